This is an optimization exercise on Yosys and OpenROAD, whose aim is small area, a short achievable clock period and few clock cycles, not a production implementation.
At most, simulation tests tie the RTL to the original design; equivalence was not proved.
The runs stand in the order in which they began. Some may have run side by side, so a run need not build on the results above it, and the first need not be the original design.
The series may have gaps, and a smaller design here may also do less where the tests do not look.
For runs 3, 4, 6 to 9, 11 to 19, 21 and 26, only the layout was checked, not whether the RTL still works.
Power figures rest on the tool's default switching activity, not on a simulated workload.

==> design.v <==
module FPU(clk, rstn, ctl, x1, x2, y, ready, en);
    input clk, rstn;
    input [4:0] ctl;
    input [31:0] x1, x2;
    input en;
    output reg ready;
    output reg [31:0] y;
    reg [3:0] count;
    wire fadd = (ctl == 0);
    wire fsub = (ctl == 1);
    wire fmul = (ctl == 2);
    wire finv = (ctl == 3);
    wire fdiv = (ctl == 4);
    wire fhalf = (ctl == 5);
    wire ftoi = (ctl == 6);
    wire itof = (ctl == 7);
    wire floor = (ctl == 8);
    wire feq = (ctl == 9);
    wire fle = (ctl == 10);
    wire fabs = (ctl == 11);
    wire fneg = (ctl == 12);
    wire fless = (ctl == 13);
    wire fmin = (ctl == 14);
    wire fmax = (ctl == 15);
    wire fiszero = (ctl == 16);
    wire fispos = (ctl == 17);
    wire fisneg = (ctl == 18);
    wire sqrt = (ctl == 19);
    wire fsqr = (ctl == 20);
    wire [31:0] fadd_y, fsub_y, fmul_y, fhalf_y, fabs_y, fneg_y;
    wire [31:0] ftoi_y, itof_y, floor_y, fmin_y, fmax_y, fsqr_y;
    wire feq_y, fle_y, fiszero_y, fispos_y, fisneg_y, fless_y;
    wire ovf_add, ovf_sub, ovf_mul, ovf_sqr;
    fadd fadd_instance(x1, x2, fadd_y, ovf_add, clk, rstn);
    fsub fsub_instance(x1, x2, fsub_y, ovf_sub, clk, rstn);
    fmul fmul_instance(x1, x2, fmul_y, ovf_mul, clk, rstn);
    fhalf fhalf_instance(x1, fhalf_y, clk, rstn);
    ftoi ftoi_instance(x1, ftoi_y, clk, rstn);
    itof itof_instance(x1, itof_y, clk, rstn);
    floor floor_instance(x1, floor_y, clk, rstn);
    feq feq_instance(x1, x2, feq_y, clk, rstn);
    fle fle_instance(x1, x2, fle_y, clk, rstn);
    fabs fabs_instance(x1, fabs_y, clk, rstn);
    fneg fneg_instance(x1, fneg_y, clk, rstn);
    fless fless_instance(x1, x2, fless_y, clk, rstn);
    fmin fmin_instance(x1, x2, fmin_y, clk, rstn);
    fmax fmax_instance(x1, x2, fmax_y, clk, rstn);
    fiszero fiszero_instance(x1, fiszero_y, clk, rstn);
    fispos fis_instance(x1, fispos_y, clk, rstn);
    fisneg fisneg_instance(x1, fisneg_y, clk, rstn);
    fmul fsqr_instance(x1, x1, fsqr_y, ovf_sqr, clk, rstn);
    localparam FADD_NSTAGE = 2;
    localparam FSUB_NSTAGE = 2;
    localparam FMUL_NSTAGE = 2;
    localparam FINV_NSTAGE = 2;
    localparam FDIV_NSTAGE = 4;
    localparam FHALF_NSTAGE = 0;
    localparam FTOI_NSTAGE = 1;
    localparam ITOF_NSTAGE = 1;
    localparam FLOOR_NSTAGE = 1;
    localparam FEQ_NSTAGE = 0;
    localparam FLE_NSTAGE = 0;
    localparam FABS_NSTAGE = 0;
    localparam FNEG_NSTAGE = 0;
    localparam FLESS_NSTAGE = 0;
    localparam FMIN_NSTAGE = 0;
    localparam FMAX_NSTAGE = 0;
    localparam FISZERO_NSTAGE = 0;
    localparam FISPOS_NSTAGE = 0;
    localparam FISNEG_NSTAGE = 0;
    localparam SQRT_NSTAGE = 4;
    localparam FSQR_NSTAGE = FMUL_NSTAGE;
    always @(posedge clk) begin
        if(~rstn) begin
            ready <= 0;
            y <= 0;
            count <= 0;
        end else if (en) begin
            if(fadd) begin
                count <= FADD_NSTAGE;
                ready <= 0;
            end else if(fsub) begin
                count <= FSUB_NSTAGE;
                ready <= 0;
            end else if(fmul) begin
                count <= FMUL_NSTAGE;
                ready <= 0;
            end else if(fhalf) begin
                count <= FHALF_NSTAGE;
                y <= fhalf_y;
                ready <= 1;
            end else if(ftoi) begin
                count <= FTOI_NSTAGE;
                ready <= 0;
            end else if(itof) begin
                count <= ITOF_NSTAGE;
                ready <= 0;
            end else if(floor) begin
                count <= FLOOR_NSTAGE;
                ready <= 0;
            end else if(feq) begin
                count <= FEQ_NSTAGE;
                y <= {31'b0, feq_y};
                ready <= 1;
            end else if(fle) begin
                count <= FLE_NSTAGE;
                y <= {31'b0, fle_y};
                ready <= 1;
            end else if(fabs) begin
                count <= FABS_NSTAGE;
                y <= fabs_y;
                ready <= 1;
            end else if(fneg) begin
                count <= FNEG_NSTAGE;
                y <= fneg_y;
                ready <= 1;
            end else if(fless) begin
                count <= FLESS_NSTAGE;
                y <= {31'b0, fless_y};
                ready <= 1;
            end else if(fmin) begin
                count <= FMIN_NSTAGE;
                y <= fmin_y;
                ready <= 1;
            end else if(fmax) begin
                count <= FMAX_NSTAGE;
                y <= fmax_y;
                ready <= 1;
            end else if(fiszero) begin
                count <= FISZERO_NSTAGE;
                y <= {31'b0, fiszero_y};
                ready <= 1;
            end else if(fispos) begin
                count <= FISPOS_NSTAGE;
                y <= {31'b0, fispos_y};
                ready <= 1;
            end else if(fisneg) begin
                count <= FISNEG_NSTAGE;
                y <= {31'b0, fisneg_y};
                ready <= 1;
            end else if(fsqr) begin
                count <= FSQR_NSTAGE;
                ready <= 0;
            end
        end else if (count == 1) begin
            if(fadd) begin
                y <= fadd_y;
            end else if (fsub) begin
                y <= fsub_y;
            end else if (fmul) begin
                y <= fmul_y;
            end else if (ftoi) begin
                y <= ftoi_y;
            end else if (itof) begin
                y <= itof_y;
            end else if (floor) begin
                y <= floor_y;
            end else if (fsqr) begin
                y <= fsqr_y;
            end
            ready <= 1;
            count <= 0;
        end else if (count == 0) begin
            ready <= 0;
        end else begin
            count <= count - 1;
        end
    end
endmodule
`default_nettype none
module fadd #(NSTAGE = 2)(
    input wire [31:0] x1,
    input wire [31:0] x2,
    output wire [31:0] y,
    output wire ovf,
    input wire clk,
    input wire rstn); 
wire [31:0] lx = (x1[30:0] >= x2[30:0]) ? x1 : x2;
wire [31:0] sx = (x1[30:0] >= x2[30:0]) ? x2 : x1;
wire [7:0] shift = lx[30:23] - sx[30:23];
wire [25:0] lf25 = {1'b1, lx[22:0], 2'b00};
wire [23:0] sfp1 = (sx[30:23] == 8'b0) ? 0 : {1'b1, sx[22:0]};
wire [25:0] sf25 =  (shift == 0) ? {sfp1, 2'b00} :
                    (shift == 1) ? {1'b0, sfp1, 1'b0} :
                    (shift == 2) ? {2'b0, sfp1} :
                    (shift == 3) ? {3'b0, sfp1[23:1]} :
                    (shift == 4) ? {4'b0, sfp1[23:2]} :
                    (shift == 5) ? {5'b0, sfp1[23:3]} :
                    (shift == 6) ? {6'b0, sfp1[23:4]} :
                    (shift == 7) ? {7'b0, sfp1[23:5]} :
                    (shift == 8) ? {8'b0, sfp1[23:6]} :
                    (shift == 9) ? {9'b0, sfp1[23:7]} :
                    (shift == 10) ? {10'b0, sfp1[23:8]} :
                    (shift == 11) ? {11'b0, sfp1[23:9]} :
                    (shift == 12) ? {12'b0, sfp1[23:10]} :
                    (shift == 13) ? {13'b0, sfp1[23:11]} :
                    (shift == 14) ? {14'b0, sfp1[23:12]} :
                    (shift == 15) ? {15'b0, sfp1[23:13]} :
                    (shift == 16) ? {16'b0, sfp1[23:14]} :
                    (shift == 17) ? {17'b0, sfp1[23:15]} :
                    (shift == 18) ? {18'b0, sfp1[23:16]} :
                    (shift == 19) ? {19'b0, sfp1[23:17]} :
                    (shift == 20) ? {20'b0, sfp1[23:18]} :
                    (shift == 21) ? {21'b0, sfp1[23:19]} :
                    (shift == 22) ? {22'b0, sfp1[23:20]} :
                    (shift == 23) ? {23'b0, sfp1[23:21]} :
                    (shift == 24) ? {24'b0, sfp1[23:22]} :
                    (shift == 25) ? {25'b0, sfp1[23]} : 26'b0;
reg [31:0] lxr[1:0];
reg [31:0] sxr;
reg [25:0] lf25r, sf25r;
wire [26:0] af26 = (lxr[0][31]^sxr[31]) ? lf25r - sf25r : lf25r + sf25r;
wire inc =  (af26[26]) ? af26[2] :
            (af26[25]) ? af26[1] :
            (af26[24]) ? af26[0] : 0;
wire [23:0] afnc =  (af26[26]) ? af26[26:3] :
                    (af26[25]) ? af26[25:2] :
                    (af26[24]) ? af26[24:1] :
                    (af26[23]) ? af26[23:0] : 
                    (af26[22]) ? {af26[22:0], 1'b0} :
                    (af26[21]) ? {af26[21:0], 2'b0} :
                    (af26[20]) ? {af26[20:0], 3'b0} :
                    (af26[19]) ? {af26[19:0], 4'b0} :
                    (af26[18]) ? {af26[18:0], 5'b0} :
                    (af26[17]) ? {af26[17:0], 6'b0} :
                    (af26[16]) ? {af26[16:0], 7'b0} :
                    (af26[15]) ? {af26[15:0], 8'b0} :
                    (af26[14]) ? {af26[14:0], 9'b0} :
                    (af26[13]) ? {af26[13:0], 10'b0} :
                    (af26[12]) ? {af26[12:0], 11'b0} :
                    (af26[11]) ? {af26[11:0], 12'b0} :
                    (af26[10]) ? {af26[10:0], 13'b0} :
                    (af26[9]) ? {af26[9:0], 14'b0} :
                    (af26[8]) ? {af26[8:0], 15'b0} :
                    (af26[7]) ? {af26[7:0], 16'b0} :
                    (af26[6]) ? {af26[6:0], 17'b0} :
                    (af26[5]) ? {af26[5:0], 18'b0} :
                    (af26[4]) ? {af26[4:0], 19'b0} :
                    (af26[3]) ? {af26[3:0], 20'b0} :
                    (af26[2]) ? {af26[2:0], 21'b0} :
                    (af26[1]) ? {af26[1:0], 22'b0} :
                    (af26[0]) ? {af26[0], 23'b0} : 0;
wire [4:0] top =    (af26[26]) ? 26 :
                    (af26[25]) ? 25 :
                    (af26[24]) ? 24 :
                    (af26[23]) ? 23 : 
                    (af26[22]) ? 22 :
                    (af26[21]) ? 21 :
                    (af26[20]) ? 20 :
                    (af26[19]) ? 19 :
                    (af26[18]) ? 18 :
                    (af26[17]) ? 17 :
                    (af26[16]) ? 16 :
                    (af26[15]) ? 15 :
                    (af26[14]) ? 14 :
                    (af26[13]) ? 13 :
                    (af26[12]) ? 12 :
                    (af26[11]) ? 11 :
                    (af26[10]) ? 10 :
                    (af26[9]) ? 9 :
                    (af26[8]) ? 8 :
                    (af26[7]) ? 7 :
                    (af26[6]) ? 6 :
                    (af26[5]) ? 5 :
                    (af26[4]) ? 4 :
                    (af26[3]) ? 3 :
                    (af26[2]) ? 2 :
                    (af26[1]) ? 1 :
                    (af26[0]) ? 0 : 0;
reg [23:0] afncr;
reg incr;
reg [4:0] topr;
wire [24:0] af = afncr + incr;
wire [4:0] ttop = topr + af[24];
wire [8:0] ae = lxr[1][30:23] + ttop - 25;
wire ys = lxr[1][31];
wire [7:0] ye = (ae[8]) ? ((ttop >= 25) ? 8'b11111111 : 8'b0) : ae[7:0];
wire [22:0] yf = (ye == 8'b0 || ye == 8'b11111111) ? 23'b0 : af[22:0];
assign y = (&lxr[1][30:23]) ? lxr[1] : {ys, ye, yf};
assign ovf = (ye == 8'b0 || ye == 8'b11111111) && (|af[22:0]);
always @(posedge clk) begin
    if(~rstn) begin
        lxr[0] <= 'b0;
        sxr <= 'b0;
        lf25r <= 'b0;
        sf25r <= 'b0;
        afncr <= 'b0;
        incr <= 'b0;
        topr <= 'b0;
    end else begin
        lxr[0] <= lx;
        lxr[1] <= lxr[0];
        sxr <= sx;
        lf25r <= lf25;
        sf25r <= sf25;
        afncr <= afnc;
        incr <= inc;
        topr <= top;
    end
end
endmodule
`default_nettype wire
`default_nettype none
module fsub #(NSTAGE = 2)(
    input wire [31:0] x1,
    input wire [31:0] x2,
    output wire [31:0] y,
    output wire ovf,
    input wire clk,
    input wire rstn); 
wire [31:0] lx = (x1[30:0] >= x2[30:0]) ? x1 : {~x2[31], x2[30:0]};
wire [31:0] sx = (x1[30:0] >= x2[30:0]) ? {~x2[31], x2[30:0]} : x1;
wire [7:0] shift = lx[30:23] - sx[30:23];
wire [25:0] lf25 = {1'b1, lx[22:0], 2'b00};
wire [23:0] sfp1 = (sx[30:23] == 8'b0) ? 0 : {1'b1, sx[22:0]};
wire [25:0] sf25 =  (shift == 0) ? {sfp1, 2'b00} :
                    (shift == 1) ? {1'b0, sfp1, 1'b0} :
                    (shift == 2) ? {2'b0, sfp1} :
                    (shift == 3) ? {3'b0, sfp1[23:1]} :
                    (shift == 4) ? {4'b0, sfp1[23:2]} :
                    (shift == 5) ? {5'b0, sfp1[23:3]} :
                    (shift == 6) ? {6'b0, sfp1[23:4]} :
                    (shift == 7) ? {7'b0, sfp1[23:5]} :
                    (shift == 8) ? {8'b0, sfp1[23:6]} :
                    (shift == 9) ? {9'b0, sfp1[23:7]} :
                    (shift == 10) ? {10'b0, sfp1[23:8]} :
                    (shift == 11) ? {11'b0, sfp1[23:9]} :
                    (shift == 12) ? {12'b0, sfp1[23:10]} :
                    (shift == 13) ? {13'b0, sfp1[23:11]} :
                    (shift == 14) ? {14'b0, sfp1[23:12]} :
                    (shift == 15) ? {15'b0, sfp1[23:13]} :
                    (shift == 16) ? {16'b0, sfp1[23:14]} :
                    (shift == 17) ? {17'b0, sfp1[23:15]} :
                    (shift == 18) ? {18'b0, sfp1[23:16]} :
                    (shift == 19) ? {19'b0, sfp1[23:17]} :
                    (shift == 20) ? {20'b0, sfp1[23:18]} :
                    (shift == 21) ? {21'b0, sfp1[23:19]} :
                    (shift == 22) ? {22'b0, sfp1[23:20]} :
                    (shift == 23) ? {23'b0, sfp1[23:21]} :
                    (shift == 24) ? {24'b0, sfp1[23:22]} :
                    (shift == 25) ? {25'b0, sfp1[23]} : 26'b0;
reg [31:0] lxr[1:0];
reg [31:0] sxr;
reg [25:0] lf25r, sf25r;
wire [26:0] af26 = (lxr[0][31]^sxr[31]) ? lf25r - sf25r : lf25r + sf25r;
wire inc =  (af26[26]) ? af26[2] :
            (af26[25]) ? af26[1] :
            (af26[24]) ? af26[0] : 0;
wire [23:0] afnc =  (af26[26]) ? af26[26:3] :
                    (af26[25]) ? af26[25:2] :
                    (af26[24]) ? af26[24:1] :
                    (af26[23]) ? af26[23:0] : 
                    (af26[22]) ? {af26[22:0], 1'b0} :
                    (af26[21]) ? {af26[21:0], 2'b0} :
                    (af26[20]) ? {af26[20:0], 3'b0} :
                    (af26[19]) ? {af26[19:0], 4'b0} :
                    (af26[18]) ? {af26[18:0], 5'b0} :
                    (af26[17]) ? {af26[17:0], 6'b0} :
                    (af26[16]) ? {af26[16:0], 7'b0} :
                    (af26[15]) ? {af26[15:0], 8'b0} :
                    (af26[14]) ? {af26[14:0], 9'b0} :
                    (af26[13]) ? {af26[13:0], 10'b0} :
                    (af26[12]) ? {af26[12:0], 11'b0} :
                    (af26[11]) ? {af26[11:0], 12'b0} :
                    (af26[10]) ? {af26[10:0], 13'b0} :
                    (af26[9]) ? {af26[9:0], 14'b0} :
                    (af26[8]) ? {af26[8:0], 15'b0} :
                    (af26[7]) ? {af26[7:0], 16'b0} :
                    (af26[6]) ? {af26[6:0], 17'b0} :
                    (af26[5]) ? {af26[5:0], 18'b0} :
                    (af26[4]) ? {af26[4:0], 19'b0} :
                    (af26[3]) ? {af26[3:0], 20'b0} :
                    (af26[2]) ? {af26[2:0], 21'b0} :
                    (af26[1]) ? {af26[1:0], 22'b0} :
                    (af26[0]) ? {af26[0], 23'b0} : 0;
wire [4:0] top =    (af26[26]) ? 26 :
                    (af26[25]) ? 25 :
                    (af26[24]) ? 24 :
                    (af26[23]) ? 23 : 
                    (af26[22]) ? 22 :
                    (af26[21]) ? 21 :
                    (af26[20]) ? 20 :
                    (af26[19]) ? 19 :
                    (af26[18]) ? 18 :
                    (af26[17]) ? 17 :
                    (af26[16]) ? 16 :
                    (af26[15]) ? 15 :
                    (af26[14]) ? 14 :
                    (af26[13]) ? 13 :
                    (af26[12]) ? 12 :
                    (af26[11]) ? 11 :
                    (af26[10]) ? 10 :
                    (af26[9]) ? 9 :
                    (af26[8]) ? 8 :
                    (af26[7]) ? 7 :
                    (af26[6]) ? 6 :
                    (af26[5]) ? 5 :
                    (af26[4]) ? 4 :
                    (af26[3]) ? 3 :
                    (af26[2]) ? 2 :
                    (af26[1]) ? 1 :
                    (af26[0]) ? 0 : 0;
reg [23:0] afncr;
reg incr;
reg [4:0] topr;
wire [24:0] af = afncr + incr;
wire [4:0] ttop = topr + af[24];
wire [8:0] ae = lxr[1][30:23] + ttop - 25;
wire ys = lxr[1][31];
wire [7:0] ye = (ae[8]) ? ((ttop >= 25) ? 8'b11111111 : 8'b0) : ae[7:0];
wire [22:0] yf = (ye == 8'b0 || ye == 8'b11111111) ? 23'b0 : af[22:0];
assign y = (&lxr[1][30:23]) ? lxr[1] : {ys, ye, yf};
assign ovf = (ye == 8'b0 || ye == 8'b11111111) && (|af[22:0]);
always @(posedge clk) begin
    if(~rstn) begin
        lxr[0] <= 'b0;
        sxr <= 'b0;
        lf25r <= 'b0;
        sf25r <= 'b0;
        afncr <= 'b0;
        incr <= 'b0;
        topr <= 'b0;
    end else begin
        lxr[0] <= lx;
        lxr[1] <= lxr[0];
        sxr <= sx;
        lf25r <= lf25;
        sf25r <= sf25;
        afncr <= afnc;
        incr <= inc;
        topr <= top;
    end
end
endmodule
`default_nettype wire
`default_nettype none
module fmul #(parameter NSTAGE = 2)(
    input wire [31:0] x1,
    input wire [31:0] x2,
    output wire [31:0] y,
    output wire ovf,
    input wire clk,
    input wire rstn);
wire [22:0] m1 = x1[22:0];
wire [22:0] m2 = x2[22:0];
wire [12:0] hi1 = {1'b1, m1[22:11]};
wire [10:0] lo1 = m1[10:0];
wire [12:0] hi2 = {1'b1, m2[22:11]};
wire [10:0] lo2 = m2[10:0];
reg [31:0] x1r[2:0];
reg [31:0] x2r[2:0];
reg [12:0] hi1r, hi2r;
reg [10:0] lo1r, lo2r;
wire [25:0] hh = hi1r * hi2r;
wire [23:0] hl = hi1r * lo2r;
wire [23:0] lh = lo1r * hi2r;
reg [25:0] hhr;
reg [23:0] hlr;
reg [23:0] lhr;
wire [26:0] mmul = hhr + hlr[23:11] + lhr[23:11] + 2;
wire [22:0] ym0 =   (mmul[26] == 1) ? mmul[25:3] :
                    (mmul[25] == 1) ? mmul[24:2] :
                    (mmul[24] == 1) ? mmul[23:1] : mmul[22:0];
wire s1 = x1r[1][31];
wire s2 = x2r[1][31];
wire ys = s1 ^ s2;
wire [7:0] e1= x1r[1][30:23];
wire [7:0] e2= x2r[1][30:23];
wire [9:0] ye0 = e1 + e2 + 129;       
wire iszero = (~(|x1r[1][30:23]) | ~(|x2r[1][30:23]));
wire isinf = (&x1r[1][30:23]) | (&x2r[1][30:23]);
wire [8:0] ye1 =    (ye0[9] == 1) ? 255 :
                    (ye0[8] == 0) ? 0 :
                    (mmul[26] == 1) ? ye0[7:0] + 2 :
                    (mmul[25] == 1) ? ye0[7:0] + 1 : ye0[7:0];
wire [7:0] ye = (ye1[8]) ? 255 : ye1[7:0];
wire [22:0] ym = (ye == 255 || ye == 0) ? 0 : ym0;
assign y =  (iszero) ? {ys, 31'b0} :
            (isinf) ? {ys, 8'b11111111, 23'b0} : {ys, ye, ym};
assign ovf = (ye0[9] == 1) ? 1 : 0;
always @(posedge clk) begin
    if(~rstn) begin
        x1r[0] <= 'b0;
        x2r[0] <= 'b0;
        hhr <= 'b0;
        hlr <= 'b0;
        lhr <= 'b0;
        hi1r <= 'b0;
        hi2r <= 'b0;
        lo1r <= 'b0;
        lo2r <= 'b0;
    end else begin
        x1r[0] <= x1;
        x2r[0] <= x2;
        x1r[1] <= x1r[0];
        x2r[1] <= x2r[0];
        hi1r <= hi1;
        lo1r <= lo1;
        hi2r <= hi2;
        lo2r <= lo2;
        hhr <= hh;
        hlr <= hl;
        lhr <= lh;
    end
end
endmodule
`default_nettype wire
`default_nettype none
module fhalf (
    input wire [31:0] x,
    output wire [31:0] y,
    input wire clk,
    input wire rstn);
wire [7:0] e = x[30:23];
wire [22:0] m = x[22:0];
wire [7:0] xem1 =   (e == 8'b00000000) ? 8'b00000000 :
                    (e == 8'b11111111) ? 8'b11111111 : e - 1;
assign y = (e == 8'b00000001) ? ( (&m) ? {x[31], 8'b00000001, 23'b0} : {x[31], 8'b0, x[23:1]} + (x[0] & x[1])) :
            {x[31], xem1, x[22:0]};
endmodule
`default_nettype wire
`default_nettype none
module ftoi #(parameter NSTAGE = 1)(
    input wire [31:0] x,
    output wire [31:0] y,
    input wire clk,
    input wire rstn);
wire [7:0] e = x[30:23];
wire [22:0] m = x[22:0];
wire [31:0] absyni =(e < 8'b01111110) ? 32'b0 :
                    (e == 8'b01111110) ? 32'b1 :
                    (e == 8'b01111111) ? 32'b1 :
                    (e == 8'b10000000) ? {31'b1, m[22]}:
                    (e == 8'b10000001) ? {30'b1, m[22:21]} :
                    (e == 8'b10000010) ? {29'b1, m[22:20]} :
                    (e == 8'b10000011) ? {28'b1, m[22:19]} :
                    (e == 8'b10000100) ? {27'b1, m[22:18]} :
                    (e == 8'b10000101) ? {26'b1, m[22:17]} :
                    (e == 8'b10000110) ? {25'b1, m[22:16]} :
                    (e == 8'b10000111) ? {24'b1, m[22:15]} :
                    (e == 8'b10001000) ? {23'b1, m[22:14]} :
                    (e == 8'b10001001) ? {22'b1, m[22:13]} :
                    (e == 8'b10001010) ? {21'b1, m[22:12]} :
                    (e == 8'b10001011) ? {20'b1, m[22:11]} :
                    (e == 8'b10001100) ? {19'b1, m[22:10]} :
                    (e == 8'b10001101) ? {18'b1, m[22:9]} :
                    (e == 8'b10001110) ? {17'b1, m[22:8]} :
                    (e == 8'b10001111) ? {16'b1, m[22:7]} :
                    (e == 8'b10010000) ? {15'b1, m[22:6]} :
                    (e == 8'b10010001) ? {14'b1, m[22:5]} :
                    (e == 8'b10010010) ? {13'b1, m[22:4]} :
                    (e == 8'b10010011) ? {12'b1, m[22:3]} :
                    (e == 8'b10010100) ? {11'b1, m[22:2]} :
                    (e == 8'b10010101) ? {10'b1, m[22:1]} :
                    (e == 8'b10010110) ? {9'b1, m[22:0]} :
                    (e == 8'b10010111) ? {8'b1, m[22:0], 1'b0} :
                    (e == 8'b10011000) ? {7'b1, m[22:0], 2'b0} :
                    (e == 8'b10011001) ? {6'b1, m[22:0], 3'b0} :
                    (e == 8'b10011010) ? {5'b1, m[22:0], 4'b0} :
                    (e == 8'b10011011) ? {4'b1, m[22:0], 5'b0} :
                    (e == 8'b10011100) ? {3'b1, m[22:0], 6'b0} :
                    (e == 8'b10011101) ? {2'b1, m[22:0], 7'b0} :
                        {1'b1, 31'b0};
wire inc =  (e == 8'b01111111) ? m[22] :
            (e == 8'b10000000) ? m[21] :
            (e == 8'b10000001) ? m[20] :
            (e == 8'b10000010) ? m[19] :
            (e == 8'b10000011) ? m[18] :
            (e == 8'b10000100) ? m[17] :
            (e == 8'b10000101) ? m[16] :
            (e == 8'b10000110) ? m[15] :
            (e == 8'b10000111) ? m[14] :
            (e == 8'b10001000) ? m[13] :
            (e == 8'b10001001) ? m[12] :
            (e == 8'b10001010) ? m[11] :
            (e == 8'b10001011) ? m[10] :
            (e == 8'b10001100) ? m[9] :
            (e == 8'b10001101) ? m[8] :
            (e == 8'b10001110) ? m[7] :
            (e == 8'b10001111) ? m[6] :
            (e == 8'b10010000) ? m[5] :
            (e == 8'b10010001) ? m[4] :
            (e == 8'b10010010) ? m[3] :
            (e == 8'b10010011) ? m[2] :
            (e == 8'b10010100) ? m[1] :
            (e == 8'b10010101) ? m[0] : 1'b0;
reg [31:0] xr;
reg [31:0] absynir;
reg incr;
wire [31:0] absy = absynir + incr;
wire s = xr[31];
assign y = (s == 0) ? absy : (~absy) + 1'b1;
always @(posedge clk) begin
    if(~rstn) begin
        xr <= 'b0;
        absynir <= 'b0;
        incr <= 'b0;
    end else begin
        xr <= x;
        absynir <= absyni;
        incr <= inc;
    end
end
endmodule
`default_nettype wire
`default_nettype none
module itof #(parameter NSTAGE = 1) (
    input wire [31:0] x,
    output wire [31:0] y,
    input wire clk,
    input wire rstn);
wire s = x[31];      
wire [31:0] absx = (s == 0) ? x : (~x) + 1'b1;       
wire [31:0] yni =   (absx[30] == 1) ? {s, 8'b10011101, absx[29:7]} :
                    (absx[29] == 1) ? {s, 8'b10011100, absx[28:6]} :
                    (absx[28] == 1) ? {s, 8'b10011011, absx[27:5]} :
                    (absx[27] == 1) ? {s, 8'b10011010, absx[26:4]} :
                    (absx[26] == 1) ? {s, 8'b10011001, absx[25:3]} :
                    (absx[25] == 1) ? {s, 8'b10011000, absx[24:2]} :
                    (absx[24] == 1) ? {s, 8'b10010111, absx[23:1]} :
                    (absx[23] == 1) ? {s, 8'b10010110, absx[22:0]} :
                    (absx[22] == 1) ? {s, 8'b10010101, absx[21:0], 1'b0} :
                    (absx[21] == 1) ? {s, 8'b10010100, absx[20:0], 2'b0} :
                    (absx[20] == 1) ? {s, 8'b10010011, absx[19:0], 3'b0} :
                    (absx[19] == 1) ? {s, 8'b10010010, absx[18:0], 4'b0} :
                    (absx[18] == 1) ? {s, 8'b10010001, absx[17:0], 5'b0} :
                    (absx[17] == 1) ? {s, 8'b10010000, absx[16:0], 6'b0} :
                    (absx[16] == 1) ? {s, 8'b10001111, absx[15:0], 7'b0} :
                    (absx[15] == 1) ? {s, 8'b10001110, absx[14:0], 8'b0} :
                    (absx[14] == 1) ? {s, 8'b10001101, absx[13:0], 9'b0} :
                    (absx[13] == 1) ? {s, 8'b10001100, absx[12:0], 10'b0} :
                    (absx[12] == 1) ? {s, 8'b10001011, absx[11:0], 11'b0} :
                    (absx[11] == 1) ? {s, 8'b10001010, absx[10:0], 12'b0} :
                    (absx[10] == 1) ? {s, 8'b10001001, absx[9:0], 13'b0} :
                    (absx[9] == 1) ? {s, 8'b10001000, absx[8:0], 14'b0} :
                    (absx[8] == 1) ? {s, 8'b10000111, absx[7:0], 15'b0} :
                    (absx[7] == 1) ? {s, 8'b10000110, absx[6:0], 16'b0} :
                    (absx[6] == 1) ? {s, 8'b10000101, absx[5:0], 17'b0} :
                    (absx[5] == 1) ? {s, 8'b10000100, absx[4:0], 18'b0} :
                    (absx[4] == 1) ? {s, 8'b10000011, absx[3:0], 19'b0} :
                    (absx[3] == 1) ? {s, 8'b10000010, absx[2:0], 20'b0} :
                    (absx[2] == 1) ? {s, 8'b10000001, absx[1:0], 21'b0} :
                    (absx[1] == 1) ? {s, 8'b10000000, absx[0], 22'b0} :
                    (absx[0] == 1) ? {s, 8'b01111111, 23'b0} : 
                    (absx[31] == 1) ? {1'b1, 8'b10011110, 23'b0} : 32'b0;
wire inc =  (absx[30] == 1) ? absx[6] :
            (absx[29] == 1) ? absx[5] :
            (absx[28] == 1) ? absx[4] :
            (absx[27] == 1) ? absx[3] :
            (absx[26] == 1) ? absx[2] :
            (absx[25] == 1) ? absx[1] :
            (absx[24] == 1) ? absx[0] : 1'b0;
reg [31:0] ynir;
reg incr;
wire [23:0] mp = ynir[22:0] + incr;
wire [8:0] ep =  ynir[30:23] + mp[23];
wire ys = ynir[31];
wire [7:0] ye = ep[7:0];
wire [22:0] ym = (mp[23]) ? {1'b0, mp[22:1]} : mp[22:0];
assign y = {ys, ye, ym};
always @(posedge clk) begin
    if(~rstn) begin
        ynir <= 'b0;
        incr <= 'b0;
    end else begin
        ynir <= yni;
        incr <= inc;
    end
end
endmodule
`default_nettype wire
`default_nettype none
module floor #(parameter NSTAGE = 1)(
    input wire [31:0] x,
    output wire [31:0] y,
    input wire clk,
    input wire rstn);
wire s = x[31];
wire [7:0] e = x[30:23];
wire [22:0] m = x[22:0];
wire [23:0] mni =   (e <= 8'b01111111) ? 24'b0 :
                    (e == 8'b10000000) ? {1'b0, m[22], 22'b0} :
                    (e == 8'b10000001) ? {1'b0, m[22:21], 21'b0} :
                    (e == 8'b10000010) ? {1'b0, m[22:20], 20'b0} :
                    (e == 8'b10000011) ? {1'b0, m[22:19], 19'b0} :
                    (e == 8'b10000100) ? {1'b0, m[22:18], 18'b0} :
                    (e == 8'b10000101) ? {1'b0, m[22:17], 17'b0} :
                    (e == 8'b10000110) ? {1'b0, m[22:16], 16'b0} :
                    (e == 8'b10000111) ? {1'b0, m[22:15], 15'b0} :
                    (e == 8'b10001000) ? {1'b0, m[22:14], 14'b0} :
                    (e == 8'b10001001) ? {1'b0, m[22:13], 13'b0} :
                    (e == 8'b10001010) ? {1'b0, m[22:12], 12'b0} :
                    (e == 8'b10001011) ? {1'b0, m[22:11], 11'b0} :
                    (e == 8'b10001100) ? {1'b0, m[22:10], 10'b0} :
                    (e == 8'b10001101) ? {1'b0, m[22:9], 9'b0} :
                    (e == 8'b10001110) ? {1'b0, m[22:8], 8'b0} :
                    (e == 8'b10001111) ? {1'b0, m[22:7], 7'b0} :
                    (e == 8'b10010000) ? {1'b0, m[22:6], 6'b0} :
                    (e == 8'b10010001) ? {1'b0, m[22:5], 5'b0} :
                    (e == 8'b10010010) ? {1'b0, m[22:4], 4'b0} :
                    (e == 8'b10010011) ? {1'b0, m[22:3], 3'b0} :
                    (e == 8'b10010100) ? {1'b0, m[22:2], 2'b0} :
                    (e == 8'b10010101) ? {1'b0, m[22:1], 1'b0} : {1'b0, m};
wire [23:0] restbit =   (e < 8'b01111111) ? {|(x[30:0]), 23'b0} :
                        (e == 8'b01111111) ? {|(m[22:0]), 23'b0} :
                        (e == 8'b10000000) ? {1'b0, |(m[21:0]), 22'b0} :
                        (e == 8'b10000001) ? {2'b0, |(m[20:0]), 21'b0} :
                        (e == 8'b10000010) ? {3'b0, |(m[19:0]), 20'b0} :
                        (e == 8'b10000011) ? {4'b0, |(m[18:0]), 19'b0} :
                        (e == 8'b10000100) ? {5'b0, |(m[17:0]), 18'b0} :
                        (e == 8'b10000101) ? {6'b0, |(m[16:0]), 17'b0} :
                        (e == 8'b10000110) ? {7'b0, |(m[15:0]), 16'b0} :
                        (e == 8'b10000111) ? {8'b0, |(m[14:0]), 15'b0} :
                        (e == 8'b10001000) ? {9'b0, |(m[13:0]), 14'b0} :
                        (e == 8'b10001001) ? {10'b0, |(m[12:0]), 13'b0} :
                        (e == 8'b10001010) ? {11'b0, |(m[11:0]), 12'b0} :
                        (e == 8'b10001011) ? {12'b0, |(m[10:0]), 11'b0} :
                        (e == 8'b10001100) ? {13'b0, |(m[9:0]), 10'b0} :
                        (e == 8'b10001101) ? {14'b0, |(m[8:0]), 9'b0} :
                        (e == 8'b10001110) ? {15'b0, |(m[7:0]), 8'b0} :
                        (e == 8'b10001111) ? {16'b0, |(m[6:0]), 7'b0} :
                        (e == 8'b10010000) ? {17'b0, |(m[5:0]), 6'b0} :
                        (e == 8'b10010001) ? {18'b0, |(m[4:0]), 5'b0} :
                        (e == 8'b10010010) ? {19'b0, |(m[3:0]), 4'b0} :
                        (e == 8'b10010011) ? {20'b0, |(m[2:0]), 3'b0} :
                        (e == 8'b10010100) ? {21'b0, |(m[1:0]), 2'b0} :
                        (e == 8'b10010101) ? {22'b0, m[0], 1'b0} : 24'b0;
wire [7:0] xep = (e < 8'b01111111) ? 8'b0 : e;
reg [31:0] xr;
reg [31:0] mnir;
reg [23:0] restbitr;
reg [7:0] xepr;
wire ys = xr[31];
wire [23:0] mp = (ys) ? mnir + restbitr : mnir;
wire [8:0] ep = (xepr == 8'b0) ? ((mp[23]) ? 9'b001111111 : 9'b000000000) : xepr + mp[23];
wire [7:0] ye = ep[7:0];
wire [22:0] ym = (mp[23]) ? {1'b0, mp[22:1]} : mp[22:0];
always @(posedge clk) begin
    if(~rstn) begin
        xr <= 'b0;
        mnir <= 'b0;
        restbitr <= 'b0;
        xepr <= 'b0;
    end else begin
        xr <= x;
        mnir <= mni;
        restbitr <= restbit;
        xepr <= xep;
    end
end
assign y = {ys, ye, ym};
endmodule
`default_nettype wire
`default_nettype none
module feq (
    input wire [31:0] x1,
    input wire [31:0] x2,
    output wire y,
    input wire clk,
    input wire rstn);
assign y = (x1 == x2);
endmodule
`default_nettype wire
`default_nettype none
module fle (
    input wire [31:0] x1,
    input wire [31:0] x2,
    output wire y,
    input wire clk,
    input wire rstn);
wire s1 = x1[31];
wire [30:0] abs1 = x1[30:0];
wire s2 = x2[31];
wire [30:0] abs2 = x2[30:0];
wire absle, abseq;
assign absle = (abs1 <= abs2);
assign abseq = (abs1 == abs2);
assign y = (~s1 & ~s2 & absle) | (s1 & ~s2) | (s1 & s2 & (~absle | abseq));
endmodule
`default_nettype wire
`default_nettype none
module fabs (
    input wire [31:0] x,
    output wire [31:0] y,
    input wire clk,
    input wire rstn);
assign y = {1'b0, x[30:0]};
endmodule
module fneg (
    input wire [31:0] x,
    output wire [31:0] y,
    input wire clk,
    input wire rstn);
wire s = x[31];
assign y = {~s, x[30:0]};
endmodule
`default_nettype wire
`default_nettype none
module fless (
    input wire [31:0] x1,
    input wire [31:0] x2,
    output wire y,
    input wire clk,
    input wire rstn);
wire s1 = x1[31];
wire [30:0] abs1 = x1[30:0];
wire s2 = x2[31];
wire [30:0] abs2 = x2[30:0];
wire abslt, abseq;
assign abslt = (abs1 < abs2);
assign abseq = (abs1 == abs2);
assign y = (~s1 & ~s2 & abslt) | (s1 & ~s2 & ((|x1[30:0]) | (|x2[30:0]))) | (s1 & s2 & ~abslt & ~abseq);
endmodule
`default_nettype wire
`default_nettype none
module fmin (
    input wire [31:0] x1,
    input wire [31:0] x2,
    output wire [31:0] y,
    input wire clk,
    input wire rstn);
wire s1 = x1[31];
wire [30:0] abs1 = x1[30:0];
wire s2 = x2[31];
wire [30:0] abs2 = x2[30:0];
wire absle = (abs1 <= abs2);
wire abseq = (abs1 == abs2);
wire le = (~s1 & ~s2 & absle) | (s1 & ~s2) | (s1 & s2 & (~absle | abseq));
assign y = (le) ? x1 : x2;
endmodule
module fmax (
    input wire [31:0] x1,
    input wire [31:0] x2,
    output wire [31:0] y,
    input wire clk,
    input wire rstn);
wire s1 = x1[31];
wire [30:0] abs1 = x1[30:0];
wire s2 = x2[31];
wire [30:0] abs2 = x2[30:0];
wire absle = (abs1 <= abs2);
wire abseq = (abs1 == abs2);
wire le = (~s1 & ~s2 & absle) | (s1 & ~s2) | (s1 & s2 & (~absle | abseq));
assign y = (le) ? x2 : x1;
endmodule
`default_nettype wire
`default_nettype none
module fiszero (
    input wire [31:0] x,
    output wire y,
    input wire clk,
    input wire rstn);
assign y = ~(|x[30:0]);
endmodule
module fispos (
    input wire [31:0] x,
    output wire y,
    input wire clk,
    input wire rstn);
assign y = (~x[31] && |x);
endmodule
module fisneg (
    input wire [31:0] x,
    output wire y,
    input wire clk,
    input wire rstn);
assign y = (x[31] && |x[30:0]);
endmodule
`default_nettype wire
==> run.sh <==
#!/bin/bash
# synth_recipe.tcl (not shown) runs the flow's synth.tcl, then flattens the netlist and writes it again
# the make line also repeats each setting of config.mk as NAME=value (left out here)
make -C /OpenROAD-flow-scripts/flow DESIGN_CONFIG=/design/flow/config.mk WORK_HOME=/design/flow/orfs CLKGATE_MAP_FILE= SYNTH_SCRIPT=/design/flow/synth_recipe.tcl finish
==> config.mk <==
export PLATFORM = sky130hd
export DESIGN_NAME = FPU
export DESIGN_NICKNAME = FPU
export VERILOG_FILES = /design/flow/design.v
export SDC_FILE = /design/flow/constraint.sdc
export NUM_CORES = 4
export LEC_CHECK = 0
export CAP_MARGIN = 20
export CORE_MARGIN = 2
export CORE_UTILIZATION = 40
export SLEW_MARGIN = 20
==> constraint.sdc <==
create_clock -name core_clock -period 10.0 [get_ports {clk}]
set_input_delay 2.0000 -clock core_clock [delete_from_list [all_inputs] [get_ports {clk}]]
set_output_delay 2.0000 -clock core_clock [all_outputs]
set_load 0.01 [all_outputs]
==> impl_summary.log, run 1 <==
[metrics] warning count from the yosys run: 11
[metrics] final hold slack: 394 ps
[metrics] setup clock skew after layout: 25.2 ps
[metrics] outcome: no timing/DRC/antenna violations
[metrics] Post-Synthesis Cells: 9856
[metrics] placeable core area: 185000 sq um
[metrics] post-CTS setup buffers: 0
[metrics] setup repair after global routing missed its margin: false
[metrics] vertical extent of the die: 435 um
[metrics] path type of the worst min-delay path: flip-flop to flip-flop
[metrics] DRC violations left: 0
[metrics] number of CTS-inserted buffers: 60
[metrics] fraction of registers with async set/reset: 0%
[metrics] number of buffers inserted by port buffering: 104
[metrics] pin count of the biggest net entering global routing: 123
[metrics] arrival time of the worst setup path: 8290 ps
[metrics] vias per cell: 6.54
[metrics] layout cell share with drive strength beyond 1: 6.90%
[metrics] share of power burned in combinational logic: 73.5%
[metrics] sequential element share of the synthesized area: 13.7%
[metrics] setup TNS: 0 ps
[metrics] post-detailed-route wirelength per cell: 29.1 um
[metrics] FMAX: 129 MHz
[metrics] Final Critical Period: 7770 ps
[metrics] synthesized cell area: 74100 sq um
[metrics] Bufs on Longest Clock Path: 3
[metrics] pwr dens: 236 nW/um^2
[metrics] Worst-Margin Slew: 1280 ps
[metrics] area grow syn2layout: 8.09%
[metrics] Chip Width: 435 um
[metrics] clock latency on the worst-skew pair: 690 ps
[metrics] largest family of logic cells by synthesized area: compound AO/OA/AOI/OAI gates
[metrics] global-route wire length before repair: 515000 um
[metrics] Post-Synth Simple-Gate Area: 21.3%
[metrics] GRT Total Usage: 36.3%
[metrics] register clock-pin slew on the reported worst setup and hold paths: 80 ps
[metrics] CTS tree: done
[metrics] Final HPWL DP: 262000 um
[metrics] via count of the first global-routing pass: 74800
[metrics] number of register bits inferred by synthesis: 483
[metrics] CP Class: flip-flop to flip-flop
[metrics] cell total after placement: 12000
[metrics] via count: 79100
[metrics] CTS HTree Levels: 2
[metrics] net total in the final layout: 10700
[metrics] Total Die Area: 189000 sq um
[metrics] Max Fanout on Critical Path: 10
[metrics] worst slew slack as a fraction of its limit: 14.6%
[metrics] hold buffers post-CTS: 0
[metrics] switching share of power: 57.2%
[metrics] number of enable flip-flop cells after synthesis: 51
[metrics] number of hold-slack violations in the final timing report: 0
[metrics] clock sink total: 483
[metrics] Internal: 0.00809 W
[metrics] clock root buffer master: sky130_fd_sc_hd__clkbuf_16
[metrics] max-slew violation count: 0
[metrics] Crit. End Element: flip-flop
[metrics] average instance area after synthesis: 7.52 sq um
[metrics] gp weighted congestion: 1.12
[metrics] Crit path required time: 10520 ps
[metrics] worst hold path depth: 0
[metrics] net switching component of the power: 0.0108 W
[metrics] total power after layout: 0.0189 W
[metrics] relative contribution of sequential cells to total power: 13.7%
[metrics] clock network fraction of total power: 12.8%
[metrics] area share of fa/ha/maj cells after synthesis: 23.3%
[metrics] instance area after placement: 77900 sq um
[metrics] total setup violations reported at the end of the flow: 0
[metrics] Worst IR Drop VDD: 450 uV
[metrics] starting density of the core: 40.1%
[metrics] I/O pins: 105
[metrics] Core Rows: 158
[metrics] total gr overflow: 0
[metrics] xor/xnor cell area share of the yosys netlist: 5.81%
[metrics] Distinct cells, synth: 126
[metrics] Final Cycle Share: 77.7%
[metrics] mux share of post-synthesis cell area: 1.76%
[metrics] max-capacitance violation count: 0
[metrics] leakage power of the design: 33.3 nW
[metrics] syn_nets: 11000
[metrics] ANT nets after route: 0
[metrics] launching element type of the critical path: flip-flop
[metrics] Synth Area in Compound Gates: 26.0%
[metrics] r2r worst-path depth: 22
[metrics] final instance area: 80100 sq um
[metrics] length of the first detailed-routing pass in iterations: 9
[metrics] Final Instance Count excl. Fillers: 12100
[metrics] total of cells resized after clock tree synthesis: 0
[metrics] flip-flop cell with the highest count after synthesis: sky130_fd_sc_hd__dfxtp_1
[metrics] number of antenna violations at the first check in global routing: 44
[metrics] Final Routed Wirelength: 353000 um
[metrics] Starting DRT DRC Count: 10400
## flip-flops by register name (all words and copies together) (netlist names), 13 cells and up
register / count
fadd_instance.lxr: 64
ftoi_instance.absynir: 32
floor_instance.restbitr: 23
fsub_instance.afncr: 24
fmul_instance.hhr: 26
fmul_instance.lhr: 13
fadd_instance.afncr: 24
fmul_instance.x2r: 20
fsqr_instance.hlr: 13
itof_instance.ynir: 31
floor_instance.mnir: 23
y: 32
fsqr_instance.hhr: 25
fsub_instance.sf25r: 23
fmul_instance.hlr: 13
## worst paths after layout
kind	startpoint	end	slack [ps]
hold reg to reg	fmul_instance.x2r[0][23]	fmul_instance.x2r[1][23]	390
hold / removal	fmul_instance.x2r[0][23]	fmul_instance.x2r[1][23]	390
setup reg to reg	fsub_instance.sf25r[2]	fadd_instance.afncr[19]	2230
setup / recovery	fsub_instance.sf25r[2]	fadd_instance.afncr[19]	2230
## final cells by class
type | instances | area, sq um
Tap cell | 2480 | 3100
Clock buffer | 73 | 1640
Multi-Input combinational cell | 7810 | 58400
Fill cell | 19000 | 105000
Clock inverter | 39 | 492
Inverter | 777 | 2920
Timing Repair Buffer | 418 | 3370
Sequential cell | 483 | 10200
Antenna cell | 22 | 55.1
## cell usage in the layout (no fill, tap or decap), types with 80 or more instances in the layout
master                            Yosys  routed
sky130_fd_sc_hd__nand2_1           1034    1034
sky130_fd_sc_hd__nor2_1             796     793
sky130_fd_sc_hd__inv_1              768     768
sky130_fd_sc_hd__a21oi_1            628     627
sky130_fd_sc_hd__o21ai_0            540     539
sky130_fd_sc_hd__ha_1               537     537
sky130_fd_sc_hd__fa_1               527     527
sky130_fd_sc_hd__dfxtp_1            432     417
sky130_fd_sc_hd__and2_1             364     364
sky130_fd_sc_hd__buf_4                3     311
sky130_fd_sc_hd__nand3_1            276     276
sky130_fd_sc_hd__xnor2_1            303     276
sky130_fd_sc_hd__nor3_1             260     255
sky130_fd_sc_hd__a211oi_1           184     181
sky130_fd_sc_hd__xor2_1             179     176
sky130_fd_sc_hd__o211ai_1           155     155
sky130_fd_sc_hd__a31oi_1            153     153
sky130_fd_sc_hd__a221oi_1           130     130
sky130_fd_sc_hd__o221ai_1           114     114
sky130_fd_sc_hd__o22ai_1            106     106
sky130_fd_sc_hd__and3_1              94      94
sky130_fd_sc_hd__clkdlybuf4s50_1      0      93
sky130_fd_sc_hd__mux2i_1             90      88
sky130_fd_sc_hd__nand4_1             80      80
## metrics by stage
step           utilization (%)  worst slack (ps)
2_1_floorplan                -              2770
3_3_place_gp              42.1              1850
3_5_place_dp              42.2              1850
4_1_cts                   43.3              2540
5_1_grt                   43.3              1760
6_report                  43.4              2230
## synth_stat cells (184+ instances only)
cell / n / area share (%)
sky130_fd_sc_hd__ha_1: 537 / 9.1
sky130_fd_sc_hd__fa_1: 527 / 14
sky130_fd_sc_hd__nand2_1: 1034 / 5.2
sky130_fd_sc_hd__a21oi_1: 628 / 4.2
sky130_fd_sc_hd__nor2_1: 796 / 4.0
sky130_fd_sc_hd__clkbuf_1: 694 / 3.5
sky130_fd_sc_hd__nor3_1: 260 / 1.8
sky130_fd_sc_hd__dfxtp_1: 432 / 12
sky130_fd_sc_hd__nand3_1: 276 / 1.9
sky130_fd_sc_hd__a211oi_1: 184 / 1.9
sky130_fd_sc_hd__xnor2_1: 303 / 3.6
sky130_fd_sc_hd__inv_1: 768 / 3.9
sky130_fd_sc_hd__and2_1: 364 / 3.1
sky130_fd_sc_hd__o21ai_0: 540 / 3.6
## kinds of logic after synthesis
group | after synthesis
AO/OA/AOI/OAI | 2830
XOR/XNOR | 487
adder cells (fa/ha/maj) | 1064
buffers and inverters | 1563
flip-flops | 483
multiplexers | 124
AND/OR/NAND/NOR | 3305
## critical path, cell delays in order, from the launching register on
cell and delay [ps]:
sky130_fd_sc_hd__dfxtp_1 440, sky130_fd_sc_hd__nor3_1 370, sky130_fd_sc_hd__nand3_1 210, sky130_fd_sc_hd__nor3_1 310
sky130_fd_sc_hd__nor3b_1 410, sky130_fd_sc_hd__nand2_1 170, sky130_fd_sc_hd__nor3_1 320, sky130_fd_sc_hd__nor3b_1 430
sky130_fd_sc_hd__nor3b_1 420, sky130_fd_sc_hd__nor3b_1 520, sky130_fd_sc_hd__nor2_1 140, sky130_fd_sc_hd__xnor2_1 170
sky130_fd_sc_hd__ha_1 380, sky130_fd_sc_hd__inv_1 110, sky130_fd_sc_hd__nor2_1 60, sky130_fd_sc_hd__o41ai_1 770
sky130_fd_sc_hd__nand2_1 260, sky130_fd_sc_hd__xor2_1 300, sky130_fd_sc_hd__nor2_1 720, sky130_fd_sc_hd__nor4b_1 690
sky130_fd_sc_hd__a211oi_1 130, sky130_fd_sc_hd__o21ai_1 190, sky130_fd_sc_hd__a311oi_1 60
## routing by layer
metal	share of wire (%)	vias to the layer above	global-route usage [%]	routed length [um]
li1	-	34600	-	-
met1	40	38500	47.1	140000
met2	42	4848	54.2	148000
met3	11	1142	8.96	37200
met4	7.6	44	22.1	26800
met5	0.080	-	0.0512	283
## power groups by stage
stage	registers, W	clock network [W]	logic, W
2_1_floorplan	0.00243	0	0.00913
3_3_place_gp	0.00262	0	0.0131
3_5_place_dp	0.00262	0	0.0132
4_1_cts	0.00258	0.00244	0.0133
5_1_grt	0.00260	0.00251	0.0148
6_report	0.00258	0.00242	0.0139
Testbench counts, summed over its fixed seeds: cycles 53,950.
==> run 2, diff against run 1 <==
==> design.v (replaced) <==
module FPU(clk, rstn, ctl, x1, x2, y, ready, en);
    input clk, rstn;
    input [4:0] ctl;
    input [31:0] x1, x2;
    input en;
    output reg ready;
    output reg [31:0] y;
    wire op_add   = (ctl == 5'd0) | (ctl == 5'd1);
    wire op_mul   = (ctl == 5'd2) | (ctl == 5'd20);
    wire op_fhalf = (ctl == 5'd5);
    wire op_ftoi  = (ctl == 5'd6);
    wire op_itof  = (ctl == 5'd7);
    wire op_floor = (ctl == 5'd8);
    wire op_feq   = (ctl == 5'd9);
    wire op_fle   = (ctl == 5'd10);
    wire op_fabs  = (ctl == 5'd11);
    wire op_fneg  = (ctl == 5'd12);
    wire op_fless = (ctl == 5'd13);
    wire op_fmin  = (ctl == 5'd14);
    wire op_fmax  = (ctl == 5'd15);
    wire op_fisz  = (ctl == 5'd16);
    wire op_fisp  = (ctl == 5'd17);
    wire op_fisn  = (ctl == 5'd18);
    wire lt = (x1[30:0] <  x2[30:0]);
    wire eq = (x1[30:0] == x2[30:0]);
    wire [31:0] add_y, mul_y, half_y, ftoi_y, itof_y, floor_y, min_y, max_y;
    wire feq_y, fle_y, fless_y;
    fadd_u  u_add  (.x1(x1), .x2(x2), .sub(ctl[0]), .ge(~lt), .y(add_y));
    fmul_u  u_mul  (.a(x1), .b(ctl[4] ? x1 : x2), .y(mul_y));
    fhalf   u_half (.x(x1), .y(half_y), .clk(clk), .rstn(rstn));
    ftoi_u  u_ftoi (.x(x1), .y(ftoi_y));
    itof_u  u_itof (.x(x1), .y(itof_y));
    floor_u u_floor(.x(x1), .y(floor_y));
    fcmp_u  u_cmp  (.x1(x1), .x2(x2), .lt(lt), .eq(eq), .feq(feq_y), .fle(fle_y),
                    .fless(fless_y), .fmin(min_y), .fmax(max_y));
    wire nz1 = |x1[30:0];
    wire bit0 = (op_feq & feq_y) | (op_fle & fle_y) | (op_fless & fless_y) |
                (op_fisz & ~nz1) | (op_fisp & ~x1[31] & nz1) | (op_fisn & x1[31] & nz1);
    wire [31:0] res =
        ({32{op_add}}   & add_y)   |
        ({32{op_mul}}   & mul_y)   |
        ({32{op_fhalf}} & half_y)  |
        ({32{op_ftoi}}  & ftoi_y)  |
        ({32{op_itof}}  & itof_y)  |
        ({32{op_floor}} & floor_y) |
        ({32{op_fmin}}  & min_y)   |
        ({32{op_fmax}}  & max_y)   |
        ({32{op_fabs}}  & {1'b0, x1[30:0]}) |
        ({32{op_fneg}}  & {~x1[31], x1[30:0]}) |
        {31'b0, bit0};
    always @(posedge clk) begin
        ready <= rstn & en;
        y <= res;
    end
endmodule
`default_nettype none
module fadd_u (
    input  wire [31:0] x1,
    input  wire [31:0] x2,
    input  wire        sub,
    input  wire        ge,       
    output wire [31:0] y);
wire [31:0] b  = {x2[31] ^ sub, x2[30:0]};
wire [31:0] lx = ge ? x1 : b;
wire [31:0] sx = ge ? b : x1;
wire [7:0]  shift = lx[30:23] - sx[30:23];
wire [25:0] lf = {1'b1, lx[22:0], 2'b00};
wire [23:0] sfp1 = (sx[30:23] == 8'b0) ? 24'd0 : {1'b1, sx[22:0]};
wire [25:0] sf = (|shift[7:5]) ? 26'd0 : ({sfp1, 2'b00} >> shift[4:0]);
wire [26:0] af26 = (lx[31] ^ sx[31]) ? lf - sf : lf + sf;
reg [4:0] lz;
integer i;
always @* begin
    lz = 5'd26;
    for (i = 0; i <= 26; i = i + 1)
        if (af26[i]) lz = 5'd26 - i[4:0];
end
wire [4:0]  top  = 5'd26 - lz;
wire [26:0] norm = af26 << lz;
wire [23:0] afnc = norm[26:3];
wire        inc  = norm[2];
wire [24:0] af   = afnc + inc;
wire [4:0]  ttop = top + af[24];
wire [8:0]  ae   = lx[30:23] + ttop - 9'd25;
wire [7:0]  ye = ae[8] ? ((ttop >= 5'd25) ? 8'hff : 8'h00) : ae[7:0];
wire [22:0] yf = (ye == 8'h00 || ye == 8'hff) ? 23'd0 : af[22:0];
assign y = (&lx[30:23]) ? lx : {lx[31], ye, yf};
endmodule
`default_nettype wire
`default_nettype none
module fmul_u (
    input  wire [31:0] a,
    input  wire [31:0] b,
    output wire [31:0] y);
wire [12:0] hi1 = {1'b1, a[22:11]};
wire [10:0] lo1 = a[10:0];
wire [12:0] hi2 = {1'b1, b[22:11]};
wire [10:0] lo2 = b[10:0];
wire [25:0] hh = hi1 * hi2;
wire [23:0] hl = hi1 * lo2;
wire [23:0] lh = lo1 * hi2;
wire [26:0] mmul = hh + hl[23:11] + lh[23:11] + 27'd2;
wire [22:0] ym0 = mmul[26] ? mmul[25:3] :
                  mmul[25] ? mmul[24:2] : mmul[23:1];
wire [7:0] e1 = a[30:23];
wire [7:0] e2 = b[30:23];
wire ys = a[31] ^ b[31];
wire [9:0] ye0 = e1 + e2 + 10'd129;
wire [8:0] c0 = {1'b0, ye0[7:0]};
wire [8:0] c1 = {1'b0, ye0[7:0]} + 9'd1;
wire [8:0] c2 = {1'b0, ye0[7:0]} + 9'd2;
wire [8:0] ye1 = ye0[9] ? 9'd255 :
                 ~ye0[8] ? 9'd0 :
                 mmul[26] ? c2 : mmul[25] ? c1 : c0;
wire [7:0] ye = ye1[8] ? 8'd255 : ye1[7:0];
wire [22:0] ym = (ye == 8'd255 || ye == 8'd0) ? 23'd0 : ym0;
wire iszero = ~(|e1) | ~(|e2);
wire isinf  = (&e1) | (&e2);
assign y = iszero ? {ys, 31'b0} :
           isinf  ? {ys, 8'hff, 23'b0} : {ys, ye, ym};
endmodule
`default_nettype wire
`default_nettype none
module fhalf (
    input wire [31:0] x,
    output wire [31:0] y,
    input wire clk,
    input wire rstn);
wire [7:0] e = x[30:23];
wire [22:0] m = x[22:0];
wire [7:0] xem1 =   (e == 8'b00000000) ? 8'b00000000 :
                    (e == 8'b11111111) ? 8'b11111111 : e - 1;
assign y = (e == 8'b00000001) ? ( (&m) ? {x[31], 8'b00000001, 23'b0} : {x[31], 8'b0, x[23:1]} + (x[0] & x[1])) :
            {x[31], xem1, x[22:0]};
endmodule
`default_nettype wire
`default_nettype none
module ftoi_u (
    input  wire [31:0] x,
    output wire [31:0] y);
wire [7:0]  e = x[30:23];
wire [31:0] r = {1'b1, x[22:0], 8'b0};      
wire [7:0]  sh = 8'd157 - e;
wire [31:0] t = (e < 8'd126) ? 32'd0 : (r >> sh[4:0]);
wire [32:0] u = {1'b0, t} ^ {33{x[31]}};
wire [32:0] z = u + 33'd1;
assign y = (e > 8'd157) ? 32'h80000000 : z[32:1];
endmodule
`default_nettype wire
`default_nettype none
module itof_u (
    input  wire [31:0] x,
    output wire [31:0] y);
wire        s = x[31];
wire [31:0] absx = s ? (~x + 32'd1) : x;
reg [4:0] lz;
integer i;
always @* begin
    lz = 5'd30;
    for (i = 0; i <= 30; i = i + 1)
        if (absx[i]) lz = 5'd30 - i[4:0];
end
wire [30:0] norm = absx[30:0] << lz;
wire [7:0]  e = 8'd157 - {3'b0, lz};
wire [30:0] r = {e, norm[29:7]} + {30'd0, norm[6]};
assign y = absx[31] ? 32'hcf000000 :
           (absx[30:0] == 31'd0) ? 32'd0 : {s, r};
endmodule
`default_nettype wire
`default_nettype none
module floor_u (
    input  wire [31:0] x,
    output wire [31:0] y);
wire        s = x[31];
wire [7:0]  e = x[30:23];
wire [22:0] m = x[22:0];
wire [7:0]  k = e - 8'd127;
wire [22:0] low = 23'h7fffff >> k[4:0];
wire        frac = |(m & low);
wire [30:0] up = {e, m | low} + 31'd1;
assign y = (e < 8'd127) ? ((s & (|x[30:0])) ? 32'hbf800000 : {s, 31'b0}) :
           (e > 8'd149) ? x :
           (s & frac)   ? {s, up} : {s, e, m & ~low};
endmodule
`default_nettype wire
`default_nettype none
module fcmp_u (
    input  wire [31:0] x1,
    input  wire [31:0] x2,
    input  wire        lt,       
    input  wire        eq,       
    output wire        feq,
    output wire        fle,
    output wire        fless,
    output wire [31:0] fmin,
    output wire [31:0] fmax);
wire s1 = x1[31];
wire s2 = x2[31];
wire absle = lt | eq;
assign feq = eq & (s1 == s2);
assign fle = (~s1 & ~s2 & absle) | (s1 & ~s2) | (s1 & s2 & (~absle | eq));
assign fless = (~s1 & ~s2 & lt) | (s1 & ~s2 & ((|x1[30:0]) | (|x2[30:0]))) |
               (s1 & s2 & ~lt & ~eq);
assign fmin = fle ? x1 : x2;
assign fmax = fle ? x2 : x1;
endmodule
`default_nettype wire
==> impl_summary.log, run 2 <==
[metrics] via count of the first global-routing pass: 42000 (-44%)
[metrics] CTS HTree Levels: 2 (unchanged)
[metrics] number of hold-slack violations in the final timing report: 0 (unchanged)
[metrics] Chip Width: 308 um (-29%)
[metrics] number of enable flip-flop cells after synthesis: 0 (-100%)
[metrics] setup repair after global routing missed its margin: true
[metrics] largest cells by area after synthesis: sky130_fd_sc_hd__fa_1 (19%), sky130_fd_sc_hd__ha_1 (12%), sky130_fd_sc_hd__nand2_1 (6.0%)
[metrics] placeable core area: 91500 sq um (-50%)
[metrics] GRT Total Usage: 38.4% (+2.0 points)
[metrics] Worst-Margin Slew: 1200 ps (-78.7 ps)
[metrics] total setup violations reported at the end of the flow: 31 (+31)
[metrics] Layout Check Failures: negative setup slack
[metrics] Largest register FFs: 32 (-50%)
[metrics] net total in the final layout: 6776 (-37%)
[metrics] sequential element share of the synthesized area: 1.79% (-12 points)
[metrics] average instance area after synthesis: 7.34 sq um (-2.5%)
[metrics] register clock-pin slew on the reported worst setup and hold paths: 60 ps (-20 ps)
[metrics] FMAX: 65.8 MHz (-49%)
[metrics] slowest cell on the critical path: sky130_fd_sc_hd__fa_1
[metrics] Crit. End Element: flip-flop
[metrics] synthesized cell area: 36900 sq um (-50%)
[metrics] Largest Register: y
[metrics] most used standard cells in the synthesized netlist: sky130_fd_sc_hd__nand2_1 (588), sky130_fd_sc_hd__inv_1 (535), sky130_fd_sc_hd__nor2_1 (462), sky130_fd_sc_hd__ha_1 (342), sky130_fd_sc_hd__fa_1 (341)
[metrics] number of antenna violations at the first check in global routing: 4 (-91%)
[metrics] Distinct cells, synth: 121 (-4.0%)
[metrics] Starting DRT DRC Count: 4856 (-53%)
[metrics] Critical Path Most Common Cell: sky130_fd_sc_hd__o21a_1
[metrics] Core Rows: 111 (-30%)
[metrics] outcome: failed layout checks
[metrics] max-capacitance violation count: 0 (unchanged)
[metrics] Crit path required time: 10150 ps (-370 ps)
[metrics] worst hold path depth: 2 (+2)
[metrics] arrival time of the worst setup path: 15350 ps (+7060 ps)
[metrics] clock root buffer master: sky130_fd_sc_hd__clkbuf_16
[metrics] Final HPWL DP: 151000 um (-42%)
[metrics] Total Die Area: 94700 sq um (-50%)
[metrics] Post-Synthesis Cells: 5030 (-49%)
[metrics] post-detailed-route wirelength per cell: 25.9 um (-11%)
[metrics] number of CTS-inserted buffers: 5 (-92%)
[metrics] syn_nets: 5785 (-47%)
[metrics] number of buffers inserted by port buffering: 104 (unchanged)
[metrics] Final Routed Wirelength: 186000 um (-47%)
[metrics] Final Instance Count excl. Fillers: 7209 (-40%)
[metrics] delay of the slowest cell on the worst path: 550 ps (-220 ps)
[metrics] total gr overflow: 0 (unchanged)
[metrics] I/O pins: 105 (unchanged)
[metrics] path type of the worst min-delay path: input port to flip-flop
[metrics] most common cell after layout, fill and taps aside: sky130_fd_sc_hd__buf_4
[metrics] via count: 43500 (-45%)
[metrics] pin count of the biggest net entering global routing: 57 (-54%)
[metrics] utilization after layout: 54.4% (+11 points)
[metrics] largest registers: y: 32 flops, ready: 1 flops
[metrics] hold buffers post-CTS: 0 (unchanged)
[metrics] Max Fanout on Critical Path: 10 (unchanged)
[metrics] Setup crit start: x2[14]
[metrics] Final Cycle Share: 152% (+74 points)
[metrics] destination of the worst hold path: ready
[metrics] count leader, synth: sky130_fd_sc_hd__nand2_1
[metrics] cell taking the most area after synthesis: sky130_fd_sc_hd__fa_1
[metrics] global-route wire length before repair: 273000 um (-47%)
[metrics] CP Class: input port to flip-flop
[metrics] warning count from the yosys run: 3 (-8)
[metrics] Buf+Inv Stages, Crit Path: 10 (+9)
[metrics] starting density of the core: 40.3% (+0.21 points)
[metrics] vertical extent of the die: 308 um (-29%)
[metrics] layout cell share with drive strength beyond 1: 28.4% (+21 points)
[metrics] final setup slack of the worst path: -5190 ps (-7430 ps)
[metrics] area grow syn2layout: 34.9%
[metrics] hold_sp: en
[metrics] final-layout fill cell count: 8753 (-54%)
[metrics] highest-count cells in the layout ignoring fill and taps: sky130_fd_sc_hd__buf_4 (1115), sky130_fd_sc_hd__nand2_1 (567), sky130_fd_sc_hd__inv_1 (506)
[metrics] number of register bits inferred by synthesis: 33 (-93%)
[metrics] cell total after placement: 7066 (-41%)
[metrics] top cell type's share of synthesized area: 18.5% (+4.3 points)
[metrics] CTS tree: done
[metrics] worst slew slack as a fraction of its limit: 19.1% (+4.5 points)
[metrics] Final Critical Period: 15190 ps (+7430 ps)
[metrics] max-slew violation count: 0 (unchanged)
[metrics] flip-flop cell with the highest count after synthesis: sky130_fd_sc_hd__dfxtp_1
[metrics] Post-Place Setup Slack: -6290 ps (-8140 ps)
[metrics] length of the first detailed-routing pass in iterations: 8 (-1)
[metrics] Bufs on Longest Clock Path: 2 (-1)
[metrics] fraction of registers with async set/reset: 0% (unchanged)
[metrics] gp weighted congestion: 1.05 (-6.3%)
[metrics] DRC violations left: 0 (unchanged)
[metrics] ANT nets after route: 0 (unchanged)
[metrics] Worst path top cell family by delay: adder cells
[metrics] vias per cell: 6.03 (-7.8%)
[metrics] launching element type of the critical path: input port
[metrics] clock sink total: 33 (-93%)
-- run 2: cell types whose count changed after synthesis, sizes merged, moves of 283 or more --
cell / before / now
nand2: 1035 / 590
clkbuf: 695 / 254
dfxtp: 432 / 33
a21oi: 629 / 258
nor2: 801 / 463
and2: 369 / 86
-- run 2: metrics by stage --
| stage | cell area, sq um | hold slack [ps] | TNS [ps] |
|---|---|---|---|
| finish | 49800 | 2310 | -151920 |
| CTS | 47900 | 2310 | -158720 |
| global route | 49800 | 2320 | -166870 |
| floorplan | 37500 | 2120 | -145080 |
| detailed placement | 46700 | 2610 | -187920 |
| global placement | 46700 | 2600 | -186170 |
-- run 2: final cells by class --
| cell class | instances | area [sq um] | share of cell area (%) |
|---|---|---|---|
| timing repair buffer | 1300 | 10700 | 21.5 |
| multi-input combinational | 4130 | 34700 | 69.7 |
| inverter | 551 | 2080 | 4.18 |
| tap | 1186 | 1480 | 2.98 |
| antenna | 1 | 2.50 | 0.00503 |
| sequential | 33 | 661 | 1.33 |
| clock inverter | 3 | 46.3 | 0.0930 |
| clock buffer | 5 | 125 | 0.251 |
-- run 2: layer usage --
metal  GRT usage (%)  part of all wire (%)
met5               0                 0.011
met3            5.98                   9.6
met4            19.8                   6.8
met1            49.9                    39
met2            61.4                    44
-- run 2: what timing repair did --
| item | in CTS | in global routing |
|---|---|---|
| setup endpoints to repair | 31 | 31 |
| cloned | 5 | 5 |
| pin swaps | 81 | 129 |
| resized for setup | 174 | 335 |
| setup buffers | 46 | 89 |
-- run 2: how the worst max path moves through the flow --
stage            end  slack [ps]  cells past startpoint
6_report       y[19]       -5190                     57
5_1_grt        y[26]       -5660                     64
4_1_cts        y[28]       -5270                     72
3_5_place_dp   y[19]       -6290                     55
3_3_place_gp   y[19]       -6280                     58
2_1_floorplan   y[7]       -4890                     62
-- run 2: cells by family (layout without fill, tap and decap cells) --
| kind of cell | count (synthesis) | count (layout) | share of synthesized area, % |
|---|---|---|---|
| mux | 242 | 242 | 8.31 |
| buf+inv | 867 | 1859 | 8.96 |
| xor+xnor | 261 | 261 | 6.28 |
| flops | 33 | 33 | 1.79 |
| other cells | 0 | 1 | 0 |
| compound gates | 1216 | 1216 | 22.5 |
| fa+ha+maj | 683 | 683 | 30.1 |
| simple gates | 1728 | 1728 | 22.1 |
Testbench counts for the RTL of run 2, summed over its fixed seeds: cycles 24,008.
Power of run 2 is not shown: default switching activity piles up to over one toggle a cycle in this logic, so the estimate is an artifact.
==> run 3, diff against run 2 <==
==> design.v (replaced) <==
module FPU(clk, rstn, ctl, x1, x2, y, ready, en);
    input clk, rstn;
    input [4:0] ctl;
    input [31:0] x1, x2;
    input en;
    output reg ready;
    output [31:0] y;
    wire op_add   = (ctl == 5'd0) | (ctl == 5'd1);
    wire op_mul   = (ctl == 5'd2) | (ctl == 5'd20);
    wire op_fhalf = (ctl == 5'd5);
    wire op_ftoi  = (ctl == 5'd6);
    wire op_itof  = (ctl == 5'd7);
    wire op_floor = (ctl == 5'd8);
    wire op_feq   = (ctl == 5'd9);
    wire op_fle   = (ctl == 5'd10);
    wire op_fabs  = (ctl == 5'd11);
    wire op_fneg  = (ctl == 5'd12);
    wire op_fless = (ctl == 5'd13);
    wire op_fmin  = (ctl == 5'd14);
    wire op_fmax  = (ctl == 5'd15);
    wire op_fisz  = (ctl == 5'd16);
    wire op_fisp  = (ctl == 5'd17);
    wire op_fisn  = (ctl == 5'd18);
    wire lt = (x1[30:0] <  x2[30:0]);
    wire eq = (x1[30:0] == x2[30:0]);
    wire [26:0] m_ra, m_rb;
    wire m_cin;
    wire [31:0] mb = ctl[4] ? x1 : x2;
    fmul_s1 u_mul1 (.a(x1[22:0]), .b(mb[22:0]), .ra(m_ra), .rb(m_rb), .cin(m_cin));
    wire [9:0] m_ye0 = x1[30:23] + mb[30:23] + 10'd129;
    wire m_zero = ~(|x1[30:23]) | ~(|mb[30:23]);
    wire m_inf  = (&x1[30:23]) | (&mb[30:23]);
    wire m_ys   = x1[31] ^ mb[31];
    wire [26:0] a_S;
    wire [24:0] a_R;
    wire [7:0]  a_le;
    wire a_effsub, a_bs, a_ls, a_near, a_spec;
    wire [31:0] a_spec_y;
    fadd_s1 u_add1 (.x1(x1), .x2(x2), .sub(ctl[0]), .ge(~lt), .S(a_S), .R(a_R), .le(a_le),
                    .effsub(a_effsub), .bs(a_bs), .ls(a_ls), .isnear(a_near),
                    .spec(a_spec), .spec_y(a_spec_y));
    wire [31:0] half_v, ftoi_v, itof_v, floor_v, min_y, max_y;
    wire half_i, ftoi_i, itof_i, floor_i;
    wire feq_y, fle_y, fless_y;
    fhalf_u u_half (.x(x1), .v(half_v), .inc(half_i));
    ftoi_u  u_ftoi (.x(x1), .v(ftoi_v), .inc(ftoi_i));
    itof_u  u_itof (.x(x1), .v(itof_v), .inc(itof_i));
    floor_u u_floor(.x(x1), .v(floor_v), .inc(floor_i));
    fcmp_u  u_cmp  (.x1(x1), .x2(x2), .lt(lt), .eq(eq), .feq(feq_y), .fle(fle_y),
                    .fless(fless_y), .fmin(min_y), .fmax(max_y));
    wire nz1 = |x1[30:0];
    wire bit0 = (op_feq & feq_y) | (op_fle & fle_y) | (op_fless & fless_y) |
                (op_fisz & ~nz1) | (op_fisp & ~x1[31] & nz1) | (op_fisn & x1[31] & nz1);
    wire add_spec = op_add & a_spec;
    wire [31:0] misc_v =
        ({32{add_spec}} & a_spec_y) |
        ({32{op_fhalf}} & half_v)  |
        ({32{op_ftoi}}  & ftoi_v)  |
        ({32{op_itof}}  & itof_v)  |
        ({32{op_floor}} & floor_v) |
        ({32{op_fmin}}  & min_y)   |
        ({32{op_fmax}}  & max_y)   |
        ({32{op_fabs}}  & {1'b0, x1[30:0]}) |
        ({32{op_fneg}}  & {~x1[31], x1[30:0]}) |
        {31'b0, bit0};
    wire misc_i = (op_fhalf & half_i) | (op_ftoi & ftoi_i) | (op_itof & itof_i) |
                  (op_floor & floor_i);
    reg sel_mul, sel_far, sel_near;
    reg [26:0] r_ra, r_rb, r_S;
    reg r_cin;
    reg [9:0] r_ye0;
    reg r_zero, r_inf, r_ys;
    reg [24:0] r_R;
    reg [7:0] r_le;
    reg r_effsub, r_bs, r_ls;
    reg [31:0] r_misc;
    reg r_inc;
    always @(posedge clk) begin
        ready <= rstn & en;
        sel_mul  <= op_mul;
        sel_far  <= op_add & ~a_spec & ~a_near;
        sel_near <= op_add & ~a_spec & a_near;
        r_ra <= m_ra; r_rb <= m_rb; r_cin <= m_cin;
        r_ye0 <= m_ye0; r_zero <= m_zero; r_inf <= m_inf; r_ys <= m_ys;
        r_S <= a_S; r_R <= a_R; r_le <= a_le;
        r_effsub <= a_effsub; r_bs <= a_bs; r_ls <= a_ls;
        r_misc <= misc_v; r_inc <= misc_i;
    end
    wire [31:0] mul_y, far_y, near_y;
    fmul_s2 u_mul2 (.ra(r_ra), .rb(r_rb), .cin(r_cin), .ye0(r_ye0), .iszero(r_zero),
                    .isinf(r_inf), .ys(r_ys), .y(mul_y));
    fadd_s2 u_add2 (.S(r_S), .R(r_R), .le(r_le), .effsub(r_effsub), .bs(r_bs), .ls(r_ls),
                    .far_y(far_y), .near_y(near_y));
    wire [31:0] misc_y = r_misc + {31'b0, r_inc};
    assign y = sel_mul ? mul_y : sel_far ? far_y : sel_near ? near_y : misc_y;
endmodule
`default_nettype none
module fadd_s1 (
    input  wire [31:0] x1,
    input  wire [31:0] x2,
    input  wire        sub,
    input  wire        ge,       
    output wire [26:0] S,        
    output wire [24:0] R,        
    output wire [7:0]  le,       
    output wire        effsub,
    output wire        bs,       
    output wire        ls,       
    output wire        isnear,
    output wire        spec,
    output wire [31:0] spec_y);
wire        s1 = x1[31];
wire        s2 = x2[31] ^ sub;
wire [7:0]  e1 = x1[30:23];
wire [7:0]  e2 = x2[30:23];
wire [22:0] m1 = x1[22:0];
wire [22:0] m2 = x2[22:0];
assign effsub = s1 ^ s2;
assign ls = ge ? s1 : s2;
wire [31:0] lx = ge ? x1 : {s2, x2[30:0]};
wire [8:0] d12 = {1'b0, e1} - {1'b0, e2};
wire [8:0] d21 = {1'b0, e2} - {1'b0, e1};
wire       e1lt = d12[8];
wire [7:0] shift = e1lt ? d21[7:0] : d12[7:0];
assign le = e1lt ? e2 : e1;
wire [22:0] bm = e1lt ? m2 : m1;
wire [22:0] sm = e1lt ? m1 : m2;
assign bs = e1lt ? s2 : s1;
wire [25:0] lf = {1'b1, bm, 2'b00};
wire [25:0] sf = (|shift[7:5]) ? 26'd0 : ({1'b1, sm, 2'b00} >> shift[4:0]);
assign S = effsub ? {1'b0, lf} - {1'b0, sf} : {1'b0, lf} + {1'b0, sf};
wire        neq = (shift == 8'd0);
wire [24:0] A = neq ? {1'b1, m1, 1'b0} : {1'b1, bm, 1'b0};
wire [24:0] B = neq ? {1'b1, m2, 1'b0} : {2'b01, sm};
wire [25:0] D  = {1'b0, A} - {1'b0, B};
wire [24:0] Dn = B - A;
assign R = D[25] ? Dn : D[24:0];
wire inf = (&e1) | (&e2);
wire z1 = ~(|e1);
wire z2 = ~(|e2);
assign spec = inf | z1 | z2;
assign spec_y = (~inf & z1 & z2) ? {ls, 31'b0} : lx;
assign isnear = effsub & (shift[7:1] == 7'd0);
endmodule
module fadd_s2 (
    input  wire [26:0] S,
    input  wire [24:0] R,
    input  wire [7:0]  le,
    input  wire        effsub,
    input  wire        bs,
    input  wire        ls,
    output wire [31:0] far_y,
    output wire [31:0] near_y);
wire t26 = ~effsub & S[26];
wire t24 = effsub & ~S[25];
wire [23:0] W = t26 ? S[26:3] : t24 ? S[24:1] : S[25:2];
wire        r = t26 ? S[2]    : t24 ? S[0]    : S[1];
wire [24:0] af = W + r;
wire [9:0]  fae = {2'b0, le} + {8'b0, t26, ~t26 & ~t24} + {9'b0, af[24]} - 10'd1;
wire [7:0]  fye = (fae[8]) ? 8'hff : fae[7:0];
wire        fflush = (fye == 8'hff) | (fye == 8'h00);
assign far_y = {bs, fye, fflush ? 23'd0 : af[22:0]};
wire [24:0] ar  = R[24:1] + R[0];
wire [7:0]  rye = le + ar[24];
wire [31:0] nr_y = {ls, rye, ar[22:0]};
reg  [4:0]  lz;
integer i;
always @* begin
    lz = 5'd24;
    for (i = 0; i <= 23; i = i + 1)
        if (R[i]) lz = 5'd23 - i[4:0];
end
wire [23:0] norm = R[23:0] << lz;
wire [8:0]  nae = {1'b0, le} - {4'b0, lz} - 9'd1;
wire        nzero = nae[8] | (nae[7:0] == 8'd0);
wire [31:0] nn_y = nzero ? {ls, 31'b0} : {ls, nae[7:0], norm[22:0]};
assign near_y = R[24] ? nr_y : nn_y;
endmodule
`default_nettype wire
`default_nettype none
module fmul_s1 (
    input  wire [22:0] a,
    input  wire [22:0] b,
    output wire [26:0] ra,
    output wire [26:0] rb,
    output wire        cin);
wire pp1 = a[11] & b[11];
wire pp2 = a[11] & b[12];
wire pp3 = a[11] & b[13];
wire pp4 = a[11] & b[14];
wire pp5 = a[11] & b[15];
wire pp6 = a[11] & b[16];
wire pp7 = a[11] & b[17];
wire pp8 = a[11] & b[18];
wire pp9 = a[11] & b[19];
wire pp10 = a[11] & b[20];
wire pp11 = a[11] & b[21];
wire pp12 = a[11] & b[22];
wire pp13 = a[12] & b[11];
wire pp14 = a[12] & b[12];
wire pp15 = a[12] & b[13];
wire pp16 = a[12] & b[14];
wire pp17 = a[12] & b[15];
wire pp18 = a[12] & b[16];
wire pp19 = a[12] & b[17];
wire pp20 = a[12] & b[18];
wire pp21 = a[12] & b[19];
wire pp22 = a[12] & b[20];
wire pp23 = a[12] & b[21];
wire pp24 = a[12] & b[22];
wire pp25 = a[13] & b[11];
wire pp26 = a[13] & b[12];
wire pp27 = a[13] & b[13];
wire pp28 = a[13] & b[14];
wire pp29 = a[13] & b[15];
wire pp30 = a[13] & b[16];
wire pp31 = a[13] & b[17];
wire pp32 = a[13] & b[18];
wire pp33 = a[13] & b[19];
wire pp34 = a[13] & b[20];
wire pp35 = a[13] & b[21];
wire pp36 = a[13] & b[22];
wire pp37 = a[14] & b[11];
wire pp38 = a[14] & b[12];
wire pp39 = a[14] & b[13];
wire pp40 = a[14] & b[14];
wire pp41 = a[14] & b[15];
wire pp42 = a[14] & b[16];
wire pp43 = a[14] & b[17];
wire pp44 = a[14] & b[18];
wire pp45 = a[14] & b[19];
wire pp46 = a[14] & b[20];
wire pp47 = a[14] & b[21];
wire pp48 = a[14] & b[22];
wire pp49 = a[15] & b[11];
wire pp50 = a[15] & b[12];
wire pp51 = a[15] & b[13];
wire pp52 = a[15] & b[14];
wire pp53 = a[15] & b[15];
wire pp54 = a[15] & b[16];
wire pp55 = a[15] & b[17];
wire pp56 = a[15] & b[18];
wire pp57 = a[15] & b[19];
wire pp58 = a[15] & b[20];
wire pp59 = a[15] & b[21];
wire pp60 = a[15] & b[22];
wire pp61 = a[16] & b[11];
wire pp62 = a[16] & b[12];
wire pp63 = a[16] & b[13];
wire pp64 = a[16] & b[14];
wire pp65 = a[16] & b[15];
wire pp66 = a[16] & b[16];
wire pp67 = a[16] & b[17];
wire pp68 = a[16] & b[18];
wire pp69 = a[16] & b[19];
wire pp70 = a[16] & b[20];
wire pp71 = a[16] & b[21];
wire pp72 = a[16] & b[22];
wire pp73 = a[17] & b[11];
wire pp74 = a[17] & b[12];
wire pp75 = a[17] & b[13];
wire pp76 = a[17] & b[14];
wire pp77 = a[17] & b[15];
wire pp78 = a[17] & b[16];
wire pp79 = a[17] & b[17];
wire pp80 = a[17] & b[18];
wire pp81 = a[17] & b[19];
wire pp82 = a[17] & b[20];
wire pp83 = a[17] & b[21];
wire pp84 = a[17] & b[22];
wire pp85 = a[18] & b[11];
wire pp86 = a[18] & b[12];
wire pp87 = a[18] & b[13];
wire pp88 = a[18] & b[14];
wire pp89 = a[18] & b[15];
wire pp90 = a[18] & b[16];
wire pp91 = a[18] & b[17];
wire pp92 = a[18] & b[18];
wire pp93 = a[18] & b[19];
wire pp94 = a[18] & b[20];
wire pp95 = a[18] & b[21];
wire pp96 = a[18] & b[22];
wire pp97 = a[19] & b[11];
wire pp98 = a[19] & b[12];
wire pp99 = a[19] & b[13];
wire pp100 = a[19] & b[14];
wire pp101 = a[19] & b[15];
wire pp102 = a[19] & b[16];
wire pp103 = a[19] & b[17];
wire pp104 = a[19] & b[18];
wire pp105 = a[19] & b[19];
wire pp106 = a[19] & b[20];
wire pp107 = a[19] & b[21];
wire pp108 = a[19] & b[22];
wire pp109 = a[20] & b[11];
wire pp110 = a[20] & b[12];
wire pp111 = a[20] & b[13];
wire pp112 = a[20] & b[14];
wire pp113 = a[20] & b[15];
wire pp114 = a[20] & b[16];
wire pp115 = a[20] & b[17];
wire pp116 = a[20] & b[18];
wire pp117 = a[20] & b[19];
wire pp118 = a[20] & b[20];
wire pp119 = a[20] & b[21];
wire pp120 = a[20] & b[22];
wire pp121 = a[21] & b[11];
wire pp122 = a[21] & b[12];
wire pp123 = a[21] & b[13];
wire pp124 = a[21] & b[14];
wire pp125 = a[21] & b[15];
wire pp126 = a[21] & b[16];
wire pp127 = a[21] & b[17];
wire pp128 = a[21] & b[18];
wire pp129 = a[21] & b[19];
wire pp130 = a[21] & b[20];
wire pp131 = a[21] & b[21];
wire pp132 = a[21] & b[22];
wire pp133 = a[22] & b[11];
wire pp134 = a[22] & b[12];
wire pp135 = a[22] & b[13];
wire pp136 = a[22] & b[14];
wire pp137 = a[22] & b[15];
wire pp138 = a[22] & b[16];
wire pp139 = a[22] & b[17];
wire pp140 = a[22] & b[18];
wire pp141 = a[22] & b[19];
wire pp142 = a[22] & b[20];
wire pp143 = a[22] & b[21];
wire pp144 = a[22] & b[22];
wire pp145 = a[11] & b[0];
wire pp146 = a[11] & b[1];
wire pp147 = a[11] & b[2];
wire pp148 = a[11] & b[3];
wire pp149 = a[11] & b[4];
wire pp150 = a[11] & b[5];
wire pp151 = a[11] & b[6];
wire pp152 = a[11] & b[7];
wire pp153 = a[11] & b[8];
wire pp154 = a[11] & b[9];
wire pp155 = a[11] & b[10];
wire pp156 = a[12] & b[0];
wire pp157 = a[12] & b[1];
wire pp158 = a[12] & b[2];
wire pp159 = a[12] & b[3];
wire pp160 = a[12] & b[4];
wire pp161 = a[12] & b[5];
wire pp162 = a[12] & b[6];
wire pp163 = a[12] & b[7];
wire pp164 = a[12] & b[8];
wire pp165 = a[12] & b[9];
wire pp166 = a[12] & b[10];
wire pp167 = a[13] & b[0];
wire pp168 = a[13] & b[1];
wire pp169 = a[13] & b[2];
wire pp170 = a[13] & b[3];
wire pp171 = a[13] & b[4];
wire pp172 = a[13] & b[5];
wire pp173 = a[13] & b[6];
wire pp174 = a[13] & b[7];
wire pp175 = a[13] & b[8];
wire pp176 = a[13] & b[9];
wire pp177 = a[13] & b[10];
wire pp178 = a[14] & b[0];
wire pp179 = a[14] & b[1];
wire pp180 = a[14] & b[2];
wire pp181 = a[14] & b[3];
wire pp182 = a[14] & b[4];
wire pp183 = a[14] & b[5];
wire pp184 = a[14] & b[6];
wire pp185 = a[14] & b[7];
wire pp186 = a[14] & b[8];
wire pp187 = a[14] & b[9];
wire pp188 = a[14] & b[10];
wire pp189 = a[15] & b[0];
wire pp190 = a[15] & b[1];
wire pp191 = a[15] & b[2];
wire pp192 = a[15] & b[3];
wire pp193 = a[15] & b[4];
wire pp194 = a[15] & b[5];
wire pp195 = a[15] & b[6];
wire pp196 = a[15] & b[7];
wire pp197 = a[15] & b[8];
wire pp198 = a[15] & b[9];
wire pp199 = a[15] & b[10];
wire pp200 = a[16] & b[0];
wire pp201 = a[16] & b[1];
wire pp202 = a[16] & b[2];
wire pp203 = a[16] & b[3];
wire pp204 = a[16] & b[4];
wire pp205 = a[16] & b[5];
wire pp206 = a[16] & b[6];
wire pp207 = a[16] & b[7];
wire pp208 = a[16] & b[8];
wire pp209 = a[16] & b[9];
wire pp210 = a[16] & b[10];
wire pp211 = a[17] & b[0];
wire pp212 = a[17] & b[1];
wire pp213 = a[17] & b[2];
wire pp214 = a[17] & b[3];
wire pp215 = a[17] & b[4];
wire pp216 = a[17] & b[5];
wire pp217 = a[17] & b[6];
wire pp218 = a[17] & b[7];
wire pp219 = a[17] & b[8];
wire pp220 = a[17] & b[9];
wire pp221 = a[17] & b[10];
wire pp222 = a[18] & b[0];
wire pp223 = a[18] & b[1];
wire pp224 = a[18] & b[2];
wire pp225 = a[18] & b[3];
wire pp226 = a[18] & b[4];
wire pp227 = a[18] & b[5];
wire pp228 = a[18] & b[6];
wire pp229 = a[18] & b[7];
wire pp230 = a[18] & b[8];
wire pp231 = a[18] & b[9];
wire pp232 = a[18] & b[10];
wire pp233 = a[19] & b[0];
wire pp234 = a[19] & b[1];
wire pp235 = a[19] & b[2];
wire pp236 = a[19] & b[3];
wire pp237 = a[19] & b[4];
wire pp238 = a[19] & b[5];
wire pp239 = a[19] & b[6];
wire pp240 = a[19] & b[7];
wire pp241 = a[19] & b[8];
wire pp242 = a[19] & b[9];
wire pp243 = a[19] & b[10];
wire pp244 = a[20] & b[0];
wire pp245 = a[20] & b[1];
wire pp246 = a[20] & b[2];
wire pp247 = a[20] & b[3];
wire pp248 = a[20] & b[4];
wire pp249 = a[20] & b[5];
wire pp250 = a[20] & b[6];
wire pp251 = a[20] & b[7];
wire pp252 = a[20] & b[8];
wire pp253 = a[20] & b[9];
wire pp254 = a[20] & b[10];
wire pp255 = a[21] & b[0];
wire pp256 = a[21] & b[1];
wire pp257 = a[21] & b[2];
wire pp258 = a[21] & b[3];
wire pp259 = a[21] & b[4];
wire pp260 = a[21] & b[5];
wire pp261 = a[21] & b[6];
wire pp262 = a[21] & b[7];
wire pp263 = a[21] & b[8];
wire pp264 = a[21] & b[9];
wire pp265 = a[21] & b[10];
wire pp266 = a[22] & b[0];
wire pp267 = a[22] & b[1];
wire pp268 = a[22] & b[2];
wire pp269 = a[22] & b[3];
wire pp270 = a[22] & b[4];
wire pp271 = a[22] & b[5];
wire pp272 = a[22] & b[6];
wire pp273 = a[22] & b[7];
wire pp274 = a[22] & b[8];
wire pp275 = a[22] & b[9];
wire pp276 = a[22] & b[10];
wire s277 = pp147 ^ pp157 ^ pp167;
wire c278 = (pp147 & pp157) | (pp147 & pp167) | (pp157 & pp167);
wire s279 = pp148 ^ pp158 ^ pp168;
wire c280 = (pp148 & pp158) | (pp148 & pp168) | (pp158 & pp168);
wire s281 = pp178 ^ c278 ^ s279;
wire c282 = (pp178 & c278) | (pp178 & s279) | (c278 & s279);
wire s283 = pp149 ^ pp159 ^ pp169;
wire c284 = (pp149 & pp159) | (pp149 & pp169) | (pp159 & pp169);
wire s285 = pp179 ^ pp189 ^ c280;
wire c286 = (pp179 & pp189) | (pp179 & c280) | (pp189 & c280);
wire s287 = s283 ^ c282 ^ s285;
wire c288 = (s283 & c282) | (s283 & s285) | (c282 & s285);
wire s289 = pp150 ^ pp160 ^ pp170;
wire c290 = (pp150 & pp160) | (pp150 & pp170) | (pp160 & pp170);
wire s291 = pp180 ^ pp190 ^ pp200;
wire c292 = (pp180 & pp190) | (pp180 & pp200) | (pp190 & pp200);
wire s293 = c284 ^ s289 ^ s291;
wire c294 = (c284 & s289) | (c284 & s291) | (s289 & s291);
wire s295 = c286 ^ s293 ^ c288;
wire c296 = (c286 & s293) | (c286 & c288) | (s293 & c288);
wire s297 = pp151 ^ pp161 ^ pp171;
wire c298 = (pp151 & pp161) | (pp151 & pp171) | (pp161 & pp171);
wire s299 = pp181 ^ pp191 ^ pp201;
wire c300 = (pp181 & pp191) | (pp181 & pp201) | (pp191 & pp201);
wire s301 = pp211 ^ c290 ^ c292;
wire c302 = (pp211 & c290) | (pp211 & c292) | (c290 & c292);
wire s303 = s297 ^ s299 ^ c294;
wire c304 = (s297 & s299) | (s297 & c294) | (s299 & c294);
wire s305 = s301 ^ s303 ^ c296;
wire c306 = (s301 & s303) | (s301 & c296) | (s303 & c296);
wire s307 = pp152 ^ pp162 ^ pp172;
wire c308 = (pp152 & pp162) | (pp152 & pp172) | (pp162 & pp172);
wire s309 = pp182 ^ pp192 ^ pp202;
wire c310 = (pp182 & pp192) | (pp182 & pp202) | (pp192 & pp202);
wire s311 = pp212 ^ pp222 ^ c298;
wire c312 = (pp212 & pp222) | (pp212 & c298) | (pp222 & c298);
wire s313 = c300 ^ s307 ^ s309;
wire c314 = (c300 & s307) | (c300 & s309) | (s307 & s309);
wire s315 = c302 ^ s311 ^ s313;
wire c316 = (c302 & s311) | (c302 & s313) | (s311 & s313);
wire s317 = c304 ^ s315 ^ c306;
wire c318 = (c304 & s315) | (c304 & c306) | (s315 & c306);
wire s319 = pp153 ^ pp163 ^ pp173;
wire c320 = (pp153 & pp163) | (pp153 & pp173) | (pp163 & pp173);
wire s321 = pp183 ^ pp193 ^ pp203;
wire c322 = (pp183 & pp193) | (pp183 & pp203) | (pp193 & pp203);
wire s323 = pp213 ^ pp223 ^ pp233;
wire c324 = (pp213 & pp223) | (pp213 & pp233) | (pp223 & pp233);
wire s325 = c308 ^ c310 ^ s319;
wire c326 = (c308 & c310) | (c308 & s319) | (c310 & s319);
wire s327 = s321 ^ s323 ^ c312;
wire c328 = (s321 & s323) | (s321 & c312) | (s323 & c312);
wire s329 = c314 ^ s325 ^ s327;
wire c330 = (c314 & s325) | (c314 & s327) | (s325 & s327);
wire s331 = c316 ^ s329 ^ c318;
wire c332 = (c316 & s329) | (c316 & c318) | (s329 & c318);
wire s333 = pp154 ^ pp164 ^ pp174;
wire c334 = (pp154 & pp164) | (pp154 & pp174) | (pp164 & pp174);
wire s335 = pp184 ^ pp194 ^ pp204;
wire c336 = (pp184 & pp194) | (pp184 & pp204) | (pp194 & pp204);
wire s337 = pp214 ^ pp224 ^ pp234;
wire c338 = (pp214 & pp224) | (pp214 & pp234) | (pp224 & pp234);
wire s339 = pp244 ^ c320 ^ c322;
wire c340 = (pp244 & c320) | (pp244 & c322) | (c320 & c322);
wire s341 = c324 ^ s333 ^ s335;
wire c342 = (c324 & s333) | (c324 & s335) | (s333 & s335);
wire s343 = s337 ^ c326 ^ s339;
wire c344 = (s337 & c326) | (s337 & s339) | (c326 & s339);
wire s345 = s341 ^ c328 ^ s343;
wire c346 = (s341 & c328) | (s341 & s343) | (c328 & s343);
wire s347 = c330 ^ s345 ^ c332;
wire c348 = (c330 & s345) | (c330 & c332) | (s345 & c332);
wire s349 = pp155 ^ pp165 ^ pp175;
wire c350 = (pp155 & pp165) | (pp155 & pp175) | (pp165 & pp175);
wire s351 = pp185 ^ pp195 ^ pp205;
wire c352 = (pp185 & pp195) | (pp185 & pp205) | (pp195 & pp205);
wire s353 = pp215 ^ pp225 ^ pp235;
wire c354 = (pp215 & pp225) | (pp215 & pp235) | (pp225 & pp235);
wire s355 = pp245 ^ pp255 ^ c334;
wire c356 = (pp245 & pp255) | (pp245 & c334) | (pp255 & c334);
wire s357 = c336 ^ c338 ^ s349;
wire c358 = (c336 & c338) | (c336 & s349) | (c338 & s349);
wire s359 = s351 ^ s353 ^ c340;
wire c360 = (s351 & s353) | (s351 & c340) | (s353 & c340);
wire s361 = c342 ^ s355 ^ s357;
wire c362 = (c342 & s355) | (c342 & s357) | (s355 & s357);
wire s363 = c344 ^ s359 ^ s361;
wire c364 = (c344 & s359) | (c344 & s361) | (s359 & s361);
wire s365 = c346 ^ s363 ^ c348;
wire c366 = (c346 & s363) | (c346 & c348) | (s363 & c348);
wire g367 = pp145 & 1'b0;
wire g368 = pp146 & pp156;
wire g369 = s277 & 1'b0;
wire g370 = s281 & 1'b0;
wire g371 = s287 & 1'b0;
wire g372 = s295 & 1'b0;
wire g373 = s305 & 1'b0;
wire g374 = s317 & 1'b0;
wire g375 = s331 & 1'b0;
wire g376 = s347 & 1'b0;
wire g377 = s365 & 1'b0;
wire p378 = pp145 ^ 1'b0;
wire p379 = pp146 ^ pp156;
wire p380 = s277 ^ 1'b0;
wire p381 = s281 ^ 1'b0;
wire p382 = s287 ^ 1'b0;
wire p383 = s295 ^ 1'b0;
wire p384 = s305 ^ 1'b0;
wire p385 = s317 ^ 1'b0;
wire p386 = s331 ^ 1'b0;
wire p387 = s347 ^ 1'b0;
wire p388 = s365 ^ 1'b0;
wire g389 = g368 | (p379 & g367);
wire q390 = p379 & p378;
wire g391 = g370 | (p381 & g369);
wire q392 = p381 & p380;
wire g393 = g372 | (p383 & g371);
wire q394 = p383 & p382;
wire g395 = g374 | (p385 & g373);
wire q396 = p385 & p384;
wire g397 = g376 | (p387 & g375);
wire q398 = p387 & p386;
wire g399 = g369 | (p380 & g389);
wire q400 = p380 & q390;
wire g401 = g391 | (q392 & g389);
wire q402 = q392 & q390;
wire g403 = g373 | (p384 & g393);
wire q404 = p384 & q394;
wire g405 = g395 | (q396 & g393);
wire q406 = q396 & q394;
wire g407 = g377 | (p388 & g397);
wire q408 = p388 & q398;
wire g409 = g371 | (p382 & g401);
wire q410 = p382 & q402;
wire g411 = g393 | (q394 & g401);
wire q412 = q394 & q402;
wire g413 = g403 | (q404 & g401);
wire q414 = q404 & q402;
wire g415 = g405 | (q406 & g401);
wire q416 = q406 & q402;
wire g417 = g375 | (p386 & g415);
wire q418 = p386 & q416;
wire g419 = g397 | (q398 & g415);
wire q420 = q398 & q416;
wire g421 = g407 | (q408 & g415);
wire q422 = q408 & q416;
wire z423 = p378 ^ 1'b0;
wire z424 = p379 ^ g367;
wire z425 = p380 ^ g389;
wire z426 = p381 ^ g399;
wire z427 = p382 ^ g401;
wire z428 = p383 ^ g409;
wire z429 = p384 ^ g411;
wire z430 = p385 ^ g413;
wire z431 = p386 ^ g415;
wire z432 = p387 ^ g417;
wire z433 = p388 ^ g419;
wire pp434 = a[0] & b[11];
wire pp435 = a[0] & b[12];
wire pp436 = a[0] & b[13];
wire pp437 = a[0] & b[14];
wire pp438 = a[0] & b[15];
wire pp439 = a[0] & b[16];
wire pp440 = a[0] & b[17];
wire pp441 = a[0] & b[18];
wire pp442 = a[0] & b[19];
wire pp443 = a[0] & b[20];
wire pp444 = a[0] & b[21];
wire pp445 = a[0] & b[22];
wire pp446 = a[1] & b[11];
wire pp447 = a[1] & b[12];
wire pp448 = a[1] & b[13];
wire pp449 = a[1] & b[14];
wire pp450 = a[1] & b[15];
wire pp451 = a[1] & b[16];
wire pp452 = a[1] & b[17];
wire pp453 = a[1] & b[18];
wire pp454 = a[1] & b[19];
wire pp455 = a[1] & b[20];
wire pp456 = a[1] & b[21];
wire pp457 = a[1] & b[22];
wire pp458 = a[2] & b[11];
wire pp459 = a[2] & b[12];
wire pp460 = a[2] & b[13];
wire pp461 = a[2] & b[14];
wire pp462 = a[2] & b[15];
wire pp463 = a[2] & b[16];
wire pp464 = a[2] & b[17];
wire pp465 = a[2] & b[18];
wire pp466 = a[2] & b[19];
wire pp467 = a[2] & b[20];
wire pp468 = a[2] & b[21];
wire pp469 = a[2] & b[22];
wire pp470 = a[3] & b[11];
wire pp471 = a[3] & b[12];
wire pp472 = a[3] & b[13];
wire pp473 = a[3] & b[14];
wire pp474 = a[3] & b[15];
wire pp475 = a[3] & b[16];
wire pp476 = a[3] & b[17];
wire pp477 = a[3] & b[18];
wire pp478 = a[3] & b[19];
wire pp479 = a[3] & b[20];
wire pp480 = a[3] & b[21];
wire pp481 = a[3] & b[22];
wire pp482 = a[4] & b[11];
wire pp483 = a[4] & b[12];
wire pp484 = a[4] & b[13];
wire pp485 = a[4] & b[14];
wire pp486 = a[4] & b[15];
wire pp487 = a[4] & b[16];
wire pp488 = a[4] & b[17];
wire pp489 = a[4] & b[18];
wire pp490 = a[4] & b[19];
wire pp491 = a[4] & b[20];
wire pp492 = a[4] & b[21];
wire pp493 = a[4] & b[22];
wire pp494 = a[5] & b[11];
wire pp495 = a[5] & b[12];
wire pp496 = a[5] & b[13];
wire pp497 = a[5] & b[14];
wire pp498 = a[5] & b[15];
wire pp499 = a[5] & b[16];
wire pp500 = a[5] & b[17];
wire pp501 = a[5] & b[18];
wire pp502 = a[5] & b[19];
wire pp503 = a[5] & b[20];
wire pp504 = a[5] & b[21];
wire pp505 = a[5] & b[22];
wire pp506 = a[6] & b[11];
wire pp507 = a[6] & b[12];
wire pp508 = a[6] & b[13];
wire pp509 = a[6] & b[14];
wire pp510 = a[6] & b[15];
wire pp511 = a[6] & b[16];
wire pp512 = a[6] & b[17];
wire pp513 = a[6] & b[18];
wire pp514 = a[6] & b[19];
wire pp515 = a[6] & b[20];
wire pp516 = a[6] & b[21];
wire pp517 = a[6] & b[22];
wire pp518 = a[7] & b[11];
wire pp519 = a[7] & b[12];
wire pp520 = a[7] & b[13];
wire pp521 = a[7] & b[14];
wire pp522 = a[7] & b[15];
wire pp523 = a[7] & b[16];
wire pp524 = a[7] & b[17];
wire pp525 = a[7] & b[18];
wire pp526 = a[7] & b[19];
wire pp527 = a[7] & b[20];
wire pp528 = a[7] & b[21];
wire pp529 = a[7] & b[22];
wire pp530 = a[8] & b[11];
wire pp531 = a[8] & b[12];
wire pp532 = a[8] & b[13];
wire pp533 = a[8] & b[14];
wire pp534 = a[8] & b[15];
wire pp535 = a[8] & b[16];
wire pp536 = a[8] & b[17];
wire pp537 = a[8] & b[18];
wire pp538 = a[8] & b[19];
wire pp539 = a[8] & b[20];
wire pp540 = a[8] & b[21];
wire pp541 = a[8] & b[22];
wire pp542 = a[9] & b[11];
wire pp543 = a[9] & b[12];
wire pp544 = a[9] & b[13];
wire pp545 = a[9] & b[14];
wire pp546 = a[9] & b[15];
wire pp547 = a[9] & b[16];
wire pp548 = a[9] & b[17];
wire pp549 = a[9] & b[18];
wire pp550 = a[9] & b[19];
wire pp551 = a[9] & b[20];
wire pp552 = a[9] & b[21];
wire pp553 = a[9] & b[22];
wire pp554 = a[10] & b[11];
wire pp555 = a[10] & b[12];
wire pp556 = a[10] & b[13];
wire pp557 = a[10] & b[14];
wire pp558 = a[10] & b[15];
wire pp559 = a[10] & b[16];
wire pp560 = a[10] & b[17];
wire pp561 = a[10] & b[18];
wire pp562 = a[10] & b[19];
wire pp563 = a[10] & b[20];
wire pp564 = a[10] & b[21];
wire pp565 = a[10] & b[22];
wire s566 = pp436 ^ pp447 ^ pp458;
wire c567 = (pp436 & pp447) | (pp436 & pp458) | (pp447 & pp458);
wire s568 = pp437 ^ pp448 ^ pp459;
wire c569 = (pp437 & pp448) | (pp437 & pp459) | (pp448 & pp459);
wire s570 = pp470 ^ c567 ^ s568;
wire c571 = (pp470 & c567) | (pp470 & s568) | (c567 & s568);
wire s572 = pp438 ^ pp449 ^ pp460;
wire c573 = (pp438 & pp449) | (pp438 & pp460) | (pp449 & pp460);
wire s574 = pp471 ^ pp482 ^ c569;
wire c575 = (pp471 & pp482) | (pp471 & c569) | (pp482 & c569);
wire s576 = s572 ^ c571 ^ s574;
wire c577 = (s572 & c571) | (s572 & s574) | (c571 & s574);
wire s578 = pp439 ^ pp450 ^ pp461;
wire c579 = (pp439 & pp450) | (pp439 & pp461) | (pp450 & pp461);
wire s580 = pp472 ^ pp483 ^ pp494;
wire c581 = (pp472 & pp483) | (pp472 & pp494) | (pp483 & pp494);
wire s582 = c573 ^ s578 ^ s580;
wire c583 = (c573 & s578) | (c573 & s580) | (s578 & s580);
wire s584 = c575 ^ s582 ^ c577;
wire c585 = (c575 & s582) | (c575 & c577) | (s582 & c577);
wire s586 = pp440 ^ pp451 ^ pp462;
wire c587 = (pp440 & pp451) | (pp440 & pp462) | (pp451 & pp462);
wire s588 = pp473 ^ pp484 ^ pp495;
wire c589 = (pp473 & pp484) | (pp473 & pp495) | (pp484 & pp495);
wire s590 = pp506 ^ c579 ^ c581;
wire c591 = (pp506 & c579) | (pp506 & c581) | (c579 & c581);
wire s592 = s586 ^ s588 ^ c583;
wire c593 = (s586 & s588) | (s586 & c583) | (s588 & c583);
wire s594 = s590 ^ s592 ^ c585;
wire c595 = (s590 & s592) | (s590 & c585) | (s592 & c585);
wire s596 = pp441 ^ pp452 ^ pp463;
wire c597 = (pp441 & pp452) | (pp441 & pp463) | (pp452 & pp463);
wire s598 = pp474 ^ pp485 ^ pp496;
wire c599 = (pp474 & pp485) | (pp474 & pp496) | (pp485 & pp496);
wire s600 = pp507 ^ pp518 ^ c587;
wire c601 = (pp507 & pp518) | (pp507 & c587) | (pp518 & c587);
wire s602 = c589 ^ s596 ^ s598;
wire c603 = (c589 & s596) | (c589 & s598) | (s596 & s598);
wire s604 = c591 ^ s600 ^ s602;
wire c605 = (c591 & s600) | (c591 & s602) | (s600 & s602);
wire s606 = c593 ^ s604 ^ c595;
wire c607 = (c593 & s604) | (c593 & c595) | (s604 & c595);
wire s608 = pp442 ^ pp453 ^ pp464;
wire c609 = (pp442 & pp453) | (pp442 & pp464) | (pp453 & pp464);
wire s610 = pp475 ^ pp486 ^ pp497;
wire c611 = (pp475 & pp486) | (pp475 & pp497) | (pp486 & pp497);
wire s612 = pp508 ^ pp519 ^ pp530;
wire c613 = (pp508 & pp519) | (pp508 & pp530) | (pp519 & pp530);
wire s614 = c597 ^ c599 ^ s608;
wire c615 = (c597 & c599) | (c597 & s608) | (c599 & s608);
wire s616 = s610 ^ s612 ^ c601;
wire c617 = (s610 & s612) | (s610 & c601) | (s612 & c601);
wire s618 = c603 ^ s614 ^ s616;
wire c619 = (c603 & s614) | (c603 & s616) | (s614 & s616);
wire s620 = c605 ^ s618 ^ c607;
wire c621 = (c605 & s618) | (c605 & c607) | (s618 & c607);
wire s622 = pp443 ^ pp454 ^ pp465;
wire c623 = (pp443 & pp454) | (pp443 & pp465) | (pp454 & pp465);
wire s624 = pp476 ^ pp487 ^ pp498;
wire c625 = (pp476 & pp487) | (pp476 & pp498) | (pp487 & pp498);
wire s626 = pp509 ^ pp520 ^ pp531;
wire c627 = (pp509 & pp520) | (pp509 & pp531) | (pp520 & pp531);
wire s628 = pp542 ^ c609 ^ c611;
wire c629 = (pp542 & c609) | (pp542 & c611) | (c609 & c611);
wire s630 = c613 ^ s622 ^ s624;
wire c631 = (c613 & s622) | (c613 & s624) | (s622 & s624);
wire s632 = s626 ^ c615 ^ s628;
wire c633 = (s626 & c615) | (s626 & s628) | (c615 & s628);
wire s634 = s630 ^ c617 ^ s632;
wire c635 = (s630 & c617) | (s630 & s632) | (c617 & s632);
wire s636 = c619 ^ s634 ^ c621;
wire c637 = (c619 & s634) | (c619 & c621) | (s634 & c621);
wire s638 = pp444 ^ pp455 ^ pp466;
wire c639 = (pp444 & pp455) | (pp444 & pp466) | (pp455 & pp466);
wire s640 = pp477 ^ pp488 ^ pp499;
wire c641 = (pp477 & pp488) | (pp477 & pp499) | (pp488 & pp499);
wire s642 = pp510 ^ pp521 ^ pp532;
wire c643 = (pp510 & pp521) | (pp510 & pp532) | (pp521 & pp532);
wire s644 = pp543 ^ pp554 ^ c623;
wire c645 = (pp543 & pp554) | (pp543 & c623) | (pp554 & c623);
wire s646 = c625 ^ c627 ^ s638;
wire c647 = (c625 & c627) | (c625 & s638) | (c627 & s638);
wire s648 = s640 ^ s642 ^ c629;
wire c649 = (s640 & s642) | (s640 & c629) | (s642 & c629);
wire s650 = c631 ^ s644 ^ s646;
wire c651 = (c631 & s644) | (c631 & s646) | (s644 & s646);
wire s652 = c633 ^ s648 ^ s650;
wire c653 = (c633 & s648) | (c633 & s650) | (s648 & s650);
wire s654 = c635 ^ s652 ^ c637;
wire c655 = (c635 & s652) | (c635 & c637) | (s652 & c637);
wire g656 = pp434 & 1'b0;
wire g657 = pp435 & pp446;
wire g658 = s566 & 1'b0;
wire g659 = s570 & 1'b0;
wire g660 = s576 & 1'b0;
wire g661 = s584 & 1'b0;
wire g662 = s594 & 1'b0;
wire g663 = s606 & 1'b0;
wire g664 = s620 & 1'b0;
wire g665 = s636 & 1'b0;
wire g666 = s654 & 1'b0;
wire p667 = pp434 ^ 1'b0;
wire p668 = pp435 ^ pp446;
wire p669 = s566 ^ 1'b0;
wire p670 = s570 ^ 1'b0;
wire p671 = s576 ^ 1'b0;
wire p672 = s584 ^ 1'b0;
wire p673 = s594 ^ 1'b0;
wire p674 = s606 ^ 1'b0;
wire p675 = s620 ^ 1'b0;
wire p676 = s636 ^ 1'b0;
wire p677 = s654 ^ 1'b0;
wire g678 = g657 | (p668 & g656);
wire q679 = p668 & p667;
wire g680 = g659 | (p670 & g658);
wire q681 = p670 & p669;
wire g682 = g661 | (p672 & g660);
wire q683 = p672 & p671;
wire g684 = g663 | (p674 & g662);
wire q685 = p674 & p673;
wire g686 = g665 | (p676 & g664);
wire q687 = p676 & p675;
wire g688 = g658 | (p669 & g678);
wire q689 = p669 & q679;
wire g690 = g680 | (q681 & g678);
wire q691 = q681 & q679;
wire g692 = g662 | (p673 & g682);
wire q693 = p673 & q683;
wire g694 = g684 | (q685 & g682);
wire q695 = q685 & q683;
wire g696 = g666 | (p677 & g686);
wire q697 = p677 & q687;
wire g698 = g660 | (p671 & g690);
wire q699 = p671 & q691;
wire g700 = g682 | (q683 & g690);
wire q701 = q683 & q691;
wire g702 = g692 | (q693 & g690);
wire q703 = q693 & q691;
wire g704 = g694 | (q695 & g690);
wire q705 = q695 & q691;
wire g706 = g664 | (p675 & g704);
wire q707 = p675 & q705;
wire g708 = g686 | (q687 & g704);
wire q709 = q687 & q705;
wire g710 = g696 | (q697 & g704);
wire q711 = q697 & q705;
wire z712 = p667 ^ 1'b0;
wire z713 = p668 ^ g656;
wire z714 = p669 ^ g678;
wire z715 = p670 ^ g688;
wire z716 = p671 ^ g690;
wire z717 = p672 ^ g698;
wire z718 = p673 ^ g700;
wire z719 = p674 ^ g702;
wire z720 = p675 ^ g704;
wire z721 = p676 ^ g706;
wire z722 = p677 ^ g708;
wire s723 = pp1 ^ pp166 ^ pp176;
wire c724 = (pp1 & pp166) | (pp1 & pp176) | (pp166 & pp176);
wire s725 = pp186 ^ pp196 ^ pp206;
wire c726 = (pp186 & pp196) | (pp186 & pp206) | (pp196 & pp206);
wire s727 = pp216 ^ pp226 ^ pp236;
wire c728 = (pp216 & pp226) | (pp216 & pp236) | (pp226 & pp236);
wire s729 = pp246 ^ pp256 ^ pp266;
wire c730 = (pp246 & pp256) | (pp246 & pp266) | (pp256 & pp266);
wire s731 = pp445 ^ pp456 ^ pp467;
wire c732 = (pp445 & pp456) | (pp445 & pp467) | (pp456 & pp467);
wire s733 = pp478 ^ pp489 ^ pp500;
wire c734 = (pp478 & pp489) | (pp478 & pp500) | (pp489 & pp500);
wire s735 = pp511 ^ pp522 ^ pp533;
wire c736 = (pp511 & pp522) | (pp511 & pp533) | (pp522 & pp533);
wire s737 = pp544 ^ pp555 ^ c350;
wire c738 = (pp544 & pp555) | (pp544 & c350) | (pp555 & c350);
wire s739 = c352 ^ c354 ^ c639;
wire c740 = (c352 & c354) | (c352 & c639) | (c354 & c639);
wire s741 = c641 ^ c643 ^ s723;
wire c742 = (c641 & c643) | (c641 & s723) | (c643 & s723);
wire s743 = s725 ^ s727 ^ s729;
wire c744 = (s725 & s727) | (s725 & s729) | (s727 & s729);
wire s745 = s731 ^ s733 ^ s735;
wire c746 = (s731 & s733) | (s731 & s735) | (s733 & s735);
wire s747 = c356 ^ c645 ^ c358;
wire c748 = (c356 & c645) | (c356 & c358) | (c645 & c358);
wire s749 = c647 ^ s737 ^ s739;
wire c750 = (c647 & s737) | (c647 & s739) | (s737 & s739);
wire s751 = s741 ^ s743 ^ s745;
wire c752 = (s741 & s743) | (s741 & s745) | (s743 & s745);
wire s753 = c360 ^ c649 ^ c362;
wire c754 = (c360 & c649) | (c360 & c362) | (c649 & c362);
wire s755 = c651 ^ s747 ^ s749;
wire c756 = (c651 & s747) | (c651 & s749) | (s747 & s749);
wire s757 = s751 ^ c364 ^ c653;
wire c758 = (s751 & c364) | (s751 & c653) | (c364 & c653);
wire s759 = s753 ^ s755 ^ s757;
wire c760 = (s753 & s755) | (s753 & s757) | (s755 & s757);
wire s761 = s759 ^ c366 ^ c655;
wire c762 = (s759 & c366) | (s759 & c655) | (c366 & c655);
wire s763 = b[0] ^ a[0] ^ 1'b1;
wire c764 = (b[0] & a[0]) | (b[0] & 1'b1) | (a[0] & 1'b1);
wire s765 = pp2 ^ pp13 ^ pp177;
wire c766 = (pp2 & pp13) | (pp2 & pp177) | (pp13 & pp177);
wire s767 = pp187 ^ pp197 ^ pp207;
wire c768 = (pp187 & pp197) | (pp187 & pp207) | (pp197 & pp207);
wire s769 = pp217 ^ pp227 ^ pp237;
wire c770 = (pp217 & pp227) | (pp217 & pp237) | (pp227 & pp237);
wire s771 = pp247 ^ pp257 ^ pp267;
wire c772 = (pp247 & pp257) | (pp247 & pp267) | (pp257 & pp267);
wire s773 = pp457 ^ pp468 ^ pp479;
wire c774 = (pp457 & pp468) | (pp457 & pp479) | (pp468 & pp479);
wire s775 = pp490 ^ pp501 ^ pp512;
wire c776 = (pp490 & pp501) | (pp490 & pp512) | (pp501 & pp512);
wire s777 = pp523 ^ pp534 ^ pp545;
wire c778 = (pp523 & pp534) | (pp523 & pp545) | (pp534 & pp545);
wire s779 = pp556 ^ s763 ^ c724;
wire c780 = (pp556 & s763) | (pp556 & c724) | (s763 & c724);
wire s781 = c726 ^ c728 ^ c730;
wire c782 = (c726 & c728) | (c726 & c730) | (c728 & c730);
wire s783 = c732 ^ c734 ^ c736;
wire c784 = (c732 & c734) | (c732 & c736) | (c734 & c736);
wire s785 = s765 ^ s767 ^ s769;
wire c786 = (s765 & s767) | (s765 & s769) | (s767 & s769);
wire s787 = s771 ^ s773 ^ s775;
wire c788 = (s771 & s773) | (s771 & s775) | (s773 & s775);
wire s789 = s777 ^ c738 ^ c740;
wire c790 = (s777 & c738) | (s777 & c740) | (c738 & c740);
wire s791 = c742 ^ c744 ^ c746;
wire c792 = (c742 & c744) | (c742 & c746) | (c744 & c746);
wire s793 = s779 ^ s781 ^ s783;
wire c794 = (s779 & s781) | (s779 & s783) | (s781 & s783);
wire s795 = s785 ^ s787 ^ c748;
wire c796 = (s785 & s787) | (s785 & c748) | (s787 & c748);
wire s797 = c750 ^ s789 ^ c752;
wire c798 = (c750 & s789) | (c750 & c752) | (s789 & c752);
wire s799 = s791 ^ s793 ^ c754;
wire c800 = (s791 & s793) | (s791 & c754) | (s793 & c754);
wire s801 = c756 ^ s795 ^ s797;
wire c802 = (c756 & s795) | (c756 & s797) | (s795 & s797);
wire s803 = s799 ^ c758 ^ s801;
wire c804 = (s799 & c758) | (s799 & s801) | (c758 & s801);
wire s805 = c760 ^ s803 ^ c762;
wire c806 = (c760 & s803) | (c760 & c762) | (s803 & c762);
wire s807 = b[1] ^ a[1] ^ pp3;
wire c808 = (b[1] & a[1]) | (b[1] & pp3) | (a[1] & pp3);
wire s809 = pp14 ^ pp25 ^ pp188;
wire c810 = (pp14 & pp25) | (pp14 & pp188) | (pp25 & pp188);
wire s811 = pp198 ^ pp208 ^ pp218;
wire c812 = (pp198 & pp208) | (pp198 & pp218) | (pp208 & pp218);
wire s813 = pp228 ^ pp238 ^ pp248;
wire c814 = (pp228 & pp238) | (pp228 & pp248) | (pp238 & pp248);
wire s815 = pp258 ^ pp268 ^ pp469;
wire c816 = (pp258 & pp268) | (pp258 & pp469) | (pp268 & pp469);
wire s817 = pp480 ^ pp491 ^ pp502;
wire c818 = (pp480 & pp491) | (pp480 & pp502) | (pp491 & pp502);
wire s819 = pp513 ^ pp524 ^ pp535;
wire c820 = (pp513 & pp524) | (pp513 & pp535) | (pp524 & pp535);
wire s821 = pp546 ^ pp557 ^ c764;
wire c822 = (pp546 & pp557) | (pp546 & c764) | (pp557 & c764);
wire s823 = c766 ^ c768 ^ c770;
wire c824 = (c766 & c768) | (c766 & c770) | (c768 & c770);
wire s825 = c772 ^ c774 ^ c776;
wire c826 = (c772 & c774) | (c772 & c776) | (c774 & c776);
wire s827 = c778 ^ s807 ^ s809;
wire c828 = (c778 & s807) | (c778 & s809) | (s807 & s809);
wire s829 = s811 ^ s813 ^ s815;
wire c830 = (s811 & s813) | (s811 & s815) | (s813 & s815);
wire s831 = s817 ^ s819 ^ s821;
wire c832 = (s817 & s819) | (s817 & s821) | (s819 & s821);
wire s833 = c780 ^ c782 ^ c784;
wire c834 = (c780 & c782) | (c780 & c784) | (c782 & c784);
wire s835 = c786 ^ c788 ^ s823;
wire c836 = (c786 & c788) | (c786 & s823) | (c788 & s823);
wire s837 = s825 ^ s827 ^ s829;
wire c838 = (s825 & s827) | (s825 & s829) | (s827 & s829);
wire s839 = s831 ^ c790 ^ c792;
wire c840 = (s831 & c790) | (s831 & c792) | (c790 & c792);
wire s841 = c794 ^ s833 ^ s835;
wire c842 = (c794 & s833) | (c794 & s835) | (s833 & s835);
wire s843 = s837 ^ c796 ^ c798;
wire c844 = (s837 & c796) | (s837 & c798) | (c796 & c798);
wire s845 = s839 ^ s841 ^ c800;
wire c846 = (s839 & s841) | (s839 & c800) | (s841 & c800);
wire s847 = s843 ^ c802 ^ s845;
wire c848 = (s843 & c802) | (s843 & s845) | (c802 & s845);
wire s849 = c804 ^ s847 ^ c806;
wire c850 = (c804 & s847) | (c804 & c806) | (s847 & c806);
wire s851 = b[2] ^ a[2] ^ pp4;
wire c852 = (b[2] & a[2]) | (b[2] & pp4) | (a[2] & pp4);
wire s853 = pp15 ^ pp26 ^ pp37;
wire c854 = (pp15 & pp26) | (pp15 & pp37) | (pp26 & pp37);
wire s855 = pp199 ^ pp209 ^ pp219;
wire c856 = (pp199 & pp209) | (pp199 & pp219) | (pp209 & pp219);
wire s857 = pp229 ^ pp239 ^ pp249;
wire c858 = (pp229 & pp239) | (pp229 & pp249) | (pp239 & pp249);
wire s859 = pp259 ^ pp269 ^ pp481;
wire c860 = (pp259 & pp269) | (pp259 & pp481) | (pp269 & pp481);
wire s861 = pp492 ^ pp503 ^ pp514;
wire c862 = (pp492 & pp503) | (pp492 & pp514) | (pp503 & pp514);
wire s863 = pp525 ^ pp536 ^ pp547;
wire c864 = (pp525 & pp536) | (pp525 & pp547) | (pp536 & pp547);
wire s865 = pp558 ^ c808 ^ c810;
wire c866 = (pp558 & c808) | (pp558 & c810) | (c808 & c810);
wire s867 = c812 ^ c814 ^ c816;
wire c868 = (c812 & c814) | (c812 & c816) | (c814 & c816);
wire s869 = c818 ^ c820 ^ s851;
wire c870 = (c818 & c820) | (c818 & s851) | (c820 & s851);
wire s871 = s853 ^ s855 ^ s857;
wire c872 = (s853 & s855) | (s853 & s857) | (s855 & s857);
wire s873 = s859 ^ s861 ^ s863;
wire c874 = (s859 & s861) | (s859 & s863) | (s861 & s863);
wire s875 = c822 ^ c824 ^ c826;
wire c876 = (c822 & c824) | (c822 & c826) | (c824 & c826);
wire s877 = c828 ^ c830 ^ s865;
wire c878 = (c828 & c830) | (c828 & s865) | (c830 & s865);
wire s879 = s867 ^ s869 ^ s871;
wire c880 = (s867 & s869) | (s867 & s871) | (s869 & s871);
wire s881 = s873 ^ c832 ^ c834;
wire c882 = (s873 & c832) | (s873 & c834) | (c832 & c834);
wire s883 = c836 ^ s875 ^ c838;
wire c884 = (c836 & s875) | (c836 & c838) | (s875 & c838);
wire s885 = s877 ^ s879 ^ s881;
wire c886 = (s877 & s879) | (s877 & s881) | (s879 & s881);
wire s887 = c840 ^ c842 ^ s883;
wire c888 = (c840 & c842) | (c840 & s883) | (c842 & s883);
wire s889 = s885 ^ c844 ^ s887;
wire c890 = (s885 & c844) | (s885 & s887) | (c844 & s887);
wire s891 = c846 ^ s889 ^ c848;
wire c892 = (c846 & s889) | (c846 & c848) | (s889 & c848);
wire s893 = b[3] ^ a[3] ^ pp5;
wire c894 = (b[3] & a[3]) | (b[3] & pp5) | (a[3] & pp5);
wire s895 = pp16 ^ pp27 ^ pp38;
wire c896 = (pp16 & pp27) | (pp16 & pp38) | (pp27 & pp38);
wire s897 = pp49 ^ pp210 ^ pp220;
wire c898 = (pp49 & pp210) | (pp49 & pp220) | (pp210 & pp220);
wire s899 = pp230 ^ pp240 ^ pp250;
wire c900 = (pp230 & pp240) | (pp230 & pp250) | (pp240 & pp250);
wire s901 = pp260 ^ pp270 ^ pp493;
wire c902 = (pp260 & pp270) | (pp260 & pp493) | (pp270 & pp493);
wire s903 = pp504 ^ pp515 ^ pp526;
wire c904 = (pp504 & pp515) | (pp504 & pp526) | (pp515 & pp526);
wire s905 = pp537 ^ pp548 ^ pp559;
wire c906 = (pp537 & pp548) | (pp537 & pp559) | (pp548 & pp559);
wire s907 = c852 ^ c854 ^ c856;
wire c908 = (c852 & c854) | (c852 & c856) | (c854 & c856);
wire s909 = c858 ^ c860 ^ c862;
wire c910 = (c858 & c860) | (c858 & c862) | (c860 & c862);
wire s911 = c864 ^ s893 ^ s895;
wire c912 = (c864 & s893) | (c864 & s895) | (s893 & s895);
wire s913 = s897 ^ s899 ^ s901;
wire c914 = (s897 & s899) | (s897 & s901) | (s899 & s901);
wire s915 = s903 ^ s905 ^ c866;
wire c916 = (s903 & s905) | (s903 & c866) | (s905 & c866);
wire s917 = c868 ^ c870 ^ c872;
wire c918 = (c868 & c870) | (c868 & c872) | (c870 & c872);
wire s919 = c874 ^ s907 ^ s909;
wire c920 = (c874 & s907) | (c874 & s909) | (s907 & s909);
wire s921 = s911 ^ s913 ^ c876;
wire c922 = (s911 & s913) | (s911 & c876) | (s913 & c876);
wire s923 = c878 ^ s915 ^ c880;
wire c924 = (c878 & s915) | (c878 & c880) | (s915 & c880);
wire s925 = s917 ^ s919 ^ c882;
wire c926 = (s917 & s919) | (s917 & c882) | (s919 & c882);
wire s927 = s921 ^ c884 ^ s923;
wire c928 = (s921 & c884) | (s921 & s923) | (c884 & s923);
wire s929 = c886 ^ s925 ^ c888;
wire c930 = (c886 & s925) | (c886 & c888) | (s925 & c888);
wire s931 = s927 ^ c890 ^ s929;
wire c932 = (s927 & c890) | (s927 & s929) | (c890 & s929);
wire s933 = b[4] ^ a[4] ^ pp6;
wire c934 = (b[4] & a[4]) | (b[4] & pp6) | (a[4] & pp6);
wire s935 = pp17 ^ pp28 ^ pp39;
wire c936 = (pp17 & pp28) | (pp17 & pp39) | (pp28 & pp39);
wire s937 = pp50 ^ pp61 ^ pp221;
wire c938 = (pp50 & pp61) | (pp50 & pp221) | (pp61 & pp221);
wire s939 = pp231 ^ pp241 ^ pp251;
wire c940 = (pp231 & pp241) | (pp231 & pp251) | (pp241 & pp251);
wire s941 = pp261 ^ pp271 ^ pp505;
wire c942 = (pp261 & pp271) | (pp261 & pp505) | (pp271 & pp505);
wire s943 = pp516 ^ pp527 ^ pp538;
wire c944 = (pp516 & pp527) | (pp516 & pp538) | (pp527 & pp538);
wire s945 = pp549 ^ pp560 ^ c894;
wire c946 = (pp549 & pp560) | (pp549 & c894) | (pp560 & c894);
wire s947 = c896 ^ c898 ^ c900;
wire c948 = (c896 & c898) | (c896 & c900) | (c898 & c900);
wire s949 = c902 ^ c904 ^ c906;
wire c950 = (c902 & c904) | (c902 & c906) | (c904 & c906);
wire s951 = s933 ^ s935 ^ s937;
wire c952 = (s933 & s935) | (s933 & s937) | (s935 & s937);
wire s953 = s939 ^ s941 ^ s943;
wire c954 = (s939 & s941) | (s939 & s943) | (s941 & s943);
wire s955 = c908 ^ c910 ^ c912;
wire c956 = (c908 & c910) | (c908 & c912) | (c910 & c912);
wire s957 = c914 ^ s945 ^ s947;
wire c958 = (c914 & s945) | (c914 & s947) | (s945 & s947);
wire s959 = s949 ^ s951 ^ s953;
wire c960 = (s949 & s951) | (s949 & s953) | (s951 & s953);
wire s961 = c916 ^ c918 ^ c920;
wire c962 = (c916 & c918) | (c916 & c920) | (c918 & c920);
wire s963 = s955 ^ s957 ^ s959;
wire c964 = (s955 & s957) | (s955 & s959) | (s957 & s959);
wire s965 = c922 ^ c924 ^ s961;
wire c966 = (c922 & c924) | (c922 & s961) | (c924 & s961);
wire s967 = s963 ^ c926 ^ s965;
wire c968 = (s963 & c926) | (s963 & s965) | (c926 & s965);
wire s969 = c928 ^ c930 ^ s967;
wire c970 = (c928 & c930) | (c928 & s967) | (c930 & s967);
wire s971 = b[5] ^ a[5] ^ pp7;
wire c972 = (b[5] & a[5]) | (b[5] & pp7) | (a[5] & pp7);
wire s973 = pp18 ^ pp29 ^ pp40;
wire c974 = (pp18 & pp29) | (pp18 & pp40) | (pp29 & pp40);
wire s975 = pp51 ^ pp62 ^ pp73;
wire c976 = (pp51 & pp62) | (pp51 & pp73) | (pp62 & pp73);
wire s977 = pp232 ^ pp242 ^ pp252;
wire c978 = (pp232 & pp242) | (pp232 & pp252) | (pp242 & pp252);
wire s979 = pp262 ^ pp272 ^ pp517;
wire c980 = (pp262 & pp272) | (pp262 & pp517) | (pp272 & pp517);
wire s981 = pp528 ^ pp539 ^ pp550;
wire c982 = (pp528 & pp539) | (pp528 & pp550) | (pp539 & pp550);
wire s983 = pp561 ^ c934 ^ c936;
wire c984 = (pp561 & c934) | (pp561 & c936) | (c934 & c936);
wire s985 = c938 ^ c940 ^ c942;
wire c986 = (c938 & c940) | (c938 & c942) | (c940 & c942);
wire s987 = c944 ^ s971 ^ s973;
wire c988 = (c944 & s971) | (c944 & s973) | (s971 & s973);
wire s989 = s975 ^ s977 ^ s979;
wire c990 = (s975 & s977) | (s975 & s979) | (s977 & s979);
wire s991 = s981 ^ c946 ^ c948;
wire c992 = (s981 & c946) | (s981 & c948) | (c946 & c948);
wire s993 = c950 ^ c952 ^ c954;
wire c994 = (c950 & c952) | (c950 & c954) | (c952 & c954);
wire s995 = s983 ^ s985 ^ s987;
wire c996 = (s983 & s985) | (s983 & s987) | (s985 & s987);
wire s997 = s989 ^ c956 ^ c958;
wire c998 = (s989 & c956) | (s989 & c958) | (c956 & c958);
wire s999 = s991 ^ c960 ^ s993;
wire c1000 = (s991 & c960) | (s991 & s993) | (c960 & s993);
wire s1001 = s995 ^ c962 ^ s997;
wire c1002 = (s995 & c962) | (s995 & s997) | (c962 & s997);
wire s1003 = c964 ^ s999 ^ c966;
wire c1004 = (c964 & s999) | (c964 & c966) | (s999 & c966);
wire s1005 = s1001 ^ c968 ^ s1003;
wire c1006 = (s1001 & c968) | (s1001 & s1003) | (c968 & s1003);
wire s1007 = b[6] ^ a[6] ^ pp8;
wire c1008 = (b[6] & a[6]) | (b[6] & pp8) | (a[6] & pp8);
wire s1009 = pp19 ^ pp30 ^ pp41;
wire c1010 = (pp19 & pp30) | (pp19 & pp41) | (pp30 & pp41);
wire s1011 = pp52 ^ pp63 ^ pp74;
wire c1012 = (pp52 & pp63) | (pp52 & pp74) | (pp63 & pp74);
wire s1013 = pp85 ^ pp243 ^ pp253;
wire c1014 = (pp85 & pp243) | (pp85 & pp253) | (pp243 & pp253);
wire s1015 = pp263 ^ pp273 ^ pp529;
wire c1016 = (pp263 & pp273) | (pp263 & pp529) | (pp273 & pp529);
wire s1017 = pp540 ^ pp551 ^ pp562;
wire c1018 = (pp540 & pp551) | (pp540 & pp562) | (pp551 & pp562);
wire s1019 = c972 ^ c974 ^ c976;
wire c1020 = (c972 & c974) | (c972 & c976) | (c974 & c976);
wire s1021 = c978 ^ c980 ^ c982;
wire c1022 = (c978 & c980) | (c978 & c982) | (c980 & c982);
wire s1023 = s1007 ^ s1009 ^ s1011;
wire c1024 = (s1007 & s1009) | (s1007 & s1011) | (s1009 & s1011);
wire s1025 = s1013 ^ s1015 ^ s1017;
wire c1026 = (s1013 & s1015) | (s1013 & s1017) | (s1015 & s1017);
wire s1027 = c984 ^ c986 ^ c988;
wire c1028 = (c984 & c986) | (c984 & c988) | (c986 & c988);
wire s1029 = c990 ^ s1019 ^ s1021;
wire c1030 = (c990 & s1019) | (c990 & s1021) | (s1019 & s1021);
wire s1031 = s1023 ^ s1025 ^ c992;
wire c1032 = (s1023 & s1025) | (s1023 & c992) | (s1025 & c992);
wire s1033 = c994 ^ c996 ^ s1027;
wire c1034 = (c994 & c996) | (c994 & s1027) | (c996 & s1027);
wire s1035 = s1029 ^ s1031 ^ c998;
wire c1036 = (s1029 & s1031) | (s1029 & c998) | (s1031 & c998);
wire s1037 = c1000 ^ s1033 ^ c1002;
wire c1038 = (c1000 & s1033) | (c1000 & c1002) | (s1033 & c1002);
wire s1039 = s1035 ^ c1004 ^ s1037;
wire c1040 = (s1035 & c1004) | (s1035 & s1037) | (c1004 & s1037);
wire s1041 = b[7] ^ a[7] ^ pp9;
wire c1042 = (b[7] & a[7]) | (b[7] & pp9) | (a[7] & pp9);
wire s1043 = pp20 ^ pp31 ^ pp42;
wire c1044 = (pp20 & pp31) | (pp20 & pp42) | (pp31 & pp42);
wire s1045 = pp53 ^ pp64 ^ pp75;
wire c1046 = (pp53 & pp64) | (pp53 & pp75) | (pp64 & pp75);
wire s1047 = pp86 ^ pp97 ^ pp254;
wire c1048 = (pp86 & pp97) | (pp86 & pp254) | (pp97 & pp254);
wire s1049 = pp264 ^ pp274 ^ pp541;
wire c1050 = (pp264 & pp274) | (pp264 & pp541) | (pp274 & pp541);
wire s1051 = pp552 ^ pp563 ^ c1008;
wire c1052 = (pp552 & pp563) | (pp552 & c1008) | (pp563 & c1008);
wire s1053 = c1010 ^ c1012 ^ c1014;
wire c1054 = (c1010 & c1012) | (c1010 & c1014) | (c1012 & c1014);
wire s1055 = c1016 ^ c1018 ^ s1041;
wire c1056 = (c1016 & c1018) | (c1016 & s1041) | (c1018 & s1041);
wire s1057 = s1043 ^ s1045 ^ s1047;
wire c1058 = (s1043 & s1045) | (s1043 & s1047) | (s1045 & s1047);
wire s1059 = s1049 ^ c1020 ^ c1022;
wire c1060 = (s1049 & c1020) | (s1049 & c1022) | (c1020 & c1022);
wire s1061 = c1024 ^ c1026 ^ s1051;
wire c1062 = (c1024 & c1026) | (c1024 & s1051) | (c1026 & s1051);
wire s1063 = s1053 ^ s1055 ^ s1057;
wire c1064 = (s1053 & s1055) | (s1053 & s1057) | (s1055 & s1057);
wire s1065 = c1028 ^ c1030 ^ s1059;
wire c1066 = (c1028 & c1030) | (c1028 & s1059) | (c1030 & s1059);
wire s1067 = s1061 ^ s1063 ^ c1032;
wire c1068 = (s1061 & s1063) | (s1061 & c1032) | (s1063 & c1032);
wire s1069 = c1034 ^ s1065 ^ s1067;
wire c1070 = (c1034 & s1065) | (c1034 & s1067) | (s1065 & s1067);
wire s1071 = c1036 ^ s1069 ^ c1038;
wire c1072 = (c1036 & s1069) | (c1036 & c1038) | (s1069 & c1038);
wire s1073 = b[8] ^ a[8] ^ pp10;
wire c1074 = (b[8] & a[8]) | (b[8] & pp10) | (a[8] & pp10);
wire s1075 = pp21 ^ pp32 ^ pp43;
wire c1076 = (pp21 & pp32) | (pp21 & pp43) | (pp32 & pp43);
wire s1077 = pp54 ^ pp65 ^ pp76;
wire c1078 = (pp54 & pp65) | (pp54 & pp76) | (pp65 & pp76);
wire s1079 = pp87 ^ pp98 ^ pp109;
wire c1080 = (pp87 & pp98) | (pp87 & pp109) | (pp98 & pp109);
wire s1081 = pp265 ^ pp275 ^ pp553;
wire c1082 = (pp265 & pp275) | (pp265 & pp553) | (pp275 & pp553);
wire s1083 = pp564 ^ c1042 ^ c1044;
wire c1084 = (pp564 & c1042) | (pp564 & c1044) | (c1042 & c1044);
wire s1085 = c1046 ^ c1048 ^ c1050;
wire c1086 = (c1046 & c1048) | (c1046 & c1050) | (c1048 & c1050);
wire s1087 = s1073 ^ s1075 ^ s1077;
wire c1088 = (s1073 & s1075) | (s1073 & s1077) | (s1075 & s1077);
wire s1089 = s1079 ^ s1081 ^ c1052;
wire c1090 = (s1079 & s1081) | (s1079 & c1052) | (s1081 & c1052);
wire s1091 = c1054 ^ c1056 ^ c1058;
wire c1092 = (c1054 & c1056) | (c1054 & c1058) | (c1056 & c1058);
wire s1093 = s1083 ^ s1085 ^ s1087;
wire c1094 = (s1083 & s1085) | (s1083 & s1087) | (s1085 & s1087);
wire s1095 = c1060 ^ c1062 ^ s1089;
wire c1096 = (c1060 & c1062) | (c1060 & s1089) | (c1062 & s1089);
wire s1097 = c1064 ^ s1091 ^ s1093;
wire c1098 = (c1064 & s1091) | (c1064 & s1093) | (s1091 & s1093);
wire s1099 = c1066 ^ s1095 ^ s1097;
wire c1100 = (c1066 & s1095) | (c1066 & s1097) | (s1095 & s1097);
wire s1101 = c1068 ^ s1099 ^ c1070;
wire c1102 = (c1068 & s1099) | (c1068 & c1070) | (s1099 & c1070);
wire s1103 = b[9] ^ a[9] ^ pp11;
wire c1104 = (b[9] & a[9]) | (b[9] & pp11) | (a[9] & pp11);
wire s1105 = pp22 ^ pp33 ^ pp44;
wire c1106 = (pp22 & pp33) | (pp22 & pp44) | (pp33 & pp44);
wire s1107 = pp55 ^ pp66 ^ pp77;
wire c1108 = (pp55 & pp66) | (pp55 & pp77) | (pp66 & pp77);
wire s1109 = pp88 ^ pp99 ^ pp110;
wire c1110 = (pp88 & pp99) | (pp88 & pp110) | (pp99 & pp110);
wire s1111 = pp121 ^ pp276 ^ pp565;
wire c1112 = (pp121 & pp276) | (pp121 & pp565) | (pp276 & pp565);
wire s1113 = c1074 ^ c1076 ^ c1078;
wire c1114 = (c1074 & c1076) | (c1074 & c1078) | (c1076 & c1078);
wire s1115 = c1080 ^ c1082 ^ s1103;
wire c1116 = (c1080 & c1082) | (c1080 & s1103) | (c1082 & s1103);
wire s1117 = s1105 ^ s1107 ^ s1109;
wire c1118 = (s1105 & s1107) | (s1105 & s1109) | (s1107 & s1109);
wire s1119 = s1111 ^ c1084 ^ c1086;
wire c1120 = (s1111 & c1084) | (s1111 & c1086) | (c1084 & c1086);
wire s1121 = c1088 ^ s1113 ^ s1115;
wire c1122 = (c1088 & s1113) | (c1088 & s1115) | (s1113 & s1115);
wire s1123 = s1117 ^ c1090 ^ c1092;
wire c1124 = (s1117 & c1090) | (s1117 & c1092) | (c1090 & c1092);
wire s1125 = s1119 ^ c1094 ^ s1121;
wire c1126 = (s1119 & c1094) | (s1119 & s1121) | (c1094 & s1121);
wire s1127 = c1096 ^ s1123 ^ c1098;
wire c1128 = (c1096 & s1123) | (c1096 & c1098) | (s1123 & c1098);
wire s1129 = s1125 ^ c1100 ^ s1127;
wire c1130 = (s1125 & c1100) | (s1125 & s1127) | (c1100 & s1127);
wire s1131 = b[10] ^ a[10] ^ pp12;
wire c1132 = (b[10] & a[10]) | (b[10] & pp12) | (a[10] & pp12);
wire s1133 = pp23 ^ pp34 ^ pp45;
wire c1134 = (pp23 & pp34) | (pp23 & pp45) | (pp34 & pp45);
wire s1135 = pp56 ^ pp67 ^ pp78;
wire c1136 = (pp56 & pp67) | (pp56 & pp78) | (pp67 & pp78);
wire s1137 = pp89 ^ pp100 ^ pp111;
wire c1138 = (pp89 & pp100) | (pp89 & pp111) | (pp100 & pp111);
wire s1139 = pp122 ^ pp133 ^ c1104;
wire c1140 = (pp122 & pp133) | (pp122 & c1104) | (pp133 & c1104);
wire s1141 = c1106 ^ c1108 ^ c1110;
wire c1142 = (c1106 & c1108) | (c1106 & c1110) | (c1108 & c1110);
wire s1143 = c1112 ^ s1131 ^ s1133;
wire c1144 = (c1112 & s1131) | (c1112 & s1133) | (s1131 & s1133);
wire s1145 = s1135 ^ s1137 ^ c1114;
wire c1146 = (s1135 & s1137) | (s1135 & c1114) | (s1137 & c1114);
wire s1147 = c1116 ^ c1118 ^ s1139;
wire c1148 = (c1116 & c1118) | (c1116 & s1139) | (c1118 & s1139);
wire s1149 = s1141 ^ s1143 ^ c1120;
wire c1150 = (s1141 & s1143) | (s1141 & c1120) | (s1143 & c1120);
wire s1151 = s1145 ^ c1122 ^ s1147;
wire c1152 = (s1145 & c1122) | (s1145 & s1147) | (c1122 & s1147);
wire s1153 = s1149 ^ c1124 ^ c1126;
wire c1154 = (s1149 & c1124) | (s1149 & c1126) | (c1124 & c1126);
wire s1155 = s1151 ^ c1128 ^ s1153;
wire c1156 = (s1151 & c1128) | (s1151 & s1153) | (c1128 & s1153);
wire s1157 = a[11] ^ b[11] ^ pp24;
wire c1158 = (a[11] & b[11]) | (a[11] & pp24) | (b[11] & pp24);
wire s1159 = pp35 ^ pp46 ^ pp57;
wire c1160 = (pp35 & pp46) | (pp35 & pp57) | (pp46 & pp57);
wire s1161 = pp68 ^ pp79 ^ pp90;
wire c1162 = (pp68 & pp79) | (pp68 & pp90) | (pp79 & pp90);
wire s1163 = pp101 ^ pp112 ^ pp123;
wire c1164 = (pp101 & pp112) | (pp101 & pp123) | (pp112 & pp123);
wire s1165 = pp134 ^ c1132 ^ c1134;
wire c1166 = (pp134 & c1132) | (pp134 & c1134) | (c1132 & c1134);
wire s1167 = c1136 ^ c1138 ^ s1157;
wire c1168 = (c1136 & c1138) | (c1136 & s1157) | (c1138 & s1157);
wire s1169 = s1159 ^ s1161 ^ s1163;
wire c1170 = (s1159 & s1161) | (s1159 & s1163) | (s1161 & s1163);
wire s1171 = c1140 ^ c1142 ^ c1144;
wire c1172 = (c1140 & c1142) | (c1140 & c1144) | (c1142 & c1144);
wire s1173 = s1165 ^ s1167 ^ s1169;
wire c1174 = (s1165 & s1167) | (s1165 & s1169) | (s1167 & s1169);
wire s1175 = c1146 ^ c1148 ^ s1171;
wire c1176 = (c1146 & c1148) | (c1146 & s1171) | (c1148 & s1171);
wire s1177 = s1173 ^ c1150 ^ c1152;
wire c1178 = (s1173 & c1150) | (s1173 & c1152) | (c1150 & c1152);
wire s1179 = s1175 ^ s1177 ^ c1154;
wire c1180 = (s1175 & s1177) | (s1175 & c1154) | (s1177 & c1154);
wire s1181 = a[12] ^ b[12] ^ pp36;
wire c1182 = (a[12] & b[12]) | (a[12] & pp36) | (b[12] & pp36);
wire s1183 = pp47 ^ pp58 ^ pp69;
wire c1184 = (pp47 & pp58) | (pp47 & pp69) | (pp58 & pp69);
wire s1185 = pp80 ^ pp91 ^ pp102;
wire c1186 = (pp80 & pp91) | (pp80 & pp102) | (pp91 & pp102);
wire s1187 = pp113 ^ pp124 ^ pp135;
wire c1188 = (pp113 & pp124) | (pp113 & pp135) | (pp124 & pp135);
wire s1189 = c1158 ^ c1160 ^ c1162;
wire c1190 = (c1158 & c1160) | (c1158 & c1162) | (c1160 & c1162);
wire s1191 = c1164 ^ s1181 ^ s1183;
wire c1192 = (c1164 & s1181) | (c1164 & s1183) | (s1181 & s1183);
wire s1193 = s1185 ^ s1187 ^ c1166;
wire c1194 = (s1185 & s1187) | (s1185 & c1166) | (s1187 & c1166);
wire s1195 = c1168 ^ c1170 ^ s1189;
wire c1196 = (c1168 & c1170) | (c1168 & s1189) | (c1170 & s1189);
wire s1197 = s1191 ^ c1172 ^ s1193;
wire c1198 = (s1191 & c1172) | (s1191 & s1193) | (c1172 & s1193);
wire s1199 = c1174 ^ s1195 ^ c1176;
wire c1200 = (c1174 & s1195) | (c1174 & c1176) | (s1195 & c1176);
wire s1201 = s1197 ^ c1178 ^ s1199;
wire c1202 = (s1197 & c1178) | (s1197 & s1199) | (c1178 & s1199);
wire s1203 = a[13] ^ b[13] ^ pp48;
wire c1204 = (a[13] & b[13]) | (a[13] & pp48) | (b[13] & pp48);
wire s1205 = pp59 ^ pp70 ^ pp81;
wire c1206 = (pp59 & pp70) | (pp59 & pp81) | (pp70 & pp81);
wire s1207 = pp92 ^ pp103 ^ pp114;
wire c1208 = (pp92 & pp103) | (pp92 & pp114) | (pp103 & pp114);
wire s1209 = pp125 ^ pp136 ^ c1182;
wire c1210 = (pp125 & pp136) | (pp125 & c1182) | (pp136 & c1182);
wire s1211 = c1184 ^ c1186 ^ c1188;
wire c1212 = (c1184 & c1186) | (c1184 & c1188) | (c1186 & c1188);
wire s1213 = s1203 ^ s1205 ^ s1207;
wire c1214 = (s1203 & s1205) | (s1203 & s1207) | (s1205 & s1207);
wire s1215 = c1190 ^ c1192 ^ s1209;
wire c1216 = (c1190 & c1192) | (c1190 & s1209) | (c1192 & s1209);
wire s1217 = s1211 ^ s1213 ^ c1194;
wire c1218 = (s1211 & s1213) | (s1211 & c1194) | (s1213 & c1194);
wire s1219 = c1196 ^ s1215 ^ s1217;
wire c1220 = (c1196 & s1215) | (c1196 & s1217) | (s1215 & s1217);
wire s1221 = c1198 ^ s1219 ^ c1200;
wire c1222 = (c1198 & s1219) | (c1198 & c1200) | (s1219 & c1200);
wire s1223 = a[14] ^ b[14] ^ pp60;
wire c1224 = (a[14] & b[14]) | (a[14] & pp60) | (b[14] & pp60);
wire s1225 = pp71 ^ pp82 ^ pp93;
wire c1226 = (pp71 & pp82) | (pp71 & pp93) | (pp82 & pp93);
wire s1227 = pp104 ^ pp115 ^ pp126;
wire c1228 = (pp104 & pp115) | (pp104 & pp126) | (pp115 & pp126);
wire s1229 = pp137 ^ c1204 ^ c1206;
wire c1230 = (pp137 & c1204) | (pp137 & c1206) | (c1204 & c1206);
wire s1231 = c1208 ^ s1223 ^ s1225;
wire c1232 = (c1208 & s1223) | (c1208 & s1225) | (s1223 & s1225);
wire s1233 = s1227 ^ c1210 ^ c1212;
wire c1234 = (s1227 & c1210) | (s1227 & c1212) | (c1210 & c1212);
wire s1235 = c1214 ^ s1229 ^ s1231;
wire c1236 = (c1214 & s1229) | (c1214 & s1231) | (s1229 & s1231);
wire s1237 = c1216 ^ s1233 ^ s1235;
wire c1238 = (c1216 & s1233) | (c1216 & s1235) | (s1233 & s1235);
wire s1239 = c1218 ^ s1237 ^ c1220;
wire c1240 = (c1218 & s1237) | (c1218 & c1220) | (s1237 & c1220);
wire s1241 = a[15] ^ b[15] ^ pp72;
wire c1242 = (a[15] & b[15]) | (a[15] & pp72) | (b[15] & pp72);
wire s1243 = pp83 ^ pp94 ^ pp105;
wire c1244 = (pp83 & pp94) | (pp83 & pp105) | (pp94 & pp105);
wire s1245 = pp116 ^ pp127 ^ pp138;
wire c1246 = (pp116 & pp127) | (pp116 & pp138) | (pp127 & pp138);
wire s1247 = c1224 ^ c1226 ^ c1228;
wire c1248 = (c1224 & c1226) | (c1224 & c1228) | (c1226 & c1228);
wire s1249 = s1241 ^ s1243 ^ s1245;
wire c1250 = (s1241 & s1243) | (s1241 & s1245) | (s1243 & s1245);
wire s1251 = c1230 ^ c1232 ^ s1247;
wire c1252 = (c1230 & c1232) | (c1230 & s1247) | (c1232 & s1247);
wire s1253 = s1249 ^ c1234 ^ c1236;
wire c1254 = (s1249 & c1234) | (s1249 & c1236) | (c1234 & c1236);
wire s1255 = s1251 ^ c1238 ^ s1253;
wire c1256 = (s1251 & c1238) | (s1251 & s1253) | (c1238 & s1253);
wire s1257 = a[16] ^ b[16] ^ pp84;
wire c1258 = (a[16] & b[16]) | (a[16] & pp84) | (b[16] & pp84);
wire s1259 = pp95 ^ pp106 ^ pp117;
wire c1260 = (pp95 & pp106) | (pp95 & pp117) | (pp106 & pp117);
wire s1261 = pp128 ^ pp139 ^ c1242;
wire c1262 = (pp128 & pp139) | (pp128 & c1242) | (pp139 & c1242);
wire s1263 = c1244 ^ c1246 ^ s1257;
wire c1264 = (c1244 & c1246) | (c1244 & s1257) | (c1246 & s1257);
wire s1265 = s1259 ^ c1248 ^ c1250;
wire c1266 = (s1259 & c1248) | (s1259 & c1250) | (c1248 & c1250);
wire s1267 = s1261 ^ s1263 ^ c1252;
wire c1268 = (s1261 & s1263) | (s1261 & c1252) | (s1263 & c1252);
wire s1269 = s1265 ^ c1254 ^ s1267;
wire c1270 = (s1265 & c1254) | (s1265 & s1267) | (c1254 & s1267);
wire s1271 = a[17] ^ b[17] ^ pp96;
wire c1272 = (a[17] & b[17]) | (a[17] & pp96) | (b[17] & pp96);
wire s1273 = pp107 ^ pp118 ^ pp129;
wire c1274 = (pp107 & pp118) | (pp107 & pp129) | (pp118 & pp129);
wire s1275 = pp140 ^ c1258 ^ c1260;
wire c1276 = (pp140 & c1258) | (pp140 & c1260) | (c1258 & c1260);
wire s1277 = s1271 ^ s1273 ^ c1262;
wire c1278 = (s1271 & s1273) | (s1271 & c1262) | (s1273 & c1262);
wire s1279 = c1264 ^ s1275 ^ c1266;
wire c1280 = (c1264 & s1275) | (c1264 & c1266) | (s1275 & c1266);
wire s1281 = s1277 ^ c1268 ^ s1279;
wire c1282 = (s1277 & c1268) | (s1277 & s1279) | (c1268 & s1279);
wire s1283 = a[18] ^ b[18] ^ pp108;
wire c1284 = (a[18] & b[18]) | (a[18] & pp108) | (b[18] & pp108);
wire s1285 = pp119 ^ pp130 ^ pp141;
wire c1286 = (pp119 & pp130) | (pp119 & pp141) | (pp130 & pp141);
wire s1287 = c1272 ^ c1274 ^ s1283;
wire c1288 = (c1272 & c1274) | (c1272 & s1283) | (c1274 & s1283);
wire s1289 = s1285 ^ c1276 ^ s1287;
wire c1290 = (s1285 & c1276) | (s1285 & s1287) | (c1276 & s1287);
wire s1291 = c1278 ^ s1289 ^ c1280;
wire c1292 = (c1278 & s1289) | (c1278 & c1280) | (s1289 & c1280);
wire s1293 = a[19] ^ b[19] ^ pp120;
wire c1294 = (a[19] & b[19]) | (a[19] & pp120) | (b[19] & pp120);
wire s1295 = pp131 ^ pp142 ^ c1284;
wire c1296 = (pp131 & pp142) | (pp131 & c1284) | (pp142 & c1284);
wire s1297 = c1286 ^ s1293 ^ c1288;
wire c1298 = (c1286 & s1293) | (c1286 & c1288) | (s1293 & c1288);
wire s1299 = s1295 ^ c1290 ^ s1297;
wire c1300 = (s1295 & c1290) | (s1295 & s1297) | (c1290 & s1297);
wire s1301 = a[20] ^ b[20] ^ pp132;
wire c1302 = (a[20] & b[20]) | (a[20] & pp132) | (b[20] & pp132);
wire s1303 = pp143 ^ c1294 ^ s1301;
wire c1304 = (pp143 & c1294) | (pp143 & s1301) | (c1294 & s1301);
wire s1305 = c1296 ^ s1303 ^ c1298;
wire c1306 = (c1296 & s1303) | (c1296 & c1298) | (s1303 & c1298);
wire s1307 = a[21] ^ b[21] ^ pp144;
wire c1308 = (a[21] & b[21]) | (a[21] & pp144) | (b[21] & pp144);
wire s1309 = c1302 ^ s1307 ^ c1304;
wire c1310 = (c1302 & s1307) | (c1302 & c1304) | (s1307 & c1304);
wire s1311 = a[22] ^ b[22] ^ c1308;
wire c1312 = (a[22] & b[22]) | (a[22] & c1308) | (b[22] & c1308);
assign ra = {1'b0, 1'b0, 1'b1, c1310, c1306, c1300, c1292, c1282, c1270, c1256, c1240, c1222, c1202, c1180, c1156, c1130, c1102, c1072, c1040, c1006, c970, c932, c892, c850, s849, s805, s761};
assign rb = {1'b0, 1'b0, c1312, s1311, s1309, s1305, s1299, s1291, s1281, s1269, s1255, s1239, s1221, s1201, s1179, s1155, s1129, s1101, s1071, s1039, s1005, s969, s931, s891, 1'b0, 1'b0, g421};
assign cin = g710;
endmodule
module fmul_s2 (
    input  wire [26:0] ra,
    input  wire [26:0] rb,
    input  wire        cin,
    input  wire [9:0]  ye0,      
    input  wire        iszero,
    input  wire        isinf,
    input  wire        ys,
    output wire [31:0] y);
wire [26:0] mmul = ra + rb + {26'd0, cin};
wire [8:0] c0 = {1'b0, ye0[7:0]};
wire [8:0] c1 = {1'b0, ye0[7:0]} + 9'd1;
wire [8:0] c2 = {1'b0, ye0[7:0]} + 9'd2;
function [8:0] fin;    
    input [9:0] y0;
    input [8:0] c;
    input zero, inf;
    reg [8:0] y1;
    reg [7:0] e;
    begin
        y1 = y0[9] ? 9'd255 : ~y0[8] ? 9'd0 : c;
        e = y1[8] ? 8'd255 : y1[7:0];
        fin = zero ? 9'h100 : inf ? {1'b1, 8'hff} : {(e == 8'd255) | (e == 8'd0), e};
    end
endfunction
wire [8:0] f0 = fin(ye0, c0, iszero, isinf);
wire [8:0] f1 = fin(ye0, c1, iszero, isinf);
wire [8:0] f2 = fin(ye0, c2, iszero, isinf);
wire [8:0]  fs  = mmul[26] ? f2 : mmul[25] ? f1 : f0;
wire [22:0] ym0 = mmul[26] ? mmul[25:3] : mmul[25] ? mmul[24:2] : mmul[23:1];
assign y = {ys, fs[7:0], fs[8] ? 23'd0 : ym0};
endmodule
`default_nettype wire
`default_nettype none
module fhalf_u (
    input  wire [31:0] x,
    output wire [31:0] v,
    output wire        inc);
wire [7:0] e = x[30:23];
wire [7:0] xem1 = (e == 8'd0) ? 8'd0 : (e == 8'hff) ? 8'hff : e - 8'd1;
wire e1 = (e == 8'd1);
assign v = e1 ? {x[31], 8'b0, x[23:1]} : {x[31], xem1, x[22:0]};
assign inc = e1 & x[0] & x[1];
endmodule
`default_nettype wire
`default_nettype none
module ftoi_u (
    input  wire [31:0] x,
    output wire [31:0] v,
    output wire        inc);
wire [7:0]  e = x[30:23];
wire [31:0] r = {1'b1, x[22:0], 8'b0};      
wire [7:0]  sh = 8'd157 - e;
wire [31:0] t = (e < 8'd126) ? 32'd0 : (r >> sh[4:0]);
wire [32:0] u = {1'b0, t} ^ {33{x[31]}};
wire        big = (e > 8'd157);
assign v = big ? 32'h80000000 : u[32:1];
assign inc = ~big & u[0];
endmodule
`default_nettype wire
`default_nettype none
module itof_u (
    input  wire [31:0] x,
    output wire [31:0] v,
    output wire        inc);
wire        s = x[31];
wire [31:0] absx = s ? (~x + 32'd1) : x;
reg [4:0] lz;
integer i;
always @* begin
    lz = 5'd30;
    for (i = 0; i <= 30; i = i + 1)
        if (absx[i]) lz = 5'd30 - i[4:0];
end
wire [30:0] norm = absx[30:0] << lz;
wire [7:0]  e = 8'd157 - {3'b0, lz};
wire        zero = (absx[30:0] == 31'd0);
assign v = absx[31] ? 32'hcf000000 : zero ? 32'd0 : {s, e, norm[29:7]};
assign inc = ~absx[31] & ~zero & norm[6];
endmodule
`default_nettype wire
`default_nettype none
module floor_u (
    input  wire [31:0] x,
    output wire [31:0] v,
    output wire        inc);
wire        s = x[31];
wire [7:0]  e = x[30:23];
wire [22:0] m = x[22:0];
wire [7:0]  k = e - 8'd127;
wire [22:0] low = 23'h7fffff >> k[4:0];
wire        frac = |(m & low);
wire        lo = (e < 8'd127);
wire        hi = (e > 8'd149);
wire        up = ~lo & ~hi & s & frac;
assign v = lo ? ((s & (|x[30:0])) ? 32'hbf800000 : {s, 31'b0}) :
           hi ? x :
           up ? {s, e, m | low} : {s, e, m & ~low};
assign inc = up;
endmodule
`default_nettype wire
`default_nettype none
module fcmp_u (
    input  wire [31:0] x1,
    input  wire [31:0] x2,
    input  wire        lt,       
    input  wire        eq,       
    output wire        feq,
    output wire        fle,
    output wire        fless,
    output wire [31:0] fmin,
    output wire [31:0] fmax);
wire s1 = x1[31];
wire s2 = x2[31];
wire absle = lt | eq;
assign feq = eq & (s1 == s2);
assign fle = (~s1 & ~s2 & absle) | (s1 & ~s2) | (s1 & s2 & (~absle | eq));
assign fless = (~s1 & ~s2 & lt) | (s1 & ~s2 & ((|x1[30:0]) | (|x2[30:0]))) |
               (s1 & s2 & ~lt & ~eq);
assign fmin = fle ? x1 : x2;
assign fmax = fle ? x2 : x1;
endmodule
`default_nettype wire
==> impl_summary.log, run 3 <==
[metrics] outcome: no timing/DRC/antenna violations
[metrics] Worst-Margin Slew: 1280 ps (+83.4 ps)
[metrics] length of the first detailed-routing pass in iterations: 8 (unchanged)
[metrics] CP Class: flip-flop to primary output
[metrics] Worst IR Drop VDD: 364 uV
[metrics] hold buffers post-CTS: 0 (unchanged)
[metrics] Post-Place Setup Slack: 642 ps (+6940 ps)
[metrics] post-CTS setup buffers: 0 (-100%)
[metrics] pin count of the biggest net entering global routing: 65 (+14%)
[metrics] most common cell after layout, fill and taps aside: sky130_fd_sc_hd__inv_1
[metrics] FMAX: 106 MHz (+61%)
[metrics] count leader, synth: sky130_fd_sc_hd__inv_1
[metrics] fraction of registers with async set/reset: 0% (unchanged)
[metrics] warning count from the yosys run: 4 (+1)
[metrics] post-detailed-route wirelength per cell: 27.0 um (+4.3%)
[metrics] flip-flop cell with the highest count after synthesis: sky130_fd_sc_hd__dfxtp_1
[metrics] Largest Register: r_misc
[metrics] setup repair after global routing missed its margin: false
[metrics] number of register bits inferred by synthesis: 161 (+390%)
[metrics] slowest cell on the critical path: sky130_fd_sc_hd__clkdlybuf4s50_1
[metrics] I/O pins: 105 (unchanged)
[metrics] area grow syn2layout: 7.20%
[metrics] clock root buffer master: sky130_fd_sc_hd__clkbuf_16
[metrics] Chip Width: 327 um (+6.2%)
[metrics] largest registers: r_misc: 32 flops, r_S: 27 flops, r_R: 25 flops
[metrics] Starting DRT DRC Count: 5243 (+8.0%)
[metrics] Final Routed Wirelength: 186000 um (-0.11%)
[metrics] Final Critical Period: 9420 ps (-5770 ps)
[metrics] Max Fanout on Critical Path: 18 (+8)
[metrics] total power after layout: 0.0102 W
[metrics] destination of the worst hold path: ready
[metrics] CTS HTree Levels: 4 (+2)
[metrics] vias per cell: 6.23 (+3.3%)
[metrics] cell taking the most area after synthesis: sky130_fd_sc_hd__fa_1
[metrics] delay of the slowest cell on the worst path: 600 ps (+50 ps)
[metrics] arrival time of the worst setup path: 7420 ps (-7930 ps)
[metrics] clock sink total: 161 (+390%)
[metrics] largest cells by area after synthesis: sky130_fd_sc_hd__fa_1 (19%), sky130_fd_sc_hd__dfxtp_1 (7.7%), sky130_fd_sc_hd__ha_1 (7.1%)
[metrics] starting density of the core: 40.3% (-0.046 points)
[metrics] Core Rows: 118 (+6.3%)
[metrics] worst slew slack as a fraction of its limit: 13.5% (-5.6 points)
[metrics] number of buffers inserted by port buffering: 104 (unchanged)
[metrics] layout cell share with drive strength beyond 1: 6.67% (-22 points)
[metrics] total gr overflow: 0 (unchanged)
[metrics] path type of the worst min-delay path: input port to flip-flop
[metrics] register clock-pin slew on the reported worst setup and hold paths: 70 ps (about the same)
[metrics] pwr dens: 227 nW/um^2
[metrics] most used standard cells in the synthesized netlist: sky130_fd_sc_hd__inv_1 (646), sky130_fd_sc_hd__nand2_1 (524), sky130_fd_sc_hd__nor2_1 (483), sky130_fd_sc_hd__fa_1 (392), sky130_fd_sc_hd__a21oi_1 (353)
[metrics] DRC violations left: 0 (unchanged)
[metrics] via count of the first global-routing pass: 41500 (-1.1%)
[metrics] launching element type of the critical path: flip-flop
[metrics] Bufs on Longest Clock Path: 2 (unchanged)
[metrics] sequential element share of the synthesized area: 7.73% (+5.9 points)
[metrics] ANT nets after route: 0 (unchanged)
[metrics] Setup crit start: r_S[25]
[metrics] hold_sp: en
[metrics] Crit path required time: 8000 ps (-2150 ps)
[metrics] Distinct cells, synth: 114 (-5.8%)
[metrics] syn_nets: 6310 (+9.1%)
[metrics] total setup violations reported at the end of the flow: 0 (-100%)
[metrics] via count: 43000 (-1.1%)
[metrics] GRT Total Usage: 34.0% (-4.3 points)
[metrics] highest-count cells in the layout ignoring fill and taps: sky130_fd_sc_hd__inv_1 (645), sky130_fd_sc_hd__nand2_1 (523), sky130_fd_sc_hd__nor2_1 (482)
[metrics] utilization after layout: 43.2% (-11 points)
[metrics] placeable core area: 103000 sq um (+13%)
[metrics] CTS tree: done
[metrics] total of cells resized after clock tree synthesis: 0 (-100%)
[metrics] setup TNS: 0 ps (+151920 ps)
[metrics] Crit. End Element: primary output
[metrics] number of hold-slack violations in the final timing report: 0 (unchanged)
[metrics] net total in the final layout: 6207 (-8.4%)
[metrics] average instance area after synthesis: 7.43 sq um (+1.3%)
[metrics] number of antenna violations at the first check in global routing: 10 (+6)
[metrics] number of enable flip-flop cells after synthesis: 0 (unchanged)
[metrics] worst hold path depth: 2 (unchanged)
[metrics] top cell type's share of synthesized area: 18.8% (+0.33 points)
[metrics] final setup slack of the worst path: 580 ps (+5770 ps)
[metrics] Total Die Area: 107000 sq um (+13%)
[metrics] Post-Synthesis Cells: 5610 (+12%)
[metrics] synthesized cell area: 41700 sq um (+13%)
[metrics] Critical Path Most Common Cell: sky130_fd_sc_hd__ha_1
[metrics] gp weighted congestion: 1.03 (-2.0%)
[metrics] Largest register FFs: 32 (unchanged)
[metrics] vertical extent of the die: 327 um (+6.2%)
[metrics] Final HPWL DP: 147000 um (-2.7%)
[metrics] max-capacitance violation count: 0 (unchanged)
[metrics] number of CTS-inserted buffers: 17 (+12)
[metrics] leakage power of the design: 19.5 nW
[metrics] max-slew violation count: 0 (unchanged)
[metrics] final-layout fill cell count: 10700 (+22%)
[metrics] Final Cycle Share: 94.2% (-58 points)
[metrics] global-route wire length before repair: 275000 um (+0.62%)
[run 3: cell count changes after synthesis, sizes merged, moves of 26 or more]
cell	before	now
ha	342	236
mux2i	151	209
dfxtp	33	161
nor2b	72	218
nand4	36	69
mux4	47	21
and2	86	34
clkbuf	254	321
fa	341	392
inv	539	652
a21oi	258	356
nand2	590	524
[run 3: per-stage QoR]
step / instances / hold WS, ps / instance area (sq um)
global placement: 6868 / 2580 / 44100
CTS: 6899 / 2090 / 44600
floorplan: 5610 / 2080 / 41700
global route: 6899 / 2110 / 44700
detailed placement: 6868 / 2590 / 44100
finish: 6902 / 2110 / 44700
[run 3: cells by family after synthesis]
logic type               synth area share (%)
AO/OA/AOI/OAI                            22.2
buffers and inverters                    9.73
adder cells (fa/ha/maj)                  25.9
multiplexers                             7.06
flip-flops                               7.73
AND/OR/NAND/NOR                          21.8
XOR/XNOR                                 5.63
[run 3: worst max-delay path, delay by kind of cell (launching register included)]
| kind | cells | cell delay, ps |
|---|---|---|
| AOI/OAI and AO/OA | 7 | 1340 |
| adders and majority gates | 5 | 1260 |
| buffers and inverters | 6 | 1410 |
| DFF | 1 | 380 |
| and+or+nand+nor | 14 | 2570 |
[run 3: where the power goes]
| part | total (W) | switching (W) | internal (W) |
|---|---|---|---|
| Sequential | 0.00125 | 0.000322 | 0.000929 |
| Clock | 0.000668 | 0.000319 | 0.000349 |
| Combinational | 0.00823 | 0.00525 | 0.00299 |
| Total | 0.0102 | 0.00589 | 0.00427 |
[run 3: worst max path at each step]
| stage | cells past startpoint | endpoint | slack (ps) |
|---|---|---|---|
| final | 32 | y[21] | 580 |
| after global routing | 33 | y[20] | 9 |
| after CTS | 31 | y[12] | 120 |
| after detailed placement | 31 | y[12] | 640 |
| after global placement | 31 | y[12] | 690 |
| after floorplan | 33 | y[20] | 1200 |
[run 3: area by class of cell]
type	instances	area (sq um)	area share, %
multi-input cells	4394	34500	77.1
flip-flops and latches	161	3230	7.22
inverters	666	2500	5.60
repair buffers	267	2180	4.88
well taps	1380	1730	3.86
clock buffers	17	425	0.952
clock inverters	14	144	0.322
diodes	3	7.51	0.0168
[run 3: metal layers]
| metal | share of wire, % | track usage (%) | vias to the layer above | wire, um |
|---|---|---|---|---|
| met4 | 5.5 | 16.2 | 4 | 10200 |
| met5 | 0.013 | 0 | - | 24 |
| met1 | 41 | 45.8 | 20800 | 76400 |
| met2 | 43 | 51.9 | 2596 | 79900 |
| li1 | - | - | 19100 | - |
| met3 | 11 | 7.12 | 505 | 19600 |
==> run 4, diff against run 3 <==
==> design.v (replaced) <==
module FPU(clk, rstn, ctl, x1, x2, y, ready, en);
    input clk, rstn;
    input [4:0] ctl;
    input [31:0] x1, x2;
    input en;
    output reg ready;
    output [31:0] y;
    wire op_add   = (ctl == 5'd0) | (ctl == 5'd1);
    wire op_mul   = (ctl == 5'd2) | (ctl == 5'd20);
    wire op_fhalf = (ctl == 5'd5);
    wire op_ftoi  = (ctl == 5'd6);
    wire op_itof  = (ctl == 5'd7);
    wire op_floor = (ctl == 5'd8);
    wire op_feq   = (ctl == 5'd9);
    wire op_fle   = (ctl == 5'd10);
    wire op_fabs  = (ctl == 5'd11);
    wire op_fneg  = (ctl == 5'd12);
    wire op_fless = (ctl == 5'd13);
    wire op_fmin  = (ctl == 5'd14);
    wire op_fmax  = (ctl == 5'd15);
    wire op_fisz  = (ctl == 5'd16);
    wire op_fisp  = (ctl == 5'd17);
    wire op_fisn  = (ctl == 5'd18);
    wire lt = (x1[30:0] <  x2[30:0]);
    wire eq = (x1[30:0] == x2[30:0]);
    wire [26:0] m_ra, m_rb;
    wire m_cin;
    wire [31:0] mb = ctl[4] ? x1 : x2;
    fmul_s1 u_mul1 (.a(x1[22:0]), .b(mb[22:0]), .ra(m_ra), .rb(m_rb), .cin(m_cin));
    wire [9:0] m_ye0 = x1[30:23] + mb[30:23] + 10'd129;
    wire m_zero = ~(|x1[30:23]) | ~(|mb[30:23]);
    wire m_inf  = (&x1[30:23]) | (&mb[30:23]);
    wire m_ys   = x1[31] ^ mb[31];
    wire [26:0] a_S;
    wire [24:0] a_R;
    wire [7:0]  a_le;
    wire a_effsub, a_bs, a_ls, a_near, a_spec;
    wire [31:0] a_spec_y;
    fadd_s1 u_add1 (.x1(x1), .x2(x2), .sub(ctl[0]), .ge(~lt), .S(a_S), .R(a_R), .le(a_le),
                    .effsub(a_effsub), .bs(a_bs), .ls(a_ls), .isnear(a_near),
                    .spec(a_spec), .spec_y(a_spec_y));
    wire [31:0] half_v, ftoi_v, itof_v, floor_v, min_y, max_y;
    wire half_i, ftoi_i, itof_i, floor_i;
    wire feq_y, fle_y, fless_y;
    fhalf_u u_half (.x(x1), .v(half_v), .inc(half_i));
    ftoi_u  u_ftoi (.x(x1), .v(ftoi_v), .inc(ftoi_i));
    itof_u  u_itof (.x(x1), .v(itof_v), .inc(itof_i));
    floor_u u_floor(.x(x1), .v(floor_v), .inc(floor_i));
    fcmp_u  u_cmp  (.x1(x1), .x2(x2), .lt(lt), .eq(eq), .feq(feq_y), .fle(fle_y),
                    .fless(fless_y), .fmin(min_y), .fmax(max_y));
    wire nz1 = |x1[30:0];
    wire bit0 = (op_feq & feq_y) | (op_fle & fle_y) | (op_fless & fless_y) |
                (op_fisz & ~nz1) | (op_fisp & ~x1[31] & nz1) | (op_fisn & x1[31] & nz1);
    wire add_spec = op_add & a_spec;
    wire [31:0] misc_v =
        ({32{add_spec}} & a_spec_y) |
        ({32{op_fhalf}} & half_v)  |
        ({32{op_ftoi}}  & ftoi_v)  |
        ({32{op_itof}}  & itof_v)  |
        ({32{op_floor}} & floor_v) |
        ({32{op_fmin}}  & min_y)   |
        ({32{op_fmax}}  & max_y)   |
        ({32{op_fabs}}  & {1'b0, x1[30:0]}) |
        ({32{op_fneg}}  & {~x1[31], x1[30:0]}) |
        {31'b0, bit0};
    wire misc_i = (op_fhalf & half_i) | (op_ftoi & ftoi_i) | (op_itof & itof_i) |
                  (op_floor & floor_i);
    reg sel_mul, sel_far, sel_near;
    reg [26:0] r_ra, r_rb, r_S;
    reg r_cin;
    reg [9:0] r_ye0;
    reg r_zero, r_inf, r_ys;
    reg [24:0] r_R;
    reg [7:0] r_le;
    reg r_effsub, r_bs, r_ls;
    reg [31:0] r_misc;
    reg r_inc;
    always @(posedge clk) begin
        ready <= rstn & en;
        sel_mul  <= op_mul;
        sel_far  <= op_add & ~a_spec & ~a_near;
        sel_near <= op_add & ~a_spec & a_near;
        r_ra <= m_ra; r_rb <= m_rb; r_cin <= m_cin;
        r_ye0 <= m_ye0; r_zero <= m_zero; r_inf <= m_inf; r_ys <= m_ys;
        r_S <= a_S; r_R <= a_R; r_le <= a_le;
        r_effsub <= a_effsub; r_bs <= a_bs; r_ls <= a_ls;
        r_misc <= misc_v; r_inc <= misc_i;
    end
    wire [31:0] mul_y, far_y, near_y;
    fmul_s2 u_mul2 (.ra(r_ra), .rb(r_rb), .cin(r_cin), .ye0(r_ye0), .iszero(r_zero),
                    .isinf(r_inf), .ys(r_ys), .y(mul_y));
    fadd_s2 u_add2 (.S(r_S), .R(r_R), .le(r_le), .effsub(r_effsub), .bs(r_bs), .ls(r_ls),
                    .far_y(far_y), .near_y(near_y));
    wire [31:0] misc_y = r_misc + {31'b0, r_inc};
    assign y = sel_mul ? mul_y : sel_far ? far_y : sel_near ? near_y : misc_y;
endmodule
`default_nettype none
module fadd_s1 (
    input  wire [31:0] x1,
    input  wire [31:0] x2,
    input  wire        sub,
    input  wire        ge,       
    output wire [26:0] S,        
    output wire [24:0] R,        
    output wire [7:0]  le,       
    output wire        effsub,
    output wire        bs,       
    output wire        ls,       
    output wire        isnear,
    output wire        spec,
    output wire [31:0] spec_y);
wire        s1 = x1[31];
wire        s2 = x2[31] ^ sub;
wire [7:0]  e1 = x1[30:23];
wire [7:0]  e2 = x2[30:23];
wire [22:0] m1 = x1[22:0];
wire [22:0] m2 = x2[22:0];
assign effsub = s1 ^ s2;
assign ls = ge ? s1 : s2;
wire [31:0] lx = ge ? x1 : {s2, x2[30:0]};
wire [8:0] d12 = {1'b0, e1} - {1'b0, e2};
wire [8:0] d21 = {1'b0, e2} - {1'b0, e1};
wire       e1lt = d12[8];
wire [7:0] shift = e1lt ? d21[7:0] : d12[7:0];
assign le = e1lt ? e2 : e1;
wire [22:0] bm = e1lt ? m2 : m1;
wire [22:0] sm = e1lt ? m1 : m2;
assign bs = e1lt ? s2 : s1;
wire [25:0] lf = {1'b1, bm, 2'b00};
wire [25:0] sf = (|shift[7:5]) ? 26'd0 : ({1'b1, sm, 2'b00} >> shift[4:0]);
assign S = effsub ? {1'b0, lf} - {1'b0, sf} : {1'b0, lf} + {1'b0, sf};
wire        neq = (shift == 8'd0);
wire [24:0] A = neq ? {1'b1, m1, 1'b0} : {1'b1, bm, 1'b0};
wire [24:0] B = neq ? {1'b1, m2, 1'b0} : {2'b01, sm};
wire [25:0] D  = {1'b0, A} - {1'b0, B};
wire [24:0] Dn = B - A;
assign R = D[25] ? Dn : D[24:0];
wire inf = (&e1) | (&e2);
wire z1 = ~(|e1);
wire z2 = ~(|e2);
assign spec = inf | z1 | z2;
assign spec_y = (~inf & z1 & z2) ? {ls, 31'b0} : lx;
assign isnear = effsub & (shift[7:1] == 7'd0);
endmodule
module fadd_s2 (
    input  wire [26:0] S,
    input  wire [24:0] R,
    input  wire [7:0]  le,
    input  wire        effsub,
    input  wire        bs,
    input  wire        ls,
    output wire [31:0] far_y,
    output wire [31:0] near_y);
wire t26 = ~effsub & S[26];
wire t24 = effsub & ~S[25];
wire [23:0] W = t26 ? S[26:3] : t24 ? S[24:1] : S[25:2];
wire        r = t26 ? S[2]    : t24 ? S[0]    : S[1];
wire [24:0] af = W + r;
wire [9:0]  fae = {2'b0, le} + {8'b0, t26, ~t26 & ~t24} + {9'b0, af[24]} - 10'd1;
wire [7:0]  fye = (fae[8]) ? 8'hff : fae[7:0];
wire        fflush = (fye == 8'hff) | (fye == 8'h00);
assign far_y = {bs, fye, fflush ? 23'd0 : af[22:0]};
wire [24:0] ar  = R[24:1] + R[0];
wire [7:0]  rye = le + ar[24];
wire [31:0] nr_y = {ls, rye, ar[22:0]};
reg  [4:0]  lz;
integer i;
always @* begin
    lz = 5'd24;
    for (i = 0; i <= 23; i = i + 1)
        if (R[i]) lz = 5'd23 - i[4:0];
end
wire [23:0] norm = R[23:0] << lz;
wire [8:0]  nae = {1'b0, le} - {4'b0, lz} - 9'd1;
wire        nzero = nae[8] | (nae[7:0] == 8'd0);
wire [31:0] nn_y = nzero ? {ls, 31'b0} : {ls, nae[7:0], norm[22:0]};
assign near_y = R[24] ? nr_y : nn_y;
endmodule
`default_nettype wire
`default_nettype none
module fmul_s1 (
    input  wire [22:0] a,
    input  wire [22:0] b,
    output wire [26:0] ra,
    output wire [26:0] rb,
    output wire        cin);
wire uone1 = b[0] ^ 1'b0;
wire utwo2 = (b[1] & ~b[0] & ~1'b0) | (~b[1] & b[0] & 1'b0);
wire upp3 = ((uone1 & a[11])) ^ b[1];
wire upp4 = ((uone1 & a[12]) | (utwo2 & a[11])) ^ b[1];
wire upp5 = ((uone1 & a[13]) | (utwo2 & a[12])) ^ b[1];
wire upp6 = ((uone1 & a[14]) | (utwo2 & a[13])) ^ b[1];
wire upp7 = ((uone1 & a[15]) | (utwo2 & a[14])) ^ b[1];
wire upp8 = ((uone1 & a[16]) | (utwo2 & a[15])) ^ b[1];
wire upp9 = ((uone1 & a[17]) | (utwo2 & a[16])) ^ b[1];
wire upp10 = ((uone1 & a[18]) | (utwo2 & a[17])) ^ b[1];
wire upp11 = ((uone1 & a[19]) | (utwo2 & a[18])) ^ b[1];
wire upp12 = ((uone1 & a[20]) | (utwo2 & a[19])) ^ b[1];
wire upp13 = ((uone1 & a[21]) | (utwo2 & a[20])) ^ b[1];
wire upp14 = ((uone1 & a[22]) | (utwo2 & a[21])) ^ b[1];
wire upp15 = (uone1 | (utwo2 & a[22])) ^ b[1];
wire upp16 = (utwo2) ^ b[1];
wire unn17 = ~b[1];
wire uone18 = b[2] ^ b[1];
wire utwo19 = (b[3] & ~b[2] & ~b[1]) | (~b[3] & b[2] & b[1]);
wire upp20 = ((uone18 & a[11])) ^ b[3];
wire upp21 = ((uone18 & a[12]) | (utwo19 & a[11])) ^ b[3];
wire upp22 = ((uone18 & a[13]) | (utwo19 & a[12])) ^ b[3];
wire upp23 = ((uone18 & a[14]) | (utwo19 & a[13])) ^ b[3];
wire upp24 = ((uone18 & a[15]) | (utwo19 & a[14])) ^ b[3];
wire upp25 = ((uone18 & a[16]) | (utwo19 & a[15])) ^ b[3];
wire upp26 = ((uone18 & a[17]) | (utwo19 & a[16])) ^ b[3];
wire upp27 = ((uone18 & a[18]) | (utwo19 & a[17])) ^ b[3];
wire upp28 = ((uone18 & a[19]) | (utwo19 & a[18])) ^ b[3];
wire upp29 = ((uone18 & a[20]) | (utwo19 & a[19])) ^ b[3];
wire upp30 = ((uone18 & a[21]) | (utwo19 & a[20])) ^ b[3];
wire upp31 = ((uone18 & a[22]) | (utwo19 & a[21])) ^ b[3];
wire upp32 = (uone18 | (utwo19 & a[22])) ^ b[3];
wire upp33 = (utwo19) ^ b[3];
wire unn34 = ~b[3];
wire uone35 = b[4] ^ b[3];
wire utwo36 = (b[5] & ~b[4] & ~b[3]) | (~b[5] & b[4] & b[3]);
wire upp37 = ((uone35 & a[11])) ^ b[5];
wire upp38 = ((uone35 & a[12]) | (utwo36 & a[11])) ^ b[5];
wire upp39 = ((uone35 & a[13]) | (utwo36 & a[12])) ^ b[5];
wire upp40 = ((uone35 & a[14]) | (utwo36 & a[13])) ^ b[5];
wire upp41 = ((uone35 & a[15]) | (utwo36 & a[14])) ^ b[5];
wire upp42 = ((uone35 & a[16]) | (utwo36 & a[15])) ^ b[5];
wire upp43 = ((uone35 & a[17]) | (utwo36 & a[16])) ^ b[5];
wire upp44 = ((uone35 & a[18]) | (utwo36 & a[17])) ^ b[5];
wire upp45 = ((uone35 & a[19]) | (utwo36 & a[18])) ^ b[5];
wire upp46 = ((uone35 & a[20]) | (utwo36 & a[19])) ^ b[5];
wire upp47 = ((uone35 & a[21]) | (utwo36 & a[20])) ^ b[5];
wire upp48 = ((uone35 & a[22]) | (utwo36 & a[21])) ^ b[5];
wire upp49 = (uone35 | (utwo36 & a[22])) ^ b[5];
wire upp50 = (utwo36) ^ b[5];
wire unn51 = ~b[5];
wire uone52 = b[6] ^ b[5];
wire utwo53 = (b[7] & ~b[6] & ~b[5]) | (~b[7] & b[6] & b[5]);
wire upp54 = ((uone52 & a[11])) ^ b[7];
wire upp55 = ((uone52 & a[12]) | (utwo53 & a[11])) ^ b[7];
wire upp56 = ((uone52 & a[13]) | (utwo53 & a[12])) ^ b[7];
wire upp57 = ((uone52 & a[14]) | (utwo53 & a[13])) ^ b[7];
wire upp58 = ((uone52 & a[15]) | (utwo53 & a[14])) ^ b[7];
wire upp59 = ((uone52 & a[16]) | (utwo53 & a[15])) ^ b[7];
wire upp60 = ((uone52 & a[17]) | (utwo53 & a[16])) ^ b[7];
wire upp61 = ((uone52 & a[18]) | (utwo53 & a[17])) ^ b[7];
wire upp62 = ((uone52 & a[19]) | (utwo53 & a[18])) ^ b[7];
wire upp63 = ((uone52 & a[20]) | (utwo53 & a[19])) ^ b[7];
wire upp64 = ((uone52 & a[21]) | (utwo53 & a[20])) ^ b[7];
wire upp65 = ((uone52 & a[22]) | (utwo53 & a[21])) ^ b[7];
wire upp66 = (uone52 | (utwo53 & a[22])) ^ b[7];
wire upp67 = (utwo53) ^ b[7];
wire unn68 = ~b[7];
wire uone69 = b[8] ^ b[7];
wire utwo70 = (b[9] & ~b[8] & ~b[7]) | (~b[9] & b[8] & b[7]);
wire upp71 = ((uone69 & a[11])) ^ b[9];
wire upp72 = ((uone69 & a[12]) | (utwo70 & a[11])) ^ b[9];
wire upp73 = ((uone69 & a[13]) | (utwo70 & a[12])) ^ b[9];
wire upp74 = ((uone69 & a[14]) | (utwo70 & a[13])) ^ b[9];
wire upp75 = ((uone69 & a[15]) | (utwo70 & a[14])) ^ b[9];
wire upp76 = ((uone69 & a[16]) | (utwo70 & a[15])) ^ b[9];
wire upp77 = ((uone69 & a[17]) | (utwo70 & a[16])) ^ b[9];
wire upp78 = ((uone69 & a[18]) | (utwo70 & a[17])) ^ b[9];
wire upp79 = ((uone69 & a[19]) | (utwo70 & a[18])) ^ b[9];
wire upp80 = ((uone69 & a[20]) | (utwo70 & a[19])) ^ b[9];
wire upp81 = ((uone69 & a[21]) | (utwo70 & a[20])) ^ b[9];
wire upp82 = ((uone69 & a[22]) | (utwo70 & a[21])) ^ b[9];
wire upp83 = (uone69 | (utwo70 & a[22])) ^ b[9];
wire upp84 = (utwo70) ^ b[9];
wire unn85 = ~b[9];
wire uone86 = b[10] ^ b[9];
wire utwo87 = (b[11] & ~b[10] & ~b[9]) | (~b[11] & b[10] & b[9]);
wire upp88 = ((uone86 & a[11])) ^ b[11];
wire upp89 = ((uone86 & a[12]) | (utwo87 & a[11])) ^ b[11];
wire upp90 = ((uone86 & a[13]) | (utwo87 & a[12])) ^ b[11];
wire upp91 = ((uone86 & a[14]) | (utwo87 & a[13])) ^ b[11];
wire upp92 = ((uone86 & a[15]) | (utwo87 & a[14])) ^ b[11];
wire upp93 = ((uone86 & a[16]) | (utwo87 & a[15])) ^ b[11];
wire upp94 = ((uone86 & a[17]) | (utwo87 & a[16])) ^ b[11];
wire upp95 = ((uone86 & a[18]) | (utwo87 & a[17])) ^ b[11];
wire upp96 = ((uone86 & a[19]) | (utwo87 & a[18])) ^ b[11];
wire upp97 = ((uone86 & a[20]) | (utwo87 & a[19])) ^ b[11];
wire upp98 = ((uone86 & a[21]) | (utwo87 & a[20])) ^ b[11];
wire upp99 = ((uone86 & a[22]) | (utwo87 & a[21])) ^ b[11];
wire upp100 = (uone86 | (utwo87 & a[22])) ^ b[11];
wire upp101 = (utwo87) ^ b[11];
wire unn102 = ~b[11];
wire uone103 = b[12] ^ b[11];
wire utwo104 = (b[13] & ~b[12] & ~b[11]) | (~b[13] & b[12] & b[11]);
wire upp105 = ((uone103 & a[11])) ^ b[13];
wire upp106 = ((uone103 & a[12]) | (utwo104 & a[11])) ^ b[13];
wire upp107 = ((uone103 & a[13]) | (utwo104 & a[12])) ^ b[13];
wire upp108 = ((uone103 & a[14]) | (utwo104 & a[13])) ^ b[13];
wire upp109 = ((uone103 & a[15]) | (utwo104 & a[14])) ^ b[13];
wire upp110 = ((uone103 & a[16]) | (utwo104 & a[15])) ^ b[13];
wire upp111 = ((uone103 & a[17]) | (utwo104 & a[16])) ^ b[13];
wire upp112 = ((uone103 & a[18]) | (utwo104 & a[17])) ^ b[13];
wire upp113 = ((uone103 & a[19]) | (utwo104 & a[18])) ^ b[13];
wire upp114 = ((uone103 & a[20]) | (utwo104 & a[19])) ^ b[13];
wire upp115 = ((uone103 & a[21]) | (utwo104 & a[20])) ^ b[13];
wire upp116 = ((uone103 & a[22]) | (utwo104 & a[21])) ^ b[13];
wire upp117 = (uone103 | (utwo104 & a[22])) ^ b[13];
wire upp118 = (utwo104) ^ b[13];
wire unn119 = ~b[13];
wire uone120 = b[14] ^ b[13];
wire utwo121 = (b[15] & ~b[14] & ~b[13]) | (~b[15] & b[14] & b[13]);
wire upp122 = ((uone120 & a[11])) ^ b[15];
wire upp123 = ((uone120 & a[12]) | (utwo121 & a[11])) ^ b[15];
wire upp124 = ((uone120 & a[13]) | (utwo121 & a[12])) ^ b[15];
wire upp125 = ((uone120 & a[14]) | (utwo121 & a[13])) ^ b[15];
wire upp126 = ((uone120 & a[15]) | (utwo121 & a[14])) ^ b[15];
wire upp127 = ((uone120 & a[16]) | (utwo121 & a[15])) ^ b[15];
wire upp128 = ((uone120 & a[17]) | (utwo121 & a[16])) ^ b[15];
wire upp129 = ((uone120 & a[18]) | (utwo121 & a[17])) ^ b[15];
wire upp130 = ((uone120 & a[19]) | (utwo121 & a[18])) ^ b[15];
wire upp131 = ((uone120 & a[20]) | (utwo121 & a[19])) ^ b[15];
wire upp132 = ((uone120 & a[21]) | (utwo121 & a[20])) ^ b[15];
wire upp133 = ((uone120 & a[22]) | (utwo121 & a[21])) ^ b[15];
wire upp134 = (uone120 | (utwo121 & a[22])) ^ b[15];
wire upp135 = (utwo121) ^ b[15];
wire unn136 = ~b[15];
wire uone137 = b[16] ^ b[15];
wire utwo138 = (b[17] & ~b[16] & ~b[15]) | (~b[17] & b[16] & b[15]);
wire upp139 = ((uone137 & a[11])) ^ b[17];
wire upp140 = ((uone137 & a[12]) | (utwo138 & a[11])) ^ b[17];
wire upp141 = ((uone137 & a[13]) | (utwo138 & a[12])) ^ b[17];
wire upp142 = ((uone137 & a[14]) | (utwo138 & a[13])) ^ b[17];
wire upp143 = ((uone137 & a[15]) | (utwo138 & a[14])) ^ b[17];
wire upp144 = ((uone137 & a[16]) | (utwo138 & a[15])) ^ b[17];
wire upp145 = ((uone137 & a[17]) | (utwo138 & a[16])) ^ b[17];
wire upp146 = ((uone137 & a[18]) | (utwo138 & a[17])) ^ b[17];
wire upp147 = ((uone137 & a[19]) | (utwo138 & a[18])) ^ b[17];
wire upp148 = ((uone137 & a[20]) | (utwo138 & a[19])) ^ b[17];
wire upp149 = ((uone137 & a[21]) | (utwo138 & a[20])) ^ b[17];
wire upp150 = ((uone137 & a[22]) | (utwo138 & a[21])) ^ b[17];
wire upp151 = (uone137 | (utwo138 & a[22])) ^ b[17];
wire upp152 = (utwo138) ^ b[17];
wire unn153 = ~b[17];
wire uone154 = b[18] ^ b[17];
wire utwo155 = (b[19] & ~b[18] & ~b[17]) | (~b[19] & b[18] & b[17]);
wire upp156 = ((uone154 & a[11])) ^ b[19];
wire upp157 = ((uone154 & a[12]) | (utwo155 & a[11])) ^ b[19];
wire upp158 = ((uone154 & a[13]) | (utwo155 & a[12])) ^ b[19];
wire upp159 = ((uone154 & a[14]) | (utwo155 & a[13])) ^ b[19];
wire upp160 = ((uone154 & a[15]) | (utwo155 & a[14])) ^ b[19];
wire upp161 = ((uone154 & a[16]) | (utwo155 & a[15])) ^ b[19];
wire upp162 = ((uone154 & a[17]) | (utwo155 & a[16])) ^ b[19];
wire upp163 = ((uone154 & a[18]) | (utwo155 & a[17])) ^ b[19];
wire upp164 = ((uone154 & a[19]) | (utwo155 & a[18])) ^ b[19];
wire upp165 = ((uone154 & a[20]) | (utwo155 & a[19])) ^ b[19];
wire upp166 = ((uone154 & a[21]) | (utwo155 & a[20])) ^ b[19];
wire upp167 = ((uone154 & a[22]) | (utwo155 & a[21])) ^ b[19];
wire upp168 = (uone154 | (utwo155 & a[22])) ^ b[19];
wire upp169 = (utwo155) ^ b[19];
wire unn170 = ~b[19];
wire uone171 = b[20] ^ b[19];
wire utwo172 = (b[21] & ~b[20] & ~b[19]) | (~b[21] & b[20] & b[19]);
wire upp173 = ((uone171 & a[11])) ^ b[21];
wire upp174 = ((uone171 & a[12]) | (utwo172 & a[11])) ^ b[21];
wire upp175 = ((uone171 & a[13]) | (utwo172 & a[12])) ^ b[21];
wire upp176 = ((uone171 & a[14]) | (utwo172 & a[13])) ^ b[21];
wire upp177 = ((uone171 & a[15]) | (utwo172 & a[14])) ^ b[21];
wire upp178 = ((uone171 & a[16]) | (utwo172 & a[15])) ^ b[21];
wire upp179 = ((uone171 & a[17]) | (utwo172 & a[16])) ^ b[21];
wire upp180 = ((uone171 & a[18]) | (utwo172 & a[17])) ^ b[21];
wire upp181 = ((uone171 & a[19]) | (utwo172 & a[18])) ^ b[21];
wire upp182 = ((uone171 & a[20]) | (utwo172 & a[19])) ^ b[21];
wire upp183 = ((uone171 & a[21]) | (utwo172 & a[20])) ^ b[21];
wire upp184 = ((uone171 & a[22]) | (utwo172 & a[21])) ^ b[21];
wire upp185 = (uone171 | (utwo172 & a[22])) ^ b[21];
wire upp186 = (utwo172) ^ b[21];
wire unn187 = ~b[21];
wire uone188 = b[22] ^ b[21];
wire utwo189 = (1'b1 & ~b[22] & ~b[21]) | (~1'b1 & b[22] & b[21]);
wire upp190 = ((uone188 & a[11])) ^ 1'b1;
wire upp191 = ((uone188 & a[12]) | (utwo189 & a[11])) ^ 1'b1;
wire upp192 = ((uone188 & a[13]) | (utwo189 & a[12])) ^ 1'b1;
wire upp193 = ((uone188 & a[14]) | (utwo189 & a[13])) ^ 1'b1;
wire upp194 = ((uone188 & a[15]) | (utwo189 & a[14])) ^ 1'b1;
wire upp195 = ((uone188 & a[16]) | (utwo189 & a[15])) ^ 1'b1;
wire upp196 = ((uone188 & a[17]) | (utwo189 & a[16])) ^ 1'b1;
wire upp197 = ((uone188 & a[18]) | (utwo189 & a[17])) ^ 1'b1;
wire upp198 = ((uone188 & a[19]) | (utwo189 & a[18])) ^ 1'b1;
wire upp199 = ((uone188 & a[20]) | (utwo189 & a[19])) ^ 1'b1;
wire upp200 = ((uone188 & a[21]) | (utwo189 & a[20])) ^ 1'b1;
wire upp201 = ((uone188 & a[22]) | (utwo189 & a[21])) ^ 1'b1;
wire upp202 = (uone188 | (utwo189 & a[22])) ^ 1'b1;
wire upp203 = (utwo189) ^ 1'b1;
wire unn204 = ~1'b1;
wire vone205 = a[0] ^ 1'b0;
wire vtwo206 = (a[1] & ~a[0] & ~1'b0) | (~a[1] & a[0] & 1'b0);
wire vpp207 = ((vone205 & b[11])) ^ a[1];
wire vpp208 = ((vone205 & b[12]) | (vtwo206 & b[11])) ^ a[1];
wire vpp209 = ((vone205 & b[13]) | (vtwo206 & b[12])) ^ a[1];
wire vpp210 = ((vone205 & b[14]) | (vtwo206 & b[13])) ^ a[1];
wire vpp211 = ((vone205 & b[15]) | (vtwo206 & b[14])) ^ a[1];
wire vpp212 = ((vone205 & b[16]) | (vtwo206 & b[15])) ^ a[1];
wire vpp213 = ((vone205 & b[17]) | (vtwo206 & b[16])) ^ a[1];
wire vpp214 = ((vone205 & b[18]) | (vtwo206 & b[17])) ^ a[1];
wire vpp215 = ((vone205 & b[19]) | (vtwo206 & b[18])) ^ a[1];
wire vpp216 = ((vone205 & b[20]) | (vtwo206 & b[19])) ^ a[1];
wire vpp217 = ((vone205 & b[21]) | (vtwo206 & b[20])) ^ a[1];
wire vpp218 = ((vone205 & b[22]) | (vtwo206 & b[21])) ^ a[1];
wire vpp219 = (vone205 | (vtwo206 & b[22])) ^ a[1];
wire vpp220 = (vtwo206) ^ a[1];
wire vnn221 = ~a[1];
wire vone222 = a[2] ^ a[1];
wire vtwo223 = (a[3] & ~a[2] & ~a[1]) | (~a[3] & a[2] & a[1]);
wire vpp224 = ((vone222 & b[11])) ^ a[3];
wire vpp225 = ((vone222 & b[12]) | (vtwo223 & b[11])) ^ a[3];
wire vpp226 = ((vone222 & b[13]) | (vtwo223 & b[12])) ^ a[3];
wire vpp227 = ((vone222 & b[14]) | (vtwo223 & b[13])) ^ a[3];
wire vpp228 = ((vone222 & b[15]) | (vtwo223 & b[14])) ^ a[3];
wire vpp229 = ((vone222 & b[16]) | (vtwo223 & b[15])) ^ a[3];
wire vpp230 = ((vone222 & b[17]) | (vtwo223 & b[16])) ^ a[3];
wire vpp231 = ((vone222 & b[18]) | (vtwo223 & b[17])) ^ a[3];
wire vpp232 = ((vone222 & b[19]) | (vtwo223 & b[18])) ^ a[3];
wire vpp233 = ((vone222 & b[20]) | (vtwo223 & b[19])) ^ a[3];
wire vpp234 = ((vone222 & b[21]) | (vtwo223 & b[20])) ^ a[3];
wire vpp235 = ((vone222 & b[22]) | (vtwo223 & b[21])) ^ a[3];
wire vpp236 = (vone222 | (vtwo223 & b[22])) ^ a[3];
wire vpp237 = (vtwo223) ^ a[3];
wire vnn238 = ~a[3];
wire vone239 = a[4] ^ a[3];
wire vtwo240 = (a[5] & ~a[4] & ~a[3]) | (~a[5] & a[4] & a[3]);
wire vpp241 = ((vone239 & b[11])) ^ a[5];
wire vpp242 = ((vone239 & b[12]) | (vtwo240 & b[11])) ^ a[5];
wire vpp243 = ((vone239 & b[13]) | (vtwo240 & b[12])) ^ a[5];
wire vpp244 = ((vone239 & b[14]) | (vtwo240 & b[13])) ^ a[5];
wire vpp245 = ((vone239 & b[15]) | (vtwo240 & b[14])) ^ a[5];
wire vpp246 = ((vone239 & b[16]) | (vtwo240 & b[15])) ^ a[5];
wire vpp247 = ((vone239 & b[17]) | (vtwo240 & b[16])) ^ a[5];
wire vpp248 = ((vone239 & b[18]) | (vtwo240 & b[17])) ^ a[5];
wire vpp249 = ((vone239 & b[19]) | (vtwo240 & b[18])) ^ a[5];
wire vpp250 = ((vone239 & b[20]) | (vtwo240 & b[19])) ^ a[5];
wire vpp251 = ((vone239 & b[21]) | (vtwo240 & b[20])) ^ a[5];
wire vpp252 = ((vone239 & b[22]) | (vtwo240 & b[21])) ^ a[5];
wire vpp253 = (vone239 | (vtwo240 & b[22])) ^ a[5];
wire vpp254 = (vtwo240) ^ a[5];
wire vnn255 = ~a[5];
wire vone256 = a[6] ^ a[5];
wire vtwo257 = (a[7] & ~a[6] & ~a[5]) | (~a[7] & a[6] & a[5]);
wire vpp258 = ((vone256 & b[11])) ^ a[7];
wire vpp259 = ((vone256 & b[12]) | (vtwo257 & b[11])) ^ a[7];
wire vpp260 = ((vone256 & b[13]) | (vtwo257 & b[12])) ^ a[7];
wire vpp261 = ((vone256 & b[14]) | (vtwo257 & b[13])) ^ a[7];
wire vpp262 = ((vone256 & b[15]) | (vtwo257 & b[14])) ^ a[7];
wire vpp263 = ((vone256 & b[16]) | (vtwo257 & b[15])) ^ a[7];
wire vpp264 = ((vone256 & b[17]) | (vtwo257 & b[16])) ^ a[7];
wire vpp265 = ((vone256 & b[18]) | (vtwo257 & b[17])) ^ a[7];
wire vpp266 = ((vone256 & b[19]) | (vtwo257 & b[18])) ^ a[7];
wire vpp267 = ((vone256 & b[20]) | (vtwo257 & b[19])) ^ a[7];
wire vpp268 = ((vone256 & b[21]) | (vtwo257 & b[20])) ^ a[7];
wire vpp269 = ((vone256 & b[22]) | (vtwo257 & b[21])) ^ a[7];
wire vpp270 = (vone256 | (vtwo257 & b[22])) ^ a[7];
wire vpp271 = (vtwo257) ^ a[7];
wire vnn272 = ~a[7];
wire vone273 = a[8] ^ a[7];
wire vtwo274 = (a[9] & ~a[8] & ~a[7]) | (~a[9] & a[8] & a[7]);
wire vpp275 = ((vone273 & b[11])) ^ a[9];
wire vpp276 = ((vone273 & b[12]) | (vtwo274 & b[11])) ^ a[9];
wire vpp277 = ((vone273 & b[13]) | (vtwo274 & b[12])) ^ a[9];
wire vpp278 = ((vone273 & b[14]) | (vtwo274 & b[13])) ^ a[9];
wire vpp279 = ((vone273 & b[15]) | (vtwo274 & b[14])) ^ a[9];
wire vpp280 = ((vone273 & b[16]) | (vtwo274 & b[15])) ^ a[9];
wire vpp281 = ((vone273 & b[17]) | (vtwo274 & b[16])) ^ a[9];
wire vpp282 = ((vone273 & b[18]) | (vtwo274 & b[17])) ^ a[9];
wire vpp283 = ((vone273 & b[19]) | (vtwo274 & b[18])) ^ a[9];
wire vpp284 = ((vone273 & b[20]) | (vtwo274 & b[19])) ^ a[9];
wire vpp285 = ((vone273 & b[21]) | (vtwo274 & b[20])) ^ a[9];
wire vpp286 = ((vone273 & b[22]) | (vtwo274 & b[21])) ^ a[9];
wire vpp287 = (vone273 | (vtwo274 & b[22])) ^ a[9];
wire vpp288 = (vtwo274) ^ a[9];
wire vnn289 = ~a[9];
wire vone290 = a[10] ^ a[9];
wire vtwo291 = (1'b0 & ~a[10] & ~a[9]) | (~1'b0 & a[10] & a[9]);
wire vpp292 = (vone290 & b[11]);
wire vpp293 = (vone290 & b[12]) | (vtwo291 & b[11]);
wire vpp294 = (vone290 & b[13]) | (vtwo291 & b[12]);
wire vpp295 = (vone290 & b[14]) | (vtwo291 & b[13]);
wire vpp296 = (vone290 & b[15]) | (vtwo291 & b[14]);
wire vpp297 = (vone290 & b[16]) | (vtwo291 & b[15]);
wire vpp298 = (vone290 & b[17]) | (vtwo291 & b[16]);
wire vpp299 = (vone290 & b[18]) | (vtwo291 & b[17]);
wire vpp300 = (vone290 & b[19]) | (vtwo291 & b[18]);
wire vpp301 = (vone290 & b[20]) | (vtwo291 & b[19]);
wire vpp302 = (vone290 & b[21]) | (vtwo291 & b[20]);
wire vpp303 = (vone290 & b[22]) | (vtwo291 & b[21]);
wire vpp304 = vone290 | (vtwo291 & b[22]);
wire vpp305 = vtwo291;
wire s306 = b[11] ^ upp13;
wire c307 = b[11] & upp13;
wire s308 = b[7] ^ upp9;
wire c309 = b[7] & upp9;
wire s310 = upp10 ^ upp25;
wire c311 = upp10 & upp25;
wire s312 = b[9] ^ upp11 ^ upp26;
wire c313 = (b[9] & upp11) | (b[9] & upp26) | (upp11 & upp26);
wire s314 = upp41 ^ upp56;
wire c315 = upp41 & upp56;
wire s316 = upp12 ^ upp27 ^ upp42;
wire c317 = (upp12 & upp27) | (upp12 & upp42) | (upp27 & upp42);
wire s318 = upp57 ^ upp72;
wire c319 = upp57 & upp72;
wire s320 = upp28 ^ upp43 ^ upp58;
wire c321 = (upp28 & upp43) | (upp28 & upp58) | (upp43 & upp58);
wire s322 = upp73 ^ upp88 ^ s306;
wire c323 = (upp73 & upp88) | (upp73 & s306) | (upp88 & s306);
wire s324 = b[5] ^ upp7;
wire c325 = b[5] & upp7;
wire s326 = upp8 ^ upp23;
wire c327 = upp8 & upp23;
wire s328 = upp24 ^ upp39 ^ upp54;
wire c329 = (upp24 & upp39) | (upp24 & upp54) | (upp39 & upp54);
wire s330 = upp40 ^ upp55 ^ c309;
wire c331 = (upp40 & upp55) | (upp40 & c309) | (upp55 & c309);
wire s332 = upp71 ^ c311 ^ s314;
wire c333 = (upp71 & c311) | (upp71 & s314) | (c311 & s314);
wire s334 = c315 ^ s318 ^ c313;
wire c335 = (c315 & s318) | (c315 & c313) | (s318 & c313);
wire s336 = c319 ^ c317 ^ s320;
wire c337 = (c319 & c317) | (c319 & s320) | (c317 & s320);
wire s338 = b[3] ^ upp5;
wire c339 = b[3] & upp5;
wire s340 = upp6 ^ upp21;
wire c341 = upp6 & upp21;
wire s342 = upp22 ^ upp37 ^ s324;
wire c343 = (upp22 & upp37) | (upp22 & s324) | (upp37 & s324);
wire s344 = upp38 ^ c325 ^ s326;
wire c345 = (upp38 & c325) | (upp38 & s326) | (c325 & s326);
wire s346 = c327 ^ s308 ^ s328;
wire c347 = (c327 & s308) | (c327 & s328) | (s308 & s328);
wire s348 = s310 ^ c329 ^ s330;
wire c349 = (s310 & c329) | (s310 & s330) | (c329 & s330);
wire s350 = s312 ^ c331 ^ s332;
wire c351 = (s312 & c331) | (s312 & s332) | (c331 & s332);
wire s352 = s316 ^ c333 ^ s334;
wire c353 = (s316 & c333) | (s316 & s334) | (c333 & s334);
wire s354 = s322 ^ c335 ^ s336;
wire c355 = (s322 & c335) | (s322 & s336) | (c335 & s336);
wire g356 = b[1] & upp3;
wire g357 = upp4 & 1'b0;
wire g358 = upp20 & s338;
wire g359 = s340 & c339;
wire g360 = s342 & c341;
wire g361 = s344 & c343;
wire g362 = s346 & c345;
wire g363 = s348 & c347;
wire g364 = s350 & c349;
wire g365 = s352 & c351;
wire g366 = s354 & c353;
wire p367 = b[1] ^ upp3;
wire p368 = upp4 ^ 1'b0;
wire p369 = upp20 ^ s338;
wire p370 = s340 ^ c339;
wire p371 = s342 ^ c341;
wire p372 = s344 ^ c343;
wire p373 = s346 ^ c345;
wire p374 = s348 ^ c347;
wire p375 = s350 ^ c349;
wire p376 = s352 ^ c351;
wire p377 = s354 ^ c353;
wire g378 = g357 | (p368 & g356);
wire q379 = p368 & p367;
wire g380 = g359 | (p370 & g358);
wire q381 = p370 & p369;
wire g382 = g361 | (p372 & g360);
wire q383 = p372 & p371;
wire g384 = g363 | (p374 & g362);
wire q385 = p374 & p373;
wire g386 = g365 | (p376 & g364);
wire q387 = p376 & p375;
wire g388 = g358 | (p369 & g378);
wire q389 = p369 & q379;
wire g390 = g380 | (q381 & g378);
wire q391 = q381 & q379;
wire g392 = g362 | (p373 & g382);
wire q393 = p373 & q383;
wire g394 = g384 | (q385 & g382);
wire q395 = q385 & q383;
wire g396 = g366 | (p377 & g386);
wire q397 = p377 & q387;
wire g398 = g360 | (p371 & g390);
wire q399 = p371 & q391;
wire g400 = g382 | (q383 & g390);
wire q401 = q383 & q391;
wire g402 = g392 | (q393 & g390);
wire q403 = q393 & q391;
wire g404 = g394 | (q395 & g390);
wire q405 = q395 & q391;
wire g406 = g364 | (p375 & g404);
wire q407 = p375 & q405;
wire g408 = g386 | (q387 & g404);
wire q409 = q387 & q405;
wire g410 = g396 | (q397 & g404);
wire q411 = q397 & q405;
wire z412 = p367 ^ 1'b0;
wire z413 = p368 ^ g356;
wire z414 = p369 ^ g378;
wire z415 = p370 ^ g388;
wire z416 = p371 ^ g390;
wire z417 = p372 ^ g398;
wire z418 = p373 ^ g400;
wire z419 = p374 ^ g402;
wire z420 = p375 ^ g404;
wire z421 = p376 ^ g406;
wire z422 = p377 ^ g408;
wire s423 = a[7] ^ vpp213;
wire c424 = a[7] & vpp213;
wire s425 = vpp214 ^ vpp229;
wire c426 = vpp214 & vpp229;
wire s427 = a[9] ^ vpp215 ^ vpp230;
wire c428 = (a[9] & vpp215) | (a[9] & vpp230) | (vpp215 & vpp230);
wire s429 = vpp245 ^ vpp260;
wire c430 = vpp245 & vpp260;
wire s431 = vpp216 ^ vpp231 ^ vpp246;
wire c432 = (vpp216 & vpp231) | (vpp216 & vpp246) | (vpp231 & vpp246);
wire s433 = vpp261 ^ vpp276;
wire c434 = vpp261 & vpp276;
wire s435 = vpp217 ^ vpp232 ^ vpp247;
wire c436 = (vpp217 & vpp232) | (vpp217 & vpp247) | (vpp232 & vpp247);
wire s437 = vpp262 ^ vpp277 ^ vpp292;
wire c438 = (vpp262 & vpp277) | (vpp262 & vpp292) | (vpp277 & vpp292);
wire s439 = a[5] ^ vpp211;
wire c440 = a[5] & vpp211;
wire s441 = vpp212 ^ vpp227;
wire c442 = vpp212 & vpp227;
wire s443 = vpp228 ^ vpp243 ^ vpp258;
wire c444 = (vpp228 & vpp243) | (vpp228 & vpp258) | (vpp243 & vpp258);
wire s445 = vpp244 ^ vpp259 ^ c424;
wire c446 = (vpp244 & vpp259) | (vpp244 & c424) | (vpp259 & c424);
wire s447 = vpp275 ^ c426 ^ s429;
wire c448 = (vpp275 & c426) | (vpp275 & s429) | (c426 & s429);
wire s449 = c430 ^ s433 ^ c428;
wire c450 = (c430 & s433) | (c430 & c428) | (s433 & c428);
wire s451 = c434 ^ c432 ^ s435;
wire c452 = (c434 & c432) | (c434 & s435) | (c432 & s435);
wire s453 = a[3] ^ vpp209;
wire c454 = a[3] & vpp209;
wire s455 = vpp210 ^ vpp225;
wire c456 = vpp210 & vpp225;
wire s457 = vpp226 ^ vpp241 ^ s439;
wire c458 = (vpp226 & vpp241) | (vpp226 & s439) | (vpp241 & s439);
wire s459 = vpp242 ^ c440 ^ s441;
wire c460 = (vpp242 & c440) | (vpp242 & s441) | (c440 & s441);
wire s461 = c442 ^ s423 ^ s443;
wire c462 = (c442 & s423) | (c442 & s443) | (s423 & s443);
wire s463 = s425 ^ c444 ^ s445;
wire c464 = (s425 & c444) | (s425 & s445) | (c444 & s445);
wire s465 = s427 ^ c446 ^ s447;
wire c466 = (s427 & c446) | (s427 & s447) | (c446 & s447);
wire s467 = s431 ^ c448 ^ s449;
wire c468 = (s431 & c448) | (s431 & s449) | (c448 & s449);
wire s469 = s437 ^ c450 ^ s451;
wire c470 = (s437 & c450) | (s437 & s451) | (c450 & s451);
wire g471 = a[1] & vpp207;
wire g472 = vpp208 & 1'b0;
wire g473 = vpp224 & s453;
wire g474 = s455 & c454;
wire g475 = s457 & c456;
wire g476 = s459 & c458;
wire g477 = s461 & c460;
wire g478 = s463 & c462;
wire g479 = s465 & c464;
wire g480 = s467 & c466;
wire g481 = s469 & c468;
wire p482 = a[1] ^ vpp207;
wire p483 = vpp208 ^ 1'b0;
wire p484 = vpp224 ^ s453;
wire p485 = s455 ^ c454;
wire p486 = s457 ^ c456;
wire p487 = s459 ^ c458;
wire p488 = s461 ^ c460;
wire p489 = s463 ^ c462;
wire p490 = s465 ^ c464;
wire p491 = s467 ^ c466;
wire p492 = s469 ^ c468;
wire g493 = g472 | (p483 & g471);
wire q494 = p483 & p482;
wire g495 = g474 | (p485 & g473);
wire q496 = p485 & p484;
wire g497 = g476 | (p487 & g475);
wire q498 = p487 & p486;
wire g499 = g478 | (p489 & g477);
wire q500 = p489 & p488;
wire g501 = g480 | (p491 & g479);
wire q502 = p491 & p490;
wire g503 = g473 | (p484 & g493);
wire q504 = p484 & q494;
wire g505 = g495 | (q496 & g493);
wire q506 = q496 & q494;
wire g507 = g477 | (p488 & g497);
wire q508 = p488 & q498;
wire g509 = g499 | (q500 & g497);
wire q510 = q500 & q498;
wire g511 = g481 | (p492 & g501);
wire q512 = p492 & q502;
wire g513 = g475 | (p486 & g505);
wire q514 = p486 & q506;
wire g515 = g497 | (q498 & g505);
wire q516 = q498 & q506;
wire g517 = g507 | (q508 & g505);
wire q518 = q508 & q506;
wire g519 = g509 | (q510 & g505);
wire q520 = q510 & q506;
wire g521 = g479 | (p490 & g519);
wire q522 = p490 & q520;
wire g523 = g501 | (q502 & g519);
wire q524 = q502 & q520;
wire g525 = g511 | (q512 & g519);
wire q526 = q512 & q520;
wire z527 = p482 ^ 1'b0;
wire z528 = p483 ^ g471;
wire z529 = p484 ^ g493;
wire z530 = p485 ^ g503;
wire z531 = p486 ^ g505;
wire z532 = p487 ^ g513;
wire z533 = p488 ^ g515;
wire z534 = p489 ^ g517;
wire z535 = p490 ^ g519;
wire z536 = p491 ^ g521;
wire z537 = p492 ^ g523;
wire s538 = upp14 ^ upp29 ^ upp44;
wire c539 = (upp14 & upp29) | (upp14 & upp44) | (upp29 & upp44);
wire s540 = upp59 ^ upp74 ^ upp89;
wire c541 = (upp59 & upp74) | (upp59 & upp89) | (upp74 & upp89);
wire s542 = vpp218 ^ vpp233 ^ vpp248;
wire c543 = (vpp218 & vpp233) | (vpp218 & vpp248) | (vpp233 & vpp248);
wire s544 = vpp263 ^ vpp278 ^ vpp293;
wire c545 = (vpp263 & vpp278) | (vpp263 & vpp293) | (vpp278 & vpp293);
wire s546 = b[13] ^ 1'b1 ^ upp15;
wire c547 = (b[13] & 1'b1) | (b[13] & upp15) | (1'b1 & upp15);
wire s548 = upp30 ^ upp45 ^ upp60;
wire c549 = (upp30 & upp45) | (upp30 & upp60) | (upp45 & upp60);
wire s550 = upp75 ^ upp90 ^ upp105;
wire c551 = (upp75 & upp90) | (upp75 & upp105) | (upp90 & upp105);
wire s552 = upp16 ^ upp31 ^ upp46;
wire c553 = (upp16 & upp31) | (upp16 & upp46) | (upp31 & upp46);
wire s554 = upp61 ^ upp76;
wire c555 = upp61 & upp76;
wire s556 = b[15] ^ unn17 ^ vnn221;
wire c557 = (b[15] & unn17) | (b[15] & vnn221) | (unn17 & vnn221);
wire s558 = upp32 ^ upp47 ^ upp62;
wire c559 = (upp32 & upp47) | (upp32 & upp62) | (upp47 & upp62);
wire s560 = 1'b1 ^ upp33 ^ upp48;
wire c561 = (1'b1 & upp33) | (1'b1 & upp48) | (upp33 & upp48);
wire s562 = b[17] ^ 1'b1 ^ unn34;
wire c563 = (b[17] & 1'b1) | (b[17] & unn34) | (1'b1 & unn34);
wire s564 = vnn238 ^ upp49;
wire c565 = vnn238 & upp49;
wire s566 = b[19] ^ 1'b1;
wire c567 = b[19] & 1'b1;
wire s568 = c307 ^ c321 ^ c436;
wire c569 = (c307 & c321) | (c307 & c436) | (c321 & c436);
wire s570 = c438 ^ s538 ^ s540;
wire c571 = (c438 & s538) | (c438 & s540) | (s538 & s540);
wire s572 = vpp219 ^ vpp234 ^ vpp249;
wire c573 = (vpp219 & vpp234) | (vpp219 & vpp249) | (vpp234 & vpp249);
wire s574 = vpp264 ^ vpp279 ^ vpp294;
wire c575 = (vpp264 & vpp279) | (vpp264 & vpp294) | (vpp279 & vpp294);
wire s576 = c539 ^ c541 ^ c543;
wire c577 = (c539 & c541) | (c539 & c543) | (c541 & c543);
wire s578 = upp91 ^ upp106 ^ vpp220;
wire c579 = (upp91 & upp106) | (upp91 & vpp220) | (upp106 & vpp220);
wire s580 = vpp235 ^ vpp250 ^ vpp265;
wire c581 = (vpp235 & vpp250) | (vpp235 & vpp265) | (vpp250 & vpp265);
wire s582 = vpp280 ^ vpp295 ^ s554;
wire c583 = (vpp280 & vpp295) | (vpp280 & s554) | (vpp295 & s554);
wire s584 = c547 ^ c549;
wire c585 = c547 & c549;
wire s586 = upp77 ^ upp92 ^ upp107;
wire c587 = (upp77 & upp92) | (upp77 & upp107) | (upp92 & upp107);
wire s588 = upp122 ^ vpp236 ^ vpp251;
wire c589 = (upp122 & vpp236) | (upp122 & vpp251) | (vpp236 & vpp251);
wire s590 = vpp266 ^ vpp281 ^ vpp296;
wire c591 = (vpp266 & vpp281) | (vpp266 & vpp296) | (vpp281 & vpp296);
wire s592 = s556 ^ c555 ^ c553;
wire c593 = (s556 & c555) | (s556 & c553) | (c555 & c553);
wire s594 = c557 ^ upp63 ^ upp78;
wire c595 = (c557 & upp63) | (c557 & upp78) | (upp63 & upp78);
wire s596 = upp93 ^ upp108 ^ upp123;
wire c597 = (upp93 & upp108) | (upp93 & upp123) | (upp108 & upp123);
wire s598 = vpp237 ^ vpp252 ^ vpp267;
wire c599 = (vpp237 & vpp252) | (vpp237 & vpp267) | (vpp252 & vpp267);
wire s600 = vpp282 ^ vpp297 ^ c559;
wire c601 = (vpp282 & vpp297) | (vpp282 & c559) | (vpp297 & c559);
wire s602 = upp64 ^ upp79 ^ upp94;
wire c603 = (upp64 & upp79) | (upp64 & upp94) | (upp79 & upp94);
wire s604 = upp109 ^ upp124 ^ upp139;
wire c605 = (upp109 & upp124) | (upp109 & upp139) | (upp124 & upp139);
wire s606 = vpp253 ^ vpp268 ^ vpp283;
wire c607 = (vpp253 & vpp268) | (vpp253 & vpp283) | (vpp268 & vpp283);
wire s608 = vpp298 ^ s562 ^ s564;
wire c609 = (vpp298 & s562) | (vpp298 & s564) | (s562 & s564);
wire s610 = c563 ^ upp50 ^ upp65;
wire c611 = (c563 & upp50) | (c563 & upp65) | (upp50 & upp65);
wire s612 = upp80 ^ upp95 ^ upp110;
wire c613 = (upp80 & upp95) | (upp80 & upp110) | (upp95 & upp110);
wire s614 = upp125 ^ upp140 ^ vpp254;
wire c615 = (upp125 & upp140) | (upp125 & vpp254) | (upp140 & vpp254);
wire s616 = vpp269 ^ vpp284 ^ vpp299;
wire c617 = (vpp269 & vpp284) | (vpp269 & vpp299) | (vpp284 & vpp299);
wire s618 = unn51 ^ vnn255 ^ s566;
wire c619 = (unn51 & vnn255) | (unn51 & s566) | (vnn255 & s566);
wire s620 = upp66 ^ upp81 ^ upp96;
wire c621 = (upp66 & upp81) | (upp66 & upp96) | (upp81 & upp96);
wire s622 = upp111 ^ upp126 ^ upp141;
wire c623 = (upp111 & upp126) | (upp111 & upp141) | (upp126 & upp141);
wire s624 = upp156 ^ vpp270 ^ vpp285;
wire c625 = (upp156 & vpp270) | (upp156 & vpp285) | (vpp270 & vpp285);
wire s626 = c567 ^ upp67 ^ upp82;
wire c627 = (c567 & upp67) | (c567 & upp82) | (upp67 & upp82);
wire s628 = upp97 ^ upp112 ^ upp127;
wire c629 = (upp97 & upp112) | (upp97 & upp127) | (upp112 & upp127);
wire s630 = upp142 ^ upp157 ^ vpp271;
wire c631 = (upp142 & upp157) | (upp142 & vpp271) | (upp157 & vpp271);
wire s632 = b[21] ^ 1'b1 ^ unn68;
wire c633 = (b[21] & 1'b1) | (b[21] & unn68) | (1'b1 & unn68);
wire s634 = vnn272 ^ upp83 ^ upp98;
wire c635 = (vnn272 & upp83) | (vnn272 & upp98) | (upp83 & upp98);
wire s636 = upp113 ^ upp128 ^ upp143;
wire c637 = (upp113 & upp128) | (upp113 & upp143) | (upp128 & upp143);
wire s638 = upp158 ^ upp173;
wire c639 = upp158 & upp173;
wire s640 = upp84 ^ upp99 ^ upp114;
wire c641 = (upp84 & upp99) | (upp84 & upp114) | (upp99 & upp114);
wire s642 = upp129 ^ upp144 ^ upp159;
wire c643 = (upp129 & upp144) | (upp129 & upp159) | (upp144 & upp159);
wire s644 = 1'b1 ^ 1'b1 ^ unn85;
wire c645 = (1'b1 & 1'b1) | (1'b1 & unn85) | (1'b1 & unn85);
wire s646 = vnn289 ^ upp100 ^ upp115;
wire c647 = (vnn289 & upp100) | (vnn289 & upp115) | (upp100 & upp115);
wire s648 = upp130 ^ upp145;
wire c649 = upp130 & upp145;
wire s650 = upp101 ^ upp116 ^ upp131;
wire c651 = (upp101 & upp116) | (upp101 & upp131) | (upp116 & upp131);
wire s652 = s542 ^ s544 ^ c323;
wire c653 = (s542 & s544) | (s542 & c323) | (s544 & c323);
wire s654 = c337 ^ c452;
wire c655 = c337 & c452;
wire s656 = c545 ^ s546 ^ s548;
wire c657 = (c545 & s546) | (c545 & s548) | (s546 & s548);
wire s658 = s550 ^ s572 ^ s574;
wire c659 = (s550 & s572) | (s550 & s574) | (s572 & s574);
wire s660 = c569 ^ s576;
wire c661 = c569 & s576;
wire s662 = c551 ^ c573 ^ c575;
wire c663 = (c551 & c573) | (c551 & c575) | (c573 & c575);
wire s664 = s552 ^ s578 ^ s580;
wire c665 = (s552 & s578) | (s552 & s580) | (s578 & s580);
wire s666 = s584 ^ s582 ^ c577;
wire c667 = (s584 & s582) | (s584 & c577) | (s582 & c577);
wire s668 = c579 ^ c581 ^ s558;
wire c669 = (c579 & c581) | (c579 & s558) | (c581 & s558);
wire s670 = s586 ^ s588 ^ s590;
wire c671 = (s586 & s588) | (s586 & s590) | (s588 & s590);
wire s672 = c585 ^ c583 ^ s592;
wire c673 = (c585 & c583) | (c585 & s592) | (c583 & s592);
wire s674 = c587 ^ c589 ^ c591;
wire c675 = (c587 & c589) | (c587 & c591) | (c589 & c591);
wire s676 = s560 ^ s594 ^ s596;
wire c677 = (s560 & s594) | (s560 & s596) | (s594 & s596);
wire s678 = s598 ^ c593 ^ s600;
wire c679 = (s598 & c593) | (s598 & s600) | (c593 & s600);
wire s680 = c561 ^ c595 ^ c597;
wire c681 = (c561 & c595) | (c561 & c597) | (c595 & c597);
wire s682 = c599 ^ s602 ^ s604;
wire c683 = (c599 & s602) | (c599 & s604) | (s602 & s604);
wire s684 = s606 ^ s608 ^ c601;
wire c685 = (s606 & s608) | (s606 & c601) | (s608 & c601);
wire s686 = c565 ^ c603 ^ c605;
wire c687 = (c565 & c603) | (c565 & c605) | (c603 & c605);
wire s688 = c607 ^ s610 ^ s612;
wire c689 = (c607 & s610) | (c607 & s612) | (s610 & s612);
wire s690 = s614 ^ s616 ^ c609;
wire c691 = (s614 & s616) | (s614 & c609) | (s616 & c609);
wire s692 = vpp300 ^ s618 ^ c611;
wire c693 = (vpp300 & s618) | (vpp300 & c611) | (s618 & c611);
wire s694 = c613 ^ c615 ^ c617;
wire c695 = (c613 & c615) | (c613 & c617) | (c615 & c617);
wire s696 = s620 ^ s622 ^ s624;
wire c697 = (s620 & s622) | (s620 & s624) | (s622 & s624);
wire s698 = vpp286 ^ vpp301 ^ c619;
wire c699 = (vpp286 & vpp301) | (vpp286 & c619) | (vpp301 & c619);
wire s700 = c621 ^ c623 ^ c625;
wire c701 = (c621 & c623) | (c621 & c625) | (c623 & c625);
wire s702 = s626 ^ s628 ^ s630;
wire c703 = (s626 & s628) | (s626 & s630) | (s628 & s630);
wire s704 = vpp287 ^ vpp302 ^ s632;
wire c705 = (vpp287 & vpp302) | (vpp287 & s632) | (vpp302 & s632);
wire s706 = s638 ^ c627 ^ c629;
wire c707 = (s638 & c627) | (s638 & c629) | (c627 & c629);
wire s708 = c631 ^ s634 ^ s636;
wire c709 = (c631 & s634) | (c631 & s636) | (s634 & s636);
wire s710 = c633 ^ upp174 ^ vpp288;
wire c711 = (c633 & upp174) | (c633 & vpp288) | (upp174 & vpp288);
wire s712 = vpp303 ^ c639 ^ c635;
wire c713 = (vpp303 & c639) | (vpp303 & c635) | (c639 & c635);
wire s714 = c637 ^ s640 ^ s642;
wire c715 = (c637 & s640) | (c637 & s642) | (s640 & s642);
wire s716 = upp160 ^ upp175 ^ upp190;
wire c717 = (upp160 & upp175) | (upp160 & upp190) | (upp175 & upp190);
wire s718 = vpp304 ^ s644 ^ s648;
wire c719 = (vpp304 & s644) | (vpp304 & s648) | (s644 & s648);
wire s720 = c641 ^ c643 ^ s646;
wire c721 = (c641 & c643) | (c641 & s646) | (c643 & s646);
wire s722 = c645 ^ upp146 ^ upp161;
wire c723 = (c645 & upp146) | (c645 & upp161) | (upp146 & upp161);
wire s724 = upp176 ^ upp191 ^ vpp305;
wire c725 = (upp176 & upp191) | (upp176 & vpp305) | (upp191 & vpp305);
wire s726 = c649 ^ c647 ^ s650;
wire c727 = (c649 & c647) | (c649 & s650) | (c647 & s650);
wire s728 = a[11] ^ unn102 ^ upp117;
wire c729 = (a[11] & unn102) | (a[11] & upp117) | (unn102 & upp117);
wire s730 = upp132 ^ upp147 ^ upp162;
wire c731 = (upp132 & upp147) | (upp132 & upp162) | (upp147 & upp162);
wire s732 = upp177 ^ upp192 ^ c651;
wire c733 = (upp177 & upp192) | (upp177 & c651) | (upp192 & c651);
wire s734 = a[12] ^ 1'b1 ^ upp118;
wire c735 = (a[12] & 1'b1) | (a[12] & upp118) | (1'b1 & upp118);
wire s736 = upp133 ^ upp148 ^ upp163;
wire c737 = (upp133 & upp148) | (upp133 & upp163) | (upp148 & upp163);
wire s738 = upp178 ^ upp193;
wire c739 = upp178 & upp193;
wire s740 = a[13] ^ unn119 ^ upp134;
wire c741 = (a[13] & unn119) | (a[13] & upp134) | (unn119 & upp134);
wire s742 = upp149 ^ upp164 ^ upp179;
wire c743 = (upp149 & upp164) | (upp149 & upp179) | (upp164 & upp179);
wire s744 = a[14] ^ 1'b1 ^ upp135;
wire c745 = (a[14] & 1'b1) | (a[14] & upp135) | (1'b1 & upp135);
wire s746 = upp150 ^ upp165;
wire c747 = upp150 & upp165;
wire s748 = a[15] ^ unn136 ^ upp151;
wire c749 = (a[15] & unn136) | (a[15] & upp151) | (unn136 & upp151);
wire s750 = a[16] ^ 1'b1;
wire c751 = a[16] & 1'b1;
wire s752 = s568 ^ s570 ^ s652;
wire c753 = (s568 & s570) | (s568 & s652) | (s570 & s652);
wire s754 = c571 ^ s656 ^ s658;
wire c755 = (c571 & s656) | (c571 & s658) | (s656 & s658);
wire s756 = c655 ^ c653;
wire c757 = c655 & c653;
wire s758 = s662 ^ c657 ^ c659;
wire c759 = (s662 & c657) | (s662 & c659) | (c657 & c659);
wire s760 = s664 ^ c661 ^ s666;
wire c761 = (s664 & c661) | (s664 & s666) | (c661 & s666);
wire s762 = c663 ^ c665 ^ s668;
wire c763 = (c663 & c665) | (c663 & s668) | (c665 & s668);
wire s764 = s670 ^ c667 ^ s672;
wire c765 = (s670 & c667) | (s670 & s672) | (c667 & s672);
wire s766 = s674 ^ c669 ^ c671;
wire c767 = (s674 & c669) | (s674 & c671) | (c669 & c671);
wire s768 = s676 ^ c673 ^ s678;
wire c769 = (s676 & c673) | (s676 & s678) | (c673 & s678);
wire s770 = c675 ^ s680 ^ c677;
wire c771 = (c675 & s680) | (c675 & c677) | (s680 & c677);
wire s772 = s682 ^ s684 ^ c679;
wire c773 = (s682 & s684) | (s682 & c679) | (s684 & c679);
wire s774 = c681 ^ s686 ^ c683;
wire c775 = (c681 & s686) | (c681 & c683) | (s686 & c683);
wire s776 = s688 ^ s690 ^ c685;
wire c777 = (s688 & s690) | (s688 & c685) | (s690 & c685);
wire s778 = c687 ^ s692 ^ s694;
wire c779 = (c687 & s692) | (c687 & s694) | (s692 & s694);
wire s780 = c689 ^ s696 ^ c691;
wire c781 = (c689 & s696) | (c689 & c691) | (s696 & c691);
wire s782 = s698 ^ c693 ^ c695;
wire c783 = (s698 & c693) | (s698 & c695) | (c693 & c695);
wire s784 = s700 ^ c697 ^ s702;
wire c785 = (s700 & c697) | (s700 & s702) | (c697 & s702);
wire s786 = s704 ^ c699 ^ c701;
wire c787 = (s704 & c699) | (s704 & c701) | (c699 & c701);
wire s788 = s706 ^ c703 ^ s708;
wire c789 = (s706 & c703) | (s706 & s708) | (c703 & s708);
wire s790 = c705 ^ s710 ^ c707;
wire c791 = (c705 & s710) | (c705 & c707) | (s710 & c707);
wire s792 = s712 ^ c709 ^ s714;
wire c793 = (s712 & c709) | (s712 & s714) | (c709 & s714);
wire s794 = c711 ^ s716 ^ s718;
wire c795 = (c711 & s716) | (c711 & s718) | (s716 & s718);
wire s796 = c713 ^ c715 ^ s720;
wire c797 = (c713 & c715) | (c713 & s720) | (c715 & s720);
wire s798 = c717 ^ s722 ^ s724;
wire c799 = (c717 & s722) | (c717 & s724) | (s722 & s724);
wire s800 = c719 ^ c721 ^ s726;
wire c801 = (c719 & c721) | (c719 & s726) | (c721 & s726);
wire s802 = c723 ^ c725 ^ s728;
wire c803 = (c723 & c725) | (c723 & s728) | (c725 & s728);
wire s804 = s730 ^ s732 ^ c727;
wire c805 = (s730 & s732) | (s730 & c727) | (s732 & c727);
wire s806 = s738 ^ c729 ^ c731;
wire c807 = (s738 & c729) | (s738 & c731) | (c729 & c731);
wire s808 = s734 ^ s736 ^ c733;
wire c809 = (s734 & s736) | (s734 & c733) | (s736 & c733);
wire s810 = upp194 ^ c739 ^ c735;
wire c811 = (upp194 & c739) | (upp194 & c735) | (c739 & c735);
wire s812 = c737 ^ s740 ^ s742;
wire c813 = (c737 & s740) | (c737 & s742) | (s740 & s742);
wire s814 = upp180 ^ upp195 ^ s746;
wire c815 = (upp180 & upp195) | (upp180 & s746) | (upp195 & s746);
wire s816 = c741 ^ c743 ^ s744;
wire c817 = (c741 & c743) | (c741 & s744) | (c743 & s744);
wire s818 = upp166 ^ upp181 ^ upp196;
wire c819 = (upp166 & upp181) | (upp166 & upp196) | (upp181 & upp196);
wire s820 = c747 ^ c745 ^ s748;
wire c821 = (c747 & c745) | (c747 & s748) | (c745 & s748);
wire s822 = s750 ^ upp152 ^ upp167;
wire c823 = (s750 & upp152) | (s750 & upp167) | (upp152 & upp167);
wire s824 = upp182 ^ upp197 ^ c749;
wire c825 = (upp182 & upp197) | (upp182 & c749) | (upp197 & c749);
wire s826 = a[17] ^ unn153 ^ c751;
wire c827 = (a[17] & unn153) | (a[17] & c751) | (unn153 & c751);
wire s828 = upp168 ^ upp183 ^ upp198;
wire c829 = (upp168 & upp183) | (upp168 & upp198) | (upp183 & upp198);
wire s830 = a[18] ^ 1'b1 ^ upp169;
wire c831 = (a[18] & 1'b1) | (a[18] & upp169) | (1'b1 & upp169);
wire s832 = upp184 ^ upp199;
wire c833 = upp184 & upp199;
wire s834 = a[19] ^ unn170 ^ upp185;
wire c835 = (a[19] & unn170) | (a[19] & upp185) | (unn170 & upp185);
wire s836 = a[20] ^ 1'b1;
wire c837 = a[20] & 1'b1;
wire s838 = s654 ^ c355;
wire c839 = s654 & c355;
wire s840 = s660 ^ s756 ^ s754;
wire c841 = (s660 & s756) | (s660 & s754) | (s756 & s754);
wire s842 = c757 ^ s758 ^ c755;
wire c843 = (c757 & s758) | (c757 & c755) | (s758 & c755);
wire s844 = c759 ^ s762 ^ c761;
wire c845 = (c759 & s762) | (c759 & c761) | (s762 & c761);
wire s846 = s766 ^ c763 ^ c765;
wire c847 = (s766 & c763) | (s766 & c765) | (c763 & c765);
wire s848 = c767 ^ s770 ^ s772;
wire c849 = (c767 & s770) | (c767 & s772) | (s770 & s772);
wire s850 = c771 ^ s774 ^ s776;
wire c851 = (c771 & s774) | (c771 & s776) | (s774 & s776);
wire s852 = c775 ^ s778 ^ s780;
wire c853 = (c775 & s778) | (c775 & s780) | (s778 & s780);
wire s854 = s782 ^ c779 ^ s784;
wire c855 = (s782 & c779) | (s782 & s784) | (c779 & s784);
wire s856 = c783 ^ s786 ^ c785;
wire c857 = (c783 & s786) | (c783 & c785) | (s786 & c785);
wire s858 = c787 ^ s790 ^ c789;
wire c859 = (c787 & s790) | (c787 & c789) | (s790 & c789);
wire s860 = s794 ^ c791 ^ c793;
wire c861 = (s794 & c791) | (s794 & c793) | (c791 & c793);
wire s862 = s798 ^ c795 ^ c797;
wire c863 = (s798 & c795) | (s798 & c797) | (c795 & c797);
wire s864 = c799 ^ s802 ^ s804;
wire c865 = (c799 & s802) | (c799 & s804) | (s802 & s804);
wire s866 = s806 ^ c803 ^ s808;
wire c867 = (s806 & c803) | (s806 & s808) | (c803 & s808);
wire s868 = c807 ^ s810 ^ s812;
wire c869 = (c807 & s810) | (c807 & s812) | (s810 & s812);
wire s870 = s814 ^ c811 ^ c813;
wire c871 = (s814 & c811) | (s814 & c813) | (c811 & c813);
wire s872 = s818 ^ c815 ^ c817;
wire c873 = (s818 & c815) | (s818 & c817) | (c815 & c817);
wire s874 = c819 ^ s822 ^ s824;
wire c875 = (c819 & s822) | (c819 & s824) | (s822 & s824);
wire s876 = s826 ^ c823 ^ s828;
wire c877 = (s826 & c823) | (s826 & s828) | (c823 & s828);
wire s878 = c827 ^ s832 ^ c829;
wire c879 = (c827 & s832) | (c827 & c829) | (s832 & c829);
wire s880 = upp200 ^ c833 ^ c831;
wire c881 = (upp200 & c833) | (upp200 & c831) | (c833 & c831);
wire s882 = s836 ^ upp186 ^ upp201;
wire c883 = (s836 & upp186) | (s836 & upp201) | (upp186 & upp201);
wire s884 = a[21] ^ unn187 ^ c837;
wire c885 = (a[21] & unn187) | (a[21] & c837) | (unn187 & c837);
wire s886 = a[22] ^ 1'b1;
wire c887 = a[22] & 1'b1;
wire s888 = c470 ^ s752 ^ s838;
wire c889 = (c470 & s752) | (c470 & s838) | (s752 & s838);
wire s890 = c839 ^ c753 ^ s840;
wire c891 = (c839 & c753) | (c839 & s840) | (c753 & s840);
wire s892 = s760 ^ s842 ^ c841;
wire c893 = (s760 & s842) | (s760 & c841) | (s842 & c841);
wire s894 = c843 ^ s764 ^ s844;
wire c895 = (c843 & s764) | (c843 & s844) | (s764 & s844);
wire s896 = s768 ^ c845 ^ s846;
wire c897 = (s768 & c845) | (s768 & s846) | (c845 & s846);
wire s898 = c769 ^ c847 ^ s848;
wire c899 = (c769 & c847) | (c769 & s848) | (c847 & s848);
wire s900 = c773 ^ s850 ^ c849;
wire c901 = (c773 & s850) | (c773 & c849) | (s850 & c849);
wire s902 = c777 ^ s852 ^ c851;
wire c903 = (c777 & s852) | (c777 & c851) | (s852 & c851);
wire s904 = c781 ^ s854 ^ c853;
wire c905 = (c781 & s854) | (c781 & c853) | (s854 & c853);
wire s906 = s788 ^ s856 ^ c855;
wire c907 = (s788 & s856) | (s788 & c855) | (s856 & c855);
wire s908 = s792 ^ c857 ^ s858;
wire c909 = (s792 & c857) | (s792 & s858) | (c857 & s858);
wire s910 = s796 ^ c859 ^ s860;
wire c911 = (s796 & c859) | (s796 & s860) | (c859 & s860);
wire s912 = s800 ^ c861 ^ s862;
wire c913 = (s800 & c861) | (s800 & s862) | (c861 & s862);
wire s914 = c801 ^ c863 ^ s864;
wire c915 = (c801 & c863) | (c801 & s864) | (c863 & s864);
wire s916 = c805 ^ s866 ^ c865;
wire c917 = (c805 & s866) | (c805 & c865) | (s866 & c865);
wire s918 = c809 ^ s868 ^ c867;
wire c919 = (c809 & s868) | (c809 & c867) | (s868 & c867);
wire s920 = s816 ^ s870 ^ c869;
wire c921 = (s816 & s870) | (s816 & c869) | (s870 & c869);
wire s922 = s820 ^ c871 ^ s872;
wire c923 = (s820 & c871) | (s820 & s872) | (c871 & s872);
wire s924 = c821 ^ c873 ^ s874;
wire c925 = (c821 & c873) | (c821 & s874) | (c873 & s874);
wire s926 = c825 ^ s876 ^ c875;
wire c927 = (c825 & s876) | (c825 & c875) | (s876 & c875);
wire s928 = s830 ^ s878 ^ c877;
wire c929 = (s830 & s878) | (s830 & c877) | (s878 & c877);
wire s930 = s834 ^ c879 ^ s880;
wire c931 = (s834 & c879) | (s834 & s880) | (c879 & s880);
wire s932 = c835 ^ s882 ^ c881;
wire c933 = (c835 & s882) | (c835 & c881) | (s882 & c881);
wire s934 = upp202 ^ s884 ^ c883;
wire c935 = (upp202 & s884) | (upp202 & c883) | (s884 & c883);
wire s936 = s886 ^ upp203 ^ c885;
wire c937 = (s886 & upp203) | (s886 & c885) | (upp203 & c885);
wire s938 = 1'b1 ^ unn204 ^ c887;
wire c939 = (1'b1 & unn204) | (1'b1 & c887) | (unn204 & c887);
assign ra = {1'b1, s938, s936, s934, s932, s930, s928, s926, s924, s922, s920, s918, s916, s914, s912, s910, s908, s906, s904, s902, s900, s898, s896, s894, s892, s890, s888};
assign rb = {c939, c937, c935, c933, c931, c929, c927, c925, c923, c921, c919, c917, c915, c913, c911, c909, c907, c905, c903, c901, c899, c897, c895, c893, c891, c889, g410};
assign cin = g525;
endmodule
module fmul_s2 (
    input  wire [26:0] ra,
    input  wire [26:0] rb,
    input  wire        cin,
    input  wire [9:0]  ye0,      
    input  wire        iszero,
    input  wire        isinf,
    input  wire        ys,
    output wire [31:0] y);
wire [26:0] mmul = ra + rb + {26'd0, cin};
wire [8:0] c0 = {1'b0, ye0[7:0]};
wire [8:0] c1 = {1'b0, ye0[7:0]} + 9'd1;
wire [8:0] c2 = {1'b0, ye0[7:0]} + 9'd2;
function [8:0] fin;    
    input [9:0] y0;
    input [8:0] c;
    input zero, inf;
    reg [8:0] y1;
    reg [7:0] e;
    begin
        y1 = y0[9] ? 9'd255 : ~y0[8] ? 9'd0 : c;
        e = y1[8] ? 8'd255 : y1[7:0];
        fin = zero ? 9'h100 : inf ? {1'b1, 8'hff} : {(e == 8'd255) | (e == 8'd0), e};
    end
endfunction
wire [8:0] f0 = fin(ye0, c0, iszero, isinf);
wire [8:0] f1 = fin(ye0, c1, iszero, isinf);
wire [8:0] f2 = fin(ye0, c2, iszero, isinf);
wire [8:0]  fs  = mmul[26] ? f2 : mmul[25] ? f1 : f0;
wire [22:0] ym0 = mmul[26] ? mmul[25:3] : mmul[25] ? mmul[24:2] : mmul[23:1];
assign y = {ys, fs[7:0], fs[8] ? 23'd0 : ym0};
endmodule
`default_nettype wire
`default_nettype none
module fhalf_u (
    input  wire [31:0] x,
    output wire [31:0] v,
    output wire        inc);
wire [7:0] e = x[30:23];
wire [7:0] xem1 = (e == 8'd0) ? 8'd0 : (e == 8'hff) ? 8'hff : e - 8'd1;
wire e1 = (e == 8'd1);
assign v = e1 ? {x[31], 8'b0, x[23:1]} : {x[31], xem1, x[22:0]};
assign inc = e1 & x[0] & x[1];
endmodule
`default_nettype wire
`default_nettype none
module ftoi_u (
    input  wire [31:0] x,
    output wire [31:0] v,
    output wire        inc);
wire [7:0]  e = x[30:23];
wire [31:0] r = {1'b1, x[22:0], 8'b0};      
wire [7:0]  sh = 8'd157 - e;
wire [31:0] t = (e < 8'd126) ? 32'd0 : (r >> sh[4:0]);
wire [32:0] u = {1'b0, t} ^ {33{x[31]}};
wire        big = (e > 8'd157);
assign v = big ? 32'h80000000 : u[32:1];
assign inc = ~big & u[0];
endmodule
`default_nettype wire
`default_nettype none
module itof_u (
    input  wire [31:0] x,
    output wire [31:0] v,
    output wire        inc);
wire        s = x[31];
wire [31:0] absx = s ? (~x + 32'd1) : x;
reg [4:0] lz;
integer i;
always @* begin
    lz = 5'd30;
    for (i = 0; i <= 30; i = i + 1)
        if (absx[i]) lz = 5'd30 - i[4:0];
end
wire [30:0] norm = absx[30:0] << lz;
wire [7:0]  e = 8'd157 - {3'b0, lz};
wire        zero = (absx[30:0] == 31'd0);
assign v = absx[31] ? 32'hcf000000 : zero ? 32'd0 : {s, e, norm[29:7]};
assign inc = ~absx[31] & ~zero & norm[6];
endmodule
`default_nettype wire
`default_nettype none
module floor_u (
    input  wire [31:0] x,
    output wire [31:0] v,
    output wire        inc);
wire        s = x[31];
wire [7:0]  e = x[30:23];
wire [22:0] m = x[22:0];
wire [7:0]  k = e - 8'd127;
wire [22:0] low = 23'h7fffff >> k[4:0];
wire        frac = |(m & low);
wire        lo = (e < 8'd127);
wire        hi = (e > 8'd149);
wire        up = ~lo & ~hi & s & frac;
assign v = lo ? ((s & (|x[30:0])) ? 32'hbf800000 : {s, 31'b0}) :
           hi ? x :
           up ? {s, e, m | low} : {s, e, m & ~low};
assign inc = up;
endmodule
`default_nettype wire
`default_nettype none
module fcmp_u (
    input  wire [31:0] x1,
    input  wire [31:0] x2,
    input  wire        lt,       
    input  wire        eq,       
    output wire        feq,
    output wire        fle,
    output wire        fless,
    output wire [31:0] fmin,
    output wire [31:0] fmax);
wire s1 = x1[31];
wire s2 = x2[31];
wire absle = lt | eq;
assign feq = eq & (s1 == s2);
assign fle = (~s1 & ~s2 & absle) | (s1 & ~s2) | (s1 & s2 & (~absle | eq));
assign fless = (~s1 & ~s2 & lt) | (s1 & ~s2 & ((|x1[30:0]) | (|x2[30:0]))) |
               (s1 & s2 & ~lt & ~eq);
assign fmin = fle ? x1 : x2;
assign fmax = fle ? x2 : x1;
endmodule
`default_nettype wire
--- a/config.mk
+++ b/config.mk
@@ -6,6 +6,8 @@
 export NUM_CORES = 4
 export LEC_CHECK = 0
+export ABC_CLOCK_PERIOD_IN_PS = 6000
 export CAP_MARGIN = 20
 export CORE_MARGIN = 2
 export CORE_UTILIZATION = 40
+export SETUP_SLACK_MARGIN = 3
 export SLEW_MARGIN = 20
==> impl_summary.log, run 4 <==
[metrics] delay of the slowest cell on the worst path: 530 ps (-70 ps)
[metrics] leakage power of the design: 20.3 nW (+3.8%)
[metrics] net total in the final layout: 6354 (+2.4%)
[metrics] total power after layout: 0.0105 W (+3.0%)
[metrics] arrival time of the worst setup path: 6090 ps (-1330 ps)
[metrics] most used standard cells in the synthesized netlist: sky130_fd_sc_hd__nand2_1 (539), sky130_fd_sc_hd__a21oi_1 (531), sky130_fd_sc_hd__nor2_1 (492), sky130_fd_sc_hd__inv_1 (476), sky130_fd_sc_hd__o21ai_0 (443)
[metrics] fraction of registers with async set/reset: 0% (unchanged)
[metrics] path type of the worst min-delay path: input port to flip-flop
[metrics] clock sink total: 167 (+3.7%)
[metrics] instance area after placement: 43000 sq um (-2.5%)
[metrics] count leader, synth: sky130_fd_sc_hd__nand2_1
[metrics] total gr overflow: 0 (unchanged)
[metrics] CTS HTree Levels: 4 (unchanged)
[metrics] starting density of the core: 40.4% (+0.16 points)
[metrics] register clock-pin slew on the reported worst setup and hold paths: 80 ps (about the same)
[metrics] Worst-Margin Slew: 1140 ps (-140 ps)
[metrics] Bufs on Longest Clock Path: 2 (unchanged)
[metrics] total setup violations reported at the end of the flow: 0 (unchanged)
[metrics] warning count from the yosys run: 4 (unchanged)
[metrics] placeable core area: 100000 sq um (-3.1%)
[metrics] Post-Synthesis Cells: 5743 (+2.4%)
[metrics] sequential element share of the synthesized area: 8.24% (+0.51 points)
[metrics] Starting DRT DRC Count: 6447 (+23%)
[metrics] flip-flop cell with the highest count after synthesis: sky130_fd_sc_hd__dfxtp_1
[metrics] Post-Place Setup Slack: 1030 ps (+386 ps)
[metrics] vertical extent of the die: 322 um (-1.3%)
[metrics] number of hold-slack violations in the final timing report: 0 (unchanged)
[metrics] Largest register FFs: 32 (unchanged)
[metrics] Distinct cells, synth: 109 (-4.4%)
[metrics] number of buffers inserted by port buffering: 104 (unchanged)
[metrics] largest cells by area after synthesis: sky130_fd_sc_hd__fa_1 (11%), sky130_fd_sc_hd__ha_1 (8.9%), sky130_fd_sc_hd__dfxtp_1 (8.2%)
[metrics] final instance area: 48100 sq um (+7.6%)
[metrics] hold buffers post-CTS: 0 (unchanged)
[metrics] via count: 46400 (+7.8%)
[metrics] I/O pins: 105 (unchanged)
[metrics] Core Rows: 116 (-1.7%)
[metrics] cell taking the most area after synthesis: sky130_fd_sc_hd__fa_1
[metrics] via count of the first global-routing pass: 42400 (+2.1%)
[metrics] vias per cell: 6.49 (+4.1%)
[metrics] slowest cell on the critical path: sky130_fd_sc_hd__or4_1
[metrics] average instance area after synthesis: 7.06 sq um (-5.0%)
[metrics] length of the first detailed-routing pass in iterations: 8 (unchanged)
[metrics] number of register bits inferred by synthesis: 167 (+3.7%)
[metrics] Critical Path Most Common Cell: sky130_fd_sc_hd__ha_4
[metrics] max-capacitance violation count: 0 (unchanged)
[metrics] pwr dens: 217 nW/um^2 (-4.3%)
[metrics] top cell type's share of synthesized area: 10.7% (-8.2 points)
[metrics] Final HPWL DP: 144000 um (-1.9%)
[metrics] synthesized cell area: 40600 sq um (-2.7%)
[metrics] hold_sp: x2[30]
[metrics] final hold slack: 1970 ps (-144 ps)
[metrics] FMAX: 124 MHz (+16%)
[metrics] number of antenna violations at the first check in global routing: 7 (-3)
[metrics] CP Class: flip-flop to primary output
[metrics] Worst path top cell family by delay: simple AND/OR/NAND/NOR gates
[metrics] Crit. End Element: primary output
[metrics] layout cell share with drive strength beyond 1: 17.4% (+11 points)
[metrics] Final Critical Period: 8090 ps (-1330 ps)
[metrics] gp weighted congestion: 1.02 (-1.5%)
[metrics] post-detailed-route wirelength per cell: 27.4 um (+1.6%)
[metrics] Final Routed Wirelength: 196000 um (+5.2%)
[metrics] Largest Register: r_misc
[metrics] largest registers: r_misc: 32 flops, r_S: 27 flops, r_rb: 27 flops
[metrics] Worst IR Drop VDD: 241 uV (-34%)
[metrics] highest-count cells in the layout ignoring fill and taps: sky130_fd_sc_hd__nand2_1 (526), sky130_fd_sc_hd__a21oi_1 (459), sky130_fd_sc_hd__inv_1 (457)
[metrics] GRT Total Usage: 36.0% (+1.9 points)
[metrics] Total Die Area: 104000 sq um (-2.7%)
[metrics] final setup slack of the worst path: 1910 ps (+1330 ps)
[metrics] Setup crit start: r_effsub
[metrics] global-route wire length before repair: 282000 um (+2.8%)
[metrics] clock root buffer master: sky130_fd_sc_hd__clkbuf_16
[metrics] setup TNS: 0 ps (unchanged)
[metrics] syn_nets: 6321 (+0.17%)
[metrics] Final Cycle Share: 80.9% (-13 points)
[metrics] most common cell after layout, fill and taps aside: sky130_fd_sc_hd__nand2_1
[metrics] ANT nets after route: 0 (unchanged)
[metrics] Max Fanout on Critical Path: 5 (-13)
[metrics] launching element type of the critical path: flip-flop
[metrics] number of enable flip-flop cells after synthesis: 0 (unchanged)
[metrics] number of CTS-inserted buffers: 17 (unchanged)
[metrics] setup repair after global routing missed its margin: true
[metrics] CTS tree: done
[metrics] worst slew slack as a fraction of its limit: 22.9% (+9.4 points)
[metrics] pin count of the biggest net entering global routing: 64 (-1.5%)
[metrics] Buf+Inv Stages, Crit Path: 4 (-2)
[metrics] Crit path required time: 8000 ps (about the same)
[metrics] max-slew violation count: 0 (unchanged)
[metrics] outcome: no timing/DRC/antenna violations
[metrics] DRC violations left: 0 (unchanged)
[metrics] area grow syn2layout: 18.6%
[metrics] Chip Width: 322 um (-1.3%)
run 4: cell count changes after synthesis, moves of 82 or more:
| cell | delta |
|---|---|
| sky130_fd_sc_hd__a21oi_1 | +178 |
| sky130_fd_sc_hd__a22oi_1 | +140 |
| sky130_fd_sc_hd__fa_1 | -176 |
| sky130_fd_sc_hd__inv_1 | -170 |
| sky130_fd_sc_hd__nor2b_1 | -183 |
| sky130_fd_sc_hd__o21ai_0 | +170 |
| sky130_fd_sc_hd__xnor2_1 | +82 |
run 4: final timing paths:
| check | endpoint | slack (ps) | cells after the start |
|---|---|---|---|
| max | y[20] | 1910 | 31 |
| min | r_misc[30] | 1970 | 2 |
run 4: area by class of cell:
type	count	area [sq um]
clock buffer	19	443
inverter	501	1980
timing repair buffer	480	4490
sequential	167	3360
multi-input combinational	4608	36000
timing repair inverter	1	7.51
clock inverter	13	158
fill	9957	52200
tap	1357	1700
antenna	2	5.00
run 4: what timing repair did:
| item | in CTS | in global routing |
|---|---|---|
| cloned | 15 | 10 |
| gates resized for setup | 482 | 310 |
| buffers inserted | 119 | 91 |
| pin swaps | 99 | 122 |
| setup endpoints to repair | 131 | 123 |
run 4: cell families after synthesis:
group,share of synthesized area (%)
mux,6.95
xor+xnor,7.26
fa+ha+maj,19.7
compound gates,30.3
buf+inv,9.27
flops,8.24
simple gates,18.3
run 4: metal layers:
layer	GRT usage [%]	vias to the layer above	share of wire, %
met2	53.9	3062	42
li1	-	20500	-
met3	8.69	676	12
met1	47.6	22100	40
met5	0	-	0.027
met4	18.9	8	6.3
run 4: power breakdown:
group          internal (W)  switching (W)
sequential         0.000975       0.000294
clock              0.000362       0.000321
combinational       0.00322        0.00529
run 4: stage by stage:
step           util, %  instances
5_1_grt           47.9       7146
3_3_place_gp      42.8       6879
2_1_floorplan        -       5743
3_5_place_dp      42.8       6879
4_1_cts           45.8       7045
6_report          48.0       7148
==> run 5, diff against run 4 <==
--- a/design.v
+++ b/design.v
@@ -66,5 +66,5 @@
     wire misc_i = (op_fhalf & half_i) | (op_ftoi & ftoi_i) | (op_itof & itof_i) |
                   (op_floor & floor_i);
-    reg sel_mul, sel_far, sel_near;
+    reg sel_mul, sel_far, sel_near, sel_misc;
     reg [26:0] r_ra, r_rb, r_S;
     reg r_cin;
@@ -81,4 +81,5 @@
         sel_far  <= op_add & ~a_spec & ~a_near;
         sel_near <= op_add & ~a_spec & a_near;
+        sel_misc <= ~op_mul & ~(op_add & ~a_spec);
         r_ra <= m_ra; r_rb <= m_rb; r_cin <= m_cin;
         r_ye0 <= m_ye0; r_zero <= m_zero; r_inf <= m_inf; r_ys <= m_ys;
@@ -93,5 +94,6 @@
                     .far_y(far_y), .near_y(near_y));
     wire [31:0] misc_y = r_misc + {31'b0, r_inc};
-    assign y = sel_mul ? mul_y : sel_far ? far_y : sel_near ? near_y : misc_y;
+    assign y = ({32{sel_mul}}  & mul_y)  | ({32{sel_far}}  & far_y) |
+               ({32{sel_near}} & near_y) | ({32{sel_misc}} & misc_y);
 endmodule
 `default_nettype none
@@ -130,5 +132,5 @@
 wire [25:0] sf = (|shift[7:5]) ? 26'd0 : ({1'b1, sm, 2'b00} >> shift[4:0]);
 assign S = effsub ? {1'b0, lf} - {1'b0, sf} : {1'b0, lf} + {1'b0, sf};
-wire        neq = (shift == 8'd0);
+wire        neq = (e1 == e2);
 wire [24:0] A = neq ? {1'b1, m1, 1'b0} : {1'b1, bm, 1'b0};
 wire [24:0] B = neq ? {1'b1, m2, 1'b0} : {2'b01, sm};
@@ -152,16 +154,31 @@
     output wire [31:0] far_y,
     output wire [31:0] near_y);
-wire t26 = ~effsub & S[26];
-wire t24 = effsub & ~S[25];
-wire [23:0] W = t26 ? S[26:3] : t24 ? S[24:1] : S[25:2];
-wire        r = t26 ? S[2]    : t24 ? S[0]    : S[1];
-wire [24:0] af = W + r;
-wire [9:0]  fae = {2'b0, le} + {8'b0, t26, ~t26 & ~t24} + {9'b0, af[24]} - 10'd1;
-wire [7:0]  fye = (fae[8]) ? 8'hff : fae[7:0];
-wire        fflush = (fye == 8'hff) | (fye == 8'h00);
-assign far_y = {bs, fye, fflush ? 23'd0 : af[22:0]};
-wire [24:0] ar  = R[24:1] + R[0];
-wire [7:0]  rye = le + ar[24];
-wire [31:0] nr_y = {ls, rye, ar[22:0]};
+function [8:0] fexp;   
+    input [9:0] e;
+    begin
+        fexp = e[8] ? {1'b1, 8'hff} : {(e[7:0] == 8'hff) | (e[7:0] == 8'h00), e[7:0]};
+    end
+endfunction
+wire [8:0] em1 = fexp({2'b0, le} - 10'd1);
+wire [8:0] e0  = fexp({2'b0, le});
+wire [8:0] ep1 = fexp({2'b0, le} + 10'd1);
+wire [8:0] ep2 = fexp({2'b0, le} + 10'd2);
+wire [23:0] w25 = S[25:2];
+wire [23:0] wx  = effsub ? S[24:1] : S[26:3];
+wire        r25 = S[1];
+wire        rx  = effsub ? S[0] : S[2];
+wire [23:0] i25 = w25 + r25;
+wire [23:0] ix  = wx + rx;
+wire        o25 = r25 & (&w25);      
+wire        ox  = rx & (&wx);
+wire        tx  = effsub ? ~S[25] : S[26];        
+wire [8:0]  fe25 = o25 ? ep1 : e0;
+wire [8:0]  fex  = effsub ? (ox ? e0 : em1) : (ox ? ep2 : ep1);
+wire [8:0]  fe   = tx ? fex : fe25;
+wire [22:0] fm   = tx ? ix[22:0] : i25[22:0];
+assign far_y = {bs, fe[7:0], fe[8] ? 23'd0 : fm};
+wire [23:0] ar  = R[24:1] + R[0];
+wire        ro  = R[0] & (&R[24:1]);
+wire [31:0] nr_y = {ls, ro ? ep1[7:0] : le, ar[22:0]};
 reg  [4:0]  lz;
 integer i;
==> impl_summary.log, run 5 <==
[metrics] warning count from the yosys run: 4 (unchanged)
[metrics] number of CTS-inserted buffers: 17 (unchanged)
[metrics] DRC violations left: 0 (unchanged)
[metrics] vias per cell: 6.41 (-1.1%)
[metrics] CTS tree: done
[metrics] average instance area after synthesis: 7.05 sq um (-0.16%)
[metrics] number of hold-slack violations in the final timing report: 0 (unchanged)
[metrics] flip-flop cell with the highest count after synthesis: sky130_fd_sc_hd__dfxtp_1
[metrics] most common cell after layout, fill and taps aside: sky130_fd_sc_hd__nand2_1
[metrics] clock root buffer master: sky130_fd_sc_hd__clkbuf_16
[metrics] number of enable flip-flop cells after synthesis: 0 (unchanged)
[metrics] fraction of registers with async set/reset: 0% (unchanged)
[metrics] max-capacitance violation count: 0 (unchanged)
[metrics] Final Routed Wirelength: 183000 um (-6.4%)
[metrics] Largest Register: r_misc
[metrics] instance area after placement: 42100 sq um (-2.0%)
[metrics] placeable core area: 98700 sq um (-1.6%)
[metrics] final instance area: 45800 sq um (-4.7%)
[metrics] count leader, synth: sky130_fd_sc_hd__nand2_1
[metrics] Max Fanout on Critical Path: 5 (unchanged)
[metrics] Total Die Area: 102000 sq um (-1.5%)
[metrics] mux share of post-synthesis cell area: 7.38% (+0.43 points)
[metrics] number of buffers inserted by port buffering: 104 (unchanged)
[metrics] final setup slack of the worst path: 2640 ps (+731 ps)
[metrics] net total in the final layout: 6216 (-2.2%)
[metrics] pin count of the biggest net entering global routing: 52 (-19%)
[metrics] number of antenna violations at the first check in global routing: 13 (+6)
[metrics] synthesized cell area: 39900 sq um (-1.6%)
[metrics] setup TNS: 0 ps (unchanged)
[metrics] ANT nets after route: 0 (unchanged)
[metrics] post-detailed-route wirelength per cell: 26.4 um (-3.6%)
[metrics] xor/xnor cell area share of the yosys netlist: 7.54% (+0.28 points)
[metrics] Post-Place Setup Slack: 916 ps (-111 ps)
[metrics] Worst IR Drop VDD: 178 uV (-26%)
[metrics] global-route wire length before repair: 268000 um (-4.9%)
[metrics] top cell type's share of synthesized area: 10.8% (+0.12 points)
[metrics] number of register bits inferred by synthesis: 168 (+0.60%)
[metrics] CP Class: flip-flop to primary output
[metrics] outcome: no timing/DRC/antenna violations
[metrics] max-slew violation count: 0 (unchanged)
[metrics] Worst-Margin Slew: 1090 ps (-52.5 ps)
[metrics] Starting DRT DRC Count: 6199 (-3.8%)
[metrics] Core Rows: 115 (-0.86%)
[metrics] starting density of the core: 40.4% (about the same)
[metrics] area share of fa/ha/maj cells after synthesis: 19.6% (-0.020 points)
[metrics] via count: 44500 (-3.9%)
[metrics] Crit. End Element: primary output
[metrics] length of the first detailed-routing pass in iterations: 10 (+2)
[metrics] syn_nets: 6230 (-1.4%)
[metrics] launching element type of the critical path: flip-flop
[metrics] CTS HTree Levels: 4 (unchanged)
[metrics] Post-Synthesis Cells: 5662 (-1.4%)
[metrics] setup repair after global routing missed its margin: true
[metrics] Bufs on Longest Clock Path: 2 (unchanged)
[metrics] area grow syn2layout: 14.8%
[metrics] total power after layout: 0.00969 W (-7.3%)
[metrics] layout cell share with drive strength beyond 1: 14.2% (-3.1 points)
[metrics] clock sink total: 168 (+0.60%)
[metrics] largest registers: r_misc: 32 flops, r_S: 27 flops, r_rb: 27 flops
[metrics] GRT Total Usage: 34.4% (-1.6 points)
[metrics] hold buffers post-CTS: 0 (unchanged)
[metrics] Crit path required time: 8000 ps (about the same)
[metrics] Chip Width: 320 um (-0.78%)
[metrics] arrival time of the worst setup path: 5360 ps (-730 ps)
[metrics] total gr overflow: 0 (unchanged)
[metrics] largest cells by area after synthesis: sky130_fd_sc_hd__fa_1 (11%), sky130_fd_sc_hd__ha_1 (8.8%), sky130_fd_sc_hd__dfxtp_1 (8.4%)
[metrics] via count of the first global-routing pass: 40900 (-3.6%)
[metrics] leakage power of the design: 19.6 nW (-3.3%)
[metrics] FMAX: 136 MHz (+9.9%)
[metrics] Synth Area in Compound Gates: 29.6% (-0.80 points)
[metrics] worst slew slack as a fraction of its limit: 26.7% (+3.8 points)
[metrics] largest family of logic cells by synthesized area: compound AO/OA/AOI/OAI gates
[metrics] Largest register FFs: 32 (unchanged)
[metrics] Final Cycle Share: 73.6% (-7.3 points)
[metrics] Final HPWL DP: 138000 um (-4.5%)
[metrics] pwr dens: 211 nW/um^2 (-2.7%)
[metrics] I/O pins: 105 (unchanged)
[metrics] Post-Synth Simple-Gate Area: 18.3% (+0.036 points)
[metrics] highest-count cells in the layout ignoring fill and taps: sky130_fd_sc_hd__nand2_1 (578), sky130_fd_sc_hd__a21oi_1 (487), sky130_fd_sc_hd__inv_1 (444)
[metrics] cell taking the most area after synthesis: sky130_fd_sc_hd__fa_1
[metrics] sequential element share of the synthesized area: 8.43% (+0.18 points)
[metrics] most used standard cells in the synthesized netlist: sky130_fd_sc_hd__nand2_1 (590), sky130_fd_sc_hd__a21oi_1 (520), sky130_fd_sc_hd__o21ai_0 (505), sky130_fd_sc_hd__inv_1 (466), sky130_fd_sc_hd__nor2_1 (423)
[metrics] total setup violations reported at the end of the flow: 0 (unchanged)
[metrics] path type of the worst min-delay path: input port to flip-flop
[metrics] vertical extent of the die: 320 um (-0.78%)
[metrics] gp weighted congestion: 1.06 (+4.5%)
[metrics] Final Critical Period: 7360 ps (-731 ps)
[metrics] Distinct cells, synth: 111 (+1.8%)
[metrics] register clock-pin slew on the reported worst setup and hold paths: 60 ps (-20 ps)
==> run 5: through the flow <==
stage	std cells	hold slack (ps)	utilization [%]
after floorplan	5662	2030	-
after global placement	6749	2580	42.7
after detailed placement	6749	2580	42.7
after CTS	6876	1960	44.9
after global routing	6943	1990	46.4
final	6945	1970	46.4
==> run 5: layout make-up <==
class	instances	area (sq um)
diodes	2	5.00
clock buffers	18	429
clock inverters	9	108
fillers	9998	52900
inverters	487	1910
multi-input cells	4556	34700
flip-flops and latches	168	3380
well taps	1287	1610
repair buffers	417	3710
repair inverters	1	6.26
==> run 5: repair_timing <==
item	CTS	global route
resized for setup	366	259
hold endpoints to repair	0	0
setup buffers	87	66
pin swaps	72	104
setup endpoints to repair	131	115
gates cloned	13	1
==> run 5: worst max-delay path: stages, from the launching register on <==
cell and delay, ps:
sky130_fd_sc_hd__dfxtp_4 390, sky130_fd_sc_hd__inv_4 60, sky130_fd_sc_hd__ha_4 160, sky130_fd_sc_hd__nor3_2 90
sky130_fd_sc_hd__nor3_1 60, sky130_fd_sc_hd__nor3_1 190, sky130_fd_sc_hd__nor3_1 70, sky130_fd_sc_hd__nor3_1 180
sky130_fd_sc_hd__nor3_1 70, sky130_fd_sc_hd__o31ai_1 250, sky130_fd_sc_hd__a211o_1 240, sky130_fd_sc_hd__nand2_4 110
sky130_fd_sc_hd__fa_2 400, sky130_fd_sc_hd__a21o_1 170, sky130_fd_sc_hd__a21o_1 190, sky130_fd_sc_hd__nor2_4 150
sky130_fd_sc_hd__o21ai_2 70, sky130_fd_sc_hd__a21oi_2 150, sky130_fd_sc_hd__a31oi_2 70, sky130_fd_sc_hd__nor4_4 300
sky130_fd_sc_hd__buf_4 190, sky130_fd_sc_hd__buf_12 100, sky130_fd_sc_hd__nor3_4 40, sky130_fd_sc_hd__a22o_1 230
sky130_fd_sc_hd__a222oi_1 510, sky130_fd_sc_hd__o21ai_1 260, sky130_fd_sc_hd__buf_2 210
==> run 5: path summary, 6_finish.rpt <==
kind | depth (start not counted) | start | endpoint | slack (ps)
setup / recovery | 26 | r_R[1] | y[2] | 2640
hold / removal | 3 | x2[27] | r_misc[27] | 1970
==> run 5: power by group <==
group          total [W]  switching, W  internal (W)
clock network   0.000643      0.000284      0.000359
logic            0.00771       0.00461       0.00309
registers        0.00134      0.000362      0.000979
total            0.00969       0.00526       0.00443
==> run 5: layer usage <==
metal / up-vias / global-route usage, % / part of all wire (%) / wire length, um
li1: 20000 / - / - / -
met1: 21000 / 47.6 / 42 / 76900
met2: 2888 / 49.7 / 40 / 74000
met3: 628 / 7.61 / 11 / 20900
met4: 6 / 17.8 / 6.3 / 11500
met5: - / 0 / 0.020 / 36
==> run 5: kinds of logic after synthesis <==
logic type,Yosys count
buf+inv,947
mux,276
xor+xnor,342
flops,168
fa+ha+maj,498
simple gates,1582
compound gates,1849
Testbench counts for the RTL of run 5, summed over its fixed seeds: cycles 24,008.
==> run 6, diff against run 5 <==
--- a/design.v
+++ b/design.v
@@ -37,16 +37,22 @@
     wire a_effsub, a_bs, a_ls, a_near, a_spec;
     wire [31:0] a_spec_y;
-    fadd_s1 u_add1 (.x1(x1), .x2(x2), .sub(ctl[0]), .ge(~lt), .S(a_S), .R(a_R), .le(a_le),
+    wire [31:0] tsh;
+    wire [31:0] mx;
+    fadd_s1 u_add1 (.x1(x1), .x2(x2), .sub(ctl[0]), .ge(~lt), .is_ftoi(op_ftoi), .mx(mx[30:0]),
+                    .tsh(tsh), .S(a_S), .R(a_R), .le(a_le),
                     .effsub(a_effsub), .bs(a_bs), .ls(a_ls), .isnear(a_near),
                     .spec(a_spec), .spec_y(a_spec_y));
-    wire [31:0] half_v, ftoi_v, itof_v, floor_v, min_y, max_y;
+    wire [31:0] half_v, ftoi_v, itof_v, floor_v;
+    wire fmin_x1;
     wire half_i, ftoi_i, itof_i, floor_i;
     wire feq_y, fle_y, fless_y;
     fhalf_u u_half (.x(x1), .v(half_v), .inc(half_i));
-    ftoi_u  u_ftoi (.x(x1), .v(ftoi_v), .inc(ftoi_i));
+    ftoi_u  u_ftoi (.x(x1), .t(tsh), .v(ftoi_v), .inc(ftoi_i));
     itof_u  u_itof (.x(x1), .v(itof_v), .inc(itof_i));
     floor_u u_floor(.x(x1), .v(floor_v), .inc(floor_i));
     fcmp_u  u_cmp  (.x1(x1), .x2(x2), .lt(lt), .eq(eq), .feq(feq_y), .fle(fle_y),
-                    .fless(fless_y), .fmin(min_y), .fmax(max_y));
+                    .fless(fless_y), .fmin_x1(fmin_x1));
+    wire pick_x1 = op_add ? ~lt : (fmin_x1 ^ op_fmax);
+    assign mx = pick_x1 ? x1 : x2;
     wire nz1 = |x1[30:0];
     wire bit0 = (op_feq & feq_y) | (op_fle & fle_y) | (op_fless & fless_y) |
@@ -59,6 +65,5 @@
         ({32{op_itof}}  & itof_v)  |
         ({32{op_floor}} & floor_v) |
-        ({32{op_fmin}}  & min_y)   |
-        ({32{op_fmax}}  & max_y)   |
+        ({32{op_fmin | op_fmax}} & mx) |
         ({32{op_fabs}}  & {1'b0, x1[30:0]}) |
         ({32{op_fneg}}  & {~x1[31], x1[30:0]}) |
@@ -103,4 +108,7 @@
     input  wire        sub,
     input  wire        ge,       
+    input  wire        is_ftoi,  
+    input  wire [30:0] mx,       
+    output wire [31:0] tsh,      
     output wire [26:0] S,        
     output wire [24:0] R,        
@@ -120,27 +128,28 @@
 assign effsub = s1 ^ s2;
 assign ls = ge ? s1 : s2;
-wire [31:0] lx = ge ? x1 : {s2, x2[30:0]};
-wire [8:0] d12 = {1'b0, e1} - {1'b0, e2};
-wire [8:0] d21 = {1'b0, e2} - {1'b0, e1};
-wire       e1lt = d12[8];
-wire [7:0] shift = e1lt ? d21[7:0] : d12[7:0];
-assign le = e1lt ? e2 : e1;
-wire [22:0] bm = e1lt ? m2 : m1;
-wire [22:0] sm = e1lt ? m1 : m2;
-assign bs = e1lt ? s2 : s1;
+wire [7:0]  d12 = e1 - e2;
+wire [7:0]  d21 = e2 - e1;
+wire [7:0]  shift = ge ? d12 : d21;
+assign le = mx[30:23];
+wire [22:0] bm = mx[22:0];
+wire [22:0] sm = (ge & ~is_ftoi) ? m2 : m1;
+assign bs = ls;
 wire [25:0] lf = {1'b1, bm, 2'b00};
-wire [25:0] sf = (|shift[7:5]) ? 26'd0 : ({1'b1, sm, 2'b00} >> shift[4:0]);
+wire [7:0]  fsh = 8'd157 - e1;
+wire [4:0]  sa = is_ftoi ? fsh[4:0] : shift[4:0];
+wire        sz = is_ftoi ? (e1 < 8'd126) : (|shift[7:5]);
+wire [31:0] sh32 = sz ? 32'd0 : ({1'b1, sm, 8'b0} >> sa);
+wire [25:0] sf = sh32[31:6];
+assign tsh = sh32;
 assign S = effsub ? {1'b0, lf} - {1'b0, sf} : {1'b0, lf} + {1'b0, sf};
 wire        neq = (e1 == e2);
-wire [24:0] A = neq ? {1'b1, m1, 1'b0} : {1'b1, bm, 1'b0};
-wire [24:0] B = neq ? {1'b1, m2, 1'b0} : {2'b01, sm};
-wire [25:0] D  = {1'b0, A} - {1'b0, B};
-wire [24:0] Dn = B - A;
-assign R = D[25] ? Dn : D[24:0];
+wire [24:0] A = {1'b1, bm, 1'b0};
+wire [24:0] B = neq ? {1'b1, sm, 1'b0} : {2'b01, sm};
+assign R = A - B;
 wire inf = (&e1) | (&e2);
 wire z1 = ~(|e1);
 wire z2 = ~(|e2);
 assign spec = inf | z1 | z2;
-assign spec_y = (~inf & z1 & z2) ? {ls, 31'b0} : lx;
+assign spec_y = {ls, (~inf & z1 & z2) ? 31'b0 : mx};
 assign isnear = effsub & (shift[7:1] == 7'd0);
 endmodule
@@ -181,12 +190,9 @@
 wire        ro  = R[0] & (&R[24:1]);
 wire [31:0] nr_y = {ls, ro ? ep1[7:0] : le, ar[22:0]};
-reg  [4:0]  lz;
-integer i;
-always @* begin
-    lz = 5'd24;
-    for (i = 0; i <= 23; i = i + 1)
-        if (R[i]) lz = 5'd23 - i[4:0];
-end
-wire [23:0] norm = R[23:0] << lz;
+wire [4:0]  lz;
+wire [31:0] nv;
+lzc32 u_lzc (.v({R[23:0], 8'h80}), .n(lz));
+shl32 u_shl (.v({R[23:0], 8'h00}), .n(lz), .y(nv));
+wire [23:0] norm = nv[31:8];
 wire [8:0]  nae = {1'b0, le} - {4'b0, lz} - 9'd1;
 wire        nzero = nae[8] | (nae[7:0] == 8'd0);
@@ -1193,10 +1199,8 @@
 module ftoi_u (
     input  wire [31:0] x,
+    input  wire [31:0] t,        
     output wire [31:0] v,
     output wire        inc);
 wire [7:0]  e = x[30:23];
-wire [31:0] r = {1'b1, x[22:0], 8'b0};      
-wire [7:0]  sh = 8'd157 - e;
-wire [31:0] t = (e < 8'd126) ? 32'd0 : (r >> sh[4:0]);
 wire [32:0] u = {1'b0, t} ^ {33{x[31]}};
 wire        big = (e > 8'd157);
@@ -1212,12 +1216,9 @@
 wire        s = x[31];
 wire [31:0] absx = s ? (~x + 32'd1) : x;
-reg [4:0] lz;
-integer i;
-always @* begin
-    lz = 5'd30;
-    for (i = 0; i <= 30; i = i + 1)
-        if (absx[i]) lz = 5'd30 - i[4:0];
-end
-wire [30:0] norm = absx[30:0] << lz;
+wire [4:0]  lz;
+wire [31:0] nv;
+lzc32 u_lzc (.v({absx[30:0], 1'b1}), .n(lz));
+shl32 u_shl (.v({absx[30:0], 1'b0}), .n(lz), .y(nv));
+wire [30:0] norm = nv[31:1];
 wire [7:0]  e = 8'd157 - {3'b0, lz};
 wire        zero = (absx[30:0] == 31'd0);
@@ -1255,6 +1256,5 @@
     output wire        fle,
     output wire        fless,
-    output wire [31:0] fmin,
-    output wire [31:0] fmax);
+    output wire        fmin_x1);   
 wire s1 = x1[31];
 wire s2 = x2[31];
@@ -1264,6 +1264,45 @@
 assign fless = (~s1 & ~s2 & lt) | (s1 & ~s2 & ((|x1[30:0]) | (|x2[30:0]))) |
                (s1 & s2 & ~lt & ~eq);
-assign fmin = fle ? x1 : x2;
-assign fmax = fle ? x2 : x1;
+assign fmin_x1 = fle;
+endmodule
+`default_nettype wire
+`default_nettype none
+module lzc32 (
+    input  wire [31:0] v,
+    output wire [4:0]  n);
+wire [15:0] z1;  wire [15:0] c1;
+wire [7:0]  z2;  wire [15:0] c2;
+wire [3:0]  z3;  wire [11:0] c3;
+wire [1:0]  z4;  wire [7:0]  c4;
+genvar i;
+generate
+    for (i = 0; i < 16; i = i + 1) begin : l1
+        assign z1[i] = ~v[2*i+1] & ~v[2*i];
+        assign c1[i] = ~v[2*i+1];
+    end
+    for (i = 0; i < 8; i = i + 1) begin : l2
+        assign z2[i] = z1[2*i+1] & z1[2*i];
+        assign c2[2*i+1:2*i] = z1[2*i+1] ? {1'b1, c1[2*i]} : {1'b0, c1[2*i+1]};
+    end
+    for (i = 0; i < 4; i = i + 1) begin : l3
+        assign z3[i] = z2[2*i+1] & z2[2*i];
+        assign c3[3*i+2:3*i] = z2[2*i+1] ? {1'b1, c2[4*i+1:4*i]} : {1'b0, c2[4*i+3:4*i+2]};
+    end
+    for (i = 0; i < 2; i = i + 1) begin : l4
+        assign z4[i] = z3[2*i+1] & z3[2*i];
+        assign c4[4*i+3:4*i] = z3[2*i+1] ? {1'b1, c3[6*i+2:6*i]} : {1'b0, c3[6*i+5:6*i+3]};
+    end
+endgenerate
+assign n = z4[1] ? {1'b1, c4[3:0]} : {1'b0, c4[7:4]};
+endmodule
+module shl32 (
+    input  wire [31:0] v,
+    input  wire [4:0]  n,
+    output wire [31:0] y);
+wire [31:0] s4 = n[4] ? {v[15:0], 16'b0} : v;
+wire [31:0] s3 = n[3] ? {s4[23:0], 8'b0} : s4;
+wire [31:0] s2 = n[2] ? {s3[27:0], 4'b0} : s3;
+wire [31:0] s1 = n[1] ? {s2[29:0], 2'b0} : s2;
+assign y = n[0] ? {s1[30:0], 1'b0} : s1;
 endmodule
 `default_nettype wire
==> impl_summary.log, run 6 <==
[metrics] delay of the slowest cell on the worst path: 520 ps (about the same)
[metrics] Largest register FFs: 32 (unchanged)
[metrics] total setup violations reported at the end of the flow: 0 (unchanged)
[metrics] number of hold-slack violations in the final timing report: 0 (unchanged)
[metrics] Post-Synthesis Cells: 5262 (-7.1%)
[metrics] FMAX: 127 MHz (-6.8%)
[metrics] Total Die Area: 95000 sq um (-7.2%)
[metrics] Worst-Margin Slew: 1160 ps (+69.9 ps)
[metrics] arrival time of the worst setup path: 8300 ps (+2940 ps)
[metrics] gp weighted congestion: 1.03 (-3.3%)
[metrics] syn_nets: 5800 (-6.9%)
[metrics] outcome: no timing/DRC/antenna violations
[metrics] post-detailed-route wirelength per cell: 26.7 um (+0.93%)
[metrics] hold buffers post-CTS: 0 (unchanged)
[metrics] Final Routed Wirelength: 178000 um (-2.8%)
[metrics] global-route wire length before repair: 260000 um (-3.2%)
[metrics] most used standard cells in the synthesized netlist: sky130_fd_sc_hd__nand2_1 (574), sky130_fd_sc_hd__o21ai_0 (530), sky130_fd_sc_hd__a21oi_1 (461), sky130_fd_sc_hd__inv_1 (429), sky130_fd_sc_hd__nor2_1 (367)
[metrics] number of CTS-inserted buffers: 17 (unchanged)
[metrics] highest-count cells in the layout ignoring fill and taps: sky130_fd_sc_hd__nand2_1 (555), sky130_fd_sc_hd__o21ai_0 (463), sky130_fd_sc_hd__a21oi_1 (402)
[metrics] synthesized cell area: 37000 sq um (-7.3%)
[metrics] count leader, synth: sky130_fd_sc_hd__nand2_1
[metrics] slowest cell on the critical path: sky130_fd_sc_hd__mux2i_1
[metrics] sequential element share of the synthesized area: 9.03% (+0.61 points)
[metrics] max-capacitance violation count: 0 (unchanged)
[metrics] setup repair after global routing missed its margin: true
[metrics] I/O pins: 105 (unchanged)
[metrics] CP Class: input port to flip-flop
[metrics] via count: 42600 (-4.3%)
[metrics] met3 capacity usage during global routing: 7.73% (+0.12 points)
[metrics] length of the first detailed-routing pass in iterations: 7 (-3)
[metrics] Distinct cells, synth: 111 (unchanged)
[metrics] path type of the worst min-delay path: input port to flip-flop
[metrics] Critical Path Most Common Cell: sky130_fd_sc_hd__a21o_1
[metrics] Crit. End Element: flip-flop
[metrics] CTS HTree Levels: 4 (unchanged)
[metrics] Final Cycle Share: 78.9% (+5.3 points)
[metrics] Crit path required time: 10410 ps (+2410 ps)
[metrics] Worst IR Drop VDD: 235 uV (+32%)
[metrics] vias per cell: 6.37 (-0.65%)
[metrics] clock root buffer master: sky130_fd_sc_hd__clkbuf_16
[metrics] DRC violations left: 0 (unchanged)
[metrics] layer carrying the most global-route usage: met2
[metrics] worst slew slack as a fraction of its limit: 21.7% (-5.0 points)
[metrics] Final HPWL DP: 133000 um (-3.7%)
[metrics] Post-Place Setup Slack: 451 ps (-465 ps)
[metrics] largest cells by area after synthesis: sky130_fd_sc_hd__fa_1 (12%), sky130_fd_sc_hd__dfxtp_1 (9.0%), sky130_fd_sc_hd__ha_1 (8.5%)
[metrics] max-slew violation count: 0 (unchanged)
[metrics] starting density of the core: 40.4% (-0.066 points)
[metrics] fraction of registers with async set/reset: 0% (unchanged)
[metrics] layout cell share with drive strength beyond 1: 20.4% (+6.2 points)
[metrics] Bufs on Longest Clock Path: 2 (unchanged)
[metrics] final-layout fill cell count: 9092 (-9.1%)
[metrics] Core Rows: 111 (-3.5%)
[metrics] area grow syn2layout: 23.1%
[metrics] most common cell after layout, fill and taps aside: sky130_fd_sc_hd__nand2_1
[metrics] number of register bits inferred by synthesis: 167 (-0.60%)
[metrics] CTS tree: done
[metrics] Chip Width: 308 um (-3.7%)
[metrics] ANT nets after route: 0 (unchanged)
[metrics] Final Critical Period: 7890 ps (+533 ps)
[metrics] via count of the first global-routing pass: 39200 (-4.0%)
[metrics] GRT Total Usage: 36.3% (+1.9 points)
[metrics] met1 Track Usage GR: 50.3% (+2.7 points)
[metrics] setup TNS: 0 ps (unchanged)
[metrics] cell taking the most area after synthesis: sky130_fd_sc_hd__fa_1
[metrics] number of buffers inserted by port buffering: 104 (unchanged)
[metrics] Starting DRT DRC Count: 5857 (-5.5%)
[metrics] net total in the final layout: 6026 (-3.1%)
[metrics] register clock-pin slew on the reported worst setup and hold paths: 80 ps (+20 ps)
[metrics] launching element type of the critical path: input port
[metrics] Largest Register: r_misc
[metrics] number of enable flip-flop cells after synthesis: 0 (unchanged)
[metrics] top cell type's share of synthesized area: 11.6% (+0.79 points)
[metrics] average instance area after synthesis: 7.03 sq um (-0.24%)
[metrics] leakage power of the design: 19.2 nW (-1.9%)
[metrics] total gr overflow: 0 (unchanged)
[metrics] clock sink total: 167 (-0.60%)
[metrics] placeable core area: 91700 sq um (-7.1%)
[metrics] final setup slack of the worst path: 2110 ps (-533 ps)
[metrics] largest registers: r_misc: 32 flops, r_S: 27 flops, r_rb: 27 flops
[metrics] met2 global-route usage: 52.0% (+2.3 points)
[metrics] Max Fanout on Critical Path: 7 (+2)
[metrics] warning count from the yosys run: 3 (-1)
[metrics] pwr dens: 233 nW/um^2 (+10%)
[metrics] flip-flop cell with the highest count after synthesis: sky130_fd_sc_hd__dfxtp_1
[metrics] pin count of the biggest net entering global routing: 67 (+29%)
[metrics] number of antenna violations at the first check in global routing: 9 (-4)
[metrics] vertical extent of the die: 308 um (-3.7%)
## run 6: changes by cell type after synthesis, sizes merged, moves of 29 or more
cell	previous run	this run
a21oi	524	467
nor2	426	373
buf	91	54
o21ai	524	555
inv	470	432
ha	281	252
mux2i	230	172
## run 6: cell type report
class	instances	area (sq um)	area share [%]
multi-input cells	4252	33000	72.3
repair buffers	605	5420	11.9
flip-flops and latches	167	3370	7.39
inverters	445	1740	3.81
well taps	1186	1480	3.26
clock buffers	17	425	0.934
clock inverters	15	159	0.349
diodes	1	2.50	0.00549
## run 6: worst paths after layout
kind	startpoint	end	slack (ps)	depth (start not counted)
setup / recovery	x2[20]	r_S[24]	2110	33
hold / removal	x1[27]	r_misc[27]	2040	6
## run 6: routing by layer
| layer | share of wire [%] | up-vias |
|---|---|---|
| met5 | 0.022 | - |
| met3 | 11 | 554 |
| met4 | 6.5 | 6 |
| met1 | 42 | 20300 |
| met2 | 41 | 2729 |
| li1 | - | 19000 |
## run 6: worst max-delay path, delay by kind of cell
family,cells,cell delay [ps]
AO/OA/AOI/OAI,22,4060
multiplexers,2,700
adder cells (fa/ha/maj),2,560
AND/OR/NAND/NOR,3,410
buffers and inverters,3,380
XOR/XNOR,1,130
## run 6: metrics by stage
stage / area (sq um) / utilization [%] / std cells / power, W / hold WS [ps]
after floorplan: 37300 / - / 5262 / 0.00609 / 2030
after global placement: 39800 / 43.4 / 6349 / 0.00857 / 2530
after detailed placement: 39800 / 43.4 / 6350 / 0.00862 / 2540
after CTS: 44200 / 48.2 / 6614 / 0.0102 / 2000
after global routing: 45600 / 49.7 / 6687 / 0.0115 / 2050
final: 45600 / 49.7 / 6688 / 0.0106 / 2040
## run 6: kinds of logic after synthesis
family          share of synthesized area, %
compound gates                          29.3
mux                                     5.64
simple gates                            18.9
flops                                   9.03
buf+inv                                 8.73
xor+xnor                                8.22
fa+ha+maj                               20.2
## run 6: timing repair
item / in CTS / in global routing
pin swaps: 197 / 141
setup endpoints to repair: 133 / 102
buffers inserted: 218 / 73
gates cloned: 14 / 0
resized for setup: 809 / 210
## run 6: report_power, final
group | switching, W | total, W | internal [W]
sequential | 0.000393 | 0.00138 | 0.000988
combinational | 0.00504 | 0.00858 | 0.00354
clock | 0.000325 | 0.000656 | 0.000331
==> run 7, diff against run 6 <==
--- a/config.mk
+++ b/config.mk
@@ -6,8 +6,8 @@
 export NUM_CORES = 4
 export LEC_CHECK = 0
-export ABC_CLOCK_PERIOD_IN_PS = 6000
+export ABC_CLOCK_PERIOD_IN_PS = 3500
 export CAP_MARGIN = 20
 export CORE_MARGIN = 2
 export CORE_UTILIZATION = 40
-export SETUP_SLACK_MARGIN = 3
+export SETUP_SLACK_MARGIN = 2.5
 export SLEW_MARGIN = 20
==> impl_summary.log, run 7 <==
[metrics] outcome: no timing/DRC/antenna violations
[metrics] xor/xnor cell area share of the yosys netlist: 8.22% (unchanged)
[metrics] net total in the final layout: 5936 (-1.5%)
[metrics] leakage power of the design: 18.5 nW (-3.5%)
[metrics] Crit. End Element: flip-flop
[metrics] layout cell share with drive strength beyond 1: 15.9% (-4.5 points)
[metrics] length of the first detailed-routing pass in iterations: 9 (+2)
[metrics] setup repair after global routing missed its margin: true
[metrics] Critical Path Most Common Cell: sky130_fd_sc_hd__a21o_1
[metrics] fraction of registers with async set/reset: 0% (unchanged)
[metrics] placeable core area: 91700 sq um (unchanged)
[metrics] ANT nets after route: 0 (unchanged)
[metrics] area share of fa/ha/maj cells after synthesis: 20.2% (unchanged)
[metrics] clock root buffer master: sky130_fd_sc_hd__clkbuf_16
[metrics] most common cell after layout, fill and taps aside: sky130_fd_sc_hd__nand2_1
[metrics] total gr overflow: 0 (unchanged)
[metrics] number of buffers inserted by port buffering: 104 (unchanged)
[metrics] Worst IR Drop VDD: 195 uV (-17%)
[metrics] net switching component of the power: 0.00561 W (-2.5%)
[metrics] gp weighted congestion: 1.01 (-1.5%)
[metrics] pin count of the biggest net entering global routing: 69 (+3.0%)
[metrics] slowest cell on the critical path: sky130_fd_sc_hd__a221o_1
[metrics] cell taking the most area after synthesis: sky130_fd_sc_hd__fa_1
[metrics] number of antenna violations at the first check in global routing: 9 (unchanged)
[metrics] largest registers: r_misc: 32 flops, r_S: 27 flops, r_rb: 27 flops
[metrics] number of register bits inferred by synthesis: 167 (unchanged)
[metrics] vias per cell: 6.31 (-0.97%)
[metrics] average instance area after synthesis: 7.03 sq um (unchanged)
[metrics] warning count from the yosys run: 3 (unchanged)
[metrics] sequential element share of the synthesized area: 9.03% (unchanged)
[metrics] max-slew violation count: 0 (unchanged)
[metrics] largest cells by area after synthesis: sky130_fd_sc_hd__fa_1 (12%), sky130_fd_sc_hd__dfxtp_1 (9.0%), sky130_fd_sc_hd__ha_1 (8.5%)
[metrics] global-route wire length before repair: 254000 um (-2.1%)
[metrics] via count of the first global-routing pass: 38600 (-1.5%)
[metrics] delay of the slowest cell on the worst path: 420 ps (-100 ps)
[metrics] setup TNS: 0 ps (unchanged)
[metrics] launching element type of the critical path: input port
[metrics] I/O pins: 105 (unchanged)
[metrics] top cell type's share of synthesized area: 11.6% (unchanged)
[metrics] Largest register FFs: 32 (unchanged)
[metrics] DRC violations left: 0 (unchanged)
[metrics] most used standard cells in the synthesized netlist: sky130_fd_sc_hd__nand2_1 (574), sky130_fd_sc_hd__o21ai_0 (530), sky130_fd_sc_hd__a21oi_1 (461), sky130_fd_sc_hd__inv_1 (429), sky130_fd_sc_hd__nor2_1 (367)
[metrics] FMAX: 126 MHz (-0.36%)
[metrics] Final Routed Wirelength: 175000 um (-2.1%)
[metrics] flip-flop cell with the highest count after synthesis: sky130_fd_sc_hd__dfxtp_1
[metrics] mux share of post-synthesis cell area: 5.64% (unchanged)
[metrics] largest family of logic cells by synthesized area: compound AO/OA/AOI/OAI gates
[metrics] switching share of power: 54.8% (+0.60 points)
[metrics] total setup violations reported at the end of the flow: 0 (unchanged)
[metrics] Max Fanout on Critical Path: 8 (+1)
[metrics] Buf+Inv Stages, Crit Path: 8 (+5)
[metrics] vertical extent of the die: 308 um (unchanged)
[metrics] starting density of the core: 40.4% (unchanged)
[metrics] Worst path top cell family by delay: compound AO/OA/AOI/OAI gates
[metrics] Post-Place Setup Slack: 377 ps (-74.8 ps)
[metrics] pwr dens: 235 nW/um^2 (+0.68%)
[metrics] Core Rows: 111 (unchanged)
[metrics] Final Critical Period: 7920 ps (+28.4 ps)
[metrics] Chip Width: 308 um (unchanged)
[metrics] via count: 41700 (-2.3%)
[metrics] path type of the worst min-delay path: input port to flip-flop
[metrics] synthesized cell area: 37000 sq um (unchanged)
[metrics] number of CTS-inserted buffers: 17 (unchanged)
[metrics] worst slew slack as a fraction of its limit: 19.3% (-2.4 points)
[metrics] Synth Area in Compound Gates: 29.3% (unchanged)
[metrics] Post-Synth Simple-Gate Area: 18.9% (unchanged)
[metrics] Distinct cells, synth: 111 (unchanged)
[metrics] number of hold-slack violations in the final timing report: 0 (unchanged)
[metrics] Worst-Margin Slew: 1200 ps (+35.8 ps)
[metrics] Final Cycle Share: 79.2% (+0.28 points)
[metrics] Internal: 0.00462 W (-4.9%)
[metrics] Post-Synthesis Cells: 5262 (unchanged)
[metrics] hold buffers post-CTS: 0 (unchanged)
[metrics] Crit path required time: 10360 ps (-50 ps)
[metrics] syn_nets: 5800 (unchanged)
[metrics] number of enable flip-flop cells after synthesis: 0 (unchanged)
[metrics] CTS HTree Levels: 4 (unchanged)
[metrics] post-detailed-route wirelength per cell: 26.4 um (-0.77%)
[metrics] Bufs on Longest Clock Path: 2 (unchanged)
[metrics] GRT Total Usage: 35.6% (-0.73 points)
[metrics] clock sink total: 167 (unchanged)
[metrics] Final HPWL DP: 133000 um (+0.52%)
[metrics] highest-count cells in the layout ignoring fill and taps: sky130_fd_sc_hd__nand2_1 (559), sky130_fd_sc_hd__o21ai_0 (479), sky130_fd_sc_hd__a21oi_1 (427)
[metrics] Starting DRT DRC Count: 5952 (+1.6%)
[metrics] CP Class: input port to flip-flop
[metrics] clock network fraction of total power: 6.5% (+0.3 points)
[metrics] register clock-pin slew on the reported worst setup and hold paths: 80 ps (about the same)
[metrics] Total Die Area: 95000 sq um (unchanged)
[metrics] relative contribution of sequential cells to total power: 13.0% (about the same)
[metrics] Largest Register: r_misc
[metrics] count leader, synth: sky130_fd_sc_hd__nand2_1
[metrics] share of power burned in combinational logic: 80.5% (-0.3 points)
[metrics] CTS tree: done
[metrics] final setup slack of the worst path: 2080 ps (-28.4 ps)
[metrics] arrival time of the worst setup path: 8270 ps (-30 ps)
[metrics] area grow syn2layout: 17.9%
[metrics] max-capacitance violation count: 0 (unchanged)
-- run 7: cell counts after synthesis --
No cell type changed its count.
-- run 7: stage by stage --
stage	total power, W	utilization [%]	cell area, sq um	hold slack, ps	cells
floorplan	0.00609	-	37300	2030	5262
global placement	0.00862	43.6	40000	2570	6379
detailed placement	0.00866	43.6	40000	2570	6379
CTS	0.00988	46.7	42800	2030	6548
global route	0.0110	47.6	43600	2040	6598
finish	0.0102	47.6	43600	2040	6601
-- run 7: tightest hold or removal path: stages --
cell,delay (ps)
sky130_fd_sc_hd__buf_6,120
sky130_fd_sc_hd__nand2_1,60
sky130_fd_sc_hd__o21ai_0,80
sky130_fd_sc_hd__clkbuf_4,210
-- run 7: cell families after synthesis --
group	count (synthesis)
mux	200
flops	167
fa+ha+maj	468
buf+inv	846
simple gates	1517
compound gates	1719
xor+xnor	345
-- run 7: final timing paths --
kind                  endpoint  slack (ps)  cells past startpoint  startpoint
worst max-delay path   r_S[18]        2080                     36      x2[10]
worst min-delay path   r_le[5]        2040                      4      x2[28]
-- run 7: what timing repair did --
item                                    in CTS  in global routing
pin swaps                                  117                 78
gates resized for setup                    507                103
buffers inserted                           131                 46
endpoints found under the setup margin     116                 94
gates cloned                                 6                  2
-- run 7: final cells by class --
class                      count  area, sq um
timing repair buffer         514         4330
clock buffer                  17          425
inverter                     445         1730
antenna                        4         10.0
tap                         1186         1480
fill                        9405        48000
sequential                   167         3360
clock inverter                15          174
multi-input combinational   4253        32100
-- run 7: per-layer routing --
metal	share of wire [%]	track usage [%]	up-vias
met5	0.0086	0	-
met4	6.2	18.3	2
met3	11	7.26	508
met2	41	51.6	2508
met1	42	49.4	19800
li1	-	-	18900
-- run 7: power groups by stage --
stage / combinational [W] / sequential, W / clock, W
3_5_place_dp: 0.00735 / 0.00131 / 0
5_1_grt: 0.00896 / 0.00135 / 0.000705
2_1_floorplan: 0.00498 / 0.00111 / 0
3_3_place_gp: 0.00730 / 0.00131 / 0
6_report: 0.00824 / 0.00133 / 0.000667
4_1_cts: 0.00788 / 0.00131 / 0.000685
==> run 8, diff against run 7 <==
--- a/design.v
+++ b/design.v
@@ -128,22 +128,25 @@
 assign effsub = s1 ^ s2;
 assign ls = ge ? s1 : s2;
-wire [7:0]  d12 = e1 - e2;
+wire [8:0]  d12 = {1'b0, e1} - {1'b0, e2};
 wire [7:0]  d21 = e2 - e1;
-wire [7:0]  shift = ge ? d12 : d21;
-assign le = mx[30:23];
-wire [22:0] bm = mx[22:0];
-wire [22:0] sm = (ge & ~is_ftoi) ? m2 : m1;
+wire        e1lt = d12[8];
+wire [7:0]  shift = e1lt ? d21 : d12[7:0];
+assign le = e1lt ? e2 : e1;
+wire [22:0] fbm = e1lt ? m2 : m1;
+wire [22:0] fsm = (e1lt | is_ftoi) ? m1 : m2;
 assign bs = ls;
-wire [25:0] lf = {1'b1, bm, 2'b00};
+wire [26:0] lf = {2'b01, fbm, 2'b00};
 wire [7:0]  fsh = 8'd157 - e1;
 wire [4:0]  sa = is_ftoi ? fsh[4:0] : shift[4:0];
 wire        sz = is_ftoi ? (e1 < 8'd126) : (|shift[7:5]);
-wire [31:0] sh32 = sz ? 32'd0 : ({1'b1, sm, 8'b0} >> sa);
-wire [25:0] sf = sh32[31:6];
+wire [31:0] sh32 = sz ? 32'd0 : ({1'b1, fsm, 8'b0} >> sa);
+wire [26:0] sf = {1'b0, sh32[31:6]};
 assign tsh = sh32;
-assign S = effsub ? {1'b0, lf} - {1'b0, sf} : {1'b0, lf} + {1'b0, sf};
+assign S = lf + (sf ^ {27{effsub}}) + {26'd0, effsub};
 wire        neq = (e1 == e2);
-wire [24:0] A = {1'b1, bm, 1'b0};
-wire [24:0] B = neq ? {1'b1, sm, 1'b0} : {2'b01, sm};
+wire [22:0] nbm = mx[22:0];
+wire [22:0] nsm = ge ? m2 : m1;
+wire [24:0] A = {1'b1, nbm, 1'b0};
+wire [24:0] B = neq ? {1'b1, nsm, 1'b0} : {2'b01, nsm};
 assign R = A - B;
 wire inf = (&e1) | (&e2);
--- a/config.mk
+++ b/config.mk
@@ -6,5 +6,4 @@
 export NUM_CORES = 4
 export LEC_CHECK = 0
-export ABC_CLOCK_PERIOD_IN_PS = 3500
 export CAP_MARGIN = 20
 export CORE_MARGIN = 2
==> impl_summary.log, run 8 <==
[metrics] sequential element share of the synthesized area: 9.12% (+0.086 points)
[metrics] I/O pins: 105 (unchanged)
[metrics] Buf+Inv Stages, Crit Path: 8 (unchanged)
[metrics] net total in the final layout: 5618 (-5.4%)
[metrics] slowest cell on the critical path: sky130_fd_sc_hd__clkdlybuf4s50_1
[metrics] synthesized cell area: 36700 sq um (-0.94%)
[metrics] ANT nets after route: 0 (unchanged)
[metrics] CTS HTree Levels: 4 (unchanged)
[metrics] largest registers: r_misc: 32 flops, r_S: 27 flops, r_rb: 27 flops
[metrics] flip-flop cell with the highest count after synthesis: sky130_fd_sc_hd__dfxtp_1
[metrics] highest-count cells in the layout ignoring fill and taps: sky130_fd_sc_hd__nand2_1 (506), sky130_fd_sc_hd__o21ai_0 (446), sky130_fd_sc_hd__a21oi_1 (407)
[metrics] hold buffers post-CTS: 0 (unchanged)
[metrics] pwr dens: 246 nW/um^2 (+5.0%)
[metrics] final-layout fill cell count: 9183 (-2.4%)
[metrics] post-detailed-route wirelength per cell: 26.7 um (+1.1%)
[metrics] total setup violations reported at the end of the flow: 0 (unchanged)
[metrics] Largest Register: r_misc
[metrics] Largest register FFs: 32 (unchanged)
[metrics] starting density of the core: 40.2% (-0.20 points)
[metrics] outcome: no timing/DRC/antenna violations
[metrics] max-capacitance violation count: 0 (unchanged)
[metrics] placeable core area: 91200 sq um (-0.45%)
[metrics] vertical extent of the die: 307 um (-0.47%)
[metrics] pin count of the biggest net entering global routing: 55 (-20%)
[metrics] number of enable flip-flop cells after synthesis: 0 (unchanged)
[metrics] warning count from the yosys run: 3 (unchanged)
[metrics] setup TNS: 0 ps (unchanged)
[metrics] most common cell after layout, fill and taps aside: sky130_fd_sc_hd__nand2_1
[metrics] register clock-pin slew on the reported worst setup and hold paths: 60 ps (-20 ps)
[metrics] most used standard cells in the synthesized netlist: sky130_fd_sc_hd__nand2_1 (514), sky130_fd_sc_hd__o21ai_0 (470), sky130_fd_sc_hd__a21oi_1 (432), sky130_fd_sc_hd__inv_1 (383), sky130_fd_sc_hd__nor2_1 (378)
[metrics] Post-Synthesis Cells: 5090 (-3.3%)
[metrics] layout cell share with drive strength beyond 1: 13.0% (-2.9 points)
[metrics] GRT Total Usage: 34.5% (-1.1 points)
[metrics] Core Rows: 111 (unchanged)
[metrics] number of buffers inserted by port buffering: 104 (unchanged)
[metrics] Worst path top cell family by delay: compound AO/OA/AOI/OAI gates
[metrics] FMAX: 133 MHz (+5.6%)
[metrics] worst slew slack as a fraction of its limit: 16.9% (-2.4 points)
[metrics] Worst IR Drop VDD: 193 uV (-0.78%)
[metrics] delay of the slowest cell on the worst path: 610 ps (+190 ps)
[metrics] path type of the worst min-delay path: input port to flip-flop
[metrics] DRC violations left: 0 (unchanged)
[metrics] Distinct cells, synth: 105 (-5.4%)
[metrics] top cell type's share of synthesized area: 11.6% (+0.056 points)
[metrics] arrival time of the worst setup path: 7710 ps (-560 ps)
[metrics] number of register bits inferred by synthesis: 167 (unchanged)
[metrics] setup repair after global routing missed its margin: true
[metrics] length of the first detailed-routing pass in iterations: 8 (-1)
[metrics] via count of the first global-routing pass: 36900 (-4.5%)
[metrics] count leader, synth: sky130_fd_sc_hd__nand2_1
[metrics] Crit. End Element: flip-flop
[metrics] total power after layout: 0.0103 W (+0.19%)
[metrics] clock root buffer master: sky130_fd_sc_hd__clkbuf_16
[metrics] Max Fanout on Critical Path: 23 (+15)
[metrics] Final HPWL DP: 127000 um (-4.4%)
[metrics] Final Cycle Share: 75.0% (-4.2 points)
[metrics] Crit path required time: 10210 ps (-150 ps)
[metrics] Chip Width: 307 um (-0.47%)
[metrics] clock sink total: 167 (unchanged)
[metrics] total gr overflow: 0 (unchanged)
[metrics] average instance area after synthesis: 7.20 sq um (+2.4%)
[metrics] gp weighted congestion: 1.05 (+3.7%)
[metrics] area grow syn2layout: 13.6%
[metrics] Worst-Margin Slew: 1230 ps (+35.7 ps)
[metrics] Final Routed Wirelength: 169000 um (-3.3%)
[metrics] Total Die Area: 94100 sq um (-0.93%)
[metrics] max-slew violation count: 0 (unchanged)
[metrics] CTS tree: done
[metrics] number of antenna violations at the first check in global routing: 6 (-3)
[metrics] number of hold-slack violations in the final timing report: 0 (unchanged)
[metrics] Critical Path Most Common Cell: sky130_fd_sc_hd__buf_4
[metrics] vias per cell: 6.44 (+2.1%)
[metrics] via count: 40700 (-2.4%)
[metrics] Starting DRT DRC Count: 6325 (+6.3%)
[metrics] cell taking the most area after synthesis: sky130_fd_sc_hd__fa_1
[metrics] number of CTS-inserted buffers: 17 (unchanged)
[metrics] CP Class: input port to flip-flop
[metrics] Final Critical Period: 7500 ps (-417 ps)
[metrics] launching element type of the critical path: input port
[metrics] largest cells by area after synthesis: sky130_fd_sc_hd__fa_1 (12%), sky130_fd_sc_hd__dfxtp_1 (9.1%), sky130_fd_sc_hd__ha_1 (7.7%)
[metrics] global-route wire length before repair: 246000 um (-3.1%)
[metrics] syn_nets: 5600 (-3.4%)
[metrics] leakage power of the design: 17.4 nW (-6.1%)
[metrics] cell chain of the critical path: clkdlybuf4s50_1 -> buf_4 -> inv_1 -> buf_4 -> ha_1 -> and2_1 -> nand4_1 -> a2111o_1 -> a211oi_1 -> o211ai_1 -> a211oi_4 -> buf_4 -> inv_1 -> nor3_1 -> a41oi_2 -> buf_4 -> buf_4 -> a211oi_1 -> a21o_1 -> o221ai_1 -> a21oi_1 -> o21ai_0
[metrics] fraction of registers with async set/reset: 0% (unchanged)
[metrics] Bufs on Longest Clock Path: 2 (unchanged)
## run 8: cell types whose count changed after synthesis, sizes merged, moves of 21 or more
cell and delta:
xor2 +24, mux2i +22, o21ai -66, inv -43, nand3 -33, nand2 -58, nor3 -24, ha -27
a21oi -30, mux2 +21
## run 8: kinds of logic (layout without fill, tap and decap cells)
logic type / count (synthesis) / in the layout / synth area share, %
compound gates: 1656 / 1656 / 28.9
simple gates: 1384 / 1385 / 17.5
buf+inv: 804 / 831 / 8.42
fa+ha+maj: 444 / 444 / 19.5
xor+xnor: 384 / 384 / 9.17
mux: 251 / 254 / 7.42
flops: 167 / 167 / 9.12
other cells: 0 / 4 / 0
## run 8: what timing repair did
item	CTS	global route
gates resized for setup	181	165
setup endpoints to repair	104	92
gates cloned	7	1
pin swaps	71	74
setup buffers	86	55
## run 8: power by group
group | switching (W) | internal (W)
logic | 0.00498 | 0.00322
registers | 0.000416 | 0.000996
clock network | 0.000288 | 0.000353
total | 0.00568 | 0.00457
## run 8: per-layer routing
layer / wire length, um / GRT usage (%) / part of all wire [%] / up-vias
met5: 129 / 0 / 0.076 / -
met4: 8860 / 15.2 / 5.3 / 8
met3: 20700 / 8.68 / 12 / 511
met2: 68500 / 49.7 / 41 / 2727
met1: 70500 / 48.3 / 42 / 19300
li1: - / - / - / 18200
## run 8: cell type report
| type | instances | area (sq um) | area share (%) |
|---|---|---|---|
| repair inverters | 1 | 5.00 | 0.0120 |
| multi-input cells | 4123 | 31300 | 75.2 |
| inverters | 402 | 1540 | 3.71 |
| diodes | 4 | 10.0 | 0.0240 |
| well taps | 1186 | 1480 | 3.56 |
| clock buffers | 20 | 447 | 1.07 |
| clock inverters | 12 | 118 | 0.283 |
| repair buffers | 396 | 3340 | 8.02 |
| flip-flops and latches | 167 | 3370 | 8.09 |
## run 8: path summary, 6_finish.rpt
path	start	to	slack (ps)	depth (start not counted)
max	x1[9]	r_misc[1]	2500	22
min	x2[30]	r_misc[30]	2020	3
## run 8: per-stage QoR
stage                     worst slack [ps]  instances  utilization [%]  hold slack (ps)  instance area (sq um)
after floorplan                       2500       5090                -             2030                  36800
after global placement                 972       6126             42.6             2570                  38900
after detailed placement               860       6126             42.6             2570                  38900
after CTS                             2500       6251             44.7             2080                  40800
after global routing                  2460       6308             45.6             2020                  41600
final                                 2500       6311             45.6             2020                  41600
## run 8: tightest hold or removal path, cell delays in order
cell	delay [ps]
sky130_fd_sc_hd__clkbuf_2	160
sky130_fd_sc_hd__a221oi_1	150
sky130_fd_sc_hd__o2111ai_1	120
==> run 9, diff against run 8 <==
--- a/design.v
+++ b/design.v
@@ -98,5 +98,6 @@
     fadd_s2 u_add2 (.S(r_S), .R(r_R), .le(r_le), .effsub(r_effsub), .bs(r_bs), .ls(r_ls),
                     .far_y(far_y), .near_y(near_y));
-    wire [31:0] misc_y = r_misc + {31'b0, r_inc};
+    wire [31:0] misc_y;
+    addw #(32) u_inc (.a(r_misc), .b(32'd0), .ci(r_inc), .s(misc_y));
     assign y = ({32{sel_mul}}  & mul_y)  | ({32{sel_far}}  & far_y) |
                ({32{sel_near}} & near_y) | ({32{sel_misc}} & misc_y);
@@ -143,5 +144,5 @@
 wire [26:0] sf = {1'b0, sh32[31:6]};
 assign tsh = sh32;
-assign S = lf + (sf ^ {27{effsub}}) + {26'd0, effsub};
+addw #(27) u_addS (.a(lf), .b(sf ^ {27{effsub}}), .ci(effsub), .s(S));
 wire        neq = (e1 == e2);
 wire [22:0] nbm = mx[22:0];
@@ -149,5 +150,5 @@
 wire [24:0] A = {1'b1, nbm, 1'b0};
 wire [24:0] B = neq ? {1'b1, nsm, 1'b0} : {2'b01, nsm};
-assign R = A - B;
+addw #(25) u_addR (.a(A), .b(~B), .ci(1'b1), .s(R));
 wire inf = (&e1) | (&e2);
 wire z1 = ~(|e1);
@@ -180,6 +181,7 @@
 wire        r25 = S[1];
 wire        rx  = effsub ? S[0] : S[2];
-wire [23:0] i25 = w25 + r25;
-wire [23:0] ix  = wx + rx;
+wire [23:0] i25, ix;
+addw #(24) u_i25 (.a(w25), .b(24'd0), .ci(r25), .s(i25));
+addw #(24) u_ix  (.a(wx),  .b(24'd0), .ci(rx),  .s(ix));
 wire        o25 = r25 & (&w25);      
 wire        ox  = rx & (&wx);
@@ -190,5 +192,6 @@
 wire [22:0] fm   = tx ? ix[22:0] : i25[22:0];
 assign far_y = {bs, fe[7:0], fe[8] ? 23'd0 : fm};
-wire [23:0] ar  = R[24:1] + R[0];
+wire [23:0] ar;
+addw #(24) u_ar (.a(R[24:1]), .b(24'd0), .ci(R[0]), .s(ar));
 wire        ro  = R[0] & (&R[24:1]);
 wire [31:0] nr_y = {ls, ro ? ep1[7:0] : le, ar[22:0]};
@@ -1163,5 +1166,6 @@
     input  wire        ys,
     output wire [31:0] y);
-wire [26:0] mmul = ra + rb + {26'd0, cin};
+wire [26:0] mmul;
+addw #(27) u_add (.a(ra), .b(rb), .ci(cin), .s(mmul));
 wire [8:0] c0 = {1'b0, ye0[7:0]};
 wire [8:0] c1 = {1'b0, ye0[7:0]} + 9'd1;
@@ -1218,5 +1222,6 @@
     output wire        inc);
 wire        s = x[31];
-wire [31:0] absx = s ? (~x + 32'd1) : x;
+wire [31:0] absx;
+addw #(32) u_neg (.a(x ^ {32{s}}), .b(32'd0), .ci(s), .s(absx));
 wire [4:0]  lz;
 wire [31:0] nv;
@@ -1310,2 +1315,11 @@
 endmodule
 `default_nettype wire
+`default_nettype none
+module addw #(parameter W = 8) (
+    input  wire [W-1:0] a,
+    input  wire [W-1:0] b,
+    input  wire         ci,
+    output wire [W-1:0] s);
+assign s = a + b + {{(W-1){1'b0}}, ci};
+endmodule
+`default_nettype wire
--- a/config.mk
+++ b/config.mk
@@ -11,2 +11,4 @@
 export SETUP_SLACK_MARGIN = 2.5
 export SLEW_MARGIN = 20
+export SYNTH_HIERARCHICAL = 1
+export SYNTH_MINIMUM_KEEP_SIZE = 400
==> impl_summary.log, run 9 <==
[metrics] clock network fraction of total power: 6.7% (+0.5 points)
[metrics] Largest register FFs: 32 (unchanged)
[metrics] fraction of registers with async set/reset: 0% (unchanged)
[metrics] Worst IR Drop VDD: 196 uV (+1.6%)
[metrics] CP Class: flip-flop to primary output
[metrics] Total Die Area: 113000 sq um (+20%)
[metrics] Bufs on Longest Clock Path: 3 (+1)
[metrics] arrival time of the worst setup path: 5440 ps (-2270 ps)
[metrics] share of power burned in combinational logic: 80.6% (+0.6 points)
[metrics] sequential element share of the synthesized area: 7.67% (-1.4 points)
[metrics] setup TNS: 0 ps (unchanged)
[metrics] net total in the final layout: 6227 (+11%)
[metrics] total setup violations reported at the end of the flow: 0 (unchanged)
[metrics] Largest Register: r_misc
[metrics] syn_nets: 6436 (+15%)
[metrics] number of hold-slack violations in the final timing report: 0 (unchanged)
[metrics] Chip Width: 336 um (+9.5%)
[metrics] outcome: no timing/DRC/antenna violations
[metrics] Crit. End Element: primary output
[metrics] max-slew violation count: 0 (unchanged)
[metrics] Core Rows: 121 (+9.0%)
[metrics] Crit path required time: 8000 ps (-2210 ps)
[metrics] leakage power of the design: 19.2 nW (+10%)
[metrics] setup repair after global routing missed its margin: true
[metrics] length of the first detailed-routing pass in iterations: 11 (+3)
[metrics] Final Cycle Share: 74.4% (-0.60 points)
[metrics] hold buffers post-CTS: 0 (unchanged)
[metrics] Distinct cells, synth: 143 (+36%)
[metrics] via count: 47100 (+16%)
[metrics] largest cells by area after synthesis: sky130_fd_sc_hd__fa_1 (9.7%), sky130_fd_sc_hd__dfxtp_1 (7.7%), sky130_fd_sc_hd__ha_1 (6.5%)
[metrics] destination of the worst hold path: r_ys
[metrics] highest-count cells in the layout ignoring fill and taps: sky130_fd_sc_hd__a21oi_1 (450), sky130_fd_sc_hd__inv_1 (428), sky130_fd_sc_hd__nand2_1 (413)
[metrics] global-route wire length before repair: 287000 um (+16%)
[metrics] average instance area after synthesis: 7.45 sq um (+3.4%)
[metrics] Internal: 0.00488 W (+6.6%)
[metrics] number of enable flip-flop cells after synthesis: 0 (unchanged)
[metrics] placeable core area: 109000 sq um (+20%)
[metrics] top cell type's share of synthesized area: 9.67% (-2.0 points)
[metrics] gp weighted congestion: 1.06 (+0.41%)
[metrics] Max Fanout on Critical Path: 11 (-52%)
[metrics] total gr overflow: 0 (unchanged)
[metrics] Post-Synthesis Cells: 5921 (+16%)
[metrics] launching element type of the critical path: flip-flop
[metrics] ANT nets after route: 0 (unchanged)
[metrics] I/O pins: 105 (unchanged)
[metrics] post-detailed-route wirelength per cell: 27.2 um (+1.6%)
[metrics] flip-flop cell with the highest count after synthesis: sky130_fd_sc_hd__dfxtp_1
[metrics] FMAX: 134 MHz (+0.81%)
[metrics] final-layout fill cell count: 11200 (+22%)
[metrics] register clock-pin slew on the reported worst setup and hold paths: 60 ps (about the same)
[metrics] vertical extent of the die: 336 um (+9.5%)
[metrics] Worst-Margin Slew: 1170 ps (-67.2 ps)
[metrics] synthesized cell area: 44100 sq um (+20%)
[metrics] max-capacitance violation count: 0 (unchanged)
[metrics] DRC violations left: 0 (unchanged)
[metrics] GRT Total Usage: 33.4% (-1.1 points)
[metrics] clock sink total: 169 (+1.2%)
[metrics] relative contribution of sequential cells to total power: 12.7% (-1.1 points)
[metrics] CTS tree: done
[metrics] hold_sp: ctl[4]
[metrics] most used standard cells in the synthesized netlist: sky130_fd_sc_hd__a21oi_1 (466), sky130_fd_sc_hd__inv_1 (436), sky130_fd_sc_hd__nand2_1 (416), sky130_fd_sc_hd__nor2_1 (373), sky130_fd_sc_hd__o21ai_0 (352)
[metrics] clock root buffer master: sky130_fd_sc_hd__clkbuf_16
[metrics] number of antenna violations at the first check in global routing: 23 (+17)
[metrics] instance area after placement: 45200 sq um (+16%)
[metrics] number of CTS-inserted buffers: 25 (+8)
[metrics] layout cell share with drive strength beyond 1: 13.5% (+0.55 points)
[metrics] pin count of the biggest net entering global routing: 67 (+22%)
[metrics] number of register bits inferred by synthesis: 169 (+1.2%)
[metrics] pwr dens: 234 nW/um^2 (-5.1%)
[metrics] multi-input logic area: 37000 sq um (+18%)
[metrics] count leader, synth: sky130_fd_sc_hd__a21oi_1
[metrics] total power after layout: 0.0112 W (+8.8%)
[metrics] via count of the first global-routing pass: 42800 (+16%)
[metrics] vias per cell: 6.54 (+1.6%)
[metrics] worst slew slack as a fraction of its limit: 21.4% (+4.5 points)
[metrics] worst hold path depth: 2 (-1)
[metrics] net switching component of the power: 0.00628 W (+10%)
[metrics] most common cell after layout, fill and taps aside: sky130_fd_sc_hd__a21oi_1
[metrics] Final Critical Period: 7440 ps (-60.4 ps)
[metrics] Final Routed Wirelength: 196000 um (+16%)
[metrics] Starting DRT DRC Count: 6359 (+0.54%)
[metrics] path type of the worst min-delay path: input port to flip-flop
[metrics] area grow syn2layout: 8.19%
[metrics] starting density of the core: 40.4% (+0.22 points)
[metrics] FF+latch area: 3400 sq um (+0.89%)
[metrics] cell taking the most area after synthesis: sky130_fd_sc_hd__fa_1
[metrics] warning count from the yosys run: 9 (+6)
[metrics] CTS HTree Levels: 4 (unchanged)
[metrics] Final HPWL DP: 147000 um (+15%)
[metrics] number of buffers inserted by port buffering: 104 (unchanged)
[metrics] switching share of power: 56.3% (+0.88 points)
[metrics] final instance area: 47700 sq um (+15%)
run 9: worst max path at each step:
stage | start | to | slack, ps | cells past startpoint
final | r_R[10] | y[19] | 2560 | 20
after CTS | r_R[18] | y[8] | 2470 | 21
after floorplan | x1[23] | r_S[26] | 2500 | 32
after global placement | x2[24] | r_S[24] | 940 | 30
after detailed placement | x2[13] | r_R[24] | 840 | 26
after global routing | r_R[14] | y[19] | 2370 | 21
run 9: stage by stage:
step | hold WS, ps | setup slack [ps] | utilization (%) | std cells
floorplan | 2100 | 2500 | - | 5921
detailed placement | 2420 | 842 | 41.4 | 7060
finish | 1940 | 2560 | 43.7 | 7201
global route | 1970 | 2370 | 43.7 | 7197
global placement | 2430 | 941 | 41.4 | 7060
CTS | 1910 | 2470 | 43.0 | 7151
run 9: power groups by stage:
stage / sequential (W) / clock (W) / combinational, W
global route: 0.00144 / 0.000791 / 0.00968
finish: 0.00141 / 0.000747 / 0.00900
detailed placement: 0.00139 / 0 / 0.00843
global placement: 0.00139 / 0 / 0.00842
floorplan: 0.00110 / 0 / 0.00673
CTS: 0.00139 / 0.000767 / 0.00864
run 9: modules after synthesis (local to each module, per instance):
module,area (sq um),times used,flops+latches
itof_u,3820,1,0
fadd_s2,5560,1,0
fmul_s1,14500,1,0
FPU,9400,1,169
fmul_s2,2920,1,0
floor_u,1290,1,0
fadd_s1,6620,1,0
run 9: layout make-up:
| cell class | count | area share, % |
|---|---|---|
| inverters | 444 | 3.51 |
| multi-input cells | 4710 | 77.5 |
| diodes | 7 | 0.0367 |
| clock inverters | 3 | 0.0367 |
| clock buffers | 30 | 1.46 |
| flip-flops and latches | 169 | 7.12 |
| well taps | 1476 | 3.87 |
| repair buffers | 362 | 6.46 |
run 9: cell families (layout without fill, tap and decap cells):
| kind of cell | count (synthesis) | count (layout) | share of synthesized area [%] |
|---|---|---|---|
| other cells | 1 | 8 | 0.00851 |
| mux | 285 | 286 | 7.71 |
| xor+xnor | 326 | 326 | 6.73 |
| fa+ha+maj | 475 | 475 | 16.9 |
| flops | 169 | 169 | 7.67 |
| compound gates | 1952 | 1955 | 30.8 |
| simple gates | 1664 | 1667 | 19.2 |
| buf+inv | 1049 | 839 | 11.0 |
run 9: critical path, stage by stage (launching register included):
cell and delay, ps:
sky130_fd_sc_hd__dfxtp_1 520, sky130_fd_sc_hd__or4_4 560, sky130_fd_sc_hd__nor4_4 240, sky130_fd_sc_hd__buf_6 180
sky130_fd_sc_hd__o32a_4 220, sky130_fd_sc_hd__nand2_4 80, sky130_fd_sc_hd__clkinvlp_4 90, sky130_fd_sc_hd__ha_1 150
sky130_fd_sc_hd__inv_1 60, sky130_fd_sc_hd__fa_1 400, sky130_fd_sc_hd__inv_1 120, sky130_fd_sc_hd__a21oi_4 80
sky130_fd_sc_hd__o2111a_1 250, sky130_fd_sc_hd__a311oi_2 370, sky130_fd_sc_hd__xnor2_1 170, sky130_fd_sc_hd__o31ai_4 300
sky130_fd_sc_hd__buf_6 200, sky130_fd_sc_hd__o32ai_1 100, sky130_fd_sc_hd__a222oi_1 220, sky130_fd_sc_hd__o21ai_0 240
sky130_fd_sc_hd__dlygate4sd2_1 390
run 9: per-layer routing:
metal | GRT usage [%] | vias to the layer above | part of all wire [%]
met5 | 0 | - | 0.039
met1 | 46.9 | 22700 | 42
li1 | - | 21200 | -
met3 | 6.10 | 490 | 10
met4 | 16.4 | 12 | 5.7
met2 | 48.7 | 2754 | 41
run 9: what timing repair did:
| action | CTS | global route |
|---|---|---|
| gates cloned | 7 | 0 |
| setup endpoints to repair | 90 | 85 |
| resized for setup | 142 | 165 |
| pin swaps | 26 | 47 |
| setup buffers | 51 | 42 |
==> run 10, diff against run 9 <==
==> design.v: back to that of run 5 <==
--- a/config.mk
+++ b/config.mk
@@ -9,6 +9,4 @@
 export CORE_MARGIN = 2
 export CORE_UTILIZATION = 40
-export SETUP_SLACK_MARGIN = 2.5
+export SETUP_SLACK_MARGIN = 3
 export SLEW_MARGIN = 20
-export SYNTH_HIERARCHICAL = 1
-export SYNTH_MINIMUM_KEEP_SIZE = 400
==> impl_summary.log, run 10 <==
[metrics] outcome: no timing/DRC/antenna violations
[metrics] layout cell share with drive strength beyond 1: 14.2% (+0.71 points)
[metrics] syn_nets: 6230 (-3.2%)
[metrics] CP Class: flip-flop to primary output
[metrics] clock root buffer master: sky130_fd_sc_hd__clkbuf_16
[metrics] launching element type of the critical path: flip-flop
[metrics] register clock-pin slew on the reported worst setup and hold paths: 60 ps (about the same)
[metrics] final instance area: 45800 sq um (-3.9%)
[metrics] area grow syn2layout: 14.8%
[metrics] Crit path required time: 8000 ps (about the same)
[metrics] top cell type's share of synthesized area: 10.8% (+1.1 points)
[metrics] Final HPWL DP: 138000 um (-6.0%)
[metrics] arrival time of the worst setup path: 5360 ps (-80 ps)
[metrics] fraction of registers with async set/reset: 0% (unchanged)
[metrics] highest-count cells in the layout ignoring fill and taps: sky130_fd_sc_hd__nand2_1 (578), sky130_fd_sc_hd__a21oi_1 (487), sky130_fd_sc_hd__inv_1 (444)
[metrics] setup repair after global routing missed its margin: true
[metrics] length of the first detailed-routing pass in iterations: 10 (-1)
[metrics] clock sink total: 168 (-0.59%)
[metrics] cell total after placement: 6749 (-4.4%)
[metrics] delay of the slowest cell on the worst path: 510 ps (-50 ps)
[metrics] Distinct cells, synth: 111 (-22%)
[metrics] CTS HTree Levels: 4 (unchanged)
[metrics] Worst path top cell family by delay: compound AO/OA/AOI/OAI gates
[metrics] cell taking the most area after synthesis: sky130_fd_sc_hd__fa_1
[metrics] Starting DRT DRC Count: 6199 (-2.5%)
[metrics] number of register bits inferred by synthesis: 168 (-0.59%)
[metrics] post-detailed-route wirelength per cell: 26.4 um (-2.8%)
[metrics] worst slew slack as a fraction of its limit: 26.7% (+5.3 points)
[metrics] CTS tree: done
[metrics] pwr dens: 211 nW/um^2 (-9.6%)
[metrics] max-slew violation count: 0 (unchanged)
[metrics] total setup violations reported at the end of the flow: 0 (unchanged)
[metrics] Total Die Area: 102000 sq um (-9.4%)
[metrics] Post-Synthesis Cells: 5662 (-4.4%)
[metrics] Worst-Margin Slew: 1090 ps (-74.2 ps)
[metrics] Core Rows: 115 (-5.0%)
[metrics] largest registers: r_misc: 32 flops, r_S: 27 flops, r_rb: 27 flops
[metrics] utilization after layout: 46.4% (+2.7 points)
[metrics] slowest cell on the critical path: sky130_fd_sc_hd__a222oi_1
[metrics] number of antenna violations at the first check in global routing: 13 (-43%)
[metrics] number of buffers inserted by port buffering: 104 (unchanged)
[metrics] Max Fanout on Critical Path: 5 (-6)
[metrics] total gr overflow: 0 (unchanged)
[metrics] FF+latch area: 3380 sq um (-0.48%)
[metrics] GRT Total Usage: 34.4% (+1.0 points)
[metrics] instance area after placement: 42100 sq um (-6.8%)
[metrics] FMAX: 136 MHz (+1.1%)
[metrics] final-layout fill cell count: 9998 (-11%)
[metrics] leakage power of the design: 19.6 nW (+2.0%)
[metrics] starting density of the core: 40.4% (+0.047 points)
[metrics] placeable core area: 98700 sq um (-9.6%)
[metrics] Chip Width: 320 um (-4.8%)
[metrics] total stage count of the critical path: 26 (+30%)
[metrics] Critical Path Most Common Cell: sky130_fd_sc_hd__nor3_1
[metrics] destination of the critical timing path: y[2]
[metrics] max-capacitance violation count: 0 (unchanged)
[metrics] number of CTS-inserted buffers: 17 (-32%)
[metrics] number of enable flip-flop cells after synthesis: 0 (unchanged)
[metrics] Final Instance Count excl. Fillers: 6945 (-3.6%)
[metrics] largest cells by area after synthesis: sky130_fd_sc_hd__fa_1 (11%), sky130_fd_sc_hd__ha_1 (8.8%), sky130_fd_sc_hd__dfxtp_1 (8.4%)
[metrics] Largest register FFs: 32 (unchanged)
[metrics] Crit. End Element: primary output
[metrics] sequential element share of the synthesized area: 8.43% (+0.75 points)
[metrics] most used standard cells in the synthesized netlist: sky130_fd_sc_hd__nand2_1 (590), sky130_fd_sc_hd__a21oi_1 (520), sky130_fd_sc_hd__o21ai_0 (505), sky130_fd_sc_hd__inv_1 (466), sky130_fd_sc_hd__nor2_1 (423)
[metrics] vias per cell: 6.41 (-2.0%)
[metrics] warning count from the yosys run: 4 (-5)
[metrics] global-route wire length before repair: 268000 um (-6.5%)
[metrics] via count: 44500 (-5.5%)
[metrics] path type of the worst min-delay path: input port to flip-flop
[metrics] most common cell after layout, fill and taps aside: sky130_fd_sc_hd__nand2_1
[metrics] Bufs on Longest Clock Path: 2 (-1)
[metrics] multi-input logic area: 34700 sq um (-6.2%)
[metrics] Final Critical Period: 7360 ps (-84.3 ps)
[metrics] gp weighted congestion: 1.06 (+0.81%)
[metrics] Worst IR Drop VDD: 178 uV (-9.2%)
[metrics] net total in the final layout: 6216 (-0.18%)
[metrics] Buf+Inv Stages, Crit Path: 4 (-2)
[metrics] via count of the first global-routing pass: 40900 (-4.4%)
[metrics] pin count of the biggest net entering global routing: 52 (-22%)
[metrics] synthesized cell area: 39900 sq um (-9.5%)
[metrics] Largest Register: r_misc
[metrics] count leader, synth: sky130_fd_sc_hd__nand2_1
[metrics] number of hold-slack violations in the final timing report: 0 (unchanged)
[metrics] DRC violations left: 0 (unchanged)
[metrics] Final Routed Wirelength: 183000 um (-6.2%)
[metrics] average instance area after synthesis: 7.05 sq um (-5.3%)
[metrics] ANT nets after route: 0 (unchanged)
[metrics] I/O pins: 105 (unchanged)
[metrics] flip-flop cell with the highest count after synthesis: sky130_fd_sc_hd__dfxtp_1
[metrics] Setup crit start: r_R[1]
[metrics] Final Cycle Share: 73.6% (-0.84 points)
[metrics] vertical extent of the die: 320 um (-4.8%)
[metrics] setup TNS: 0 ps (unchanged)
run 10: cell types whose count changed after synthesis, moves of 64 or more:
cell,previous run,this run
sky130_fd_sc_hd__o21ai_0,352,505
sky130_fd_sc_hd__nand3_1,185,121
sky130_fd_sc_hd__buf_4,98,5
sky130_fd_sc_hd__clkbuf_1,246,369
sky130_fd_sc_hd__o22ai_1,120,18
sky130_fd_sc_hd__nand2_1,416,590
sky130_fd_sc_hd__buf_2,193,28
run 10: stage by stage:
step / hold WS (ps) / setup WS (ps) / power (W)
finish: 1970 / 2640 / 0.00969
global route: 1990 / 2480 / 0.0106
CTS: 1960 / 2560 / 0.00940
detailed placement: 2580 / 916 / 0.00842
global placement: 2580 / 1090 / 0.00832
floorplan: 2030 / 2670 / 0.00622
run 10: worst min path at each step:
stage                start         end  depth (start not counted)
detailed placement      en       ready                          2
finish              x2[27]  r_misc[27]                          3
CTS                 x2[28]     r_le[5]                          3
floorplan           x1[22]    r_rb[26]                          0
global route        x2[27]  r_misc[27]                          3
global placement        en       ready                          2
run 10: layer usage:
layer  vias up  track usage (%)  routed length (um)  part of all wire (%)
li1      20000                -                   -                     -
met1     21000             47.6               76900                    42
met2      2888             49.7               74000                    40
met3       628             7.61               20900                    11
met4         6             17.8               11500                   6.3
met5         -                0                  36                 0.020
run 10: timing repair:
| action | CTS | global route |
|---|---|---|
| gates cloned | 13 | 1 |
| pin swaps | 72 | 104 |
| hold buffers | 0 | 0 |
| setup endpoints to repair | 131 | 115 |
| hold endpoints to repair | 0 | 0 |
| buffers inserted | 87 | 66 |
| resized for setup | 366 | 259 |
run 10: area by class of cell:
| type | count | area share (%) |
|---|---|---|
| antenna | 2 | 0.0109 |
| clock buffer | 18 | 0.936 |
| clock inverter | 9 | 0.235 |
| inverter | 487 | 4.17 |
| multi-input combinational | 4556 | 75.7 |
| sequential | 168 | 7.37 |
| tap | 1287 | 3.51 |
| timing repair buffer | 417 | 8.10 |
| timing repair inverter | 1 | 0.0136 |
run 10: cells by family after synthesis:
family                     Yosys count  share of synthesized area [%]
and+or+nand+nor                   1582                           18.3
adders and majority gates          498                           19.6
buffers and inverters              947                           9.15
muxes                              276                           7.38
AOI/OAI and AO/OA                 1849                           29.6
xor gates and xnor gates           342                           7.54
DFF                                168                           8.43
run 10: report_power, final:
part	switching [W]	total, W	internal [W]
Sequential	0.000362	0.00134	0.000979
Clock	0.000284	0.000643	0.000359
Combinational	0.00461	0.00771	0.00309
Total	0.00526	0.00969	0.00443
run 10: worst min-delay path, stage by stage:
cell and delay, ps:
sky130_fd_sc_hd__buf_6 110, sky130_fd_sc_hd__a221oi_1 90, sky130_fd_sc_hd__nand2_1 170
Testbench counts for the RTL of run 10, summed over its fixed seeds: cycles 24,008.
==> run 11, diff against run 10 <==
--- a/design.v
+++ b/design.v
@@ -37,16 +37,22 @@
     wire a_effsub, a_bs, a_ls, a_near, a_spec;
     wire [31:0] a_spec_y;
-    fadd_s1 u_add1 (.x1(x1), .x2(x2), .sub(ctl[0]), .ge(~lt), .S(a_S), .R(a_R), .le(a_le),
+    wire [31:0] tsh;
+    wire [31:0] mx;
+    fadd_s1 u_add1 (.x1(x1), .x2(x2), .sub(ctl[0]), .ge(~lt), .is_ftoi(op_ftoi), .mx(mx[30:0]),
+                    .tsh(tsh), .S(a_S), .R(a_R), .le(a_le),
                     .effsub(a_effsub), .bs(a_bs), .ls(a_ls), .isnear(a_near),
                     .spec(a_spec), .spec_y(a_spec_y));
-    wire [31:0] half_v, ftoi_v, itof_v, floor_v, min_y, max_y;
+    wire [31:0] half_v, ftoi_v, itof_v, floor_v;
+    wire fmin_x1;
     wire half_i, ftoi_i, itof_i, floor_i;
     wire feq_y, fle_y, fless_y;
     fhalf_u u_half (.x(x1), .v(half_v), .inc(half_i));
-    ftoi_u  u_ftoi (.x(x1), .v(ftoi_v), .inc(ftoi_i));
+    ftoi_u  u_ftoi (.x(x1), .t(tsh), .v(ftoi_v), .inc(ftoi_i));
     itof_u  u_itof (.x(x1), .v(itof_v), .inc(itof_i));
     floor_u u_floor(.x(x1), .v(floor_v), .inc(floor_i));
     fcmp_u  u_cmp  (.x1(x1), .x2(x2), .lt(lt), .eq(eq), .feq(feq_y), .fle(fle_y),
-                    .fless(fless_y), .fmin(min_y), .fmax(max_y));
+                    .fless(fless_y), .fmin_x1(fmin_x1));
+    wire pick_x1 = op_add ? ~lt : (fmin_x1 ^ op_fmax);
+    assign mx = pick_x1 ? x1 : x2;
     wire nz1 = |x1[30:0];
     wire bit0 = (op_feq & feq_y) | (op_fle & fle_y) | (op_fless & fless_y) |
@@ -59,6 +65,5 @@
         ({32{op_itof}}  & itof_v)  |
         ({32{op_floor}} & floor_v) |
-        ({32{op_fmin}}  & min_y)   |
-        ({32{op_fmax}}  & max_y)   |
+        ({32{op_fmin | op_fmax}} & mx) |
         ({32{op_fabs}}  & {1'b0, x1[30:0]}) |
         ({32{op_fneg}}  & {~x1[31], x1[30:0]}) |
@@ -71,5 +76,4 @@
     reg [9:0] r_ye0;
     reg r_zero, r_inf, r_ys;
-    reg [24:0] r_R;
     reg [7:0] r_le;
     reg r_effsub, r_bs, r_ls;
@@ -84,5 +88,5 @@
         r_ra <= m_ra; r_rb <= m_rb; r_cin <= m_cin;
         r_ye0 <= m_ye0; r_zero <= m_zero; r_inf <= m_inf; r_ys <= m_ys;
-        r_S <= a_S; r_R <= a_R; r_le <= a_le;
+        r_S <= a_S; r_le <= a_le;
         r_effsub <= a_effsub; r_bs <= a_bs; r_ls <= a_ls;
         r_misc <= misc_v; r_inc <= misc_i;
@@ -91,5 +95,5 @@
     fmul_s2 u_mul2 (.ra(r_ra), .rb(r_rb), .cin(r_cin), .ye0(r_ye0), .iszero(r_zero),
                     .isinf(r_inf), .ys(r_ys), .y(mul_y));
-    fadd_s2 u_add2 (.S(r_S), .R(r_R), .le(r_le), .effsub(r_effsub), .bs(r_bs), .ls(r_ls),
+    fadd_s2 u_add2 (.S(r_S), .R(r_S[25:1]), .le(r_le), .effsub(r_effsub), .bs(r_bs), .ls(r_ls),
                     .far_y(far_y), .near_y(near_y));
     wire [31:0] misc_y = r_misc + {31'b0, r_inc};
@@ -103,4 +107,7 @@
     input  wire        sub,
     input  wire        ge,       
+    input  wire        is_ftoi,  
+    input  wire [30:0] mx,       
+    output wire [31:0] tsh,      
     output wire [26:0] S,        
     output wire [24:0] R,        
@@ -120,27 +127,30 @@
 assign effsub = s1 ^ s2;
 assign ls = ge ? s1 : s2;
-wire [31:0] lx = ge ? x1 : {s2, x2[30:0]};
-wire [8:0] d12 = {1'b0, e1} - {1'b0, e2};
-wire [8:0] d21 = {1'b0, e2} - {1'b0, e1};
-wire       e1lt = d12[8];
-wire [7:0] shift = e1lt ? d21[7:0] : d12[7:0];
+wire [8:0]  d12 = {1'b0, e1} - {1'b0, e2};
+wire [7:0]  d21 = e2 - e1;
+wire        e1lt = d12[8];
+wire [7:0]  shift = e1lt ? d21 : d12[7:0];
 assign le = e1lt ? e2 : e1;
-wire [22:0] bm = e1lt ? m2 : m1;
-wire [22:0] sm = e1lt ? m1 : m2;
-assign bs = e1lt ? s2 : s1;
-wire [25:0] lf = {1'b1, bm, 2'b00};
-wire [25:0] sf = (|shift[7:5]) ? 26'd0 : ({1'b1, sm, 2'b00} >> shift[4:0]);
-assign S = effsub ? {1'b0, lf} - {1'b0, sf} : {1'b0, lf} + {1'b0, sf};
+wire [22:0] fbm = e1lt ? m2 : m1;
+wire [22:0] fsm = (e1lt | is_ftoi) ? m1 : m2;
+assign bs = ls;
+wire [26:0] lf = {2'b01, fbm, 2'b00};
+wire [7:0]  fsh = 8'd157 - e1;
+wire [4:0]  sa = is_ftoi ? fsh[4:0] : shift[4:0];
+wire        sz = is_ftoi ? (e1 < 8'd126) : (|shift[7:5]);
+wire [31:0] sh32 = sz ? 32'd0 : ({1'b1, fsm, 8'b0} >> sa);
+wire [26:0] sf = {1'b0, sh32[31:6]};
+assign tsh = sh32;
 wire        neq = (e1 == e2);
-wire [24:0] A = neq ? {1'b1, m1, 1'b0} : {1'b1, bm, 1'b0};
-wire [24:0] B = neq ? {1'b1, m2, 1'b0} : {2'b01, sm};
-wire [25:0] D  = {1'b0, A} - {1'b0, B};
-wire [24:0] Dn = B - A;
-assign R = D[25] ? Dn : D[24:0];
+wire        swap = neq & ~ge;
+wire [26:0] opa = swap ? sf : lf;
+wire [26:0] opb = swap ? lf : sf;
+assign S = opa + (opb ^ {27{effsub}}) + {26'd0, effsub};
+assign R = S[25:1];
 wire inf = (&e1) | (&e2);
 wire z1 = ~(|e1);
 wire z2 = ~(|e2);
 assign spec = inf | z1 | z2;
-assign spec_y = (~inf & z1 & z2) ? {ls, 31'b0} : lx;
+assign spec_y = {ls, (~inf & z1 & z2) ? 31'b0 : mx};
 assign isnear = effsub & (shift[7:1] == 7'd0);
 endmodule
@@ -181,12 +191,9 @@
 wire        ro  = R[0] & (&R[24:1]);
 wire [31:0] nr_y = {ls, ro ? ep1[7:0] : le, ar[22:0]};
-reg  [4:0]  lz;
-integer i;
-always @* begin
-    lz = 5'd24;
-    for (i = 0; i <= 23; i = i + 1)
-        if (R[i]) lz = 5'd23 - i[4:0];
-end
-wire [23:0] norm = R[23:0] << lz;
+wire [4:0]  lz;
+wire [31:0] nv;
+lzc32 u_lzc (.v({R[23:0], 8'h80}), .n(lz));
+shl32 u_shl (.v({R[23:0], 8'h00}), .n(lz), .y(nv));
+wire [23:0] norm = nv[31:8];
 wire [8:0]  nae = {1'b0, le} - {4'b0, lz} - 9'd1;
 wire        nzero = nae[8] | (nae[7:0] == 8'd0);
@@ -1193,10 +1200,8 @@
 module ftoi_u (
     input  wire [31:0] x,
+    input  wire [31:0] t,        
     output wire [31:0] v,
     output wire        inc);
 wire [7:0]  e = x[30:23];
-wire [31:0] r = {1'b1, x[22:0], 8'b0};      
-wire [7:0]  sh = 8'd157 - e;
-wire [31:0] t = (e < 8'd126) ? 32'd0 : (r >> sh[4:0]);
 wire [32:0] u = {1'b0, t} ^ {33{x[31]}};
 wire        big = (e > 8'd157);
@@ -1212,12 +1217,9 @@
 wire        s = x[31];
 wire [31:0] absx = s ? (~x + 32'd1) : x;
-reg [4:0] lz;
-integer i;
-always @* begin
-    lz = 5'd30;
-    for (i = 0; i <= 30; i = i + 1)
-        if (absx[i]) lz = 5'd30 - i[4:0];
-end
-wire [30:0] norm = absx[30:0] << lz;
+wire [4:0]  lz;
+wire [31:0] nv;
+lzc32 u_lzc (.v({absx[30:0], 1'b1}), .n(lz));
+shl32 u_shl (.v({absx[30:0], 1'b0}), .n(lz), .y(nv));
+wire [30:0] norm = nv[31:1];
 wire [7:0]  e = 8'd157 - {3'b0, lz};
 wire        zero = (absx[30:0] == 31'd0);
@@ -1255,6 +1257,5 @@
     output wire        fle,
     output wire        fless,
-    output wire [31:0] fmin,
-    output wire [31:0] fmax);
+    output wire        fmin_x1);   
 wire s1 = x1[31];
 wire s2 = x2[31];
@@ -1264,6 +1265,45 @@
 assign fless = (~s1 & ~s2 & lt) | (s1 & ~s2 & ((|x1[30:0]) | (|x2[30:0]))) |
                (s1 & s2 & ~lt & ~eq);
-assign fmin = fle ? x1 : x2;
-assign fmax = fle ? x2 : x1;
+assign fmin_x1 = fle;
+endmodule
+`default_nettype wire
+`default_nettype none
+module lzc32 (
+    input  wire [31:0] v,
+    output wire [4:0]  n);
+wire [15:0] z1;  wire [15:0] c1;
+wire [7:0]  z2;  wire [15:0] c2;
+wire [3:0]  z3;  wire [11:0] c3;
+wire [1:0]  z4;  wire [7:0]  c4;
+genvar i;
+generate
+    for (i = 0; i < 16; i = i + 1) begin : l1
+        assign z1[i] = ~v[2*i+1] & ~v[2*i];
+        assign c1[i] = ~v[2*i+1];
+    end
+    for (i = 0; i < 8; i = i + 1) begin : l2
+        assign z2[i] = z1[2*i+1] & z1[2*i];
+        assign c2[2*i+1:2*i] = z1[2*i+1] ? {1'b1, c1[2*i]} : {1'b0, c1[2*i+1]};
+    end
+    for (i = 0; i < 4; i = i + 1) begin : l3
+        assign z3[i] = z2[2*i+1] & z2[2*i];
+        assign c3[3*i+2:3*i] = z2[2*i+1] ? {1'b1, c2[4*i+1:4*i]} : {1'b0, c2[4*i+3:4*i+2]};
+    end
+    for (i = 0; i < 2; i = i + 1) begin : l4
+        assign z4[i] = z3[2*i+1] & z3[2*i];
+        assign c4[4*i+3:4*i] = z3[2*i+1] ? {1'b1, c3[6*i+2:6*i]} : {1'b0, c3[6*i+5:6*i+3]};
+    end
+endgenerate
+assign n = z4[1] ? {1'b1, c4[3:0]} : {1'b0, c4[7:4]};
+endmodule
+module shl32 (
+    input  wire [31:0] v,
+    input  wire [4:0]  n,
+    output wire [31:0] y);
+wire [31:0] s4 = n[4] ? {v[15:0], 16'b0} : v;
+wire [31:0] s3 = n[3] ? {s4[23:0], 8'b0} : s4;
+wire [31:0] s2 = n[2] ? {s3[27:0], 4'b0} : s3;
+wire [31:0] s1 = n[1] ? {s2[29:0], 2'b0} : s2;
+assign y = n[0] ? {s1[30:0], 1'b0} : s1;
 endmodule
 `default_nettype wire
--- a/config.mk
+++ b/config.mk
@@ -9,4 +9,4 @@
 export CORE_MARGIN = 2
 export CORE_UTILIZATION = 40
-export SETUP_SLACK_MARGIN = 3
+export SETUP_SLACK_MARGIN = 2.5
 export SLEW_MARGIN = 20
==> impl_summary.log, run 11 <==
[metrics] Core Rows: 107 (-7.0%)
[metrics] GRT Total Usage: 35.3% (+0.86 points)
[metrics] Buf+Inv Stages, Crit Path: 2 (-2)
[metrics] DRC violations left: 0 (unchanged)
[metrics] most common cell after layout, fill and taps aside: sky130_fd_sc_hd__o21ai_0
[metrics] Total Die Area: 88600 sq um (-13%)
[metrics] delay of the slowest cell on the worst path: 550 ps (+40 ps)
[metrics] hold_sp: x2[30]
[metrics] most used standard cells in the synthesized netlist: sky130_fd_sc_hd__o21ai_0 (502), sky130_fd_sc_hd__nand2_1 (432), sky130_fd_sc_hd__a21oi_1 (392), sky130_fd_sc_hd__nor2_1 (385), sky130_fd_sc_hd__inv_1 (378)
[metrics] length of the first detailed-routing pass in iterations: 9 (-1)
[metrics] sequential element share of the synthesized area: 8.24% (-0.18 points)
[metrics] Bufs on Longest Clock Path: 2 (unchanged)
[metrics] hold buffers post-CTS: 0 (unchanged)
[metrics] CTS tree: done
[metrics] arrival time of the worst setup path: 7910 ps (+2550 ps)
[metrics] clock root buffer master: sky130_fd_sc_hd__clkbuf_16
[metrics] ANT nets after route: 0 (unchanged)
[metrics] path type of the worst min-delay path: input port to flip-flop
[metrics] number of antenna violations at the first check in global routing: 6 (-7)
[metrics] clock sink total: 142 (-15%)
[metrics] instance area after placement: 36700 sq um (-13%)
[metrics] worst hold path depth: 3 (unchanged)
[metrics] Distinct cells, synth: 111 (unchanged)
[metrics] Largest Register: r_misc
[metrics] outcome: no timing/DRC/antenna violations
[metrics] layout cell share with drive strength beyond 1: 12.1% (-2.2 points)
[metrics] Critical Path Most Common Cell: sky130_fd_sc_hd__o21ai_2
[metrics] total setup violations reported at the end of the flow: 0 (unchanged)
[metrics] I/O pins: 105 (unchanged)
[metrics] pwr dens: 236 nW/um^2 (+12%)
[metrics] fraction of registers with async set/reset: 0% (unchanged)
[metrics] total power after layout: 0.00919 W (-5.1%)
[metrics] Final Cycle Share: 75.0% (+1.4 points)
[metrics] Worst IR Drop VDD: 180 uV (+1.2%)
[metrics] Final HPWL DP: 122000 um (-11%)
[metrics] average instance area after synthesis: 7.13 sq um (+1.2%)
[metrics] Worst-Margin Slew: 1170 ps (+76.2 ps)
[metrics] count leader, synth: sky130_fd_sc_hd__o21ai_0
[metrics] vias per cell: 6.45 (+0.56%)
[metrics] largest cells by area after synthesis: sky130_fd_sc_hd__fa_1 (12%), sky130_fd_sc_hd__dfxtp_1 (8.2%), sky130_fd_sc_hd__ha_1 (7.5%)
[metrics] vertical extent of the die: 298 um (-7.0%)
[metrics] Crit path required time: 10410 ps (+2410 ps)
[metrics] max-slew violation count: 0 (unchanged)
[metrics] starting density of the core: 40.4% (about the same)
[metrics] max-capacitance violation count: 0 (unchanged)
[metrics] register clock-pin slew on the reported worst setup and hold paths: 70 ps (about the same)
[metrics] number of hold-slack violations in the final timing report: 0 (unchanged)
[metrics] warning count from the yosys run: 3 (-1)
[metrics] Max Fanout on Critical Path: 25 (+20)
[metrics] syn_nets: 5330 (-14%)
[metrics] setup repair after global routing missed its margin: true
[metrics] global-route wire length before repair: 238000 um (-11%)
[metrics] via count of the first global-routing pass: 35700 (-13%)
[metrics] slowest cell on the critical path: sky130_fd_sc_hd__mux4_2
[metrics] Starting DRT DRC Count: 5977 (-3.6%)
[metrics] cell total after placement: 5850 (-13%)
[metrics] Chip Width: 298 um (-7.0%)
[metrics] Post-Synthesis Cells: 4837 (-15%)
[metrics] Largest register FFs: 32 (unchanged)
[metrics] synthesized cell area: 34500 sq um (-14%)
[metrics] setup TNS: 0 ps (unchanged)
[metrics] flip-flop cell with the highest count after synthesis: sky130_fd_sc_hd__dfxtp_1
[metrics] area grow syn2layout: 13.0%
[metrics] CP Class: input port to flip-flop
[metrics] launching element type of the critical path: input port
[metrics] Crit. End Element: flip-flop
[metrics] destination of the worst hold path: r_le[7]
[metrics] final instance area: 39000 sq um (-15%)
[metrics] number of enable flip-flop cells after synthesis: 0 (unchanged)
[metrics] post-detailed-route wirelength per cell: 27.0 um (+2.2%)
[metrics] FMAX: 133 MHz (-1.9%)
[metrics] placeable core area: 85300 sq um (-14%)
[metrics] Final Routed Wirelength: 161000 um (-12%)
[metrics] utilization after layout: 45.7% (-0.72 points)
[metrics] Final Critical Period: 7500 ps (+144 ps)
[metrics] via count: 38500 (-13%)
[metrics] worst slew slack as a fraction of its limit: 21.4% (-5.3 points)
[metrics] pin count of the biggest net entering global routing: 65 (+25%)
[metrics] Final Instance Count excl. Fillers: 5976 (-14%)
[metrics] highest-count cells in the layout ignoring fill and taps: sky130_fd_sc_hd__o21ai_0 (467), sky130_fd_sc_hd__nand2_1 (430), sky130_fd_sc_hd__nor2_1 (377)
[metrics] Worst path top cell family by delay: compound AO/OA/AOI/OAI gates
[metrics] cell taking the most area after synthesis: sky130_fd_sc_hd__fa_1
[metrics] total gr overflow: 0 (unchanged)
[metrics] number of buffers inserted by port buffering: 104 (unchanged)
[metrics] number of CTS-inserted buffers: 17 (unchanged)
[metrics] top cell type's share of synthesized area: 12.4% (+1.6 points)
[metrics] gp weighted congestion: 1.04 (-2.6%)
[metrics] CTS HTree Levels: 4 (unchanged)
[metrics] largest registers: r_misc: 32 flops, r_S: 27 flops, r_rb: 27 flops
[metrics] net total in the final layout: 5308 (-15%)
[metrics] leakage power of the design: 16.0 nW (-18%)
[metrics] number of register bits inferred by synthesis: 142 (-15%)
[run 11: cell types whose count changed in the layout (fill, tap and decap cells not counted), sizes merged, moves of 23 or more]
cell           change
and3              -24
inv               -72
mux2i             -66
buf               -79
ha                -73
xor2              -32
nor2              -43
nand2            -162
nor3              -30
a21oi            -124
clkdlybuf4s50     +23
dfxtp             -26
[run 11: logic make-up after synthesis]
logic type / after synthesis / share of synthesized area [%]
AND/OR/NAND/NOR: 1294 / 17.6
AO/OA/AOI/OAI: 1646 / 30.4
XOR/XNOR: 324 / 8.27
multiplexers: 200 / 6.43
flip-flops: 142 / 8.24
adder cells (fa/ha/maj): 421 / 19.9
buffers and inverters: 810 / 9.15
[run 11: worst max-delay path by stage]
stage,to,cells after the start,start,slack [ps]
global route,r_S[26],32,x1[29],2280
detailed placement,r_S[26],30,x2[23],1090
global placement,r_S[26],31,x1[25],1080
CTS,y[21],20,r_S[20],2440
finish,r_S[26],27,ctl[1],2500
floorplan,r_S[26],33,x1[23],2380
[run 11: metal layers]
layer	vias to the layer above	global-route usage [%]	routed length, um
li1	17200	-	-
met1	18200	47.7	65700
met2	2574	51.4	66100
met3	596	7.07	17800
met4	8	21.4	11700
met5	-	0	50
[run 11: through the flow]
stage               hold slack (ps)  setup slack, ps
detailed placement             2510             1090
CTS                            1940             2440
global route                   1890             2280
global placement               2520             1080
floorplan                      2030             2380
finish                         1890             2500
[run 11: repair_timing]
item                       CTS  global route
pin swaps                   59            32
setup endpoints to repair   81            80
buffers inserted            53            29
resized for setup          206            88
gates cloned                 4             2
[run 11: power by group]
part	switching (W)	internal [W]	total (W)
combinational	0.00451	0.00288	0.00738
sequential	0.000267	0.000841	0.00111
clock	0.000297	0.000405	0.000702
total	0.00507	0.00412	0.00919
[run 11: area by class of cell]
type	count	area [sq um]
Tap cell	1144	1430
Clock buffer	17	425
Inverter	404	1570
Sequential cell	142	2870
Fill cell	8788	46300
Timing Repair Buffer	362	3060
Antenna cell	4	10.0
Multi-Input combinational cell	3888	29400
Clock inverter	15	208
==> run 12, diff against run 11 <==
--- a/design.v
+++ b/design.v
@@ -76,4 +76,5 @@
     reg [9:0] r_ye0;
     reg r_zero, r_inf, r_ys;
+    reg [24:0] r_R;
     reg [7:0] r_le;
     reg r_effsub, r_bs, r_ls;
@@ -88,5 +89,5 @@
         r_ra <= m_ra; r_rb <= m_rb; r_cin <= m_cin;
         r_ye0 <= m_ye0; r_zero <= m_zero; r_inf <= m_inf; r_ys <= m_ys;
-        r_S <= a_S; r_le <= a_le;
+        r_S <= a_S; r_R <= a_R; r_le <= a_le;
         r_effsub <= a_effsub; r_bs <= a_bs; r_ls <= a_ls;
         r_misc <= misc_v; r_inc <= misc_i;
@@ -95,5 +96,5 @@
     fmul_s2 u_mul2 (.ra(r_ra), .rb(r_rb), .cin(r_cin), .ye0(r_ye0), .iszero(r_zero),
                     .isinf(r_inf), .ys(r_ys), .y(mul_y));
-    fadd_s2 u_add2 (.S(r_S), .R(r_S[25:1]), .le(r_le), .effsub(r_effsub), .bs(r_bs), .ls(r_ls),
+    fadd_s2 u_add2 (.S(r_S), .R(r_R), .le(r_le), .effsub(r_effsub), .bs(r_bs), .ls(r_ls),
                     .far_y(far_y), .near_y(near_y));
     wire [31:0] misc_y = r_misc + {31'b0, r_inc};
@@ -142,10 +143,11 @@
 wire [26:0] sf = {1'b0, sh32[31:6]};
 assign tsh = sh32;
+assign S = lf + (sf ^ {27{effsub}}) + {26'd0, effsub};
 wire        neq = (e1 == e2);
-wire        swap = neq & ~ge;
-wire [26:0] opa = swap ? sf : lf;
-wire [26:0] opb = swap ? lf : sf;
-assign S = opa + (opb ^ {27{effsub}}) + {26'd0, effsub};
-assign R = S[25:1];
+wire [22:0] nbm = mx[22:0];
+wire [22:0] nsm = ge ? m2 : m1;
+wire [24:0] A = {1'b1, nbm, 1'b0};
+wire [24:0] B = neq ? {1'b1, nsm, 1'b0} : {2'b01, nsm};
+assign R = A - B;
 wire inf = (&e1) | (&e2);
 wire z1 = ~(|e1);
==> flow/run.sh (new file) <==
#!/bin/bash
# The standard layout (standard.sh: ORFS synthesis to finish, same
# constraints and settings), with two changes to how it is made:
#  - MATCH_CELL_FOOTPRINT=0: the resizer may swap a cell for any drive
#    strength of the same function (sky130hd's platform file limits it to
#    cells of the same footprint, so most gates cannot be upsized);
#  - the port buffers that buffer_ports puts on every input and output start
#    as buf_4 instead of a delay buffer.
# The whole make output goes to make.log; ORFS's per-step logs stay under
# orfs/logs.
set -euo pipefail
bash standard.sh MATCH_CELL_FOOTPRINT=0 \
    "BUFFER_PORTS_ARGS=-buffer_cell sky130_fd_sc_hd__buf_4" finish > make.log 2>&1
==> standard.sh (new file) <==
#!/bin/bash
# synth_recipe.tcl (not shown) runs the flow's synth.tcl, then flattens the netlist and writes it again
# the make line also repeats each setting of config.mk as NAME=value (left out here)
make -C /OpenROAD-flow-scripts/flow DESIGN_CONFIG=/design/flow/config.mk WORK_HOME=/design/flow/orfs CLKGATE_MAP_FILE= SYNTH_SCRIPT=/design/flow/synth_recipe.tcl "${@:-finish}"
removed: run.sh
==> impl_summary.log, run 12 <==
[metrics] outcome: no timing/DRC/antenna violations
[metrics] setup repair after global routing missed its margin: true
[metrics] Post-Synthesis Cells: 5090 (+5.2%)
[metrics] Synth Area in Compound Gates: 28.9% (-1.5 points)
[metrics] largest family of logic cells by synthesized area: compound AO/OA/AOI/OAI gates
[metrics] area share of fa/ha/maj cells after synthesis: 19.5% (-0.43 points)
[metrics] instance area after placement: 38300 sq um (+4.3%)
[metrics] net total in the final layout: 5539 (+4.4%)
[metrics] Post-Place Setup Slack: 974 ps (-112 ps)
[metrics] layout cell share with drive strength beyond 1: 12.7% (+0.60 points)
[metrics] top cell type's share of synthesized area: 11.6% (-0.73 points)
[metrics] Crit path required time: 8000 ps (-2410 ps)
[metrics] highest-count cells in the layout ignoring fill and taps: sky130_fd_sc_hd__nand2_1 (504), sky130_fd_sc_hd__o21ai_0 (460), sky130_fd_sc_hd__a21oi_1 (413)
[metrics] pin count of the biggest net entering global routing: 59 (-9.2%)
[metrics] xor/xnor cell area share of the yosys netlist: 9.17% (+0.90 points)
[metrics] arrival time of the worst setup path: 5480 ps (-2430 ps)
[metrics] leakage power of the design: 16.8 nW (+4.6%)
[metrics] Final HPWL DP: 128000 um (+5.3%)
[metrics] number of CTS-inserted buffers: 17 (unchanged)
[metrics] max-capacitance violation count: 0 (unchanged)
[metrics] Bufs on Longest Clock Path: 2 (unchanged)
[metrics] clock network fraction of total power: 6.7% (-0.9 points)
[metrics] Distinct cells, synth: 105 (-5.4%)
[metrics] share of power burned in combinational logic: 79.3% (-1.0 points)
[metrics] Chip Width: 307 um (+3.0%)
[metrics] CP Class: flip-flop to primary output
[metrics] worst slew slack as a fraction of its limit: 21.2% (-0.18 points)
[metrics] clock root buffer master: sky130_fd_sc_hd__clkbuf_16
[metrics] post-detailed-route wirelength per cell: 27.6 um (+2.1%)
[metrics] most used standard cells in the synthesized netlist: sky130_fd_sc_hd__nand2_1 (514), sky130_fd_sc_hd__o21ai_0 (470), sky130_fd_sc_hd__a21oi_1 (432), sky130_fd_sc_hd__inv_1 (383), sky130_fd_sc_hd__nor2_1 (378)
[metrics] launching element type of the critical path: flip-flop
[metrics] area grow syn2layout: 11.3%
[metrics] Final Instance Count excl. Fillers: 6230 (+4.3%)
[metrics] Max Fanout on Critical Path: 7 (-72%)
[metrics] net switching component of the power: 0.00560 W (+10%)
[metrics] total gr overflow: 0 (unchanged)
[metrics] synthesized cell area: 36700 sq um (+6.3%)
[metrics] clock sink total: 167 (+18%)
[metrics] largest registers: r_misc: 32 flops, r_S: 27 flops, r_rb: 27 flops
[metrics] ANT nets after route: 0 (unchanged)
[metrics] multi-input logic area: 31300 sq um (+6.3%)
[metrics] Core Rows: 111 (+3.7%)
[metrics] via count of the first global-routing pass: 36900 (+3.3%)
[metrics] Final Routed Wirelength: 172000 um (+6.4%)
[metrics] number of enable flip-flop cells after synthesis: 0 (unchanged)
[metrics] Internal: 0.00449 W (+9.0%)
[metrics] hold buffers post-CTS: 0 (unchanged)
[metrics] mux share of post-synthesis cell area: 7.42% (+0.98 points)
[metrics] most common cell after layout, fill and taps aside: sky130_fd_sc_hd__nand2_1
[metrics] warning count from the yosys run: 3 (unchanged)
[metrics] DRC violations left: 0 (unchanged)
[metrics] Largest register FFs: 32 (unchanged)
[metrics] CTS tree: done
[metrics] flip-flop cell with the highest count after synthesis: sky130_fd_sc_hd__dfxtp_1
[metrics] pwr dens: 247 nW/um^2 (+4.9%)
[metrics] switching share of power: 55.5% (+0.32 points)
[metrics] Final Cycle Share: 74.8% (-0.16 points)
[metrics] path type of the worst min-delay path: input port to flip-flop
[metrics] largest cells by area after synthesis: sky130_fd_sc_hd__fa_1 (12%), sky130_fd_sc_hd__dfxtp_1 (9.1%), sky130_fd_sc_hd__ha_1 (7.7%)
[metrics] Largest Register: r_misc
[metrics] max-slew violation count: 0 (unchanged)
[metrics] Crit. End Element: primary output
[metrics] average instance area after synthesis: 7.20 sq um (+0.99%)
[metrics] placeable core area: 91200 sq um (+7.0%)
[metrics] final-layout fill cell count: 9379 (+6.7%)
[metrics] number of register bits inferred by synthesis: 167 (+18%)
[metrics] via count: 39900 (+3.6%)
[metrics] Total Die Area: 94100 sq um (+6.2%)
[metrics] final instance area: 40800 sq um (+4.7%)
[metrics] relative contribution of sequential cells to total power: 14.0% (+1.9 points)
[metrics] Worst IR Drop VDD: 185 uV (+2.4%)
[metrics] Worst-Margin Slew: 1170 ps (+4.50 ps)
[metrics] FMAX: 134 MHz (+0.21%)
[metrics] length of the first detailed-routing pass in iterations: 10 (+1)
[metrics] register clock-pin slew on the reported worst setup and hold paths: 70 ps (about the same)
[metrics] cell total after placement: 6077 (+3.9%)
[metrics] final setup slack of the worst path: 2520 ps (+15.9 ps)
[metrics] cell taking the most area after synthesis: sky130_fd_sc_hd__fa_1
[metrics] total setup violations reported at the end of the flow: 0 (unchanged)
[metrics] syn_nets: 5600 (+5.1%)
[metrics] starting density of the core: 40.2% (-0.27 points)
[metrics] global-route wire length before repair: 250000 um (+5.2%)
[metrics] Starting DRT DRC Count: 5720 (-4.3%)
[metrics] GRT Total Usage: 35.3% (about the same)
[metrics] setup TNS: 0 ps (unchanged)
[metrics] CTS HTree Levels: 4 (unchanged)
[metrics] number of hold-slack violations in the final timing report: 0 (unchanged)
[metrics] fraction of registers with async set/reset: 0% (unchanged)
[metrics] count leader, synth: sky130_fd_sc_hd__nand2_1
[metrics] gp weighted congestion: 1.02 (-1.9%)
[metrics] sequential element share of the synthesized area: 9.12% (+0.88 points)
[metrics] Post-Synth Simple-Gate Area: 17.5% (-0.14 points)
[metrics] number of buffers inserted by port buffering: 104 (unchanged)
[metrics] FF+latch area: 3370 sq um (+17%)
[metrics] vias per cell: 6.41 (-0.65%)
[metrics] Final Critical Period: 7480 ps (-15.9 ps)
[metrics] I/O pins: 105 (unchanged)
[metrics] number of antenna violations at the first check in global routing: 5 (-1)
[metrics] vertical extent of the die: 307 um (+3.0%)
## run 12: changes by cell type after synthesis, sizes merged, moves of 26 or more
cell and change:
nand2 +83, o21ai -45, a21oi +36, xor2 +34
mux2i +30, xnor2 +26
## run 12: metal layers
layer	track usage (%)	wire length [um]
met5	0	13
met2	50.1	69200
met4	14.7	8280
met3	8.36	19700
met1	50.7	74500
## run 12: path summary, 6_finish.rpt
kind / from / end / cells after the start
max: r_R[15] / y[3] / 22
min: en / ready / 2
## run 12: power groups by stage
stage	clock network (W)	logic, W	registers (W)
global route	0.000723	0.00876	0.00144
detailed placement	0	0.00751	0.00140
global placement	0	0.00744	0.00140
floorplan	0	0.00516	0.00111
finish	0.000679	0.00800	0.00141
CTS	0.000702	0.00768	0.00139
## run 12: final cells by class
type                       instances  share of cell area (%)
multi-input combinational       4126                    76.6
clock inverter                    12                   0.322
clock buffer                      20                    1.14
inverter                         402                    3.80
antenna                            2                  0.0123
timing repair buffer             315                    6.21
sequential                       167                    8.25
tap                             1186                    3.64
## run 12: kinds of logic after synthesis
kind of cell             after synthesis
buffers and inverters                804
AO/OA/AOI/OAI                       1656
flip-flops                           167
XOR/XNOR                             384
multiplexers                         251
AND/OR/NAND/NOR                     1384
adder cells (fa/ha/maj)              444
## run 12: per-stage QoR
| step | total power, W | hold slack (ps) | util, % |
|---|---|---|---|
| after floorplan | 0.00627 | 2030 | - |
| after global placement | 0.00884 | 2200 | 42.0 |
| after detailed placement | 0.00890 | 2210 | 42.0 |
| after CTS | 0.00977 | 1700 | 43.5 |
| after global routing | 0.0109 | 1720 | 44.7 |
| final | 0.0101 | 1740 | 44.7 |
## run 12: timing repair
action | in CTS | in global routing
resized for setup | 81 | 130
setup endpoints to repair | 57 | 76
gates cloned | 6 | 3
pin swaps | 16 | 58
setup buffers | 37 | 72
## run 12: critical path: stages, from the launching register on
cell and delay [ps]:
sky130_fd_sc_hd__dfxtp_4 350, sky130_fd_sc_hd__or4_4 560, sky130_fd_sc_hd__nor4b_4 290, sky130_fd_sc_hd__buf_4 160
sky130_fd_sc_hd__and2_4 170, sky130_fd_sc_hd__a31oi_4 80, sky130_fd_sc_hd__a21oi_2 140, sky130_fd_sc_hd__buf_6 130
sky130_fd_sc_hd__clkinvlp_4 170, sky130_fd_sc_hd__ha_4 290, sky130_fd_sc_hd__a21oi_2 120, sky130_fd_sc_hd__o21bai_2 100
sky130_fd_sc_hd__nor2_2 160, sky130_fd_sc_hd__o21ai_1 110, sky130_fd_sc_hd__a21oi_2 180, sky130_fd_sc_hd__a31oi_2 70
sky130_fd_sc_hd__o41ai_4 410, sky130_fd_sc_hd__buf_6 210, sky130_fd_sc_hd__nor2_2 50, sky130_fd_sc_hd__a32o_2 250
sky130_fd_sc_hd__a222oi_1 580, sky130_fd_sc_hd__o21ai_1 210, sky130_fd_sc_hd__buf_4 200
==> run 13, diff against run 12 <==
--- a/design.v
+++ b/design.v
@@ -76,5 +76,4 @@
     reg [9:0] r_ye0;
     reg r_zero, r_inf, r_ys;
-    reg [24:0] r_R;
     reg [7:0] r_le;
     reg r_effsub, r_bs, r_ls;
@@ -89,5 +88,5 @@
         r_ra <= m_ra; r_rb <= m_rb; r_cin <= m_cin;
         r_ye0 <= m_ye0; r_zero <= m_zero; r_inf <= m_inf; r_ys <= m_ys;
-        r_S <= a_S; r_R <= a_R; r_le <= a_le;
+        r_S <= a_S; r_le <= a_le;
         r_effsub <= a_effsub; r_bs <= a_bs; r_ls <= a_ls;
         r_misc <= misc_v; r_inc <= misc_i;
@@ -96,5 +95,5 @@
     fmul_s2 u_mul2 (.ra(r_ra), .rb(r_rb), .cin(r_cin), .ye0(r_ye0), .iszero(r_zero),
                     .isinf(r_inf), .ys(r_ys), .y(mul_y));
-    fadd_s2 u_add2 (.S(r_S), .R(r_R), .le(r_le), .effsub(r_effsub), .bs(r_bs), .ls(r_ls),
+    fadd_s2 u_add2 (.S(r_S), .R(r_S[25:1]), .le(r_le), .effsub(r_effsub), .bs(r_bs), .ls(r_ls),
                     .far_y(far_y), .near_y(near_y));
     wire [31:0] misc_y = r_misc + {31'b0, r_inc};
@@ -143,11 +142,10 @@
 wire [26:0] sf = {1'b0, sh32[31:6]};
 assign tsh = sh32;
-assign S = lf + (sf ^ {27{effsub}}) + {26'd0, effsub};
 wire        neq = (e1 == e2);
-wire [22:0] nbm = mx[22:0];
-wire [22:0] nsm = ge ? m2 : m1;
-wire [24:0] A = {1'b1, nbm, 1'b0};
-wire [24:0] B = neq ? {1'b1, nsm, 1'b0} : {2'b01, nsm};
-assign R = A - B;
+wire        swap = neq & ~ge;
+wire [26:0] opa = swap ? sf : lf;
+wire [26:0] opb = swap ? lf : sf;
+assign S = opa + (opb ^ {27{effsub}}) + {26'd0, effsub};
+assign R = S[25:1];
 wire inf = (&e1) | (&e2);
 wire z1 = ~(|e1);
==> impl_summary.log, run 13 <==
[metrics] outcome: no timing/DRC/antenna violations
[metrics] clock root buffer master: sky130_fd_sc_hd__clkbuf_16
[metrics] destination of the critical timing path: y[2]
[metrics] Final HPWL DP: 119000 um (-7.1%)
[metrics] number of antenna violations at the first check in global routing: 5 (unchanged)
[metrics] Worst path top cell family by delay: compound AO/OA/AOI/OAI gates
[metrics] max-capacitance violation count: 0 (unchanged)
[metrics] Bufs on Longest Clock Path: 2 (unchanged)
[metrics] Setup crit start: r_S[2]
[metrics] CTS tree: done
[metrics] total gr overflow: 0 (unchanged)
[metrics] Final Cycle Share: 76.7% (+1.9 points)
[metrics] setup TNS: 0 ps (unchanged)
[metrics] vias per cell: 6.46 (+0.86%)
[metrics] register clock-pin slew on the reported worst setup and hold paths: 70 ps (about the same)
[metrics] slowest cell on the critical path: sky130_fd_sc_hd__a2111oi_1
[metrics] flip-flop cell with the highest count after synthesis: sky130_fd_sc_hd__dfxtp_1
[metrics] net total in the final layout: 5238 (-5.4%)
[metrics] setup repair after global routing missed its margin: true
[metrics] Largest register FFs: 32 (unchanged)
[metrics] Crit path required time: 8000 ps (about the same)
[metrics] most used standard cells in the synthesized netlist: sky130_fd_sc_hd__o21ai_0 (502), sky130_fd_sc_hd__nand2_1 (432), sky130_fd_sc_hd__a21oi_1 (392), sky130_fd_sc_hd__nor2_1 (385), sky130_fd_sc_hd__inv_1 (378)
[metrics] global-route wire length before repair: 233000 um (-6.8%)
[metrics] gp weighted congestion: 1.02 (+0.20%)
[metrics] DRC violations left: 0 (unchanged)
[metrics] placeable core area: 85300 sq um (-6.5%)
[metrics] count leader, synth: sky130_fd_sc_hd__o21ai_0
[metrics] number of register bits inferred by synthesis: 142 (-15%)
[metrics] Final Critical Period: 7670 ps (+187 ps)
[metrics] GRT Total Usage: 34.6% (-0.64 points)
[metrics] starting density of the core: 40.4% (+0.27 points)
[metrics] fraction of registers with async set/reset: 0% (unchanged)
[metrics] final-layout fill cell count: 8826 (-5.9%)
[metrics] arrival time of the worst setup path: 5670 ps (+190 ps)
[metrics] Total Die Area: 88600 sq um (-5.8%)
[metrics] Core Rows: 107 (-3.6%)
[metrics] Distinct cells, synth: 111 (+5.7%)
[metrics] Crit. End Element: primary output
[metrics] total stage count of the critical path: 21 (-4.5%)
[metrics] Buf+Inv Stages, Crit Path: 5 (unchanged)
[metrics] syn_nets: 5330 (-4.8%)
[metrics] I/O pins: 105 (unchanged)
[metrics] Worst IR Drop VDD: 255 uV (+38%)
[metrics] CTS HTree Levels: 4 (unchanged)
[metrics] delay of the slowest cell on the worst path: 700 ps (+120 ps)
[metrics] length of the first detailed-routing pass in iterations: 11 (+1)
[metrics] Chip Width: 298 um (-3.0%)
[metrics] synthesized cell area: 34500 sq um (-5.9%)
[metrics] path type of the worst min-delay path: input port to flip-flop
[metrics] cell taking the most area after synthesis: sky130_fd_sc_hd__fa_1
[metrics] post-detailed-route wirelength per cell: 27.1 um (-1.8%)
[metrics] cell chain of the critical path: inv_1 -> ha_2 -> nor3_1 -> o31ai_1 -> a2111oi_1 -> a21oi_2 -> buf_6 -> ha_1 -> a21o_1 -> a21oi_1 -> o21bai_1 -> a21oi_1 -> xnor2_1 -> a41oi_1 -> nor2_2 -> buf_6 -> clkbuf_2 -> o41ai_1 -> a222oi_1 -> o21ai_1 -> buf_4
[metrics] Starting DRT DRC Count: 5328 (-6.9%)
[metrics] warning count from the yosys run: 3 (unchanged)
[metrics] Post-Synthesis Cells: 4837 (-5.0%)
[metrics] number of enable flip-flop cells after synthesis: 0 (unchanged)
[metrics] max-slew violation count: 0 (unchanged)
[metrics] total setup violations reported at the end of the flow: 0 (unchanged)
[metrics] Max Fanout on Critical Path: 11 (+4)
[metrics] number of CTS-inserted buffers: 17 (unchanged)
[metrics] Worst-Margin Slew: 1260 ps (+84.9 ps)
[metrics] area grow syn2layout: 10.6%
[metrics] launching element type of the critical path: flip-flop
[metrics] largest cells by area after synthesis: sky130_fd_sc_hd__fa_1 (12%), sky130_fd_sc_hd__dfxtp_1 (8.2%), sky130_fd_sc_hd__ha_1 (7.5%)
[metrics] highest-count cells in the layout ignoring fill and taps: sky130_fd_sc_hd__o21ai_0 (470), sky130_fd_sc_hd__nand2_1 (431), sky130_fd_sc_hd__nor2_1 (380)
[metrics] CP Class: flip-flop to primary output
[metrics] vertical extent of the die: 298 um (-3.0%)
[metrics] number of hold-slack violations in the final timing report: 0 (unchanged)
[metrics] clock sink total: 142 (-15%)
[metrics] cell total after placement: 5784 (-4.8%)
[metrics] layout cell share with drive strength beyond 1: 12.2% (-0.44 points)
[metrics] top cell type's share of synthesized area: 12.4% (+0.73 points)
[metrics] average instance area after synthesis: 7.13 sq um (-0.98%)
[metrics] via count of the first global-routing pass: 35100 (-4.8%)
[metrics] largest registers: r_misc: 32 flops, r_S: 27 flops, r_rb: 27 flops
[metrics] most common cell after layout, fill and taps aside: sky130_fd_sc_hd__o21ai_0
[metrics] Final Instance Count excl. Fillers: 5903 (-5.2%)
[metrics] Largest Register: r_misc
[metrics] number of buffers inserted by port buffering: 104 (unchanged)
[metrics] pwr dens: 241 nW/um^2 (-2.7%)
[metrics] via count: 38200 (-4.4%)
[metrics] ANT nets after route: 0 (unchanged)
[metrics] pin count of the biggest net entering global routing: 62 (+5.1%)
[metrics] worst slew slack as a fraction of its limit: 15.5% (-5.7 points)
[metrics] Final Routed Wirelength: 160000 um (-7.0%)
[metrics] leakage power of the design: 15.6 nW (-7.0%)
[metrics] sequential element share of the synthesized area: 8.24% (-0.88 points)
[metrics] FMAX: 130 MHz (-2.4%)
-- run 13: layer usage --
| layer | GRT usage (%) | vias up | wire length [um] |
|---|---|---|---|
| met5 | 0 | - | 39 |
| met4 | 18.6 | 8 | 10000 |
| met3 | 8.01 | 526 | 17300 |
| met2 | 51.3 | 2470 | 67000 |
| met1 | 46.5 | 18100 | 65300 |
| li1 | - | 17100 | - |
-- run 13: kinds of logic (layout without fill, tap and decap cells) --
family	after synthesis	count (layout)	share of synthesized area, %
other	0	1	0
multiplexers	200	200	6.43
AO/OA/AOI/OAI	1646	1649	30.4
AND/OR/NAND/NOR	1294	1297	17.6
adder cells (fa/ha/maj)	421	421	19.9
buffers and inverters	810	725	9.15
XOR/XNOR	324	324	8.27
flip-flops	142	142	8.24
-- run 13: final cells by class --
class	instances	area (sq um)	area share, %
timing repair buffer	289	2310	6.06
multi-input combinational	3891	29400	77.0
inverter	404	1540	4.05
antenna	1	2.50	0.00656
clock inverter	14	160	0.420
sequential	142	2880	7.54
clock buffer	18	439	1.15
tap	1144	1430	3.75
-- run 13: worst min path at each step --
stage,start,end,slack [ps],cells after the start
after floorplan,x1[22],r_rb[26],2030,0
after global placement,en,ready,2200,2
after detailed placement,en,ready,2210,2
after CTS,en,ready,1700,2
after global routing,en,ready,1720,2
final,en,ready,1740,2
-- run 13: through the flow --
| stage | hold slack [ps] | utilization, % | total power [W] | instance area, sq um | worst slack (ps) |
|---|---|---|---|---|---|
| floorplan | 2030 | - | 0.00581 | 34700 | 2410 |
| finish | 1740 | 44.7 | 0.00918 | 38100 | 2330 |
| CTS | 1700 | 43.7 | 0.00892 | 37300 | 2470 |
| detailed placement | 2210 | 42.3 | 0.00813 | 36100 | 830 |
| global placement | 2200 | 42.3 | 0.00805 | 36100 | 835 |
| global route | 1720 | 44.7 | 0.0100 | 38100 | 2220 |
-- run 13: power breakdown --
part           total [W]  switching (W)  internal, W
Combinational    0.00739        0.00456      0.00284
Clock           0.000648       0.000286     0.000362
Sequential       0.00114       0.000293     0.000844
Total            0.00918        0.00514      0.00404
-- run 13: timing repair --
action	in CTS	in global routing
resized for setup	93	114
pin swaps	26	57
endpoints found under the setup margin	53	63
buffers inserted	27	51
gates cloned	4	4
hold buffers	0	0
==> run 14, diff against run 13 <==
--- a/config.mk
+++ b/config.mk
@@ -9,4 +9,4 @@
 export CORE_MARGIN = 2
 export CORE_UTILIZATION = 40
-export SETUP_SLACK_MARGIN = 2.5
+export SETUP_SLACK_MARGIN = 3
 export SLEW_MARGIN = 20
==> impl_summary.log, run 14 <==
[metrics] Critical Path Most Common Cell: sky130_fd_sc_hd__o21ai_2
[metrics] gp weighted congestion: 0.994 (-2.5%)
[metrics] number of CTS-inserted buffers: 17 (unchanged)
[metrics] largest registers: r_misc: 32 flops, r_S: 27 flops, r_rb: 27 flops
[metrics] flip-flop cell with the highest count after synthesis: sky130_fd_sc_hd__dfxtp_1
[metrics] worst slew slack as a fraction of its limit: 16.0% (+0.53 points)
[metrics] Final Routed Wirelength: 159000 um (-0.29%)
[metrics] outcome: no timing/DRC/antenna violations
[metrics] Max Fanout on Critical Path: 9 (-2)
[metrics] Total Die Area: 88600 sq um (unchanged)
[metrics] Post-Place Setup Slack: 999 ps (+169 ps)
[metrics] largest cells by area after synthesis: sky130_fd_sc_hd__fa_1 (12%), sky130_fd_sc_hd__dfxtp_1 (8.2%), sky130_fd_sc_hd__ha_1 (7.5%)
[metrics] most common cell after layout, fill and taps aside: sky130_fd_sc_hd__o21ai_0
[metrics] via count: 38300 (+0.44%)
[metrics] met2 global-route usage: 53.2% (+1.9 points)
[metrics] arrival time of the worst setup path: 7570 ps (+1900 ps)
[metrics] Crit path required time: 10410 ps (+2410 ps)
[metrics] total gr overflow: 0 (unchanged)
[metrics] top cell type's share of synthesized area: 12.4% (unchanged)
[metrics] Final HPWL DP: 119000 um (-0.19%)
[metrics] relative contribution of sequential cells to total power: 11.9% (-0.5 points)
[metrics] warning count from the yosys run: 3 (unchanged)
[metrics] net total in the final layout: 5295 (+1.1%)
[metrics] launching element type of the critical path: input port
[metrics] clock sink total: 142 (unchanged)
[metrics] DRC violations left: 0 (unchanged)
[metrics] count leader, synth: sky130_fd_sc_hd__o21ai_0
[metrics] number of enable flip-flop cells after synthesis: 0 (unchanged)
[metrics] Worst path top cell family by delay: compound AO/OA/AOI/OAI gates
[metrics] Worst-Margin Slew: 1250 ps (-9.84 ps)
[metrics] met3 capacity usage during global routing: 7.02% (-0.99 points)
[metrics] Largest register FFs: 32 (unchanged)
[metrics] Starting DRT DRC Count: 5035 (-5.5%)
[metrics] CP Class: input port to flip-flop
[metrics] Buf+Inv Stages, Crit Path: 6 (+1)
[metrics] via count of the first global-routing pass: 35600 (+1.3%)
[metrics] CTS tree: done
[metrics] placeable core area: 85300 sq um (unchanged)
[metrics] area grow syn2layout: 13.0%
[metrics] layout cell share with drive strength beyond 1: 14.3% (+2.1 points)
[metrics] total setup violations reported at the end of the flow: 0 (unchanged)
[metrics] delay of the slowest cell on the worst path: 430 ps (-270 ps)
[metrics] vertical extent of the die: 298 um (unchanged)
[metrics] final hold slack: 1730 ps (-6.91 ps)
[metrics] Worst IR Drop VDD: 252 uV (-1.3%)
[metrics] number of antenna violations at the first check in global routing: 5 (unchanged)
[metrics] cell taking the most area after synthesis: sky130_fd_sc_hd__fa_1
[metrics] final-layout fill cell count: 8782 (-0.50%)
[metrics] number of buffers inserted by port buffering: 104 (unchanged)
[metrics] GRT Total Usage: 34.7% (+0.11 points)
[metrics] layer carrying the most global-route usage: met2
[metrics] syn_nets: 5330 (unchanged)
[metrics] net switching component of the power: 0.00519 W (+1.1%)
[metrics] I/O pins: 105 (unchanged)
[metrics] Crit. End Element: flip-flop
[metrics] Distinct cells, synth: 111 (unchanged)
[metrics] Internal: 0.00412 W (+2.0%)
[metrics] max-capacitance violation count: 0 (unchanged)
[metrics] pin count of the biggest net entering global routing: 75 (+21%)
[metrics] Core Rows: 107 (unchanged)
[metrics] Final Cycle Share: 71.6% (-5.1 points)
[metrics] setup TNS: 0 ps (unchanged)
[metrics] final setup slack of the worst path: 2840 ps (+513 ps)
[metrics] Setup crit start: x2[24]
[metrics] Final Critical Period: 7160 ps (-513 ps)
[metrics] max-slew violation count: 0 (unchanged)
[metrics] total stage count of the critical path: 33 (+57%)
[metrics] clock network fraction of total power: 7.3% (+0.2 points)
[metrics] number of register bits inferred by synthesis: 142 (unchanged)
[metrics] register clock-pin slew on the reported worst setup and hold paths: 70 ps (about the same)
[metrics] slowest cell on the critical path: sky130_fd_sc_hd__fa_2
[metrics] leakage power of the design: 16.0 nW (+2.3%)
[metrics] Chip Width: 298 um (unchanged)
[metrics] highest-count cells in the layout ignoring fill and taps: sky130_fd_sc_hd__o21ai_0 (458), sky130_fd_sc_hd__nand2_1 (428), sky130_fd_sc_hd__a21oi_1 (369), sky130_fd_sc_hd__nor2_1 (369), sky130_fd_sc_hd__inv_1 (364)
[metrics] hold buffers post-CTS: 0 (unchanged)
[metrics] post-detailed-route wirelength per cell: 26.7 um (-1.3%)
[metrics] CTS HTree Levels: 4 (unchanged)
[metrics] switching share of power: 55.7% (-0.24 points)
[metrics] vias per cell: 6.43 (-0.55%)
[metrics] Post-Synthesis Cells: 4837 (unchanged)
[metrics] met1 Track Usage GR: 45.7% (-0.81 points)
[metrics] average instance area after synthesis: 7.13 sq um (unchanged)
[metrics] Largest Register: r_misc
[metrics] most used standard cells in the synthesized netlist: sky130_fd_sc_hd__o21ai_0 (502), sky130_fd_sc_hd__nand2_1 (432), sky130_fd_sc_hd__a21oi_1 (392), sky130_fd_sc_hd__nor2_1 (385), sky130_fd_sc_hd__inv_1 (378)
[metrics] synthesized cell area: 34500 sq um (unchanged)
[metrics] pwr dens: 239 nW/um^2 (-0.70%)
[metrics] clock root buffer master: sky130_fd_sc_hd__clkbuf_16
[metrics] fraction of registers with async set/reset: 0% (unchanged)
[metrics] Bufs on Longest Clock Path: 2 (unchanged)
[metrics] sequential element share of the synthesized area: 8.24% (unchanged)
[metrics] setup repair after global routing missed its margin: true
[metrics] share of power burned in combinational logic: 80.8% (+0.2 points)
[metrics] path type of the worst min-delay path: input port to flip-flop
[metrics] ANT nets after route: 0 (unchanged)
[metrics] starting density of the core: 40.4% (unchanged)
[metrics] number of hold-slack violations in the final timing report: 0 (unchanged)
[metrics] total power after layout: 0.00932 W (+1.5%)
[metrics] FMAX: 140 MHz (+7.2%)
[metrics] global-route wire length before repair: 235000 um (+0.75%)
[metrics] length of the first detailed-routing pass in iterations: 10 (-1)
[metrics] destination of the critical timing path: r_S[26]
==> run 14: cell counts after synthesis <==
No cell type changed its count.
==> run 14: what timing repair did <==
action                                  in CTS  in global routing
cloned                                       6                  1
buffers inserted                            84                 50
endpoints found under the setup margin      89                 94
pin swaps                                   61                 56
gates resized for setup                    187                126
==> run 14: through the flow <==
step | util [%] | cells | instance area (sq um)
3_3_place_gp | 42.3 | 5784 | 36100
2_1_floorplan | - | 4837 | 34700
4_1_cts | 44.7 | 5907 | 38100
6_report | 45.7 | 5962 | 39000
5_1_grt | 45.7 | 5959 | 39000
3_5_place_dp | 42.3 | 5785 | 36100
==> run 14: cells by family after synthesis <==
logic type / after synthesis / share of synthesized area (%)
buffers and inverters: 810 / 9.15
DFF: 142 / 8.24
adders and majority gates: 421 / 19.9
xor gates and xnor gates: 324 / 8.27
muxes: 200 / 6.43
AOI/OAI and AO/OA: 1646 / 30.4
and+or+nand+nor: 1294 / 17.6
==> run 14: final cells by class <==
class | instances | area (sq um) | share of cell area [%]
well taps | 1144 | 1430 | 3.67
clock inverters | 15 | 189 | 0.485
flip-flops and latches | 142 | 2900 | 7.43
multi-input cells | 3890 | 29600 | 75.9
diodes | 3 | 7.51 | 0.0193
clock buffers | 17 | 425 | 1.09
repair buffers | 347 | 2860 | 7.35
inverters | 404 | 1580 | 4.05
==> run 14: power by group through the flow <==
stage	logic [W]	clock network, W	registers (W)
floorplan	0.00489	0	0.000921
global placement	0.00695	0	0.00112
detailed placement	0.00700	0	0.00112
CTS	0.00734	0.000696	0.00109
global route	0.00836	0.000715	0.00112
finish	0.00753	0.000681	0.00111
==> run 14: how the worst min path moves through the flow <==
stage | from | end | slack [ps] | depth (start not counted)
2_1_floorplan | x1[22] | r_rb[26] | 2030 | 0
3_3_place_gp | en | ready | 2200 | 2
3_5_place_dp | en | ready | 2210 | 2
4_1_cts | en | ready | 1710 | 2
5_1_grt | en | ready | 1720 | 2
6_report | en | ready | 1730 | 2
==> run 14: layer usage <==
metal | routed length (um) | vias to the layer above
li1 | - | 17200
met1 | 63800 | 18100
met2 | 67800 | 2515
met3 | 16800 | 552
met4 | 10800 | 6
met5 | 40 | -
==> run 15, diff against run 14 <==
--- a/design.v
+++ b/design.v
@@ -39,5 +39,5 @@
     wire [31:0] tsh;
     wire [31:0] mx;
-    fadd_s1 u_add1 (.x1(x1), .x2(x2), .sub(ctl[0]), .ge(~lt), .is_ftoi(op_ftoi), .mx(mx[30:0]),
+    fadd_s1 u_add1 (.x1(x1), .x2(x2), .sub(ctl[0]), .ge(~lt), .is_ftoi(ctl[2]), .mx(mx[30:0]),
                     .tsh(tsh), .S(a_S), .R(a_R), .le(a_le),
                     .effsub(a_effsub), .bs(a_bs), .ls(a_ls), .isnear(a_near),
@@ -53,5 +53,5 @@
     fcmp_u  u_cmp  (.x1(x1), .x2(x2), .lt(lt), .eq(eq), .feq(feq_y), .fle(fle_y),
                     .fless(fless_y), .fmin_x1(fmin_x1));
-    wire pick_x1 = op_add ? ~lt : (fmin_x1 ^ op_fmax);
+    wire pick_x1 = ctl[3] ? (fmin_x1 ^ ctl[0]) : ~lt;
     assign mx = pick_x1 ? x1 : x2;
     wire nz1 = |x1[30:0];
@@ -1236,13 +1236,21 @@
 wire [7:0]  e = x[30:23];
 wire [22:0] m = x[22:0];
-wire [7:0]  k = e - 8'd127;
-wire [22:0] low = 23'h7fffff >> k[4:0];
-wire        frac = |(m & low);
+wire [22:0] low;
+genvar i;
+generate
+    for (i = 0; i < 23; i = i + 1) begin : g_low
+        assign low[i] = (e < 8'd150 - i);
+    end
+endgenerate
 wire        lo = (e < 8'd127);
-wire        hi = (e > 8'd149);
-wire        up = ~lo & ~hi & s & frac;
-assign v = lo ? ((s & (|x[30:0])) ? 32'hbf800000 : {s, 31'b0}) :
-           hi ? x :
-           up ? {s, e, m | low} : {s, e, m & ~low};
+wire        frac = |(m & low);
+wire        up = ~lo & s & frac;       
+wire [22:0] mv;
+generate
+    for (i = 0; i < 23; i = i + 1) begin : g_mv
+        assign mv[i] = low[i] ? up : m[i];
+    end
+endgenerate
+assign v = lo ? ((s & (|x[30:0])) ? 32'hbf800000 : {s, 31'b0}) : {s, e, mv};
 assign inc = up;
 endmodule
==> impl_summary.log, run 15 <==
[metrics] outcome: no timing/DRC/antenna violations
[metrics] slowest cell on the critical path: sky130_fd_sc_hd__a222oi_1
[metrics] number of antenna violations at the first check in global routing: 3 (-2)
[metrics] Final Routed Wirelength: 160000 um (+0.52%)
[metrics] Buf+Inv Stages, Crit Path: 5 (-1)
[metrics] register clock-pin slew on the reported worst setup and hold paths: 60 ps (about the same)
[metrics] Distinct cells, synth: 99 (-11%)
[metrics] most used standard cells in the synthesized netlist: sky130_fd_sc_hd__nand2_1 (409), sky130_fd_sc_hd__a21oi_1 (395), sky130_fd_sc_hd__o21ai_0 (392), sky130_fd_sc_hd__inv_1 (363)
[metrics] Crit path required time: 8000 ps (-2410 ps)
[metrics] placeable core area: 85100 sq um (-0.16%)
[metrics] Final Critical Period: 7310 ps (+152 ps)
[metrics] top cell type's share of synthesized area: 12.4% (+0.036 points)
[metrics] Worst path top cell family by delay: simple AND/OR/NAND/NOR gates
[metrics] max-slew violation count: 0 (unchanged)
[metrics] largest registers: r_misc: 32 flops, r_S: 27 flops, r_rb: 27 flops
[metrics] number of buffers inserted by port buffering: 104 (unchanged)
[metrics] starting density of the core: 40.4% (-0.054 points)
[metrics] average instance area after synthesis: 7.27 sq um (+1.9%)
[metrics] setup TNS: 0 ps (unchanged)
[metrics] fraction of registers with async set/reset: 0% (unchanged)
[metrics] I/O pins: 105 (unchanged)
[metrics] pin count of the biggest net entering global routing: 60 (-20%)
[metrics] CTS tree: done
[metrics] gp weighted congestion: 1.08 (+8.4%)
[metrics] layout cell share with drive strength beyond 1: 14.1% (-0.20 points)
[metrics] Starting DRT DRC Count: 5165 (+2.6%)
[metrics] ANT nets after route: 0 (unchanged)
[metrics] Crit. End Element: primary output
[metrics] post-detailed-route wirelength per cell: 27.4 um (+2.5%)
[metrics] most common cell after layout, fill and taps aside: sky130_fd_sc_hd__nand2_1
[metrics] via count of the first global-routing pass: 35200 (-1.1%)
[metrics] syn_nets: 5222 (-2.0%)
[metrics] number of register bits inferred by synthesis: 142 (unchanged)
[metrics] flip-flop cell with the highest count after synthesis: sky130_fd_sc_hd__dfxtp_1
[metrics] hold_sp: en
[metrics] highest-count cells in the layout ignoring fill and taps: sky130_fd_sc_hd__nand2_1 (396), sky130_fd_sc_hd__a21oi_1 (373), sky130_fd_sc_hd__o21ai_0 (368)
[metrics] launching element type of the critical path: flip-flop
[metrics] number of hold-slack violations in the final timing report: 0 (unchanged)
[metrics] CTS HTree Levels: 4 (unchanged)
[metrics] total setup violations reported at the end of the flow: 0 (unchanged)
[metrics] arrival time of the worst setup path: 5310 ps (-2260 ps)
[metrics] Setup crit start: r_S[21]
[metrics] sequential element share of the synthesized area: 8.27% (+0.024 points)
[metrics] setup repair after global routing missed its margin: true
[metrics] Worst IR Drop VDD: 239 uV (-5.1%)
[metrics] length of the first detailed-routing pass in iterations: 8 (-2)
[metrics] CP Class: flip-flop to primary output
[metrics] area grow syn2layout: 13.5%
[metrics] Chip Width: 297 um (-0.14%)
[metrics] leakage power of the design: 16.1 nW (+0.41%)
[metrics] total gr overflow: 0 (unchanged)
[metrics] cell taking the most area after synthesis: sky130_fd_sc_hd__fa_1
[metrics] DRC violations left: 0 (unchanged)
[metrics] worst slew slack as a fraction of its limit: 28.4% (+12 points)
[metrics] final hold slack: 1750 ps (+15.4 ps)
[metrics] Final Cycle Share: 73.1% (+1.5 points)
[metrics] Largest Register: r_misc
[metrics] max-capacitance violation count: 0 (unchanged)
[metrics] Max Fanout on Critical Path: 4 (-5)
[metrics] cell chain of the critical path: or4_4 -> nor2_4 -> buf_6 -> and3_4 -> clkinvlp_4 -> buf_6 -> a311oi_4 -> fa_2 -> or4_4 -> nor2_4 -> a31oi_2 -> buf_6 -> a32o_2 -> a222oi_1 -> nand2_1 -> buf_6
[metrics] number of enable flip-flop cells after synthesis: 0 (unchanged)
[metrics] net total in the final layout: 5176 (-2.2%)
[metrics] final instance area: 39000 sq um (+0.15%)
[metrics] instance area after placement: 36000 sq um (-0.35%)
[metrics] Final HPWL DP: 117000 um (-1.8%)
[metrics] Bufs on Longest Clock Path: 2 (unchanged)
[metrics] vertical extent of the die: 297 um (-0.14%)
[metrics] Critical Path Most Common Cell: sky130_fd_sc_hd__buf_6
[metrics] vias per cell: 6.49 (+1.0%)
[metrics] Total Die Area: 88300 sq um (-0.29%)
[metrics] Worst-Margin Slew: 1070 ps (-178 ps)
[metrics] synthesized cell area: 34400 sq um (-0.29%)
[metrics] Post-Synthesis Cells: 4733 (-2.2%)
[metrics] Largest register FFs: 32 (unchanged)
[metrics] FMAX: 137 MHz (-2.1%)
[metrics] largest cells by area after synthesis: sky130_fd_sc_hd__fa_1 (12%), sky130_fd_sc_hd__dfxtp_1 (8.3%), sky130_fd_sc_hd__ha_1 (7.4%)
[metrics] clock sink total: 142 (unchanged)
[metrics] GRT Total Usage: 34.5% (-0.21 points)
[metrics] global-route wire length before repair: 233000 um (-0.77%)
[metrics] Core Rows: 107 (unchanged)
[metrics] path type of the worst min-delay path: input port to flip-flop
[metrics] delay of the slowest cell on the worst path: 870 ps (+440 ps)
[metrics] count leader, synth: sky130_fd_sc_hd__nand2_1
[metrics] warning count from the yosys run: 3 (unchanged)
[metrics] via count: 37900 (-1.0%)
[metrics] number of antenna cells inserted: 0 (-3)
[metrics] utilization after layout: 45.8% (+0.14 points)
[metrics] clock root buffer master: sky130_fd_sc_hd__clkbuf_16
[metrics] number of CTS-inserted buffers: 17 (unchanged)
[metrics] pwr dens: 238 nW/um^2 (-0.28%)
run 15: cell count changes after synthesis, moves of 18 or more:
cell | previous run | this run
sky130_fd_sc_hd__clkbuf_1 | 320 | 343
sky130_fd_sc_hd__mux2i_1 | 163 | 225
sky130_fd_sc_hd__o21ai_0 | 502 | 392
sky130_fd_sc_hd__a22oi_1 | 165 | 123
sky130_fd_sc_hd__nor2_1 | 385 | 343
sky130_fd_sc_hd__nand2_1 | 432 | 409
sky130_fd_sc_hd__o21a_1 | 24 | 46
sky130_fd_sc_hd__o211ai_1 | 38 | 56
run 15: path summary, 6_finish.rpt:
kind                 to  slack (ps)  depth (start not counted)
setup / recovery   y[3]        2690                         16
hold / removal    ready        1750                          2
run 15: cells by family (layout without fill, tap and decap cells):
group / after synthesis / in the layout / synth area share, %
AO/OA/AOI/OAI: 1537 / 1541 / 28.8
AND/OR/NAND/NOR: 1235 / 1235 / 16.8
buffers and inverters: 791 / 754 / 8.80
adder cells (fa/ha/maj): 420 / 420 / 19.9
XOR/XNOR: 330 / 330 / 8.40
multiplexers: 278 / 278 / 9.04
flip-flops: 142 / 142 / 8.27
run 15: where the power goes:
group | leakage [nW] | switching [W] | total (W) | internal [W]
clock | 0.268 | 0.000297 | 0.000624 | 0.000327
combinational | 14.6 | 0.00448 | 0.00752 | 0.00304
sequential | 1.19 | 0.000310 | 0.00116 | 0.000848
total | 16.1 | 0.00509 | 0.00930 | 0.00422
run 15: per-layer routing:
layer | global-route usage (%) | routed length [um]
met3 | 8.38 | 18800
met2 | 51.2 | 67300
met1 | 47.2 | 65200
met5 | 0 | 10
met4 | 15.8 | 8720
run 15: through the flow:
step                      worst slack [ps]  instances  power (W)
final                                 2690       5844    0.00930
after global routing                  2560       5844     0.0102
after CTS                             2720       5758    0.00894
after detailed placement              1550       5667    0.00801
after global placement                1680       5667    0.00795
after floorplan                       2970       4733    0.00584
run 15: final cells by class:
cell class | instances | area, sq um
Fill cell | 8613 | 46100
Inverter | 389 | 1540
Clock inverter | 14 | 128
Multi-Input combinational cell | 3804 | 29800
Sequential cell | 142 | 2880
Timing Repair Buffer | 331 | 2840
Timing Repair inverter | 2 | 10.0
Tap cell | 1144 | 1430
Clock buffer | 18 | 429
run 15: timing repair:
| item | 4_1_cts | 5_1_grt |
|---|---|---|
| cloned | 6 | 3 |
| endpoints found under the setup margin | 78 | 84 |
| hold endpoints to repair | 0 | 0 |
| pin swaps | 53 | 102 |
| hold buffers | 0 | 0 |
| buffers inserted | 53 | 82 |
| gates resized for setup | 145 | 166 |
==> run 16, diff against run 15 <==
--- a/config.mk
+++ b/config.mk
@@ -9,4 +9,4 @@
 export CORE_MARGIN = 2
 export CORE_UTILIZATION = 40
-export SETUP_SLACK_MARGIN = 3
+export SETUP_SLACK_MARGIN = 3.5
 export SLEW_MARGIN = 20
==> impl_summary.log, run 16 <==
[metrics] via count: 39000 (+2.8%)
[metrics] outcome: no timing/DRC/antenna violations
[metrics] net total in the final layout: 5304 (+2.5%)
[metrics] placeable core area: 85100 sq um (unchanged)
[metrics] leakage power of the design: 17.0 nW (+5.9%)
[metrics] launching element type of the critical path: flip-flop
[metrics] switching share of power: 53.2% (-1.4 points)
[metrics] warning count from the yosys run: 3 (unchanged)
[metrics] clock network fraction of total power: 6.7% (about the same)
[metrics] max-slew violation count: 0 (unchanged)
[metrics] clock sink total: 142 (unchanged)
[metrics] most used standard cells in the synthesized netlist: sky130_fd_sc_hd__nand2_1 (409), sky130_fd_sc_hd__a21oi_1 (395), sky130_fd_sc_hd__o21ai_0 (392), sky130_fd_sc_hd__inv_1 (363)
[metrics] gp weighted congestion: 1.02 (-5.2%)
[metrics] cell taking the most area after synthesis: sky130_fd_sc_hd__fa_1
[metrics] CTS HTree Levels: 4 (unchanged)
[metrics] vias per cell: 6.53 (+0.63%)
[metrics] synthesized cell area: 34400 sq um (unchanged)
[metrics] cell chain of the critical path: or4_4 -> nor2_4 -> and3_4 -> clkinvlp_4 -> nor4_4 -> a311oi_4 -> buf_12 -> fa_2 -> a21oi_2 -> o21bai_1 -> nor2_1 -> o21ai_1 -> a21oi_2 -> a31o_4 -> a31oi_4 -> buf_6 -> buf_6 -> a32o_1 -> a222oi_1 -> o21ai_2 -> buf_4
[metrics] Final HPWL DP: 117000 um (-0.36%)
[metrics] net switching component of the power: 0.00524 W (+3.1%)
[metrics] length of the first detailed-routing pass in iterations: 11 (+3)
[metrics] pin count of the biggest net entering global routing: 62 (+3.3%)
[metrics] number of register bits inferred by synthesis: 142 (unchanged)
[metrics] Max Fanout on Critical Path: 5 (+1)
[metrics] CTS tree: done
[metrics] Chip Width: 297 um (unchanged)
[metrics] fraction of registers with async set/reset: 0% (unchanged)
[metrics] number of CTS-inserted buffers: 17 (unchanged)
[metrics] top cell type's share of synthesized area: 12.4% (unchanged)
[metrics] post-detailed-route wirelength per cell: 27.5 um (+0.30%)
[metrics] count leader, synth: sky130_fd_sc_hd__nand2_1
[metrics] most common cell after layout, fill and taps aside: sky130_fd_sc_hd__nand2_1
[metrics] Buf+Inv Stages, Crit Path: 5 (unchanged)
[metrics] worst hold path depth: 2 (unchanged)
[metrics] via count of the first global-routing pass: 35900 (+2.2%)
[metrics] Worst path top cell family by delay: compound AO/OA/AOI/OAI gates
[metrics] sequential element share of the synthesized area: 8.27% (unchanged)
[metrics] average instance area after synthesis: 7.27 sq um (unchanged)
[metrics] DRC violations left: 0 (unchanged)
[metrics] slowest cell on the critical path: sky130_fd_sc_hd__a222oi_1
[metrics] global-route wire length before repair: 238000 um (+1.9%)
[metrics] Largest Register: r_misc
[metrics] Internal: 0.00461 W (+9.2%)
[metrics] Crit. End Element: primary output
[metrics] max-capacitance violation count: 0 (unchanged)
[metrics] Total Die Area: 88300 sq um (unchanged)
[metrics] setup TNS: 0 ps (unchanged)
[metrics] register clock-pin slew on the reported worst setup and hold paths: 60 ps (about the same)
[metrics] final hold slack: 1730 ps (-15.9 ps)
[metrics] number of hold-slack violations in the final timing report: 0 (unchanged)
[metrics] relative contribution of sequential cells to total power: 11.1% (-1.3 points)
[metrics] total setup violations reported at the end of the flow: 0 (unchanged)
[metrics] flip-flop cell with the highest count after synthesis: sky130_fd_sc_hd__dfxtp_1
[metrics] Final Cycle Share: 73.7% (+0.56 points)
[metrics] Final Critical Period: 7370 ps (+56.2 ps)
[metrics] layout cell share with drive strength beyond 1: 18.9% (+4.8 points)
[metrics] number of antenna violations at the first check in global routing: 4 (+1)
[metrics] Worst IR Drop VDD: 219 uV (-8.4%)
[metrics] total gr overflow: 0 (unchanged)
[metrics] arrival time of the worst setup path: 5370 ps (+60 ps)
[metrics] syn_nets: 5222 (unchanged)
[metrics] delay of the slowest cell on the worst path: 590 ps (-280 ps)
[metrics] FMAX: 136 MHz (-0.76%)
[metrics] I/O pins: 105 (unchanged)
[metrics] setup repair after global routing missed its margin: true
[metrics] GRT Total Usage: 35.0% (+0.49 points)
[metrics] path type of the worst min-delay path: input port to flip-flop
[metrics] pwr dens: 239 nW/um^2 (+0.40%)
[metrics] share of power burned in combinational logic: 82.2% (+1.4 points)
[metrics] ANT nets after route: 0 (unchanged)
[metrics] Largest register FFs: 32 (unchanged)
[metrics] Crit path required time: 8000 ps (about the same)
[metrics] starting density of the core: 40.4% (unchanged)
[metrics] number of buffers inserted by port buffering: 104 (unchanged)
[metrics] worst slew slack as a fraction of its limit: 25.9% (-2.5 points)
[metrics] largest cells by area after synthesis: sky130_fd_sc_hd__fa_1 (12%), sky130_fd_sc_hd__dfxtp_1 (8.3%), sky130_fd_sc_hd__ha_1 (7.4%)
[metrics] vertical extent of the die: 297 um (unchanged)
[metrics] Worst-Margin Slew: 1110 ps (+37.7 ps)
[metrics] Distinct cells, synth: 99 (unchanged)
[metrics] Post-Synthesis Cells: 4733 (unchanged)
[metrics] area grow syn2layout: 19.7%
[metrics] Bufs on Longest Clock Path: 2 (unchanged)
[metrics] largest registers: r_misc: 32 flops, r_S: 27 flops, r_rb: 27 flops
[metrics] Final Routed Wirelength: 164000 um (+2.5%)
[metrics] highest-count cells in the layout ignoring fill and taps: sky130_fd_sc_hd__nand2_1 (390), sky130_fd_sc_hd__o21ai_0 (357), sky130_fd_sc_hd__a21oi_1 (356)
[metrics] Starting DRT DRC Count: 5907 (+14%)
[metrics] total stage count of the critical path: 21 (+5)
[metrics] final-layout fill cell count: 8416 (-2.3%)
[metrics] Core Rows: 107 (unchanged)
[metrics] CP Class: flip-flop to primary output
[metrics] clock root buffer master: sky130_fd_sc_hd__clkbuf_16
[metrics] number of enable flip-flop cells after synthesis: 0 (unchanged)
[metrics] number of antenna cells inserted: 0 (unchanged)
==> run 16: logic make-up after synthesis <==
family                   Yosys count  synth area share (%)
flip-flops                       142                  8.27
buffers and inverters            791                  8.80
multiplexers                     278                  9.04
adder cells (fa/ha/maj)          420                  19.9
AND/OR/NAND/NOR                 1235                  16.8
AO/OA/AOI/OAI                   1537                  28.8
XOR/XNOR                         330                  8.40
==> run 16: metal layers <==
layer | wire, um | track usage (%) | up-vias | share of wire, %
met2 | 68000 | 51.3 | 2655 | 41
met5 | 46 | 0 | - | 0.028
met4 | 10600 | 18.5 | 6 | 6.5
met1 | 66900 | 47.7 | 18700 | 41
met3 | 18500 | 8.03 | 535 | 11
li1 | - | - | 17100 | -
==> run 16: cell type report <==
type	count	area [sq um]	area share, %
Timing Repair Buffer	457	4200	10.2
Multi-Input combinational cell	3806	30500	74.0
Tap cell	1144	1430	3.48
Clock buffer	19	443	1.08
Inverter	389	1550	3.76
Clock inverter	12	159	0.386
Sequential cell	142	2900	7.04
Timing Repair inverter	2	10.0	0.0243
==> run 16: path summary, 6_finish.rpt <==
check	from	slack, ps	end
hold / removal	en	1730	ready
setup / recovery	r_S[23]	2630	y[0]
==> run 16: what timing repair did <==
action | in CTS | in global routing
resized for setup | 310 | 216
cloned | 16 | 5
setup endpoints to repair | 119 | 96
pin swaps | 129 | 138
buffers inserted | 175 | 86
hold buffers | 0 | 0
==> run 16: power by group through the flow <==
stage	sequential, W	combinational, W	clock [W]
floorplan	0.000916	0.00494	0
global placement	0.00108	0.00687	0
detailed placement	0.00109	0.00688	0
CTS	0.00107	0.00754	0.000681
global route	0.00111	0.00886	0.000700
finish	0.00109	0.00809	0.000663
==> run 16: through the flow <==
step | instance area, sq um | instances | utilization [%] | setup slack [ps] | power (W)
detailed placement | 36000 | 5657 | 42.2 | 1580 | 0.00798
floorplan | 34800 | 4733 | - | 3040 | 0.00586
global placement | 36000 | 5657 | 42.2 | 1740 | 0.00795
global route | 41200 | 5971 | 48.3 | 2490 | 0.0107
CTS | 39500 | 5879 | 46.4 | 2810 | 0.00929
finish | 41200 | 5971 | 48.3 | 2630 | 0.00985
==> run 17, diff against run 16 <==
==> flow/run.sh (replaced) <==
#!/bin/bash
# The standard layout (standard.sh: ORFS synthesis to finish, same
# constraints and settings), with three changes to how it is made:
#  - ADDER_MAP_FILE empty: synthesis does not pre-map full and half adders
#    into adder cells before abc, so abc sees whole carry paths and keeps the
#    parallel-prefix adders instead of relaxing them into ripple chains;
#  - MATCH_CELL_FOOTPRINT=0: the resizer may swap a cell for any drive
#    strength of the same function (sky130hd's platform file limits it to
#    cells of the same footprint);
#  - the port buffers that buffer_ports puts on every input and output start
#    as buf_4 instead of a delay buffer.
# Registers, their names and cell types are those of the standard synthesis.
# The whole make output goes to make.log; ORFS's per-step logs stay under
# orfs/logs.
set -euo pipefail
bash standard.sh ADDER_MAP_FILE= MATCH_CELL_FOOTPRINT=0 \
    "BUFFER_PORTS_ARGS=-buffer_cell sky130_fd_sc_hd__buf_4" finish > make.log 2>&1
--- a/config.mk
+++ b/config.mk
@@ -9,4 +9,4 @@
 export CORE_MARGIN = 2
 export CORE_UTILIZATION = 40
-export SETUP_SLACK_MARGIN = 3.5
+export SETUP_SLACK_MARGIN = 3
 export SLEW_MARGIN = 20
==> impl_summary.log, run 17 <==
[metrics] number of hold-slack violations in the final timing report: 0 (unchanged)
[metrics] Crit path required time: 8000 ps (about the same)
[metrics] clock root buffer master: sky130_fd_sc_hd__clkbuf_16
[metrics] max-capacitance violation count: 0 (unchanged)
[metrics] register clock-pin slew on the reported worst setup and hold paths: 70 ps (about the same)
[metrics] total gr overflow: 0 (unchanged)
[metrics] max-slew violation count: 0 (unchanged)
[metrics] utilization after layout: 44.1% (-4.2 points)
[metrics] Final Cycle Share: 71.2% (-2.4 points)
[metrics] delay of the slowest cell on the worst path: 750 ps (+160 ps)
[metrics] via count of the first global-routing pass: 39200 (+9.1%)
[metrics] Total Die Area: 96800 sq um (+9.5%)
[metrics] I/O pins: 105 (unchanged)
[metrics] number of enable flip-flop cells after synthesis: 0 (unchanged)
[metrics] CTS tree: done
[metrics] path type of the worst min-delay path: input port to flip-flop
[metrics] Final Routed Wirelength: 175000 um (+6.9%)
[metrics] via count: 44800 (+15%)
[metrics] final hold slack: 1720 ps (-12.7 ps)
[metrics] GRT Total Usage: 34.3% (-0.68 points)
[metrics] total setup violations reported at the end of the flow: 0 (unchanged)
[metrics] average instance area after synthesis: 6.50 sq um (-11%)
[metrics] outcome: no timing/DRC/antenna violations
[metrics] pin count of the biggest net entering global routing: 65 (+4.8%)
[metrics] net total in the final layout: 5642 (+6.4%)
[metrics] vertical extent of the die: 311 um (+4.7%)
[metrics] Largest Register: r_misc
[metrics] leakage power of the design: 15.1 nW (-11%)
[metrics] number of buffers inserted by port buffering: 104 (unchanged)
[metrics] most used standard cells in the synthesized netlist: sky130_fd_sc_hd__nand2_1 (721), sky130_fd_sc_hd__nor2_1 (610), sky130_fd_sc_hd__o21ai_0 (541), sky130_fd_sc_hd__xnor2_1 (535), sky130_fd_sc_hd__a21oi_1 (445)
[metrics] arrival time of the worst setup path: 5120 ps (-250 ps)
[metrics] placeable core area: 93300 sq um (+9.6%)
[metrics] number of register bits inferred by synthesis: 142 (unchanged)
[metrics] slowest cell on the critical path: sky130_fd_sc_hd__a222oi_1
[metrics] DRC violations left: 0 (unchanged)
[metrics] starting density of the core: 40.4% (about the same)
[metrics] warning count from the yosys run: 3 (unchanged)
[metrics] count leader, synth: sky130_fd_sc_hd__nand2_1
[metrics] Final HPWL DP: 128000 um (+10%)
[metrics] length of the first detailed-routing pass in iterations: 10 (-1)
[metrics] destination of the critical timing path: y[14]
[metrics] worst slew slack as a fraction of its limit: 21.9% (-4.0 points)
[metrics] Setup crit start: r_S[2]
[metrics] largest registers: r_misc: 32 flops, r_S: 27 flops, r_rb: 27 flops
[metrics] syn_nets: 5877 (+13%)
[metrics] Worst-Margin Slew: 1170 ps (+64.2 ps)
[metrics] layout cell share with drive strength beyond 1: 12.4% (-6.5 points)
[metrics] clock sink total: 142 (unchanged)
[metrics] Worst IR Drop VDD: 255 uV (+17%)
[metrics] ANT nets after route: 0 (unchanged)
[metrics] most common cell after layout, fill and taps aside: sky130_fd_sc_hd__nand2_1
[metrics] sequential element share of the synthesized area: 7.54% (-0.73 points)
[metrics] Max Fanout on Critical Path: 20 (+15)
[metrics] number of CTS-inserted buffers: 17 (unchanged)
[metrics] flip-flop cell with the highest count after synthesis: sky130_fd_sc_hd__dfxtp_1
[metrics] Final Critical Period: 7120 ps (-245 ps)
[metrics] synthesized cell area: 37700 sq um (+9.7%)
[metrics] Core Rows: 112 (+4.7%)
[metrics] area grow syn2layout: 9.08%
[metrics] largest cells by area after synthesis: sky130_fd_sc_hd__xnor2_1 (12%), sky130_fd_sc_hd__dfxtp_1 (7.5%), sky130_fd_sc_hd__o21ai_0 (7.2%)
[metrics] Starting DRT DRC Count: 6364 (+7.7%)
[metrics] top cell type's share of synthesized area: 12.4% (+0.024 points)
[metrics] fraction of registers with async set/reset: 0% (unchanged)
[metrics] Largest register FFs: 32 (unchanged)
[metrics] number of antenna violations at the first check in global routing: 9 (+5)
[metrics] vias per cell: 6.54 (+0.13%)
[metrics] launching element type of the critical path: flip-flop
[metrics] FMAX: 140 MHz (+3.4%)
[metrics] cell chain of the critical path: buf_6 -> nand2b_1 -> a21oi_2 -> o21bai_2 -> a21oi_2 -> o221ai_4 -> and2_4 -> maj3_1 -> maj3_2 -> maj3_2 -> maj3_2 -> a21oi_2 -> nor2_1 -> buf_6 -> a22o_1 -> a222oi_1 -> nand2_1 -> buf_4
[metrics] post-detailed-route wirelength per cell: 25.6 um (-6.7%)
[metrics] Post-Synthesis Cells: 5805 (+23%)
[metrics] worst hold path depth: 2 (unchanged)
[metrics] highest-count cells in the layout ignoring fill and taps: sky130_fd_sc_hd__nand2_1 (708), sky130_fd_sc_hd__nor2_1 (593), sky130_fd_sc_hd__xnor2_1 (529), sky130_fd_sc_hd__o21ai_0 (529), sky130_fd_sc_hd__a21oi_1 (432)
[metrics] CP Class: flip-flop to primary output
[metrics] setup TNS: 0 ps (unchanged)
[metrics] Bufs on Longest Clock Path: 2 (unchanged)
[metrics] Chip Width: 311 um (+4.7%)
[metrics] final-layout fill cell count: 9928 (+18%)
[metrics] gp weighted congestion: 1.04 (+1.8%)
[metrics] setup repair after global routing missed its margin: true
[metrics] Distinct cells, synth: 127 (+28%)
[metrics] Crit. End Element: primary output
[metrics] CTS HTree Levels: 4 (unchanged)
[metrics] global-route wire length before repair: 258000 um (+8.6%)
[metrics] cell taking the most area after synthesis: sky130_fd_sc_hd__xnor2_1
[metrics] pwr dens: 239 nW/um^2 (-0.13%)
==> run 17: cell count changes after synthesis, sizes merged, moves of 54 or more <==
cell,change
a21oi,+54
buf,+66
clkbuf,+68
fa,-213
ha,-204
inv,-260
maj3,+154
nand2,+317
nor2,+272
o21ai,+174
o22ai,+75
xnor2,+263
xor2,+130
==> run 17: worst max-delay path, delay by kind of cell (launching register included) <==
family | cells | cell delay, ps
AOI/OAI and AO/OA | 7 | 1730
adders and majority gates | 4 | 1400
buffers and inverters | 3 | 540
DFF | 1 | 310
and+or+nand+nor | 4 | 630
==> run 17: cell families after synthesis <==
group | count (synthesis) | synth area share (%)
AOI/OAI and AO/OA | 1875 | 32.3
xor gates and xnor gates | 725 | 17.0
adders and majority gates | 157 | 4.17
buffers and inverters | 651 | 7.03
DFF | 142 | 7.54
muxes | 315 | 8.93
and+or+nand+nor | 1940 | 23.0
==> run 17: repair_timing <==
item	CTS	global route
gates resized for setup	158	120
hold buffers	0	0
pin swaps	35	48
cloned	5	1
hold endpoints to repair	0	0
buffers inserted	34	35
endpoints found under the setup margin	80	80
==> run 17: area by class of cell <==
| class | instances | area [sq um] | area share, % |
|---|---|---|---|
| clock inverters | 15 | 191 | 0.465 |
| diodes | 4 | 10.0 | 0.0243 |
| well taps | 1254 | 1570 | 3.81 |
| inverters | 115 | 432 | 1.05 |
| flip-flops and latches | 142 | 2900 | 7.04 |
| multi-input cells | 5014 | 33300 | 80.8 |
| repair buffers | 280 | 2370 | 5.77 |
| clock buffers | 17 | 425 | 1.03 |
==> run 17: how the worst min path moves through the flow <==
stage | startpoint | to | slack [ps]
after floorplan | x1[22] | r_rb[26] | 2030
after global placement | en | ready | 2200
after detailed placement | en | ready | 2210
after CTS | en | ready | 1680
after global routing | en | ready | 1700
final | en | ready | 1720
==> run 17: metal layers <==
layer  vias to the layer above  GRT usage, %  routed length, um
met5                         -             0                  7
met1                     21000          47.5              73500
li1                      20400             -                  -
met3                       490          7.38              20400
met4                         2          14.5               8880
met2                      2867          51.0              72600
==> run 17: stage by stage <==
step           power, W  area, sq um  cells  worst slack, ps
6_report        0.00983        41100   6841             2880
2_1_floorplan   0.00661        37700   5805             3430
3_5_place_dp    0.00853        38800   6730             1850
4_1_cts         0.00962        40400   6801             2980
3_3_place_gp    0.00845        38800   6730             1870
5_1_grt          0.0106        41100   6837             2790
==> run 17: power by group <==
part           switching (W)  internal, W
combinational        0.00470      0.00325
sequential          0.000358     0.000829
clock               0.000311     0.000381
==> run 18, diff against run 17 <==
==> flow/run.sh (replaced) <==
#!/bin/bash
# The standard layout (standard.sh: ORFS synthesis to finish, same
# constraints and settings), with two changes to how it is made:
#  - MATCH_CELL_FOOTPRINT=0: the resizer may swap a cell for any drive
#    strength of the same function (sky130hd's platform file limits it to
#    cells of the same footprint, so most gates cannot be upsized);
#  - the port buffers that buffer_ports puts on every input and output start
#    as buf_4 instead of a delay buffer.
# The whole make output goes to make.log; ORFS's per-step logs stay under
# orfs/logs.
set -euo pipefail
bash standard.sh MATCH_CELL_FOOTPRINT=0 \
    "BUFFER_PORTS_ARGS=-buffer_cell sky130_fd_sc_hd__buf_4" finish > make.log 2>&1
--- a/config.mk
+++ b/config.mk
@@ -8,5 +8,5 @@
 export CAP_MARGIN = 20
 export CORE_MARGIN = 2
-export CORE_UTILIZATION = 40
+export CORE_UTILIZATION = 55
 export SETUP_SLACK_MARGIN = 3
 export SLEW_MARGIN = 20
==> impl_summary.log, run 18 <==
[metrics] Total Die Area: 64600 sq um (-33%)
[metrics] CP Class: input port to flip-flop
[metrics] Post-Synthesis Cells: 4733 (-18%)
[metrics] post-detailed-route wirelength per cell: 28.6 um (+11%)
[metrics] share of power burned in combinational logic: 81.1% (+0.2 points)
[metrics] count leader, synth: sky130_fd_sc_hd__nand2_1
[metrics] syn_nets: 5222 (-11%)
[metrics] worst hold path depth: 2 (unchanged)
[metrics] global-route wire length before repair: 225000 um (-13%)
[metrics] sequential element share of the synthesized area: 8.27% (+0.73 points)
[metrics] Chip Width: 254 um (-18%)
[metrics] clock network fraction of total power: 7.0% (about the same)
[metrics] FMAX: 140 MHz (-0.50%)
[metrics] starting density of the core: 55.7% (+15 points)
[metrics] length of the first detailed-routing pass in iterations: 10 (unchanged)
[metrics] highest-count cells in the layout ignoring fill and taps: sky130_fd_sc_hd__nand2_1 (396), sky130_fd_sc_hd__a21oi_1 (374), sky130_fd_sc_hd__o21ai_0 (369)
[metrics] worst slew slack as a fraction of its limit: 17.3% (-4.6 points)
[metrics] pin count of the biggest net entering global routing: 66 (+1.5%)
[metrics] layout cell share with drive strength beyond 1: 14.1% (+1.7 points)
[metrics] warning count from the yosys run: 3 (unchanged)
[metrics] GRT Total Usage: 46.6% (+12 points)
[metrics] setup repair after global routing missed its margin: true
[metrics] Worst-Margin Slew: 1240 ps (+67.1 ps)
[metrics] number of register bits inferred by synthesis: 142 (unchanged)
[metrics] register clock-pin slew on the reported worst setup and hold paths: 70 ps (about the same)
[metrics] most common cell after layout, fill and taps aside: sky130_fd_sc_hd__nand2_1
[metrics] most used standard cells in the synthesized netlist: sky130_fd_sc_hd__nand2_1 (409), sky130_fd_sc_hd__a21oi_1 (395), sky130_fd_sc_hd__o21ai_0 (392), sky130_fd_sc_hd__inv_1 (363)
[metrics] CTS tree: done
[metrics] setup TNS: 0 ps (unchanged)
[metrics] Final Routed Wirelength: 158000 um (-9.8%)
[metrics] number of CTS-inserted buffers: 17 (unchanged)
[metrics] total setup violations reported at the end of the flow: 0 (unchanged)
[metrics] number of buffers inserted by port buffering: 104 (unchanged)
[metrics] destination of the worst hold path: ready
[metrics] Crit. End Element: flip-flop
[metrics] via count of the first global-routing pass: 34600 (-12%)
[metrics] average instance area after synthesis: 7.27 sq um (+12%)
[metrics] largest registers: r_misc: 32 flops, r_S: 27 flops, r_rb: 27 flops
[metrics] Post-Place Setup Slack: 1560 ps (-284 ps)
[metrics] arrival time of the worst setup path: 7530 ps (+2410 ps)
[metrics] I/O pins: 105 (unchanged)
[metrics] top cell type's share of synthesized area: 12.4% (-0.024 points)
[metrics] hold buffers post-CTS: 0 (unchanged)
[metrics] cell taking the most area after synthesis: sky130_fd_sc_hd__fa_1
[metrics] hold_sp: en
[metrics] Starting DRT DRC Count: 6603 (+3.8%)
[metrics] Max Fanout on Critical Path: 59 (+200%)
[metrics] total gr overflow: 0 (unchanged)
[metrics] clock sink total: 142 (unchanged)
[metrics] number of enable flip-flop cells after synthesis: 0 (unchanged)
[metrics] area grow syn2layout: 12.6%
[metrics] synthesized cell area: 34400 sq um (-8.8%)
[metrics] switching share of power: 54.9% (+0.27 points)
[metrics] placeable core area: 61700 sq um (-34%)
[metrics] CTS HTree Levels: 4 (unchanged)
[metrics] launching element type of the critical path: input port
[metrics] relative contribution of sequential cells to total power: 11.9% (-0.2 points)
[metrics] Final Cycle Share: 71.6% (+0.35 points)
[metrics] Internal: 0.00434 W (-2.6%)
[metrics] fraction of registers with async set/reset: 0% (unchanged)
[metrics] net total in the final layout: 5165 (-8.5%)
[metrics] final setup slack of the worst path: 2840 ps (-35.4 ps)
[metrics] Core Rows: 91 (-19%)
[metrics] max-slew violation count: 0 (unchanged)
[metrics] vias per cell: 7.04 (+7.6%)
[metrics] DRC violations left: 0 (unchanged)
[metrics] Largest register FFs: 32 (unchanged)
[metrics] path type of the worst min-delay path: input port to flip-flop
[metrics] Crit path required time: 10370 ps (+2370 ps)
[metrics] Distinct cells, synth: 99 (-22%)
[metrics] largest cells by area after synthesis: sky130_fd_sc_hd__fa_1 (12%), sky130_fd_sc_hd__dfxtp_1 (8.3%), sky130_fd_sc_hd__ha_1 (7.4%)
[metrics] via count: 38900 (-13%)
[metrics] outcome: no timing/DRC/antenna violations
[metrics] net switching component of the power: 0.00529 W (-1.5%)
[metrics] ANT nets after route: 0 (unchanged)
[metrics] Largest Register: r_misc
[metrics] Bufs on Longest Clock Path: 2 (unchanged)
[metrics] pwr dens: 249 nW/um^2 (+4.1%)
[metrics] gp weighted congestion: 1.10 (+6.1%)
[metrics] leakage power of the design: 16.0 nW (+6.2%)
[metrics] number of antenna violations at the first check in global routing: 9 (unchanged)
[metrics] Final Critical Period: 7160 ps (+35.4 ps)
[metrics] clock root buffer master: sky130_fd_sc_hd__clkbuf_16
[metrics] Worst IR Drop VDD: 300 uV (+18%)
[metrics] Final HPWL DP: 112000 um (-13%)
[metrics] number of hold-slack violations in the final timing report: 0 (unchanged)
[metrics] vertical extent of the die: 254 um (-18%)
[metrics] flip-flop cell with the highest count after synthesis: sky130_fd_sc_hd__dfxtp_1
[metrics] max-capacitance violation count: 0 (unchanged)
## run 18: final cells by class
type	count	area, sq um
inverters	389	1560
repair buffers	317	2740
flip-flops and latches	142	2870
diodes	7	17.5
clock inverters	13	155
multi-input cells	3807	29900
well taps	837	1050
repair inverters	2	10.0
clock buffers	19	443
fillers	5681	23000
## run 18: repair_timing
item	in CTS	in global routing
pin swaps	41	93
endpoints found under the setup margin	72	88
setup buffers	54	75
endpoints found under the hold margin	0	0
cloned	7	6
resized for setup	146	175
## run 18: stage by stage
step                      hold WS (ps)  instance area, sq um  utilization, %  power, W  std cells
final                             1750                 38700            62.8   0.00964       5533
after global routing              1740                 38700            62.7    0.0103       5526
after CTS                         1730                 37300            60.4   0.00909       5445
after detailed placement          2210                 35500            57.6   0.00810       5352
after global placement            2210                 35500            57.6   0.00804       5352
after floorplan                   2030                 34600               -   0.00584       4733
## run 18: how the worst max path moves through the flow
stage,from,end,slack (ps),cells past startpoint
floorplan,x1[23],r_S[24],2970,30
global placement,x1[26],r_S[24],1700,28
detailed placement,x1[25],r_S[24],1560,26
CTS,r_S[18],y[3],2990,16
global route,x1[24],r_S[26],2570,27
finish,x1[26],r_S[26],2840,25
## run 18: worst max-delay path, cell delays in order
cell and delay [ps]:
sky130_fd_sc_hd__buf_8 170, sky130_fd_sc_hd__inv_4 90, sky130_fd_sc_hd__ha_4 370, sky130_fd_sc_hd__buf_4 150, sky130_fd_sc_hd__nand4_1 110, sky130_fd_sc_hd__nor2_1 670, sky130_fd_sc_hd__nand4_1 260, sky130_fd_sc_hd__a211o_1 360
sky130_fd_sc_hd__nand4_1 140, sky130_fd_sc_hd__buf_6 410, sky130_fd_sc_hd__nand2_2 120, sky130_fd_sc_hd__xnor2_2 180, sky130_fd_sc_hd__fa_2 380, sky130_fd_sc_hd__a21o_1 200, sky130_fd_sc_hd__a21oi_2 190, sky130_fd_sc_hd__o21bai_2 120
sky130_fd_sc_hd__a21o_1 190, sky130_fd_sc_hd__a21oi_2 190, sky130_fd_sc_hd__o21ai_2 100, sky130_fd_sc_hd__a31oi_2 220, sky130_fd_sc_hd__o211ai_1 180, sky130_fd_sc_hd__nand2_1 160, sky130_fd_sc_hd__o2111ai_2 130, sky130_fd_sc_hd__a211o_1 310
sky130_fd_sc_hd__o211ai_1 80
## run 18: routing by layer
metal	wire (um)	share of wire, %	global-route usage [%]
met5	34	0.021	0
met4	10200	6.4	23.2
met3	25300	16	16.9
met2	61900	39	64.6
met1	60800	38	63.1
## run 18: power by group through the flow
stage          logic, W  registers, W  clock network (W)
2_1_floorplan   0.00492      0.000916                  0
3_3_place_gp    0.00689       0.00115                  0
3_5_place_dp    0.00695       0.00115                  0
4_1_cts         0.00729       0.00112           0.000679
5_1_grt         0.00841       0.00116           0.000699
6_report        0.00781       0.00115           0.000671
## run 18: logic make-up (layout without fill, tap and decap cells)
group	Yosys count	in the layout	share of synthesized area, %
AOI/OAI and AO/OA	1537	1540	28.8
and+or+nand+nor	1235	1239	16.8
buffers and inverters	791	740	8.80
adders and majority gates	420	420	19.9
xor gates and xnor gates	330	330	8.40
muxes	278	278	9.04
DFF	142	142	8.27
other	0	7	0
==> run 19, diff against run 18 <==
--- a/config.mk
+++ b/config.mk
@@ -8,5 +8,5 @@
 export CAP_MARGIN = 20
 export CORE_MARGIN = 2
-export CORE_UTILIZATION = 55
-export SETUP_SLACK_MARGIN = 3
+export CORE_UTILIZATION = 40
+export SETUP_SLACK_MARGIN = 3.25
 export SLEW_MARGIN = 20
==> impl_summary.log, run 19 <==
[metrics] max-slew violation count: 0 (unchanged)
[metrics] number of register bits inferred by synthesis: 142 (unchanged)
[metrics] hold buffers post-CTS: 0 (unchanged)
[metrics] largest cells by area after synthesis: sky130_fd_sc_hd__fa_1 (12%), sky130_fd_sc_hd__dfxtp_1 (8.3%), sky130_fd_sc_hd__ha_1 (7.4%)
[metrics] Distinct cells, synth: 99 (unchanged)
[metrics] syn_nets: 5222 (unchanged)
[metrics] Bufs on Longest Clock Path: 2 (unchanged)
[metrics] met3 capacity usage during global routing: 8.67% (-8.3 points)
[metrics] area grow syn2layout: 13.8%
[metrics] sequential element share of the synthesized area: 8.27% (unchanged)
[metrics] clock root buffer master: sky130_fd_sc_hd__clkbuf_16
[metrics] pwr dens: 242 nW/um^2 (-2.6%)
[metrics] gp weighted congestion: 1.03 (-6.9%)
[metrics] launching element type of the critical path: flip-flop
[metrics] Buf+Inv Stages, Crit Path: 4 (unchanged)
[metrics] CP Class: flip-flop to primary output
[metrics] Crit path required time: 8000 ps (-2370 ps)
[metrics] total setup violations reported at the end of the flow: 0 (unchanged)
[metrics] Post-Synthesis Cells: 4733 (unchanged)
[metrics] Worst-Margin Slew: 1070 ps (-169 ps)
[metrics] count leader, synth: sky130_fd_sc_hd__nand2_1
[metrics] warning count from the yosys run: 3 (unchanged)
[metrics] highest-count cells in the layout ignoring fill and taps: sky130_fd_sc_hd__nand2_1 (395), sky130_fd_sc_hd__a21oi_1 (369), sky130_fd_sc_hd__o21ai_0 (364)
[metrics] layout cell share with drive strength beyond 1: 14.9% (+0.73 points)
[metrics] Max Fanout on Critical Path: 3 (-95%)
[metrics] leakage power of the design: 16.1 nW (+0.42%)
[metrics] most used standard cells in the synthesized netlist: sky130_fd_sc_hd__nand2_1 (409), sky130_fd_sc_hd__a21oi_1 (395), sky130_fd_sc_hd__o21ai_0 (392), sky130_fd_sc_hd__inv_1 (363)
[metrics] number of buffers inserted by port buffering: 104 (unchanged)
[metrics] number of enable flip-flop cells after synthesis: 0 (unchanged)
[metrics] Critical Path Most Common Cell: sky130_fd_sc_hd__buf_6
[metrics] synthesized cell area: 34400 sq um (unchanged)
[metrics] cell chain of the critical path: or4_4 -> nor2_4 -> and3_4 -> clkinvlp_4 -> buf_6 -> nor4_4 -> a311oi_4 -> ha_1 -> a21o_1 -> a21oi_2 -> o21bai_1 -> a21oi_2 -> xnor2_2 -> a31oi_4 -> buf_6 -> a32o_2 -> a222oi_1 -> nand2_1 -> buf_6
[metrics] Chip Width: 297 um (+17%)
[metrics] starting density of the core: 40.4% (-15 points)
[metrics] number of CTS-inserted buffers: 17 (unchanged)
[metrics] slowest cell on the critical path: sky130_fd_sc_hd__a222oi_1
[metrics] met1 Track Usage GR: 47.1% (-16 points)
[metrics] Largest register FFs: 32 (unchanged)
[metrics] ANT nets after route: 0 (unchanged)
[metrics] global-route wire length before repair: 235000 um (+4.4%)
[metrics] arrival time of the worst setup path: 5220 ps (-2310 ps)
[metrics] post-detailed-route wirelength per cell: 27.4 um (-4.2%)
[metrics] Final Critical Period: 7220 ps (+65.1 ps)
[metrics] max-capacitance violation count: 0 (unchanged)
[metrics] CTS tree: done
[metrics] cell taking the most area after synthesis: sky130_fd_sc_hd__fa_1
[metrics] delay of the slowest cell on the worst path: 770 ps (+100 ps)
[metrics] most common cell after layout, fill and taps aside: sky130_fd_sc_hd__nand2_1
[metrics] vias per cell: 6.49 (-7.7%)
[metrics] number of hold-slack violations in the final timing report: 0 (unchanged)
[metrics] worst slew slack as a fraction of its limit: 28.0% (+11 points)
[metrics] final hold slack: 1730 ps (-13.7 ps)
[metrics] Worst IR Drop VDD: 293 uV (-2.2%)
[metrics] placeable core area: 85100 sq um (+38%)
[metrics] layer carrying the most global-route usage: met2
[metrics] Largest Register: r_misc
[metrics] GRT Total Usage: 34.8% (-12 points)
[metrics] clock sink total: 142 (unchanged)
[metrics] flip-flop cell with the highest count after synthesis: sky130_fd_sc_hd__dfxtp_1
[metrics] top cell type's share of synthesized area: 12.4% (unchanged)
[metrics] fraction of registers with async set/reset: 0% (unchanged)
[metrics] average instance area after synthesis: 7.27 sq um (unchanged)
[metrics] vertical extent of the die: 297 um (+17%)
[metrics] via count of the first global-routing pass: 35400 (+2.3%)
[metrics] largest registers: r_misc: 32 flops, r_S: 27 flops, r_rb: 27 flops
[metrics] register clock-pin slew on the reported worst setup and hold paths: 70 ps (about the same)
[metrics] path type of the worst min-delay path: input port to flip-flop
[metrics] DRC violations left: 0 (unchanged)
[metrics] FMAX: 138 MHz (-0.90%)
[metrics] outcome: no timing/DRC/antenna violations
[metrics] length of the first detailed-routing pass in iterations: 9 (-1)
[metrics] Starting DRT DRC Count: 4816 (-27%)
[metrics] total gr overflow: 0 (unchanged)
[metrics] Worst path top cell family by delay: compound AO/OA/AOI/OAI gates
[metrics] net total in the final layout: 5183 (+0.35%)
[metrics] via count: 38000 (-2.4%)
[metrics] Core Rows: 107 (+18%)
[metrics] CTS HTree Levels: 4 (unchanged)
[metrics] setup repair after global routing missed its margin: true
[metrics] Final Cycle Share: 72.2% (+0.65 points)
[metrics] met2 global-route usage: 52.3% (-12 points)
[metrics] setup TNS: 0 ps (unchanged)
[metrics] pin count of the biggest net entering global routing: 62 (-6.1%)
[metrics] number of antenna violations at the first check in global routing: 2 (-7)
[metrics] Total Die Area: 88300 sq um (+37%)
[metrics] Final Routed Wirelength: 160000 um (+1.3%)
[metrics] Crit. End Element: primary output
[metrics] I/O pins: 105 (unchanged)
[metrics] Final HPWL DP: 119000 um (+5.9%)
==> run 19: cell counts after synthesis <==
No cell type changed its count.
==> run 19: cell families (layout without fill, tap and decap cells) <==
family | count (synthesis) | after routing | share of synthesized area (%)
AO/OA/AOI/OAI | 1537 | 1539 | 28.8
AND/OR/NAND/NOR | 1235 | 1235 | 16.8
buffers and inverters | 791 | 763 | 8.80
adder cells (fa/ha/maj) | 420 | 420 | 19.9
XOR/XNOR | 330 | 330 | 8.40
multiplexers | 278 | 278 | 9.04
flip-flops | 142 | 142 | 8.27
other | 0 | 1 | 0
==> run 19: path summary, 6_finish.rpt <==
path	startpoint	to	slack [ps]	depth (start not counted)
setup / recovery	r_S[22]	y[3]	2780	19
hold / removal	en	ready	1730	2
==> run 19: timing repair <==
action,CTS,global route
endpoints found under the setup margin,108,97
resized for setup,218,121
buffers inserted,109,53
gates cloned,4,1
pin swaps,96,88
==> run 19: layout make-up <==
class,count,area [sq um]
Timing Repair inverter,2,10.0
Multi-Input combinational cell,3802,29800
Timing Repair Buffer,340,2870
Antenna cell,1,2.50
Clock buffer,18,439
Inverter,389,1550
Clock inverter,14,143
Sequential cell,142,2880
Fill cell,8688,46000
Tap cell,1144,1430
==> run 19: per-stage QoR <==
stage	util, %	worst slack (ps)	instance area (sq um)	cells	total power (W)
3_5_place_dp	42.1	1500	35900	5652	0.00811
3_3_place_gp	42.1	1560	35900	5652	0.00810
4_1_cts	44.9	2970	38200	5797	0.00913
5_1_grt	46.0	2750	39200	5851	0.0103
6_report	46.0	2780	39200	5852	0.00948
2_1_floorplan	-	3010	34700	4733	0.00584
==> run 19: power by group <==
group | leakage [nW] | switching, W | total [W] | internal (W)
clock network | 0.288 | 0.000301 | 0.000639 | 0.000337
registers | 1.19 | 0.000270 | 0.00112 | 0.000850
logic | 14.6 | 0.00463 | 0.00772 | 0.00309
total | 16.1 | 0.00520 | 0.00948 | 0.00428
==> run 19: metal layers <==
layer,up-vias,share of wire [%]
met5,-,0
met4,0,5.0
met3,449,12
met2,2459,42
met1,18200,41
li1,16900,-
==> run 20, diff against run 19 <==
--- a/design.v
+++ b/design.v
@@ -1236,21 +1236,13 @@
 wire [7:0]  e = x[30:23];
 wire [22:0] m = x[22:0];
-wire [22:0] low;
-genvar i;
-generate
-    for (i = 0; i < 23; i = i + 1) begin : g_low
-        assign low[i] = (e < 8'd150 - i);
-    end
-endgenerate
-wire        lo = (e < 8'd127);
+wire [7:0]  k = e - 8'd127;
+wire [22:0] low = 23'h7fffff >> k[4:0];
 wire        frac = |(m & low);
-wire        up = ~lo & s & frac;       
-wire [22:0] mv;
-generate
-    for (i = 0; i < 23; i = i + 1) begin : g_mv
-        assign mv[i] = low[i] ? up : m[i];
-    end
-endgenerate
-assign v = lo ? ((s & (|x[30:0])) ? 32'hbf800000 : {s, 31'b0}) : {s, e, mv};
+wire        lo = (e < 8'd127);
+wire        hi = (e > 8'd149);
+wire        up = ~lo & ~hi & s & frac;
+assign v = lo ? ((s & (|x[30:0])) ? 32'hbf800000 : {s, 31'b0}) :
+           hi ? x :
+           up ? {s, e, m | low} : {s, e, m & ~low};
 assign inc = up;
 endmodule
--- a/config.mk
+++ b/config.mk
@@ -9,4 +9,4 @@
 export CORE_MARGIN = 2
 export CORE_UTILIZATION = 40
-export SETUP_SLACK_MARGIN = 3.25
+export SETUP_SLACK_MARGIN = 3
 export SLEW_MARGIN = 20
==> impl_summary.log, run 20 <==
[metrics] outcome: no timing/DRC/antenna violations
[metrics] area grow syn2layout: 12.4%
[metrics] CTS HTree Levels: 4 (unchanged)
[metrics] post-detailed-route wirelength per cell: 26.0 um (-5.2%)
[metrics] GRT Total Usage: 32.8% (-2.0 points)
[metrics] number of CTS-inserted buffers: 17 (unchanged)
[metrics] Final Routed Wirelength: 151000 um (-6.1%)
[metrics] Crit. End Element: flip-flop
[metrics] Largest register FFs: 32 (unchanged)
[metrics] Chip Width: 297 um (-0.14%)
[metrics] pwr dens: 234 nW/um^2 (-3.2%)
[metrics] instance area after placement: 35800 sq um (about the same)
[metrics] path type of the worst min-delay path: input port to flip-flop
[metrics] Max Fanout on Critical Path: 6 (+3)
[metrics] utilization after layout: 45.4% (-0.62 points)
[metrics] slowest cell on the critical path: sky130_fd_sc_hd__or3_1
[metrics] syn_nets: 5201 (-0.40%)
[metrics] final-layout fill cell count: 8615 (-0.84%)
[metrics] Total Die Area: 88100 sq um (-0.28%)
[metrics] total gr overflow: 0 (unchanged)
[metrics] vertical extent of the die: 297 um (-0.14%)
[metrics] I/O pins: 105 (unchanged)
[metrics] Final Cycle Share: 71.2% (-1.1 points)
[metrics] worst slew slack as a fraction of its limit: 25.1% (-2.9 points)
[metrics] flip-flop cell with the highest count after synthesis: sky130_fd_sc_hd__dfxtp_1
[metrics] synthesized cell area: 34300 sq um (-0.28%)
[metrics] number of antenna violations at the first check in global routing: 6 (+4)
[metrics] setup TNS: 0 ps (unchanged)
[metrics] Largest Register: r_misc
[metrics] Core Rows: 107 (unchanged)
[metrics] arrival time of the worst setup path: 7440 ps (+2220 ps)
[metrics] DRC violations left: 0 (unchanged)
[metrics] net total in the final layout: 5135 (-0.93%)
[metrics] most common cell after layout, fill and taps aside: sky130_fd_sc_hd__o21ai_0
[metrics] total setup violations reported at the end of the flow: 0 (unchanged)
[metrics] top cell type's share of synthesized area: 12.4% (+0.035 points)
[metrics] Final HPWL DP: 110000 um (-6.8%)
[metrics] length of the first detailed-routing pass in iterations: 12 (+3)
[metrics] FF+latch area: 2900 sq um (+0.39%)
[metrics] Crit path required time: 10320 ps (+2320 ps)
[metrics] pin count of the biggest net entering global routing: 66 (+6.5%)
[metrics] ANT nets after route: 0 (unchanged)
[metrics] number of register bits inferred by synthesis: 142 (unchanged)
[metrics] Distinct cells, synth: 98 (-1.0%)
[metrics] vias per cell: 6.39 (-1.6%)
[metrics] Starting DRT DRC Count: 5012 (+4.1%)
[metrics] max-slew violation count: 0 (unchanged)
[metrics] Worst IR Drop VDD: 161 uV (-45%)
[metrics] largest registers: r_misc: 32 flops, r_S: 27 flops, r_rb: 27 flops
[metrics] Final Critical Period: 7120 ps (-106 ps)
[metrics] via count: 37100 (-2.5%)
[metrics] multi-input logic area: 29600 sq um (-0.75%)
[metrics] fraction of registers with async set/reset: 0% (unchanged)
[metrics] clock sink total: 142 (unchanged)
[metrics] Worst-Margin Slew: 1120 ps (+45.9 ps)
[metrics] register clock-pin slew on the reported worst setup and hold paths: 70 ps (about the same)
[metrics] number of buffers inserted by port buffering: 104 (unchanged)
[metrics] gp weighted congestion: 1.01 (-1.2%)
[metrics] final instance area: 38600 sq um (-1.5%)
[metrics] CTS tree: done
[metrics] global-route wire length before repair: 224000 um (-4.4%)
[metrics] leakage power of the design: 15.9 nW (-1.4%)
[metrics] number of hold-slack violations in the final timing report: 0 (unchanged)
[metrics] delay of the slowest cell on the worst path: 330 ps (-440 ps)
[metrics] clock root buffer master: sky130_fd_sc_hd__clkbuf_16
[metrics] CP Class: input port to flip-flop
[metrics] setup repair after global routing missed its margin: true
[metrics] warning count from the yosys run: 3 (unchanged)
[metrics] cell taking the most area after synthesis: sky130_fd_sc_hd__fa_1
[metrics] largest cells by area after synthesis: sky130_fd_sc_hd__fa_1 (12%), sky130_fd_sc_hd__dfxtp_1 (8.3%), sky130_fd_sc_hd__ha_1 (7.6%)
[metrics] layout cell share with drive strength beyond 1: 13.5% (-1.4 points)
[metrics] highest-count cells in the layout ignoring fill and taps: sky130_fd_sc_hd__o21ai_0 (390), sky130_fd_sc_hd__nand2_1 (382), sky130_fd_sc_hd__inv_1 (366)
[metrics] sequential element share of the synthesized area: 8.29% (+0.023 points)
[metrics] via count of the first global-routing pass: 34500 (-2.4%)
[metrics] FMAX: 141 MHz (+1.5%)
[metrics] most used standard cells in the synthesized netlist: sky130_fd_sc_hd__o21ai_0 (423), sky130_fd_sc_hd__a21oi_1 (388), sky130_fd_sc_hd__nand2_1 (386), sky130_fd_sc_hd__inv_1 (373), sky130_fd_sc_hd__nor2_1 (349)
[metrics] count leader, synth: sky130_fd_sc_hd__o21ai_0
[metrics] launching element type of the critical path: input port
[metrics] number of enable flip-flop cells after synthesis: 0 (unchanged)
[metrics] max-capacitance violation count: 0 (unchanged)
[metrics] placeable core area: 85000 sq um (-0.16%)
[metrics] average instance area after synthesis: 7.29 sq um (+0.25%)
[metrics] Bufs on Longest Clock Path: 2 (unchanged)
[metrics] starting density of the core: 40.3% (-0.050 points)
[metrics] Post-Synthesis Cells: 4708 (-0.53%)
## run 20: cell type report
cell class,count,area share [%]
Antenna cell,1,0.00649
Clock buffer,18,1.11
Clock inverter,14,0.467
Inverter,396,3.96
Multi-Input combinational cell,3790,76.8
Sequential cell,142,7.51
Tap cell,1144,3.71
Timing Repair Buffer,295,6.47
## run 20: critical path, delay by kind of cell
kind | cells | cell delay, ps
AO/OA/AOI/OAI | 16 | 2600
adder cells (fa/ha/maj) | 2 | 550
buffers and inverters | 5 | 610
XOR/XNOR | 1 | 140
multiplexers | 2 | 450
AND/OR/NAND/NOR | 6 | 1050
## run 20: through the flow
step / cells / power, W / hold WS [ps] / setup slack [ps]
final: 5800 / 0.00904 / 1750 / 2880
after global routing: 5799 / 0.00992 / 1740 / 2650
after CTS: 5772 / 0.00884 / 1730 / 2980
after detailed placement: 5650 / 0.00786 / 2210 / 1230
after global placement: 5650 / 0.00784 / 2200 / 1280
after floorplan: 4708 / 0.00580 / 2030 / 2520
## run 20: worst paths after layout
| check | start | endpoint | slack (ps) | cells after the start |
|---|---|---|---|---|
| worst max-delay path | x1[28] | r_S[22] | 2880 | 32 |
| worst min-delay path | en | ready | 1750 | 2 |
## run 20: kinds of logic after synthesis
kind of cell    after synthesis  share of synthesized area (%)
flops                       142                           8.29
fa+ha+maj                   423                           20.1
simple gates               1208                           16.4
buf+inv                     782                           8.78
compound gates             1524                           28.4
mux                         291                           9.34
xor+xnor                    338                           8.70
## run 20: power by group
group | internal (W) | switching, W
combinational | 0.00290 | 0.00428
clock | 0.000396 | 0.000262
sequential | 0.000854 | 0.000354
## run 20: metal layers
layer	wire length [um]	track usage, %
met3	15500	5.24
met4	8140	15.6
met2	63700	49.1
met1	63200	45.8
met5	47	0
## run 20: what timing repair did
item                                    CTS  global route
gates cloned                             10             0
setup buffers                            80            26
hold buffers                              0             0
pin swaps                                66            57
gates resized for setup                 193            92
endpoints found under the setup margin   89            87
Testbench counts for the RTL of run 20, summed over its fixed seeds: cycles 24,008.
==> run 21, diff against run 20 <==
--- a/design.v
+++ b/design.v
@@ -1236,13 +1236,21 @@
 wire [7:0]  e = x[30:23];
 wire [22:0] m = x[22:0];
-wire [7:0]  k = e - 8'd127;
-wire [22:0] low = 23'h7fffff >> k[4:0];
-wire        frac = |(m & low);
+wire [22:0] low;
+genvar i;
+generate
+    for (i = 0; i < 23; i = i + 1) begin : g_low
+        assign low[i] = (e < 8'd150 - i);
+    end
+endgenerate
 wire        lo = (e < 8'd127);
-wire        hi = (e > 8'd149);
-wire        up = ~lo & ~hi & s & frac;
-assign v = lo ? ((s & (|x[30:0])) ? 32'hbf800000 : {s, 31'b0}) :
-           hi ? x :
-           up ? {s, e, m | low} : {s, e, m & ~low};
+wire        frac = |(m & low);
+wire        up = ~lo & s & frac;       
+wire [22:0] mv;
+generate
+    for (i = 0; i < 23; i = i + 1) begin : g_mv
+        assign mv[i] = low[i] ? up : m[i];
+    end
+endgenerate
+assign v = lo ? ((s & (|x[30:0])) ? 32'hbf800000 : {s, 31'b0}) : {s, e, mv};
 assign inc = up;
 endmodule
--- a/config.mk
+++ b/config.mk
@@ -6,7 +6,7 @@
 export NUM_CORES = 4
 export LEC_CHECK = 0
-export CAP_MARGIN = 20
+export CAP_MARGIN = 5
 export CORE_MARGIN = 2
 export CORE_UTILIZATION = 40
 export SETUP_SLACK_MARGIN = 3
-export SLEW_MARGIN = 20
+export SLEW_MARGIN = 5
==> impl_summary.log, run 21 <==
[metrics] flip-flop cell with the highest count after synthesis: sky130_fd_sc_hd__dfxtp_1
[metrics] pin count of the biggest net entering global routing: 60 (-9.1%)
[metrics] clock sink total: 142 (unchanged)
[metrics] net total in the final layout: 5197 (+1.2%)
[metrics] placeable core area: 85100 sq um (+0.16%)
[metrics] GRT Total Usage: 34.5% (+1.7 points)
[metrics] Worst-Margin Slew: 1320 ps (+199 ps)
[metrics] FMAX: 136 MHz (-3.3%)
[metrics] max-capacitance violation count: 0 (unchanged)
[metrics] ANT nets after route: 0 (unchanged)
[metrics] Crit. End Element: primary output
[metrics] post-detailed-route wirelength per cell: 27.1 um (+4.5%)
[metrics] Distinct cells, synth: 99 (+1.0%)
[metrics] Core Rows: 107 (unchanged)
[metrics] cell taking the most area after synthesis: sky130_fd_sc_hd__fa_1
[metrics] total gr overflow: 0 (unchanged)
[metrics] max-slew violation count: 0 (unchanged)
[metrics] launching element type of the critical path: flip-flop
[metrics] register clock-pin slew on the reported worst setup and hold paths: 60 ps (about the same)
[metrics] number of register bits inferred by synthesis: 142 (unchanged)
[metrics] clock root buffer master: sky130_fd_sc_hd__clkbuf_16
[metrics] largest registers: r_misc: 32 flops, r_S: 27 flops, r_rb: 27 flops
[metrics] met3 capacity usage during global routing: 8.94% (+3.7 points)
[metrics] top cell type's share of synthesized area: 12.4% (-0.035 points)
[metrics] Worst path top cell family by delay: simple AND/OR/NAND/NOR gates
[metrics] length of the first detailed-routing pass in iterations: 13 (+1)
[metrics] total stage count of the critical path: 20 (-38%)
[metrics] gp weighted congestion: 1.08 (+6.2%)
[metrics] worst slew slack as a fraction of its limit: 11.2% (-14 points)
[metrics] vias per cell: 6.47 (+1.2%)
[metrics] fraction of registers with async set/reset: 0% (unchanged)
[metrics] setup repair after global routing missed its margin: true
[metrics] largest family of logic cells by synthesized area: compound AO/OA/AOI/OAI gates
[metrics] Final Instance Count excl. Fillers: 5868 (+1.2%)
[metrics] layer carrying the most global-route usage: met2
[metrics] total power after layout: 0.00937 W (+3.7%)
[metrics] met2 global-route usage: 50.7% (+1.7 points)
[metrics] Total Die Area: 88300 sq um (+0.28%)
[metrics] final hold slack: 1740 ps (-1.17 ps)
[metrics] via count of the first global-routing pass: 35200 (+2.0%)
[metrics] number of CTS-inserted buffers: 17 (unchanged)
[metrics] Setup crit start: r_S[17]
[metrics] starting density of the core: 40.4% (+0.050 points)
[metrics] area grow syn2layout: 14.3%
[metrics] vertical extent of the die: 297 um (+0.14%)
[metrics] Post-Place Setup Slack: 1590 ps (+362 ps)
[metrics] Chip Width: 297 um (+0.14%)
[metrics] Post-Synthesis Cells: 4733 (+0.53%)
[metrics] number of antenna violations at the first check in global routing: 4 (-2)
[metrics] number of buffers inserted by port buffering: 104 (unchanged)
[metrics] area share of fa/ha/maj cells after synthesis: 19.9% (-0.17 points)
[metrics] Post-Synth Simple-Gate Area: 16.8% (+0.35 points)
[metrics] setup TNS: 0 ps (unchanged)
[metrics] Largest Register: r_misc
[metrics] leakage power of the design: 16.2 nW (+1.9%)
[metrics] largest cells by area after synthesis: sky130_fd_sc_hd__fa_1 (12%), sky130_fd_sc_hd__dfxtp_1 (8.3%), sky130_fd_sc_hd__ha_1 (7.4%)
[metrics] number of hold-slack violations in the final timing report: 0 (unchanged)
[metrics] Final HPWL DP: 117000 um (+5.9%)
[metrics] CTS HTree Levels: 4 (unchanged)
[metrics] via count: 37900 (+2.4%)
[metrics] multi-input logic area: 29900 sq um (+0.90%)
[metrics] syn_nets: 5222 (+0.40%)
[metrics] Synth Area in Compound Gates: 28.8% (+0.42 points)
[metrics] I/O pins: 105 (unchanged)
[metrics] count leader, synth: sky130_fd_sc_hd__nand2_1
[metrics] Crit path required time: 8000 ps (-2320 ps)
[metrics] warning count from the yosys run: 3 (unchanged)
[metrics] xor/xnor cell area share of the yosys netlist: 8.40% (-0.29 points)
[metrics] most common cell after layout, fill and taps aside: sky130_fd_sc_hd__nand2_1
[metrics] layout cell share with drive strength beyond 1: 14.9% (+1.4 points)
[metrics] Largest register FFs: 32 (unchanged)
[metrics] Starting DRT DRC Count: 5150 (+2.8%)
[metrics] Final Critical Period: 7360 ps (+244 ps)
[metrics] Critical Path Most Common Cell: sky130_fd_sc_hd__buf_6
[metrics] CP Class: flip-flop to primary output
[metrics] delay of the slowest cell on the worst path: 900 ps (+570 ps)
[metrics] global-route wire length before repair: 233000 um (+3.6%)
[metrics] DRC violations left: 0 (unchanged)
[metrics] average instance area after synthesis: 7.27 sq um (-0.25%)
[metrics] highest-count cells in the layout ignoring fill and taps: sky130_fd_sc_hd__nand2_1 (398), sky130_fd_sc_hd__a21oi_1 (369), sky130_fd_sc_hd__o21ai_0 (367)
[metrics] total setup violations reported at the end of the flow: 0 (unchanged)
[metrics] FF+latch area: 2880 sq um (-0.61%)
[metrics] pwr dens: 238 nW/um^2 (+1.7%)
[metrics] met1 Track Usage GR: 46.7% (+0.90 points)
[metrics] outcome: no timing/DRC/antenna violations
[metrics] path type of the worst min-delay path: input port to flip-flop
[metrics] Final Cycle Share: 73.6% (+2.4 points)
[metrics] synthesized cell area: 34400 sq um (+0.28%)
[metrics] Final Routed Wirelength: 159000 um (+5.8%)
[metrics] slowest cell on the critical path: sky130_fd_sc_hd__a222oi_1
[metrics] cell total after placement: 5667 (+0.30%)
[metrics] Bufs on Longest Clock Path: 2 (unchanged)
[metrics] number of enable flip-flop cells after synthesis: 0 (unchanged)
[metrics] arrival time of the worst setup path: 5360 ps (-2080 ps)
[metrics] cell chain of the critical path: or4_4 -> nor2_4 -> buf_6 -> and3_4 -> clkinvlp_4 -> buf_6 -> a21oi_4 -> a21oi_4 -> buf_12 -> clkinv_8 -> ha_4 -> fa_2 -> or4_4 -> nor2_4 -> a31oi_2 -> buf_6 -> a32o_2 -> a222oi_1 -> nand2_1 -> buf_6
[metrics] CTS tree: done
[metrics] destination of the critical timing path: y[3]
[metrics] final-layout fill cell count: 8657 (+0.49%)
[metrics] Max Fanout on Critical Path: 4 (-2)
[metrics] mux share of post-synthesis cell area: 9.04% (-0.31 points)
[metrics] sequential element share of the synthesized area: 8.27% (-0.023 points)
[metrics] Worst IR Drop VDD: 249 uV (+55%)
[metrics] final setup slack of the worst path: 2640 ps (-244 ps)
[metrics] Buf+Inv Stages, Crit Path: 7 (+2)
[metrics] most used standard cells in the synthesized netlist: sky130_fd_sc_hd__nand2_1 (409), sky130_fd_sc_hd__a21oi_1 (395), sky130_fd_sc_hd__o21ai_0 (392), sky130_fd_sc_hd__inv_1 (363)
## run 21: cell count changes in the layout (fill, tap and decap cells not counted), sizes merged, moves of 10 or more
cell / change
a211oi: -11
a221oi: +20
a222oi: -18
buf: +59
inv: -10
mux2i: -13
nand2: +24
nand4: +14
o211ai: +25
o21ai: -32
o221ai: -19
o22ai: -15
## run 21: logic make-up after synthesis
group,count (synthesis)
AOI/OAI and AO/OA,1537
and+or+nand+nor,1235
buffers and inverters,791
adders and majority gates,420
xor gates and xnor gates,330
muxes,278
DFF,142
## run 21: layout make-up
cell class	instances	share of cell area [%]
multi-input combinational	3803	76.0
inverter	389	3.94
clock inverter	14	0.315
sequential	142	7.32
timing repair buffer	353	7.68
antenna	3	0.0191
tap	1144	3.64
clock buffer	18	1.09
timing repair inverter	2	0.0255
## run 21: timing repair
action	CTS	global route
endpoints found under the setup margin	79	89
hold buffers	0	0
hold endpoints to repair	0	0
pin swaps	58	105
cloned	5	2
setup buffers	61	98
gates resized for setup	146	202
## run 21: power by group
group | switching, W | internal [W]
combinational | 0.00452 | 0.00308
clock | 0.000295 | 0.000325
sequential | 0.000305 | 0.000847
total | 0.00512 | 0.00425
## run 21: metal layers
layer | part of all wire, % | up-vias | wire [um]
li1 | - | 16900 | -
met1 | 41 | 18200 | 65100
met2 | 42 | 2379 | 66900
met3 | 12 | 443 | 18500
met4 | 5.5 | 2 | 8820
met5 | 0.0082 | - | 13
## run 21: worst min path at each step
stage                      start       end  slack (ps)  cells past startpoint
after detailed placement      en     ready        2210                      2
final                         en     ready        1740                      2
after global routing          en     ready        1730                      2
after CTS                     en     ready        1710                      2
after floorplan           x1[22]  r_rb[26]        2030                      0
after global placement        en     ready        2200                      2
## run 21: per-stage QoR
stage | instance area, sq um | util (%)
after CTS | 37700 | 44.3
final | 39300 | 46.2
after global placement | 36000 | 42.2
after floorplan | 34600 | -
after detailed placement | 36000 | 42.2
after global routing | 39300 | 46.2
==> run 22, diff against run 21 <==
--- a/design.v
+++ b/design.v
@@ -1236,21 +1236,13 @@
 wire [7:0]  e = x[30:23];
 wire [22:0] m = x[22:0];
-wire [22:0] low;
-genvar i;
-generate
-    for (i = 0; i < 23; i = i + 1) begin : g_low
-        assign low[i] = (e < 8'd150 - i);
-    end
-endgenerate
-wire        lo = (e < 8'd127);
+wire [7:0]  k = e - 8'd127;
+wire [22:0] low = 23'h7fffff >> k[4:0];
 wire        frac = |(m & low);
-wire        up = ~lo & s & frac;       
-wire [22:0] mv;
-generate
-    for (i = 0; i < 23; i = i + 1) begin : g_mv
-        assign mv[i] = low[i] ? up : m[i];
-    end
-endgenerate
-assign v = lo ? ((s & (|x[30:0])) ? 32'hbf800000 : {s, 31'b0}) : {s, e, mv};
+wire        lo = (e < 8'd127);
+wire        hi = (e > 8'd149);
+wire        up = ~lo & ~hi & s & frac;
+assign v = lo ? ((s & (|x[30:0])) ? 32'hbf800000 : {s, 31'b0}) :
+           hi ? x :
+           up ? {s, e, m | low} : {s, e, m & ~low};
 assign inc = up;
 endmodule
==> flow/run.sh (replaced) <==
#!/bin/bash
# The standard layout (standard.sh: ORFS synthesis to finish, same
# constraints and settings), with three changes to how it is made:
#  - ADDER_MAP_FILE empty: synthesis does not pre-map full and half adders
#    into adder cells before abc, so abc sees whole carry paths and keeps the
#    parallel-prefix adders instead of relaxing them into ripple chains;
#  - MATCH_CELL_FOOTPRINT=0: the resizer may swap a cell for any drive
#    strength of the same function (sky130hd's platform file limits it to
#    cells of the same footprint);
#  - the port buffers that buffer_ports puts on every input and output start
#    as buf_4 instead of a delay buffer.
# Registers, their names and cell types are those of the standard synthesis.
# The whole make output goes to make.log; ORFS's per-step logs stay under
# orfs/logs.
set -euo pipefail
bash standard.sh ADDER_MAP_FILE= MATCH_CELL_FOOTPRINT=0 \
    "BUFFER_PORTS_ARGS=-buffer_cell sky130_fd_sc_hd__buf_4" finish > make.log 2>&1
--- a/config.mk
+++ b/config.mk
@@ -6,7 +6,8 @@
 export NUM_CORES = 4
 export LEC_CHECK = 0
-export CAP_MARGIN = 5
+export ABC_AREA = 1
+export CAP_MARGIN = 20
 export CORE_MARGIN = 2
 export CORE_UTILIZATION = 40
 export SETUP_SLACK_MARGIN = 3
-export SLEW_MARGIN = 5
+export SLEW_MARGIN = 20
==> impl_summary.log, run 22 <==
[metrics] average instance area after synthesis: 5.23 sq um (-28%)
[metrics] starting density of the core: 40.3% (-0.054 points)
[metrics] Buf+Inv Stages, Crit Path: 6 (-1)
[metrics] synthesized cell area: 35000 sq um (+1.7%)
[metrics] count leader, synth: sky130_fd_sc_hd__nand2_1
[metrics] register clock-pin slew on the reported worst setup and hold paths: 70 ps (about the same)
[metrics] largest cells by area after synthesis: sky130_fd_sc_hd__nand2_1 (21%), sky130_fd_sc_hd__xor2_1 (10%), sky130_fd_sc_hd__inv_1 (8.5%)
[metrics] CP Class: input port to flip-flop
[metrics] max-capacitance violation count: 0 (unchanged)
[metrics] DRC violations left: 0 (unchanged)
[metrics] flip-flop cell with the highest count after synthesis: sky130_fd_sc_hd__dfxtp_1
[metrics] total stage count of the critical path: 25 (+25%)
[metrics] hold_sp: en
[metrics] worst slew slack as a fraction of its limit: 22.9% (+12 points)
[metrics] Largest Register: r_misc
[metrics] clock root buffer master: sky130_fd_sc_hd__clkbuf_16
[metrics] ANT nets after route: 0 (unchanged)
[metrics] CTS tree: done
[metrics] Distinct cells, synth: 84 (-15%)
[metrics] via count of the first global-routing pass: 38900 (+10%)
[metrics] Final HPWL DP: 139000 um (+19%)
[metrics] highest-count cells in the layout ignoring fill and taps: sky130_fd_sc_hd__nand2_1 (1969), sky130_fd_sc_hd__inv_1 (785), sky130_fd_sc_hd__nor2_1 (628)
[metrics] Worst-Margin Slew: 1150 ps (-166 ps)
[metrics] total gr overflow: 0 (unchanged)
[metrics] warning count from the yosys run: 3 (unchanged)
[metrics] hold buffers post-CTS: 0 (unchanged)
[metrics] Bufs on Longest Clock Path: 2 (unchanged)
[metrics] total setup violations reported at the end of the flow: 0 (unchanged)
[metrics] cell taking the most area after synthesis: sky130_fd_sc_hd__nand2_1
[metrics] Final Routed Wirelength: 174000 um (+9.2%)
[metrics] utilization after layout: 42.7% (-3.5 points)
[metrics] leakage power of the design: 19.1 nW (+18%)
[metrics] final setup slack of the worst path: 3140 ps (+503 ps)
[metrics] Final Instance Count excl. Fillers: 7744 (+32%)
[metrics] FMAX: 146 MHz (+7.3%)
[metrics] final-layout fill cell count: 9886 (+14%)
[metrics] path type of the worst min-delay path: input port to flip-flop
[metrics] global-route wire length before repair: 253000 um (+8.9%)
[metrics] Post-Place Setup Slack: 2270 ps (+684 ps)
[metrics] gp weighted congestion: 1.07 (-0.90%)
[metrics] launching element type of the critical path: input port
[metrics] number of register bits inferred by synthesis: 142 (unchanged)
[metrics] cell total after placement: 7690 (+36%)
[metrics] placeable core area: 86800 sq um (+1.9%)
[metrics] Final Critical Period: 6860 ps (-503 ps)
[metrics] number of CTS-inserted buffers: 17 (unchanged)
[metrics] vertical extent of the die: 300 um (+0.86%)
[metrics] layout cell share with drive strength beyond 1: 7.55% (-7.3 points)
[metrics] Critical Path Most Common Cell: sky130_fd_sc_hd__nand2_1
[metrics] Worst IR Drop VDD: 300 uV (+21%)
[metrics] most common cell after layout, fill and taps aside: sky130_fd_sc_hd__nand2_1
[metrics] Starting DRT DRC Count: 5597 (+8.7%)
[metrics] syn_nets: 6762 (+29%)
[metrics] Setup crit start: x1[23]
[metrics] Largest register FFs: 32 (unchanged)
[metrics] via count: 44400 (+17%)
[metrics] top cell type's share of synthesized area: 21.2% (+8.8 points)
[metrics] Worst path top cell family by delay: simple AND/OR/NAND/NOR gates
[metrics] setup repair after global routing missed its margin: false
[metrics] total power after layout: 0.00943 W (+0.59%)
[metrics] length of the first detailed-routing pass in iterations: 6 (-7)
[metrics] Crit path required time: 10360 ps (+2360 ps)
[metrics] post-detailed-route wirelength per cell: 22.5 um (-17%)
[metrics] largest registers: r_misc: 32 flops, r_S: 27 flops, r_rb: 27 flops
[metrics] pin count of the biggest net entering global routing: 64 (+6.7%)
[metrics] Max Fanout on Critical Path: 27 (+23)
[metrics] number of enable flip-flop cells after synthesis: 0 (unchanged)
[metrics] net total in the final layout: 6645 (+28%)
[metrics] number of antenna violations at the first check in global routing: 5 (+1)
[metrics] slowest cell on the critical path: sky130_fd_sc_hd__nor2_1
[metrics] setup TNS: 0 ps (unchanged)
[metrics] vias per cell: 5.74 (-11%)
[metrics] Total Die Area: 89900 sq um (+1.7%)
[metrics] Crit. End Element: flip-flop
[metrics] CTS HTree Levels: 4 (unchanged)
[metrics] Post-Synthesis Cells: 6690 (+41%)
[metrics] pwr dens: 254 nW/um^2 (+6.8%)
[metrics] delay of the slowest cell on the worst path: 530 ps (-370 ps)
[metrics] number of hold-slack violations in the final timing report: 0 (unchanged)
[metrics] Core Rows: 108 (+0.93%)
[metrics] Final Cycle Share: 68.6% (-5.0 points)
[metrics] destination of the critical timing path: r_S[14]
[metrics] area grow syn2layout: 5.83%
[metrics] max-slew violation count: 0 (unchanged)
[metrics] GRT Total Usage: 37.3% (+2.8 points)
[metrics] Chip Width: 300 um (+0.86%)
[metrics] fraction of registers with async set/reset: 0% (unchanged)
[metrics] most used standard cells in the synthesized netlist: sky130_fd_sc_hd__nand2_1 (1977), sky130_fd_sc_hd__inv_1 (790), sky130_fd_sc_hd__nor2_1 (634), sky130_fd_sc_hd__nand3_1 (546), sky130_fd_sc_hd__o21ai_0 (431)
[metrics] arrival time of the worst setup path: 7210 ps (+1850 ps)
[metrics] outcome: no timing/DRC/antenna violations
[metrics] I/O pins: 105 (unchanged)
[metrics] sequential element share of the synthesized area: 8.12% (-0.14 points)
[metrics] number of buffers inserted by port buffering: 104 (unchanged)
[metrics] clock sink total: 142 (unchanged)
## run 22: changes by cell type after synthesis, moves of 204 or more
cell / delta
sky130_fd_sc_hd__xor2_1: +361
sky130_fd_sc_hd__fa_1: -213
sky130_fd_sc_hd__nand3_1: +435
sky130_fd_sc_hd__nand2_1: +1568
sky130_fd_sc_hd__mux2i_1: -218
sky130_fd_sc_hd__inv_1: +427
sky130_fd_sc_hd__nor2_1: +291
sky130_fd_sc_hd__ha_1: -204
## run 22: repair_timing
item / CTS / global route
gates resized for setup: 11 / 27
setup endpoints to repair: 31 / 62
buffers inserted: 1 / 14
pin swaps: 1 / 3
cloned: 2 / 2
## run 22: cell families after synthesis
group,synth area share (%)
flops,8.12
xor+xnor,12.6
simple gates,43.1
fa+ha+maj,0.0858
compound gates,22.3
mux,0.200
buf+inv,13.5
## run 22: power by group
group	internal (W)	switching (W)
logic	0.00241	0.00533
clock network	0.000383	0.000327
registers	0.000808	0.000168
total	0.00360	0.00583
## run 22: through the flow
stage / hold slack [ps] / area (sq um)
after CTS: 1640 / 36800
after global placement: 2180 / 36200
final: 1670 / 37000
after floorplan: 2030 / 35000
after detailed placement: 2180 / 36200
after global routing: 1720 / 37000
## run 22: cell type report
type	count	area, sq um	share of cell area (%)
multi-input combinational	5379	27500	74.4
inverter	856	3240	8.76
sequential	142	2840	7.68
tap	1155	1450	3.90
timing repair buffer	174	1320	3.57
clock buffer	18	439	1.19
clock inverter	14	169	0.456
timing repair inverter	3	15.0	0.0405
antenna	3	7.51	0.0203
## run 22: worst min path at each step
stage                          end  depth (start not counted)
after floorplan           r_rb[26]                          0
after global placement       ready                          3
after detailed placement     ready                          3
after CTS                    ready                          3
after global routing         ready                          3
final                        ready                          3
## run 22: tightest hold or removal path, stage by stage
cell,delay (ps)
sky130_fd_sc_hd__buf_4,70
sky130_fd_sc_hd__nand2_1,30
sky130_fd_sc_hd__inv_1,40
## run 22: layer usage
| metal | wire length (um) | track usage [%] | vias up |
|---|---|---|---|
| li1 | - | - | 21500 |
| met5 | 8 | 0 | - |
| met1 | 76200 | 52.4 | 20100 |
| met4 | 11900 | 21.0 | 2 |
| met3 | 18300 | 7.37 | 437 |
| met2 | 67600 | 52.6 | 2404 |
Testbench counts for the RTL of run 22, summed over its fixed seeds: cycles 24,008.
==> run 23, diff against run 22 <==
--- a/config.mk
+++ b/config.mk
@@ -10,4 +10,4 @@
 export CORE_MARGIN = 2
 export CORE_UTILIZATION = 40
-export SETUP_SLACK_MARGIN = 3
+export SETUP_SLACK_MARGIN = 4
 export SLEW_MARGIN = 20
==> impl_summary.log, run 23 <==
[metrics] outcome: no timing/DRC/antenna violations
[metrics] Buf+Inv Stages, Crit Path: 5 (-1)
[metrics] count leader, synth: sky130_fd_sc_hd__nand2_1
[metrics] clock sink total: 142 (unchanged)
[metrics] register clock-pin slew on the reported worst setup and hold paths: 70 ps (about the same)
[metrics] GRT Total Usage: 38.1% (+0.78 points)
[metrics] setup TNS: 0 ps (unchanged)
[metrics] clock network fraction of total power: 6.9% (-0.6 points)
[metrics] met2 global-route usage: 54.0% (+1.4 points)
[metrics] Total Die Area: 89900 sq um (unchanged)
[metrics] number of buffers inserted by port buffering: 104 (unchanged)
[metrics] Post-Synthesis Cells: 6690 (unchanged)
[metrics] Crit. End Element: primary output
[metrics] Final Critical Period: 6080 ps (-775 ps)
[metrics] share of power burned in combinational logic: 83.3% (+1.2 points)
[metrics] fraction of registers with async set/reset: 0% (unchanged)
[metrics] ANT nets after route: 0 (unchanged)
[metrics] worst slew slack as a fraction of its limit: 21.4% (-1.6 points)
[metrics] largest registers: r_misc: 32 flops, r_S: 27 flops, r_rb: 27 flops
[metrics] Crit path required time: 8000 ps (-2360 ps)
[metrics] met1 Track Usage GR: 53.1% (+0.70 points)
[metrics] pwr dens: 259 nW/um^2 (+1.8%)
[metrics] launching element type of the critical path: flip-flop
[metrics] Largest register FFs: 32 (unchanged)
[metrics] destination of the worst hold path: ready
[metrics] post-detailed-route wirelength per cell: 22.8 um (+1.6%)
[metrics] layer carrying the most global-route usage: met2
[metrics] via count of the first global-routing pass: 39700 (+2.0%)
[metrics] cell taking the most area after synthesis: sky130_fd_sc_hd__nand2_1
[metrics] Final Routed Wirelength: 180000 um (+3.3%)
[metrics] warning count from the yosys run: 3 (unchanged)
[metrics] Chip Width: 300 um (unchanged)
[metrics] Max Fanout on Critical Path: 6 (-78%)
[metrics] leakage power of the design: 20.1 nW (+5.4%)
[metrics] top cell type's share of synthesized area: 21.2% (unchanged)
[metrics] I/O pins: 105 (unchanged)
[metrics] Starting DRT DRC Count: 5619 (+0.39%)
[metrics] net switching component of the power: 0.00625 W (+7.3%)
[metrics] length of the first detailed-routing pass in iterations: 9 (+3)
[metrics] worst hold path depth: 3 (unchanged)
[metrics] most used standard cells in the synthesized netlist: sky130_fd_sc_hd__nand2_1 (1977), sky130_fd_sc_hd__inv_1 (790), sky130_fd_sc_hd__nor2_1 (634), sky130_fd_sc_hd__nand3_1 (546), sky130_fd_sc_hd__o21ai_0 (431)
[metrics] number of antenna violations at the first check in global routing: 4 (-1)
[metrics] max-capacitance violation count: 0 (unchanged)
[metrics] final-layout fill cell count: 9637 (-2.5%)
[metrics] starting density of the core: 40.3% (unchanged)
[metrics] met3 capacity usage during global routing: 7.73% (+0.36 points)
[metrics] Core Rows: 108 (unchanged)
[metrics] Largest Register: r_misc
[metrics] gp weighted congestion: 1.07 (unchanged)
[metrics] number of CTS-inserted buffers: 17 (unchanged)
[metrics] CTS HTree Levels: 4 (unchanged)
[metrics] multi-input logic area: 28800 sq um (+4.7%)
[metrics] sequential element share of the synthesized area: 8.12% (unchanged)
[metrics] FMAX: 164 MHz (+13%)
[metrics] DRC violations left: 0 (unchanged)
[metrics] Bufs on Longest Clock Path: 2 (unchanged)
[metrics] Worst path top cell family by delay: simple AND/OR/NAND/NOR gates
[metrics] Internal: 0.00405 W (+12%)
[metrics] delay of the slowest cell on the worst path: 440 ps (-90 ps)
[metrics] max-slew violation count: 0 (unchanged)
[metrics] slowest cell on the critical path: sky130_fd_sc_hd__dfxtp_2
[metrics] Worst-Margin Slew: 1170 ps (+23.2 ps)
[metrics] arrival time of the worst setup path: 4080 ps (-3130 ps)
[metrics] Critical Path Most Common Cell: sky130_fd_sc_hd__nand2_1
[metrics] clock root buffer master: sky130_fd_sc_hd__clkbuf_16
[metrics] total power after layout: 0.0103 W (+9.3%)
[metrics] net total in the final layout: 6769 (+1.9%)
[metrics] CP Class: flip-flop to primary output
[metrics] average instance area after synthesis: 5.23 sq um (unchanged)
[metrics] CTS tree: done
[metrics] flip-flop cell with the highest count after synthesis: sky130_fd_sc_hd__dfxtp_1
[metrics] global-route wire length before repair: 258000 um (+2.0%)
[metrics] Distinct cells, synth: 84 (unchanged)
[metrics] Final Cycle Share: 60.8% (-7.8 points)
[metrics] synthesized cell area: 35000 sq um (unchanged)
[metrics] vertical extent of the die: 300 um (unchanged)
[metrics] Worst IR Drop VDD: 306 uV (+1.8%)
[metrics] vias per cell: 5.79 (+0.89%)
[metrics] number of enable flip-flop cells after synthesis: 0 (unchanged)
[metrics] via count: 45500 (+2.5%)
[metrics] switching share of power: 60.7% (-1.1 points)
[metrics] FF+latch area: 2880 sq um (+1.2%)
[metrics] Final HPWL DP: 139000 um (unchanged)
[metrics] path type of the worst min-delay path: input port to flip-flop
[metrics] setup repair after global routing missed its margin: true
[metrics] highest-count cells in the layout ignoring fill and taps: sky130_fd_sc_hd__nand2_1 (1912), sky130_fd_sc_hd__inv_1 (752), sky130_fd_sc_hd__nor2_1 (575)
[metrics] most common cell after layout, fill and taps aside: sky130_fd_sc_hd__nand2_1
[metrics] layout cell share with drive strength beyond 1: 13.2% (+5.7 points)
[metrics] total gr overflow: 0 (unchanged)
[metrics] hold_sp: en
[metrics] area grow syn2layout: 13.6%
[metrics] number of register bits inferred by synthesis: 142 (unchanged)
[metrics] pin count of the biggest net entering global routing: 63 (-1.6%)
[metrics] number of hold-slack violations in the final timing report: 0 (unchanged)
[metrics] placeable core area: 86800 sq um (unchanged)
[metrics] relative contribution of sequential cells to total power: 9.8% (-0.6 points)
[metrics] syn_nets: 6762 (unchanged)
[metrics] largest cells by area after synthesis: sky130_fd_sc_hd__nand2_1 (21%), sky130_fd_sc_hd__xor2_1 (10%), sky130_fd_sc_hd__inv_1 (8.5%)
[metrics] total setup violations reported at the end of the flow: 0 (unchanged)
-- run 23: cell counts after synthesis --
No cell type changed its count.
-- run 23: kinds of logic (layout without fill, tap and decap cells) --
kind of cell / count (synthesis) / after routing / synth area share [%]
flip-flops: 142 / 142 / 8.12
buffers and inverters: 1170 / 1182 / 13.5
XOR/XNOR: 500 / 500 / 12.6
AND/OR/NAND/NOR: 3536 / 3542 / 43.1
AO/OA/AOI/OAI: 1332 / 1334 / 22.3
adder cells (fa/ha/maj): 3 / 3 / 0.0858
multiplexers: 7 / 7 / 0.200
other: 0 / 3 / 0
-- run 23: worst max path at each step --
stage,start,to,slack (ps),cells past startpoint
4_1_cts,r_misc[0],y[31],3810,24
5_1_grt,r_S[22],y[23],3810,26
3_3_place_gp,r_S[22],y[21],2430,27
3_5_place_dp,r_S[22],y[15],2270,27
2_1_floorplan,r_inc,y[31],4850,23
6_report,r_S[19],y[23],3920,25
-- run 23: repair_timing --
action | in CTS | in global routing
gates cloned | 12 | 6
pin swaps | 47 | 71
setup buffers | 66 | 59
setup endpoints to repair | 104 | 117
hold buffers | 0 | 0
resized for setup | 204 | 321
-- run 23: final cells by class --
class / count / share of cell area (%)
tap: 1155 / 3.64
clock buffer: 18 / 1.10
clock inverter: 14 / 0.425
multi-input combinational: 5386 / 72.6
inverter: 856 / 8.40
antenna: 3 / 0.0189
timing repair inverter: 5 / 0.0913
sequential: 142 / 7.24
timing repair buffer: 289 / 6.51
-- run 23: tightest hold or removal path, cell delays in order --
cell                      delay (ps)
sky130_fd_sc_hd__buf_4            70
sky130_fd_sc_hd__nand2_1          40
sky130_fd_sc_hd__inv_1            40
-- run 23: metrics by stage --
step | instances | hold slack, ps | instance area (sq um) | setup WS, ps | util (%)
6_report | 7868 | 1670 | 39700 | 3920 | 45.8
5_1_grt | 7866 | 1720 | 39700 | 3810 | 45.8
4_1_cts | 7800 | 1640 | 38100 | 3810 | 43.9
3_5_place_dp | 7690 | 2180 | 36200 | 2270 | 41.7
3_3_place_gp | 7690 | 2180 | 36200 | 2430 | 41.7
2_1_floorplan | 6690 | 2030 | 35000 | 4850 | -
-- run 23: power groups by stage --
stage	clock [W]	sequential, W	combinational, W
2_1_floorplan	0	0.000911	0.00540
3_3_place_gp	0	0.000973	0.00745
4_1_cts	0.000725	0.000980	0.00792
5_1_grt	0.000741	0.00103	0.00936
3_5_place_dp	0	0.000983	0.00747
6_report	0.000713	0.00100	0.00858
-- run 23: routing by layer --
metal	wire length, um	vias up
li1	-	21800
met1	76500	20700
met2	71400	2579
met3	19600	470
met4	12100	4
met5	27	-
==> run 24, diff against run 23 <==
--- a/config.mk
+++ b/config.mk
@@ -10,4 +10,4 @@
 export CORE_MARGIN = 2
 export CORE_UTILIZATION = 40
-export SETUP_SLACK_MARGIN = 4
+export SETUP_SLACK_MARGIN = 3.5
 export SLEW_MARGIN = 20
==> impl_summary.log, run 24 <==
[metrics] total setup violations reported at the end of the flow: 0 (unchanged)
[metrics] clock root buffer master: sky130_fd_sc_hd__clkbuf_16
[metrics] launching element type of the critical path: input port
[metrics] Core Rows: 108 (unchanged)
[metrics] Final Cycle Share: 64.3% (+3.5 points)
[metrics] synthesized cell area: 35000 sq um (unchanged)
[metrics] placeable core area: 86800 sq um (unchanged)
[metrics] Critical Path Most Common Cell: sky130_fd_sc_hd__nand2_1
[metrics] warning count from the yosys run: 3 (unchanged)
[metrics] most used standard cells in the synthesized netlist: sky130_fd_sc_hd__nand2_1 (1977), sky130_fd_sc_hd__inv_1 (790), sky130_fd_sc_hd__nor2_1 (634), sky130_fd_sc_hd__nand3_1 (546), sky130_fd_sc_hd__o21ai_0 (431)
[metrics] CTS HTree Levels: 4 (unchanged)
[metrics] number of register bits inferred by synthesis: 142 (unchanged)
[metrics] global-route wire length before repair: 254000 um (-1.8%)
[metrics] area grow syn2layout: 7.25%
[metrics] via count: 44600 (-2.1%)
[metrics] setup repair after global routing missed its margin: true
[metrics] largest cells by area after synthesis: sky130_fd_sc_hd__nand2_1 (21%), sky130_fd_sc_hd__xor2_1 (10%), sky130_fd_sc_hd__inv_1 (8.5%)
[metrics] Max Fanout on Critical Path: 14 (+8)
[metrics] worst slew slack as a fraction of its limit: 21.7% (+0.37 points)
[metrics] most common cell after layout, fill and taps aside: sky130_fd_sc_hd__nand2_1
[metrics] starting density of the core: 40.3% (unchanged)
[metrics] number of hold-slack violations in the final timing report: 0 (unchanged)
[metrics] max-slew violation count: 0 (unchanged)
[metrics] length of the first detailed-routing pass in iterations: 7 (-2)
[metrics] layout cell share with drive strength beyond 1: 8.53% (-4.7 points)
[metrics] fraction of registers with async set/reset: 0% (unchanged)
[metrics] number of enable flip-flop cells after synthesis: 0 (unchanged)
[metrics] max-capacitance violation count: 0 (unchanged)
[metrics] cell total after placement: 7690 (unchanged)
[metrics] setup TNS: 0 ps (unchanged)
[metrics] Final Critical Period: 6430 ps (+345 ps)
[metrics] Post-Synthesis Cells: 6690 (unchanged)
[metrics] flip-flop cell with the highest count after synthesis: sky130_fd_sc_hd__dfxtp_1
[metrics] average instance area after synthesis: 5.23 sq um (unchanged)
[metrics] highest-count cells in the layout ignoring fill and taps: sky130_fd_sc_hd__nand2_1 (1963), sky130_fd_sc_hd__inv_1 (780), sky130_fd_sc_hd__nor2_1 (618)
[metrics] Worst IR Drop VDD: 301 uV (-1.7%)
[metrics] pin count of the biggest net entering global routing: 64 (+1.6%)
[metrics] vias per cell: 5.73 (-0.92%)
[metrics] Setup crit start: x1[25]
[metrics] Post-Place Setup Slack: 2270 ps (unchanged)
[metrics] cell chain of the critical path: buf_4 -> nand2_1 -> nor2_1 -> nand2_1 -> o21ai_1 -> buf_4 -> inv_1 -> a31oi_1 -> o22ai_1 -> nor3_1 -> o2111ai_1 -> nand2_1 -> inv_1 -> nand2_1 -> o21ai_0 -> a211oi_1 -> nand4_1
[metrics] Final HPWL DP: 139000 um (unchanged)
[metrics] Total Die Area: 89900 sq um (unchanged)
[metrics] destination of the critical timing path: r_misc[14]
[metrics] ANT nets after route: 0 (unchanged)
[metrics] pwr dens: 253 nW/um^2 (-2.2%)
[metrics] Buf+Inv Stages, Crit Path: 4 (-1)
[metrics] number of CTS-inserted buffers: 17 (unchanged)
[metrics] Worst path top cell family by delay: simple AND/OR/NAND/NOR gates
[metrics] cell taking the most area after synthesis: sky130_fd_sc_hd__nand2_1
[metrics] hold buffers post-CTS: 0 (unchanged)
[metrics] number of antenna violations at the first check in global routing: 5 (+1)
[metrics] GRT Total Usage: 37.4% (-0.70 points)
[metrics] total gr overflow: 0 (unchanged)
[metrics] count leader, synth: sky130_fd_sc_hd__nand2_1
[metrics] post-detailed-route wirelength per cell: 22.5 um (-1.5%)
[metrics] clock sink total: 142 (unchanged)
[metrics] Largest register FFs: 32 (unchanged)
[metrics] total power after layout: 0.00951 W (-7.6%)
[metrics] Starting DRT DRC Count: 5234 (-6.9%)
[metrics] FMAX: 156 MHz (-5.4%)
[metrics] arrival time of the worst setup path: 6780 ps (+2700 ps)
[metrics] net total in the final layout: 6674 (-1.4%)
[metrics] slowest cell on the critical path: sky130_fd_sc_hd__a211oi_1
[metrics] largest registers: r_misc: 32 flops, r_S: 27 flops, r_rb: 27 flops
[metrics] Final Instance Count excl. Fillers: 7772 (-1.2%)
[metrics] vertical extent of the die: 300 um (unchanged)
[metrics] outcome: no timing/DRC/antenna violations
[metrics] Crit. End Element: flip-flop
[metrics] leakage power of the design: 19.3 nW (-4.1%)
[metrics] Largest Register: r_misc
[metrics] Worst-Margin Slew: 1170 ps (-5.57 ps)
[metrics] path type of the worst min-delay path: input port to flip-flop
[metrics] Bufs on Longest Clock Path: 2 (unchanged)
[metrics] I/O pins: 105 (unchanged)
[metrics] CTS tree: done
[metrics] syn_nets: 6762 (unchanged)
[metrics] number of buffers inserted by port buffering: 104 (unchanged)
[metrics] via count of the first global-routing pass: 39000 (-1.7%)
[metrics] gp weighted congestion: 1.07 (unchanged)
[metrics] DRC violations left: 0 (unchanged)
[metrics] final setup slack of the worst path: 3570 ps (-345 ps)
[metrics] total stage count of the critical path: 17 (-32%)
[metrics] Chip Width: 300 um (unchanged)
[metrics] Crit path required time: 10350 ps (+2350 ps)
[metrics] instance area after placement: 36200 sq um (unchanged)
[metrics] CP Class: input port to flip-flop
[metrics] sequential element share of the synthesized area: 8.12% (unchanged)
[metrics] final instance area: 37500 sq um (-5.6%)
[metrics] top cell type's share of synthesized area: 21.2% (unchanged)
[metrics] register clock-pin slew on the reported worst setup and hold paths: 80 ps (about the same)
[metrics] Final Routed Wirelength: 175000 um (-2.7%)
[metrics] delay of the slowest cell on the worst path: 780 ps (+340 ps)
[metrics] Distinct cells, synth: 84 (unchanged)
## run 24: cell types whose count changed in the layout (fill, tap and decap cells not counted), moves of 27 or more
cell                      before   now
sky130_fd_sc_hd__buf_4       230   190
sky130_fd_sc_hd__buf_6        36     3
sky130_fd_sc_hd__inv_1       752   780
sky130_fd_sc_hd__nand2_1    1912  1963
sky130_fd_sc_hd__nand2_2      80    44
sky130_fd_sc_hd__nand3_1     514   541
sky130_fd_sc_hd__nor2_1      575   618
sky130_fd_sc_hd__nor2_2       55    26
sky130_fd_sc_hd__o21ai_0     392   420
## run 24: final cells by class
cell class	count	area, sq um
flip-flops and latches	142	2850
inverters	856	3260
diodes	2	5.00
clock inverters	14	169
well taps	1155	1450
fillers	9865	49200
clock buffers	18	439
repair buffers	200	1590
multi-input cells	5382	27800
repair inverters	3	17.5
## run 24: cell families after synthesis
family | share of synthesized area (%)
muxes | 0.200
xor gates and xnor gates | 12.6
buffers and inverters | 13.5
AOI/OAI and AO/OA | 22.3
adders and majority gates | 0.0858
and+or+nand+nor | 43.1
DFF | 8.12
## run 24: tightest hold or removal path, stage by stage
cell                      delay, ps
sky130_fd_sc_hd__buf_4           70
sky130_fd_sc_hd__nand2_1         30
sky130_fd_sc_hd__inv_1           40
## run 24: through the flow
step / utilization [%] / hold WS [ps]
finish: 43.3 / 1670
global route: 43.3 / 1720
CTS: 42.6 / 1640
detailed placement: 41.7 / 2180
global placement: 41.7 / 2180
floorplan: - / 2030
## run 24: worst min path at each step
stage	start	slack, ps	depth (start not counted)	to
floorplan	x1[22]	2030	0	r_rb[26]
global placement	en	2180	3	ready
detailed placement	en	2180	3	ready
CTS	en	1640	3	ready
global route	en	1720	3	ready
finish	en	1670	3	ready
## run 24: what timing repair did
item | CTS | global route
pin swaps | 4 | 24
cloned | 3 | 4
setup endpoints to repair | 61 | 102
resized for setup | 46 | 71
buffers inserted | 6 | 35
## run 24: per-layer routing
layer	up-vias	global-route usage [%]	wire [um]
li1	21600	-	-
met1	20100	52.4	76000
met2	2449	52.6	68300
met3	449	7.69	18800
met4	2	21.4	11600
met5	-	0	8
## run 24: report_power, final
group	switching (W)	leakage [nW]	total, W	internal, W
registers	0.000171	1.19	0.000980	0.000808
logic	0.00536	17.8	0.00782	0.00246
clock network	0.000330	0.290	0.000712	0.000382
total	0.00587	19.3	0.00951	0.00365
==> run 25, diff against run 24 <==
--- a/flow/run.sh
+++ b/flow/run.sh
@@ -1,7 +1,8 @@
 #!/bin/bash
 # The standard layout (standard.sh: ORFS synthesis to finish, same
-# constraints and settings), with three changes to how it is made:
+# constraints; config.mk's settings, among them ABC_AREA 1, apply as usual),
+# with three changes to how it is made:
 #  - ADDER_MAP_FILE empty: synthesis does not pre-map full and half adders
-#    into adder cells before abc, so abc sees whole carry paths and keeps the
+#    into adder cells before abc, so abc maps whole carry paths and keeps the
 #    parallel-prefix adders instead of relaxing them into ripple chains;
 #  - MATCH_CELL_FOOTPRINT=0: the resizer may swap a cell for any drive
--- a/config.mk
+++ b/config.mk
@@ -10,4 +10,4 @@
 export CORE_MARGIN = 2
 export CORE_UTILIZATION = 40
-export SETUP_SLACK_MARGIN = 3.5
+export SETUP_SLACK_MARGIN = 4
 export SLEW_MARGIN = 20
==> impl_summary.log, run 25 <==
[metrics] global-route wire length before repair: 258000 um (+1.8%)
[metrics] arrival time of the worst setup path: 4080 ps (-2700 ps)
[metrics] sequential element share of the synthesized area: 8.12% (unchanged)
[metrics] Largest Register: r_misc
[metrics] warning count from the yosys run: 3 (unchanged)
[metrics] vias per cell: 5.79 (+0.93%)
[metrics] Worst-Margin Slew: 1170 ps (+5.57 ps)
[metrics] Largest register FFs: 32 (unchanged)
[metrics] area grow syn2layout: 13.6%
[metrics] Crit. End Element: primary output
[metrics] via count of the first global-routing pass: 39700 (+1.7%)
[metrics] Post-Synthesis Cells: 6690 (unchanged)
[metrics] number of hold-slack violations in the final timing report: 0 (unchanged)
[metrics] area share of fa/ha/maj cells after synthesis: 0.0858% (unchanged)
[metrics] Max Fanout on Critical Path: 6 (-8)
[metrics] GRT Total Usage: 38.1% (+0.70 points)
[metrics] fraction of registers with async set/reset: 0% (unchanged)
[metrics] Final Critical Period: 6080 ps (-345 ps)
[metrics] multi-input logic area: 28800 sq um (+3.9%)
[metrics] top cell type's share of synthesized area: 21.2% (unchanged)
[metrics] mux share of post-synthesis cell area: 0.200% (unchanged)
[metrics] pwr dens: 259 nW/um^2 (+2.2%)
[metrics] I/O pins: 105 (unchanged)
[metrics] via count: 45500 (+2.2%)
[metrics] syn_nets: 6762 (unchanged)
[metrics] Post-Place Setup Slack: 2270 ps (unchanged)
[metrics] Crit path required time: 8000 ps (-2350 ps)
[metrics] Total Die Area: 89900 sq um (unchanged)
[metrics] cell taking the most area after synthesis: sky130_fd_sc_hd__nand2_1
[metrics] Chip Width: 300 um (unchanged)
[metrics] Worst IR Drop VDD: 306 uV (+1.8%)
[metrics] CTS HTree Levels: 4 (unchanged)
[metrics] total power after layout: 0.0103 W (+8.3%)
[metrics] max-slew violation count: 0 (unchanged)
[metrics] worst slew slack as a fraction of its limit: 21.4% (-0.37 points)
[metrics] register clock-pin slew on the reported worst setup and hold paths: 70 ps (about the same)
[metrics] post-detailed-route wirelength per cell: 22.8 um (+1.6%)
[metrics] worst hold path depth: 3 (unchanged)
[metrics] Core Rows: 108 (unchanged)
[metrics] pin count of the biggest net entering global routing: 63 (-1.6%)
[metrics] average instance area after synthesis: 5.23 sq um (unchanged)
[metrics] total gr overflow: 0 (unchanged)
[metrics] destination of the worst hold path: ready
[metrics] instance area after placement: 36200 sq um (unchanged)
[metrics] path type of the worst min-delay path: input port to flip-flop
[metrics] gp weighted congestion: 1.07 (unchanged)
[metrics] most common cell after layout, fill and taps aside: sky130_fd_sc_hd__nand2_1
[metrics] number of CTS-inserted buffers: 17 (unchanged)
[metrics] layout cell share with drive strength beyond 1: 13.2% (+4.7 points)
[metrics] starting density of the core: 40.3% (unchanged)
[metrics] xor/xnor cell area share of the yosys netlist: 12.6% (unchanged)
[metrics] launching element type of the critical path: flip-flop
[metrics] FMAX: 164 MHz (+5.7%)
[metrics] Final HPWL DP: 139000 um (unchanged)
[metrics] largest family of logic cells by synthesized area: simple AND/OR/NAND/NOR gates
[metrics] net total in the final layout: 6769 (+1.4%)
[metrics] CP Class: flip-flop to primary output
[metrics] final-layout fill cell count: 9637 (-2.3%)
[metrics] count leader, synth: sky130_fd_sc_hd__nand2_1
[metrics] Final Instance Count excl. Fillers: 7868 (+1.2%)
[metrics] flip-flop cell with the highest count after synthesis: sky130_fd_sc_hd__dfxtp_1
[metrics] outcome: no timing/DRC/antenna violations
[metrics] largest registers: r_misc: 32 flops, r_S: 27 flops, r_rb: 27 flops
[metrics] Bufs on Longest Clock Path: 2 (unchanged)
[metrics] Distinct cells, synth: 84 (unchanged)
[metrics] total setup violations reported at the end of the flow: 0 (unchanged)
[metrics] FF+latch area: 2880 sq um (+1.1%)
[metrics] length of the first detailed-routing pass in iterations: 9 (+2)
[metrics] Starting DRT DRC Count: 5619 (+7.4%)
[metrics] max-capacitance violation count: 0 (unchanged)
[metrics] highest-count cells in the layout ignoring fill and taps: sky130_fd_sc_hd__nand2_1 (1912), sky130_fd_sc_hd__inv_1 (752), sky130_fd_sc_hd__nor2_1 (575)
[metrics] synthesized cell area: 35000 sq um (unchanged)
[metrics] final instance area: 39700 sq um (+5.9%)
[metrics] number of enable flip-flop cells after synthesis: 0 (unchanged)
[metrics] setup repair after global routing missed its margin: true
[metrics] Final Cycle Share: 60.8% (-3.5 points)
[metrics] clock root buffer master: sky130_fd_sc_hd__clkbuf_16
[metrics] number of antenna violations at the first check in global routing: 4 (-1)
[metrics] setup TNS: 0 ps (unchanged)
[metrics] vertical extent of the die: 300 um (unchanged)
[metrics] Final Routed Wirelength: 180000 um (+2.8%)
[metrics] most used standard cells in the synthesized netlist: sky130_fd_sc_hd__nand2_1 (1977), sky130_fd_sc_hd__inv_1 (790), sky130_fd_sc_hd__nor2_1 (634), sky130_fd_sc_hd__nand3_1 (546), sky130_fd_sc_hd__o21ai_0 (431)
[metrics] DRC violations left: 0 (unchanged)
[metrics] clock sink total: 142 (unchanged)
[metrics] ANT nets after route: 0 (unchanged)
[metrics] hold buffers post-CTS: 0 (unchanged)
[metrics] CTS tree: done
[metrics] hold_sp: en
[metrics] largest cells by area after synthesis: sky130_fd_sc_hd__nand2_1 (21%), sky130_fd_sc_hd__xor2_1 (10%), sky130_fd_sc_hd__inv_1 (8.5%)
[metrics] placeable core area: 86800 sq um (unchanged)
[metrics] Synth Area in Compound Gates: 22.3% (unchanged)
[metrics] final setup slack of the worst path: 3920 ps (+345 ps)
[metrics] Post-Synth Simple-Gate Area: 43.1% (unchanged)
[metrics] cell total after placement: 7690 (unchanged)
[metrics] leakage power of the design: 20.1 nW (+4.3%)
[metrics] number of register bits inferred by synthesis: 142 (unchanged)
[metrics] number of buffers inserted by port buffering: 104 (unchanged)
==> run 25: cell counts after synthesis <==
Identical to the previous run, type by type.
==> run 25: worst max path at each step <==
stage | start | endpoint | slack [ps] | depth (start not counted)
2_1_floorplan | r_inc | y[31] | 4850 | 23
3_3_place_gp | r_S[22] | y[21] | 2430 | 27
3_5_place_dp | r_S[22] | y[15] | 2270 | 27
4_1_cts | r_misc[0] | y[31] | 3810 | 24
5_1_grt | r_S[22] | y[23] | 3810 | 26
6_report | r_S[19] | y[23] | 3920 | 25
==> run 25: cell type report <==
class | count | area share, %
well taps | 1155 | 3.64
clock buffers | 18 | 1.10
diodes | 3 | 0.0189
repair buffers | 289 | 6.51
clock inverters | 14 | 0.425
inverters | 856 | 8.40
multi-input cells | 5386 | 72.6
flip-flops and latches | 142 | 7.24
repair inverters | 5 | 0.0913
==> run 25: worst max-delay path, cell delays in order (launching register included) <==
cell and delay (ps):
sky130_fd_sc_hd__dfxtp_2 440, sky130_fd_sc_hd__inv_2 90, sky130_fd_sc_hd__nand4_1 140, sky130_fd_sc_hd__nor2_4 60
sky130_fd_sc_hd__buf_8 130, sky130_fd_sc_hd__nand2_1 60, sky130_fd_sc_hd__nor3b_4 270, sky130_fd_sc_hd__nand2_4 120
sky130_fd_sc_hd__nand2_1 150, sky130_fd_sc_hd__nand4_1 180, sky130_fd_sc_hd__nand2_2 160, sky130_fd_sc_hd__a21oi_4 80
sky130_fd_sc_hd__o21ai_2 200, sky130_fd_sc_hd__nand3_2 130, sky130_fd_sc_hd__nand3_4 100, sky130_fd_sc_hd__inv_2 40
sky130_fd_sc_hd__nand2_2 70, sky130_fd_sc_hd__nand3_2 90, sky130_fd_sc_hd__nor2_4 140, sky130_fd_sc_hd__nand3_4 120
sky130_fd_sc_hd__buf_6 160, sky130_fd_sc_hd__nand3b_1 120, sky130_fd_sc_hd__nand2_1 70, sky130_fd_sc_hd__nand2_1 80
sky130_fd_sc_hd__nand4_1 160, sky130_fd_sc_hd__buf_4 220
==> run 25: layer usage <==
metal / GRT usage [%] / vias to the layer above / share of wire, %
li1: - / 21800 / -
met1: 53.1 / 20700 / 43
met2: 54.0 / 2579 / 40
met3: 7.73 / 470 / 11
met4: 21.5 / 4 / 6.7
met5: 0 / - / 0.015
==> run 25: timing repair <==
item,CTS,global route
gates resized for setup,204,321
buffers inserted,66,59
pin swaps,47,71
setup endpoints to repair,104,117
cloned,12,6
==> run 25: power by group <==
part	internal (W)	switching (W)	leakage (nW)
combinational	0.00285	0.00573	18.6
sequential	0.000817	0.000187	1.19
clock	0.000383	0.000330	0.290
total	0.00405	0.00625	20.1
==> run 25: kinds of logic (layout without fill, tap and decap cells) <==
group | after synthesis | after routing
adders and majority gates | 3 | 3
xor gates and xnor gates | 500 | 500
buffers and inverters | 1170 | 1182
AOI/OAI and AO/OA | 1332 | 1334
other | 0 | 3
DFF | 142 | 142
and+or+nand+nor | 3536 | 3542
muxes | 7 | 7
==> run 25: per-stage QoR <==
stage	hold slack [ps]	util, %
floorplan	2030	-
global placement	2180	41.7
detailed placement	2180	41.7
CTS	1640	43.9
global route	1720	45.8
finish	1670	45.8
==> run 26, diff against run 25 <==
--- a/design.v
+++ b/design.v
@@ -1236,13 +1236,21 @@
 wire [7:0]  e = x[30:23];
 wire [22:0] m = x[22:0];
-wire [7:0]  k = e - 8'd127;
-wire [22:0] low = 23'h7fffff >> k[4:0];
-wire        frac = |(m & low);
+wire [22:0] low;
+genvar i;
+generate
+    for (i = 0; i < 23; i = i + 1) begin : g_low
+        assign low[i] = (e < 8'd150 - i);
+    end
+endgenerate
 wire        lo = (e < 8'd127);
-wire        hi = (e > 8'd149);
-wire        up = ~lo & ~hi & s & frac;
-assign v = lo ? ((s & (|x[30:0])) ? 32'hbf800000 : {s, 31'b0}) :
-           hi ? x :
-           up ? {s, e, m | low} : {s, e, m & ~low};
+wire        frac = |(m & low);
+wire        up = ~lo & s & frac;       
+wire [22:0] mv;
+generate
+    for (i = 0; i < 23; i = i + 1) begin : g_mv
+        assign mv[i] = low[i] ? up : m[i];
+    end
+endgenerate
+assign v = lo ? ((s & (|x[30:0])) ? 32'hbf800000 : {s, 31'b0}) : {s, e, mv};
 assign inc = up;
 endmodule
==> impl_summary.log, run 26 <==
[metrics] count leader, synth: sky130_fd_sc_hd__nand2_1
[metrics] placeable core area: 88000 sq um (+1.4%)
[metrics] pwr dens: 250 nW/um^2 (-3.5%)
[metrics] Final Cycle Share: 60.4% (-0.37 points)
[metrics] flip-flop cell with the highest count after synthesis: sky130_fd_sc_hd__dfxtp_1
[metrics] number of hold-slack violations in the final timing report: 0 (unchanged)
[metrics] Final Routed Wirelength: 189000 um (+5.1%)
[metrics] Core Rows: 109 (+0.93%)
[metrics] leakage power of the design: 20.6 nW (+2.5%)
[metrics] hold buffers post-CTS: 0 (unchanged)
[metrics] layout cell share with drive strength beyond 1: 15.5% (+2.3 points)
[metrics] FMAX: 165 MHz (+0.61%)
[metrics] slowest cell on the critical path: sky130_fd_sc_hd__dfxtp_4
[metrics] Distinct cells, synth: 83 (-1.2%)
[metrics] Total Die Area: 90800 sq um (+1.0%)
[metrics] Bufs on Longest Clock Path: 2 (unchanged)
[metrics] Post-Place Setup Slack: 2560 ps (+294 ps)
[metrics] via count of the first global-routing pass: 42000 (+5.7%)
[metrics] vertical extent of the die: 301 um (+0.51%)
[metrics] Chip Width: 301 um (+0.51%)
[metrics] delay of the slowest cell on the worst path: 460 ps (+20 ps)
[metrics] max-capacitance violation count: 0 (unchanged)
[metrics] final hold slack: 1700 ps (+30.0 ps)
[metrics] highest-count cells in the layout ignoring fill and taps: sky130_fd_sc_hd__nand2_1 (1841), sky130_fd_sc_hd__inv_1 (738), sky130_fd_sc_hd__nor2_1 (595)
[metrics] syn_nets: 6773 (+0.16%)
[metrics] most common cell after layout, fill and taps aside: sky130_fd_sc_hd__nand2_1
[metrics] global-route wire length before repair: 272000 um (+5.3%)
[metrics] Worst path top cell family by delay: simple AND/OR/NAND/NOR gates
[metrics] warning count from the yosys run: 3 (unchanged)
[metrics] utilization after layout: 46.9% (+1.0 points)
[metrics] outcome: no timing/DRC/antenna violations
[metrics] CP Class: flip-flop to primary output
[metrics] max-slew violation count: 0 (unchanged)
[metrics] total gr overflow: 0 (unchanged)
[metrics] gp weighted congestion: 1.08 (+1.2%)
[metrics] area grow syn2layout: 16.6%
[metrics] final-layout fill cell count: 9652 (+0.16%)
[metrics] Final Critical Period: 6040 ps (-36.7 ps)
[metrics] vias per cell: 5.87 (+1.4%)
[metrics] pin count of the biggest net entering global routing: 66 (+4.8%)
[metrics] Crit. End Element: primary output
[metrics] setup repair after global routing missed its margin: true
[metrics] FF+latch area: 2930 sq um (+1.7%)
[metrics] clock sink total: 142 (unchanged)
[metrics] most used standard cells in the synthesized netlist: sky130_fd_sc_hd__nand2_1 (1908), sky130_fd_sc_hd__inv_1 (778), sky130_fd_sc_hd__nor2_1 (655), sky130_fd_sc_hd__nand3_1 (619), sky130_fd_sc_hd__xor2_1 (413)
[metrics] GRT Total Usage: 39.9% (+1.8 points)
[metrics] CTS tree: done
[metrics] cell chain of the critical path: buf_6 -> buf_4 -> nand2_1 -> o21ai_1 -> nand4_1 -> nor4_1 -> nand2_2 -> inv_1 -> a21oi_1 -> nand2_1 -> o311ai_1 -> nand3_1 -> buf_4 -> a21oi_1 -> a21oi_2 -> nand3_2 -> buf_6
[metrics] largest cells by area after synthesis: sky130_fd_sc_hd__nand2_1 (20%), sky130_fd_sc_hd__xor2_1 (10%), sky130_fd_sc_hd__nand3_1 (8.8%)
[metrics] Starting DRT DRC Count: 5735 (+2.1%)
[metrics] number of enable flip-flop cells after synthesis: 0 (unchanged)
[metrics] launching element type of the critical path: flip-flop
[metrics] total setup violations reported at the end of the flow: 0 (unchanged)
[metrics] net total in the final layout: 6858 (+1.3%)
[metrics] instance area after placement: 36500 sq um (+0.94%)
[metrics] Worst IR Drop VDD: 316 uV (+3.3%)
[metrics] final setup slack of the worst path: 3960 ps (+36.7 ps)
[metrics] ANT nets after route: 0 (unchanged)
[metrics] Buf+Inv Stages, Crit Path: 5 (unchanged)
[metrics] number of CTS-inserted buffers: 17 (unchanged)
[metrics] post-detailed-route wirelength per cell: 23.7 um (+3.7%)
[metrics] number of buffers inserted by port buffering: 104 (unchanged)
[metrics] sequential element share of the synthesized area: 8.04% (-0.084 points)
[metrics] path type of the worst min-delay path: input port to flip-flop
[metrics] number of register bits inferred by synthesis: 142 (unchanged)
[metrics] Post-Synthesis Cells: 6701 (+0.16%)
[metrics] cell taking the most area after synthesis: sky130_fd_sc_hd__nand2_1
[metrics] DRC violations left: 0 (unchanged)
[metrics] via count: 46800 (+2.8%)
[metrics] register clock-pin slew on the reported worst setup and hold paths: 80 ps (about the same)
[metrics] Worst-Margin Slew: 1280 ps (+113 ps)
[metrics] arrival time of the worst setup path: 4040 ps (-40 ps)
[metrics] clock root buffer master: sky130_fd_sc_hd__clkbuf_16
[metrics] final instance area: 41200 sq um (+3.7%)
[metrics] I/O pins: 105 (unchanged)
[metrics] Final HPWL DP: 142000 um (+1.9%)
[metrics] Crit path required time: 8000 ps (about the same)
[metrics] fraction of registers with async set/reset: 0% (unchanged)
[metrics] length of the first detailed-routing pass in iterations: 7 (-2)
[metrics] multi-input logic area: 29500 sq um (+2.3%)
[metrics] setup TNS: 0 ps (unchanged)
[metrics] CTS HTree Levels: 4 (unchanged)
[metrics] Largest Register: r_misc
[metrics] starting density of the core: 40.2% (-0.14 points)
[metrics] synthesized cell area: 35400 sq um (+1.0%)
[metrics] largest registers: r_misc: 32 flops, r_S: 27 flops, r_rb: 27 flops
[metrics] worst slew slack as a fraction of its limit: 13.5% (-7.9 points)
[metrics] number of antenna violations at the first check in global routing: 13 (+9)
[metrics] top cell type's share of synthesized area: 20.3% (-0.95 points)
[metrics] Max Fanout on Critical Path: 17 (+11)
[metrics] average instance area after synthesis: 5.28 sq um (+0.88%)
[metrics] Largest register FFs: 32 (unchanged)
-- run 26: cell type report --
type | count | area share, %
timing repair inverter | 5 | 0.0941
timing repair buffer | 374 | 8.20
antenna | 12 | 0.0728
sequential | 142 | 7.11
clock buffer | 17 | 1.03
tap | 1165 | 3.54
clock inverter | 15 | 0.413
multi-input combinational | 5404 | 71.6
inverter | 842 | 7.99
-- run 26: path summary, 6_finish.rpt --
check | startpoint | endpoint | slack [ps] | cells after the start
worst max-delay path | r_effsub | y[17] | 3960 | 17
worst min-delay path | en | ready | 1700 | 3
-- run 26: what timing repair did --
item                                    4_1_cts  5_1_grt
pin swaps                                    95      116
endpoints found under the setup margin      114      115
gates resized for setup                     386      283
setup buffers                               114       80
cloned                                       18        7
-- run 26: power by group --
| group | switching, W | total (W) | internal (W) |
|---|---|---|---|
| Sequential | 0.000205 | 0.00104 | 0.000831 |
| Clock | 0.000328 | 0.000683 | 0.000355 |
| Combinational | 0.00568 | 0.00859 | 0.00291 |
| Total | 0.00621 | 0.0103 | 0.00410 |
-- run 26: stage by stage --
stage,power [W],instances
final,0.0103,7976
after global routing,0.0112,7966
after CTS,0.00972,7877
after detailed placement,0.00831,7713
after global placement,0.00826,7713
after floorplan,0.00623,6701
-- run 26: kinds of logic (layout without fill, tap and decap cells) --
kind of cell | count (synthesis) | after routing | synth area share, %
compound gates | 1289 | 1293 | 21.7
xor+xnor | 510 | 510 | 12.7
fa+ha+maj | 6 | 6 | 0.170
buf+inv | 1165 | 1253 | 13.6
flops | 142 | 142 | 8.04
mux | 5 | 5 | 0.142
other cells | 0 | 12 | 0
simple gates | 3584 | 3590 | 43.7
-- run 26: tightest hold or removal path, delay by kind of cell --
family | cells | cell delay, ps
simple gates | 1 | 40
buf+inv | 2 | 130
-- run 26: routing by layer --
| layer | vias to the layer above | global-route usage (%) | wire length (um) |
|---|---|---|---|
| met4 | 12 | 23.3 | 12900 |
| met5 | - | 0 | 72 |
| li1 | 22100 | - | - |
| met1 | 21400 | 53.0 | 77600 |
| met3 | 617 | 8.96 | 21000 |
| met2 | 2773 | 58.7 | 77100 |
==> run 27, diff against run 26 <==
--- a/design.v
+++ b/design.v
@@ -1236,21 +1236,13 @@
 wire [7:0]  e = x[30:23];
 wire [22:0] m = x[22:0];
-wire [22:0] low;
-genvar i;
-generate
-    for (i = 0; i < 23; i = i + 1) begin : g_low
-        assign low[i] = (e < 8'd150 - i);
-    end
-endgenerate
-wire        lo = (e < 8'd127);
+wire [7:0]  k = e - 8'd127;
+wire [22:0] low = 23'h7fffff >> k[4:0];
 wire        frac = |(m & low);
-wire        up = ~lo & s & frac;       
-wire [22:0] mv;
-generate
-    for (i = 0; i < 23; i = i + 1) begin : g_mv
-        assign mv[i] = low[i] ? up : m[i];
-    end
-endgenerate
-assign v = lo ? ((s & (|x[30:0])) ? 32'hbf800000 : {s, 31'b0}) : {s, e, mv};
+wire        lo = (e < 8'd127);
+wire        hi = (e > 8'd149);
+wire        up = ~lo & ~hi & s & frac;
+assign v = lo ? ((s & (|x[30:0])) ? 32'hbf800000 : {s, 31'b0}) :
+           hi ? x :
+           up ? {s, e, m | low} : {s, e, m & ~low};
 assign inc = up;
 endmodule
--- a/config.mk
+++ b/config.mk
@@ -9,5 +9,5 @@
 export CAP_MARGIN = 20
 export CORE_MARGIN = 2
-export CORE_UTILIZATION = 40
+export CORE_UTILIZATION = 55
 export SETUP_SLACK_MARGIN = 4
 export SLEW_MARGIN = 20
==> impl_summary.log, run 27 <==
[metrics] ANT nets after route: 0 (unchanged)
[metrics] top cell type's share of synthesized area: 21.2% (+0.95 points)
[metrics] worst slew slack as a fraction of its limit: 28.5% (+15 points)
[metrics] Crit. End Element: primary output
[metrics] FMAX: 164 MHz (-0.94%)
[metrics] Distinct cells, synth: 84 (+1.2%)
[metrics] CP Class: flip-flop to primary output
[metrics] Final Cycle Share: 61.0% (+0.57 points)
[metrics] Chip Width: 256 um (-15%)
[metrics] largest cells by area after synthesis: sky130_fd_sc_hd__nand2_1 (21%), sky130_fd_sc_hd__xor2_1 (10%), sky130_fd_sc_hd__inv_1 (8.5%)
[metrics] cell taking the most area after synthesis: sky130_fd_sc_hd__nand2_1
[metrics] highest-count cells in the layout ignoring fill and taps: sky130_fd_sc_hd__nand2_1 (1936), sky130_fd_sc_hd__inv_1 (759), sky130_fd_sc_hd__nor2_1 (590)
[metrics] Largest Register: r_misc
[metrics] Largest register FFs: 32 (unchanged)
[metrics] CTS HTree Levels: 4 (unchanged)
[metrics] launching element type of the critical path: flip-flop
[metrics] Critical Path Most Common Cell: sky130_fd_sc_hd__nand2_1
[metrics] final-layout fill cell count: 6402 (-34%)
[metrics] total setup violations reported at the end of the flow: 0 (unchanged)
[metrics] fraction of registers with async set/reset: 0% (unchanged)
[metrics] most common cell after layout, fill and taps aside: sky130_fd_sc_hd__nand2_1
[metrics] flip-flop cell with the highest count after synthesis: sky130_fd_sc_hd__dfxtp_1
[metrics] path type of the worst min-delay path: input port to flip-flop
[metrics] cell chain of the critical path: buf_12 -> clkbuf_16 -> o21ai_0 -> nand4_1 -> nor4_1 -> nand2_1 -> inv_1 -> nand2_1 -> o22ai_1 -> nand2_1 -> o21ai_0 -> a21oi_1 -> a31oi_1 -> nand3_2 -> buf_4
[metrics] vias per cell: 6.28 (+7.0%)
[metrics] Final Instance Count excl. Fillers: 7533 (-5.6%)
[metrics] clock network fraction of total power: 7.1% (+0.5 points)
[metrics] via count: 47300 (+1.0%)
[metrics] net switching component of the power: 0.00597 W (-4.0%)
[metrics] Max Fanout on Critical Path: 16 (-1)
[metrics] Final HPWL DP: 128000 um (-9.9%)
[metrics] warning count from the yosys run: 3 (unchanged)
[metrics] number of buffers inserted by port buffering: 104 (unchanged)
[metrics] number of CTS-inserted buffers: 17 (unchanged)
[metrics] net total in the final layout: 6746 (-1.6%)
[metrics] length of the first detailed-routing pass in iterations: 12 (+5)
[metrics] number of antenna cells inserted: 0 (-12)
[metrics] vertical extent of the die: 256 um (-15%)
[metrics] via count of the first global-routing pass: 40400 (-3.8%)
[metrics] average instance area after synthesis: 5.23 sq um (-0.87%)
[metrics] Synth Area in Compound Gates: 22.3% (+0.65 points)
[metrics] Worst-Margin Slew: 1060 ps (-220 ps)
[metrics] pin count of the biggest net entering global routing: 64 (-3.0%)
[metrics] register clock-pin slew on the reported worst setup and hold paths: 70 ps (about the same)
[metrics] placeable core area: 63000 sq um (-28%)
[metrics] number of register bits inferred by synthesis: 142 (unchanged)
[metrics] number of antenna violations at the first check in global routing: 2 (-11)
[metrics] syn_nets: 6762 (-0.16%)
[metrics] setup TNS: 0 ps (unchanged)
[metrics] pwr dens: 252 nW/um^2 (+0.89%)
[metrics] Post-Synth Simple-Gate Area: 43.1% (-0.55 points)
[metrics] clock sink total: 142 (unchanged)
[metrics] synthesized cell area: 35000 sq um (-1.0%)
[metrics] count leader, synth: sky130_fd_sc_hd__nand2_1
[metrics] xor/xnor cell area share of the yosys netlist: 12.6% (-0.075 points)
[metrics] mux share of post-synthesis cell area: 0.200% (+0.059 points)
[metrics] global-route wire length before repair: 244000 um (-10%)
[metrics] setup repair after global routing missed its margin: true
[metrics] slowest cell on the critical path: sky130_fd_sc_hd__o21ai_0
[metrics] number of hold-slack violations in the final timing report: 0 (unchanged)
[metrics] hold buffers post-CTS: 0 (unchanged)
[metrics] max-capacitance violation count: 0 (unchanged)
[metrics] largest registers: r_misc: 32 flops, r_S: 27 flops, r_rb: 27 flops
[metrics] starting density of the core: 55.6% (+15 points)
[metrics] I/O pins: 105 (unchanged)
[metrics] max-slew violation count: 0 (unchanged)
[metrics] switching share of power: 61.0% (+0.79 points)
[metrics] DRC violations left: 0 (unchanged)
[metrics] leakage power of the design: 19.9 nW (-3.8%)
[metrics] number of enable flip-flop cells after synthesis: 0 (unchanged)
[metrics] Crit path required time: 8000 ps (about the same)
[metrics] Internal: 0.00381 W (-7.1%)
[metrics] Post-Synthesis Cells: 6690 (-0.16%)
[metrics] Final Routed Wirelength: 170000 um (-9.8%)
[metrics] gp weighted congestion: 1.13 (+4.7%)
[metrics] layout cell share with drive strength beyond 1: 11.7% (-3.8 points)
[metrics] Final Critical Period: 6100 ps (+57.4 ps)
[metrics] Worst IR Drop VDD: 285 uV (-10%)
[metrics] GRT Total Usage: 48.3% (+8.4 points)
[metrics] outcome: no timing/DRC/antenna violations
[metrics] FF+latch area: 2870 sq um (-1.9%)
[metrics] most used standard cells in the synthesized netlist: sky130_fd_sc_hd__nand2_1 (1977), sky130_fd_sc_hd__inv_1 (790), sky130_fd_sc_hd__nor2_1 (634), sky130_fd_sc_hd__nand3_1 (546), sky130_fd_sc_hd__o21ai_0 (431)
[metrics] CTS tree: done
[metrics] area share of fa/ha/maj cells after synthesis: 0.0858% (-0.084 points)
[metrics] final instance area: 38700 sq um (-6.1%)
[metrics] instance area after placement: 35800 sq um (-2.0%)
[metrics] total gr overflow: 0 (unchanged)
[metrics] delay of the slowest cell on the worst path: 550 ps (+90 ps)
[metrics] relative contribution of sequential cells to total power: 10.2% (+0.2 points)
[metrics] Bufs on Longest Clock Path: 2 (unchanged)
[metrics] area grow syn2layout: 10.6%
[metrics] clock root buffer master: sky130_fd_sc_hd__clkbuf_16
[metrics] Total Die Area: 65700 sq um (-28%)
[metrics] largest family of logic cells by synthesized area: simple AND/OR/NAND/NOR gates
[metrics] multi-input logic area: 28500 sq um (-3.3%)
[metrics] Core Rows: 92 (-16%)
[metrics] arrival time of the worst setup path: 4100 ps (+60 ps)
[metrics] post-detailed-route wirelength per cell: 22.6 um (-4.5%)
[metrics] sequential element share of the synthesized area: 8.12% (+0.084 points)
[metrics] cell total after placement: 7379 (-4.3%)
[metrics] share of power burned in combinational logic: 82.7% (-0.6 points)
[metrics] Starting DRT DRC Count: 7805 (+36%)
-- run 27: cells by family after synthesis --
family          count (synthesis)
simple gates                 3536
compound gates               1332
buf+inv                      1170
xor+xnor                      500
flops                         142
mux                             7
fa+ha+maj                       3
-- run 27: power by group through the flow --
stage	Clock [W]	Combinational (W)	Sequential, W
finish	0.000691	0.00808	0.000997
global route	0.000719	0.00879	0.00101
CTS	0.000694	0.00746	0.000972
detailed placement	0	0.00726	0.000981
floorplan	0	0.00540	0.000911
global placement	0	0.00713	0.000977
-- run 27: cell type report --
| class | count | area share [%] |
|---|---|---|
| Clock inverter | 14 | 0.446 |
| Timing Repair inverter | 4 | 0.0582 |
| Tap cell | 846 | 2.73 |
| Clock buffer | 18 | 1.13 |
| Sequential cell | 142 | 7.42 |
| Inverter | 856 | 8.58 |
| Timing Repair Buffer | 264 | 5.93 |
| Multi-Input combinational cell | 5389 | 73.7 |
-- run 27: final timing paths --
check             startpoint    end  slack, ps  depth (start not counted)
setup / recovery    r_effsub  y[28]       3900                         15
hold / removal            en  ready       1700                          3
-- run 27: timing repair --
item / 4_1_cts / 5_1_grt
pin swaps: 33 / 61
endpoints found under the hold margin: 0 / 0
gates cloned: 11 / 8
setup endpoints to repair: 100 / 123
resized for setup: 112 / 276
setup buffers: 64 / 38
-- run 27: metal layers --
| metal | track usage [%] | routed length (um) |
|---|---|---|
| met1 | 63.6 | 64800 |
| met2 | 67.0 | 65000 |
| met3 | 15.8 | 26100 |
| met4 | 30.4 | 14300 |
| met5 | 0.365 | 63 |
-- run 27: worst max-delay path, delay by kind of cell (launching register included) --
kind            cells  cell delay (ps)
compound gates      5             1360
buf+inv             4              730
flops               1              360
simple gates        6             1160
-- run 27: metrics by stage --
stage / power, W / hold slack (ps) / util [%] / setup WS [ps]
after global placement: 0.00811 / 2180 / 56.8 / 2550
after detailed placement: 0.00825 / 2180 / 56.8 / 2490
final: 0.00977 / 1700 / 61.5 / 3900
after CTS: 0.00913 / 1680 / 59.3 / 3880
after floorplan: 0.00631 / 2030 / - / 4850
after global routing: 0.0105 / 1730 / 61.5 / 3790
Testbench counts for the RTL of run 27, summed over its fixed seeds: cycles 24,008.

==> afterwards: timing with drivers on the ports <==
How much do the figures lean on ideal ports? The routed layouts below were timed once more, with nothing changed but the port constraints.
Step 1, drivers: a clkbuf_16 drives clk and a buf_2 each remaining input, both assumed.
Step 2 also shifts input and output timing later by t, the mid clock arrival at the registers, as if the neighbouring blocks saw the same clock.
Three values: ideal ports, drivers, drivers and shift; two values: the first two.
run | t (ns) | setup WS [ns] | worst hold slack (ns) | worst register clock-pin slew, ns | cell pins on the clock port's net
run 1 | 0.766 | 2.234 / 2.234 / 1.527 | 0.394 / 0.394 / 0.394 | 0.08 / 0.08 | 1
run 2 | 0.327 | -5.194 / -5.306 / -5.632 | 2.305 / 2.287 / 2.614 | 0.07 / 0.07 | 1
run 3 | 0.513 | 0.580 / 0.520 / 0.616 | 2.114 / 2.079 / 2.592 | 0.08 / 0.08 | 1
run 4 | 0.550 | 1.913 / 1.844 / 1.976 | 1.970 / 1.924 / 2.474 | 0.08 / 0.08 | 1
run 5 | 0.527 | 2.644 / 2.580 / 2.397 | 1.974 / 1.946 / 2.473 | 0.08 / 0.08 | 1
run 6 | 0.534 | 2.111 / 2.137 / 1.604 | 2.037 / 2.040 / 2.573 | 0.08 / 0.08 | 1
run 7 | 0.528 | 2.083 / 2.092 / 1.565 | 2.044 / 2.023 / 2.550 | 0.08 / 0.08 | 1
run 8 | 0.519 | 2.499 / 2.484 / 2.026 | 2.018 / 1.976 / 2.495 | 0.07 / 0.07 | 1
run 9 | 0.550 | 2.560 / 2.499 / 2.075 | 1.935 / 1.957 / 2.506 | 0.07 / 0.07 | 1
run 10 | 0.527 | 2.644 / 2.580 / 2.397 | 1.974 / 1.946 / 2.473 | 0.08 / 0.08 | 1
run 11 | 0.541 | 2.499 / 2.497 / 1.956 | 1.889 / 1.842 / 2.383 | 0.08 / 0.08 | 1
run 12 | 0.538 | 2.515 / 2.447 / 2.036 | 1.741 / 1.699 / 2.237 | 0.09 / 0.09 | 1
run 13 | 0.525 | 2.329 / 2.265 / 2.016 | 1.737 / 1.699 / 2.224 | 0.07 / 0.07 | 1
run 14 | 0.533 | 2.841 / 2.807 / 2.327 | 1.730 / 1.690 / 2.223 | 0.08 / 0.08 | 1
run 15 | 0.528 | 2.689 / 2.625 / 2.383 | 1.745 / 1.711 / 2.240 | 0.10 / 0.10 | 1
run 16 | 0.529 | 2.633 / 2.569 / 2.415 | 1.729 / 1.693 / 2.222 | 0.07 / 0.07 | 1
run 17 | 0.546 | 2.878 / 2.817 / 2.600 | 1.717 / 1.681 / 2.226 | 0.08 / 0.08 | 1
run 18 | 0.509 | 2.842 / 2.812 / 2.335 | 1.747 / 1.721 / 2.230 | 0.08 / 0.08 | 1
run 19 | 0.535 | 2.777 / 2.721 / 2.432 | 1.734 / 1.707 / 2.242 | 0.09 / 0.09 | 1
run 20 | 0.510 | 2.883 / 2.881 / 2.378 | 1.745 / 1.706 / 2.216 | 0.07 / 0.07 | 1
run 21 | 0.522 | 2.640 / 2.581 / 2.464 | 1.744 / 1.715 / 2.237 | 0.10 / 0.10 | 1
run 22 | 0.558 | 3.143 / 3.183 / 2.624 | 1.672 / 1.636 / 2.194 | 0.09 / 0.09 | 1
run 23 | 0.565 | 3.919 / 3.855 / 3.455 | 1.670 / 1.634 / 2.199 | 0.09 / 0.09 | 1
run 24 | 0.569 | 3.573 / 3.613 / 3.044 | 1.669 / 1.631 / 2.200 | 0.09 / 0.09 | 1
run 25 | 0.565 | 3.919 / 3.855 / 3.455 | 1.670 / 1.634 / 2.199 | 0.09 / 0.09 | 1
run 26 | 0.554 | 3.955 / 3.882 / 3.507 | 1.700 / 1.655 / 2.209 | 0.09 / 0.09 | 1
run 27 | 0.552 | 3.898 / 3.825 / 3.411 | 1.699 / 1.652 / 2.205 | 0.10 / 0.10 | 1
The setup slack of run 1, which loses most, moves by 0.000 ns with the drivers and by -0.707 ns with both steps.
